This is an optimization exercise on Yosys and OpenROAD, whose aim is small area, a short achievable clock period and few clock cycles, not a production implementation. At most, simulation tests tie the RTL to the original design; equivalence was not proved. Order is by start time. A run may have started before the one above it ended, and the first run may already hold edits. Some runs may be left out. An edit can pass the tests and still lose a function that they never use. Function not checked in runs 7, 8, 10, 11, 13 to 17, 27, 28, 31 and 38: the RTL went through the layout flow alone.

$ cat run.sh
#!/bin/bash
# synth_recipe.tcl (not shown) runs the flow's synth.tcl, then flattens the netlist and writes it again
# the make line also repeats each setting of config.mk as NAME=value (left out here)
make -C /OpenROAD-flow-scripts/flow DESIGN_CONFIG=/design/flow/config.mk WORK_HOME=/design/flow/orfs CLKGATE_MAP_FILE= SYNTH_SCRIPT=/design/flow/synth_recipe.tcl finish
$ cat config.mk
export PLATFORM = sky130hd
export DESIGN_NAME = Cordic
export DESIGN_NICKNAME = Cordic
export VERILOG_FILES = /design/flow/design.v
export SDC_FILE = /design/flow/constraint.sdc
export NUM_CORES = 4
export LEC_CHECK = 0
export CAP_MARGIN = 20
export CORE_MARGIN = 2
export CORE_UTILIZATION = 40
export SLEW_MARGIN = 20
$ cat constraint.sdc
create_clock -name core_clock -period 8.0 [get_ports {clk}]
set_input_delay 1.6000 -clock core_clock [delete_from_list [all_inputs] [get_ports {clk}]]
set_output_delay 1.6000 -clock core_clock [all_outputs]
set_load 0.01 [all_outputs]
$ cat design.v
module AtanROM #(parameter DW = 16 , AW = 4)(
	input         [(AW-1):0] address,
	output signed [DW-1:0]   AtanValue);
	reg           [DW-1:0]   romAtan;
	always @ (*)
	begin
		case (address)
			4'd0:    romAtan = 16'h3244;
			4'd1:    romAtan = 16'h1dac;
			4'd2:    romAtan = 16'h0fae;
			4'd3:    romAtan = 16'h07f5;
			4'd4:    romAtan = 16'h03ff;
			4'd5:    romAtan = 16'h0200;
			4'd6:    romAtan = 16'h0100;
			4'd7:    romAtan = 16'h0080;
			4'd8:    romAtan = 16'h0040;
			4'd9:    romAtan = 16'h0020;
			4'd10:   romAtan = 16'h0010;
			4'd11:   romAtan = 16'h0008;
			4'd12:   romAtan = 16'h0004;
			4'd13:   romAtan = 16'h0002;
			4'd14:   romAtan = 16'h0001;
			default: romAtan = 16'h0001;
		endcase
	end
	assign AtanValue 	= romAtan;
endmodule
module Cordic #(parameter DW=16, AW=4)(
	input                  clk, rst, en,
	output                 done,
	input  signed [DW-1:0] z,
	output signed [DW-1:0] x,y);
	reg signed 	[19:0] 	 x_present, x_next;
	reg signed 	[19:0] 	 y_present, y_next;
	reg signed 	[19:0] 	 z_present, z_next;
	reg 		[1:0] 	 state, state_next; 
	reg 		[AW-1:0] n, n_next;
	reg                  done_int, done_delay;	
	localparam IDLE 	 = 1'b0;
	localparam ITERATION = 1'b1;
	wire        [DW-1:0] AtanValue;
	AtanROM #(.DW(DW),.AW(AW)) UUT (.address(n), .AtanValue(AtanValue));
	always @ (posedge clk, posedge rst) 
	begin
		if (rst)
		begin
			state 		<= 	IDLE;
			n 	  	    <= 	0;
			x_present 	<= 	0;
			y_present 	<= 	0;
			z_present 	<= 	0;
			done_delay 	<=	1;
		end
		else
		begin
			state 		<= 	state_next;
			n 	  	    <= 	n_next;
			x_present 	<= 	x_next;
			y_present 	<= 	y_next;
			z_present 	<= 	z_next;
			done_delay 	<= 	done_int;
		end	
	end
	always @ (*)
	begin
		n_next 			        = n;
		state_next 		        = state;
		x_next 			        = x_present;
		y_next 			        = y_present;
		z_next 			        = z_present;
		done_int 		        = 1'b0;
		case (state)
			IDLE:
			begin
				n_next 			= 0;
				done_int		= 1'b1;
				x_next 			= 16'h26dd;
				y_next 			= 0;
				z_next 			= z;	
				if (en) 
				begin
					state_next 	= ITERATION;
				end
				else 
				begin
					state_next 	= IDLE;
				end			
			end
			ITERATION:
			begin
				if (z_present[DW-1] == 1'b0) 
				begin
					x_next 		= x_present - (y_present >>> n);
					y_next 		= y_present + (x_present >>> n);
					z_next 		= z_present - AtanValue;
				end
				else
				begin
					x_next 		= x_present + (y_present >>> n);
					y_next 		= y_present - (x_present >>> n);
					z_next 		= z_present + AtanValue;
				end
				if (n == (DW-2)) 
				begin
					state_next 	= IDLE;
				end
				else 
				begin
					n_next 		= n + 1'b1;
					state_next 	= ITERATION;
				end				
			end		
		endcase
	end
	assign done 	           = done_int & (~done_delay);   
	assign x 	               = done ? x_present : 0;
	assign y 	               = done ? y_present : 0;
endmodule
==> results of run 1 <==
worst max-delay path: cells and delay by family (launching register included):
kind            cells  cell delay [ns]
compound gates      6             1.08
xor+xnor            2             0.55
fa+ha+maj           2             0.58
buf+inv             1             0.53
flops               1             0.94
mux                 2             0.92
simple gates        5             0.83
metrics by stage:
step | setup slack, ns | util | hold WS (ns)
2_1_floorplan | 3.495 | - | 0.5642
3_3_place_gp | 2.624 | 0.4386 | 0.5870
3_5_place_dp | 2.564 | 0.4386 | 0.5986
4_1_cts | 2.515 | 0.4556 | 0.6111
5_1_grt | 2.058 | 0.4558 | 0.6371
6_report | 2.479 | 0.4558 | 0.6038
logic make-up (layout without fill, tap and decap cells):
family | count (synthesis) | after routing
fa+ha+maj | 72 | 72
xor+xnor | 81 | 81
simple gates | 311 | 311
compound gates | 227 | 227
mux | 98 | 98
flops | 62 | 62
buf+inv | 83 | 110
metal layers:
metal / GRT usage / part of all wire
met5: 0 / 0
met4: 0.06214 / 0.022
met3: 0.03500 / 0.059
met2: 0.3411 / 0.45
met1: 0.3146 / 0.47
state kept, by name, summed over array words and instances, names as in the netlist:
| signal | cells |
|---|---|
| n | 4 |
| state | 1 |
| done_delay | 1 |
| x_present | 20 |
| z_present | 16 |
| y_present | 20 |
placed cells by master, fill, tap and decap left out, drive strengths merged, types with 4 or more instances in the layout:
cell type / synthesis / routed
nor3b: 9 / 9
o2111ai: 5 / 5
clkdlybuf4s50: 0 / 51
o21ai: 37 / 37
and3: 13 / 13
mux2i: 39 / 39
o31ai: 7 / 7
buf: 21 / 10
o211ai: 7 / 7
xor2: 37 / 37
o221ai: 4 / 4
nor2: 95 / 95
nand3: 13 / 13
or3: 5 / 5
nor2b: 17 / 17
dfrtp: 61 / 61
a31oi: 17 / 17
or2: 4 / 4
mux2: 25 / 25
clkbuf: 29 / 12
o21a: 17 / 17
nand2b: 18 / 18
a21oi: 64 / 64
a21boi: 6 / 6
a22oi: 9 / 9
nor3: 21 / 21
nand2: 61 / 61
nand3b: 4 / 4
and2: 38 / 38
inv: 33 / 33
mux4: 34 / 34
a21o: 12 / 12
a211oi: 8 / 8
nor4: 4 / 4
ha: 69 / 69
xnor2: 42 / 42
how the worst max path moves through the flow:
stage | from | end | slack (ns)
floorplan | n[0]$_DFFE_PP0P_ | x_present[19]$_DFF_PP0_ | 3.49
global placement | n[1]$_DFFE_PP0P_ | y_present[19]$_DFF_PP0_ | 2.62
detailed placement | n[1]$_DFFE_PP0P_ | y_present[19]$_DFF_PP0_ | 2.56
CTS | n[1]$_DFFE_PP0P_ | y_present[19]$_DFF_PP0_ | 2.51
global route | n[1]$_DFFE_PP0P_ | y_present[19]$_DFF_PP0_ | 2.06
finish | n[1]$_DFFE_PP0P_ | y_present[19]$_DFF_PP0_ | 2.48
cell type report:
cell class                      count  area [µm²]
Sequential cell                    62        1556
Multi-Input combinational cell    789        6218
Timing Repair Buffer               61       585.6
Clock buffer                       12       246.5
Clock inverter                      4       95.09
Tap cell                          270       337.8
Inverter                           33       123.9
Fill cell                        1969       10940
==> flow_summary_export.csv, run 1 <==
group,metric,value,unit
status,outcome,"complete, no violations",
sta,fin_worst_skew,0.007033,ns
synthesis,synth-edff-count,0,
synthesis,ys_ff_latch,62,
synthesis,yosysSeqAreaShare,0.1908,
synthesis,synth_ff_type,"dfrtp_1",
clocking,insertion_delay,0.35,ns
cells_and_area,fin_cells,1231,
detailed_routing,via_count,7194,
global_route,grt_pass1_vias,6902,
setup_path,worstReg2RegEnd,"y_present[19]$_DFF_PP0_",
setup_path,cp_data_required_time,8.28,ns
cells_and_area,syn_to_final_growth,12.62,%
detailed_routing,first_iter_violations,696,
floorplan,fp-row-count,52,
clocking,cts-htree-levels,3,
synthesis,synthTopCellsByArea,"dfrtp_1, ha_1, mux4_2",
synthesis,synth.avg_cell_area,8.712,µm²
setup_path,arrival,5.80,ns
setup_path,worst_setup_path_start_kind,"flip-flop",
synthesis,synth.most_common_cell,"nor2_1",
clocking,cts_root_buffer,"clkbuf_16",
setup_path,cp_max_fo,41,
synthesis,yosys_warnings,2,
floorplan,die_h,146.6,µm
synthesis,synth_nets,1025,
worst_hold_path,min_from,"z_present[0]$_DFF_PP0_",
clocking,cts.reportedPaths.clkPinSlew,0.06,ns
clocking,cts_tree,"yes",
clocking,cts_hold_buffers,0,
sta,hold_viol,0,
detailed_routing,drtPass1Iterations,7,
synthesis,ys_async_sr_fraction,1.000,
global_route,grt_pass1_wl,37550,µm
worst_hold_path,worst_hold_path.num_cells,2,
sta,setup_tns,0,ns
detailed_routing,ant_nets,0,
setup_path,crit_chain,"buf_4, mux2_2, mux4_2, a21oi_2, ha_1, nand2_1, nor4_2, nor2_1, xnor2_1, ha_1, o21a_1, o21a_1, o21ai_0, a311oi_1, nor2_1, a21oi_1, xnor3_1, nor2_1",
placed_design,place_inst,1215,
placed_design,dp_hpwl,16990,µm
global_route,gr-total-overflow,0,
placed_design,port_buffers,51,
run,maxCapViolations,0,
sta,period_minus_slack,5.521,ns
floorplan,core_area,20100,µm²
worst_hold_path,worstHoldPathType,"flip-flop to flip-flop",
floorplan,dieWidth,146.6,µm
setup_path,rr_startpoint,"n[1]$_DFFE_PP0P_",
synthesis,synth_top_family_by_area,"simple AND/OR/NAND/NOR gates",
setup_path,crit_top_cell,"nor2_1",
setup_path,cpMaxStageDelayCell,"dfrtp_2",
cells_and_area,drive_gt1_frac,0.1113,
synthesis,synthXorXnorAreaFrac,0.09057,
sta,setup_violations,0,
sta,max_freq,181.1,MHz
cells_and_area,antennaDiodeCount,0,
sta,min_period_over_period,0.6901,
setup_path,rr_worst_depth,18,
synthesis,netlist_area,8137,µm²
detailed_routing,wl_per_cell,18.78,µm
setup_path,cp-end-kind,"flip-flop",
synthesis,synthTopCellsByCount,"nor2_1, ha_1, a21oi_1",
sta,rsz0062_at_grt,"false",
detailed_routing,finalWirelength,23120,µm
synthesis,muxShareOfSynthArea,0.1787,
synthesis,yosys.area.top_type,"dfrtp_1",
setup_path,max_stage_delay,0.94,ns
sta,slew_viol_final,0,
synthesis,synth_top_area_share,0.1876,
cells_and_area,final_design_area_no_fill,9164,µm²
floorplan,initial_core_util,0.4047,
clocking,ctsResizeCount,0,
synthesis,synth_compound_area_frac,0.1838,
global_route,grt_max_degree,63,
clocking,cts_made_buffers,9,
worst_hold_path,whs_endpoint,"z_present[0]$_DFF_PP0_",
floorplan,dieArea,21500,µm²
sta,worstMarginPinSlew,0.8756,ns
placed_design,placed_area,8817,µm²
global_route,antenna_found_initial,0,
synthesis,post_synth_and_or_nand_nor_area_fraction,0.1968,
clocking,cts_num_sinks,62,
floorplan,pin_count,52,
cells_and_area,fin_nets,1047,
clocking,clock_path_buffers,2,
global_route,grt_use_total,0.2191,
placed_design,gp_congestion,0.9074,
synthesis,synth-adder-area-share,0.1135,
synthesis,syn-instance-count,934,
clocking,postCtsSetupBuffers,0,
setup_path,r2r_setup_slack,2.48,ns
detailed_routing,vias_per_cell,5.844,
synthesis,ys_types,78,
detailed_routing,drc,0,
sta,slew_headroom,0.4163,
setup_path,critPathKind,"flip-flop to flip-flop",
Testbench counts, summed over its fixed seeds: cycles 51,200.
Power of run 1 is left out: the tool's default activity adds up to more than one toggle a clock period on the data nets, which glitch-free logic cannot reach.
==> inputs of run 2 (changes only) <==
==> design.v (replaced) <==
module AtanROM #(parameter DW = 16 , AW = 4)(
	input         [(AW-1):0] address,
	output signed [DW-1:0]   AtanValue);
	reg           [DW-1:0]   romAtan;
	always @ (*)
	begin
		case (address)
			4'd0:    romAtan = 16'h3244;
			4'd1:    romAtan = 16'h1dac;
			4'd2:    romAtan = 16'h0fae;
			4'd3:    romAtan = 16'h07f5;
			4'd4:    romAtan = 16'h03ff;
			4'd5:    romAtan = 16'h0200;
			4'd6:    romAtan = 16'h0100;
			4'd7:    romAtan = 16'h0080;
			4'd8:    romAtan = 16'h0040;
			4'd9:    romAtan = 16'h0020;
			4'd10:   romAtan = 16'h0010;
			4'd11:   romAtan = 16'h0008;
			4'd12:   romAtan = 16'h0004;
			4'd13:   romAtan = 16'h0002;
			4'd14:   romAtan = 16'h0001;
			default: romAtan = 16'h0001;
		endcase
	end
	assign AtanValue = romAtan;
endmodule
module Cordic #(parameter DW=16, AW=4)(
	input                  clk, rst, en,
	output                 done,
	input  signed [DW-1:0] z,
	output signed [DW-1:0] x,y);
	reg signed [15:0] X, Y;
	reg        [15:0] Z;
	reg        [3:0]  n;         
	reg               busy, done_r;
	wire        [15:0] AtanValue;
	AtanROM #(.DW(16),.AW(4)) UUT (.address(n), .AtanValue(AtanValue));
	wire        start = en & ~busy;
	wire        last  = (n == 4'd14);
	always @ (posedge clk, posedge rst)
		if (rst) begin
			busy   <= 1'b0;
			done_r <= 1'b0;
			n      <= 4'd0;
		end else begin
			busy   <= busy ? ~last : en;
			done_r <= busy & last;
			n      <= (busy & ~last) | start ? n + 4'd1 : 4'd0;
		end
	wire               pos = ~Z[15];
	wire signed [15:0] ysh = Y >>> n;
	wire signed [15:0] xsh = X >>> n;
	wire signed [15:0] xi  = pos ? X - ysh : X + ysh;
	wire signed [15:0] yi  = pos ? Y + xsh : Y - xsh;
	wire        [15:0] zi  = pos ? Z - AtanValue : Z + AtanValue;
	wire        [15:0] z0  = z[15] ? z + 16'h3244 : z - 16'h3244;
	always @ (posedge clk) begin
		X <= busy ? xi : 16'h26dd;
		Y <= busy ? yi : (z[15] ? -16'sh26dd : 16'sh26dd);
		Z <= busy ? zi : z0;
	end
	assign done = done_r;
	assign x = X;
	assign y = Y;
endmodule
==> flow_summary_export.csv, run 2 <==
group,metric,value,unit
detailed_routing,vias_per_cell,5.717,
detailed_routing,drtPass1Iterations,5,
sta,rsz0062_at_grt,"false",
clocking,cts_num_sinks,54,
detailed_routing,drc,0,
synthesis,synthTopCellsByArea,"dfxtp_1, ha_1, a21oi_1",
detailed_routing,ant_nets,0,
placed_design,dp_hpwl,13520,µm
clocking,cts_hold_buffers,0,
status,outcome,"complete, no violations",
synthesis,yosys_warnings,2,
run,maxCapViolations,0,
detailed_routing,finalWirelength,18050,µm
sta,worstMarginPinSlew,0.8271,ns
sta,min_period_over_period,0.6632,
synthesis,syn-instance-count,839,
cells_and_area,top_regs,"X x16, Y x16, Z x16",
cells_and_area,final_common_cell,"nor2_1",
floorplan,dieWidth,135.8,µm
detailed_routing,wl_per_cell,16.57,µm
floorplan,fp-row-count,48,
setup_path,cp_data_required_time,8.19,ns
setup_path,cp-end-kind,"flip-flop",
global_route,grt_max_degree,53,
global_route,grt_pass1_vias,5696,
setup_path,worst_setup_path_start_kind,"flip-flop",
cells_and_area,fin_nets,958,
cells_and_area,fillers,1738,
sta,fin_worst_skew,0.009517,ns
floorplan,core_area,17120,µm²
clocking,cts-htree-levels,2,
global_route,grt_use_total,0.1983,
placed_design,gp_congestion,0.8300,
synthesis,synth_top_area_share,0.1383,
sta,slew_viol_final,0,
setup_path,cpMaxStageDelayCell,"dfrtp_2",
sta,max_freq,188.5,MHz
synthesis,synth.most_common_cell,"nor2_1",
clocking,cts_tree,"yes",
synthesis,synth.avg_cell_area,8.280,µm²
synthesis,synth-edff-count,0,
synthesis,yosysSeqAreaShare,0.1599,
clocking,clock_path_buffers,2,
synthesis,yosys.area.top_type,"dfxtp_1",
floorplan,die_h,135.8,µm
setup_path,crit_top_cell,"o21ai_0",
cells_and_area,antennaDiodeCount,0,
synthesis,ys_types,75,
global_route,gr-total-overflow,0,
global_route,grt_pass1_wl,29270,µm
clocking,postCtsSetupBuffers,0,
sta,period_minus_slack,5.305,ns
sta,setup_violations,0,
global_route,antenna_found_initial,0,
sta,hold_viol,0,
synthesis,synth_nets,934,
setup_path,cp_num_buf_inv,2,
clocking,ctsResizeCount,0,
cells_and_area,syn_to_final_growth,11.53,%
floorplan,dieArea,18440,µm²
synthesis,netlist_area,6947,µm²
cells_and_area,seq_area,1114,µm²
clocking,cts_made_buffers,5,
floorplan,pin_count,52,
sta,setup_tns,0,ns
cells_and_area,drive_gt1_frac,0.08565,
cells_and_area,multi_input_area,5509,µm²
clocking,cts_root_buffer,"clkbuf_16",
setup_path,crit_chain,"buf_4, mux2i_1, mux4_2, o21ai_0, inv_1, ha_1, nor2_1, xor2_1, ha_1, a21o_1, a21oi_1, o21ai_0, a31oi_1, o21ai_0, a2111oi_0, nor3_1, nand4b_1",
synthesis,ys_ff_latch,54,
synthesis,synth_ff_type,"dfxtp_1",
detailed_routing,first_iter_violations,415,
clocking,insertion_delay,0.31,ns
setup_path,path_delay_family,"compound AO/OA/AOI/OAI gates",
clocking,cts.reportedPaths.clkPinSlew,0.08,ns
setup_path,max_stage_delay,0.65,ns
worst_hold_path,worstHoldPathType,"flip-flop to flip-flop",
synthesis,ys_async_sr_fraction,0.1111,
synthesis,synthTopCellsByCount,"nor2_1, a21oi_1, ha_1",
floorplan,initial_core_util,0.4058,
setup_path,arrival,5.49,ns
setup_path,critPathKind,"flip-flop to flip-flop",
cells_and_area,layout.cells.most_common_list,"nor2_1, a21oi_1, ha_1",
detailed_routing,via_count,6226,
placed_design,port_buffers,51,
sta,slew_headroom,0.4480,
setup_path,cp_max_fo,32,
run 2: final cells by class:
| cell class | instances | area share |
|---|---|---|
| tap | 225 | 0.03634 |
| multi-input combinational | 713 | 0.7111 |
| inverter | 30 | 0.01453 |
| sequential | 54 | 0.1437 |
| clock inverter | 2 | 0.001292 |
| timing repair buffer | 59 | 0.07364 |
| clock buffer | 6 | 0.01938 |
run 2: logic make-up (layout without fill, tap and decap cells):
| family | Yosys count | after routing | synth area share |
|---|---|---|---|
| multiplexers | 75 | 75 | 0.1558 |
| adder cells (fa/ha/maj) | 76 | 76 | 0.1412 |
| flip-flops | 54 | 54 | 0.1599 |
| AO/OA/AOI/OAI | 229 | 229 | 0.2165 |
| XOR/XNOR | 82 | 82 | 0.1034 |
| buffers and inverters | 72 | 97 | 0.04701 |
| AND/OR/NAND/NOR | 251 | 251 | 0.1762 |
run 2: final timing paths:
kind / start / end / slack (ns) / depth (start not counted)
worst max-delay path: n[1]$_DFF_PP0_ / Y[14]$_DFF_P_ / 2.69 / 17
worst min-delay path: Y[0]$_SDFF_PN1_ / Y[0]$_SDFF_PN1_ / 0.58 / 3
worst max register to register: n[1]$_DFF_PP0_ / Y[14]$_DFF_P_ / 2.69 / 17
worst min register to register: Y[0]$_SDFF_PN1_ / Y[0]$_SDFF_PN1_ / 0.58 / 3
max in group asynchronous: rst / n[1]$_DFF_PP0_ / 6.26 / 2
min in group asynchronous: rst / busy$_DFF_PP0_ / 1.52 / 2
run 2: worst min-delay path, cell delays in order (launching register included):
cell,delay [ns]
dfxtp_1,0.32
inv_1,0.05
ha_1,0.12
nand2_1,0.04
run 2: through the flow:
step           setup WS (ns)  cell area, µm²  cells  utilization  hold slack [ns]
4_1_cts                2.691            7747   1089       0.4526           0.5888
3_3_place_gp           2.866            7587   1081       0.4433           0.5654
6_report               2.695            7747   1089       0.4526           0.5824
2_1_floorplan          3.343            6947    839            -           0.5556
5_1_grt                2.087            7747   1089       0.4526           0.6097
3_5_place_dp           2.740            7587   1081       0.4433           0.5767
run 2: layer usage:
layer | vias up | wire length, µm | global-route usage
met5 | - | 0 | 0
li1 | 3112 | - | -
met1 | 2950 | 8463 | 0.2678
met2 | 143 | 8514 | 0.3302
met3 | 21 | 757 | 0.02993
met4 | 0 | 313 | 0.05266
Testbench counts for the RTL of run 2, summed over its fixed seeds: cycles 48,000.
Power of run 2 is left out for the same reason.
==> inputs of run 3 (changes only) <==
--- a/config.mk
+++ b/config.mk
@@ -10,2 +10,3 @@
 export CORE_UTILIZATION = 40
+export SETUP_SLACK_MARGIN = 3.0
 export SLEW_MARGIN = 20
==> flow_summary_export.csv, run 3 <==
group,metric,value,unit
sta,rsz0062_at_grt,"true",
synthesis,synth.avg_cell_area,8.280,µm²
clocking,postCtsSetupBuffers,0,
synthesis,yosys.area.top_type,"dfxtp_1",
floorplan,dieWidth,135.8,µm
setup_path,arrival,4.94,ns
synthesis,syn-instance-count,839,
setup_path,cp-end-kind,"flip-flop",
synthesis,synthTopCellsByArea,"dfxtp_1, ha_1, a21oi_1",
synthesis,synth_nets,934,
cells_and_area,top_regs,"X x16, Y x16, Z x16",
synthesis,ys_ff_latch,54,
setup_path,cp_data_required_time,8.19,ns
floorplan,dieArea,18440,µm²
setup_path,crit_chain,"buf_6, mux4_1, mux4_2, inv_1, ha_1, nor2_1, xor2_1, ha_1, a21o_1, a21oi_1, o21ai_0, a31oi_1, o21ai_0, a2111oi_2, nor3_1, nand4b_1",
synthesis,synth_ff_type,"dfxtp_1",
clocking,clock_path_buffers,2,
setup_path,critPathKind,"flip-flop to flip-flop",
clocking,cts_num_sinks,54,
global_route,grt_max_degree,53,
global_route,grt_use_total,0.1982,
synthesis,yosysSeqAreaShare,0.1599,
clocking,cts_root_buffer,"clkbuf_16",
detailed_routing,first_iter_violations,450,
sta,period_minus_slack,4.754,ns
detailed_routing,vias_per_cell,5.738,
setup_path,max_stage_delay,0.67,ns
global_route,antenna_found_initial,0,
placed_design,port_buffers,51,
synthesis,synth_top_area_share,0.1383,
floorplan,fp-row-count,48,
floorplan,die_h,135.8,µm
clocking,cts_tree,"yes",
synthesis,ys_async_sr_fraction,0.1111,
synthesis,synth-edff-count,0,
sta,slew_viol_final,0,
cells_and_area,fin_nets,958,
detailed_routing,via_count,6249,
clocking,insertion_delay,0.31,ns
floorplan,initial_core_util,0.4058,
sta,min_period_over_period,0.5943,
cells_and_area,syn_to_final_growth,11.87,%
placed_design,dp_hpwl,13520,µm
synthesis,synthTopCellsByCount,"nor2_1, a21oi_1, ha_1",
detailed_routing,ant_nets,0,
cells_and_area,fillers,1738,
sta,setup_violations,0,
detailed_routing,drc,0,
cells_and_area,final_common_cell,"nor2_1",
floorplan,core_area,17120,µm²
sta,fin_worst_skew,0.009453,ns
clocking,cts-htree-levels,2,
sta,slew_headroom,0.4416,
status,outcome,"complete, no violations",
detailed_routing,wl_per_cell,16.54,µm
cells_and_area,antennaDiodeCount,0,
clocking,cts.reportedPaths.clkPinSlew,0.08,ns
setup_path,cp_max_fo,35,
synthesis,netlist_area,6947,µm²
synthesis,synth.most_common_cell,"nor2_1",
sta,holdWs,0.5821,ns
setup_path,cpMaxStageDelayCell,"mux4_1",
setup_path,worst_setup_path_start_kind,"flip-flop",
sta,setup_tns,0,ns
detailed_routing,finalWirelength,18010,µm
synthesis,yosys_warnings,2,
clocking,cts_made_buffers,5,
cells_and_area,layout.cells.most_common_list,"nor2_1, a21oi_1, ha_1",
setup_path,path_delay_family,"compound AO/OA/AOI/OAI gates",
global_route,grt_pass1_wl,29240,µm
floorplan,pin_count,52,
cells_and_area,drive_gt1_frac,0.08912,
sta,worstMarginPinSlew,0.8367,ns
sta,hold_viol,0,
global_route,grt_pass1_vias,5704,
setup_path,cp_num_buf_inv,2,
detailed_routing,drtPass1Iterations,5,
synthesis,ys_types,75,
worst_hold_path,worstHoldPathType,"flip-flop to flip-flop",
sta,max_freq,210.3,MHz
setup_path,r2r_setup_slack,3.25,ns
placed_design,gp_congestion,0.8300,
global_route,gr-total-overflow,0,
run,maxCapViolations,0,
[run 3: area by class of cell]
type	count	area (µm²)	share of cell area
repair buffers	59	578.1	0.07438
multi-input cells	713	5519	0.7102
clock inverters	2	10.01	0.001288
clock buffers	6	150.1	0.01932
well taps	225	281.5	0.03623
inverters	30	116.4	0.01497
flip-flops and latches	54	1116	0.1436
[run 3: cell families after synthesis]
logic type / Yosys count / share of synthesized area
AO/OA/AOI/OAI: 229 / 0.2165
multiplexers: 75 / 0.1558
adder cells (fa/ha/maj): 76 / 0.1412
flip-flops: 54 / 0.1599
XOR/XNOR: 82 / 0.1034
buffers and inverters: 72 / 0.04701
AND/OR/NAND/NOR: 251 / 0.1762
[run 3: final timing paths]
kind / startpoint / end / cells past startpoint
max: n[0]$_DFF_PP0_ / Y[14]$_DFF_P_ / 16
min: Y[0]$_SDFF_PN1_ / Y[0]$_SDFF_PN1_ / 3
max reg2reg: n[0]$_DFF_PP0_ / Y[14]$_DFF_P_ / 16
min reg2reg: Y[0]$_SDFF_PN1_ / Y[0]$_SDFF_PN1_ / 3
max in group asynchronous: rst / n[1]$_DFF_PP0_ / 2
min in group asynchronous: rst / n[1]$_DFF_PP0_ / 2
[run 3: worst register-to-register path, cell delays in order (launching register included)]
cell       delay, ns
dfrtp_1         0.42
buf_6           0.35
mux4_1          0.68
mux4_2          0.53
inv_1           0.08
ha_1            0.20
nor2_1          0.07
xor2_1          0.17
ha_1            0.34
a21o_1          0.19
a21oi_1         0.27
o21ai_0         0.13
a31oi_1         0.32
o21ai_0         0.22
a2111oi_2       0.38
nor3_1          0.10
nand4b_1        0.19
[run 3: metal layers]
layer / up-vias / part of all wire / global-route usage
li1: 3108 / - / -
met1: 2966 / 0.46 / 0.2660
met2: 152 / 0.47 / 0.3297
met3: 23 / 0.047 / 0.03180
met4: 0 / 0.018 / 0.05440
met5: - / 0 / 0
[run 3: what timing repair did]
| action | in CTS | in global routing |
|---|---|---|
| resized for setup | 3 | 5 |
| hold buffers | 0 | 0 |
| pin swaps | 0 | 0 |
| setup endpoints to repair | 4 | 6 |
[run 3: metrics by stage]
step	instance area, µm²	util	cells	setup slack (ns)
CTS	7754	0.4530	1089	3.049
global route	7771	0.4540	1089	2.888
floorplan	6947	-	839	3.343
finish	7771	0.4540	1089	3.246
detailed placement	7587	0.4433	1081	2.740
global placement	7587	0.4433	1081	2.866
Power of run 3 is left out for the same reason.
==> inputs of run 4 (changes only) <==
--- a/config.mk
+++ b/config.mk
@@ -10,3 +10,3 @@
 export CORE_UTILIZATION = 40
-export SETUP_SLACK_MARGIN = 3.0
+export SETUP_SLACK_MARGIN = 4.5
 export SLEW_MARGIN = 20
==> flow_summary_export.csv, run 4 <==
group,metric,value,unit
detailed_routing,finalWirelength,20700,µm
placed_design,port_buffers,51,
worst_hold_path,worst_hold_path.num_cells,2,
sta,setup_tns,0,ns
synthesis,synth-edff-count,0,
sta,period_minus_slack,4.233,ns
synthesis,ys_async_sr_fraction,0.1111,
run,maxCapViolations,0,
worst_hold_path,worstHoldPathType,"flip-flop to flip-flop",
sta,slew_headroom,0.3516,
cells_and_area,final_common_cell,"buf_4",
synthesis,synthTopCellsByArea,"dfxtp_1, ha_1, a21oi_1",
setup_path,cp-end-kind,"flip-flop",
sta,worstMarginPinSlew,0.9726,ns
sta,rsz0062_at_grt,"true",
detailed_routing,drtPass1Iterations,5,
synthesis,synth.avg_cell_area,8.280,µm²
setup_path,cp_data_required_time,8.20,ns
global_route,grt_use_total,0.2248,
synthesis,yosysSeqAreaShare,0.1599,
detailed_routing,ant_nets,0,
setup_path,rr_worst_depth,15,
detailed_routing,via_count,6797,
floorplan,dieWidth,135.8,µm
cells_and_area,drive_gt1_frac,0.2859,
synthesis,netlist_area,6947,µm²
floorplan,core_area,17120,µm²
floorplan,fp-row-count,48,
synthesis,synthTopCellsByCount,"nor2_1, a21oi_1, ha_1",
clocking,cts.reportedPaths.clkPinSlew,0.07,ns
synthesis,synth.most_common_cell,"nor2_1",
global_route,grt_pass1_vias,6525,
detailed_routing,drc,0,
detailed_routing,wl_per_cell,17.54,µm
cells_and_area,syn_to_final_growth,32.56,%
detailed_routing,vias_per_cell,5.760,
sta,fin_worst_skew,0.008123,ns
clocking,cts_root_buffer,"clkbuf_16",
cells_and_area,layout.cells.most_common_list,"buf_4, nor2_1, nand2_1",
sta,max_freq,236.2,MHz
setup_path,critPathKind,"flip-flop to flip-flop",
floorplan,die_h,135.8,µm
placed_design,dp_slack,3.154,ns
setup_path,r2r_setup_slack,3.77,ns
global_route,antenna_found_initial,0,
clocking,cts_made_buffers,5,
global_route,grt_pass1_wl,33260,µm
synthesis,ys_ff_latch,54,
sta,min_period_over_period,0.5292,
cells_and_area,top_regs,"X x16, Y x16, Z x16",
placed_design,dp_hpwl,13750,µm
cells_and_area,antennaDiodeCount,0,
setup_path,worst_setup_path_start_kind,"flip-flop",
global_route,gr-total-overflow,0,
clocking,cts_tree,"yes",
synthesis,synth_nets,934,
clocking,insertion_delay,0.32,ns
detailed_routing,first_iter_violations,487,
clocking,clock_path_buffers,2,
sta,setup_ws,3.767,ns
synthesis,yosys_warnings,2,
clocking,cts_num_sinks,54,
synthesis,ys_types,75,
sta,hold_viol,0,
floorplan,dieArea,18440,µm²
synthesis,yosys.area.top_type,"dfxtp_1",
clocking,cts-htree-levels,2,
synthesis,synth_ff_type,"dfxtp_1",
placed_design,gp_congestion,0.8876,
setup_path,arrival,4.44,ns
global_route,grt_max_degree,53,
cells_and_area,fin_nets,1049,
cells_and_area,post-route-util,0.5380,
sta,slew_viol_final,0,
floorplan,pin_count,52,
synthesis,synth_top_area_share,0.1383,
clocking,cts_hold_buffers,0,
status,outcome,"complete, no violations",
setup_path,cp_max_fo,5,
floorplan,initial_core_util,0.4058,
synthesis,syn-instance-count,839,
sta,setup_violations,0,
[run 4: cell counts after synthesis]
Identical to the previous run, type by type.
[run 4: path summary, 6_finish.rpt]
check	start	end
max	n[1]$_DFF_PP0_	X[15]$_SDFF_PN0_
min	Z[0]$_DFF_P_	Z[0]$_DFF_P_
max reg2reg	n[1]$_DFF_PP0_	X[15]$_SDFF_PN0_
min reg2reg	Z[0]$_DFF_P_	Z[0]$_DFF_P_
max in group asynchronous	rst	n[1]$_DFF_PP0_
min in group asynchronous	rst	done_r$_DFF_PP0_
[run 4: cells by family after synthesis]
| logic type | count (synthesis) | share of synthesized area |
|---|---|---|
| multiplexers | 75 | 0.1558 |
| AO/OA/AOI/OAI | 229 | 0.2165 |
| adder cells (fa/ha/maj) | 76 | 0.1412 |
| buffers and inverters | 72 | 0.04701 |
| flip-flops | 54 | 0.1599 |
| XOR/XNOR | 82 | 0.1034 |
| AND/OR/NAND/NOR | 251 | 0.1762 |
[run 4: what timing repair did]
action | in CTS | in global routing
setup buffers | 73 | 18
cloned | 2 | 0
setup endpoints to repair | 43 | 34
gates resized for setup | 92 | 63
pin swaps | 48 | 62
[run 4: layout make-up]
cell class | count | area [µm²]
Clock buffer | 5 | 125.1
Timing Repair inverter | 1 | 5.005
Multi-Input combinational cell | 713 | 6065
Fill cell | 1597 | 7908
Inverter | 30 | 128.9
Sequential cell | 54 | 1120
Tap cell | 225 | 281.5
Clock inverter | 3 | 40.04
Timing Repair Buffer | 149 | 1444
[run 4: worst max-delay path, cell delays in order (launching register included)]
cell and delay [ns]:
dfrtp_4 0.52, buf_12 0.15, buf_8 0.13, mux2_4 0.32, mux2_4 0.28, mux4_2 0.48
nand4bb_4 0.26, nor3_4 0.33, nand4_1 0.20, a32oi_2 0.27, o22ai_1 0.12, ha_2 0.24
or3_4 0.34, o31ai_4 0.26, nand2b_4 0.15, mux2i_1 0.06
[run 4: stage by stage]
stage	instance area, µm²	cells	hold WS, ns
2_1_floorplan	7123	839	0.5556
3_3_place_gp	7716	1079	0.5648
3_5_place_dp	7716	1079	0.5697
4_1_cts	8826	1162	0.5874
5_1_grt	9209	1180	0.6298
6_report	9209	1180	0.5815
[run 4: per-layer routing]
| layer | GRT usage | up-vias | routed length [µm] |
|---|---|---|---|
| met3 | 0.02469 | 31 | 911 |
| met5 | 0 | - | 0 |
| met1 | 0.2981 | 3317 | 9143 |
| li1 | - | 3298 | - |
| met2 | 0.3875 | 151 | 10250 |
| met4 | 0.06076 | 0 | 395 |
Power of run 4 is left out for the same reason.
==> inputs of run 5 (changes only) <==
--- a/config.mk
+++ b/config.mk
@@ -7,2 +7,3 @@
 export LEC_CHECK = 0
+export ABC_AREA = 1
 export CAP_MARGIN = 20
@@ -10,3 +11,3 @@
 export CORE_UTILIZATION = 40
-export SETUP_SLACK_MARGIN = 4.5
+export SETUP_SLACK_MARGIN = 4
 export SLEW_MARGIN = 20
==> flow_summary_export.csv, run 5 <==
group,metric,value,unit
setup_path,rr_worst_depth,22,
setup_path,critPathCapture,"Z[15]$_DFF_P_",
setup_path,r2r_setup_slack,4.22,ns
worst_hold_path,worstHoldPathType,"flip-flop to flip-flop",
detailed_routing,drtPass1Iterations,6,
detailed_routing,ant_nets,0,
cells_and_area,drive_gt1_frac,0.08903,
floorplan,core_area,16000,µm²
run,maxCapViolations,0,
synthesis,yosysSeqAreaShare,0.1685,
detailed_routing,wl_per_cell,14.49,µm
cells_and_area,layout.cells.most_common_list,"nand2_1, nand3_1, inv_1",
synthesis,synth.avg_cell_area,6.216,µm²
global_route,grt_pass1_wl,30930,µm
floorplan,initial_core_util,0.4122,
clocking,clock_path_buffers,2,
synthesis,synth.most_common_cell,"nand2_1",
global_route,use_met1,0.3183,
setup_path,cp_max_fo,11,
placed_design,port_buffers,51,
setup_path,worst_setup_path_start_kind,"flip-flop",
synthesis,synth_nets,1156,
placed_design,dp_hpwl,14420,µm
setup_path,crit_chain,"buf_4, clkbuf_16, ha_1, nand2_1, a21oi_1, a21oi_2, ha_1, inv_1, nor3_2, nand3_1, nor2_2, a21oi_2, xor2_1, ha_1, a21oi_2, o21bai_1, a21oi_1, o21ai_0, a21oi_1, xor2_1, nand2_1, nand2_1",
clocking,cts_tree,"yes",
floorplan,dieWidth,132.4,µm
clocking,cts-htree-levels,2,
sta,worstMarginPinSlew,0.5575,ns
detailed_routing,first_iter_violations,592,
floorplan,pin_count,52,
sta,setup_tns,0,ns
clocking,cts_num_sinks,54,
floorplan,dieArea,17530,µm²
sta,rsz0062_at_grt,"true",
cells_and_area,antennaDiodeCount,0,
setup_path,cp_data_required_time,8.26,ns
setup_path,critPathKind,"flip-flop to flip-flop",
sta,fin_worst_skew,0.01250,ns
sta,slew_headroom,0.6278,
sta,hold_viol,0,
synthesis,synthTopCellsByArea,"nand2_1, dfxtp_1, ha_1",
sta,setup_violations,0,
sta,min_period_over_period,0.4727,
setup_path,arrival,4.04,ns
detailed_routing,vias_per_cell,5.287,
global_route,grt_use_total,0.2137,
synthesis,ys_ff_latch,54,
cells_and_area,post-route-util,0.4857,
sta,slew_viol_final,0,
global_route,use_met3,0.02999,
synthesis,yosys.area.top_type,"nand2_1",
cells_and_area,fin_nets,1206,
clocking,cts.reportedPaths.clkPinSlew,0.08,ns
clocking,insertion_delay,0.31,ns
setup_path,crit_start,"n[0]$_DFF_PP0_",
synthesis,ys_async_sr_fraction,0.1111,
setup_path,rr_startpoint,"n[0]$_DFF_PP0_",
global_route,use_met2,0.3276,
global_route,grt_max_degree,45,
synthesis,synth_top_area_share,0.1702,
setup_path,cpMaxStageDelayCell,"dfrtp_2",
clocking,cts_root_buffer,"clkbuf_16",
floorplan,fp-row-count,46,
synthesis,netlist_area,6595,µm²
cells_and_area,final_common_cell,"nand2_1",
cells_and_area,top_regs,"X x16, Y x16, Z x16",
cells_and_area,syn_to_final_growth,17.83,%
global_route,grt-busiest-layer,"met2",
clocking,cts_made_buffers,5,
clocking,cts_hold_buffers,0,
detailed_routing,drc,0,
synthesis,synth_ff_type,"dfxtp_1",
sta,period_minus_slack,3.782,ns
detailed_routing,via_count,7021,
synthesis,synthTopCellsByCount,"nand2_1, nand3_1, inv_1",
global_route,grt_pass1_vias,6166,
synthesis,yosys_warnings,2,
sta,max_freq,264.4,MHz
setup_path,worstReg2RegEnd,"Z[15]$_DFF_P_",
synthesis,synth-edff-count,0,
synthesis,ys_types,46,
setup_path,max_stage_delay,0.46,ns
status,outcome,"complete, no violations",
floorplan,die_h,132.4,µm
synthesis,syn-instance-count,1061,
setup_path,cp-end-kind,"flip-flop",
global_route,gr-total-overflow,0,
detailed_routing,finalWirelength,19240,µm
placed_design,gp_congestion,0.9315,
global_route,antenna_found_initial,0,
run 5: timing repair:
item | 4_1_cts | 5_1_grt
resized for setup | 19 | 37
gates cloned | 1 | 2
setup buffers | 4 | 14
pin swaps | 2 | 6
setup endpoints to repair | 33 | 23
run 5: cell type report:
cell class | count | area [µm²]
Fill cell | 1747 | 8229
Multi-Input combinational cell | 870 | 5027
Sequential cell | 54 | 1120
Timing Repair Buffer | 76 | 760.7
Inverter | 104 | 422.9
Tap cell | 216 | 270.3
Clock buffer | 5 | 125.1
Clock inverter | 3 | 45.04
run 5: metal layers:
metal | up-vias | routed length, µm | share of wire
met2 | 192 | 8251 | 0.43
met1 | 3157 | 9814 | 0.51
met3 | 22 | 940 | 0.049
met5 | - | 0 | 0
li1 | 3650 | - | -
met4 | 0 | 233 | 0.012
run 5: worst min-delay path by stage:
stage | start | endpoint | cells past startpoint
5_1_grt | Z[0]$_DFF_P_ | Z[0]$_DFF_P_ | 3
3_5_place_dp | Z[0]$_DFF_P_ | Z[0]$_DFF_P_ | 3
2_1_floorplan | Z[0]$_DFF_P_ | Z[0]$_DFF_P_ | 3
3_3_place_gp | Z[0]$_DFF_P_ | Z[0]$_DFF_P_ | 3
4_1_cts | Z[0]$_DFF_P_ | Z[0]$_DFF_P_ | 3
6_report | Z[0]$_DFF_P_ | Z[0]$_DFF_P_ | 3
run 5: kinds of logic (layout without fill, tap and decap cells):
family | count (synthesis) | after routing | synth area share
DFF | 54 | 54 | 0.1685
AOI/OAI and AO/OA | 211 | 211 | 0.1800
buffers and inverters | 138 | 188 | 0.08727
and+or+nand+nor | 523 | 524 | 0.3371
xor gates and xnor gates | 59 | 59 | 0.07835
adders and majority gates | 76 | 76 | 0.1487
run 5: critical path, delay by kind of cell, from the launching register on:
family,cells,cell delay [ns]
AOI/OAI and AO/OA,8,1.03
buffers and inverters,3,0.39
xor gates and xnor gates,2,0.35
DFF,1,0.46
adders and majority gates,3,0.72
and+or+nand+nor,6,0.79
run 5: per-stage QoR:
| step | cell area [µm²] | setup slack (ns) | std cells | hold WS [ns] |
|---|---|---|---|---|
| floorplan | 6595 | 4.464 | 1061 | 0.5258 |
| global placement | 7228 | 3.062 | 1299 | 0.5390 |
| detailed placement | 7228 | 3.010 | 1299 | 0.5505 |
| CTS | 7486 | 4.021 | 1312 | 0.5704 |
| global route | 7771 | 3.917 | 1328 | 0.6212 |
| finish | 7771 | 4.218 | 1328 | 0.5654 |
Power of run 5 is left out for the same reason.
==> inputs of run 6 (changes only) <==
--- a/config.mk
+++ b/config.mk
@@ -11,3 +11,3 @@
 export CORE_UTILIZATION = 40
-export SETUP_SLACK_MARGIN = 4
+export SETUP_SLACK_MARGIN = 3
 export SLEW_MARGIN = 20
==> flow_summary_export.csv, run 6 <==
group,metric,value,unit
placed_design,gp_congestion,0.9315,
synthesis,yosysSeqAreaShare,0.1685,
cells_and_area,drive_gt1_frac,0.04858,
worst_hold_path,worst_hold_path.num_cells,3,
sta,slew_viol_final,0,
cells_and_area,syn_to_final_growth,12.24,%
synthesis,synth_nets,1156,
floorplan,die_h,132.4,µm
synthesis,synthXorXnorAreaFrac,0.07835,
clocking,cts.reportedPaths.clkPinSlew,0.08,ns
clocking,cts_made_buffers,5,
placed_design,dp_slack,3.010,ns
status,outcome,"complete, no violations",
worst_hold_path,whs_endpoint,"Z[0]$_DFF_P_",
sta,worstMarginPinSlew,0.8649,ns
detailed_routing,wl_per_cell,14.04,µm
setup_path,rr_startpoint,"n[0]$_DFF_PP0_",
synthesis,netlist_area,6595,µm²
setup_path,critPathKind,"flip-flop to flip-flop",
clocking,cts-htree-levels,2,
global_route,gr-total-overflow,0,
floorplan,core_area,16000,µm²
synthesis,ys_ff_latch,54,
clocking,cts_tree,"yes",
synthesis,muxShareOfSynthArea,0,
sta,setup_tns,0,ns
floorplan,pin_count,52,
global_route,grt_pass1_vias,6067,
synthesis,synth_compound_area_frac,0.1800,
synthesis,yosys_warnings,2,
sta,slew_headroom,0.4228,
setup_path,rr_worst_depth,21,
sta,setup_violations,0,
synthesis,ys_types,46,
synthesis,synth.most_common_cell,"nand2_1",
setup_path,cp_data_required_time,8.19,ns
global_route,grt_max_degree,45,
synthesis,ys_async_sr_fraction,0.1111,
placed_design,dp_hpwl,14420,µm
cells_and_area,fin_cells,1307,
detailed_routing,vias_per_cell,5.225,
cells_and_area,final_common_cell,"nand2_1",
synthesis,syn-instance-count,1061,
synthesis,synthTopCellsByCount,"nand2_1, nand3_1, inv_1",
clocking,clock_path_buffers,2,
placed_design,port_buffers,51,
synthesis,synthTopCellsByArea,"nand2_1, dfxtp_1, ha_1",
run,maxCapViolations,0,
floorplan,dieWidth,132.4,µm
sta,period_minus_slack,4.522,ns
detailed_routing,drc,0,
cells_and_area,fin_nets,1185,
setup_path,r2r_setup_slack,3.48,ns
cells_and_area,layout.cells.most_common_list,"nand2_1, nand3_1, inv_1",
global_route,grt_pass1_wl,30310,µm
synthesis,synth.avg_cell_area,6.216,µm²
worst_hold_path,min_from,"Z[0]$_DFF_P_",
setup_path,cp_max_fo,44,
clocking,cts_root_buffer,"clkbuf_16",
cells_and_area,top_regs,"X x16, Y x16, Z x16",
setup_path,arrival,4.71,ns
floorplan,fp-row-count,46,
sta,min_period_over_period,0.5652,
synthesis,synth_top_area_share,0.1702,
synthesis,synth_ff_type,"dfxtp_1",
clocking,cts_num_sinks,54,
synthesis,post_synth_and_or_nand_nor_area_fraction,0.3371,
cells_and_area,antennaDiodeCount,0,
sta,rsz0062_at_grt,"false",
synthesis,synth_top_family_by_area,"simple AND/OR/NAND/NOR gates",
sta,hold_viol,0,
clocking,insertion_delay,0.31,ns
sta,max_freq,221.2,MHz
global_route,grt_use_total,0.2095,
global_route,antenna_found_initial,0,
floorplan,dieArea,17530,µm²
clocking,cts_hold_buffers,0,
setup_path,cp-end-kind,"flip-flop",
cells_and_area,post-route-util,0.4626,
synthesis,synth-adder-area-share,0.1487,
synthesis,yosys.area.top_type,"nand2_1",
sta,fin_worst_skew,0.01098,ns
detailed_routing,ant_nets,0,
worst_hold_path,worstHoldPathType,"flip-flop to flip-flop",
detailed_routing,via_count,6829,
placed_design,place_inst,1299,
detailed_routing,finalWirelength,18350,µm
sta,setup_ws,3.478,ns
detailed_routing,first_iter_violations,477,
setup_path,worst_setup_path_start_kind,"flip-flop",
detailed_routing,drtPass1Iterations,5,
floorplan,initial_core_util,0.4122,
setup_path,worstReg2RegEnd,"Z[9]$_DFF_P_",
synthesis,synth-edff-count,0,
-- run 6: worst max-delay path: stages (launching register included) --
cell and delay [ns]:
dfrtp_1 0.33, buf_4 0.39, inv_2 0.37, ha_1 0.33, nand2_1 0.15, a21oi_1 0.11, a21oi_1 0.26, ha_1 0.20
inv_1 0.05, nor3_1 0.23, nand3_1 0.14, nand2_1 0.09, xor2_1 0.15, inv_1 0.06, ha_1 0.34, nand2_1 0.11
o21ai_0 0.53, nand3_1 0.15, nand2_1 0.12, o21ai_0 0.08, a21oi_1 0.15, a21oi_1 0.05
-- run 6: per-stage QoR --
stage	hold WS (ns)	area (µm²)
after detailed placement	0.5505	7228
after CTS	0.5704	7400
after global placement	0.5390	7228
final	0.5652	7402
after floorplan	0.5258	6595
after global routing	0.6212	7402
-- run 6: cell type report --
| type | instances | area, µm² |
|---|---|---|
| flip-flops and latches | 54 | 1115 |
| well taps | 216 | 270.3 |
| clock inverters | 3 | 45.04 |
| multi-input cells | 869 | 4908 |
| fillers | 1780 | 8598 |
| repair buffers | 56 | 548.0 |
| inverters | 104 | 390.4 |
| clock buffers | 5 | 125.1 |
-- run 6: worst max-delay path by stage --
stage	startpoint	to	depth (start not counted)
6_report	n[0]$_DFF_PP0_	Z[9]$_DFF_P_	21
5_1_grt	n[0]$_DFF_PP0_	Z[9]$_DFF_P_	21
4_1_cts	n[1]$_DFF_PP0_	Z[9]$_DFF_P_	20
3_5_place_dp	n[1]$_DFF_PP0_	Z[9]$_DFF_P_	20
3_3_place_gp	n[1]$_DFF_PP0_	Z[12]$_DFF_P_	23
2_1_floorplan	n[0]$_DFF_PP0_	Z[15]$_DFF_P_	25
-- run 6: layer usage --
metal | GRT usage | vias to the layer above | wire (µm)
met5 | 0 | - | 0
met4 | 0.04002 | 0 | 203
met3 | 0.02999 | 15 | 916
met2 | 0.3195 | 179 | 7762
met1 | 0.3134 | 3031 | 9472
li1 | - | 3604 | -
-- run 6: what timing repair did --
item	in CTS	in global routing
resized for setup	1	1
endpoints found under the setup margin	2	3
setup buffers	0	0
-- run 6: cells by family after synthesis --
kind of cell | Yosys count
AND/OR/NAND/NOR | 523
AO/OA/AOI/OAI | 211
buffers and inverters | 138
adder cells (fa/ha/maj) | 76
XOR/XNOR | 59
flip-flops | 54
Power of run 6 is left out for the same reason.
==> inputs of run 7 (changes only) <==
==> design.v (replaced) <==
module AtanROM #(parameter DW = 16 , AW = 4)(
	input         [(AW-1):0] address,
	output signed [DW-1:0]   AtanValue);
	reg           [DW-1:0]   romAtan;
	always @ (*)
	begin
		case (address)
			4'd0:    romAtan = 16'h1dac;
			4'd1:    romAtan = 16'h0fae;
			4'd2:    romAtan = 16'h07f5;
			4'd3:    romAtan = 16'h03ff;
			4'd4:    romAtan = 16'h0200;
			4'd5:    romAtan = 16'h0100;
			4'd6:    romAtan = 16'h0080;
			4'd7:    romAtan = 16'h0040;
			4'd8:    romAtan = 16'h0020;
			4'd9:    romAtan = 16'h0010;
			4'd10:   romAtan = 16'h0008;
			4'd11:   romAtan = 16'h0004;
			4'd12:   romAtan = 16'h0002;
			default: romAtan = 16'h0001;
		endcase
	end
	assign AtanValue = romAtan;
endmodule
module Cordic #(parameter DW=16, AW=4)(
	input                  clk, rst, en,
	output                 done,
	input  signed [DW-1:0] z,
	output signed [DW-1:0] x,y);
	reg signed [15:0] X, Y;
	reg        [15:0] Z;
	reg        [3:0]  m;         
	reg               busy, done_r;
	wire        [15:0] AtanValue;
	AtanROM #(.DW(16),.AW(4)) UUT (.address(m), .AtanValue(AtanValue));
	wire        last  = (m == 4'd13);
	always @ (posedge clk, posedge rst)
		if (rst) begin
			busy   <= 1'b0;
			done_r <= 1'b0;
			m      <= 4'd0;
		end else begin
			busy   <= busy ? ~last : en;
			done_r <= busy & last;
			m      <= busy & ~last ? m + 4'd1 : 4'd0;
		end
	wire               pos = ~Z[15];
	wire signed [14:0] y1  = Y[15:1];
	wire signed [14:0] x1  = X[15:1];
	wire signed [14:0] ysh = y1 >>> m;
	wire signed [14:0] xsh = x1 >>> m;
	wire signed [15:0] xi  = pos ? X - ysh : X + ysh;
	wire signed [15:0] yi  = pos ? Y + xsh : Y - xsh;
	wire        [15:0] zi  = pos ? Z - AtanValue : Z + AtanValue;
	wire        [15:0] z0  = z[15] ? z + 16'h3244 : z - 16'h3244;
	always @ (posedge clk) begin
		X <= busy ? xi : 16'h26dd;
		Y <= busy ? yi : (z[15] ? -16'sh26dd : 16'sh26dd);
		Z <= busy ? zi : z0;
	end
	assign done = done_r;
	assign x = X;
	assign y = Y;
endmodule
--- a/config.mk
+++ b/config.mk
@@ -11,3 +11,3 @@
 export CORE_UTILIZATION = 40
-export SETUP_SLACK_MARGIN = 3
+export SETUP_SLACK_MARGIN = 4.5
 export SLEW_MARGIN = 20
==> flow_summary_export.csv, run 7 <==
group,metric,value,unit
cells_and_area,syn_to_final_growth,40.56,%
synthesis,synth_top_family_by_area,"simple AND/OR/NAND/NOR gates",
cells_and_area,drive_gt1_frac,0.3057,
cells_and_area,antennaDiodeCount,0,
synthesis,synth_compound_area_frac,0.1728,
global_route,antenna_found_initial,0,
cells_and_area,layout.cells.most_common_list,"nand2_1, nand3_1, inv_1",
worst_hold_path,min_from,"Z[0]$_DFF_P_",
placed_design,gp_congestion,0.9448,
synthesis,syn-instance-count,1051,
floorplan,dieWidth,132.3,µm
synthesis,ys_types,50,
sta,slew_viol_final,0,
detailed_routing,first_iter_violations,536,
sta,setup_tns,0,ns
cells_and_area,fin_nets,1249,
worst_hold_path,worst_hold_path.num_cells,3,
synthesis,synthTopCellsByArea,"nand2_1, dfxtp_1, ha_1",
synthesis,yosysSeqAreaShare,0.1686,
setup_path,rr_worst_depth,26,
setup_path,cp-end-kind,"flip-flop",
floorplan,pin_count,52,
synthesis,muxShareOfSynthArea,0,
clocking,cts-htree-levels,2,
status,outcome,"complete, no violations",
global_route,grt_use_total,0.2325,
synthesis,netlist_area,6589,µm²
global_route,grt_max_degree,38,
setup_path,worstReg2RegEnd,"Y[15]$_DFF_P_",
synthesis,synth_nets,1143,
sta,holdWs,0.5722,ns
setup_path,worst_setup_path_start_kind,"flip-flop",
cells_and_area,fin_cells,1374,
setup_path,cp_max_fo,5,
detailed_routing,drc,0,
synthesis,synthTopCellsByCount,"nand2_1, nand3_1, inv_1",
sta,fin_worst_skew,0.007968,ns
sta,rsz0062_at_grt,"true",
sta,hold_viol,0,
global_route,grt_pass1_vias,6750,
clocking,cts_root_buffer,"clkbuf_16",
setup_path,r2r_setup_slack,4.34,ns
clocking,cts_num_sinks,54,
placed_design,place_inst,1286,
setup_path,cp_data_required_time,8.20,ns
floorplan,initial_core_util,0.4118,
detailed_routing,drtPass1Iterations,8,
clocking,cts_tree,"yes",
detailed_routing,via_count,7413,
clocking,insertion_delay,0.31,ns
synthesis,ys_ff_latch,54,
detailed_routing,ant_nets,0,
sta,setup_violations,0,
cells_and_area,fillers,1548,
clocking,cts_hold_buffers,0,
synthesis,synth_top_area_share,0.1601,
worst_hold_path,whs_endpoint,"Z[0]$_DFF_P_",
setup_path,rr_startpoint,"m[0]$_DFF_PP0_",
synthesis,yosys.area.top_type,"nand2_1",
run,maxCapViolations,0,
global_route,gr-total-overflow,0,
placed_design,dp_slack,3.145,ns
setup_path,critPathKind,"flip-flop to flip-flop",
sta,max_freq,273.2,MHz
placed_design,dp_hpwl,14230,µm
cells_and_area,multi_input_area,5948,µm²
placed_design,port_buffers,51,
sta,setup_ws,4.340,ns
synthesis,post_synth_and_or_nand_nor_area_fraction,0.3452,
sta,min_period_over_period,0.4575,
cells_and_area,final_common_cell,"nand2_1",
detailed_routing,wl_per_cell,16.05,µm
cells_and_area,seq_area,1125,µm²
detailed_routing,finalWirelength,22050,µm
setup_path,arrival,3.86,ns
synthesis,synth_ff_type,"dfxtp_1",
global_route,grt_pass1_wl,33230,µm
clocking,cts_made_buffers,5,
synthesis,synth-adder-area-share,0.1432,
synthesis,synthXorXnorAreaFrac,0.07444,
synthesis,ys_async_sr_fraction,0.1111,
synthesis,synth.most_common_cell,"nand2_1",
floorplan,dieArea,17520,µm²
floorplan,fp-row-count,46,
floorplan,core_area,16000,µm²
worst_hold_path,worstHoldPathType,"flip-flop to flip-flop",
clocking,clock_path_buffers,2,
synthesis,synth-edff-count,0,
sta,worstMarginPinSlew,0.5521,ns
clocking,cts.reportedPaths.clkPinSlew,0.08,ns
sta,period_minus_slack,3.660,ns
floorplan,die_h,132.3,µm
cells_and_area,top_regs,"X x16, Y x16, Z x16",
synthesis,yosys_warnings,2,
detailed_routing,vias_per_cell,5.395,
sta,slew_headroom,0.6319,
synthesis,synth.avg_cell_area,6.269,µm²
==> run 7: worst max path at each step <==
stage              startpoint            end  slack [ns]
2_1_floorplan  m[1]$_DFF_PP0_  Z[15]$_DFF_P_        4.66
3_3_place_gp   m[3]$_DFF_PP0_  Y[15]$_DFF_P_        3.08
3_5_place_dp   m[3]$_DFF_PP0_  Y[15]$_DFF_P_        3.14
4_1_cts        m[0]$_DFF_PP0_  Y[15]$_DFF_P_        4.36
5_1_grt        m[0]$_DFF_PP0_  Z[15]$_DFF_P_        4.19
6_report       m[0]$_DFF_PP0_  Y[15]$_DFF_P_        4.34
==> run 7: routing by layer <==
layer | routed length [µm] | track usage
met1 | 9433 | 0.2992
met2 | 10570 | 0.3981
met3 | 1284 | 0.03306
met4 | 768 | 0.07826
met5 | 0 | 0
==> run 7: final cells by class <==
class / instances / share of cell area
Clock buffer: 6 / 0.01392
Clock inverter: 2 / 0.004053
Inverter: 108 / 0.04999
Multi-Input combinational cell: 854 / 0.6423
Sequential cell: 54 / 0.1215
Tap cell: 216 / 0.02918
Timing Repair Buffer: 130 / 0.1356
Timing Repair inverter: 4 / 0.003513
==> run 7: timing repair <==
| item | CTS | global route |
|---|---|---|
| setup endpoints to repair | 43 | 28 |
| gates cloned | 7 | 3 |
| resized for setup | 116 | 216 |
| setup buffers | 21 | 49 |
| pin swaps | 26 | 103 |
==> run 7: logic make-up (layout without fill, tap and decap cells) <==
family          Yosys count  after routing
compound gates          206            206
xor+xnor                 56             56
fa+ha+maj                73             73
buf+inv                 143            250
flops                    54             54
simple gates            519            519
==> run 7: critical path, stage by stage (launching register included) <==
cell	delay, ns
dfrtp_2	0.47
buf_6	0.17
clkbuf_16	0.16
nand2_1	0.07
nand3_2	0.09
nand3_1	0.15
nand3_2	0.11
nand2_2	0.12
inv_2	0.04
nor2_2	0.15
nand2_4	0.08
nor2_4	0.12
nand2_2	0.08
nor2_2	0.13
nand3_2	0.09
nand2_1	0.06
nand2_1	0.08
nand2_2	0.07
ha_4	0.20
a21o_1	0.19
a21oi_1	0.15
nor2_1	0.08
a211o_1	0.30
a31oi_4	0.18
nand3_2	0.08
nand3_1	0.08
nand2_1	0.05
==> run 7: per-stage QoR <==
step,instance area (µm²),util
3_5_place_dp,7174,0.4484
5_1_grt,9261,0.5788
6_report,9261,0.5788
4_1_cts,7978,0.4986
3_3_place_gp,7174,0.4484
2_1_floorplan,6589,-
Power of run 7 is left out for the same reason.
==> inputs of run 8 (changes only) <==
==> design.v (replaced) <==
module AtanROM #(parameter DW = 16)(
	input         [3:0]    hi,
	input         [3:0]    lo,
	output        [DW-1:0] AtanValue);
	function [15:0] atan(input integer k);    
		case (k)
			0:  atan = 16'h1dac;  1:  atan = 16'h0fae;
			2:  atan = 16'h07f5;  3:  atan = 16'h03ff;
			4:  atan = 16'h0200;  5:  atan = 16'h0100;
			6:  atan = 16'h0080;  7:  atan = 16'h0040;
			8:  atan = 16'h0020;  9:  atan = 16'h0010;
			10: atan = 16'h0008;  11: atan = 16'h0004;
			12: atan = 16'h0002;  default: atan = 16'h0001;
		endcase
	endfunction
	reg [15:0] v;
	integer h, l;
	always @ (*) begin
		v = 16'h0000;
		for (h = 0; h < 4; h = h + 1)
			for (l = 0; l < 4; l = l + 1)
				if (4*h + l < 14)
					v = v | ({16{hi[h] & lo[l]}} & atan(4*h + l));
	end
	assign AtanValue = v;
endmodule
module Cordic #(parameter DW=16, AW=4)(
	input                  clk, rst, en,
	output                 done,
	input  signed [DW-1:0] z,
	output signed [DW-1:0] x,y);
	reg signed [15:0] X, Y;
	reg        [15:0] Z;
	reg        [3:0]  hi, lo;    
	reg               busy, done_r;
	wire        [15:0] AtanValue;
	AtanROM #(.DW(16)) UUT (.hi(hi), .lo(lo), .AtanValue(AtanValue));
	wire        last  = hi[3] & lo[1];           
	wire        step  = busy & ~last;
	always @ (posedge clk, posedge rst)
		if (rst) begin
			busy   <= 1'b0;
			done_r <= 1'b0;
		end else begin
			busy   <= busy ? ~last : en;
			done_r <= busy & last;
		end
	always @ (posedge clk) begin
		lo <= step ? {lo[2:0], lo[3]} : 4'b0001;
		hi <= step ? (lo[3] ? {hi[2:0], hi[3]} : hi) : 4'b0001;
	end
	function [14:0] shr(input [14:0] a, input [3:0] h1, input [3:0] l1);
		reg [14:0] s;
		begin
			s =   ({15{l1[0]}} & a)
			    | ({15{l1[1]}} & {{1{a[14]}}, a[14:1]})
			    | ({15{l1[2]}} & {{2{a[14]}}, a[14:2]})
			    | ({15{l1[3]}} & {{3{a[14]}}, a[14:3]});
			shr = ({15{h1[0]}} & s)
			    | ({15{h1[1]}} & {{4{s[14]}}, s[14:4]})
			    | ({15{h1[2]}} & {{8{s[14]}}, s[14:8]})
			    | ({15{h1[3]}} & {{12{s[14]}}, s[14:12]});
		end
	endfunction
	wire               pos = ~Z[15];
	wire        [15:0] yc  = Y ^ {16{pos}};
	wire        [15:0] xc  = X ^ {16{~pos}};
	wire        [14:0] ysh = shr(yc[15:1], hi, lo);
	wire        [14:0] xsh = shr(xc[15:1], hi, lo);
	wire        [15:0] xi  = X + {ysh[14], ysh} + {15'd0, pos};
	wire        [15:0] yi  = Y + {xsh[14], xsh} + {15'd0, ~pos};
	wire        [15:0] zi  = Z + (AtanValue ^ {16{pos}}) + {15'd0, pos};
	wire        [15:0] z0  = z[15] ? z + 16'h3244 : z - 16'h3244;
	always @ (posedge clk) begin
		X <= busy ? xi : 16'h26dd;
		Y <= busy ? yi : (z[15] ? 16'hd923 : 16'h26dd);
		Z <= busy ? zi : z0;
	end
	assign done = done_r;
	assign x = X;
	assign y = Y;
endmodule
--- a/config.mk
+++ b/config.mk
@@ -11,3 +11,3 @@
 export CORE_UTILIZATION = 40
-export SETUP_SLACK_MARGIN = 4.5
+export SETUP_SLACK_MARGIN = 4
 export SLEW_MARGIN = 20
==> flow_summary_export.csv, run 8 <==
group,metric,value,unit
setup_path,worstReg2RegEnd,"X[10]$_SDFF_PN1_",
synthesis,netlist_area,6190,µm²
sta,setup_ws,4.362,ns
placed_design,dp_hpwl,14300,µm
global_route,grt_max_degree,47,
clocking,insertion_delay,0.35,ns
cells_and_area,top_regs,"X x16, Y x16, Z x16",
sta,slew_viol_final,0,
synthesis,synth_nets,1094,
sta,hold_viol,0,
global_route,grt_pass1_wl,30260,µm
setup_path,critPathCapture,"X[10]$_SDFF_PN1_",
clocking,cts_num_sinks,58,
floorplan,fp-row-count,45,
clocking,cts-htree-levels,3,
cells_and_area,layout.cells.most_common_list,"nand2_1, a21oi_1, inv_1",
setup_path,crit_top_cell,"nand2_1",
detailed_routing,wl_per_cell,14.85,µm
synthesis,yosys.area.top_type,"nand2_1",
cells_and_area,final_common_cell,"nand2_1",
floorplan,initial_core_util,0.4087,
sta,setup_violations,0,
sta,setup_tns,0,ns
setup_path,critPathKind,"flip-flop to flip-flop",
synthesis,yosys_warnings,2,
cells_and_area,antennaDiodeCount,0,
cells_and_area,syn_to_final_growth,16.82,%
setup_path,rr_startpoint,"Z[15]$_DFF_P_",
floorplan,dieArea,16490,µm²
floorplan,die_h,128.4,µm
detailed_routing,wl_met3,1018,µm
floorplan,core_area,15150,µm²
synthesis,ys_async_sr_fraction,0.03448,
synthesis,synth.most_common_cell,"nand2_1",
synthesis,ys_types,45,
setup_path,r2r_setup_slack,4.36,ns
detailed_routing,ant_nets,0,
placed_design,gp_congestion,0.9430,
synthesis,yosysSeqAreaShare,0.1892,
run,maxCapViolations,0,
setup_path,path_depth,17,
sta,rsz0062_at_grt,"false",
detailed_routing,wl_met2,8798,µm
setup_path,cp_num_buf_inv,3,
floorplan,pin_count,52,
status,outcome,"complete, no violations",
sta,slew_headroom,0.3857,
setup_path,cpMaxStageDelayCell,"dfxtp_4",
worst_hold_path,worstHoldPathType,"flip-flop to flip-flop",
global_route,gr-total-overflow,0,
clocking,cts_made_buffers,9,
detailed_routing,wl_met1,8533,µm
placed_design,port_buffers,51,
setup_path,crit_chain,"clkinvlp_4, buf_4, or2_0, nand2_1, inv_1, a21oi_2, o21a_1, nand2_1, fa_1, fa_1, nand3_1, nand2_1, nand2_1, nand2_1, a21oi_1, or2_2, nand3_1",
detailed_routing,first_iter_violations,484,
setup_path,cp_data_required_time,8.21,ns
detailed_routing,finalWirelength,18640,µm
detailed_routing,highest_layer,"met4",
synthesis,synth.avg_cell_area,6.098,µm²
setup_path,rr_worst_depth,17,
clocking,cts_root_buffer,"clkbuf_16",
synthesis,synthTopCellsByArea,"nand2_1, dfxtp_1, ha_1",
detailed_routing,vias_per_cell,5.375,
setup_path,arrival,3.85,ns
cells_and_area,drive_gt1_frac,0.04686,
global_route,antenna_found_initial,0,
setup_path,crit_start,"Z[15]$_DFF_P_",
synthesis,synth-edff-count,0,
detailed_routing,via_count,6746,
global_route,grt_pass1_vias,6021,
synthesis,synth_ff_type,"dfxtp_1",
setup_path,max_stage_delay,0.72,ns
setup_path,path_delay_family,"simple AND/OR/NAND/NOR gates",
synthesis,synth_top_area_share,0.2122,
clocking,cts_tree,"yes",
cells_and_area,fin_nets,1141,
setup_path,worst_setup_path_start_kind,"flip-flop",
clocking,cts.reportedPaths.clkPinSlew,0.06,ns
synthesis,synthTopCellsByCount,"nand2_1, a21oi_1, inv_1",
sta,period_minus_slack,3.638,ns
sta,max_freq,274.9,MHz
placed_design,dp_slack,3.597,ns
setup_path,cp_max_fo,39,
sta,fin_worst_skew,0.009352,ns
worst_hold_path,min_from,"Z[0]$_DFF_P_",
setup_path,cp-end-kind,"flip-flop",
global_route,grt_use_total,0.2299,
detailed_routing,drtPass1Iterations,5,
synthesis,syn-instance-count,1015,
sta,min_period_over_period,0.4547,
sta,worstMarginPinSlew,0.9202,ns
synthesis,ys_ff_latch,58,
clocking,clock_path_buffers,2,
floorplan,dieWidth,128.4,µm
detailed_routing,drc,0,
## run 8: worst register-to-register path, delay by kind of cell, from the launching register on
family                     cells  cell delay, ns
and+or+nand+nor                9            0.97
adders and majority gates      2            0.90
DFF                            1            0.72
AOI/OAI and AO/OA              3            0.49
buffers and inverters          3            0.45
## run 8: worst min-delay path by stage
stage	to	slack [ns]	cells after the start
2_1_floorplan	Z[0]$_DFF_P_	0.46	2
3_3_place_gp	Z[0]$_DFF_P_	0.48	2
3_5_place_dp	Z[0]$_DFF_P_	0.49	2
4_1_cts	Z[0]$_DFF_P_	0.49	2
5_1_grt	Z[0]$_DFF_P_	0.53	2
6_report	Z[0]$_DFF_P_	0.49	2
## run 8: per-stage QoR
stage,std cells,area (µm²),hold WS (ns),utilization
3_5_place_dp,1230,6828,0.4853,0.4508
3_3_place_gp,1230,6828,0.4849,0.4508
6_report,1255,7231,0.4917,0.4774
5_1_grt,1255,7231,0.5312,0.4774
2_1_floorplan,1015,6190,0.4640,-
4_1_cts,1246,7159,0.4932,0.4727
## run 8: layout make-up
cell class | instances | area [µm²]
inverters | 88 | 334.1
clock buffers | 10 | 239.0
fillers | 1617 | 7915
flip-flops and latches | 58 | 1175
clock inverters | 6 | 90.09
well taps | 188 | 235.2
multi-input cells | 839 | 4534
repair buffers | 66 | 623.1
## run 8: metal layers
| metal | global-route usage | vias to the layer above |
|---|---|---|
| met5 | 0 | - |
| met1 | 0.3035 | 3046 |
| met4 | 0.07369 | 0 |
| met2 | 0.3827 | 201 |
| li1 | - | 3475 |
| met3 | 0.03950 | 24 |
## run 8: repair_timing
item,CTS,global route
hold endpoints to repair,0,0
hold buffers,0,0
gates resized for setup,1,1
setup endpoints to repair,11,6
setup buffers,0,9
## run 8: cells by family (layout without fill, tap and decap cells)
| group | count (synthesis) | in the layout | share of synthesized area |
|---|---|---|---|
| XOR/XNOR | 47 | 47 | 0.06893 |
| AO/OA/AOI/OAI | 198 | 198 | 0.1767 |
| flip-flops | 58 | 58 | 0.1892 |
| buffers and inverters | 118 | 170 | 0.07823 |
| AND/OR/NAND/NOR | 534 | 534 | 0.3584 |
| adder cells (fa/ha/maj) | 60 | 60 | 0.1286 |
Power of run 8 is left out for the same reason.
==> inputs of run 9 (changes only) <==
==> design.v (replaced) <==
module AtanROM #(parameter DW = 16 , AW = 4)(
	input         [(AW-1):0] address,
	output signed [DW-1:0]   AtanValue);
	reg           [DW-1:0]   romAtan;
	always @ (*)
	begin
		case (address)
			4'd0:    romAtan = 16'h1dac;
			4'd1:    romAtan = 16'h0fae;
			4'd2:    romAtan = 16'h07f5;
			4'd3:    romAtan = 16'h03ff;
			4'd4:    romAtan = 16'h0200;
			4'd5:    romAtan = 16'h0100;
			4'd6:    romAtan = 16'h0080;
			4'd7:    romAtan = 16'h0040;
			4'd8:    romAtan = 16'h0020;
			4'd9:    romAtan = 16'h0010;
			4'd10:   romAtan = 16'h0008;
			4'd11:   romAtan = 16'h0004;
			4'd12:   romAtan = 16'h0002;
			default: romAtan = 16'h0001;
		endcase
	end
	assign AtanValue = romAtan;
endmodule
module Cordic #(parameter DW=16, AW=4)(
	input                  clk, rst, en,
	output                 done,
	input  signed [DW-1:0] z,
	output signed [DW-1:0] x,y);
	reg signed [15:0] X, Y;
	reg        [15:0] Z;
	reg        [3:0]  m;         
	reg               busy, done_r;
	wire        [15:0] AtanValue;
	AtanROM #(.DW(16),.AW(4)) UUT (.address(m), .AtanValue(AtanValue));
	wire        last  = (m == 4'd13);
	always @ (posedge clk, posedge rst)
		if (rst) begin
			busy   <= 1'b0;
			done_r <= 1'b0;
			m      <= 4'd0;
		end else begin
			busy   <= busy ? ~last : en;
			done_r <= busy & last;
			m      <= busy & ~last ? m + 4'd1 : 4'd0;
		end
	wire               pos = ~Z[15];
	wire signed [15:0] yc  = Y ^ {16{pos}};    
	wire signed [15:0] xc  = X ^ {16{~pos}};   
	wire signed [14:0] y1  = yc[15:1];
	wire signed [14:0] x1  = xc[15:1];
	wire signed [14:0] ysh = y1 >>> m;
	wire signed [14:0] xsh = x1 >>> m;
	wire signed [15:0] xi  = X + {ysh[14], ysh} + pos;    
	wire signed [15:0] yi  = Y + {xsh[14], xsh} + {15'd0, ~pos};
	wire        [15:0] zi  = Z + (AtanValue ^ {16{pos}}) + pos;
	wire        [15:0] z0  = z[15] ? z + 16'h3244 : z - 16'h3244;
	always @ (posedge clk) begin
		X <= busy ? xi : 16'h26dd;
		Y <= busy ? yi : (z[15] ? -16'sh26dd : 16'sh26dd);
		Z <= busy ? zi : z0;
	end
	assign done = done_r;
	assign x = X;
	assign y = Y;
endmodule
==> flow_summary_export.csv, run 9 <==
group,metric,value,unit
status,outcome,"complete, no violations",
global_route,grt_max_degree,46,
placed_design,gp_congestion,0.9506,
synthesis,synthTopCellsByCount,"nand2_1, nand3_1, inv_1",
global_route,antenna_found_initial,0,
cells_and_area,antennaDiodeCount,0,
synthesis,yosysSeqAreaShare,0.1763,
sta,rsz0062_at_grt,"false",
detailed_routing,highest_layer,"met4",
floorplan,fp-row-count,45,
sta,min_period_over_period,0.4571,
synthesis,synth.most_common_cell,"nand2_1",
clocking,cts-htree-levels,2,
synthesis,ys_ff_latch,54,
detailed_routing,via_count,6545,
synthesis,synth_top_area_share,0.1734,
sta,hold_viol,0,
detailed_routing,finalWirelength,18210,µm
global_route,gr-total-overflow,0,
sta,max_freq,273.4,MHz
sta,worstMarginPinSlew,0.8619,ns
setup_path,arrival,3.85,ns
clocking,cts.reportedPaths.clkPinSlew,0.07,ns
clocking,cts_made_buffers,5,
cells_and_area,layout.cells.most_common_list,"nand2_1, nand3_1, inv_1",
setup_path,cp-end-kind,"flip-flop",
cells_and_area,top_regs,"X x16, Y x16, Z x16",
worst_hold_path,min_from,"Z[0]$_DFF_P_",
worst_hold_path,whs_endpoint,"Z[0]$_DFF_P_",
synthesis,synth_nets,1094,
synthesis,yosys.area.top_type,"nand2_1",
setup_path,r2r_setup_slack,4.46,ns
synthesis,ys_async_sr_fraction,0.1111,
detailed_routing,wl_met3,800,µm
sta,fin_worst_skew,0.003997,ns
setup_path,rr_worst_depth,15,
setup_path,cp_max_fo,10,
detailed_routing,vias_per_cell,5.240,
clocking,clock_path_buffers,2,
global_route,grt_pass1_vias,6028,
floorplan,core_area,15310,µm²
setup_path,max_stage_delay,0.69,ns
setup_path,cpMaxStageDelayCell,"clkdlybuf4s50_1",
synthesis,synth-edff-count,0,
sta,setup_violations,0,
synthesis,syn-instance-count,1007,
cells_and_area,syn_to_final_growth,13.01,%
sta,period_minus_slack,3.657,ns
placed_design,dp_slack,3.702,ns
detailed_routing,drtPass1Iterations,7,
cells_and_area,fin_cells,1249,
synthesis,netlist_area,6301,µm²
detailed_routing,wl_per_cell,14.58,µm
placed_design,port_buffers,51,
floorplan,dieWidth,129.5,µm
setup_path,cp_data_required_time,8.20,ns
detailed_routing,wl_met1,8730,µm
setup_path,rr_startpoint,"m[2]$_DFF_PP0_",
setup_path,worstReg2RegEnd,"X[10]$_SDFF_PN1_",
setup_path,critPathKind,"input pin to flip-flop",
cells_and_area,post-route-util,0.4650,
global_route,grt_use_total,0.2224,
sta,slew_headroom,0.4254,
clocking,cts_num_sinks,54,
clocking,cts_tree,"yes",
run,maxCapViolations,0,
synthesis,yosys_warnings,2,
floorplan,initial_core_util,0.4114,
placed_design,place_inst,1240,
cells_and_area,final_common_cell,"nand2_1",
detailed_routing,ant_nets,0,
cells_and_area,drive_gt1_frac,0.03179,
sta,setup_tns,0,ns
worst_hold_path,worst_hold_path.num_cells,2,
synthesis,synth.avg_cell_area,6.257,µm²
synthesis,synth_ff_type,"dfxtp_1",
detailed_routing,drc,0,
setup_path,crit_chain,"clkdlybuf4s50_1, inv_1, ha_1, a21oi_1, nand2_1, nand2_1, nand2_1, o21ai_0, nand2_1",
setup_path,crit_top_cell,"nand2_1",
global_route,grt_pass1_wl,29840,µm
synthesis,synthTopCellsByArea,"nand2_1, dfxtp_1, ha_1",
clocking,insertion_delay,0.31,ns
floorplan,die_h,129.5,µm
floorplan,pin_count,52,
floorplan,dieArea,16770,µm²
cells_and_area,fin_nets,1124,
synthesis,ys_types,42,
worst_hold_path,worstHoldPathType,"flip-flop to flip-flop",
detailed_routing,wl_met2,8381,µm
clocking,cts_root_buffer,"clkbuf_16",
detailed_routing,first_iter_violations,420,
setup_path,worst_setup_path_start_kind,"input pin",
sta,slew_viol_final,0,
placed_design,dp_hpwl,13920,µm
sta,setup_ws,4.343,ns
==> run 9: worst max path at each step <==
| stage | end | cells after the start | startpoint | slack, ns |
|---|---|---|---|---|
| after floorplan | X[10]$_SDFF_PN1_ | 18 | m[0]$_DFF_PP0_ | 4.93 |
| after global placement | X[10]$_SDFF_PN1_ | 17 | m[1]$_DFF_PP0_ | 3.90 |
| after detailed placement | X[10]$_SDFF_PN1_ | 17 | m[1]$_DFF_PP0_ | 3.70 |
| after CTS | X[10]$_SDFF_PN1_ | 14 | m[2]$_DFF_PP0_ | 4.08 |
| after global routing | X[10]$_SDFF_PN1_ | 20 | Z[15]$_DFF_P_ | 4.06 |
| final | Z[9]$_DFF_P_ | 9 | z[15] | 4.34 |
==> run 9: cell type report <==
type                            count  area, µm²
Inverter                           89      340.3
Timing Repair inverter              1      5.005
Sequential cell                    54       1116
Clock buffer                        6      128.9
Clock inverter                      2      37.54
Multi-Input combinational cell    829       4669
Timing Repair Buffer               57      559.3
Fill cell                        1679       8194
Tap cell                          211      264.0
==> run 9: layer usage <==
layer / up-vias / GRT usage
li1: 3413 / -
met5: - / 0
met2: 151 / 0.3734
met4: 0 / 0.05693
met3: 20 / 0.02477
met1: 2961 / 0.3050
==> run 9: critical path: cells and delay by family <==
kind | cells | cell delay, ns
buffers and inverters | 2 | 1.01
AOI/OAI and AO/OA | 2 | 0.46
adders and majority gates | 1 | 0.42
and+or+nand+nor | 4 | 0.36
==> run 9: cells by family after synthesis <==
family,after synthesis,share of synthesized area
AOI/OAI and AO/OA,189,0.1660
adders and majority gates,68,0.1422
buffers and inverters,124,0.08380
and+or+nand+nor,511,0.3407
xor gates and xnor gates,60,0.08936
DFF,54,0.1763
muxes,1,0.001589
==> run 9: what timing repair did <==
item	4_1_cts	5_1_grt
pin swaps	0	0
gates cloned	0	1
setup endpoints to repair	4	26
gates resized for setup	1	6
setup buffers	0	0
hold buffers	0	0
==> run 9: metrics by stage <==
| step | instance area, µm² | hold slack, ns |
|---|---|---|
| 2_1_floorplan | 6301 | 0.4756 |
| 3_3_place_gp | 6930 | 0.4975 |
| 3_5_place_dp | 6930 | 0.5043 |
| 4_1_cts | 7098 | 0.5146 |
| 5_1_grt | 7121 | 0.5491 |
| 6_report | 7121 | 0.5143 |
Testbench counts for the RTL of run 9, summed over its fixed seeds: cycles 48,000.
Power of run 9 is left out for the same reason.
==> inputs of run 10 (changes only) <==
==> design.v (replaced) <==
module AtanROM #(parameter DW = 16)(
	input         [3:0]    hi,
	input         [3:0]    lo,
	output        [DW-1:0] AtanValue);
	function [15:0] atan(input integer k);    
		case (k)
			0:  atan = 16'h1dac;  1:  atan = 16'h0fae;
			2:  atan = 16'h07f5;  3:  atan = 16'h03ff;
			4:  atan = 16'h0200;  5:  atan = 16'h0100;
			6:  atan = 16'h0080;  7:  atan = 16'h0040;
			8:  atan = 16'h0020;  9:  atan = 16'h0010;
			10: atan = 16'h0008;  11: atan = 16'h0004;
			12: atan = 16'h0002;  default: atan = 16'h0001;
		endcase
	endfunction
	reg [15:0] v;
	integer h, l;
	always @ (*) begin
		v = 16'h0000;
		for (h = 0; h < 4; h = h + 1)
			for (l = 0; l < 4; l = l + 1)
				if (4*h + l < 14)
					v = v | ({16{hi[h] & lo[l]}} & atan(4*h + l));
	end
	assign AtanValue = v;
endmodule
module Cordic #(parameter DW=16, AW=4)(
	input                  clk, rst, en,
	output                 done,
	input  signed [DW-1:0] z,
	output signed [DW-1:0] x,y);
	reg signed [15:0] X, Y;
	reg        [15:0] Z;
	reg        [3:0]  hx, lx;    
	reg        [3:0]  hy, ly;    
	reg        [3:0]  hz, lz;    
	reg               px, py;    
	reg               busy, done_r;
	wire        [15:0] AtanValue;
	AtanROM #(.DW(16)) UUT (.hi(hz), .lo(lz), .AtanValue(AtanValue));
	wire        last  = hz[3] & lz[1];           
	wire        step  = busy & ~last;
	always @ (posedge clk, posedge rst)
		if (rst) begin
			busy   <= 1'b0;
			done_r <= 1'b0;
		end else begin
			busy   <= busy ? ~last : en;
			done_r <= busy & last;
		end
	always @ (posedge clk) begin
		lx <= step ? {lx[2:0], lx[3]} : 4'b0001;
		hx <= step ? (lx[3] ? {hx[2:0], hx[3]} : hx) : 4'b0001;
		ly <= step ? {ly[2:0], ly[3]} : 4'b0001;
		hy <= step ? (ly[3] ? {hy[2:0], hy[3]} : hy) : 4'b0001;
		lz <= step ? {lz[2:0], lz[3]} : 4'b0001;
		hz <= step ? (lz[3] ? {hz[2:0], hz[3]} : hz) : 4'b0001;
	end
	function [14:0] shr(input [14:0] a, input [3:0] h1, input [3:0] l1);
		reg [14:0] s;
		begin
			s =   ({15{l1[0]}} & a)
			    | ({15{l1[1]}} & {{1{a[14]}}, a[14:1]})
			    | ({15{l1[2]}} & {{2{a[14]}}, a[14:2]})
			    | ({15{l1[3]}} & {{3{a[14]}}, a[14:3]});
			shr = ({15{h1[0]}} & s)
			    | ({15{h1[1]}} & {{4{s[14]}}, s[14:4]})
			    | ({15{h1[2]}} & {{8{s[14]}}, s[14:8]})
			    | ({15{h1[3]}} & {{12{s[14]}}, s[14:12]});
		end
	endfunction
	function [15:0] add16(input [15:0] a, input [15:0] b, input ci);
		reg [15:0] g, p, gg, pp;
		integer i, k;
		begin
			g = a & b;
			p = a ^ b;
			gg = g; pp = p;
			gg[0] = g[0] | (p[0] & ci);
			for (k = 1; k < 16; k = k * 2)
				for (i = 0; i < 16; i = i + 1)
					if (i & k) begin
						gg[i] = gg[i] | (pp[i] & gg[(i & ~(k - 1)) - 1]);
						pp[i] = pp[i] & pp[(i & ~(k - 1)) - 1];
					end
			add16 = p ^ {gg[14:0], ci};
		end
	endfunction
	wire               pz  = ~Z[15];
	wire        [15:0] yc  = Y ^ {16{px}};
	wire        [15:0] xc  = X ^ {16{~py}};
	wire        [14:0] ysh = shr(yc[15:1], hx, lx);
	wire        [14:0] xsh = shr(xc[15:1], hy, ly);
	wire        [15:0] xi  = add16(X, {ysh[14], ysh}, px);
	wire        [15:0] yi  = add16(Y, {xsh[14], xsh}, ~py);
	wire        [15:0] zi  = add16(Z, AtanValue ^ {16{pz}}, pz);
	wire        [15:0] z0  = z[15] ? z + 16'h3244 : z - 16'h3244;
	wire        [15:0] zn  = busy ? zi : z0;
	always @ (posedge clk) begin
		X  <= busy ? xi : 16'h26dd;
		Y  <= busy ? yi : (z[15] ? 16'hd923 : 16'h26dd);
		Z  <= zn;
		px <= ~zn[15];
		py <= ~zn[15];
	end
	assign done = done_r;
	assign x = X;
	assign y = Y;
endmodule
==> flow_summary_export.csv, run 10 <==
group,metric,value,unit
status,outcome,"complete, no violations",
sta,worstMarginPinSlew,0.5505,ns
synthesis,ys_async_sr_fraction,0.02667,
synthesis,ys_types,44,
cells_and_area,final_common_cell,"nand2_1",
setup_path,rr_startpoint,"px$_DFF_P_",
detailed_routing,drtPass1Iterations,5,
sta,holdWs,0.4810,ns
clocking,clock_path_buffers,2,
global_route,grt_pass1_wl,29300,µm
synthesis,yosys.area.top_type,"dfxtp_1",
worst_hold_path,whs_endpoint,"lz[2]$_SDFF_PN0_",
synthesis,synth.avg_cell_area,6.303,µm²
sta,setup_violations,0,
setup_path,cp-end-kind,"flip-flop",
clocking,postCtsSetupBuffers,0,
global_route,grt_max_degree,37,
setup_path,critPathKind,"flip-flop to flip-flop",
clocking,cts_hold_buffers,0,
sta,period_minus_slack,3.620,ns
detailed_routing,vias_per_cell,4.964,
clocking,ctsResizeCount,0,
setup_path,worstReg2RegEnd,"Y[8]$_DFF_P_",
sta,min_period_over_period,0.4524,
placed_design,gp_congestion,0.9098,
cells_and_area,drive_gt1_frac,0.03906,
setup_path,cp_data_required_time,8.22,ns
worst_hold_path,worstHoldPathType,"flip-flop to flip-flop",
sta,max_freq,276.3,MHz
global_route,grt_use_total,0.2045,
placed_design,port_buffers,51,
setup_path,r2r_setup_slack,4.38,ns
floorplan,pin_count,52,
cells_and_area,layout.cells.most_common_list,"nand2_1, inv_1, nand3_1",
floorplan,die_h,133.1,µm
setup_path,worst_setup_path_start_kind,"flip-flop",
synthesis,netlist_area,6669,µm²
detailed_routing,ant_nets,0,
clocking,cts_made_buffers,9,
floorplan,dieArea,17720,µm²
global_route,grt_pass1_vias,6020,
cells_and_area,fin_cells,1321,
detailed_routing,finalWirelength,17870,µm
setup_path,arrival,3.84,ns
detailed_routing,wl_per_cell,13.53,µm
clocking,insertion_delay,0.35,ns
clocking,cts.reportedPaths.clkPinSlew,0.06,ns
detailed_routing,drc,0,
setup_path,cp_max_fo,34,
synthesis,synth_nets,1143,
synthesis,ys_ff_latch,75,
synthesis,yosysSeqAreaShare,0.2266,
global_route,gr-total-overflow,0,
synthesis,yosys_warnings,2,
clocking,cts_num_sinks,75,
synthesis,synth.most_common_cell,"nand2_1",
cells_and_area,seq_area,1515,µm²
cells_and_area,multi_input_area,4483,µm²
sta,setup_tns,0,ns
cells_and_area,fin_nets,1181,
floorplan,fp-row-count,47,
synthesis,synthTopCellsByArea,"dfxtp_1, nand2_1, ha_1",
worst_hold_path,min_from,"lz[1]$_SDFF_PN0_",
clocking,cts_root_buffer,"clkbuf_16",
sta,rsz0062_at_grt,"false",
sta,slew_headroom,0.6325,
floorplan,core_area,16470,µm²
cells_and_area,syn_to_final_growth,14.58,%
synthesis,synth_top_area_share,0.2191,
run,maxCapViolations,0,
floorplan,dieWidth,133.1,µm
placed_design,place_inst,1305,
placed_design,dp_hpwl,14070,µm
cells_and_area,top_regs,"X x16, Y x16, Z x16",
sta,fin_worst_skew,0.009613,ns
detailed_routing,via_count,6557,
worst_hold_path,worst_hold_path.num_cells,2,
floorplan,initial_core_util,0.4050,
synthesis,synth_ff_type,"dfxtp_1",
global_route,antenna_found_initial,0,
cells_and_area,antennaDiodeCount,0,
clocking,cts_tree,"yes",
setup_path,rr_worst_depth,17,
sta,hold_viol,0,
clocking,cts-htree-levels,3,
cells_and_area,fillers,1761,
synthesis,synthTopCellsByCount,"nand2_1, inv_1, nand3_1",
sta,slew_viol_final,0,
synthesis,synth-edff-count,0,
synthesis,syn-instance-count,1058,
detailed_routing,first_iter_violations,421,
-- run 10: cell types whose count changed after synthesis, moves of 10 or more --
cell and delta:
nand2_1 +84, inv_1 +50, nor3_1 -10, nand4_1 +17, a21oi_1 -31, ha_1 -11
dfxtp_1 +25, nand3_1 -42
-- run 10: metrics by stage --
step / util / setup slack (ns) / instance area [µm²]
2_1_floorplan: - / 4.900 / 6669
3_3_place_gp: 0.4451 / 4.173 / 7330
3_5_place_dp: 0.4451 / 4.089 / 7330
4_1_cts: 0.4639 / 4.076 / 7639
5_1_grt: 0.4641 / 4.066 / 7641
6_report: 0.4641 / 4.380 / 7641
-- run 10: final cells by class --
class | instances | share of cell area
inverters | 142 | 0.06976
flip-flops and latches | 75 | 0.1983
multi-input cells | 815 | 0.5867
repair buffers | 53 | 0.06877
clock buffers | 9 | 0.02947
well taps | 220 | 0.03602
clock inverters | 7 | 0.01097
-- run 10: cell families after synthesis --
family | synth area share
AO/OA/AOI/OAI | 0.1141
buffers and inverters | 0.1011
flip-flops | 0.2266
multiplexers | 0.003189
adder cells (fa/ha/maj) | 0.1407
AND/OR/NAND/NOR | 0.3482
XOR/XNOR | 0.06604
-- run 10: worst max-delay path by stage --
stage | start | to | slack [ns]
2_1_floorplan | px$_DFF_P_ | Y[8]$_DFF_P_ | 4.90
3_3_place_gp | px$_DFF_P_ | Y[8]$_DFF_P_ | 4.17
3_5_place_dp | px$_DFF_P_ | Y[8]$_DFF_P_ | 4.09
4_1_cts | px$_DFF_P_ | Y[8]$_DFF_P_ | 4.08
5_1_grt | px$_DFF_P_ | Y[8]$_DFF_P_ | 4.07
6_report | px$_DFF_P_ | Y[8]$_DFF_P_ | 4.38
-- run 10: worst max-delay path, stage by stage, from the launching register on --
cell     delay [ns]
dfxtp_4        0.70
inv_2          0.18
nand2_1        0.10
nand2_1        0.10
o22ai_1        0.19
nor2_1         0.08
o21ai_1        0.13
nor2_1         0.07
fa_1           0.39
fa_1           0.40
inv_1          0.10
nand3_1        0.07
nand2_1        0.11
nand2_1        0.06
nand2_1        0.21
fa_1           0.46
nand2_1        0.07
nand2_1        0.05
-- run 10: per-layer routing --
layer | wire length [µm] | GRT usage
met1 | 8400 | 0.2626
met2 | 8469 | 0.3518
met3 | 655 | 0.03729
met4 | 344 | 0.05969
met5 | 0 | 0
Power of run 10 is left out for the same reason.
==> inputs of run 11 (changes only) <==
--- a/design.v
+++ b/design.v
@@ -88,2 +88,3 @@
 	endfunction
+	wire               first = hz[0] & lz[0];       
 	wire               pz  = ~Z[15];
@@ -95,5 +96,14 @@
 	wire        [15:0] yi  = add16(Y, {xsh[14], xsh}, ~py);
-	wire        [15:0] zi  = add16(Z, AtanValue ^ {16{pz}}, pz);
-	wire        [15:0] z0  = z[15] ? z + 16'h3244 : z - 16'h3244;
-	wire        [15:0] zn  = busy ? zi : z0;
+	reg         [15:0] k01;
+	always @ (*)
+		case ({Z[15], px})
+			2'b01:   k01 = 16'h0000 - 16'h3244 - 16'h1dac;
+			2'b00:   k01 = 16'h0000 - 16'h3244 + 16'h1dac;
+			2'b11:   k01 = 16'h3244 - 16'h1dac;
+			default: k01 = 16'h3244 + 16'h1dac;
+		endcase
+	wire        [15:0] zb  = first ? k01 : AtanValue ^ {16{pz}};
+	wire        [15:0] zi  = add16(Z, zb, pz & ~first);
+	wire               p1  = z[15] ? ($signed(z) >= -16'sh3244) : ($signed(z) >= 16'sh3244);
+	wire        [15:0] zn  = busy ? zi : z;
 	always @ (posedge clk) begin
@@ -102,4 +112,4 @@
 		Z  <= zn;
-		px <= ~zn[15];
-		py <= ~zn[15];
+		px <= busy ? ~zi[15] : p1;
+		py <= busy ? ~zi[15] : p1;
 	end
==> flow_summary_export.csv, run 11 <==
group,metric,value,unit
setup_path,path_delay_family,"simple AND/OR/NAND/NOR gates",
cells_and_area,syn_to_final_growth,15.24,%
synthesis,ys_ff_latch,75,
detailed_routing,ant_nets,0,
detailed_routing,drc,0,
floorplan,dieWidth,130.2,µm
placed_design,dp_hpwl,13270,µm
setup_path,arrival,3.81,ns
global_route,grt_pass1_wl,28990,µm
synthesis,synth-adder-area-share,0.1335,
run,maxCapViolations,0,
cells_and_area,fin_nets,1145,
clocking,cts_tree,"yes",
sta,period_minus_slack,3.583,ns
setup_path,max_stage_delay,0.46,ns
global_route,grt_pass1_vias,5804,
clocking,cts_root_buffer,"clkbuf_16",
clocking,cts-htree-levels,3,
sta,worstMarginPinSlew,0.7327,ns
setup_path,cp_num_buf_inv,2,
sta,fin_worst_skew,0.009699,ns
synthesis,synth-edff-count,0,
detailed_routing,vias_per_cell,4.898,
setup_path,rr_startpoint,"px$_DFF_P_",
setup_path,worst_setup_path_start_kind,"flip-flop",
synthesis,post_synth_and_or_nand_nor_area_fraction,0.3684,
detailed_routing,finalWirelength,17500,µm
setup_path,r2r_setup_slack,4.42,ns
global_route,grt_use_total,0.2172,
floorplan,core_area,15710,µm²
synthesis,synth_ff_type,"dfxtp_1",
detailed_routing,wl_per_cell,13.59,µm
sta,setup_violations,0,
clocking,clock_path_buffers,2,
sta,hold_viol,0,
clocking,cts_hold_buffers,0,
setup_path,worstReg2RegEnd,"Y[8]$_DFF_P_",
clocking,cts_made_buffers,9,
floorplan,die_h,130.2,µm
cells_and_area,drive_gt1_frac,0.03172,
global_route,gr-total-overflow,0,
synthesis,synth_top_family_by_area,"simple AND/OR/NAND/NOR gates",
sta,max_freq,279.1,MHz
synthesis,synthXorXnorAreaFrac,0.05558,
clocking,cts.reportedPaths.clkPinSlew,0.07,ns
setup_path,cp_data_required_time,8.23,ns
cells_and_area,top_regs,"X x16, Y x16, Z x16",
synthesis,yosys_warnings,2,
floorplan,fp-row-count,46,
synthesis,synth.avg_cell_area,6.168,µm²
synthesis,muxShareOfSynthArea,0,
synthesis,yosysSeqAreaShare,0.2372,
cells_and_area,final_common_cell,"nand2_1",
synthesis,synthTopCellsByCount,"nand2_1, inv_1, dfxtp_1",
synthesis,synth_nets,1111,
worst_hold_path,worst_hold_path.num_cells,2,
floorplan,dieArea,16950,µm²
status,outcome,"complete, no violations",
floorplan,pin_count,52,
clocking,insertion_delay,0.35,ns
synthesis,syn-instance-count,1033,
cells_and_area,antennaDiodeCount,0,
global_route,grt_max_degree,38,
synthesis,netlist_area,6371,µm²
sta,slew_headroom,0.5108,
setup_path,crit_chain,"inv_1, nand2_1, nand2_1, nand2_1, nand3_2, nand2_1, nand2_1, nor3_2, fa_1, fa_1, inv_1, nand3_1, nand2_1, nand2_1, nand2_1, fa_1, nand2_1, nand2_1",
sta,setup_tns,0,ns
setup_path,cpMaxStageDelayCell,"dfxtp_4",
setup_path,cp_max_fo,20,
synthesis,synth.most_common_cell,"nand2_1",
setup_path,critPathKind,"flip-flop to flip-flop",
sta,slew_viol_final,0,
sta,rsz0062_at_grt,"false",
synthesis,ys_async_sr_fraction,0.02667,
synthesis,synthTopCellsByArea,"nand2_1, dfxtp_1, ha_1",
detailed_routing,drtPass1Iterations,5,
setup_path,cp-end-kind,"flip-flop",
global_route,antenna_found_initial,0,
clocking,cts_num_sinks,75,
detailed_routing,first_iter_violations,370,
floorplan,initial_core_util,0.4055,
synthesis,synth_compound_area_frac,0.1029,
placed_design,gp_congestion,0.9089,
synthesis,synth_top_area_share,0.2398,
sta,holdWs,0.4971,ns
detailed_routing,via_count,6308,
worst_hold_path,min_from,"lz[2]$_SDFF_PN0_",
synthesis,ys_types,40,
cells_and_area,fillers,1629,
setup_path,crit_top_cell,"nand2_1",
worst_hold_path,worstHoldPathType,"flip-flop to flip-flop",
sta,min_period_over_period,0.4479,
worst_hold_path,whs_endpoint,"lz[3]$_SDFF_PN0_",
synthesis,yosys.area.top_type,"nand2_1",
placed_design,port_buffers,51,
setup_path,rr_worst_depth,18,
cells_and_area,layout.cells.most_common_list,"nand2_1, inv_1, dfxtp_1",
run 11: timing repair:
action                                  in CTS  in global routing
gates cloned                                 0                  0
endpoints found under the setup margin       3                  3
setup buffers                                0                  1
resized for setup                            1                  0
run 11: area by class of cell:
class                   instances  area (µm²)  area share
multi-input cells             795        4208      0.5731
flip-flops and latches         75        1515      0.2064
repair buffers                 53       545.5     0.07430
inverters                     133       499.2     0.06800
well taps                     216       270.3     0.03681
clock buffers                   9       225.2     0.03067
clock inverters                 7       78.83     0.01074
run 11: worst reg2reg max path: stages (launching register included):
cell	delay (ns)
dfxtp_4	0.46
inv_1	0.28
nand2_1	0.08
nand2_1	0.25
nand2_1	0.11
nand3_2	0.13
nand2_1	0.06
nand2_1	0.08
nor3_2	0.05
fa_1	0.39
fa_1	0.41
inv_1	0.10
nand3_1	0.07
nand2_1	0.11
nand2_1	0.06
nand2_1	0.23
fa_1	0.46
nand2_1	0.07
nand2_1	0.05
run 11: kinds of logic after synthesis:
| family | Yosys count |
|---|---|
| compound gates | 122 |
| xor+xnor | 37 |
| fa+ha+maj | 59 |
| buf+inv | 163 |
| flops | 75 |
| simple gates | 577 |
run 11: worst max path at each step:
stage,to,slack [ns],depth (start not counted),from
after floorplan,Y[8]$_DFF_P_,4.84,18,px$_DFF_P_
after global placement,Y[8]$_DFF_P_,3.96,19,px$_DFF_P_
after detailed placement,Y[8]$_DFF_P_,3.84,19,px$_DFF_P_
after CTS,Y[8]$_DFF_P_,4.20,19,px$_DFF_P_
after global routing,Y[8]$_DFF_P_,4.08,19,px$_DFF_P_
final,Y[8]$_DFF_P_,4.42,18,px$_DFF_P_
run 11: layer usage:
layer	global-route usage	part of all wire	vias to the layer above
li1	-	-	3323
met4	0.06325	0.020	0
met5	0	0	-
met2	0.3616	0.47	173
met1	0.2928	0.46	2789
met3	0.03239	0.050	23
run 11: through the flow:
step	std cells	util	cell area [µm²]	setup WS (ns)
floorplan	1033	-	6371	4.841
global placement	1271	0.4460	7008	3.961
detailed placement	1271	0.4460	7008	3.843
CTS	1287	0.4655	7315	4.203
global route	1288	0.4673	7342	4.079
finish	1288	0.4673	7342	4.417
Power of run 11 is left out for the same reason.
==> inputs of run 12 (changes only) <==
==> design.v (replaced) <==
module AtanROM #(parameter DW = 16 , AW = 4)(
	input         [(AW-1):0] address,
	output signed [DW-1:0]   AtanValue);
	reg           [DW-1:0]   romAtan;
	always @ (*)
	begin
		case (address)
			4'd0:    romAtan = 16'h1dac;
			4'd1:    romAtan = 16'h0fae;
			4'd2:    romAtan = 16'h07f5;
			4'd3:    romAtan = 16'h03ff;
			4'd4:    romAtan = 16'h0200;
			4'd5:    romAtan = 16'h0100;
			4'd6:    romAtan = 16'h0080;
			4'd7:    romAtan = 16'h0040;
			4'd8:    romAtan = 16'h0020;
			4'd9:    romAtan = 16'h0010;
			4'd10:   romAtan = 16'h0008;
			4'd11:   romAtan = 16'h0004;
			4'd12:   romAtan = 16'h0002;
			default: romAtan = 16'h0001;
		endcase
	end
	assign AtanValue = romAtan;
endmodule
module Cordic #(parameter DW=16, AW=4)(
	input                  clk, rst, en,
	output                 done,
	input  signed [DW-1:0] z,
	output signed [DW-1:0] x,y);
	reg signed [15:0] X, Y;
	reg        [15:0] Z;
	reg        [3:0]  m;         
	reg               busy, done_r;
	wire        [15:0] AtanValue;
	AtanROM #(.DW(16),.AW(4)) UUT (.address(m), .AtanValue(AtanValue));
	wire        last  = (m == 4'd13);
	always @ (posedge clk, posedge rst)
		if (rst) begin
			busy   <= 1'b0;
			done_r <= 1'b0;
			m      <= 4'd0;
		end else begin
			busy   <= busy ? ~last : en;
			done_r <= busy & last;
			m      <= busy & ~last ? m + 4'd1 : 4'd0;
		end
	wire               pos = ~Z[15];
	wire signed [15:0] yc  = Y ^ {16{pos}};    
	wire signed [15:0] xc  = X ^ {16{~pos}};   
	wire signed [14:0] y1  = yc[15:1];
	wire signed [14:0] x1  = xc[15:1];
	wire signed [14:0] ysh = y1 >>> m;
	wire signed [14:0] xsh = x1 >>> m;
	wire signed [15:0] xi  = X + {ysh[14], ysh} + pos;    
	wire signed [15:0] yi  = Y + {xsh[14], xsh} + {15'd0, ~pos};
	wire        [15:0] zi  = Z + (AtanValue ^ {16{pos}}) + pos;
	wire        [15:0] z0  = z[15] ? z + 16'h3244 : z - 16'h3244;
	always @ (posedge clk) begin
		X <= busy ? xi : 16'h26dd;
		Y <= busy ? yi : (z[15] ? -16'sh26dd : 16'sh26dd);
		Z <= busy ? zi : z0;
	end
	assign done = done_r;
	assign x = X;
	assign y = Y;
endmodule
==> flow/run.sh (new file) <==
#!/bin/bash
# The standard layout (standard synthesis included), with the ports
# buffered by the smallest buffer instead of the delay cell buffer_ports
# picks by default. The whole output of the flow goes to flow.log here;
# each ORFS step also keeps its own log under orfs/logs/.
set -euo pipefail
export BUFFER_PORTS_ARGS="-buffer_cell sky130_fd_sc_hd__buf_1"
bash standard.sh finish > flow.log 2>&1
==> standard.sh (new file) <==
#!/bin/bash
# synth_recipe.tcl (not shown) runs the flow's synth.tcl, then flattens the netlist and writes it again
# the make line also repeats each setting of config.mk as NAME=value (left out here)
make -C /OpenROAD-flow-scripts/flow DESIGN_CONFIG=/design/flow/config.mk WORK_HOME=/design/flow/orfs CLKGATE_MAP_FILE= SYNTH_SCRIPT=/design/flow/synth_recipe.tcl "${@:-finish}"
removed: run.sh
==> flow_summary_export.csv, run 12 <==
group,metric,value,unit
floorplan,dieArea,16770,µm²
floorplan,initial_core_util,0.4114,
detailed_routing,first_iter_violations,504,
sta,rsz0062_at_grt,"false",
synthesis,yosysSeqAreaShare,0.1763,
setup_path,cpMaxStageDelayCell,"clkinvlp_2",
clocking,cts_root_buffer,"clkbuf_16",
global_route,grt_pass1_vias,5951,
synthesis,ys_async_sr_fraction,0.1111,
worst_hold_path,min_from,"Z[0]$_DFF_P_",
setup_path,cp_data_required_time,8.19,ns
synthesis,yosys_warnings,2,
setup_path,cp_max_fo,45,
floorplan,fp-row-count,45,
synthesis,synth_nets,1094,
floorplan,die_h,129.5,µm
sta,fin_worst_skew,0.008372,ns
setup_path,cp_num_buf_inv,3,
synthesis,yosys.area.top_type,"nand2_1",
cells_and_area,post-route-util,0.4451,
cells_and_area,syn_to_final_growth,8.181,%
sta,hold_viol,0,
worst_hold_path,whs_endpoint,"Z[0]$_DFF_P_",
floorplan,dieWidth,129.5,µm
global_route,gr-total-overflow,0,
synthesis,synth_ff_type,"dfxtp_1",
synthesis,netlist_area,6301,µm²
cells_and_area,final_common_cell,"nand2_1",
setup_path,path_delay_family,"simple AND/OR/NAND/NOR gates",
detailed_routing,wl_per_cell,14.35,µm
setup_path,arrival,3.87,ns
setup_path,worstReg2RegEnd,"Y[14]$_DFF_P_",
global_route,grt_use_total,0.2172,
sta,period_minus_slack,3.676,ns
detailed_routing,ant_nets,0,
floorplan,pin_count,52,
cells_and_area,fin_nets,1127,
run,maxCapViolations,0,
sta,slew_viol_final,0,
clocking,cts_made_buffers,5,
sta,max_freq,272.0,MHz
placed_design,port_buffers,51,
global_route,antenna_found_initial,0,
setup_path,max_stage_delay,0.68,ns
setup_path,crit_chain,"buf_4, clkinvlp_2, nand2_1, o21ai_0, nand2_1, nand3_1, nand2_1, nand2_1, fa_1, inv_1, fa_1, nand3_1, nand3_1, nand3_1, nand2_1, nand2_1, nand2_1, nand2_1, nand3_1, nand2_1",
placed_design,gp_congestion,0.9359,
detailed_routing,via_count,6574,
detailed_routing,finalWirelength,17970,µm
synthesis,synth_top_area_share,0.1734,
clocking,cts.reportedPaths.clkPinSlew,0.07,ns
status,outcome,"complete, no violations",
detailed_routing,drc,0,
global_route,grt_max_degree,46,
synthesis,synthTopCellsByArea,"nand2_1, dfxtp_1, ha_1",
clocking,cts_tree,"yes",
sta,worstMarginPinSlew,0.7844,ns
synthesis,ys_ff_latch,54,
cells_and_area,antennaDiodeCount,0,
clocking,clock_path_buffers,2,
cells_and_area,layout.cells.most_common_list,"nand2_1, nand3_1, inv_1",
setup_path,worst_setup_path_start_kind,"flip-flop",
cells_and_area,top_regs,"X x16, Y x16, Z x16",
clocking,insertion_delay,0.32,ns
setup_path,rr_startpoint,"m[0]$_DFF_PP0_",
floorplan,core_area,15310,µm²
cells_and_area,drive_gt1_frac,0.03842,
setup_path,r2r_setup_slack,4.32,ns
sta,setup_violations,0,
worst_hold_path,worstHoldPathType,"flip-flop to flip-flop",
sta,min_period_over_period,0.4596,
synthesis,syn-instance-count,1007,
synthesis,synth.avg_cell_area,6.257,µm²
synthesis,synth-edff-count,0,
setup_path,cp-end-kind,"flip-flop",
worst_hold_path,worst_hold_path.num_cells,2,
clocking,cts_num_sinks,54,
synthesis,synth.most_common_cell,"nand2_1",
detailed_routing,drtPass1Iterations,5,
synthesis,ys_types,42,
sta,slew_headroom,0.4765,
clocking,cts-htree-levels,2,
setup_path,crit_top_cell,"nand2_1",
detailed_routing,vias_per_cell,5.251,
setup_path,rr_worst_depth,20,
global_route,grt_pass1_wl,29070,µm
sta,setup_tns,0,ns
placed_design,dp_hpwl,13760,µm
setup_path,critPathKind,"flip-flop to flip-flop",
synthesis,synthTopCellsByCount,"nand2_1, nand3_1, inv_1",
[run 12: metrics by stage]
step	cells	hold slack [ns]	worst slack, ns	cell area [µm²]
6_report	1252	0.5161	4.324	6817
5_1_grt	1252	0.5580	4.014	6817
4_1_cts	1245	0.5159	4.099	6745
3_5_place_dp	1237	0.5061	3.794	6589
3_3_place_gp	1237	0.4981	3.881	6589
2_1_floorplan	1007	0.4756	4.933	6301
[run 12: kinds of logic (layout without fill, tap and decap cells)]
group | count (synthesis) | in the layout | share of synthesized area
AOI/OAI and AO/OA | 189 | 189 | 0.1660
xor gates and xnor gates | 60 | 60 | 0.08936
adders and majority gates | 68 | 68 | 0.1422
buffers and inverters | 124 | 158 | 0.08380
DFF | 54 | 54 | 0.1763
muxes | 1 | 1 | 0.001589
and+or+nand+nor | 511 | 511 | 0.3407
[run 12: final cells by class]
| class | instances | area [µm²] |
|---|---|---|
| Multi-Input combinational cell | 829 | 4669 |
| Clock inverter | 2 | 16.27 |
| Timing Repair inverter | 2 | 10.01 |
| Tap cell | 211 | 264.0 |
| Timing Repair Buffer | 59 | 255.2 |
| Sequential cell | 54 | 1119 |
| Inverter | 89 | 344.1 |
| Clock buffer | 6 | 138.9 |
| Fill cell | 1705 | 8498 |
[run 12: how the worst max path moves through the flow]
stage,startpoint,slack [ns],cells past startpoint,to
6_report,m[0]$_DFF_PP0_,4.32,20,Y[14]$_DFF_P_
5_1_grt,m[0]$_DFF_PP0_,4.01,20,Y[14]$_DFF_P_
4_1_cts,m[2]$_DFF_PP0_,4.10,14,X[10]$_SDFF_PN1_
3_5_place_dp,m[1]$_DFF_PP0_,3.79,17,X[10]$_SDFF_PN1_
3_3_place_gp,m[1]$_DFF_PP0_,3.88,17,X[10]$_SDFF_PN1_
2_1_floorplan,m[0]$_DFF_PP0_,4.93,18,X[10]$_SDFF_PN1_
[run 12: routing by layer]
layer | wire [µm] | global-route usage | vias to the layer above
met3 | 761 | 0.02519 | 26
met1 | 8723 | 0.2989 | 2960
met5 | 0 | 0 | -
li1 | - | - | 3419
met4 | 364 | 0.06641 | 0
met2 | 8117 | 0.3576 | 169
[run 12: timing repair]
item	CTS	global route
endpoints found under the setup margin	4	30
hold buffers	0	0
gates resized for setup	1	9
gates cloned	0	2
buffers inserted	0	5
[run 12: tightest hold or removal path: stages (launching register included)]
cell	delay [ns]
dfxtp_1	0.32
nand3_1	0.08
a31oi_1	0.07
Testbench counts for the RTL of run 12, summed over its fixed seeds: cycles 48,000.
Power of run 12 is left out for the same reason.
==> inputs of run 13 (changes only) <==
==> design.v: back to that of run 11 <==
==> flow/run.sh (replaced) <==
#!/bin/bash
# The standard layout with two changes: adders are left to abc as plain
# gates (no full/half adder cells, ADDER_MAP_FILE empty), and the ports are
# buffered by the smallest buffer instead of the delay cell buffer_ports
# picks by default. Synthesis is otherwise the standard one (synth_recipe.tcl:
# no fsm or share pass, flattened, function nets renamed), so the registers
# and their names are the standard synthesis's. The whole output goes to
# flow.log here; each ORFS step also keeps its own log under orfs/logs/.
set -euo pipefail
export ADDER_MAP_FILE=
export BUFFER_PORTS_ARGS="-buffer_cell sky130_fd_sc_hd__buf_1"
bash standard.sh finish > flow.log 2>&1
==> flow_summary_export.csv, run 13 <==
group,metric,value,unit
cells_and_area,final_common_cell,"nand2_1",
global_route,antenna_found_initial,1,
synthesis,synth.most_common_cell,"nand2_1",
synthesis,yosysSeqAreaShare,0.2308,
synthesis,yosys_warnings,2,
sta,max_freq,305.4,MHz
detailed_routing,drc,0,
run,maxCapViolations,0,
global_route,grt_max_degree,37,
clocking,cts_root_buffer,"clkbuf_16",
clocking,clock_path_buffers,2,
floorplan,initial_core_util,0.4108,
clocking,cts_tree,"yes",
detailed_routing,via_count,7011,
cells_and_area,antennaDiodeCount,0,
synthesis,netlist_area,6550,µm²
sta,setup_tns,0,ns
floorplan,fp-row-count,46,
cells_and_area,seq_area,1513,µm²
cells_and_area,multi_input_area,4313,µm²
synthesis,ys_ff_latch,75,
detailed_routing,drtPass1Iterations,5,
synthesis,syn-instance-count,1159,
synthesis,yosys.area.top_type,"nand2_1",
cells_and_area,layout.cells.most_common_list,"nand2_1, inv_1, nor2_1",
detailed_routing,wl_per_cell,13.10,µm
cells_and_area,top_regs,"X x16, Y x16, Z x16",
floorplan,dieWidth,132.0,µm
sta,slew_viol_final,0,
synthesis,synth-edff-count,0,
detailed_routing,finalWirelength,18510,µm
floorplan,die_h,132.0,µm
sta,worstMarginPinSlew,0.9752,ns
setup_path,worstReg2RegEnd,"Y[9]$_DFF_P_",
sta,hold_viol,0,
global_route,grt_use_total,0.2164,
detailed_routing,first_iter_violations,435,
synthesis,ys_async_sr_fraction,0.02667,
clocking,cts_made_buffers,9,
placed_design,port_buffers,51,
global_route,grt_pass1_wl,30840,µm
global_route,grt_pass1_vias,6398,
placed_design,dp_hpwl,14420,µm
setup_path,cp_max_fo,36,
placed_design,gp_congestion,0.9312,
worst_hold_path,worstHoldPathType,"flip-flop to flip-flop",
floorplan,pin_count,52,
cells_and_area,drive_gt1_frac,0.06767,
sta,setup_violations,0,
synthesis,synthTopCellsByArea,"nand2_1, dfxtp_1, inv_1",
global_route,gr-total-overflow,0,
sta,rsz0062_at_grt,"false",
setup_path,cp-end-kind,"flip-flop",
setup_path,r2r_setup_slack,4.73,ns
setup_path,critPathKind,"flip-flop to flip-flop",
clocking,cts_num_sinks,75,
synthesis,ys_types,56,
sta,fin_worst_skew,0.008535,ns
sta,period_minus_slack,3.274,ns
sta,holdWs,0.4894,ns
clocking,ctsResizeCount,0,
setup_path,worst_setup_path_start_kind,"flip-flop",
clocking,cts-htree-levels,3,
setup_path,rr_worst_depth,20,
sta,min_period_over_period,0.4093,
synthesis,synth_ff_type,"dfxtp_1",
synthesis,synthTopCellsByCount,"nand2_1, inv_1, nor2_1",
synthesis,synth_nets,1178,
synthesis,synth_top_area_share,0.2481,
status,outcome,"complete, no violations",
clocking,postCtsSetupBuffers,0,
detailed_routing,vias_per_cell,4.962,
clocking,cts.reportedPaths.clkPinSlew,0.07,ns
setup_path,arrival,3.51,ns
setup_path,critPathCapture,"Y[9]$_DFF_P_",
cells_and_area,fin_nets,1211,
cells_and_area,syn_to_final_growth,9.188,%
cells_and_area,fillers,1790,
floorplan,core_area,15940,µm²
clocking,insertion_delay,0.36,ns
setup_path,rr_startpoint,"px$_DFF_P_",
synthesis,synth.avg_cell_area,5.651,µm²
sta,slew_headroom,0.3499,
detailed_routing,ant_nets,0,
floorplan,dieArea,17410,µm²
setup_path,cp_data_required_time,8.24,ns
setup_path,crit_start,"px$_DFF_P_",
clocking,cts_hold_buffers,0,
-- run 13: cell types whose count changed in the layout (fill, tap and decap cells not counted), moves of 9 or more --
| cell | delta |
|---|---|
| a21oi_1 | -32 |
| a21o_1 | -9 |
| inv_1 | +49 |
| ha_1 | -62 |
| nand2_1 | +142 |
| xnor2_1 | -17 |
| nor2_1 | +43 |
| nand2_2 | +19 |
| nand3_1 | -23 |
| dfxtp_1 | +25 |
-- run 13: through the flow --
stage | utilization | instance area [µm²] | setup WS [ns] | instances
after floorplan | - | 6550 | 5.218 | 1159
after global placement | 0.4291 | 6840 | 4.724 | 1397
after detailed placement | 0.4291 | 6840 | 4.737 | 1397
after CTS | 0.4486 | 7152 | 4.733 | 1413
after global routing | 0.4486 | 7152 | 4.345 | 1413
final | 0.4486 | 7152 | 4.726 | 1413
-- run 13: routing by layer --
metal / track usage / part of all wire
met4: 0.06341 / 0.016
met5: 0 / 0
met1: 0.2747 / 0.47
met2: 0.3750 / 0.47
met3: 0.03768 / 0.038
-- run 13: final cells by class --
class                           instances  area share
Inverter                              144     0.07628
Sequential cell                        75      0.2115
Tap cell                              216     0.03779
Clock inverter                          7     0.01207
Clock buffer                            9     0.03149
Timing Repair Buffer                   52     0.02782
Multi-Input combinational cell        910      0.6030
-- run 13: how the worst min path moves through the flow --
stage / endpoint / start / cells after the start / slack (ns)
after floorplan: lz[3]$_SDFF_PN0_ / lz[2]$_SDFF_PN0_ / 2 / 0.44
after global placement: hy[3]$_SDFFE_PN0P_ / hy[3]$_SDFFE_PN0P_ / 2 / 0.47
after detailed placement: hx[3]$_SDFFE_PN0P_ / hx[3]$_SDFFE_PN0P_ / 2 / 0.48
after CTS: hx[3]$_SDFFE_PN0P_ / hx[3]$_SDFFE_PN0P_ / 2 / 0.49
after global routing: hx[3]$_SDFFE_PN0P_ / hx[3]$_SDFFE_PN0P_ / 2 / 0.51
final: hx[3]$_SDFFE_PN0P_ / hx[3]$_SDFFE_PN0P_ / 2 / 0.49
-- run 13: logic make-up (layout without fill, tap and decap cells) --
kind of cell	count (synthesis)	count (layout)	synth area share
AOI/OAI and AO/OA	157	157	0.1408
xor gates and xnor gates	35	35	0.04967
buffers and inverters	174	212	0.1108
DFF	75	75	0.2308
and+or+nand+nor	718	718	0.4680
-- run 13: worst max-delay path, cell delays in order, from the launching register on --
cell	delay [ns]
dfxtp_2	0.97
inv_6	0.23
nand2_1	0.12
nand2_1	0.11
nand2_1	0.13
nor2_1	0.08
inv_2	0.08
nand2_1	0.09
inv_1	0.10
nand3_1	0.12
or2_0	0.23
nand2_1	0.11
inv_1	0.06
nand2_1	0.08
nor2_1	0.05
nor2_2	0.14
nand2_4	0.10
nand2_1	0.11
nand3b_1	0.08
nand3_1	0.08
nand2_1	0.06
Power of run 13 is left out for the same reason.
==> inputs of run 14 (changes only) <==
--- a/config.mk
+++ b/config.mk
@@ -11,3 +11,3 @@
 export CORE_UTILIZATION = 40
-export SETUP_SLACK_MARGIN = 4
+export SETUP_SLACK_MARGIN = 4.5
 export SLEW_MARGIN = 20
==> flow_summary_export.csv, run 14 <==
group,metric,value,unit
sta,hold_viol,0,
clocking,cts.reportedPaths.clkPinSlew,0.07,ns
setup_path,cp-end-kind,"flip-flop",
placed_design,placed_area,6840,µm²
global_route,grt_use_total,0.2164,
clocking,clock_path_buffers,2,
clocking,cts_num_sinks,75,
cells_and_area,syn_to_final_growth,9.226,%
synthesis,synthXorXnorAreaFrac,0.04967,
clocking,cts-htree-levels,3,
global_route,grt_pass1_wl,30840,µm
synthesis,netlist_area,6550,µm²
global_route,gr-total-overflow,0,
global_route,grt_pass1_vias,6398,
detailed_routing,ant_nets,0,
synthesis,ys_ff_latch,75,
setup_path,cp_data_required_time,8.24,ns
detailed_routing,vias_per_cell,4.968,
sta,min_period_over_period,0.3675,
detailed_routing,drtPass1Iterations,7,
synthesis,ys_async_sr_fraction,0.02667,
sta,setup_tns,0,ns
placed_design,dp_slack,4.737,ns
cells_and_area,seq_area,1515,µm²
sta,setup_violations,0,
cells_and_area,final_design_area_no_fill,7154,µm²
synthesis,yosysSeqAreaShare,0.2308,
synthesis,synthTopCellsByCount,"nand2_1, inv_1, nor2_1",
clocking,insertion_delay,0.36,ns
cells_and_area,final_common_cell,"nand2_1",
clocking,cts_tree,"yes",
placed_design,port_buffers,51,
setup_path,critPathKind,"flip-flop to flip-flop",
floorplan,dieWidth,132.0,µm
setup_path,cp_max_fo,36,
synthesis,synthTopCellsByArea,"nand2_1, dfxtp_1, inv_1",
cells_and_area,fin_nets,1211,
cells_and_area,antennaDiodeCount,0,
global_route,grt_max_degree,37,
sta,fin_worst_skew,0.008444,ns
sta,rsz0062_at_grt,"false",
floorplan,pin_count,52,
synthesis,synth_compound_area_frac,0.1408,
placed_design,gp_congestion,0.9312,
synthesis,yosys.area.top_type,"nand2_1",
synthesis,synth_nets,1178,
status,outcome,"complete, no violations",
floorplan,die_h,132.0,µm
cells_and_area,multi_input_area,4313,µm²
synthesis,synth-edff-count,0,
synthesis,synth_top_family_by_area,"simple AND/OR/NAND/NOR gates",
worst_hold_path,worstHoldPathType,"flip-flop to flip-flop",
cells_and_area,fillers,1789,
sta,setup_ws,5.060,ns
detailed_routing,drc,0,
cells_and_area,drive_gt1_frac,0.06767,
sta,worstMarginPinSlew,0.8967,ns
synthesis,synth.avg_cell_area,5.651,µm²
synthesis,yosys_warnings,2,
floorplan,dieArea,17410,µm²
sta,slew_headroom,0.3985,
synthesis,synth-adder-area-share,0,
floorplan,fp-row-count,46,
sta,slew_viol_final,0,
synthesis,synth.most_common_cell,"nand2_1",
sta,period_minus_slack,2.940,ns
clocking,postCtsSetupBuffers,0,
synthesis,post_synth_and_or_nand_nor_area_fraction,0.4680,
synthesis,syn-instance-count,1159,
clocking,cts_hold_buffers,0,
global_route,antenna_found_initial,1,
run,maxCapViolations,0,
setup_path,arrival,3.18,ns
synthesis,synth_top_area_share,0.2481,
synthesis,muxShareOfSynthArea,0,
sta,max_freq,340.1,MHz
clocking,cts_root_buffer,"clkbuf_16",
detailed_routing,via_count,7020,
cells_and_area,layout.cells.most_common_list,"nand2_1, inv_1, nor2_1",
clocking,cts_made_buffers,9,
floorplan,core_area,15940,µm²
setup_path,worst_setup_path_start_kind,"flip-flop",
detailed_routing,first_iter_violations,430,
floorplan,initial_core_util,0.4108,
detailed_routing,wl_per_cell,13.08,µm
synthesis,ys_types,56,
placed_design,dp_hpwl,14420,µm
detailed_routing,finalWirelength,18490,µm
cells_and_area,top_regs,"X x16, Y x16, Z x16",
synthesis,synth_ff_type,"dfxtp_1",
run 14: cell counts after synthesis:
No cell type changed its count.
run 14: what timing repair did:
item,in CTS,in global routing
resized for setup,0,1
hold endpoints to repair,0,0
endpoints found under the setup margin,0,7
run 14: layer usage:
layer | up-vias | wire (µm) | GRT usage
li1 | 3740 | - | -
met5 | - | 0 | 0
met3 | 21 | 702 | 0.03768
met4 | 0 | 304 | 0.06341
met2 | 132 | 8708 | 0.3750
met1 | 3127 | 8769 | 0.2747
run 14: worst max-delay path: stages, from the launching register on:
cell and delay, ns:
dfxtp_4 0.70, inv_6 0.19, nand2_1 0.10, nand2_1 0.10
nand2_1 0.13, nor2_1 0.08, inv_2 0.08, nand2_1 0.09
inv_1 0.10, nand3_1 0.12, or2_0 0.23, nand2_1 0.11
inv_1 0.06, nand2_1 0.08, nor2_1 0.05, nor2_2 0.14
nand2_4 0.10, nand2_1 0.11, nand3b_1 0.08, nand3_1 0.08
nand2_1 0.06
run 14: kinds of logic (layout without fill, tap and decap cells):
logic type / count (synthesis) / count (layout)
AND/OR/NAND/NOR: 718 / 718
buffers and inverters: 174 / 212
AO/OA/AOI/OAI: 157 / 157
flip-flops: 75 / 75
XOR/XNOR: 35 / 35
run 14: area by class of cell:
type / instances / share of cell area
clock buffers: 9 / 0.03148
flip-flops and latches: 75 / 0.2118
well taps: 216 / 0.03778
multi-input cells: 910 / 0.6028
repair buffers: 52 / 0.02781
clock inverters: 7 / 0.01207
inverters: 144 / 0.07625
run 14: final timing paths:
kind                                     from                  to  slack [ns]  cells past startpoint
max in group asynchronous                 rst      busy$_DFF_PP0_        6.84                      2
max                                px$_DFF_P_        Y[9]$_DFF_P_        5.06                     20
max reg2reg                        px$_DFF_P_        Y[9]$_DFF_P_        5.06                     20
min reg2reg                hx[3]$_SDFFE_PN0P_  hx[3]$_SDFFE_PN0P_        0.49                      2
min in group asynchronous                 rst    done_r$_DFF_PP0_        1.05                      2
min                        hx[3]$_SDFFE_PN0P_  hx[3]$_SDFFE_PN0P_        0.49                      2
run 14: through the flow:
stage | instances | util | hold WS [ns]
after floorplan | 1159 | - | 0.4406
after detailed placement | 1397 | 0.4291 | 0.4774
after CTS | 1413 | 0.4486 | 0.4891
final | 1413 | 0.4488 | 0.4894
after global routing | 1413 | 0.4488 | 0.5108
after global placement | 1397 | 0.4291 | 0.4746
Power of run 14 is left out for the same reason.
==> inputs of run 15 (changes only) <==
--- a/config.mk
+++ b/config.mk
@@ -11,3 +11,3 @@
 export CORE_UTILIZATION = 40
-export SETUP_SLACK_MARGIN = 4.5
+export SETUP_SLACK_MARGIN = 5
 export SLEW_MARGIN = 20
==> flow_summary_export.csv, run 15 <==
group,metric,value,unit
global_route,gr-total-overflow,0,
synthesis,synthTopCellsByArea,"nand2_1, dfxtp_1, inv_1",
detailed_routing,finalWirelength,18780,µm
sta,worstMarginPinSlew,0.8793,ns
sta,setup_tns,0,ns
floorplan,dieArea,17410,µm²
placed_design,port_buffers,51,
cells_and_area,syn_to_final_growth,10.45,%
synthesis,ys_ff_latch,75,
cells_and_area,fillers,1785,
synthesis,yosysSeqAreaShare,0.2308,
synthesis,synth.avg_cell_area,5.651,µm²
clocking,cts_num_sinks,75,
detailed_routing,via_count,7074,
setup_path,critPathKind,"input pin to flip-flop",
sta,hold_viol,0,
detailed_routing,ant_nets,0,
detailed_routing,vias_per_cell,4.989,
synthesis,syn-instance-count,1159,
sta,max_freq,346.8,MHz
worst_hold_path,whs_endpoint,"hx[3]$_SDFFE_PN0P_",
clocking,cts-htree-levels,3,
synthesis,synth-edff-count,0,
worst_hold_path,worstHoldPathType,"flip-flop to flip-flop",
synthesis,synth_ff_type,"dfxtp_1",
setup_path,worst_setup_path_start_kind,"input pin",
clocking,cts_root_buffer,"clkbuf_16",
global_route,grt_use_total,0.2164,
clocking,insertion_delay,0.36,ns
setup_path,cp_max_fo,3,
sta,slew_headroom,0.4124,
status,outcome,"complete, no violations",
setup_path,worstReg2RegEnd,"Y[13]$_DFF_P_",
clocking,cts.reportedPaths.clkPinSlew,0.07,ns
cells_and_area,antennaDiodeCount,0,
synthesis,synth_top_area_share,0.2481,
sta,rsz0062_at_grt,"false",
placed_design,gp_congestion,0.9312,
cells_and_area,drive_gt1_frac,0.07820,
synthesis,netlist_area,6550,µm²
floorplan,pin_count,52,
setup_path,r2r_setup_slack,5.31,ns
detailed_routing,wl_per_cell,13.24,µm
sta,period_minus_slack,2.883,ns
clocking,cts_hold_buffers,0,
synthesis,yosys.area.top_type,"nand2_1",
global_route,antenna_found_initial,1,
synthesis,yosys_warnings,2,
synthesis,synth.most_common_cell,"nand2_1",
setup_path,cp-end-kind,"flip-flop",
floorplan,die_h,132.0,µm
synthesis,synthTopCellsByCount,"nand2_1, inv_1, nor2_1",
clocking,cts_made_buffers,9,
cells_and_area,seq_area,1523,µm²
sta,fin_worst_skew,0.008061,ns
cells_and_area,layout.cells.most_common_list,"nand2_1, inv_1, nor2_1",
detailed_routing,drtPass1Iterations,8,
run,maxCapViolations,0,
detailed_routing,drc,0,
synthesis,ys_async_sr_fraction,0.02667,
detailed_routing,first_iter_violations,417,
setup_path,arrival,3.12,ns
sta,min_period_over_period,0.3604,
sta,slew_viol_final,0,
global_route,grt_pass1_wl,30840,µm
placed_design,dp_hpwl,14420,µm
synthesis,ys_types,56,
floorplan,fp-row-count,46,
setup_path,rr_startpoint,"px$_DFF_P_",
floorplan,initial_core_util,0.4108,
sta,setup_violations,0,
floorplan,core_area,15940,µm²
cells_and_area,final_common_cell,"nand2_1",
cells_and_area,top_regs,"X x16, Y x16, Z x16",
clocking,cts_tree,"yes",
setup_path,cp_data_required_time,8.23,ns
cells_and_area,fin_nets,1216,
floorplan,dieWidth,132.0,µm
worst_hold_path,min_from,"hx[3]$_SDFFE_PN0P_",
setup_path,rr_worst_depth,21,
synthesis,synth_nets,1178,
cells_and_area,multi_input_area,4324,µm²
worst_hold_path,worst_hold_path.num_cells,2,
clocking,clock_path_buffers,2,
global_route,grt_max_degree,37,
global_route,grt_pass1_vias,6398,
-- run 15: how the worst max path moves through the flow --
stage / depth (start not counted) / from / end
after floorplan: 7 / z[5] / px$_DFF_P_
after global placement: 8 / z[5] / px$_DFF_P_
after detailed placement: 8 / z[5] / px$_DFF_P_
after CTS: 20 / px$_DFF_P_ / Y[9]$_DFF_P_
after global routing: 21 / px$_DFF_P_ / Y[9]$_DFF_P_
final: 8 / z[5] / px$_DFF_P_
-- run 15: per-layer routing --
| layer | track usage | share of wire |
|---|---|---|
| met5 | 0 | 0 |
| met2 | 0.3750 | 0.47 |
| met4 | 0.06341 | 0.019 |
| met3 | 0.03768 | 0.038 |
| met1 | 0.2747 | 0.47 |
-- run 15: layout make-up --
cell class,instances,area share
clock buffers,9,0.03113
clock inverters,7,0.01193
inverters,144,0.07627
multi-input cells,910,0.5977
flip-flops and latches,75,0.2105
well taps,216,0.03736
repair buffers,57,0.03511
-- run 15: timing repair --
item | in CTS | in global routing
setup endpoints to repair | 28 | 27
pin swaps | 0 | 0
gates cloned | 0 | 0
endpoints found under the hold margin | 0 | 0
resized for setup | 1 | 10
buffers inserted | 0 | 5
-- run 15: worst max-delay path, cell delays in order --
cell and delay, ns:
buf_1 0.10, nor4_2 0.30, nor2_1 0.07, o31a_1 0.25
o311ai_0 0.33, a21oi_1 0.12, a31oi_1 0.22, nand2_1 0.12
-- run 15: kinds of logic (layout without fill, tap and decap cells) --
| kind of cell | Yosys count | after routing | share of synthesized area |
|---|---|---|---|
| simple gates | 718 | 718 | 0.4680 |
| compound gates | 157 | 157 | 0.1408 |
| xor+xnor | 35 | 35 | 0.04967 |
| flops | 75 | 75 | 0.2308 |
| buf+inv | 174 | 217 | 0.1108 |
-- run 15: through the flow --
stage / setup WS [ns] / instances / area, µm² / utilization / hold WS [ns]
after floorplan: 5.218 / 1159 / 6550 / - / 0.4406
after global placement: 4.724 / 1397 / 6840 / 0.4291 / 0.4746
after detailed placement: 4.737 / 1397 / 6840 / 0.4291 / 0.4774
after CTS: 5.060 / 1413 / 7154 / 0.4488 / 0.4891
after global routing: 4.989 / 1418 / 7234 / 0.4538 / 0.5108
final: 5.117 / 1418 / 7234 / 0.4538 / 0.4911
Power of run 15 is left out for the same reason.
==> inputs of run 16 (changes only) <==
--- a/design.v
+++ b/design.v
@@ -36,3 +36,3 @@
 	reg        [3:0]  hz, lz;    
-	reg               px, py;    
+	reg               px, ny;    
 	reg               busy, done_r;
@@ -91,3 +91,3 @@
 	wire        [15:0] yc  = Y ^ {16{px}};
-	wire        [15:0] xc  = X ^ {16{~py}};
+	wire        [15:0] xc  = X ^ {16{ny}};
 	wire        [14:0] ysh = shr(yc[15:1], hx, lx);
@@ -95,3 +95,3 @@
 	wire        [15:0] xi  = add16(X, {ysh[14], ysh}, px);
-	wire        [15:0] yi  = add16(Y, {xsh[14], xsh}, ~py);
+	wire        [15:0] yi  = add16(Y, {xsh[14], xsh}, ny);
 	reg         [15:0] k01;
@@ -113,3 +113,3 @@
 		px <= busy ? ~zi[15] : p1;
-		py <= busy ? ~zi[15] : p1;
+		ny <= busy ? zi[15] : ~p1;
 	end
==> flow_summary_export.csv, run 16 <==
group,metric,value,unit
synthesis,syn-instance-count,1151,
status,outcome,"complete, no violations",
synthesis,synth_ff_type,"dfxtp_1",
worst_hold_path,worstHoldPathType,"flip-flop to flip-flop",
floorplan,initial_core_util,0.4100,
setup_path,cp_data_required_time,8.22,ns
synthesis,synthTopCellsByCount,"nand2_1, inv_1, nor2_1",
synthesis,ys_async_sr_fraction,0.02632,
cells_and_area,fin_nets,1206,
floorplan,fp-row-count,46,
run,maxCapViolations,0,
sta,setup_tns,0,ns
worst_hold_path,worst_hold_path.num_cells,2,
clocking,cts.reportedPaths.clkPinSlew,0.06,ns
detailed_routing,finalWirelength,18280,µm
worst_hold_path,whs_endpoint,"hy[3]$_SDFFE_PN0P_",
floorplan,die_h,131.6,µm
synthesis,synth-edff-count,0,
global_route,gr-total-overflow,0,
synthesis,synth_compound_area_frac,0.1364,
setup_path,arrival,2.95,ns
floorplan,core_area,15890,µm²
clocking,cts_made_buffers,9,
setup_path,cp-end-kind,"flip-flop",
setup_path,max_stage_delay,0.53,ns
clocking,cts_num_sinks,76,
setup_path,cp_max_fo,17,
synthesis,muxShareOfSynthArea,0,
sta,min_period_over_period,0.3416,
floorplan,dieWidth,131.6,µm
floorplan,pin_count,52,
floorplan,dieArea,17320,µm²
detailed_routing,first_iter_violations,430,
global_route,grt_pass1_wl,30910,µm
setup_path,r2r_setup_slack,5.27,ns
global_route,antenna_found_initial,0,
synthesis,synthTopCellsByArea,"nand2_1, dfxtp_1, inv_1",
worst_hold_path,min_from,"hy[3]$_SDFFE_PN0P_",
detailed_routing,vias_per_cell,4.952,
sta,slew_headroom,0.5212,
setup_path,crit_top_cell,"nand2_1",
sta,fin_worst_skew,0.007242,ns
synthesis,synth-adder-area-share,0.001537,
detailed_routing,wl_per_cell,12.99,µm
detailed_routing,drc,0,
detailed_routing,ant_nets,0,
cells_and_area,drive_gt1_frac,0.07466,
setup_path,rr_startpoint,"px$_DFF_P_",
cells_and_area,antennaDiodeCount,0,
setup_path,critPathKind,"flip-flop to flip-flop",
setup_path,crit_chain,"xor2_1, nand2_1, nand3_1, nand2_1, nand2_1, nor2_1, nor2_1, a21oi_2, o21bai_4, nand2_2, nand2_2, nand2_2, nand2_4, nand2_1, nand3b_1, nand3_1",
placed_design,port_buffers,51,
sta,period_minus_slack,2.732,ns
synthesis,synth.most_common_cell,"nand2_1",
setup_path,rr_worst_depth,16,
sta,rsz0062_at_grt,"false",
cells_and_area,top_regs,"X x16, Y x16, Z x16",
clocking,clock_path_buffers,2,
synthesis,synth_top_area_share,0.2352,
clocking,cts_tree,"yes",
synthesis,synth.avg_cell_area,5.658,µm²
sta,setup_violations,0,
sta,hold_viol,0,
sta,slew_viol_final,0,
synthesis,ys_ff_latch,76,
clocking,cts_root_buffer,"clkbuf_16",
cells_and_area,final_common_cell,"nand2_1",
synthesis,yosysSeqAreaShare,0.2352,
setup_path,cpMaxStageDelayCell,"dfxtp_4",
clocking,postCtsSetupBuffers,0,
cells_and_area,syn_to_final_growth,9.798,%
synthesis,synth_top_family_by_area,"simple AND/OR/NAND/NOR gates",
setup_path,worstReg2RegEnd,"X[13]$_SDFF_PN1_",
clocking,cts-htree-levels,3,
global_route,grt_use_total,0.2168,
sta,max_freq,366.0,MHz
clocking,insertion_delay,0.35,ns
synthesis,synthXorXnorAreaFrac,0.04899,
setup_path,path_delay_family,"simple AND/OR/NAND/NOR gates",
global_route,grt_pass1_vias,6464,
sta,worstMarginPinSlew,0.7155,ns
synthesis,ys_types,50,
synthesis,post_synth_and_or_nand_nor_area_fraction,0.4646,
synthesis,yosys.area.top_type,"nand2_1",
placed_design,dp_hpwl,14280,µm
synthesis,yosys_warnings,2,
detailed_routing,drtPass1Iterations,7,
synthesis,synth_nets,1170,
setup_path,cp_num_buf_inv,0,
detailed_routing,via_count,6973,
setup_path,worst_setup_path_start_kind,"flip-flop",
cells_and_area,layout.cells.most_common_list,"nand2_1, inv_1, nor2_1",
placed_design,gp_congestion,0.9574,
synthesis,netlist_area,6512,µm²
global_route,grt_max_degree,40,
-- run 16: cells by family after synthesis --
family | after synthesis
AND/OR/NAND/NOR | 707
buffers and inverters | 183
AO/OA/AOI/OAI | 151
flip-flops | 76
XOR/XNOR | 33
adder cells (fa/ha/maj) | 1
-- run 16: area by class of cell --
type	instances	area, µm²
Clock inverter	6	63.81
Multi-Input combinational cell	892	4245
Timing Repair Buffer	53	206.4
Sequential cell	76	1549
Clock buffer	10	229.0
Fill cell	1777	8735
Tap cell	216	270.3
Inverter	155	586.8
-- run 16: worst max-delay path by stage --
stage / startpoint / slack (ns) / cells past startpoint / endpoint
6_report: px$_DFF_P_ / 5.27 / 16 / X[13]$_SDFF_PN1_
5_1_grt: hz[0]$_SDFFE_PN1P_ / 5.01 / 15 / Z[9]$_DFF_P_
4_1_cts: px$_DFF_P_ / 5.15 / 16 / X[10]$_SDFF_PN1_
3_5_place_dp: px$_DFF_P_ / 4.73 / 17 / X[13]$_SDFF_PN1_
3_3_place_gp: px$_DFF_P_ / 4.81 / 18 / px$_DFF_P_
2_1_floorplan: z[5] / 5.51 / 8 / px$_DFF_P_
-- run 16: layer usage --
metal  GRT usage  wire length (µm)  up-vias
met4     0.07669               491        0
met2      0.3752              8728      167
li1            -                 -     3716
met3     0.04167               822       41
met5           0                 0        -
met1      0.2677              8241     3049
-- run 16: what timing repair did --
item | CTS | global route
hold buffers | 0 | 0
endpoints found under the setup margin | 32 | 30
resized for setup | 2 | 12
-- run 16: tightest hold or removal path, stage by stage, from the launching register on --
cell	delay [ns]
dfxtp_1	0.32
nand2_1	0.06
a21oi_1	0.05
-- run 16: stage by stage --
| step | hold WS [ns] | setup WS [ns] | area, µm² | util | instances |
|---|---|---|---|---|---|
| 3_5_place_dp | 0.4801 | 4.732 | 6838 | 0.4305 | 1392 |
| 2_1_floorplan | 0.4427 | 5.515 | 6513 | - | 1151 |
| 4_1_cts | 0.4892 | 5.148 | 7133 | 0.4490 | 1408 |
| 6_report | 0.4844 | 5.268 | 7151 | 0.4501 | 1408 |
| 5_1_grt | 0.5254 | 5.009 | 7151 | 0.4501 | 1408 |
| 3_3_place_gp | 0.4766 | 4.808 | 6838 | 0.4305 | 1392 |
Power of run 16 is left out for the same reason.
==> inputs of run 17 (changes only) <==
--- a/design.v
+++ b/design.v
@@ -33,4 +33,2 @@
 	reg        [15:0] Z;
-	reg        [3:0]  hx, lx;    
-	reg        [3:0]  hy, ly;    
 	reg        [3:0]  hz, lz;    
@@ -51,6 +49,2 @@
 	always @ (posedge clk) begin
-		lx <= step ? {lx[2:0], lx[3]} : 4'b0001;
-		hx <= step ? (lx[3] ? {hx[2:0], hx[3]} : hx) : 4'b0001;
-		ly <= step ? {ly[2:0], ly[3]} : 4'b0001;
-		hy <= step ? (ly[3] ? {hy[2:0], hy[3]} : hy) : 4'b0001;
 		lz <= step ? {lz[2:0], lz[3]} : 4'b0001;
@@ -92,4 +86,4 @@
 	wire        [15:0] xc  = X ^ {16{ny}};
-	wire        [14:0] ysh = shr(yc[15:1], hx, lx);
-	wire        [14:0] xsh = shr(xc[15:1], hy, ly);
+	wire        [14:0] ysh = shr(yc[15:1], hz, lz);
+	wire        [14:0] xsh = shr(xc[15:1], hz, lz);
 	wire        [15:0] xi  = add16(X, {ysh[14], ysh}, px);
==> flow_summary_export.csv, run 17 <==
group,metric,value,unit
status,outcome,"complete, no violations",
placed_design,dp_hpwl,14020,µm
synthesis,synth-edff-count,0,
detailed_routing,first_iter_violations,474,
run,maxCapViolations,0,
clocking,cts_made_buffers,9,
detailed_routing,finalWirelength,18320,µm
synthesis,synthTopCellsByArea,"nand2_1, dfxtp_1, nand3_1",
synthesis,synth_top_area_share,0.2511,
sta,setup_violations,0,
cells_and_area,multi_input_area,4099,µm²
setup_path,rr_startpoint,"lz[2]$_SDFF_PN0_",
synthesis,syn-instance-count,1117,
cells_and_area,layout.cells.most_common_list,"nand2_1, inv_1, nor2_1",
clocking,cts-htree-levels,3,
setup_path,cp_max_fo,23,
detailed_routing,via_count,6802,
synthesis,ys_ff_latch,60,
detailed_routing,drc,0,
worst_hold_path,whs_endpoint,"Z[15]$_DFF_P_",
sta,rsz0062_at_grt,"false",
global_route,antenna_found_initial,0,
detailed_routing,vias_per_cell,5.084,
setup_path,max_stage_delay,0.43,ns
setup_path,r2r_setup_slack,5.26,ns
synthesis,ys_types,48,
detailed_routing,drtPass1Iterations,5,
clocking,cts_root_buffer,"clkbuf_16",
floorplan,dieArea,16090,µm²
detailed_routing,ant_nets,0,
worst_hold_path,worst_hold_path.num_cells,3,
sta,fin_worst_skew,0.01299,ns
global_route,gr-total-overflow,0,
floorplan,die_h,126.9,µm
sta,period_minus_slack,2.741,ns
setup_path,worst_setup_path_start_kind,"flip-flop",
cells_and_area,top_regs,"X x16, Y x16, Z x16",
synthesis,yosys_warnings,2,
clocking,cts_num_sinks,60,
global_route,grt_use_total,0.2303,
floorplan,dieWidth,126.9,µm
synthesis,netlist_area,6038,µm²
sta,slew_headroom,0.4753,
sta,slew_viol_final,0,
setup_path,arrival,2.97,ns
placed_design,port_buffers,51,
synthesis,synthTopCellsByCount,"nand2_1, inv_1, nor2_1",
floorplan,core_area,14640,µm²
synthesis,yosysSeqAreaShare,0.2006,
clocking,cts_hold_buffers,0,
setup_path,cpMaxStageDelayCell,"dfxtp_4",
global_route,grt_max_degree,42,
setup_path,cp-end-kind,"flip-flop",
clocking,cts_tree,"yes",
clocking,cts.reportedPaths.clkPinSlew,0.06,ns
setup_path,rr_worst_depth,21,
floorplan,pin_count,52,
synthesis,synth.most_common_cell,"nand2_1",
placed_design,gp_congestion,1.007,
synthesis,synth.avg_cell_area,5.406,µm²
global_route,grt_pass1_vias,6047,
cells_and_area,final_common_cell,"nand2_1",
floorplan,fp-row-count,44,
cells_and_area,drive_gt1_frac,0.07886,
setup_path,critPathKind,"flip-flop to flip-flop",
global_route,grt_pass1_wl,29930,µm
floorplan,initial_core_util,0.4123,
detailed_routing,wl_per_cell,13.69,µm
setup_path,cp_data_required_time,8.22,ns
setup_path,worstReg2RegEnd,"Y[10]$_DFF_P_",
sta,hold_viol,0,
setup_path,crit_top_cell,"nand2_1",
cells_and_area,antennaDiodeCount,0,
sta,holdWs,0.5622,ns
synthesis,synth_nets,1136,
setup_path,crit_chain,"inv_2, nand2_1, nor2_2, nand2_2, nand2_2, inv_2, nand2_1, nand3_1, nor2_2, nand3_1, nand2_1, nand2_1, o21a_1, nand2_4, nand2_4, nand2_4, nand2_1, nand2_1, nand2_1, nand3_1, nand2_1",
clocking,clock_path_buffers,2,
synthesis,yosys.area.top_type,"nand2_1",
clocking,insertion_delay,0.35,ns
cells_and_area,fillers,1633,
cells_and_area,seq_area,1241,µm²
sta,max_freq,364.8,MHz
sta,min_period_over_period,0.3426,
cells_and_area,syn_to_final_growth,10.07,%
worst_hold_path,worstHoldPathType,"flip-flop to flip-flop",
sta,setup_tns,0,ns
synthesis,ys_async_sr_fraction,0.03333,
worst_hold_path,min_from,"Z[14]$_DFF_P_",
synthesis,synth_ff_type,"dfxtp_1",
cells_and_area,fin_nets,1169,
sta,worstMarginPinSlew,0.7822,ns
==> run 17: cell types whose count changed in the layout (fill, tap and decap cells not counted), moves of 8 or more <==
cell,before,now
dfxtp_1,64,48
inv_1,141,126
inv_2,12,20
nand3_1,96,113
nor2_1,109,117
o21ai_0,53,31
o21ai_1,10,22
==> run 17: routing by layer <==
metal | up-vias | track usage | wire length (µm)
li1 | 3600 | - | -
met5 | - | 0 | 0
met3 | 25 | 0.05609 | 923
met1 | 3037 | 0.3126 | 9017
met4 | 0 | 0.06335 | 314
met2 | 140 | 0.3653 | 8061
==> run 17: how the worst max path moves through the flow <==
stage / from / slack (ns) / endpoint
after floorplan: z[5] / 5.51 / px$_DFF_P_
after global placement: lz[0]$_SDFF_PN1_ / 4.66 / px$_DFF_P_
after detailed placement: lz[0]$_SDFF_PN1_ / 4.71 / px$_DFF_P_
after CTS: lz[0]$_SDFF_PN1_ / 5.11 / ny$_DFF_P_
after global routing: ny$_DFF_P_ / 5.00 / Y[10]$_DFF_P_
final: lz[2]$_SDFF_PN0_ / 5.26 / Y[10]$_DFF_P_
==> run 17: final cells by class <==
class,count,share of cell area
tap,184,0.03464
timing repair buffer,52,0.02993
clock inverter,2,0.005271
multi-input combinational,875,0.6167
clock buffer,13,0.03916
sequential,60,0.1867
inverter,152,0.08754
==> run 17: timing repair <==
action / in CTS / in global routing
endpoints found under the setup margin: 35 / 32
gates resized for setup: 8 / 15
buffers inserted: 0 / 0
endpoints found under the hold margin: 0 / 0
==> run 17: logic make-up after synthesis <==
group / after synthesis / share of synthesized area
DFF: 60 / 0.2006
xor gates and xnor gates: 26 / 0.03896
AOI/OAI and AO/OA: 135 / 0.1312
and+or+nand+nor: 714 / 0.5056
buffers and inverters: 182 / 0.1237
==> run 17: worst max-delay path: cells and delay by family (launching register included) <==
family | cells | cell delay, ns
DFF | 1 | 0.43
and+or+nand+nor | 18 | 1.74
AOI/OAI and AO/OA | 1 | 0.22
buffers and inverters | 2 | 0.19
==> run 17: through the flow <==
stage / utilization / cells / area (µm²) / worst slack, ns
after CTS: 0.4508 / 1338 / 6601 / 5.113
after detailed placement: 0.4299 / 1323 / 6296 / 4.713
final: 0.4539 / 1338 / 6646 / 5.259
after global placement: 0.4299 / 1323 / 6296 / 4.665
after global routing: 0.4539 / 1338 / 6646 / 5.000
after floorplan: - / 1117 / 6038 / 5.508
Power of run 17 is left out for the same reason.
==> inputs of run 18 (changes only) <==
--- a/design.v
+++ b/design.v
@@ -33,2 +33,4 @@
 	reg        [15:0] Z;
+	reg        [3:0]  hx, lx;    
+	reg        [3:0]  hy, ly;    
 	reg        [3:0]  hz, lz;    
@@ -49,2 +51,6 @@
 	always @ (posedge clk) begin
+		lx <= step ? {lx[2:0], lx[3]} : 4'b0001;
+		hx <= step ? (lx[3] ? {hx[2:0], hx[3]} : hx) : 4'b0001;
+		ly <= step ? {ly[2:0], ly[3]} : 4'b0001;
+		hy <= step ? (ly[3] ? {hy[2:0], hy[3]} : hy) : 4'b0001;
 		lz <= step ? {lz[2:0], lz[3]} : 4'b0001;
@@ -86,4 +92,4 @@
 	wire        [15:0] xc  = X ^ {16{ny}};
-	wire        [14:0] ysh = shr(yc[15:1], hz, lz);
-	wire        [14:0] xsh = shr(xc[15:1], hz, lz);
+	wire        [14:0] ysh = shr(yc[15:1], hx, lx);
+	wire        [14:0] xsh = shr(xc[15:1], hy, ly);
 	wire        [15:0] xi  = add16(X, {ysh[14], ysh}, px);
@@ -100,3 +106,3 @@
 	wire        [15:0] zi  = add16(Z, zb, pz & ~first);
-	wire               p1  = z[15] ? ($signed(z) >= -16'sh3244) : ($signed(z) >= 16'sh3244);
+	wire               p1  = z[15] ? (z >= 16'hcdbc) : (z >= 16'h3244);
 	wire        [15:0] zn  = busy ? zi : z;
==> flow_summary_export.csv, run 18 <==
group,metric,value,unit
status,outcome,"complete, no violations",
clocking,cts-htree-levels,3,
synthesis,yosys.area.top_type,"nand2_1",
cells_and_area,drive_gt1_frac,0.08063,
sta,max_freq,364.6,MHz
sta,worstMarginPinSlew,0.7705,ns
placed_design,port_buffers,51,
setup_path,cpMaxStageDelayCell,"maj3_1",
sta,setup_violations,0,
detailed_routing,drc,0,
setup_path,cp-end-kind,"flip-flop",
floorplan,dieWidth,132.7,µm
global_route,gr-total-overflow,0,
synthesis,synthTopCellsByCount,"nand2_1, inv_1, nor2_1",
floorplan,die_h,132.7,µm
sta,slew_viol_final,0,
clocking,postCtsSetupBuffers,0,
global_route,use_met2,0.3742,
cells_and_area,fillers,1799,
cells_and_area,antennaDiodeCount,0,
clocking,insertion_delay,0.35,ns
cells_and_area,final_common_cell,"nand2_1",
detailed_routing,wl_per_cell,13.04,µm
synthesis,synth.most_common_cell,"nand2_1",
global_route,grt_use_total,0.2155,
synthesis,synth_nets,1183,
synthesis,synth_ff_type,"dfxtp_1",
sta,slew_headroom,0.4844,
synthesis,ys_ff_latch,76,
detailed_routing,finalWirelength,18560,µm
setup_path,crit_chain,"nand2_2, inv_1, nor2_2, inv_1, maj3_1, o21ai_1, nand2_1, nand2_1, nand2_1, nand2_2, nand2_1, nand2_1, nand2_1, nand3_1, nand2_1",
setup_path,crit_top_cell,"nand2_1",
global_route,grt-busiest-layer,"met2",
sta,period_minus_slack,2.743,ns
clocking,cts_num_sinks,76,
sta,min_period_over_period,0.3428,
detailed_routing,first_iter_violations,403,
clocking,clock_path_buffers,2,
synthesis,synthTopCellsByArea,"nand2_1, dfxtp_1, inv_1",
synthesis,ys_types,54,
global_route,grt_pass1_vias,6300,
sta,fin_worst_skew,0.009936,ns
synthesis,netlist_area,6621,µm²
synthesis,yosysSeqAreaShare,0.2313,
placed_design,dp_hpwl,14530,µm
sta,rsz0062_at_grt,"false",
detailed_routing,drtPass1Iterations,5,
synthesis,yosys_warnings,2,
cells_and_area,top_regs,"X x16, Y x16, Z x16",
global_route,antenna_found_initial,0,
floorplan,initial_core_util,0.4036,
cells_and_area,fin_nets,1218,
synthesis,synth-edff-count,0,
detailed_routing,via_count,7028,
synthesis,ys_async_sr_fraction,0.02632,
floorplan,core_area,16410,µm²
synthesis,synth.avg_cell_area,5.688,µm²
placed_design,gp_congestion,0.9379,
global_route,use_met1,0.2712,
synthesis,synth_top_area_share,0.2347,
clocking,cts.reportedPaths.clkPinSlew,0.06,ns
setup_path,cp_num_buf_inv,2,
cells_and_area,layout.cells.most_common_list,"nand2_1, inv_1, nor2_1",
clocking,cts_made_buffers,9,
cells_and_area,syn_to_final_growth,9.524,%
detailed_routing,ant_nets,0,
floorplan,dieArea,17600,µm²
floorplan,pin_count,52,
sta,setup_tns,0,ns
worst_hold_path,worstHoldPathType,"flip-flop to flip-flop",
clocking,cts_root_buffer,"clkbuf_16",
floorplan,fp-row-count,47,
global_route,use_met3,0.02797,
setup_path,critPathKind,"flip-flop to flip-flop",
detailed_routing,vias_per_cell,4.939,
setup_path,path_delay_family,"simple AND/OR/NAND/NOR gates",
setup_path,cp_max_fo,12,
setup_path,max_stage_delay,0.40,ns
synthesis,syn-instance-count,1164,
clocking,cts_tree,"yes",
global_route,grt_max_degree,41,
setup_path,worst_setup_path_start_kind,"flip-flop",
global_route,grt_pass1_wl,30870,µm
setup_path,arrival,2.94,ns
run,maxCapViolations,0,
sta,hold_viol,0,
setup_path,cp_data_required_time,8.19,ns
==> run 18: cell type report <==
| cell class | count | area (µm²) | share of cell area |
|---|---|---|---|
| Multi-Input combinational cell | 910 | 4363 | 0.6016 |
| Sequential cell | 76 | 1539 | 0.2122 |
| Inverter | 148 | 561.8 | 0.07747 |
| Tap cell | 220 | 275.3 | 0.03796 |
| Clock buffer | 10 | 239.0 | 0.03295 |
| Timing Repair Buffer | 54 | 221.5 | 0.03054 |
| Clock inverter | 5 | 52.55 | 0.007246 |
==> run 18: metrics by stage <==
step	instances	setup WS, ns	hold slack [ns]	util	cell area [µm²]
final	1423	5.257	0.4937	0.4420	7252
after global routing	1423	5.012	0.5249	0.4420	7252
after CTS	1423	5.005	0.4928	0.4406	7229
after detailed placement	1408	5.025	0.4820	0.4229	6938
after global placement	1408	5.021	0.4749	0.4229	6938
after floorplan	1164	5.573	0.4427	-	6621
==> run 18: worst paths after layout <==
kind / cells after the start / from / end / slack [ns]
min: 2 / hy[3]$_SDFFE_PN0P_ / hy[3]$_SDFFE_PN0P_ / 0.49
min in group asynchronous: 2 / rst / busy$_DFF_PP0_ / 1.07
max in group asynchronous: 2 / rst / done_r$_DFF_PP0_ / 6.82
min reg2reg: 2 / hy[3]$_SDFFE_PN0P_ / hy[3]$_SDFFE_PN0P_ / 0.49
max reg2reg: 15 / hz[0]$_SDFFE_PN1P_ / ny$_DFF_P_ / 5.26
max: 15 / hz[0]$_SDFFE_PN1P_ / ny$_DFF_P_ / 5.26
==> run 18: per-layer routing <==
metal,up-vias,part of all wire
li1,3738,-
met4,0,0.024
met5,-,0
met1,3131,0.46
met3,32,0.033
met2,127,0.48
==> run 18: timing repair <==
action | in CTS | in global routing
gates resized for setup | 0 | 10
endpoints found under the hold margin | 0 | 0
endpoints found under the setup margin | 0 | 30
hold buffers | 0 | 0
==> run 18: worst register-to-register path, cell delays in order, from the launching register on <==
cell and delay [ns]:
dfxtp_1 0.36, nand2_2 0.22, inv_1 0.14, nor2_2 0.19, inv_1 0.14, maj3_1 0.40
o21ai_1 0.24, nand2_1 0.08, nand2_1 0.11, nand2_1 0.11, nand2_2 0.14, nand2_1 0.08
nand2_1 0.09, nand2_1 0.05, nand3_1 0.09, nand2_1 0.15
==> run 18: cells by family (layout without fill, tap and decap cells) <==
family	Yosys count	after routing	synth area share
AND/OR/NAND/NOR	729	729	0.4745
buffers and inverters	178	217	0.1109
AO/OA/AOI/OAI	149	149	0.1323
flip-flops	76	76	0.2313
XOR/XNOR	31	31	0.04951
adder cells (fa/ha/maj)	1	1	0.001512
Testbench counts for the RTL of run 18, summed over its fixed seeds: cycles 48,000.
Power of run 18 is left out for the same reason.
==> inputs of run 19 (changes only) <==
--- a/design.v
+++ b/design.v
@@ -33,4 +33,2 @@
 	reg        [15:0] Z;
-	reg        [3:0]  hx, lx;    
-	reg        [3:0]  hy, ly;    
 	reg        [3:0]  hz, lz;    
@@ -51,6 +49,2 @@
 	always @ (posedge clk) begin
-		lx <= step ? {lx[2:0], lx[3]} : 4'b0001;
-		hx <= step ? (lx[3] ? {hx[2:0], hx[3]} : hx) : 4'b0001;
-		ly <= step ? {ly[2:0], ly[3]} : 4'b0001;
-		hy <= step ? (ly[3] ? {hy[2:0], hy[3]} : hy) : 4'b0001;
 		lz <= step ? {lz[2:0], lz[3]} : 4'b0001;
@@ -92,4 +86,4 @@
 	wire        [15:0] xc  = X ^ {16{ny}};
-	wire        [14:0] ysh = shr(yc[15:1], hx, lx);
-	wire        [14:0] xsh = shr(xc[15:1], hy, ly);
+	wire        [14:0] ysh = shr(yc[15:1], hz, lz);
+	wire        [14:0] xsh = shr(xc[15:1], hz, lz);
 	wire        [15:0] xi  = add16(X, {ysh[14], ysh}, px);
--- a/config.mk
+++ b/config.mk
@@ -11,2 +11,3 @@
 export CORE_UTILIZATION = 40
+export CTS_BUF_LIST = sky130_fd_sc_hd__clkbuf_4
 export SETUP_SLACK_MARGIN = 5
==> flow_summary_export.csv, run 19 <==
group,metric,value,unit
status,outcome,"complete, no violations",
synthesis,synth_nets,1132,
synthesis,syn-instance-count,1113,
detailed_routing,drc,0,
sta,max_freq,357.5,MHz
global_route,gr-total-overflow,0,
clocking,insertion_delay,0.48,ns
synthesis,synth.most_common_cell,"nand2_1",
floorplan,die_h,127.4,µm
cells_and_area,drive_gt1_frac,0.1023,
clocking,cts.reportedPaths.clkPinSlew,0.12,ns
setup_path,critPathKind,"flip-flop to flip-flop",
synthesis,synthTopCellsByCount,"nand2_1, nand3_1, inv_1",
setup_path,arrival,3.16,ns
run,maxCapViolations,0,
synthesis,synth-edff-count,0,
floorplan,core_area,15030,µm²
synthesis,ys_async_sr_fraction,0.03333,
clocking,clock_path_buffers,2,
sta,fin_worst_skew,0.01729,ns
setup_path,worst_setup_path_start_kind,"flip-flop",
synthesis,ys_ff_latch,60,
global_route,grt_max_degree,44,
synthesis,synthTopCellsByArea,"nand2_1, dfxtp_1, nand3_1",
sta,rsz0062_at_grt,"true",
sta,hold_viol,0,
clocking,cts_num_sinks,60,
sta,setup_violations,0,
synthesis,yosysSeqAreaShare,0.1989,
placed_design,dp_hpwl,13580,µm
global_route,grt_use_total,0.2230,
synthesis,ys_types,50,
floorplan,dieArea,16230,µm²
global_route,antenna_found_initial,1,
floorplan,pin_count,52,
setup_path,cp-end-kind,"flip-flop",
clocking,cts_tree,"yes",
detailed_routing,ant_nets,0,
detailed_routing,via_count,6778,
floorplan,dieWidth,127.4,µm
synthesis,yosys_warnings,2,
cells_and_area,seq_area,1237,µm²
cells_and_area,syn_to_final_growth,7.335,%
sta,worstMarginPinSlew,0.7297,ns
clocking,cts_root_buffer,"clkbuf_4",
worst_hold_path,worstHoldPathType,"flip-flop to flip-flop",
clocking,cts_made_buffers,9,
placed_design,port_buffers,51,
detailed_routing,finalWirelength,17900,µm
setup_path,r2r_setup_slack,5.20,ns
synthesis,synth_ff_type,"dfxtp_1",
detailed_routing,wl_per_cell,13.34,µm
detailed_routing,vias_per_cell,5.051,
detailed_routing,first_iter_violations,572,
sta,period_minus_slack,2.797,ns
cells_and_area,multi_input_area,4135,µm²
floorplan,fp-row-count,45,
synthesis,netlist_area,6090,µm²
synthesis,yosys.area.top_type,"nand2_1",
cells_and_area,final_common_cell,"nand2_1",
sta,min_period_over_period,0.3496,
cells_and_area,fin_nets,1167,
placed_design,gp_congestion,1.020,
sta,slew_viol_final,0,
global_route,grt_pass1_wl,29360,µm
global_route,grt_pass1_vias,5943,
cells_and_area,fillers,1688,
cells_and_area,layout.cells.most_common_list,"nand2_1, nand3_1, inv_1",
synthesis,synth.avg_cell_area,5.471,µm²
sta,setup_tns,0,ns
synthesis,synth_top_area_share,0.2527,
clocking,cts-htree-levels,3,
sta,slew_headroom,0.5105,
cells_and_area,top_regs,"X x16, Y x16, Z x16",
setup_path,cp_max_fo,25,
floorplan,initial_core_util,0.4051,
detailed_routing,drtPass1Iterations,5,
setup_path,cp_data_required_time,8.36,ns
-- run 19: per-layer routing --
metal,up-vias,track usage,share of wire
met4,0,0.07628,0.022
met2,197,0.3363,0.41
met5,-,0,0
li1,3602,-,-
met3,30,0.03224,0.064
met1,2949,0.3243,0.50
-- run 19: critical path, cell delays in order, from the launching register on --
cell and delay, ns:
dfxtp_4 0.46, inv_2 0.17, nand2_2 0.11, nor2_4 0.12, nand2_2 0.09, nand2_2 0.12, nor2_2 0.08, nor3_1 0.33
nand3_1 0.23, xor2_2 0.22, o21a_1 0.20, nand2_2 0.10, nand2_2 0.07, nand2_4 0.12, nand2_1 0.09, nand3b_1 0.09
nand3_1 0.07
-- run 19: final cells by class --
cell class                 instances  area share
antenna                            1   0.0003828
clock buffer                      10     0.01149
clock inverter                     6    0.009954
inverter                         144     0.08518
multi-input combinational        877      0.6327
sequential                        60      0.1893
tap                              188     0.03599
timing repair buffer              56     0.03503
-- run 19: logic make-up after synthesis --
logic type,share of synthesized area
DFF,0.1989
and+or+nand+nor,0.5118
buffers and inverters,0.1233
xor gates and xnor gates,0.04150
AOI/OAI and AO/OA,0.1245
-- run 19: what timing repair did --
item / 4_1_cts / 5_1_grt
buffers inserted: 0 / 4
hold buffers: 0 / 0
setup endpoints to repair: 36 / 35
gates resized for setup: 7 / 12
-- run 19: final timing paths --
path | from | cells past startpoint | endpoint
min in group asynchronous | rst | 2 | done_r$_DFF_PP0_
setup reg to reg | lz[3]$_SDFF_PN0_ | 16 | X[9]$_SDFF_PN1_
hold / removal | X[6]$_SDFF_PN1_ | 3 | X[7]$_SDFF_PN1_
setup / recovery | lz[3]$_SDFF_PN0_ | 16 | X[9]$_SDFF_PN1_
max in group asynchronous | rst | 2 | busy$_DFF_PP0_
hold reg to reg | X[6]$_SDFF_PN1_ | 3 | X[7]$_SDFF_PN1_
-- run 19: per-stage QoR --
stage | worst slack (ns) | area (µm²) | hold WS, ns | instances | utilization
finish | 5.203 | 6536 | 0.6382 | 1342 | 0.4348
global route | 4.988 | 6536 | 0.6829 | 1342 | 0.4348
CTS | 5.039 | 6467 | 0.6547 | 1337 | 0.4302
detailed placement | 4.648 | 6319 | 0.6221 | 1321 | 0.4203
global placement | 4.613 | 6319 | 0.6189 | 1321 | 0.4203
floorplan | 5.566 | 6090 | 0.5418 | 1113 | -
Testbench counts for the RTL of run 19, summed over its fixed seeds: cycles 48,000.
Power of run 19 is left out for the same reason.
==> inputs of run 20 (changes only) <==
--- a/config.mk
+++ b/config.mk
@@ -11,3 +11,2 @@
 export CORE_UTILIZATION = 40
-export CTS_BUF_LIST = sky130_fd_sc_hd__clkbuf_4
 export SETUP_SLACK_MARGIN = 5
==> flow_summary_export.csv, run 20 <==
group,metric,value,unit
status,outcome,"complete, no violations",
sta,period_minus_slack,2.745,ns
synthesis,yosys_warnings,2,
clocking,cts_tree,"yes",
synthesis,synth_compound_area_frac,0.1245,
placed_design,dp_hpwl,13580,µm
synthesis,muxShareOfSynthArea,0,
floorplan,pin_count,52,
floorplan,die_h,127.4,µm
detailed_routing,ant_nets,0,
synthesis,yosysSeqAreaShare,0.1989,
synthesis,netlist_area,6090,µm²
sta,max_freq,364.3,MHz
clocking,insertion_delay,0.35,ns
setup_path,cp-end-kind,"flip-flop",
clocking,cts.reportedPaths.clkPinSlew,0.06,ns
global_route,grt_pass1_vias,5935,
clocking,cts_root_buffer,"clkbuf_16",
sta,setup_violations,0,
cells_and_area,final_common_cell,"nand2_1",
global_route,grt_max_degree,44,
detailed_routing,drc,0,
floorplan,initial_core_util,0.4051,
setup_path,cp_max_fo,20,
synthesis,synth-edff-count,0,
synthesis,post_synth_and_or_nand_nor_area_fraction,0.5118,
cells_and_area,layout.cells.most_common_list,"nand2_1, nand3_1, inv_1",
synthesis,synth_top_family_by_area,"simple AND/OR/NAND/NOR gates",
sta,hold_viol,0,
detailed_routing,drtPass1Iterations,5,
sta,min_period_over_period,0.3431,
clocking,cts_hold_buffers,0,
synthesis,synth_nets,1132,
detailed_routing,via_count,6786,
run,maxCapViolations,0,
cells_and_area,fin_nets,1166,
global_route,gr-total-overflow,0,
synthesis,synth.most_common_cell,"nand2_1",
floorplan,dieWidth,127.4,µm
synthesis,synth.avg_cell_area,5.471,µm²
synthesis,ys_ff_latch,60,
sta,slew_viol_final,0,
synthesis,synthTopCellsByArea,"nand2_1, dfxtp_1, nand3_1",
placed_design,port_buffers,51,
cells_and_area,syn_to_final_growth,9.862,%
clocking,cts-htree-levels,3,
global_route,grt_pass1_wl,29420,µm
setup_path,arrival,2.96,ns
floorplan,dieArea,16230,µm²
placed_design,gp_congestion,1.020,
floorplan,fp-row-count,45,
synthesis,synthXorXnorAreaFrac,0.04150,
global_route,antenna_found_initial,0,
sta,slew_headroom,0.5112,
sta,fin_worst_skew,0.007368,ns
detailed_routing,wl_per_cell,13.38,µm
sta,rsz0062_at_grt,"true",
detailed_routing,first_iter_violations,572,
setup_path,cp_data_required_time,8.22,ns
synthesis,ys_async_sr_fraction,0.03333,
sta,worstMarginPinSlew,0.7287,ns
clocking,clock_path_buffers,2,
synthesis,yosys.area.top_type,"nand2_1",
synthesis,synth_ff_type,"dfxtp_1",
global_route,grt_use_total,0.2241,
worst_hold_path,worstHoldPathType,"flip-flop to flip-flop",
cells_and_area,drive_gt1_frac,0.1024,
clocking,cts_made_buffers,9,
synthesis,synth_top_area_share,0.2527,
cells_and_area,top_regs,"X x16, Y x16, Z x16",
sta,setup_tns,0,ns
clocking,cts_num_sinks,60,
setup_path,worst_setup_path_start_kind,"flip-flop",
floorplan,core_area,15030,µm²
synthesis,synth-adder-area-share,0,
synthesis,syn-instance-count,1113,
cells_and_area,antennaDiodeCount,0,
detailed_routing,finalWirelength,17930,µm
synthesis,synthTopCellsByCount,"nand2_1, nand3_1, inv_1",
setup_path,critPathKind,"flip-flop to flip-flop",
detailed_routing,vias_per_cell,5.064,
synthesis,ys_types,50,
==> run 20: per-layer routing <==
layer,global-route usage,part of all wire,vias up
met5,0,0,-
met4,0.08339,0.021,0
met3,0.03224,0.058,27
met2,0.3356,0.41,204
met1,0.3254,0.51,2956
li1,-,-,3599
==> run 20: final cells by class <==
cell class,count,area [µm²]
Sequential cell,60,1237
Clock buffer,10,229.0
Tap cell,188,235.2
Timing Repair Buffer,55,221.5
Fill cell,1674,8343
Inverter,144,556.8
Multi-Input combinational cell,877,4145
Clock inverter,6,65.06
==> run 20: through the flow <==
stage / hold slack, ns / setup slack, ns / utilization / std cells / cell area, µm²
after floorplan: 0.5418 / 5.566 / - / 1113 / 6090
after global placement: 0.6189 / 4.613 / 0.4203 / 1321 / 6319
after detailed placement: 0.6221 / 4.648 / 0.4203 / 1321 / 6319
after CTS: 0.6368 / 5.053 / 0.4404 / 1337 / 6621
after global routing: 0.6900 / 4.948 / 0.4450 / 1340 / 6690
final: 0.6354 / 5.255 / 0.4450 / 1340 / 6690
==> run 20: worst max-delay path, stage by stage (launching register included) <==
cell and delay [ns]:
dfxtp_4 0.49, clkinvlp_4 0.23, nand2_2 0.16, nand2_1 0.08, nand3_1 0.31, nand2_1 0.10, nand3_1 0.13, nor3_1 0.07
o21ai_1 0.21, nand2_1 0.10, nand2_1 0.09, nand2_1 0.08, nand2_2 0.10, nand2_2 0.07, nand2_4 0.12, nand2_1 0.09
nand3b_1 0.09, nand3_1 0.07
==> run 20: cells by family (layout without fill, tap and decap cells) <==
kind of cell | count (synthesis) | count (layout)
buffers and inverters | 176 | 215
flip-flops | 60 | 60
XOR/XNOR | 28 | 28
AND/OR/NAND/NOR | 717 | 717
AO/OA/AOI/OAI | 132 | 132
==> run 20: timing repair <==
action,CTS,global route
setup buffers,0,3
resized for setup,7,14
endpoints found under the hold margin,0,0
endpoints found under the setup margin,35,35
==> run 20: final timing paths <==
check	startpoint	endpoint	slack, ns	cells after the start
worst max-delay path	lz[2]$_SDFF_PN0_	X[9]$_SDFF_PN1_	5.25	17
worst min-delay path	X[6]$_SDFF_PN1_	X[7]$_SDFF_PN1_	0.64	3
worst max register to register	lz[2]$_SDFF_PN0_	X[9]$_SDFF_PN1_	5.25	17
worst min register to register	X[6]$_SDFF_PN1_	X[7]$_SDFF_PN1_	0.64	3
max in group asynchronous	rst	busy$_DFF_PP0_	6.83	2
min in group asynchronous	rst	done_r$_DFF_PP0_	1.06	2
Power of run 20 is left out for the same reason.
==> inputs of run 21 (changes only) <==
--- a/config.mk
+++ b/config.mk
@@ -11,2 +11,3 @@
 export CORE_UTILIZATION = 40
+export CTS_BUF_LIST = sky130_fd_sc_hd__clkbuf_8
 export SETUP_SLACK_MARGIN = 5
==> flow_summary_export.csv, run 21 <==
group,metric,value,unit
setup_path,arrival,3.06,ns
cells_and_area,fin_nets,1167,
detailed_routing,finalWirelength,18020,µm
cells_and_area,antennaDiodeCount,0,
setup_path,cpMaxStageDelayCell,"dfxtp_4",
floorplan,pin_count,52,
setup_path,cp-end-kind,"flip-flop",
sta,setup_tns,0,ns
setup_path,crit_top_cell,"nand2_2",
sta,slew_headroom,0.5034,
synthesis,synthTopCellsByCount,"nand2_1, nand3_1, inv_1",
sta,hold_viol,0,
setup_path,crit_chain,"inv_2, nand2_2, nor2_4, nand2_2, nand2_2, nor2_2, nor3_1, nand3_1, xor2_2, o21a_1, nand2_2, nand2_2, nand2_4, nand2_1, nand3b_1, nand3_1",
detailed_routing,drtPass1Iterations,6,
worst_hold_path,worstHoldPathType,"flip-flop to flip-flop",
synthesis,yosys.area.top_type,"nand2_1",
placed_design,dp_hpwl,13580,µm
setup_path,r2r_setup_slack,5.19,ns
floorplan,dieArea,16230,µm²
floorplan,initial_core_util,0.4051,
detailed_routing,via_count,6829,
sta,period_minus_slack,2.811,ns
sta,slew_viol_final,0,
cells_and_area,multi_input_area,4135,µm²
setup_path,cp_data_required_time,8.25,ns
global_route,antenna_found_initial,0,
clocking,clock_path_buffers,2,
global_route,grt_pass1_vias,5946,
detailed_routing,vias_per_cell,5.092,
cells_and_area,top_regs,"X x16, Y x16, Z x16",
detailed_routing,wl_per_cell,13.43,µm
synthesis,synth.most_common_cell,"nand2_1",
synthesis,ys_async_sr_fraction,0.03333,
sta,max_freq,355.7,MHz
floorplan,core_area,15030,µm²
placed_design,gp_congestion,1.020,
sta,rsz0062_at_grt,"true",
floorplan,fp-row-count,45,
global_route,grt_max_degree,44,
setup_path,critPathCapture,"X[9]$_SDFF_PN1_",
synthesis,ys_types,50,
global_route,gr-total-overflow,0,
synthesis,synth.avg_cell_area,5.471,µm²
clocking,cts_made_buffers,9,
cells_and_area,layout.cells.most_common_list,"nand2_1, nand3_1, inv_1",
clocking,cts_tree,"yes",
cells_and_area,seq_area,1237,µm²
detailed_routing,first_iter_violations,575,
setup_path,rr_startpoint,"lz[3]$_SDFF_PN0_",
cells_and_area,final_common_cell,"nand2_1",
cells_and_area,fillers,1679,
clocking,cts-htree-levels,3,
placed_design,port_buffers,51,
run,maxCapViolations,0,
synthesis,synth_nets,1132,
synthesis,yosys_warnings,2,
clocking,cts_root_buffer,"clkbuf_8",
synthesis,syn-instance-count,1113,
setup_path,worst_setup_path_start_kind,"flip-flop",
setup_path,cp_max_fo,25,
clocking,cts_num_sinks,60,
cells_and_area,drive_gt1_frac,0.1015,
global_route,grt_pass1_wl,29410,µm
floorplan,die_h,127.4,µm
synthesis,synthTopCellsByArea,"nand2_1, dfxtp_1, nand3_1",
cells_and_area,syn_to_final_growth,8.157,%
setup_path,worstReg2RegEnd,"X[9]$_SDFF_PN1_",
synthesis,synth_top_area_share,0.2527,
sta,worstMarginPinSlew,0.7403,ns
synthesis,netlist_area,6090,µm²
synthesis,synth-edff-count,0,
synthesis,yosysSeqAreaShare,0.1989,
sta,fin_worst_skew,0.01103,ns
floorplan,dieWidth,127.4,µm
synthesis,synth_ff_type,"dfxtp_1",
status,outcome,"complete, no violations",
setup_path,critPathKind,"flip-flop to flip-flop",
clocking,cts_hold_buffers,0,
detailed_routing,drc,0,
setup_path,crit_start,"lz[3]$_SDFF_PN0_",
synthesis,ys_ff_latch,60,
setup_path,rr_worst_depth,16,
setup_path,max_stage_delay,0.45,ns
detailed_routing,ant_nets,0,
clocking,insertion_delay,0.38,ns
clocking,cts.reportedPaths.clkPinSlew,0.08,ns
sta,setup_violations,0,
sta,min_period_over_period,0.3514,
global_route,grt_use_total,0.2234,
==> run 21: worst max-delay path: cells and delay by family (launching register included) <==
family,cells,cell delay [ns]
AND/OR/NAND/NOR,13,1.63
flip-flops,1,0.45
XOR/XNOR,1,0.22
AO/OA/AOI/OAI,1,0.20
buffers and inverters,1,0.17
==> run 21: stage by stage <==
stage	cell area (µm²)	util	hold WS [ns]	setup WS [ns]	instances
after floorplan	6090	-	0.5418	5.566	1113
final	6586	0.4381	0.6321	5.189	1341
after CTS	6520	0.4337	0.6455	5.050	1337
after global routing	6586	0.4381	0.6828	4.993	1341
after global placement	6319	0.4203	0.6189	4.613	1321
after detailed placement	6319	0.4203	0.6221	4.648	1321
==> run 21: per-layer routing <==
| metal | GRT usage | share of wire |
|---|---|---|
| met4 | 0.07563 | 0.023 |
| met2 | 0.3360 | 0.41 |
| met5 | 0 | 0 |
| met1 | 0.3254 | 0.51 |
| met3 | 0.03350 | 0.060 |
==> run 21: what timing repair did <==
item / CTS / global route
resized for setup: 7 / 12
endpoints found under the setup margin: 36 / 35
buffers inserted: 0 / 4
pin swaps: 0 / 0
==> run 21: worst min path at each step <==
stage | startpoint | end | slack, ns | depth (start not counted)
after floorplan | hz[3]$_SDFFE_PN0P_ | done_r$_DFF_PP0_ | 0.54 | 2
after global placement | X[6]$_SDFF_PN1_ | X[7]$_SDFF_PN1_ | 0.62 | 3
after detailed placement | X[6]$_SDFF_PN1_ | X[7]$_SDFF_PN1_ | 0.62 | 3
after CTS | Z[14]$_DFF_P_ | Z[15]$_DFF_P_ | 0.65 | 5
after global routing | lz[2]$_SDFF_PN0_ | lz[3]$_SDFF_PN0_ | 0.68 | 2
final | X[6]$_SDFF_PN1_ | X[7]$_SDFF_PN1_ | 0.63 | 3
==> run 21: kinds of logic after synthesis <==
group           count (synthesis)  synth area share
simple gates                  717            0.5118
xor+xnor                       28           0.04150
buf+inv                       176            0.1233
compound gates                132            0.1245
flops                          60            0.1989
==> run 21: area by class of cell <==
type                            count  area share
Multi-Input combinational cell    877      0.6278
Sequential cell                    60      0.1879
Inverter                          144     0.08454
Tap cell                          188     0.03571
Timing Repair Buffer               56     0.03476
Clock buffer                        9     0.01881
Clock inverter                      7     0.01045
Power of run 21 is left out for the same reason.
==> inputs of run 22 (changes only) <==
--- a/config.mk
+++ b/config.mk
@@ -7,3 +7,3 @@
 export LEC_CHECK = 0
-export ABC_AREA = 1
+export ABC_AREA = 0
 export CAP_MARGIN = 20
@@ -11,3 +11,2 @@
 export CORE_UTILIZATION = 40
-export CTS_BUF_LIST = sky130_fd_sc_hd__clkbuf_8
 export SETUP_SLACK_MARGIN = 5
==> flow_summary_export.csv, run 22 <==
group,metric,value,unit
cells_and_area,drive_gt1_frac,0.3298,
sta,hold_viol,0,
synthesis,syn-instance-count,747,
worst_hold_path,worstHoldPathType,"flip-flop to flip-flop",
cells_and_area,fin_nets,872,
sta,holdWs,0.6022,ns
clocking,clock_path_buffers,2,
floorplan,dieWidth,123.0,µm
global_route,use_met3,0.05581,
synthesis,yosys_warnings,2,
detailed_routing,via_count,6280,
placed_design,port_buffers,51,
detailed_routing,drc,0,
detailed_routing,drtPass1Iterations,5,
global_route,use_met2,0.4548,
synthesis,ys_async_sr_fraction,0.03333,
global_route,grt_max_degree,57,
setup_path,arrival,4.00,ns
floorplan,initial_core_util,0.4083,
global_route,grt_pass1_vias,6176,
sta,setup_tns,0,ns
status,outcome,"complete, no violations",
placed_design,dp_hpwl,13080,µm
floorplan,dieArea,15140,µm²
global_route,grt_pass1_wl,32580,µm
synthesis,synth_nets,766,
synthesis,synth.most_common_cell,"nand2_1",
worst_hold_path,worst_hold_path.num_cells,3,
synthesis,synth_ff_type,"dfxtp_1",
clocking,cts_tree,"yes",
placed_design,gp_congestion,0.9710,
clocking,cts.reportedPaths.clkPinSlew,0.06,ns
detailed_routing,vias_per_cell,6.050,
cells_and_area,fillers,1191,
cells_and_area,top_regs,"X x16, Y x16, Z x16",
global_route,gr-total-overflow,0,
detailed_routing,first_iter_violations,545,
clocking,cts-htree-levels,3,
sta,fin_worst_skew,0.009177,ns
synthesis,synthTopCellsByArea,"dfxtp_1, xnor2_1, xor2_1",
sta,rsz0062_at_grt,"true",
setup_path,cp_data_required_time,8.24,ns
detailed_routing,ant_nets,0,
global_route,grt_use_total,0.2805,
sta,slew_headroom,0.4391,
floorplan,fp-row-count,43,
global_route,grt-busiest-layer,"met2",
synthesis,synth.avg_cell_area,7.588,µm²
clocking,cts_root_buffer,"clkbuf_16",
setup_path,rr_worst_depth,14,
synthesis,synth-edff-count,0,
clocking,cts_num_sinks,60,
cells_and_area,multi_input_area,5156,µm²
detailed_routing,finalWirelength,20840,µm
setup_path,worst_setup_path_start_kind,"flip-flop",
detailed_routing,wl_per_cell,20.07,µm
cells_and_area,syn_to_final_growth,45.98,%
sta,setup_violations,0,
synthesis,synth_top_area_share,0.2049,
cells_and_area,seq_area,1247,µm²
synthesis,yosys.area.top_type,"dfxtp_1",
synthesis,netlist_area,5668,µm²
global_route,antenna_found_initial,0,
setup_path,cp-end-kind,"flip-flop",
sta,period_minus_slack,3.761,ns
clocking,cts_hold_buffers,0,
cells_and_area,layout.cells.most_common_list,"buf_4, xnor2_1, nand2_1",
sta,worstMarginPinSlew,0.8397,ns
floorplan,pin_count,52,
floorplan,core_area,13880,µm²
sta,min_period_over_period,0.4702,
synthesis,yosysSeqAreaShare,0.2137,
floorplan,die_h,123.0,µm
cells_and_area,final_common_cell,"buf_4",
clocking,cts_made_buffers,9,
clocking,insertion_delay,0.35,ns
cells_and_area,antennaDiodeCount,0,
setup_path,critPathKind,"flip-flop to flip-flop",
run,maxCapViolations,0,
setup_path,cp_max_fo,6,
global_route,use_met1,0.3476,
synthesis,synthTopCellsByCount,"nand2_1, xnor2_1, a21oi_1",
sta,slew_viol_final,0,
synthesis,ys_ff_latch,60,
sta,max_freq,265.9,MHz
synthesis,ys_types,74,
[run 22: layer usage]
layer,share of wire,vias up,wire length [µm]
met5,0,-,0
met4,0.053,0,1099
met3,0.070,74,1462
met2,0.47,280,9851
met1,0.40,3021,8424
li1,-,2905,-
[run 22: metrics by stage]
stage,setup slack (ns),util,instance area [µm²],cells
2_1_floorplan,4.644,-,5971,747
3_3_place_gp,3.820,0.4447,6172,940
3_5_place_dp,3.710,0.4447,6172,940
4_1_cts,4.438,0.5765,8003,1029
5_1_grt,4.164,0.5961,8274,1038
6_report,4.239,0.5961,8274,1038
[run 22: final cells by class]
type	count	area share
Clock buffer	9	0.02722
Timing Repair Buffer	140	0.1415
Tap cell	180	0.02722
Clock inverter	7	0.01497
Inverter	31	0.01512
Multi-Input combinational cell	611	0.6232
Sequential cell	60	0.1508
[run 22: kinds of logic (layout without fill, tap and decap cells)]
family,count (synthesis),in the layout,share of synthesized area
adder cells (fa/ha/maj),24,24,0.04349
buffers and inverters,76,187,0.05960
XOR/XNOR,111,111,0.1728
multiplexers,9,9,0.01722
AO/OA/AOI/OAI,253,253,0.3102
AND/OR/NAND/NOR,214,214,0.1830
flip-flops,60,60,0.2137
[run 22: worst paths after layout]
check	from	end	slack (ns)
worst max register to register	ny$_DFF_P_	Y[15]$_DFF_P_	4.24
min in group asynchronous	rst	done_r$_DFF_PP0_	1.06
max in group asynchronous	rst	busy$_DFF_PP0_	6.83
worst min register to register	Z[14]$_DFF_P_	Z[15]$_DFF_P_	0.60
worst min-delay path	Z[14]$_DFF_P_	Z[15]$_DFF_P_	0.60
worst max-delay path	ny$_DFF_P_	Y[15]$_DFF_P_	4.24
[run 22: repair_timing]
item                                    in CTS  in global routing
cloned                                       6                  0
pin swaps                                   48                 22
setup buffers                               67                  9
gates resized for setup                    139                 38
endpoints found under the setup margin      37                 34
[run 22: critical path, stage by stage (launching register included)]
cell      delay (ns)
dfxtp_4         0.40
buf_12          0.19
xor2_4          0.23
a22o_1          0.27
o21ai_1         0.16
and3_1          0.23
maj3_1          0.35
maj3_2          0.35
a211oi_4        0.39
o31ai_4         0.13
a31oi_2         0.24
maj3_2          0.24
mux2i_1         0.21
xnor2_1         0.09
a21o_1          0.15
Power of run 22 is left out for the same reason.
==> inputs of run 23 (changes only) <==
--- a/config.mk
+++ b/config.mk
@@ -7,3 +7,3 @@
 export LEC_CHECK = 0
-export ABC_AREA = 0
+export ABC_AREA = 1
 export CAP_MARGIN = 20
@@ -11,2 +11,4 @@
 export CORE_UTILIZATION = 40
+export CTS_CLUSTER_DIAMETER = 200
+export CTS_CLUSTER_SIZE = 40
 export SETUP_SLACK_MARGIN = 5
==> flow_summary_export.csv, run 23 <==
group,metric,value,unit
status,outcome,"complete, no violations",
sta,fin_worst_skew,0.007368,ns
detailed_routing,wl_per_cell,13.38,µm
setup_path,cp-end-kind,"flip-flop",
clocking,cts_root_buffer,"clkbuf_16",
cells_and_area,layout.cells.most_common_list,"nand2_1, nand3_1, inv_1",
sta,period_minus_slack,2.745,ns
clocking,cts-htree-levels,3,
synthesis,muxShareOfSynthArea,0,
global_route,grt_pass1_wl,29420,µm
sta,slew_viol_final,0,
synthesis,ys_async_sr_fraction,0.03333,
synthesis,synth_top_family_by_area,"simple AND/OR/NAND/NOR gates",
global_route,gr-total-overflow,0,
setup_path,worst_setup_path_start_kind,"flip-flop",
floorplan,die_h,127.4,µm
setup_path,arrival,2.96,ns
sta,worstMarginPinSlew,0.7287,ns
global_route,grt_use_total,0.2241,
sta,setup_tns,0,ns
cells_and_area,top_regs,"X x16, Y x16, Z x16",
cells_and_area,syn_to_final_growth,9.862,%
cells_and_area,drive_gt1_frac,0.1024,
setup_path,cp_data_required_time,8.22,ns
detailed_routing,drc,0,
clocking,cts.reportedPaths.clkPinSlew,0.06,ns
clocking,insertion_delay,0.35,ns
synthesis,synth_compound_area_frac,0.1245,
setup_path,rr_worst_depth,17,
sta,setup_ws,5.255,ns
detailed_routing,ant_nets,0,
clocking,cts_tree,"yes",
detailed_routing,finalWirelength,17930,µm
cells_and_area,final_common_cell,"nand2_1",
sta,slew_headroom,0.5112,
placed_design,dp_hpwl,13580,µm
synthesis,synthTopCellsByArea,"nand2_1, dfxtp_1, nand3_1",
sta,max_freq,364.3,MHz
sta,setup_violations,0,
detailed_routing,via_count,6786,
synthesis,netlist_area,6090,µm²
synthesis,synth_ff_type,"dfxtp_1",
floorplan,dieArea,16230,µm²
cells_and_area,antennaDiodeCount,0,
sta,min_period_over_period,0.3431,
synthesis,synth-adder-area-share,0,
floorplan,fp-row-count,45,
synthesis,synth.most_common_cell,"nand2_1",
synthesis,yosysSeqAreaShare,0.1989,
placed_design,port_buffers,51,
clocking,cts_num_sinks,60,
synthesis,synth.avg_cell_area,5.471,µm²
setup_path,critPathKind,"flip-flop to flip-flop",
floorplan,dieWidth,127.4,µm
floorplan,core_area,15030,µm²
floorplan,pin_count,52,
sta,hold_viol,0,
worst_hold_path,worstHoldPathType,"flip-flop to flip-flop",
placed_design,dp_slack,4.648,ns
synthesis,syn-instance-count,1113,
placed_design,gp_congestion,1.020,
global_route,antenna_found_initial,0,
cells_and_area,fin_nets,1166,
synthesis,ys_ff_latch,60,
detailed_routing,first_iter_violations,572,
detailed_routing,vias_per_cell,5.064,
synthesis,synth_top_area_share,0.2527,
global_route,grt_max_degree,44,
synthesis,post_synth_and_or_nand_nor_area_fraction,0.5118,
run,maxCapViolations,0,
sta,rsz0062_at_grt,"true",
clocking,clock_path_buffers,2,
detailed_routing,drtPass1Iterations,5,
synthesis,synth_nets,1132,
synthesis,synth-edff-count,0,
global_route,grt_pass1_vias,5935,
clocking,cts_made_buffers,9,
synthesis,ys_types,50,
worst_hold_path,worst_hold_path.num_cells,3,
synthesis,synthXorXnorAreaFrac,0.04150,
synthesis,yosys.area.top_type,"nand2_1",
synthesis,synthTopCellsByCount,"nand2_1, nand3_1, inv_1",
setup_path,cp_max_fo,20,
synthesis,yosys_warnings,2,
floorplan,initial_core_util,0.4051,
run 23: cell types whose count changed after synthesis, sizes merged, moves of 25 or more:
| cell | previous run | this run |
|---|---|---|
| nand2 | 64 | 434 |
| nand3 | 11 | 125 |
| inv | 30 | 142 |
| xnor2 | 63 | 4 |
| nor2 | 54 | 111 |
| a22oi | 32 | 1 |
| o21ai | 40 | 65 |
run 23: critical path, stage by stage, from the launching register on:
cell and delay [ns]:
dfxtp_4 0.49, clkinvlp_4 0.23, nand2_2 0.16, nand2_1 0.08
nand3_1 0.31, nand2_1 0.10, nand3_1 0.13, nor3_1 0.07
o21ai_1 0.21, nand2_1 0.10, nand2_1 0.09, nand2_1 0.08
nand2_2 0.10, nand2_2 0.07, nand2_4 0.12, nand2_1 0.09
nand3b_1 0.09, nand3_1 0.07
run 23: kinds of logic after synthesis:
| family | count (synthesis) |
|---|---|
| compound gates | 132 |
| flops | 60 |
| xor+xnor | 28 |
| buf+inv | 176 |
| simple gates | 717 |
run 23: routing by layer:
metal | share of wire | GRT usage | up-vias
met1 | 0.51 | 0.3254 | 2956
li1 | - | - | 3599
met2 | 0.41 | 0.3356 | 204
met4 | 0.021 | 0.08339 | 0
met5 | 0 | 0 | -
met3 | 0.058 | 0.03224 | 27
run 23: repair_timing:
action / 4_1_cts / 5_1_grt
setup endpoints to repair: 35 / 35
pin swaps: 0 / 0
hold buffers: 0 / 0
hold endpoints to repair: 0 / 0
resized for setup: 7 / 14
buffers inserted: 0 / 3
run 23: cell type report:
cell class                      instances  area, µm²
Clock inverter                          6      65.06
Clock buffer                           10      229.0
Inverter                              144      556.8
Sequential cell                        60       1237
Tap cell                              188      235.2
Timing Repair Buffer                   55      221.5
Fill cell                            1674       8343
Multi-Input combinational cell        877       4145
run 23: through the flow:
stage,std cells,utilization,hold WS [ns],instance area [µm²]
floorplan,1113,-,0.5418,6090
global placement,1321,0.4203,0.6189,6319
detailed placement,1321,0.4203,0.6221,6319
CTS,1337,0.4404,0.6368,6621
global route,1340,0.4450,0.6900,6690
finish,1340,0.4450,0.6354,6690
run 23: final timing paths:
check / start / endpoint / slack, ns
setup reg to reg: lz[2]$_SDFF_PN0_ / X[9]$_SDFF_PN1_ / 5.25
hold / removal: X[6]$_SDFF_PN1_ / X[7]$_SDFF_PN1_ / 0.64
hold reg to reg: X[6]$_SDFF_PN1_ / X[7]$_SDFF_PN1_ / 0.64
setup / recovery: lz[2]$_SDFF_PN0_ / X[9]$_SDFF_PN1_ / 5.25
min in group asynchronous: rst / done_r$_DFF_PP0_ / 1.06
max in group asynchronous: rst / busy$_DFF_PP0_ / 6.83
Power of run 23 is left out for the same reason.
==> inputs of run 24 (changes only) <==
==> flow/run.sh (replaced) <==
#!/bin/bash
# The standard layout with three changes:
#  - abc maps for area (flow/abc_area.script: "map -a" instead of "map"),
#    through a copy of ORFS's scripts folder that differs only in that file;
#  - adders are left to abc as plain gates (ADDER_MAP_FILE empty);
#  - the ports are buffered by the smallest buffer (buf_1) instead of the
#    delay cell buffer_ports picks by default.
# Synthesis is otherwise the standard one (synth_recipe.tcl: no fsm or share
# pass, flattened, function nets renamed), so the registers and their names
# are the standard synthesis's. The whole output goes to flow.log here; each
# ORFS step also keeps its own log under orfs/logs/.
set -euo pipefail
here=$(pwd)
cp -r "$FLOW_HOME/scripts" "$here/scripts"
cp "$here/flow/abc_area.script" "$here/scripts/abc_area.script"
export SCRIPTS_DIR="$here/scripts"
export ADDER_MAP_FILE=
export BUFFER_PORTS_ARGS="-buffer_cell sky130_fd_sc_hd__buf_1"
bash standard.sh finish > flow.log 2>&1
==> flow/abc_area.script (new file) <==
strash
dch
map -a -B 0.9
topo
stime -c
buffer -c
upsize -c
dnsize -c
--- a/config.mk
+++ b/config.mk
@@ -10,5 +10,3 @@
 export CORE_MARGIN = 2
-export CORE_UTILIZATION = 40
-export CTS_CLUSTER_DIAMETER = 200
-export CTS_CLUSTER_SIZE = 40
+export CORE_UTILIZATION = 60
 export SETUP_SLACK_MARGIN = 5
==> flow_summary_export.csv, run 24 <==
group,metric,value,unit
floorplan,fp-row-count,34,
global_route,grt_max_degree,49,
synthesis,synth-adder-area-share,0.008471,
detailed_routing,finalWirelength,19150,µm
synthesis,synth_top_area_share,0.2184,
setup_path,crit_top_cell,"nor3_2",
sta,fin_worst_skew,0.01638,ns
cells_and_area,layout.cells.most_common_list,"nand2_1, nor2_1, inv_1",
floorplan,dieWidth,98.14,µm
synthesis,post_synth_and_or_nand_nor_area_fraction,0.2741,
detailed_routing,drc,0,
synthesis,syn-instance-count,847,
global_route,grt_pass1_vias,5838,
detailed_routing,ant_nets,0,
floorplan,core_area,8678,µm²
setup_path,cp_data_required_time,8.29,ns
clocking,clock_path_buffers,2,
floorplan,dieArea,9631,µm²
global_route,antenna_found_initial,0,
setup_path,max_stage_delay,0.38,ns
clocking,cts_num_sinks,60,
clocking,cts-htree-levels,3,
status,outcome,"complete, no violations",
detailed_routing,via_count,6524,
synthesis,synth_ff_type,"dfxtp_1",
placed_design,place_inst,975,
floorplan,initial_core_util,0.6127,
synthesis,synthXorXnorAreaFrac,0.1132,
cells_and_area,fin_nets,985,
setup_path,path_delay_family,"simple AND/OR/NAND/NOR gates",
sta,worstMarginPinSlew,0.8447,ns
cells_and_area,final_common_cell,"nand2_1",
synthesis,yosys.area.top_type,"dfxtp_1",
cells_and_area,fin_cells,1079,
cells_and_area,final_design_area_no_fill,7153,µm²
floorplan,die_h,98.14,µm
setup_path,arrival,3.59,ns
setup_path,critPathKind,"flip-flop to flip-flop",
synthesis,synthTopCellsByCount,"nand2_1, nor2_1, inv_1",
setup_path,cp_max_fo,7,
worst_hold_path,worstHoldPathType,"flip-flop to flip-flop",
setup_path,critPathCapture,"X[15]$_SDFF_PN0_",
clocking,cts_root_buffer,"clkbuf_8",
cells_and_area,syn_to_final_growth,34.52,%
detailed_routing,wl_per_cell,17.75,µm
synthesis,yosys_warnings,2,
floorplan,pin_count,52,
setup_path,cp-end-kind,"flip-flop",
global_route,grt_pass1_wl,28480,µm
cells_and_area,top_regs,"X x16, Y x16, Z x16",
cells_and_area,antennaDiodeCount,0,
synthesis,synth.avg_cell_area,6.278,µm²
global_route,gr-total-overflow,0,
placed_design,dp_hpwl,11800,µm
synthesis,netlist_area,5318,µm²
sta,slew_viol_final,0,
placed_design,gp_congestion,1.019,
detailed_routing,first_iter_violations,776,
global_route,grt_use_total,0.3632,
synthesis,ys_async_sr_fraction,0.03333,
clocking,cts_tree,"yes",
synthesis,synth_compound_area_frac,0.2605,
synthesis,synthTopCellsByArea,"dfxtp_1, nand2_1, xor2_1",
setup_path,crit_start,"px$_DFF_P_",
clocking,cts_hold_buffers,0,
setup_path,r2r_setup_slack,4.70,ns
sta,setup_tns,0,ns
synthesis,synth_nets,866,
detailed_routing,vias_per_cell,6.046,
synthesis,muxShareOfSynthArea,0.001882,
sta,rsz0062_at_grt,"true",
sta,min_period_over_period,0.4119,
setup_path,rr_startpoint,"px$_DFF_P_",
synthesis,ys_types,58,
setup_path,worst_setup_path_start_kind,"flip-flop",
synthesis,synth_top_family_by_area,"simple AND/OR/NAND/NOR gates",
detailed_routing,drtPass1Iterations,8,
placed_design,port_buffers,51,
synthesis,synth-edff-count,0,
run,maxCapViolations,0,
sta,slew_headroom,0.4368,
synthesis,yosysSeqAreaShare,0.2278,
setup_path,rr_worst_depth,20,
sta,hold_viol,0,
clocking,insertion_delay,0.36,ns
clocking,cts_made_buffers,9,
setup_path,worstReg2RegEnd,"X[15]$_SDFF_PN0_",
setup_path,cpMaxStageDelayCell,"dfxtp_4",
sta,setup_violations,0,
cells_and_area,drive_gt1_frac,0.2812,
synthesis,ys_ff_latch,60,
sta,period_minus_slack,3.295,ns
sta,max_freq,303.5,MHz
placed_design,placed_area,5484,µm²
setup_path,crit_chain,"buf_4, buf_4, or2_4, nand2_2, o22ai_1, a221oi_2, nor2_1, nor3_2, nor2_1, inv_1, nand2_1, nor3_2, nand3_2, nand2_4, inv_4, nor3_2, inv_2, o41ai_4, o21ai_1, a21oi_1",
synthesis,synth.most_common_cell,"nand2_1",
setup_path,cp_num_buf_inv,5,
setup_path,path_depth,20,
clocking,cts.reportedPaths.clkPinSlew,0.08,ns
-- run 24: timing repair --
| action | CTS | global route |
|---|---|---|
| gates cloned | 2 | 1 |
| endpoints found under the setup margin | 42 | 38 |
| setup buffers | 49 | 36 |
| pin swaps | 31 | 43 |
| resized for setup | 91 | 109 |
-- run 24: final cells by class --
cell class	instances	area [µm²]
clock buffers	10	127.6
flip-flops and latches	60	1242
fillers	581	1525
clock inverters	6	90.09
repair buffers	137	928.4
well taps	108	135.1
inverters	117	489.2
multi-input cells	638	4119
repair inverters	3	21.27
-- run 24: cell families (layout without fill, tap and decap cells) --
logic type,after synthesis,in the layout
buffers and inverters,149,273
AND/OR/NAND/NOR,346,346
adder cells (fa/ha/maj),4,4
flip-flops,60,60
AO/OA/AOI/OAI,220,220
XOR/XNOR,67,67
multiplexers,1,1
-- run 24: worst reg2reg max path, stage by stage (launching register included) --
cell      delay [ns]
dfxtp_4         0.38
buf_4           0.14
buf_4           0.16
or2_4           0.26
nand2_2         0.08
o22ai_1         0.11
a221oi_2        0.26
nor2_1          0.09
nor3_2          0.24
nor2_1          0.15
inv_1           0.08
nand2_1         0.10
nor3_2          0.22
nand3_2         0.14
nand2_4         0.10
inv_4           0.04
nor3_2          0.13
inv_2           0.09
o41ai_4         0.23
o21ai_1         0.08
a21oi_1         0.14
-- run 24: metrics by stage --
stage | hold WS, ns | utilization | setup WS [ns]
CTS | 0.5845 | 0.7457 | 4.779
finish | 0.6192 | 0.8243 | 4.705
global placement | 0.6087 | 0.6319 | 4.084
detailed placement | 0.5990 | 0.6319 | 4.080
floorplan | 0.4980 | - | 5.038
global route | 0.6346 | 0.8243 | 4.501
-- run 24: how the worst min path moves through the flow --
stage,from,end,depth (start not counted)
after global placement,Z[14]$_DFF_P_,Z[15]$_DFF_P_,3
final,Z[14]$_DFF_P_,Z[15]$_DFF_P_,3
after floorplan,hz[3]$_SDFFE_PN0P_,done_r$_DFF_PP0_,2
after global routing,Z[14]$_DFF_P_,Z[15]$_DFF_P_,3
after detailed placement,Z[14]$_DFF_P_,Z[15]$_DFF_P_,3
after CTS,lz[1]$_SDFF_PN0_,lz[2]$_SDFF_PN0_,2
-- run 24: layer usage --
metal,share of wire,up-vias,global-route usage
met2,0.46,414,0.5927
met3,0.096,113,0.07158
li1,-,3028,-
met5,0,-,0
met1,0.39,2969,0.4729
met4,0.048,0,0.1475
Power of run 24 is left out for the same reason.
==> inputs of run 25 (changes only) <==
==> flow/run.sh (replaced) <==
#!/bin/bash
# The standard layout with two changes: adders are left to abc as plain
# gates (no full/half adder cells, ADDER_MAP_FILE empty), and the ports are
# buffered by the smallest buffer instead of the delay cell buffer_ports
# picks by default. Synthesis is otherwise the standard one (synth_recipe.tcl:
# no fsm or share pass, flattened, function nets renamed), so the registers
# and their names are the standard synthesis's. The whole output goes to
# flow.log here; each ORFS step also keeps its own log under orfs/logs/.
set -euo pipefail
export ADDER_MAP_FILE=
export BUFFER_PORTS_ARGS="-buffer_cell sky130_fd_sc_hd__buf_1"
bash standard.sh finish > flow.log 2>&1
--- a/config.mk
+++ b/config.mk
@@ -10,3 +10,3 @@
 export CORE_MARGIN = 2
-export CORE_UTILIZATION = 60
+export CORE_UTILIZATION = 75
 export SETUP_SLACK_MARGIN = 5
removed: flow/abc_area.script
==> flow_summary_export.csv, run 25 <==
group,metric,value,unit
status,outcome,"complete, no violations",
synthesis,yosys.area.top_type,"nand2_1",
setup_path,arrival,3.11,ns
setup_path,critPathKind,"flip-flop to flip-flop",
setup_path,crit_chain,"nand2_2, nand3_2, nor2_2, o21ai_1, nand2_1, nand2_1, o21ai_1, or2_1, nand2_1, o21ai_1, a21boi_2, nand2_4, nand2_1, nand2_1, nand2_1, nand2_1, nand2_1, inv_2",
clocking,cts_made_buffers,9,
sta,hold_viol,0,
clocking,insertion_delay,0.36,ns
placed_design,place_inst,1236,
sta,period_minus_slack,2.846,ns
global_route,grt_pass1_wl,28740,µm
setup_path,cpMaxStageDelayCell,"dfxtp_2",
clocking,cts.reportedPaths.clkPinSlew,0.08,ns
sta,max_freq,351.3,MHz
clocking,clock_path_buffers,2,
sta,slew_headroom,0.4934,
setup_path,max_stage_delay,0.67,ns
clocking,cts_root_buffer,"clkbuf_8",
detailed_routing,via_count,7161,
cells_and_area,final_common_cell,"nand2_1",
placed_design,placed_area,6218,µm²
global_route,grt_use_total,0.3999,
detailed_routing,wl_per_cell,13.95,µm
synthesis,ys_types,50,
setup_path,worst_setup_path_start_kind,"flip-flop",
clocking,cts-htree-levels,3,
synthesis,netlist_area,6090,µm²
global_route,grt-busiest-layer,"met2",
global_route,grt_pass1_vias,6378,
setup_path,rr_startpoint,"lz[1]$_SDFF_PN0_",
synthesis,synthTopCellsByArea,"nand2_1, dfxtp_1, nand3_1",
cells_and_area,syn_to_final_growth,6.780,%
cells_and_area,fin_nets,1165,
setup_path,cp_num_buf_inv,1,
setup_path,cp_data_required_time,8.27,ns
sta,setup_violations,0,
global_route,antenna_found_initial,0,
cells_and_area,final_design_area_no_fill,6502,µm²
worst_hold_path,min_from,"lz[3]$_SDFF_PN0_",
synthesis,synth.most_common_cell,"nand2_1",
detailed_routing,drc,0,
cells_and_area,drive_gt1_frac,0.1008,
floorplan,dieArea,8857,µm²
worst_hold_path,worst_hold_path.num_cells,2,
global_route,use_met1,0.5539,
setup_path,cp_max_fo,24,
cells_and_area,antennaDiodeCount,0,
setup_path,path_delay_family,"simple AND/OR/NAND/NOR gates",
floorplan,die_h,94.11,µm
setup_path,crit_top_cell,"nand2_1",
setup_path,r2r_setup_slack,5.15,ns
global_route,use_met3,0.07865,
worst_hold_path,worstHoldPathType,"flip-flop to flip-flop",
floorplan,pin_count,52,
detailed_routing,finalWirelength,17480,µm
worst_hold_path,whs_endpoint,"hz[2]$_SDFFE_PN0P_",
run,maxCapViolations,0,
floorplan,core_area,7807,µm²
cells_and_area,fin_cells,1253,
sta,min_period_over_period,0.3558,
clocking,cts_tree,"yes",
synthesis,ys_async_sr_fraction,0.03333,
sta,rsz0062_at_grt,"false",
synthesis,synthTopCellsByCount,"nand2_1, nand3_1, inv_1",
global_route,use_met2,0.6304,
setup_path,worstReg2RegEnd,"px$_DFF_P_",
detailed_routing,vias_per_cell,5.715,
placed_design,port_buffers,51,
placed_design,dp_hpwl,12680,µm
placed_design,gp_congestion,1.022,
global_route,grt_max_degree,45,
detailed_routing,first_iter_violations,939,
detailed_routing,ant_nets,0,
synthesis,ys_ff_latch,60,
clocking,cts_hold_buffers,0,
floorplan,initial_core_util,0.7800,
cells_and_area,layout.cells.most_common_list,"nand2_1, nand3_1, inv_1",
clocking,cts_num_sinks,60,
sta,slew_viol_final,0,
cells_and_area,top_regs,"X x16, Y x16, Z x16",
synthesis,synth-edff-count,0,
sta,fin_worst_skew,0.01120,ns
sta,worstMarginPinSlew,0.7552,ns
synthesis,yosys_warnings,2,
synthesis,synth.avg_cell_area,5.471,µm²
synthesis,syn-instance-count,1113,
setup_path,rr_worst_depth,18,
synthesis,synth_ff_type,"dfxtp_1",
floorplan,dieWidth,94.11,µm
floorplan,fp-row-count,32,
synthesis,yosysSeqAreaShare,0.1989,
detailed_routing,drtPass1Iterations,6,
global_route,gr-total-overflow,0,
synthesis,synth_top_area_share,0.2527,
sta,setup_tns,0,ns
synthesis,synth_nets,1132,
setup_path,cp-end-kind,"flip-flop",
run 25: cell count changes after synthesis, moves of 13 or more:
cell	previous run	this run
nand2_2	4	20
inv_2	12	25
a21oi_1	50	34
nand3_1	11	123
xnor2_1	18	4
xor2_1	47	23
o21ai_0	64	34
nand2_1	186	410
run 25: area by class of cell:
| class | count | area [µm²] |
|---|---|---|
| Clock buffer | 9 | 123.9 |
| Inverter | 144 | 549.3 |
| Clock inverter | 7 | 100.1 |
| Multi-Input combinational cell | 877 | 4149 |
| Tap cell | 102 | 127.6 |
| Timing Repair Buffer | 54 | 217.7 |
| Fill cell | 611 | 1305 |
| Sequential cell | 60 | 1235 |
run 25: how the worst max path moves through the flow:
stage	startpoint	endpoint	slack, ns	cells past startpoint
6_report	lz[1]$_SDFF_PN0_	px$_DFF_P_	5.15	18
5_1_grt	lz[1]$_SDFF_PN0_	px$_DFF_P_	5.00	18
4_1_cts	ny$_DFF_P_	Y[11]$_DFF_P_	5.05	20
3_5_place_dp	hz[0]$_SDFFE_PN1P_	px$_DFF_P_	4.72	18
3_3_place_gp	hz[0]$_SDFFE_PN1P_	px$_DFF_P_	4.88	17
2_1_floorplan	z[5]	px$_DFF_P_	5.57	8
run 25: cell families after synthesis:
| family | synth area share |
|---|---|
| AND/OR/NAND/NOR | 0.5118 |
| buffers and inverters | 0.1233 |
| AO/OA/AOI/OAI | 0.1245 |
| flip-flops | 0.1989 |
| XOR/XNOR | 0.04150 |
run 25: tightest hold or removal path, cell delays in order (launching register included):
cell     delay, ns
dfxtp_2       0.37
nand2_1       0.12
o22ai_1       0.10
run 25: repair_timing:
| action | 4_1_cts | 5_1_grt |
|---|---|---|
| cloned | 0 | 0 |
| setup buffers | 0 | 1 |
| pin swaps | 0 | 1 |
| endpoints found under the setup margin | 31 | 32 |
| resized for setup | 6 | 15 |
| hold endpoints to repair | 0 | 0 |
run 25: per-layer routing:
layer,part of all wire,vias up
met5,0,-
met4,0.023,0
met3,0.11,49
met2,0.43,392
met1,0.44,3128
li1,-,3592
run 25: stage by stage:
stage	worst slack (ns)	hold WS, ns	util
final	5.154	0.6329	0.8329
after global routing	5.001	0.6529	0.8329
after CTS	5.051	0.6539	0.8261
after detailed placement	4.725	0.6345	0.7965
after global placement	4.882	0.6143	0.7965
after floorplan	5.566	0.5418	-
Power of run 25 is left out for the same reason.
==> inputs of run 26 (changes only) <==
--- a/config.mk
+++ b/config.mk
@@ -10,3 +10,3 @@
 export CORE_MARGIN = 2
-export CORE_UTILIZATION = 75
+export CORE_UTILIZATION = 60
 export SETUP_SLACK_MARGIN = 5
==> flow_summary_export.csv, run 26 <==
group,metric,value,unit
status,outcome,"complete, no violations",
sta,max_freq,370.0,MHz
sta,fin_worst_skew,0.01346,ns
sta,min_period_over_period,0.3378,
cells_and_area,fillers,1033,
sta,slew_headroom,0.5164,
setup_path,cpMaxStageDelayCell,"dfxtp_2",
synthesis,synth-edff-count,0,
sta,setup_tns,0,ns
global_route,gr-total-overflow,0,
sta,rsz0062_at_grt,"false",
detailed_routing,via_count,6831,
placed_design,port_buffers,51,
placed_design,gp_congestion,1.023,
setup_path,critPathKind,"flip-flop to flip-flop",
clocking,cts_made_buffers,9,
placed_design,dp_hpwl,12630,µm
clocking,insertion_delay,0.38,ns
clocking,cts.reportedPaths.clkPinSlew,0.08,ns
synthesis,yosys_warnings,2,
floorplan,dieArea,10970,µm²
setup_path,cp_max_fo,19,
floorplan,fp-row-count,36,
synthesis,netlist_area,6090,µm²
cells_and_area,top_regs,"X x16, Y x16, Z x16",
global_route,grt_use_total,0.3085,
cells_and_area,fin_nets,1164,
sta,setup_violations,0,
clocking,cts_root_buffer,"clkbuf_8",
synthesis,ys_types,50,
setup_path,cp_data_required_time,8.25,ns
floorplan,dieWidth,104.7,µm
clocking,cts-htree-levels,3,
sta,hold_viol,0,
sta,slew_viol_final,0,
detailed_routing,drtPass1Iterations,5,
floorplan,pin_count,52,
global_route,antenna_found_initial,0,
sta,period_minus_slack,2.703,ns
floorplan,initial_core_util,0.6202,
clocking,cts_num_sinks,60,
setup_path,cp-end-kind,"flip-flop",
cells_and_area,antennaDiodeCount,0,
synthesis,syn-instance-count,1113,
detailed_routing,finalWirelength,16630,µm
cells_and_area,post-route-util,0.6625,
synthesis,synth.avg_cell_area,5.471,µm²
synthesis,synth_nets,1132,
global_route,grt_max_degree,45,
setup_path,cp_num_buf_inv,4,
synthesis,synth.most_common_cell,"nand2_1",
synthesis,ys_async_sr_fraction,0.03333,
setup_path,path_delay_family,"simple AND/OR/NAND/NOR gates",
setup_path,max_stage_delay,0.37,ns
synthesis,yosys.area.top_type,"nand2_1",
detailed_routing,wl_per_cell,12.96,µm
global_route,grt_pass1_wl,27610,µm
setup_path,crit_top_cell,"nand2_1",
setup_path,worst_setup_path_start_kind,"flip-flop",
cells_and_area,syn_to_final_growth,6.821,%
detailed_routing,drc,0,
detailed_routing,ant_nets,0,
floorplan,core_area,9819,µm²
floorplan,die_h,104.7,µm
cells_and_area,final_common_cell,"nand2_1",
synthesis,synthTopCellsByCount,"nand2_1, nand3_1, inv_1",
synthesis,yosysSeqAreaShare,0.1989,
worst_hold_path,worstHoldPathType,"flip-flop to flip-flop",
cells_and_area,layout.cells.most_common_list,"nand2_1, nand3_1, inv_1",
setup_path,arrival,2.95,ns
synthesis,synthTopCellsByArea,"nand2_1, dfxtp_1, nand3_1",
detailed_routing,first_iter_violations,669,
clocking,cts_hold_buffers,0,
sta,worstMarginPinSlew,0.7210,ns
detailed_routing,vias_per_cell,5.324,
synthesis,synth_top_area_share,0.2527,
clocking,cts_tree,"yes",
cells_and_area,drive_gt1_frac,0.1000,
run,maxCapViolations,0,
synthesis,synth_ff_type,"dfxtp_1",
synthesis,ys_ff_latch,60,
global_route,grt_pass1_vias,5818,
clocking,clock_path_buffers,2,
clocking,postCtsSetupBuffers,0,
setup_path,crit_chain,"buf_6, inv_2, nand2_2, nor2_4, nand2_2, nand2_4, nor2_2, inv_2, nand2_1, a21oi_2, nand2_1, nand2_1, nand2_1, nor2_2, inv_2, nor2_1, nand2_2, nand2_4, nand2_1, nand2_1, nand2_1, nand3_1, nand2_1",
clocking,ctsResizeCount,4,
-- run 26: cell counts after synthesis --
No cell type changed its count.
-- run 26: layout make-up --
| class | count | area [µm²] | area share |
|---|---|---|---|
| Sequential cell | 60 | 1235 | 0.1898 |
| Clock buffer | 10 | 137.6 | 0.02116 |
| Timing Repair Buffer | 53 | 210.2 | 0.03231 |
| Inverter | 144 | 549.3 | 0.08444 |
| Clock inverter | 6 | 63.81 | 0.009810 |
| Multi-Input combinational cell | 877 | 4143 | 0.6369 |
| Tap cell | 133 | 166.4 | 0.02558 |
-- run 26: worst reg2reg max path: cells and delay by family, from the launching register on --
family	cells	cell delay [ns]
flops	1	0.37
simple gates	18	1.64
compound gates	1	0.12
buf+inv	4	0.45
-- run 26: kinds of logic after synthesis --
| kind of cell | after synthesis | synth area share |
|---|---|---|
| AO/OA/AOI/OAI | 132 | 0.1245 |
| XOR/XNOR | 28 | 0.04150 |
| buffers and inverters | 176 | 0.1233 |
| flip-flops | 60 | 0.1989 |
| AND/OR/NAND/NOR | 717 | 0.5118 |
-- run 26: worst paths after layout --
| path | start | endpoint | slack, ns | cells after the start |
|---|---|---|---|---|
| worst max register to register | lz[3]$_SDFF_PN0_ | Y[11]$_DFF_P_ | 5.30 | 23 |
| worst min register to register | lz[3]$_SDFF_PN0_ | hz[2]$_SDFFE_PN0P_ | 0.61 | 2 |
| max in group asynchronous | rst | done_r$_DFF_PP0_ | 6.86 | 2 |
| worst max-delay path | lz[3]$_SDFF_PN0_ | Y[11]$_DFF_P_ | 5.30 | 23 |
| min in group asynchronous | rst | busy$_DFF_PP0_ | 1.03 | 2 |
| worst min-delay path | lz[3]$_SDFF_PN0_ | hz[2]$_SDFFE_PN0P_ | 0.61 | 2 |
-- run 26: stage by stage --
stage	instance area (µm²)	hold slack, ns	setup WS (ns)	instances
2_1_floorplan	6090	0.5418	5.566	1113
3_3_place_gp	6257	0.6154	4.828	1267
3_5_place_dp	6257	0.6155	4.812	1267
4_1_cts	6464	0.6299	4.995	1283
5_1_grt	6505	0.6526	5.012	1283
6_report	6505	0.6063	5.297	1283
-- run 26: per-layer routing --
metal,up-vias,GRT usage,part of all wire
met5,-,0,0
met4,0,0.09524,0.014
met3,25,0.06613,0.083
met2,266,0.4332,0.40
met1,2959,0.4653,0.51
li1,3581,-,-
Power of run 26 is left out for the same reason.
==> inputs of run 27 (changes only) <==
--- a/design.v
+++ b/design.v
@@ -33,3 +33,5 @@
 	reg        [15:0] Z;
-	reg        [3:0]  hz, lz;    
+	reg        [3:0]  m;         
+	wire       [3:0]  hz = 4'b0001 << m[3:2];    
+	wire       [3:0]  lz = 4'b0001 << m[1:0];    
 	reg               px, ny;    
@@ -49,4 +51,3 @@
 	always @ (posedge clk) begin
-		lz <= step ? {lz[2:0], lz[3]} : 4'b0001;
-		hz <= step ? (lz[3] ? {hz[2:0], hz[3]} : hz) : 4'b0001;
+		m  <= step ? m + 4'd1 : 4'd0;
 	end
==> flow_summary_export.csv, run 27 <==
group,metric,value,unit
setup_path,cp_max_fo,19,
sta,fin_worst_skew,0.01333,ns
floorplan,dieWidth,103.2,µm
detailed_routing,ant_nets,0,
global_route,antenna_found_initial,0,
setup_path,cp_data_required_time,8.23,ns
cells_and_area,fin_nets,1159,
detailed_routing,vias_per_cell,5.338,
synthesis,netlist_area,5907,µm²
global_route,grt_use_total,0.3148,
placed_design,dp_hpwl,12220,µm
detailed_routing,finalWirelength,16830,µm
synthesis,synth-edff-count,0,
cells_and_area,final_design_area_no_fill,6386,µm²
detailed_routing,first_iter_violations,544,
sta,max_freq,360.8,MHz
floorplan,initial_core_util,0.6099,
cells_and_area,layout.cells.most_common_list,"nand2_1, inv_1, nor2_1",
cells_and_area,syn_to_final_growth,8.113,%
cells_and_area,drive_gt1_frac,0.08764,
synthesis,ys_async_sr_fraction,0.03571,
synthesis,ys_types,49,
cells_and_area,antennaDiodeCount,0,
cells_and_area,post-route-util,0.6594,
synthesis,synth.most_common_cell,"nand2_1",
setup_path,crit_top_cell,"nand2_1",
synthesis,yosys.area.top_type,"nand2_1",
placed_design,gp_congestion,0.9683,
setup_path,crit_chain,"inv_6, nand2_1, nand2_2, inv_1, o21ai_1, nand2_1, nand2_1, nor2_1, nor2_1, nor2_1, a21oi_2, o21bai_1, a21boi_1, nand2_1, nand2_1, nand3_1, nand2_1",
sta,slew_viol_final,0,
global_route,gr-total-overflow,0,
floorplan,pin_count,52,
run,maxCapViolations,0,
detailed_routing,wl_per_cell,13.21,µm
clocking,cts_num_sinks,56,
floorplan,die_h,103.2,µm
global_route,grt_max_degree,45,
worst_hold_path,worstHoldPathType,"flip-flop to flip-flop",
global_route,grt_pass1_wl,26720,µm
cells_and_area,top_regs,"X x16, Y x16, Z x16",
detailed_routing,via_count,6800,
setup_path,critPathKind,"flip-flop to flip-flop",
floorplan,fp-row-count,36,
detailed_routing,drtPass1Iterations,6,
sta,min_period_over_period,0.3464,
synthesis,synth_ff_type,"dfxtp_1",
clocking,cts_tree,"yes",
clocking,cts-htree-levels,2,
placed_design,port_buffers,51,
global_route,grt_pass1_vias,5697,
synthesis,synth.avg_cell_area,5.404,µm²
clocking,cts.reportedPaths.clkPinSlew,0.12,ns
clocking,cts_root_buffer,"clkbuf_8",
synthesis,yosysSeqAreaShare,0.1915,
synthesis,synth_nets,1112,
cells_and_area,final_common_cell,"nand2_1",
sta,hold_viol,0,
clocking,cts_made_buffers,5,
setup_path,arrival,3.00,ns
clocking,insertion_delay,0.34,ns
synthesis,synthTopCellsByArea,"nand2_1, dfxtp_1, nand3_1",
setup_path,cp-end-kind,"flip-flop",
synthesis,syn-instance-count,1093,
synthesis,synth_top_area_share,0.2650,
sta,setup_violations,0,
detailed_routing,drc,0,
status,outcome,"complete, no violations",
sta,setup_tns,0,ns
floorplan,core_area,9684,µm²
setup_path,cpMaxStageDelayCell,"dfxtp_4",
floorplan,dieArea,10650,µm²
placed_design,placed_area,6063,µm²
sta,slew_headroom,0.4561,
setup_path,max_stage_delay,0.53,ns
synthesis,ys_ff_latch,56,
synthesis,synthTopCellsByCount,"nand2_1, inv_1, nor2_1",
setup_path,worst_setup_path_start_kind,"flip-flop",
clocking,clock_path_buffers,2,
sta,rsz0062_at_grt,"true",
sta,period_minus_slack,2.771,ns
sta,worstMarginPinSlew,0.8108,ns
synthesis,yosys_warnings,2,
==> run 27: critical path, delay by kind of cell, from the launching register on <==
family          cells  cell delay [ns]
buf+inv             2             0.31
flops               1             0.53
simple gates       11             1.00
compound gates      4             0.80
==> run 27: worst paths after layout <==
path / cells after the start / startpoint / to / slack, ns
min in group asynchronous: 2 / rst / done_r$_DFF_PP0_ / 1.07
worst min register to register: 1 / m[0]$_SDFF_PN0_ / m[0]$_SDFF_PN0_ / 0.55
worst min-delay path: 1 / m[0]$_SDFF_PN0_ / m[0]$_SDFF_PN0_ / 0.55
worst max register to register: 17 / ny$_DFF_P_ / Y[14]$_DFF_P_ / 5.23
worst max-delay path: 17 / ny$_DFF_P_ / Y[14]$_DFF_P_ / 5.23
max in group asynchronous: 2 / rst / busy$_DFF_PP0_ / 6.83
==> run 27: repair_timing <==
action,CTS,global route
hold buffers,0,0
setup endpoints to repair,33,35
gates resized for setup,3,18
gates cloned,2,2
buffers inserted,0,14
pin swaps,2,4
==> run 27: cell type report <==
| cell class | instances | area (µm²) |
|---|---|---|
| Multi-Input combinational cell | 872 | 4088 |
| Fill cell | 991 | 3298 |
| Sequential cell | 56 | 1149 |
| Inverter | 139 | 533.0 |
| Timing Repair Buffer | 66 | 329.1 |
| Tap cell | 133 | 166.4 |
| Clock buffer | 6 | 82.58 |
| Clock inverter | 2 | 38.79 |
==> run 27: kinds of logic (layout without fill, tap and decap cells) <==
kind of cell,count (synthesis),in the layout,synth area share
xor gates and xnor gates,30,30,0.04448
adders and majority gates,1,1,0.001906
AOI/OAI and AO/OA,122,122,0.1146
buffers and inverters,169,213,0.1248
DFF,56,56,0.1915
and+or+nand+nor,715,719,0.5228
==> run 27: per-layer routing <==
layer / up-vias / wire, µm / GRT usage
met5: - / 0 / 0
met4: 0 / 570 / 0.1113
met3: 58 / 1427 / 0.05981
met2: 297 / 7182 / 0.4870
met1: 2916 / 7645 / 0.4387
li1: 3529 / - / -
==> run 27: metrics by stage <==
step | cells | worst slack (ns) | hold slack, ns
6_report | 1274 | 5.229 | 0.5526
5_1_grt | 1274 | 4.956 | 0.5603
4_1_cts | 1258 | 5.005 | 0.6288
3_5_place_dp | 1248 | 4.680 | 0.5941
3_3_place_gp | 1248 | 4.723 | 0.5872
2_1_floorplan | 1093 | 5.566 | 0.5381
Power of run 27 is left out for the same reason.
==> inputs of run 28 (changes only) <==
--- a/design.v
+++ b/design.v
@@ -33,5 +33,3 @@
 	reg        [15:0] Z;
-	reg        [3:0]  m;         
-	wire       [3:0]  hz = 4'b0001 << m[3:2];    
-	wire       [3:0]  lz = 4'b0001 << m[1:0];    
+	reg        [3:0]  hz, lz;    
 	reg               px, ny;    
@@ -51,3 +49,4 @@
 	always @ (posedge clk) begin
-		m  <= step ? m + 4'd1 : 4'd0;
+		lz <= step ? {lz[2:0], lz[3]} : 4'b0001;
+		hz <= step ? (lz[3] ? {hz[2:0], hz[3]} : hz) : 4'b0001;
 	end
@@ -75,7 +74,11 @@
 			for (k = 1; k < 16; k = k * 2)
-				for (i = 0; i < 16; i = i + 1)
-					if (i & k) begin
-						gg[i] = gg[i] | (pp[i] & gg[(i & ~(k - 1)) - 1]);
-						pp[i] = pp[i] & pp[(i & ~(k - 1)) - 1];
-					end
+				for (i = 2 * k - 1; i < 16; i = i + 2 * k) begin
+					gg[i] = gg[i] | (pp[i] & gg[i - k]);
+					pp[i] = pp[i] & pp[i - k];
+				end
+			for (k = 4; k >= 1; k = k / 2)
+				for (i = 3 * k - 1; i < 16; i = i + 2 * k) begin
+					gg[i] = gg[i] | (pp[i] & gg[i - k]);
+					pp[i] = pp[i] & pp[i - k];
+				end
 			add16 = p ^ {gg[14:0], ci};
==> flow_summary_export.csv, run 28 <==
group,metric,value,unit
clocking,cts_tree,"yes",
setup_path,cp_data_required_time,8.24,ns
synthesis,ys_types,49,
sta,holdWs,0.5883,ns
sta,rsz0062_at_grt,"true",
setup_path,cpMaxStageDelayCell,"dfxtp_4",
setup_path,crit_chain,"clkinvlp_4, buf_4, o21bai_1, or2_1, nand3_2, xor2_2, inv_2, nand2_2, nand2_1, nand2_2, nand2_2, nand2_2, nand2_2, nand3_2, nand2_2, nand2_2, nand2_1, nand2_1, nand2_1, nand2_1, nand2_1, nand2_2",
placed_design,gp_congestion,0.9720,
global_route,grt_pass1_vias,5865,
clocking,insertion_delay,0.36,ns
global_route,grt_use_total,0.3356,
global_route,grt_pass1_wl,27660,µm
floorplan,core_area,9328,µm²
placed_design,dp_hpwl,12660,µm
synthesis,ys_ff_latch,60,
cells_and_area,top_regs,"X x16, Y x16, Z x16",
synthesis,synthTopCellsByArea,"nand2_1, dfxtp_1, inv_1",
synthesis,syn-instance-count,1020,
cells_and_area,fin_nets,1087,
floorplan,die_h,102.3,µm
setup_path,cp_max_fo,13,
status,outcome,"complete, no violations",
sta,period_minus_slack,2.829,ns
detailed_routing,drc,0,
clocking,cts_made_buffers,9,
synthesis,synth.most_common_cell,"nand2_1",
floorplan,fp-row-count,35,
floorplan,dieArea,10470,µm²
global_route,gr-total-overflow,0,
cells_and_area,fillers,931,
sta,setup_violations,0,
placed_design,port_buffers,51,
detailed_routing,first_iter_violations,633,
cells_and_area,final_common_cell,"nand2_1",
setup_path,cp_num_buf_inv,3,
synthesis,synthTopCellsByCount,"nand2_1, inv_1, nor2_1",
floorplan,dieWidth,102.3,µm
setup_path,cp-end-kind,"flip-flop",
clocking,cts.reportedPaths.clkPinSlew,0.07,ns
synthesis,yosysSeqAreaShare,0.2088,
cells_and_area,drive_gt1_frac,0.1323,
worst_hold_path,worstHoldPathType,"flip-flop to flip-flop",
setup_path,arrival,3.06,ns
sta,hold_viol,0,
detailed_routing,vias_per_cell,5.469,
setup_path,critPathKind,"flip-flop to flip-flop",
cells_and_area,layout.cells.most_common_list,"nand2_1, inv_1, nor2_1",
floorplan,pin_count,52,
setup_path,max_stage_delay,0.49,ns
synthesis,netlist_area,5799,µm²
global_route,antenna_found_initial,0,
detailed_routing,finalWirelength,17520,µm
synthesis,yosys.area.top_type,"nand2_1",
global_route,grt_max_degree,39,
sta,min_period_over_period,0.3536,
setup_path,path_delay_family,"simple AND/OR/NAND/NOR gates",
sta,fin_worst_skew,0.01114,ns
synthesis,ys_async_sr_fraction,0.03333,
synthesis,yosys_warnings,2,
synthesis,synth.avg_cell_area,5.686,µm²
synthesis,synth_ff_type,"dfxtp_1",
detailed_routing,wl_per_cell,14.58,µm
detailed_routing,ant_nets,0,
setup_path,worst_setup_path_start_kind,"flip-flop",
sta,max_freq,353.5,MHz
cells_and_area,antennaDiodeCount,0,
detailed_routing,via_count,6574,
sta,slew_headroom,0.6137,
cells_and_area,syn_to_final_growth,11.59,%
floorplan,initial_core_util,0.6217,
clocking,cts-htree-levels,3,
synthesis,synth-edff-count,0,
sta,setup_tns,0,ns
clocking,cts_hold_buffers,0,
sta,slew_viol_final,0,
run,maxCapViolations,0,
sta,worstMarginPinSlew,0.5788,ns
clocking,cts_root_buffer,"clkbuf_8",
setup_path,crit_top_cell,"nand2_2",
synthesis,synth_nets,1039,
clocking,clock_path_buffers,2,
detailed_routing,drtPass1Iterations,6,
synthesis,synth_top_area_share,0.2324,
clocking,cts_num_sinks,60,
[run 28: changes by cell type after synthesis, moves of 15 or more]
cell     previous run  this run
a21oi_1            44        29
inv_1             122       106
nand3_1            96        76
nor2_1            114        92
nand2_2            21        37
o21ai_0            39        66
nand2_1           417       359
[run 28: path summary, 6_finish.rpt]
check                                        start                 end  slack, ns  cells past startpoint
worst max-delay path              lz[0]$_SDFF_PN1_          ny$_DFF_P_       5.17                     22
worst min-delay path            hz[0]$_SDFFE_PN1P_  hz[0]$_SDFFE_PN1P_       0.59                      2
worst max register to register    lz[0]$_SDFF_PN1_          ny$_DFF_P_       5.17                     22
worst min register to register  hz[0]$_SDFFE_PN1P_  hz[0]$_SDFFE_PN1P_       0.59                      2
max in group asynchronous                      rst      busy$_DFF_PP0_       6.77                      2
min in group asynchronous                      rst    done_r$_DFF_PP0_       1.08                      2
[run 28: layer usage]
layer | track usage | up-vias | wire (µm)
met5 | 0 | - | 0
li1 | - | 3331 | -
met1 | 0.4341 | 2887 | 7543
met2 | 0.5369 | 303 | 7843
met4 | 0.1621 | 0 | 696
met3 | 0.06566 | 53 | 1438
[run 28: cell families (layout without fill, tap and decap cells)]
| group | count (synthesis) | count (layout) | synth area share |
|---|---|---|---|
| XOR/XNOR | 42 | 42 | 0.06473 |
| AND/OR/NAND/NOR | 621 | 621 | 0.4675 |
| buffers and inverters | 148 | 201 | 0.1133 |
| flip-flops | 60 | 60 | 0.2088 |
| AO/OA/AOI/OAI | 149 | 149 | 0.1456 |
[run 28: worst min-delay path: stages, from the launching register on]
cell and delay, ns:
dfxtp_4 0.39, nand2_1 0.08, o211ai_1 0.08
[run 28: final cells by class]
cell class | instances | area [µm²] | area share
multi-input cells | 812 | 4014 | 0.6203
flip-flops and latches | 60 | 1237 | 0.1912
inverters | 114 | 450.4 | 0.06961
repair buffers | 70 | 386.6 | 0.05974
well taps | 129 | 161.4 | 0.02494
clock buffers | 11 | 141.4 | 0.02185
clock inverters | 5 | 75.07 | 0.01160
repair inverters | 1 | 5.005 | 0.0007734
[run 28: what timing repair did]
action | CTS | global route
pin swaps | 0 | 4
endpoints found under the setup margin | 35 | 30
gates cloned | 0 | 1
resized for setup | 6 | 38
buffers inserted | 0 | 15
[run 28: metrics by stage]
step | instances | setup WS (ns) | util | area (µm²)
finish | 1202 | 5.171 | 0.6938 | 6471
global route | 1202 | 4.929 | 0.6938 | 6471
CTS | 1186 | 4.988 | 0.6632 | 6186
detailed placement | 1170 | 4.568 | 0.6390 | 5961
global placement | 1170 | 4.568 | 0.6390 | 5961
floorplan | 1020 | 5.566 | - | 5799
Power of run 28 is left out for the same reason.
==> inputs of run 29 (changes only) <==
--- a/design.v
+++ b/design.v
@@ -74,11 +74,7 @@
 			for (k = 1; k < 16; k = k * 2)
-				for (i = 2 * k - 1; i < 16; i = i + 2 * k) begin
-					gg[i] = gg[i] | (pp[i] & gg[i - k]);
-					pp[i] = pp[i] & pp[i - k];
-				end
-			for (k = 4; k >= 1; k = k / 2)
-				for (i = 3 * k - 1; i < 16; i = i + 2 * k) begin
-					gg[i] = gg[i] | (pp[i] & gg[i - k]);
-					pp[i] = pp[i] & pp[i - k];
-				end
+				for (i = 0; i < 16; i = i + 1)
+					if (i & k) begin
+						gg[i] = gg[i] | (pp[i] & gg[(i & ~(k - 1)) - 1]);
+						pp[i] = pp[i] & pp[(i & ~(k - 1)) - 1];
+					end
 			add16 = p ^ {gg[14:0], ci};
--- a/config.mk
+++ b/config.mk
@@ -11,2 +11,3 @@
 export CORE_UTILIZATION = 60
+export GPL_TIMING_DRIVEN = 1
 export SETUP_SLACK_MARGIN = 5
==> flow_summary_export.csv, run 29 <==
group,metric,value,unit
clocking,cts.reportedPaths.clkPinSlew,0.08,ns
run,maxCapViolations,0,
setup_path,critPathKind,"flip-flop to flip-flop",
clocking,cts_made_buffers,9,
cells_and_area,antennaDiodeCount,0,
synthesis,ys_ff_latch,60,
setup_path,rr_startpoint,"lz[3]$_SDFF_PN0_",
sta,setup_violations,0,
sta,max_freq,370.0,MHz
synthesis,synth_ff_type,"dfxtp_1",
cells_and_area,fin_nets,1164,
sta,period_minus_slack,2.703,ns
floorplan,initial_core_util,0.6202,
synthesis,synth-edff-count,0,
detailed_routing,finalWirelength,16630,µm
global_route,use_met1,0.4653,
setup_path,worst_setup_path_start_kind,"flip-flop",
detailed_routing,ant_nets,0,
setup_path,cp_data_required_time,8.25,ns
global_route,gr-total-overflow,0,
placed_design,port_buffers,51,
global_route,grt_pass1_wl,27610,µm
synthesis,yosys_warnings,2,
global_route,grt_pass1_vias,5818,
worst_hold_path,min_from,"lz[3]$_SDFF_PN0_",
floorplan,dieArea,10970,µm²
setup_path,cp-end-kind,"flip-flop",
detailed_routing,drtPass1Iterations,5,
synthesis,synth.most_common_cell,"nand2_1",
sta,slew_headroom,0.5164,
setup_path,arrival,2.95,ns
floorplan,dieWidth,104.7,µm
clocking,cts_num_sinks,60,
global_route,antenna_found_initial,0,
synthesis,yosys.area.top_type,"nand2_1",
placed_design,gp_congestion,1.023,
clocking,cts_root_buffer,"clkbuf_8",
synthesis,synth.avg_cell_area,5.471,µm²
global_route,grt_use_total,0.3085,
synthesis,synthTopCellsByArea,"nand2_1, dfxtp_1, nand3_1",
status,outcome,"complete, no violations",
detailed_routing,via_count,6831,
clocking,cts_tree,"yes",
synthesis,syn-instance-count,1113,
cells_and_area,layout.cells.most_common_list,"nand2_1, nand3_1, inv_1",
cells_and_area,top_regs,"X x16, Y x16, Z x16",
clocking,clock_path_buffers,2,
global_route,grt-busiest-layer,"met1",
synthesis,synth_top_area_share,0.2527,
global_route,grt_max_degree,45,
setup_path,crit_top_cell,"nand2_1",
setup_path,max_stage_delay,0.37,ns
sta,slew_viol_final,0,
synthesis,yosysSeqAreaShare,0.1989,
sta,min_period_over_period,0.3378,
synthesis,synthTopCellsByCount,"nand2_1, nand3_1, inv_1",
setup_path,crit_start,"lz[3]$_SDFF_PN0_",
setup_path,crit_chain,"buf_6, inv_2, nand2_2, nor2_4, nand2_2, nand2_4, nor2_2, inv_2, nand2_1, a21oi_2, nand2_1, nand2_1, nand2_1, nor2_2, inv_2, nor2_1, nand2_2, nand2_4, nand2_1, nand2_1, nand2_1, nand3_1, nand2_1",
detailed_routing,vias_per_cell,5.324,
synthesis,netlist_area,6090,µm²
sta,worstMarginPinSlew,0.7210,ns
detailed_routing,wl_per_cell,12.96,µm
cells_and_area,seq_area,1235,µm²
synthesis,ys_types,50,
clocking,insertion_delay,0.38,ns
cells_and_area,multi_input_area,4143,µm²
cells_and_area,final_common_cell,"nand2_1",
global_route,use_met2,0.4332,
setup_path,cp_max_fo,19,
floorplan,pin_count,52,
sta,setup_tns,0,ns
placed_design,dp_hpwl,12630,µm
setup_path,path_delay_family,"simple AND/OR/NAND/NOR gates",
synthesis,synth_nets,1132,
detailed_routing,first_iter_violations,669,
synthesis,ys_async_sr_fraction,0.03333,
floorplan,fp-row-count,36,
cells_and_area,syn_to_final_growth,6.821,%
sta,fin_worst_skew,0.01346,ns
setup_path,cpMaxStageDelayCell,"dfxtp_2",
cells_and_area,fillers,1033,
global_route,use_met3,0.06613,
floorplan,die_h,104.7,µm
worst_hold_path,worstHoldPathType,"flip-flop to flip-flop",
sta,rsz0062_at_grt,"false",
detailed_routing,drc,0,
floorplan,core_area,9819,µm²
clocking,cts_hold_buffers,0,
sta,hold_viol,0,
cells_and_area,drive_gt1_frac,0.1000,
clocking,cts-htree-levels,3,
setup_path,cp_num_buf_inv,4,
==> run 29: cell count changes after synthesis, sizes merged, moves of 4 or more <==
cell	delta
nand2	+37
xnor2	-4
nor2	+12
inv	+28
a21oi	+6
xor2	-10
o21ai	-25
nand3	+45
==> run 29: timing repair <==
| action | 4_1_cts | 5_1_grt |
|---|---|---|
| gates resized for setup | 4 | 16 |
| hold endpoints to repair | 0 | 0 |
| setup endpoints to repair | 29 | 38 |
| setup buffers | 0 | 0 |
==> run 29: final cells by class <==
type | instances | area share
inverters | 144 | 0.08444
clock inverters | 6 | 0.009810
clock buffers | 10 | 0.02116
repair buffers | 53 | 0.03231
multi-input cells | 877 | 0.6369
flip-flops and latches | 60 | 0.1898
well taps | 133 | 0.02558
==> run 29: cells by family after synthesis <==
| kind of cell | synth area share |
|---|---|
| and+or+nand+nor | 0.5118 |
| AOI/OAI and AO/OA | 0.1245 |
| DFF | 0.1989 |
| buffers and inverters | 0.1233 |
| xor gates and xnor gates | 0.04150 |
==> run 29: worst paths after layout <==
| check | slack, ns | endpoint | cells after the start |
|---|---|---|---|
| setup / recovery | 5.30 | Y[11]$_DFF_P_ | 23 |
| hold / removal | 0.61 | hz[2]$_SDFFE_PN0P_ | 2 |
| setup reg to reg | 5.30 | Y[11]$_DFF_P_ | 23 |
| hold reg to reg | 0.61 | hz[2]$_SDFFE_PN0P_ | 2 |
| max in group asynchronous | 6.86 | done_r$_DFF_PP0_ | 2 |
| min in group asynchronous | 1.03 | busy$_DFF_PP0_ | 2 |
==> run 29: stage by stage <==
stage | utilization | area [µm²] | std cells | worst slack, ns | hold slack, ns
3_5_place_dp | 0.6372 | 6257 | 1267 | 4.812 | 0.6155
2_1_floorplan | - | 6090 | 1113 | 5.566 | 0.5418
6_report | 0.6625 | 6505 | 1283 | 5.297 | 0.6063
4_1_cts | 0.6583 | 6464 | 1283 | 4.995 | 0.6299
3_3_place_gp | 0.6372 | 6257 | 1267 | 4.828 | 0.6154
5_1_grt | 0.6625 | 6505 | 1283 | 5.012 | 0.6526
==> run 29: metal layers <==
layer,routed length (µm),vias to the layer above
met2,6609,266
met5,0,-
met1,8404,2959
met3,1379,25
met4,240,0
li1,-,3581
==> run 29: worst register-to-register path, cell delays in order (launching register included) <==
cell and delay [ns]:
dfxtp_2 0.37, buf_6 0.18, inv_2 0.15, nand2_2 0.10
nor2_4 0.12, nand2_2 0.09, nand2_4 0.11, nor2_2 0.05
inv_2 0.08, nand2_1 0.06, a21oi_2 0.12, nand2_1 0.08
nand2_1 0.13, nand2_1 0.12, nor2_2 0.18, inv_2 0.04
nor2_1 0.13, nand2_2 0.09, nand2_4 0.10, nand2_1 0.07
nand2_1 0.06, nand2_1 0.04, nand3_1 0.06, nand2_1 0.05
Testbench counts for the RTL of run 29, summed over its fixed seeds: cycles 48,000.
Power of run 29 is left out for the same reason.
==> inputs of run 30 (changes only) <==
--- a/config.mk
+++ b/config.mk
@@ -10,4 +10,3 @@
 export CORE_MARGIN = 2
-export CORE_UTILIZATION = 60
-export GPL_TIMING_DRIVEN = 1
+export CORE_UTILIZATION = 50
 export SETUP_SLACK_MARGIN = 5
==> flow_summary_export.csv, run 30 <==
group,metric,value,unit
setup_path,rr_worst_depth,18,
sta,setup_violations,0,
detailed_routing,wl_per_cell,13.87,µm
synthesis,yosys.area.top_type,"nand2_1",
synthesis,yosysSeqAreaShare,0.1989,
setup_path,r2r_setup_slack,5.28,ns
sta,min_period_over_period,0.3402,
synthesis,synth.avg_cell_area,5.471,µm²
cells_and_area,top_regs,"X x16, Y x16, Z x16",
setup_path,cpMaxStageDelayCell,"dfxtp_4",
global_route,antenna_found_initial,0,
cells_and_area,drive_gt1_frac,0.1016,
cells_and_area,post-route-util,0.5550,
cells_and_area,final_common_cell,"nand2_1",
worst_hold_path,worstHoldPathType,"flip-flop to flip-flop",
floorplan,core_area,11960,µm²
synthesis,synth_top_area_share,0.2527,
synthesis,synth_nets,1132,
floorplan,dieWidth,114.4,µm
global_route,grt_pass1_wl,29370,µm
floorplan,initial_core_util,0.5091,
sta,slew_viol_final,0,
detailed_routing,vias_per_cell,5.206,
synthesis,synth_ff_type,"dfxtp_1",
synthesis,ys_async_sr_fraction,0.03333,
detailed_routing,first_iter_violations,600,
global_route,grt_max_degree,44,
synthesis,synth-edff-count,0,
detailed_routing,drtPass1Iterations,6,
synthesis,syn-instance-count,1113,
detailed_routing,ant_nets,0,
synthesis,synthTopCellsByCount,"nand2_1, nand3_1, inv_1",
cells_and_area,antennaDiodeCount,0,
clocking,cts-htree-levels,3,
synthesis,netlist_area,6090,µm²
sta,period_minus_slack,2.721,ns
cells_and_area,syn_to_final_growth,9.020,%
clocking,cts_root_buffer,"clkbuf_16",
placed_design,dp_hpwl,13710,µm
sta,fin_worst_skew,0.008831,ns
setup_path,cp_num_buf_inv,1,
sta,hold_viol,0,
sta,rsz0062_at_grt,"false",
clocking,clock_path_buffers,2,
synthesis,synthTopCellsByArea,"nand2_1, dfxtp_1, nand3_1",
setup_path,cp_data_required_time,8.24,ns
clocking,cts.reportedPaths.clkPinSlew,0.06,ns
setup_path,critPathKind,"flip-flop to flip-flop",
setup_path,path_depth,18,
sta,setup_tns,0,ns
run,maxCapViolations,0,
cells_and_area,layout.cells.most_common_list,"nand2_1, nand3_1, inv_1",
floorplan,dieArea,13080,µm²
placed_design,gp_congestion,0.9535,
cells_and_area,fin_nets,1166,
setup_path,cp_max_fo,24,
setup_path,arrival,2.96,ns
clocking,cts_made_buffers,9,
synthesis,ys_ff_latch,60,
clocking,insertion_delay,0.35,ns
global_route,grt_pass1_vias,5795,
setup_path,crit_chain,"nand2_2, nand3_2, nor2_2, o21ai_1, nand2_1, nand2_1, o21ai_1, or2_1, nand2_1, o21ai_1, a21boi_2, nand2_4, nand2_1, nand2_1, nand2_1, nand2_1, nand2_1, inv_2",
global_route,gr-total-overflow,0,
setup_path,crit_top_cell,"nand2_1",
sta,max_freq,367.5,MHz
placed_design,port_buffers,51,
detailed_routing,via_count,6763,
worst_hold_path,worst_hold_path.num_cells,5,
floorplan,die_h,114.4,µm
setup_path,path_delay_family,"simple AND/OR/NAND/NOR gates",
setup_path,max_stage_delay,0.53,ns
sta,worstMarginPinSlew,0.5327,ns
detailed_routing,drc,0,
status,outcome,"complete, no violations",
detailed_routing,finalWirelength,18010,µm
sta,slew_headroom,0.6449,
clocking,cts_tree,"yes",
clocking,cts_num_sinks,60,
synthesis,synth.most_common_cell,"nand2_1",
synthesis,yosys_warnings,2,
floorplan,fp-row-count,40,
global_route,grt_use_total,0.2825,
setup_path,worst_setup_path_start_kind,"flip-flop",
synthesis,ys_types,50,
floorplan,pin_count,52,
setup_path,cp-end-kind,"flip-flop",
run 30: cell counts after synthesis:
No cell type changed its count.
run 30: cell type report:
class                           instances  area (µm²)
Fill cell                            1273        5323
Clock buffer                           10       229.0
Timing Repair Buffer                   55       221.5
Clock inverter                          6       65.06
Inverter                              144       549.3
Tap cell                              147       183.9
Sequential cell                        60        1232
Multi-Input combinational cell        877        4158
run 30: through the flow:
step	instance area, µm²	cells	hold WS, ns	setup slack (ns)
2_1_floorplan	6090	1113	0.5418	5.566
3_3_place_gp	6290	1283	0.6273	4.679
3_5_place_dp	6290	1283	0.6249	4.714
4_1_cts	6589	1299	0.6389	5.012
5_1_grt	6639	1299	0.6869	5.027
6_report	6639	1299	0.6348	5.279
run 30: logic make-up (layout without fill, tap and decap cells):
| group | count (synthesis) | in the layout | share of synthesized area |
|---|---|---|---|
| compound gates | 132 | 132 | 0.1245 |
| simple gates | 717 | 717 | 0.5118 |
| xor+xnor | 28 | 28 | 0.04150 |
| flops | 60 | 60 | 0.1989 |
| buf+inv | 176 | 215 | 0.1233 |
run 30: worst reg2reg max path: cells and delay by family (launching register included):
family | cells | cell delay (ns)
AND/OR/NAND/NOR | 13 | 1.52
flip-flops | 1 | 0.53
AO/OA/AOI/OAI | 4 | 0.54
buffers and inverters | 1 | 0.03
run 30: metal layers:
metal,share of wire,GRT usage
met5,0,0
met4,0.016,0.09106
met3,0.057,0.03653
met2,0.39,0.3968
met1,0.54,0.4395
run 30: final timing paths:
kind | start | endpoint
setup / recovery | hz[0]$_SDFFE_PN1P_ | px$_DFF_P_
hold / removal | Z[14]$_DFF_P_ | Z[15]$_DFF_P_
setup reg to reg | hz[0]$_SDFFE_PN1P_ | px$_DFF_P_
hold reg to reg | Z[14]$_DFF_P_ | Z[15]$_DFF_P_
max in group asynchronous | rst | busy$_DFF_PP0_
min in group asynchronous | rst | done_r$_DFF_PP0_
run 30: timing repair:
| item | 4_1_cts | 5_1_grt |
|---|---|---|
| hold buffers | 0 | 0 |
| setup endpoints to repair | 33 | 31 |
| buffers inserted | 0 | 0 |
| gates resized for setup | 4 | 15 |
Power of run 30 is left out for the same reason.
==> inputs of run 31 (changes only) <==
--- a/design.v
+++ b/design.v
@@ -34,2 +34,3 @@
 	reg        [3:0]  hz, lz;    
+	reg        [3:0]  ly;        
 	reg               px, ny;    
@@ -50,2 +51,3 @@
 		lz <= step ? {lz[2:0], lz[3]} : 4'b0001;
+		ly <= step ? {ly[2:0], ly[3]} : 4'b0001;
 		hz <= step ? (lz[3] ? {hz[2:0], hz[3]} : hz) : 4'b0001;
@@ -87,3 +89,3 @@
 	wire        [14:0] ysh = shr(yc[15:1], hz, lz);
-	wire        [14:0] xsh = shr(xc[15:1], hz, lz);
+	wire        [14:0] xsh = shr(xc[15:1], hz, ly);
 	wire        [15:0] xi  = add16(X, {ysh[14], ysh}, px);
--- a/config.mk
+++ b/config.mk
@@ -10,3 +10,3 @@
 export CORE_MARGIN = 2
-export CORE_UTILIZATION = 50
+export CORE_UTILIZATION = 60
 export SETUP_SLACK_MARGIN = 5
==> flow_summary_export.csv, run 31 <==
group,metric,value,unit
worst_hold_path,min_from,"ly[2]$_SDFF_PN0_",
cells_and_area,antennaDiodeCount,0,
clocking,clock_path_buffers,2,
floorplan,dieWidth,106.5,µm
placed_design,placed_area,6454,µm²
global_route,gr-total-overflow,0,
floorplan,dieArea,11340,µm²
synthesis,synth.most_common_cell,"nand2_1",
synthesis,synthTopCellsByArea,"nand2_1, dfxtp_1, nand3_1",
global_route,grt_pass1_wl,27700,µm
placed_design,dp_slack,4.683,ns
clocking,insertion_delay,0.38,ns
synthesis,netlist_area,6301,µm²
cells_and_area,post-route-util,0.6549,
sta,min_period_over_period,0.3345,
sta,setup_ws,5.324,ns
global_route,grt_pass1_vias,6007,
synthesis,yosysSeqAreaShare,0.2049,
synthesis,ys_types,55,
floorplan,die_h,106.5,µm
synthesis,yosys_warnings,2,
cells_and_area,fin_nets,1168,
synthesis,synth_nets,1136,
synthesis,synth_ff_type,"dfxtp_1",
setup_path,worst_setup_path_start_kind,"flip-flop",
global_route,grt_max_degree,44,
global_route,antenna_found_initial,0,
cells_and_area,top_regs,"X x16, Y x16, Z x16",
detailed_routing,first_iter_violations,527,
setup_path,crit_chain,"xor2_1, nand2_1, nand2_1, nor2_1, o21ai_2, nor2_1, nor2_1, a21oi_2, o21ai_2, nand2_2, nand2_2, nand2_2, nand2_4, nand2_1, nand3b_1, nand3_1",
sta,hold_viol,0,
synthesis,syn-instance-count,1117,
clocking,cts_made_buffers,9,
sta,period_minus_slack,2.676,ns
synthesis,synth.avg_cell_area,5.641,µm²
sta,setup_violations,0,
detailed_routing,via_count,6908,
setup_path,path_delay_family,"simple AND/OR/NAND/NOR gates",
floorplan,pin_count,52,
sta,slew_headroom,0.5628,
setup_path,arrival,2.93,ns
sta,max_freq,373.7,MHz
setup_path,cp_max_fo,17,
synthesis,synth-edff-count,0,
placed_design,port_buffers,51,
cells_and_area,final_common_cell,"nand2_1",
status,outcome,"complete, no violations",
cells_and_area,layout.cells.most_common_list,"nand2_1, inv_1, nor2_1",
placed_design,dp_hpwl,13160,µm
floorplan,initial_core_util,0.6131,
detailed_routing,wl_per_cell,13.36,µm
detailed_routing,vias_per_cell,5.355,
sta,rsz0062_at_grt,"false",
setup_path,cp_data_required_time,8.25,ns
synthesis,synth_top_area_share,0.2389,
cells_and_area,syn_to_final_growth,6.811,%
detailed_routing,drc,0,
clocking,cts_tree,"yes",
sta,setup_tns,0,ns
setup_path,cp_num_buf_inv,0,
setup_path,critPathKind,"flip-flop to flip-flop",
sta,slew_viol_final,0,
setup_path,cpMaxStageDelayCell,"dfxtp_4",
setup_path,max_stage_delay,0.57,ns
clocking,cts-htree-levels,3,
detailed_routing,finalWirelength,17230,µm
global_route,grt_use_total,0.3067,
cells_and_area,fillers,1028,
cells_and_area,drive_gt1_frac,0.1066,
synthesis,synthTopCellsByCount,"nand2_1, inv_1, nor2_1",
detailed_routing,ant_nets,0,
synthesis,ys_async_sr_fraction,0.03125,
clocking,cts_num_sinks,64,
setup_path,cp-end-kind,"flip-flop",
floorplan,fp-row-count,37,
worst_hold_path,worstHoldPathType,"flip-flop to flip-flop",
detailed_routing,drtPass1Iterations,5,
setup_path,crit_start,"px$_DFF_P_",
run,maxCapViolations,0,
setup_path,rr_startpoint,"px$_DFF_P_",
sta,worstMarginPinSlew,0.6550,ns
clocking,cts_root_buffer,"clkbuf_8",
clocking,cts.reportedPaths.clkPinSlew,0.08,ns
placed_design,gp_congestion,0.9572,
synthesis,yosys.area.top_type,"nand2_1",
floorplan,core_area,10280,µm²
sta,fin_worst_skew,0.01200,ns
cells_and_area,final_design_area_no_fill,6730,µm²
synthesis,ys_ff_latch,64,
==> run 31: changes by cell type in the layout (fill, tap and decap cells not counted), moves of 12 or more <==
cell	previous run	this run
nand3_1	123	102
inv_2	26	11
o21ai_1	28	14
nor2_1	97	109
==> run 31: area by class of cell <==
type / count / area [µm²] / share of cell area
clock inverter: 6 / 91.34 / 0.01357
timing repair buffer: 56 / 229.0 / 0.03402
tap: 136 / 170.2 / 0.02528
inverter: 134 / 514.2 / 0.07641
multi-input combinational: 884 / 4278 / 0.6356
sequential: 64 / 1310 / 0.1946
clock buffer: 10 / 137.6 / 0.02045
==> run 31: path summary, 6_finish.rpt <==
check	endpoint	slack, ns	depth (start not counted)
hold reg to reg	ly[3]$_SDFF_PN0_	0.60	2
setup / recovery	X[9]$_SDFF_PN1_	5.32	16
min in group asynchronous	done_r$_DFF_PP0_	1.02	2
setup reg to reg	X[9]$_SDFF_PN1_	5.32	16
max in group asynchronous	busy$_DFF_PP0_	6.87	2
hold / removal	ly[3]$_SDFF_PN0_	0.60	2
==> run 31: routing by layer <==
layer,share of wire,global-route usage
met1,0.46,0.3923
met2,0.46,0.5201
met3,0.055,0.03801
met4,0.028,0.1299
met5,0,0
==> run 31: what timing repair did <==
item / CTS / global route
gates resized for setup: 3 / 11
pin swaps: 0 / 0
hold buffers: 0 / 0
buffers inserted: 0 / 3
gates cloned: 0 / 0
setup endpoints to repair: 26 / 27
==> run 31: logic make-up after synthesis <==
group	after synthesis	share of synthesized area
AO/OA/AOI/OAI	134	0.1277
AND/OR/NAND/NOR	716	0.4958
flip-flops	64	0.2049
buffers and inverters	169	0.1166
XOR/XNOR	34	0.05500
==> run 31: stage by stage <==
stage / hold WS [ns] / instances
floorplan: 0.4885 / 1117
global placement: 0.6023 / 1271
detailed placement: 0.6065 / 1271
CTS: 0.6276 / 1287
global route: 0.6251 / 1290
finish: 0.5974 / 1290
==> run 31: tightest hold or removal path, delay by kind of cell (launching register included) <==
family | cells | cell delay, ns
buffers and inverters | 1 | 0.09
and+or+nand+nor | 1 | 0.04
DFF | 1 | 0.43
Power of run 31 is left out for the same reason.
==> inputs of run 32 (changes only) <==
--- a/design.v
+++ b/design.v
@@ -34,3 +34,2 @@
 	reg        [3:0]  hz, lz;    
-	reg        [3:0]  ly;        
 	reg               px, ny;    
@@ -51,3 +50,2 @@
 		lz <= step ? {lz[2:0], lz[3]} : 4'b0001;
-		ly <= step ? {ly[2:0], ly[3]} : 4'b0001;
 		hz <= step ? (lz[3] ? {hz[2:0], hz[3]} : hz) : 4'b0001;
@@ -89,3 +87,3 @@
 	wire        [14:0] ysh = shr(yc[15:1], hz, lz);
-	wire        [14:0] xsh = shr(xc[15:1], hz, ly);
+	wire        [14:0] xsh = shr(xc[15:1], hz, lz);
 	wire        [15:0] xi  = add16(X, {ysh[14], ysh}, px);
==> flow/run.sh (replaced) <==
#!/bin/bash
# The standard layout with three changes:
#  - adders are left to abc as plain gates (ADDER_MAP_FILE empty);
#  - the ports are buffered by the smallest buffer (buf_1) instead of the
#    delay cell buffer_ports picks by default;
#  - timing repair aims at 5.5 ns of setup slack (SETUP_SLACK_MARGIN).
# Synthesis is otherwise the standard one (synth_recipe.tcl: no fsm or share
# pass, flattened, function nets renamed), so the registers and their names
# are the standard synthesis's. The whole output goes to flow.log here; each
# ORFS step also keeps its own log under orfs/logs/.
set -euo pipefail
export ADDER_MAP_FILE=
export BUFFER_PORTS_ARGS="-buffer_cell sky130_fd_sc_hd__buf_1"
export SETUP_SLACK_MARGIN=5.5
bash standard.sh finish > flow.log 2>&1
--- a/config.mk
+++ b/config.mk
@@ -11,3 +11,2 @@
 export CORE_UTILIZATION = 60
-export SETUP_SLACK_MARGIN = 5
 export SLEW_MARGIN = 20
==> flow_summary_export.csv, run 32 <==
group,metric,value,unit
floorplan,dieArea,10970,µm²
cells_and_area,fillers,659,
synthesis,syn-instance-count,1113,
floorplan,core_area,9819,µm²
clocking,cts_num_sinks,60,
setup_path,arrival,2.96,ns
detailed_routing,highest_layer,"met4",
detailed_routing,ant_nets,0,
placed_design,dp_hpwl,12630,µm
setup_path,critPathKind,"flip-flop to flip-flop",
clocking,cts.reportedPaths.clkPinSlew,0.07,ns
sta,setup_tns,0,ns
synthesis,ys_types,50,
synthesis,yosysSeqAreaShare,0.1989,
detailed_routing,via_count,7926,
clocking,cts_root_buffer,"clkbuf_8",
clocking,cts_tree,"yes",
clocking,clock_path_buffers,2,
synthesis,synth.avg_cell_area,5.471,µm²
run,maxCapViolations,0,
synthesis,synth_top_area_share,0.2527,
cells_and_area,final_common_cell,"nand2_1",
floorplan,fp-row-count,36,
floorplan,pin_count,52,
synthesis,synth_compound_area_frac,0.1245,
cells_and_area,antennaDiodeCount,0,
sta,min_period_over_period,0.3311,
sta,hold_viol,0,
detailed_routing,first_iter_violations,1101,
floorplan,initial_core_util,0.6202,
detailed_routing,wl_per_cell,15.74,µm
detailed_routing,wl_met2,9499,µm
synthesis,netlist_area,6090,µm²
sta,worstMarginPinSlew,0.5338,ns
setup_path,cp-end-kind,"flip-flop",
setup_path,worst_setup_path_start_kind,"flip-flop",
clocking,insertion_delay,0.38,ns
synthesis,synth_ff_type,"dfxtp_1",
synthesis,synth-edff-count,0,
placed_design,place_inst,1267,
cells_and_area,syn_to_final_growth,35.89,%
global_route,grt_use_total,0.3202,
setup_path,r2r_setup_slack,5.35,ns
placed_design,gp_congestion,1.023,
detailed_routing,vias_per_cell,5.764,
sta,rsz0062_at_grt,"true",
sta,slew_headroom,0.6438,
detailed_routing,finalWirelength,21640,µm
global_route,grt_pass1_wl,28530,µm
synthesis,synth-adder-area-share,0,
sta,fin_worst_skew,0.01747,ns
detailed_routing,drtPass1Iterations,6,
global_route,gr-total-overflow,0,
global_route,grt_max_degree,45,
worst_hold_path,worstHoldPathType,"flip-flop to flip-flop",
synthesis,synth_nets,1132,
setup_path,cp_max_fo,7,
sta,slew_viol_final,0,
sta,holdWs,0.5950,ns
synthesis,synth.most_common_cell,"nand2_1",
setup_path,cp_data_required_time,8.31,ns
detailed_routing,drc,0,
sta,setup_violations,0,
cells_and_area,drive_gt1_frac,0.3599,
status,outcome,"complete, no violations",
clocking,cts-htree-levels,3,
floorplan,dieWidth,104.7,µm
cells_and_area,post-route-util,0.8428,
detailed_routing,wl_met3,2257,µm
detailed_routing,wl_met1,8953,µm
setup_path,rr_worst_depth,18,
sta,period_minus_slack,2.649,ns
placed_design,port_buffers,51,
global_route,grt_pass1_vias,6024,
floorplan,die_h,104.7,µm
synthesis,yosys.area.top_type,"nand2_1",
synthesis,yosys_warnings,2,
cells_and_area,fin_nets,1256,
clocking,cts_made_buffers,9,
cells_and_area,fin_cells,1375,
global_route,antenna_found_initial,0,
synthesis,muxShareOfSynthArea,0,
synthesis,synth_top_family_by_area,"simple AND/OR/NAND/NOR gates",
worst_hold_path,worst_hold_path.num_cells,2,
cells_and_area,top_regs,"X x16, Y x16, Z x16",
synthesis,ys_async_sr_fraction,0.03333,
synthesis,synthXorXnorAreaFrac,0.04150,
synthesis,synthTopCellsByCount,"nand2_1, nand3_1, inv_1",
sta,max_freq,377.5,MHz
synthesis,synthTopCellsByArea,"nand2_1, dfxtp_1, nand3_1",
synthesis,ys_ff_latch,60,
synthesis,post_synth_and_or_nand_nor_area_fraction,0.5118,
cells_and_area,layout.cells.most_common_list,"nand2_1, nand3_1, inv_1",
## run 32: changes by cell type after synthesis, sizes merged, moves of 4 or more
cell	change
a21oi	-6
and2	-4
dfxtp	-4
inv	+10
nand3	+18
nor2	-8
nor3	-4
o22ai	+4
xor2	-6
## run 32: logic make-up after synthesis
group	count (synthesis)
buffers and inverters	176
AO/OA/AOI/OAI	132
AND/OR/NAND/NOR	717
flip-flops	60
XOR/XNOR	28
## run 32: final timing paths
path                                     from                  to
setup / recovery                   ny$_DFF_P_       Y[15]$_DFF_P_
hold / removal             hz[1]$_SDFFE_PN0P_  hz[2]$_SDFFE_PN0P_
setup reg to reg                   ny$_DFF_P_       Y[15]$_DFF_P_
hold reg to reg            hz[1]$_SDFFE_PN0P_  hz[2]$_SDFFE_PN0P_
max in group asynchronous                 rst    done_r$_DFF_PP0_
min in group asynchronous                 rst      busy$_DFF_PP0_
## run 32: through the flow
| stage | worst slack [ns] | area [µm²] |
|---|---|---|
| after global placement | 4.828 | 6257 |
| after detailed placement | 4.812 | 6257 |
| after floorplan | 5.566 | 6090 |
| final | 5.351 | 8275 |
| after CTS | 5.457 | 6769 |
| after global routing | 5.226 | 8275 |
## run 32: critical path: stages (launching register included)
cell,delay (ns)
dfxtp_4,0.37
buf_4,0.12
buf_12,0.13
nand2_2,0.07
nand3_1,0.08
nand2_1,0.08
o21ai_0,0.41
nand2_1,0.16
nand2_2,0.15
nand2_2,0.08
nand2_2,0.08
nor2_1,0.06
nor2_2,0.24
nand2_8,0.15
nand2_4,0.11
nand2_2,0.04
nand2_1,0.06
nand3_1,0.09
nand2_1,0.08
## run 32: repair_timing
item	in CTS	in global routing
pin swaps	7	91
resized for setup	103	260
setup buffers	15	74
hold endpoints to repair	0	0
hold buffers	0	0
setup endpoints to repair	75	55
cloned	0	3
## run 32: layout make-up
type	instances	area, µm²	area share
Timing Repair Buffer	142	1006	0.1216
Timing Repair inverter	2	17.52	0.002117
Multi-Input combinational cell	878	4974	0.6010
Clock buffer	10	137.6	0.01663
Sequential cell	60	1313	0.1586
Inverter	144	598.1	0.07227
Tap cell	133	166.4	0.02011
Clock inverter	6	63.81	0.007711
## run 32: layer usage
| layer | up-vias | global-route usage |
|---|---|---|
| li1 | 3775 | - |
| met1 | 3497 | 0.4666 |
| met2 | 535 | 0.4587 |
| met3 | 119 | 0.07486 |
| met4 | 0 | 0.1114 |
| met5 | - | 0 |
Testbench counts for the RTL of run 32, summed over its fixed seeds: cycles 48,000.
Power of run 32 is left out for the same reason.
==> inputs of run 33 (changes only) <==
==> flow/run.sh (replaced) <==
#!/bin/bash
# The standard layout with two changes: adders are left to abc as plain
# gates (no full/half adder cells, ADDER_MAP_FILE empty), and the ports are
# buffered by the smallest buffer instead of the delay cell buffer_ports
# picks by default. Synthesis is otherwise the standard one (synth_recipe.tcl:
# no fsm or share pass, flattened, function nets renamed), so the registers
# and their names are the standard synthesis's. The whole output goes to
# flow.log here; each ORFS step also keeps its own log under orfs/logs/.
set -euo pipefail
export ADDER_MAP_FILE=
export BUFFER_PORTS_ARGS="-buffer_cell sky130_fd_sc_hd__buf_1"
bash standard.sh finish > flow.log 2>&1
--- a/config.mk
+++ b/config.mk
@@ -10,3 +10,4 @@
 export CORE_MARGIN = 2
-export CORE_UTILIZATION = 60
+export CORE_UTILIZATION = 65
+export SETUP_SLACK_MARGIN = 5
 export SLEW_MARGIN = 20
==> flow_summary_export.csv, run 33 <==
group,metric,value,unit
status,outcome,"complete, no violations",
cells_and_area,fin_nets,1165,
cells_and_area,layout.cells.most_common_list,"nand2_1, nand3_1, inv_1",
floorplan,initial_core_util,0.6653,
synthesis,synth-edff-count,0,
placed_design,placed_area,6237,µm²
setup_path,max_stage_delay,0.30,ns
global_route,grt_pass1_vias,5961,
sta,max_freq,357.1,MHz
synthesis,synth_top_area_share,0.2527,
synthesis,yosys.area.top_type,"nand2_1",
setup_path,arrival,3.05,ns
sta,setup_ws,5.200,ns
detailed_routing,drc,0,
detailed_routing,via_count,6859,
detailed_routing,vias_per_cell,5.439,
sta,fin_worst_skew,0.01467,ns
floorplan,fp-row-count,35,
cells_and_area,fillers,884,
floorplan,pin_count,52,
synthesis,synth.avg_cell_area,5.471,µm²
clocking,cts_num_sinks,60,
detailed_routing,drtPass1Iterations,8,
synthesis,netlist_area,6090,µm²
placed_design,port_buffers,51,
detailed_routing,first_iter_violations,635,
cells_and_area,antennaDiodeCount,0,
sta,hold_viol,0,
floorplan,dieWidth,100.8,µm
synthesis,syn-instance-count,1113,
placed_design,dp_hpwl,12760,µm
global_route,antenna_found_initial,0,
cells_and_area,drive_gt1_frac,0.09913,
clocking,cts_tree,"yes",
synthesis,synth.most_common_cell,"nand2_1",
synthesis,yosysSeqAreaShare,0.1989,
sta,min_period_over_period,0.3500,
sta,slew_viol_final,0,
global_route,grt_max_degree,45,
floorplan,die_h,100.8,µm
setup_path,cp_max_fo,25,
global_route,grt_pass1_wl,27790,µm
cells_and_area,top_regs,"X x16, Y x16, Z x16",
clocking,clock_path_buffers,2,
sta,period_minus_slack,2.800,ns
synthesis,ys_types,50,
global_route,gr-total-overflow,0,
setup_path,cpMaxStageDelayCell,"dfxtp_1",
setup_path,critPathKind,"flip-flop to flip-flop",
clocking,cts-htree-levels,3,
synthesis,ys_ff_latch,60,
worst_hold_path,worstHoldPathType,"flip-flop to flip-flop",
setup_path,crit_top_cell,"nand2_2",
synthesis,synth_nets,1132,
sta,slew_headroom,0.6262,
synthesis,synthTopCellsByCount,"nand2_1, nand3_1, inv_1",
detailed_routing,wl_per_cell,13.36,µm
synthesis,synthTopCellsByArea,"nand2_1, dfxtp_1, nand3_1",
setup_path,path_delay_family,"simple AND/OR/NAND/NOR gates",
sta,worstMarginPinSlew,0.5607,ns
setup_path,crit_chain,"buf_4, inv_2, nand2_2, nor2_4, nand2_2, nand2_2, nor2_2, nor3_1, nand3_1, xor2_2, o21a_1, nand2_2, nand2_2, nand2_4, nand2_2, a21oi_1, nor2_1",
placed_design,dp_slack,4.827,ns
synthesis,ys_async_sr_fraction,0.03333,
cells_and_area,final_design_area_no_fill,6445,µm²
cells_and_area,final_common_cell,"nand2_1",
detailed_routing,finalWirelength,16840,µm
clocking,postCtsSetupBuffers,0,
clocking,cts_root_buffer,"clkbuf_8",
clocking,cts_hold_buffers,0,
placed_design,gp_congestion,0.9850,
run,maxCapViolations,0,
setup_path,worst_setup_path_start_kind,"flip-flop",
clocking,insertion_delay,0.35,ns
floorplan,dieArea,10160,µm²
global_route,grt_use_total,0.3382,
clocking,cts_made_buffers,9,
sta,setup_tns,0,ns
detailed_routing,ant_nets,0,
clocking,ctsResizeCount,4,
sta,rsz0062_at_grt,"true",
floorplan,core_area,9153,µm²
synthesis,synth_ff_type,"dfxtp_1",
sta,setup_violations,0,
synthesis,yosys_warnings,2,
setup_path,cp-end-kind,"flip-flop",
setup_path,cp_data_required_time,8.25,ns
setup_path,cp_num_buf_inv,2,
clocking,cts.reportedPaths.clkPinSlew,0.08,ns
cells_and_area,syn_to_final_growth,5.835,%
-- run 33: per-layer routing --
| metal | wire, µm | share of wire | track usage |
|---|---|---|---|
| met1 | 8353 | 0.50 | 0.5102 |
| met2 | 6880 | 0.41 | 0.4990 |
| met3 | 1382 | 0.082 | 0.04993 |
| met4 | 227 | 0.013 | 0.08957 |
| met5 | 0 | 0 | 0 |
-- run 33: area by class of cell --
cell class / instances / area [µm²] / area share
Tap cell: 111 / 138.9 / 0.02155
Multi-Input combinational cell: 877 / 4140 / 0.6424
Sequential cell: 60 / 1226 / 0.1903
Inverter: 144 / 549.3 / 0.08523
Clock buffer: 11 / 151.4 / 0.02349
Clock inverter: 4 / 25.02 / 0.003883
Timing Repair Buffer: 54 / 214.0 / 0.03320
-- run 33: kinds of logic after synthesis --
logic type             after synthesis  synth area share
flip-flops                          60            0.1989
AO/OA/AOI/OAI                      132            0.1245
XOR/XNOR                            28           0.04150
buffers and inverters              176            0.1233
AND/OR/NAND/NOR                    717            0.5118
-- run 33: metrics by stage --
step,cells,util,hold slack [ns]
2_1_floorplan,1113,-,0.5418
3_3_place_gp,1246,0.6815,0.6169
3_5_place_dp,1246,0.6815,0.6309
4_1_cts,1261,0.7013,0.6452
5_1_grt,1261,0.7042,0.6866
6_report,1261,0.7042,0.6440
-- run 33: worst paths after layout --
kind	cells after the start	to	slack, ns	from
setup / recovery	17	X[15]$_SDFF_PN0_	5.20	lz[3]$_SDFF_PN0_
hold / removal	3	X[7]$_SDFF_PN1_	0.64	X[6]$_SDFF_PN1_
setup reg to reg	17	X[15]$_SDFF_PN0_	5.20	lz[3]$_SDFF_PN0_
hold reg to reg	3	X[7]$_SDFF_PN1_	0.64	X[6]$_SDFF_PN1_
max in group asynchronous	2	busy$_DFF_PP0_	6.84	rst
min in group asynchronous	2	done_r$_DFF_PP0_	1.06	rst
-- run 33: worst reg2reg max path, stage by stage (launching register included) --
cell,delay (ns)
dfxtp_1,0.30
buf_4,0.22
inv_2,0.18
nand2_2,0.11
nor2_4,0.12
nand2_2,0.10
nand2_2,0.15
nor2_2,0.08
nor3_1,0.26
nand3_1,0.19
xor2_2,0.20
o21a_1,0.20
nand2_2,0.10
nand2_2,0.07
nand2_4,0.12
nand2_2,0.08
a21oi_1,0.14
nor2_1,0.06
Power of run 33 is left out for the same reason.
==> inputs of run 34 (changes only) <==
--- a/config.mk
+++ b/config.mk
@@ -9,4 +9,6 @@
 export CAP_MARGIN = 20
+export CELL_PAD_IN_SITES_DETAIL_PLACEMENT = 0
+export CELL_PAD_IN_SITES_GLOBAL_PLACEMENT = 0
 export CORE_MARGIN = 2
-export CORE_UTILIZATION = 65
+export CORE_UTILIZATION = 60
 export SETUP_SLACK_MARGIN = 5
==> flow_summary_export.csv, run 34 <==
group,metric,value,unit
synthesis,synthTopCellsByArea,"nand2_1, dfxtp_1, nand3_1",
global_route,gr-total-overflow,0,
synthesis,synth_nets,1132,
setup_path,worst_setup_path_start_kind,"flip-flop",
global_route,grt_pass1_wl,27610,µm
cells_and_area,fillers,1033,
cells_and_area,drive_gt1_frac,0.1000,
sta,setup_tns,0,ns
synthesis,yosysSeqAreaShare,0.1989,
sta,period_minus_slack,2.703,ns
cells_and_area,final_common_cell,"nand2_1",
sta,worstMarginPinSlew,0.7210,ns
sta,fin_worst_skew,0.01346,ns
cells_and_area,fin_nets,1164,
setup_path,cp_max_fo,19,
synthesis,syn-instance-count,1113,
global_route,grt_use_total,0.3085,
status,outcome,"complete, no violations",
placed_design,dp_hpwl,12630,µm
floorplan,dieArea,10970,µm²
synthesis,synth.avg_cell_area,5.471,µm²
clocking,postCtsSetupBuffers,0,
synthesis,ys_types,50,
detailed_routing,ant_nets,0,
floorplan,fp-row-count,36,
detailed_routing,vias_per_cell,5.324,
cells_and_area,antennaDiodeCount,0,
setup_path,cp_data_required_time,8.25,ns
synthesis,yosys_warnings,2,
detailed_routing,first_iter_violations,669,
sta,max_freq,370.0,MHz
detailed_routing,finalWirelength,16630,µm
cells_and_area,layout.cells.most_common_list,"nand2_1, nand3_1, inv_1",
placed_design,gp_congestion,1.023,
clocking,cts_made_buffers,9,
detailed_routing,wl_per_cell,12.96,µm
floorplan,pin_count,52,
synthesis,synth_top_area_share,0.2527,
global_route,antenna_found_initial,0,
synthesis,synth_ff_type,"dfxtp_1",
synthesis,yosys.area.top_type,"nand2_1",
detailed_routing,drtPass1Iterations,5,
sta,setup_violations,0,
sta,slew_headroom,0.5164,
floorplan,die_h,104.7,µm
cells_and_area,syn_to_final_growth,6.821,%
cells_and_area,fin_cells,1283,
clocking,cts_num_sinks,60,
setup_path,cp-end-kind,"flip-flop",
floorplan,initial_core_util,0.6202,
clocking,cts_tree,"yes",
run,maxCapViolations,0,
worst_hold_path,worstHoldPathType,"flip-flop to flip-flop",
synthesis,ys_ff_latch,60,
placed_design,port_buffers,51,
sta,rsz0062_at_grt,"false",
global_route,grt_pass1_vias,5818,
clocking,clock_path_buffers,2,
synthesis,synth-edff-count,0,
synthesis,synth.most_common_cell,"nand2_1",
synthesis,netlist_area,6090,µm²
clocking,cts-htree-levels,3,
global_route,grt_max_degree,45,
detailed_routing,via_count,6831,
sta,min_period_over_period,0.3378,
clocking,cts_root_buffer,"clkbuf_8",
floorplan,core_area,9819,µm²
clocking,cts_hold_buffers,0,
clocking,insertion_delay,0.38,ns
placed_design,place_inst,1267,
cells_and_area,top_regs,"X x16, Y x16, Z x16",
setup_path,arrival,2.95,ns
clocking,ctsResizeCount,4,
synthesis,ys_async_sr_fraction,0.03333,
clocking,cts.reportedPaths.clkPinSlew,0.08,ns
detailed_routing,drc,0,
setup_path,critPathKind,"flip-flop to flip-flop",
floorplan,dieWidth,104.7,µm
sta,hold_viol,0,
synthesis,synthTopCellsByCount,"nand2_1, nand3_1, inv_1",
sta,slew_viol_final,0,
==> run 34: cell counts after synthesis <==
No cell type changed its count.
==> run 34: final timing paths <==
check                                      start                  to  slack (ns)  cells past startpoint
worst min register to register  lz[3]$_SDFF_PN0_  hz[2]$_SDFFE_PN0P_        0.61                      2
worst min-delay path            lz[3]$_SDFF_PN0_  hz[2]$_SDFFE_PN0P_        0.61                      2
worst max register to register  lz[3]$_SDFF_PN0_       Y[11]$_DFF_P_        5.30                     23
min in group asynchronous                    rst      busy$_DFF_PP0_        1.03                      2
worst max-delay path            lz[3]$_SDFF_PN0_       Y[11]$_DFF_P_        5.30                     23
max in group asynchronous                    rst    done_r$_DFF_PP0_        6.86                      2
==> run 34: cell families (layout without fill, tap and decap cells) <==
group                     Yosys count  in the layout  synth area share
DFF                                60             60            0.1989
xor gates and xnor gates           28             28           0.04150
buffers and inverters             176            213            0.1233
and+or+nand+nor                   717            717            0.5118
AOI/OAI and AO/OA                 132            132            0.1245
==> run 34: worst max-delay path, stage by stage (launching register included) <==
cell	delay, ns
dfxtp_2	0.37
buf_6	0.18
inv_2	0.14
nand2_2	0.10
nor2_4	0.12
nand2_2	0.09
nand2_4	0.11
nor2_2	0.05
inv_2	0.08
nand2_1	0.06
a21oi_2	0.12
nand2_1	0.08
nand2_1	0.13
nand2_1	0.12
nor2_2	0.18
inv_2	0.04
nor2_1	0.13
nand2_2	0.09
nand2_4	0.10
nand2_1	0.07
nand2_1	0.06
nand2_1	0.04
nand3_1	0.06
nand2_1	0.05
==> run 34: stage by stage <==
stage | cell area [µm²] | util | setup slack [ns] | hold WS (ns)
floorplan | 6090 | - | 5.566 | 0.5418
global placement | 6257 | 0.6372 | 4.828 | 0.6154
detailed placement | 6257 | 0.6372 | 4.812 | 0.6155
CTS | 6464 | 0.6583 | 4.995 | 0.6299
global route | 6505 | 0.6625 | 5.012 | 0.6526
finish | 6505 | 0.6625 | 5.297 | 0.6063
==> run 34: per-layer routing <==
layer | vias to the layer above | wire, µm | global-route usage
met4 | 0 | 240 | 0.09524
li1 | 3581 | - | -
met3 | 25 | 1379 | 0.06613
met1 | 2959 | 8404 | 0.4653
met2 | 266 | 6609 | 0.4332
met5 | - | 0 | 0
==> run 34: cell type report <==
| type | instances | area, µm² | area share |
|---|---|---|---|
| Sequential cell | 60 | 1235 | 0.1898 |
| Multi-Input combinational cell | 877 | 4143 | 0.6369 |
| Inverter | 144 | 549.3 | 0.08444 |
| Clock buffer | 10 | 137.6 | 0.02116 |
| Clock inverter | 6 | 63.81 | 0.009810 |
| Tap cell | 133 | 166.4 | 0.02558 |
| Timing Repair Buffer | 53 | 210.2 | 0.03231 |
Power of run 34 is left out for the same reason.
==> inputs of run 35 (changes only) <==
--- a/config.mk
+++ b/config.mk
@@ -9,6 +9,5 @@
 export CAP_MARGIN = 20
-export CELL_PAD_IN_SITES_DETAIL_PLACEMENT = 0
-export CELL_PAD_IN_SITES_GLOBAL_PLACEMENT = 0
 export CORE_MARGIN = 2
 export CORE_UTILIZATION = 60
+export PLACE_DENSITY = 0.8
 export SETUP_SLACK_MARGIN = 5
==> flow_summary_export.csv, run 35 <==
group,metric,value,unit
sta,setup_violations,0,
synthesis,synth-edff-count,0,
sta,min_period_over_period,0.3411,
cells_and_area,layout.cells.most_common_list,"nand2_1, nand3_1, inv_1",
floorplan,fp-row-count,36,
cells_and_area,antennaDiodeCount,0,
clocking,postCtsSetupBuffers,0,
synthesis,ys_ff_latch,60,
detailed_routing,vias_per_cell,5.414,
detailed_routing,wl_met1,8023,µm
sta,hold_viol,0,
global_route,grt_pass1_wl,27740,µm
setup_path,rr_worst_depth,22,
global_route,grt_max_degree,45,
setup_path,path_delay_family,"simple AND/OR/NAND/NOR gates",
clocking,clock_path_buffers,2,
global_route,gr-total-overflow,0,
cells_and_area,final_common_cell,"nand2_1",
clocking,cts.reportedPaths.clkPinSlew,0.08,ns
setup_path,cp-end-kind,"flip-flop",
clocking,cts-htree-levels,3,
detailed_routing,drtPass1Iterations,6,
status,outcome,"complete, no violations",
synthesis,yosys.area.top_type,"nand2_1",
detailed_routing,ant_nets,0,
cells_and_area,fin_cells,1282,
placed_design,dp_hpwl,12410,µm
synthesis,synth.most_common_cell,"nand2_1",
cells_and_area,top_regs,"X x16, Y x16, Z x16",
floorplan,dieWidth,104.7,µm
detailed_routing,wl_per_cell,12.97,µm
synthesis,synth_ff_type,"dfxtp_1",
setup_path,crit_chain,"clkinvlp_4, nand2_2, nand3_1, nand3_1, nand2_1, inv_1, nor2_1, nand2_1, nand2_1, nand3_1, nand2_1, nand2_1, nand2_2, nand2_2, nand2_2, nand2_2, nand2_4, nand2_1, nand2_1, nand2_1, nand3_1, nand2_1",
cells_and_area,fillers,1006,
clocking,insertion_delay,0.37,ns
cells_and_area,fin_nets,1163,
worst_hold_path,worst_hold_path.num_cells,3,
synthesis,syn-instance-count,1113,
setup_path,arrival,2.99,ns
cells_and_area,post-route-util,0.6674,
detailed_routing,drc,0,
setup_path,crit_top_cell,"nand2_1",
clocking,cts_tree,"yes",
placed_design,port_buffers,51,
detailed_routing,first_iter_violations,778,
sta,slew_viol_final,0,
synthesis,yosys_warnings,2,
run,maxCapViolations,0,
sta,holdWs,0.6530,ns
synthesis,ys_async_sr_fraction,0.03333,
setup_path,critPathKind,"flip-flop to flip-flop",
setup_path,worst_setup_path_start_kind,"flip-flop",
clocking,cts_root_buffer,"clkbuf_8",
floorplan,pin_count,52,
floorplan,die_h,104.7,µm
global_route,grt_pass1_vias,5987,
sta,period_minus_slack,2.729,ns
cells_and_area,syn_to_final_growth,7.623,%
setup_path,rr_startpoint,"lz[2]$_SDFF_PN0_",
sta,worstMarginPinSlew,0.7354,ns
worst_hold_path,min_from,"X[6]$_SDFF_PN1_",
setup_path,cpMaxStageDelayCell,"dfxtp_4",
placed_design,place_inst,1266,
detailed_routing,wl_met2,6679,µm
sta,slew_headroom,0.5067,
setup_path,max_stage_delay,0.43,ns
setup_path,cp_max_fo,20,
setup_path,cp_data_required_time,8.26,ns
detailed_routing,finalWirelength,16620,µm
synthesis,synth.avg_cell_area,5.471,µm²
synthesis,synth_top_area_share,0.2527,
global_route,grt_use_total,0.3055,
sta,rsz0062_at_grt,"false",
synthesis,yosysSeqAreaShare,0.1989,
cells_and_area,drive_gt1_frac,0.09922,
clocking,cts_num_sinks,60,
setup_path,crit_start,"lz[2]$_SDFF_PN0_",
synthesis,synth_nets,1132,
clocking,cts_made_buffers,9,
detailed_routing,highest_layer,"met4",
floorplan,initial_core_util,0.6202,
setup_path,cp_num_buf_inv,2,
setup_path,r2r_setup_slack,5.27,ns
synthesis,synthTopCellsByArea,"nand2_1, dfxtp_1, nand3_1",
sta,max_freq,366.4,MHz
synthesis,ys_types,50,
detailed_routing,via_count,6941,
placed_design,gp_congestion,1.011,
worst_hold_path,whs_endpoint,"X[7]$_SDFF_PN1_",
synthesis,synthTopCellsByCount,"nand2_1, nand3_1, inv_1",
sta,fin_worst_skew,0.009764,ns
worst_hold_path,worstHoldPathType,"flip-flop to flip-flop",
floorplan,core_area,9819,µm²
global_route,antenna_found_initial,0,
setup_path,worstReg2RegEnd,"Y[13]$_DFF_P_",
floorplan,dieArea,10970,µm²
sta,setup_tns,0,ns
synthesis,netlist_area,6090,µm²
detailed_routing,wl_met3,1549,µm
==> run 35: repair_timing <==
| action | 4_1_cts | 5_1_grt |
|---|---|---|
| setup endpoints to repair | 26 | 38 |
| resized for setup | 4 | 15 |
| hold buffers | 0 | 0 |
| pin swaps | 0 | 0 |
==> run 35: logic make-up after synthesis <==
kind of cell           Yosys count  share of synthesized area
flip-flops                      60                     0.1989
AO/OA/AOI/OAI                  132                     0.1245
buffers and inverters          176                     0.1233
AND/OR/NAND/NOR                717                     0.5118
XOR/XNOR                        28                    0.04150
==> run 35: tightest hold or removal path, stage by stage, from the launching register on <==
cell,delay (ns)
dfxtp_1,0.35
nand2_1,0.12
nand3_1,0.08
nand3_1,0.08
==> run 35: worst max path at each step <==
| stage | cells past startpoint | slack (ns) | to |
|---|---|---|---|
| floorplan | 8 | 5.57 | px$_DFF_P_ |
| global placement | 18 | 4.86 | Y[15]$_DFF_P_ |
| detailed placement | 18 | 4.86 | Y[15]$_DFF_P_ |
| CTS | 18 | 5.02 | px$_DFF_P_ |
| global route | 22 | 5.00 | Y[14]$_DFF_P_ |
| finish | 22 | 5.27 | Y[13]$_DFF_P_ |
==> run 35: cell type report <==
| cell class | count | area (µm²) | share of cell area |
|---|---|---|---|
| Timing Repair Buffer | 52 | 198.9 | 0.03036 |
| Clock inverter | 5 | 107.6 | 0.01642 |
| Inverter | 144 | 553.0 | 0.08438 |
| Clock buffer | 11 | 151.4 | 0.02310 |
| Sequential cell | 60 | 1237 | 0.1888 |
| Tap cell | 133 | 166.4 | 0.02539 |
| Multi-Input combinational cell | 877 | 4139 | 0.6315 |
==> run 35: routing by layer <==
metal / vias up / global-route usage
met5: - / 0
met4: 0 / 0.09524
met3: 42 / 0.05802
met2: 307 / 0.4471
met1: 3005 / 0.4495
li1: 3587 / -
==> run 35: through the flow <==
stage	setup WS, ns	area (µm²)
detailed placement	4.864	6250
finish	5.271	6554
CTS	5.017	6514
global route	4.996	6554
floorplan	5.566	6090
global placement	4.864	6250
Power of run 35 is left out for the same reason.
==> inputs of run 36 (changes only) <==
--- a/config.mk
+++ b/config.mk
@@ -11,4 +11,4 @@
 export CORE_UTILIZATION = 60
-export PLACE_DENSITY = 0.8
 export SETUP_SLACK_MARGIN = 5
 export SLEW_MARGIN = 20
+export TNS_END_PERCENT = 30
==> flow_summary_export.csv, run 36 <==
group,metric,value,unit
status,outcome,"complete, no violations",
placed_design,dp_hpwl,12630,µm
cells_and_area,antennaDiodeCount,0,
synthesis,ys_types,50,
detailed_routing,drtPass1Iterations,5,
cells_and_area,syn_to_final_growth,6.821,%
placed_design,placed_area,6257,µm²
floorplan,core_area,9819,µm²
placed_design,port_buffers,51,
sta,rsz0062_at_grt,"false",
clocking,clock_path_buffers,2,
setup_path,critPathKind,"flip-flop to flip-flop",
setup_path,arrival,2.95,ns
cells_and_area,fin_nets,1164,
synthesis,netlist_area,6090,µm²
setup_path,rr_startpoint,"lz[3]$_SDFF_PN0_",
cells_and_area,final_design_area_no_fill,6505,µm²
synthesis,yosysSeqAreaShare,0.1989,
synthesis,yosys_warnings,2,
detailed_routing,vias_per_cell,5.324,
synthesis,synth_compound_area_frac,0.1245,
global_route,grt_use_total,0.3085,
global_route,antenna_found_initial,0,
detailed_routing,ant_nets,0,
global_route,grt_pass1_vias,5818,
sta,slew_headroom,0.5164,
clocking,cts_root_buffer,"clkbuf_8",
setup_path,cp-end-kind,"flip-flop",
sta,max_freq,370.0,MHz
sta,slew_viol_final,0,
synthesis,yosys.area.top_type,"nand2_1",
synthesis,synthTopCellsByCount,"nand2_1, nand3_1, inv_1",
clocking,insertion_delay,0.38,ns
detailed_routing,via_count,6831,
global_route,grt_pass1_wl,27610,µm
global_route,grt_max_degree,45,
floorplan,fp-row-count,36,
setup_path,cp_data_required_time,8.25,ns
setup_path,worst_setup_path_start_kind,"flip-flop",
synthesis,ys_ff_latch,60,
sta,hold_viol,0,
floorplan,pin_count,52,
worst_hold_path,min_from,"lz[3]$_SDFF_PN0_",
clocking,cts_tree,"yes",
synthesis,synth_ff_type,"dfxtp_1",
synthesis,synth.most_common_cell,"nand2_1",
placed_design,gp_congestion,1.023,
cells_and_area,drive_gt1_frac,0.1000,
detailed_routing,finalWirelength,16630,µm
cells_and_area,fillers,1033,
clocking,cts_num_sinks,60,
setup_path,crit_start,"lz[3]$_SDFF_PN0_",
sta,fin_worst_skew,0.01346,ns
floorplan,initial_core_util,0.6202,
cells_and_area,top_regs,"X x16, Y x16, Z x16",
sta,setup_tns,0,ns
synthesis,synth_top_family_by_area,"simple AND/OR/NAND/NOR gates",
cells_and_area,layout.cells.most_common_list,"nand2_1, nand3_1, inv_1",
run,maxCapViolations,0,
synthesis,synthTopCellsByArea,"nand2_1, dfxtp_1, nand3_1",
synthesis,post_synth_and_or_nand_nor_area_fraction,0.5118,
sta,min_period_over_period,0.3378,
floorplan,dieArea,10970,µm²
setup_path,cp_max_fo,19,
cells_and_area,final_common_cell,"nand2_1",
sta,period_minus_slack,2.703,ns
synthesis,syn-instance-count,1113,
sta,setup_violations,0,
worst_hold_path,worstHoldPathType,"flip-flop to flip-flop",
detailed_routing,wl_per_cell,12.96,µm
clocking,cts.reportedPaths.clkPinSlew,0.08,ns
clocking,cts-htree-levels,3,
detailed_routing,first_iter_violations,669,
clocking,cts_made_buffers,9,
clocking,postCtsSetupBuffers,0,
synthesis,synth_top_area_share,0.2527,
synthesis,synth-edff-count,0,
global_route,gr-total-overflow,0,
synthesis,synthXorXnorAreaFrac,0.04150,
synthesis,ys_async_sr_fraction,0.03333,
detailed_routing,drc,0,
floorplan,die_h,104.7,µm
synthesis,synth_nets,1132,
synthesis,muxShareOfSynthArea,0,
synthesis,synth.avg_cell_area,5.471,µm²
floorplan,dieWidth,104.7,µm
synthesis,synth-adder-area-share,0,
sta,worstMarginPinSlew,0.7210,ns
==> run 36: cell types whose count changed in the layout (fill, tap and decap cells not counted), sizes merged <==
cell and change:
inv +1, bufinv -2, clkbuf -1, clkinvlp +1, buf +1, clkinv +1
==> run 36: cell type report <==
class | count | area, µm² | area share
well taps | 133 | 166.4 | 0.02558
flip-flops and latches | 60 | 1235 | 0.1898
inverters | 144 | 549.3 | 0.08444
multi-input cells | 877 | 4143 | 0.6369
repair buffers | 53 | 210.2 | 0.03231
clock buffers | 10 | 137.6 | 0.02116
clock inverters | 6 | 63.81 | 0.009810
==> run 36: worst max-delay path, cell delays in order (launching register included) <==
cell and delay [ns]:
dfxtp_2 0.37, buf_6 0.18, inv_2 0.14, nand2_2 0.10
nor2_4 0.12, nand2_2 0.09, nand2_4 0.11, nor2_2 0.05
inv_2 0.08, nand2_1 0.06, a21oi_2 0.12, nand2_1 0.08
nand2_1 0.13, nand2_1 0.12, nor2_2 0.18, inv_2 0.04
nor2_1 0.13, nand2_2 0.09, nand2_4 0.10, nand2_1 0.07
nand2_1 0.06, nand2_1 0.04, nand3_1 0.06, nand2_1 0.05
==> run 36: what timing repair did <==
| action | CTS | global route |
|---|---|---|
| gates cloned | 0 | 0 |
| gates resized for setup | 4 | 16 |
| hold buffers | 0 | 0 |
| endpoints found under the setup margin | 29 | 38 |
==> run 36: cells by family after synthesis <==
logic type | count (synthesis)
simple gates | 717
buf+inv | 176
compound gates | 132
flops | 60
xor+xnor | 28
==> run 36: layer usage <==
| metal | part of all wire | wire length [µm] | up-vias | GRT usage |
|---|---|---|---|---|
| met5 | 0 | 0 | - | 0 |
| met4 | 0.014 | 240 | 0 | 0.09524 |
| met3 | 0.083 | 1379 | 25 | 0.06613 |
| met2 | 0.40 | 6609 | 266 | 0.4332 |
| met1 | 0.51 | 8404 | 2959 | 0.4653 |
| li1 | - | - | 3581 | - |
==> run 36: final timing paths <==
check | to | slack (ns) | cells past startpoint
min reg2reg | hz[2]$_SDFFE_PN0P_ | 0.61 | 2
max reg2reg | Y[11]$_DFF_P_ | 5.30 | 23
max in group asynchronous | done_r$_DFF_PP0_ | 6.86 | 2
max | Y[11]$_DFF_P_ | 5.30 | 23
min in group asynchronous | busy$_DFF_PP0_ | 1.03 | 2
min | hz[2]$_SDFFE_PN0P_ | 0.61 | 2
==> run 36: per-stage QoR <==
stage | hold slack [ns] | setup slack, ns | std cells | util
after floorplan | 0.5418 | 5.566 | 1113 | -
after global placement | 0.6154 | 4.828 | 1267 | 0.6372
after detailed placement | 0.6155 | 4.812 | 1267 | 0.6372
after CTS | 0.6299 | 4.995 | 1283 | 0.6583
after global routing | 0.6526 | 5.012 | 1283 | 0.6625
final | 0.6063 | 5.297 | 1283 | 0.6625
Power of run 36 is left out for the same reason.
==> inputs of run 37 (changes only) <==
--- a/config.mk
+++ b/config.mk
@@ -13,2 +13,2 @@
 export SLEW_MARGIN = 20
-export TNS_END_PERCENT = 30
+export TNS_END_PERCENT = 0
==> flow_summary_export.csv, run 37 <==
group,metric,value,unit
detailed_routing,finalWirelength,16640,µm
clocking,insertion_delay,0.37,ns
setup_path,r2r_setup_slack,5.22,ns
setup_path,arrival,3.06,ns
sta,setup_tns,0,ns
sta,slew_headroom,0.5163,
synthesis,ys_async_sr_fraction,0.03333,
cells_and_area,fin_nets,1164,
setup_path,worst_setup_path_start_kind,"flip-flop",
detailed_routing,first_iter_violations,666,
sta,setup_ws,5.215,ns
floorplan,die_h,104.7,µm
floorplan,core_area,9819,µm²
clocking,cts_tree,"yes",
synthesis,synthTopCellsByCount,"nand2_1, nand3_1, inv_1",
placed_design,port_buffers,51,
placed_design,place_inst,1267,
sta,min_period_over_period,0.3481,
clocking,cts_made_buffers,9,
placed_design,gp_congestion,1.023,
synthesis,ys_types,50,
global_route,gr-total-overflow,0,
clocking,clock_path_buffers,2,
synthesis,netlist_area,6090,µm²
cells_and_area,final_common_cell,"nand2_1",
synthesis,syn-instance-count,1113,
setup_path,cpMaxStageDelayCell,"dfxtp_1",
setup_path,rr_worst_depth,16,
floorplan,initial_core_util,0.6202,
floorplan,fp-row-count,36,
clocking,cts-htree-levels,3,
sta,worstMarginPinSlew,0.7211,ns
clocking,cts_num_sinks,60,
run,maxCapViolations,0,
detailed_routing,vias_per_cell,5.345,
floorplan,dieArea,10970,µm²
global_route,grt_pass1_wl,27610,µm
sta,fin_worst_skew,0.01530,ns
sta,slew_viol_final,0,
cells_and_area,antennaDiodeCount,0,
detailed_routing,wl_per_cell,12.97,µm
synthesis,synth_ff_type,"dfxtp_1",
floorplan,pin_count,52,
global_route,grt_use_total,0.3085,
global_route,grt_pass1_vias,5818,
sta,max_freq,359.1,MHz
placed_design,dp_hpwl,12630,µm
floorplan,dieWidth,104.7,µm
clocking,cts_root_buffer,"clkbuf_8",
setup_path,worstReg2RegEnd,"px$_DFF_P_",
detailed_routing,via_count,6858,
clocking,cts_hold_buffers,0,
cells_and_area,top_regs,"X x16, Y x16, Z x16",
setup_path,critPathKind,"flip-flop to flip-flop",
synthesis,synth_top_area_share,0.2527,
setup_path,crit_top_cell,"nand2_1",
synthesis,synth-edff-count,0,
status,outcome,"complete, no violations",
detailed_routing,drc,0,
setup_path,crit_start,"hz[2]$_SDFFE_PN0P_",
synthesis,synth_nets,1132,
synthesis,ys_ff_latch,60,
setup_path,max_stage_delay,0.65,ns
clocking,postCtsSetupBuffers,0,
clocking,cts.reportedPaths.clkPinSlew,0.07,ns
cells_and_area,layout.cells.most_common_list,"nand2_1, nand3_1, inv_1",
setup_path,crit_chain,"clkinvlp_4, o21ai_1, nand2_1, nand2_1, o21ai_1, or2_1, nand2_1, o21ai_1, a21boi_2, nand2_4, nand2_1, nand2_1, nand2_1, nand2_1, nand2_1, inv_2",
setup_path,critPathCapture,"px$_DFF_P_",
detailed_routing,drtPass1Iterations,6,
synthesis,synthTopCellsByArea,"nand2_1, dfxtp_1, nand3_1",
synthesis,yosys_warnings,2,
detailed_routing,ant_nets,0,
synthesis,synth.most_common_cell,"nand2_1",
setup_path,rr_startpoint,"hz[2]$_SDFFE_PN0P_",
cells_and_area,drive_gt1_frac,0.09826,
synthesis,synth.avg_cell_area,5.471,µm²
synthesis,yosys.area.top_type,"nand2_1",
setup_path,cp_max_fo,10,
global_route,antenna_found_initial,0,
cells_and_area,fin_cells,1283,
sta,period_minus_slack,2.785,ns
sta,setup_violations,0,
setup_path,cp_data_required_time,8.28,ns
sta,hold_viol,0,
sta,rsz0062_at_grt,"true",
synthesis,yosysSeqAreaShare,0.1989,
worst_hold_path,worstHoldPathType,"flip-flop to flip-flop",
cells_and_area,syn_to_final_growth,6.719,%
setup_path,cp-end-kind,"flip-flop",
global_route,grt_max_degree,45,
placed_design,dp_slack,4.812,ns
==> run 37: cell counts after synthesis <==
Identical to the previous run, type by type.
==> run 37: routing by layer <==
layer	wire, µm	GRT usage	vias to the layer above	share of wire
li1	-	-	3581	-
met4	279	0.09524	0	0.017
met1	8389	0.4653	2966	0.50
met3	1408	0.06613	31	0.085
met2	6566	0.4332	280	0.39
met5	0	0	-	0
==> run 37: how the worst min path moves through the flow <==
stage / start / to / slack, ns / depth (start not counted)
global route: lz[3]$_SDFF_PN0_ / hz[2]$_SDFFE_PN0P_ / 0.66 / 2
detailed placement: X[6]$_SDFF_PN1_ / X[7]$_SDFF_PN1_ / 0.62 / 3
CTS: X[6]$_SDFF_PN1_ / X[7]$_SDFF_PN1_ / 0.63 / 3
finish: lz[3]$_SDFF_PN0_ / hz[2]$_SDFFE_PN0P_ / 0.61 / 2
global placement: X[6]$_SDFF_PN1_ / X[7]$_SDFF_PN1_ / 0.62 / 3
floorplan: hz[3]$_SDFFE_PN0P_ / done_r$_DFF_PP0_ / 0.54 / 2
==> run 37: logic make-up (layout without fill, tap and decap cells) <==
kind of cell           after synthesis  after routing  share of synthesized area
AO/OA/AOI/OAI                      132            132                     0.1245
XOR/XNOR                            28             28                    0.04150
buffers and inverters              176            213                     0.1233
flip-flops                          60             60                     0.1989
AND/OR/NAND/NOR                    717            717                     0.5118
==> run 37: per-stage QoR <==
step | hold WS (ns) | utilization | cell area, µm²
2_1_floorplan | 0.5418 | - | 6090
3_3_place_gp | 0.6154 | 0.6372 | 6257
3_5_place_dp | 0.6155 | 0.6372 | 6257
4_1_cts | 0.6299 | 0.6583 | 6464
5_1_grt | 0.6601 | 0.6618 | 6499
6_report | 0.6125 | 0.6618 | 6499
==> run 37: timing repair <==
action / CTS / global route
endpoints found under the setup margin: 29 / 38
endpoints found under the hold margin: 0 / 0
gates resized for setup: 4 / 14
==> run 37: critical path: cells and delay by family (launching register included) <==
family	cells	cell delay (ns)
AO/OA/AOI/OAI	4	0.62
buffers and inverters	2	0.42
flip-flops	1	0.65
AND/OR/NAND/NOR	10	0.98
==> run 37: layout make-up <==
cell class | instances | area (µm²)
clock buffers | 10 | 137.6
clock inverters | 6 | 63.81
fillers | 1035 | 3321
inverters | 144 | 549.3
multi-input cells | 877 | 4138
flip-flops and latches | 60 | 1234
well taps | 133 | 166.4
repair buffers | 53 | 210.2
Power of run 37 is left out for the same reason.
==> inputs of run 38 (changes only) <==
--- a/design.v
+++ b/design.v
@@ -33,3 +33,4 @@
 	reg        [15:0] Z;
-	reg        [3:0]  hz, lz;    
+	reg        [3:0]  hz, lzn;   
+	wire       [3:0]  lz = ~lzn;
 	reg               px, ny;    
@@ -49,3 +50,3 @@
 	always @ (posedge clk) begin
-		lz <= step ? {lz[2:0], lz[3]} : 4'b0001;
+		lzn <= step ? {lzn[2:0], lzn[3]} : 4'b1110;
 		hz <= step ? (lz[3] ? {hz[2:0], hz[3]} : hz) : 4'b0001;
--- a/config.mk
+++ b/config.mk
@@ -13,2 +13 @@
 export SLEW_MARGIN = 20
-export TNS_END_PERCENT = 0
==> flow_summary_export.csv, run 38 <==
group,metric,value,unit
setup_path,worst_setup_path_start_kind,"flip-flop",
sta,slew_viol_final,0,
global_route,grt_max_degree,41,
clocking,cts_hold_buffers,0,
status,outcome,"complete, no violations",
clocking,insertion_delay,0.37,ns
sta,max_freq,361.3,MHz
global_route,grt_pass1_wl,28740,µm
setup_path,cp_max_fo,26,
detailed_routing,first_iter_violations,596,
detailed_routing,vias_per_cell,5.298,
sta,fin_worst_skew,0.008096,ns
setup_path,cp-end-kind,"flip-flop",
clocking,cts_root_buffer,"clkbuf_8",
floorplan,initial_core_util,0.6128,
global_route,grt_pass1_vias,5877,
synthesis,netlist_area,6270,µm²
detailed_routing,drc,0,
global_route,antenna_found_initial,0,
synthesis,synth.most_common_cell,"nand2_1",
sta,holdWs,0.5741,ns
detailed_routing,finalWirelength,17340,µm
sta,min_period_over_period,0.3460,
placed_design,dp_hpwl,13050,µm
synthesis,yosysSeqAreaShare,0.1932,
clocking,cts_made_buffers,9,
synthesis,yosys_warnings,2,
clocking,clock_path_buffers,2,
cells_and_area,final_design_area_no_fill,6696,µm²
sta,rsz0062_at_grt,"true",
sta,setup_violations,0,
placed_design,gp_congestion,0.9477,
floorplan,fp-row-count,37,
synthesis,synth.avg_cell_area,5.583,µm²
setup_path,arrival,3.05,ns
floorplan,core_area,10230,µm²
synthesis,synth_ff_type,"dfxtp_1",
cells_and_area,drive_gt1_frac,0.1104,
cells_and_area,top_regs,"X x16, Y x16, Z x16",
clocking,cts-htree-levels,3,
global_route,grt_use_total,0.3178,
sta,period_minus_slack,2.768,ns
synthesis,synth-edff-count,0,
sta,worstMarginPinSlew,0.9624,ns
floorplan,dieWidth,106.2,µm
detailed_routing,ant_nets,0,
synthesis,synth_top_area_share,0.2407,
cells_and_area,antennaDiodeCount,0,
placed_design,port_buffers,51,
cells_and_area,layout.cells.most_common_list,"nand2_1, inv_1, nand3_1",
cells_and_area,final_common_cell,"nand2_1",
clocking,cts.reportedPaths.clkPinSlew,0.08,ns
placed_design,placed_area,6442,µm²
sta,hold_viol,0,
run,maxCapViolations,0,
detailed_routing,via_count,6861,
global_route,gr-total-overflow,0,
cells_and_area,post-route-util,0.6545,
synthesis,synth_nets,1142,
worst_hold_path,worstHoldPathType,"flip-flop to flip-flop",
cells_and_area,fin_nets,1173,
detailed_routing,drtPass1Iterations,5,
synthesis,ys_types,52,
synthesis,ys_ff_latch,60,
setup_path,critPathKind,"flip-flop to flip-flop",
synthesis,syn-instance-count,1123,
synthesis,synthTopCellsByArea,"nand2_1, dfxtp_1, nand3_1",
cells_and_area,syn_to_final_growth,6.805,%
synthesis,yosys.area.top_type,"nand2_1",
clocking,cts_tree,"yes",
floorplan,dieArea,11280,µm²
clocking,cts_num_sinks,60,
floorplan,die_h,106.2,µm
synthesis,ys_async_sr_fraction,0.03333,
detailed_routing,wl_per_cell,13.39,µm
synthesis,synthTopCellsByCount,"nand2_1, inv_1, nand3_1",
floorplan,pin_count,52,
sta,setup_tns,0,ns
sta,slew_headroom,0.3577,
setup_path,cp_data_required_time,8.28,ns
## run 38: path summary, 6_finish.rpt
| check | to | startpoint | slack, ns | depth (start not counted) |
|---|---|---|---|---|
| setup reg to reg | px$_DFF_P_ | lzn[1]$_SDFF_PN1_ | 5.23 | 19 |
| setup / recovery | px$_DFF_P_ | lzn[1]$_SDFF_PN1_ | 5.23 | 19 |
| hold / removal | Z[15]$_DFF_P_ | Z[14]$_DFF_P_ | 0.57 | 3 |
| max in group asynchronous | done_r$_DFF_PP0_ | rst | 6.85 | 2 |
| hold reg to reg | Z[15]$_DFF_P_ | Z[14]$_DFF_P_ | 0.57 | 3 |
| min in group asynchronous | busy$_DFF_PP0_ | rst | 1.04 | 2 |
## run 38: area by class of cell
cell class              instances  area, µm²
fillers                      1034       3535
repair buffers                 53      214.0
clock inverters                 7      98.84
well taps                     136      170.2
clock buffers                   9      123.9
flip-flops and latches         60       1225
multi-input cells             891       4328
inverters                     139      536.8
## run 38: logic make-up after synthesis
family          after synthesis  synth area share
xor+xnor                     26           0.03871
flops                        60            0.1932
compound gates              133            0.1261
simple gates                732            0.5254
buf+inv                     172            0.1165
## run 38: repair_timing
item / in CTS / in global routing
endpoints found under the setup margin: 24 / 28
resized for setup: 3 / 14
setup buffers: 0 / 0
pin swaps: 0 / 0
## run 38: metal layers
metal  routed length, µm  track usage
met4                 333       0.1015
met2                7043       0.4652
met5                   0            0
met3                1210      0.04966
met1                8747       0.4736
## run 38: worst max-delay path, cell delays in order (launching register included)
cell and delay (ns):
dfxtp_1 0.41, inv_2 0.41, nand2_1 0.28, nand2_1 0.13
nand2_1 0.07, nand3_1 0.09, xor2_1 0.26, o21ai_2 0.11
nand2_1 0.08, nand2_2 0.07, nand2_1 0.08, nand2_2 0.06
nand2_1 0.12, nand2_2 0.12, nand2_2 0.09, nand2_2 0.05
nand2_1 0.07, nand3_2 0.07, nand2_2 0.08, inv_2 0.03
## run 38: per-stage QoR
step | setup WS (ns) | cells
5_1_grt | 4.979 | 1295
2_1_floorplan | 5.566 | 1123
3_5_place_dp | 4.758 | 1279
3_3_place_gp | 4.779 | 1279
6_report | 5.232 | 1295
4_1_cts | 5.024 | 1295
Power of run 38 is left out for the same reason.
==> inputs of run 39 (changes only) <==
--- a/design.v
+++ b/design.v
@@ -33,4 +33,3 @@
 	reg        [15:0] Z;
-	reg        [3:0]  hz, lzn;   
-	wire       [3:0]  lz = ~lzn;
+	reg        [3:0]  hz, lz;    
 	reg               px, ny;    
@@ -50,3 +49,3 @@
 	always @ (posedge clk) begin
-		lzn <= step ? {lzn[2:0], lzn[3]} : 4'b1110;
+		lz <= step ? {lz[2:0], lz[3]} : 4'b0001;
 		hz <= step ? (lz[3] ? {hz[2:0], hz[3]} : hz) : 4'b0001;
--- a/config.mk
+++ b/config.mk
@@ -8,3 +8,3 @@
 export ABC_AREA = 1
-export CAP_MARGIN = 20
+export CAP_MARGIN = 5
 export CORE_MARGIN = 2
@@ -12,2 +12,2 @@
 export SETUP_SLACK_MARGIN = 5
-export SLEW_MARGIN = 20
+export SLEW_MARGIN = 5
==> flow_summary_export.csv, run 39 <==
group,metric,value,unit
status,outcome,"complete, no violations",
floorplan,pin_count,52,
sta,setup_tns,0,ns
clocking,cts_made_buffers,9,
sta,max_freq,370.0,MHz
synthesis,synth_top_area_share,0.2527,
synthesis,synth_ff_type,"dfxtp_1",
synthesis,netlist_area,6090,µm²
clocking,postCtsSetupBuffers,0,
sta,min_period_over_period,0.3378,
floorplan,dieArea,10970,µm²
setup_path,crit_chain,"buf_6, inv_2, nand2_2, nor2_4, nand2_2, nand2_4, nor2_2, inv_2, nand2_1, a21oi_2, nand2_1, nand2_1, nand2_1, nor2_2, inv_2, nor2_1, nand2_2, nand2_4, nand2_1, nand2_1, nand2_1, nand3_1, nand2_1",
floorplan,die_h,104.7,µm
detailed_routing,wl_per_cell,12.96,µm
sta,fin_worst_skew,0.01346,ns
detailed_routing,via_count,6831,
detailed_routing,vias_per_cell,5.324,
cells_and_area,drive_gt1_frac,0.1000,
global_route,antenna_found_initial,0,
cells_and_area,antennaDiodeCount,0,
clocking,cts-htree-levels,3,
sta,slew_headroom,0.5164,
clocking,clock_path_buffers,2,
global_route,grt_pass1_wl,27610,µm
global_route,grt_use_total,0.3085,
detailed_routing,drc,0,
floorplan,core_area,9819,µm²
sta,period_minus_slack,2.703,ns
setup_path,cpMaxStageDelayCell,"dfxtp_2",
synthesis,synthTopCellsByCount,"nand2_1, nand3_1, inv_1",
global_route,gr-total-overflow,0,
synthesis,synthTopCellsByArea,"nand2_1, dfxtp_1, nand3_1",
synthesis,ys_ff_latch,60,
setup_path,cp_max_fo,19,
detailed_routing,first_iter_violations,669,
floorplan,fp-row-count,36,
sta,rsz0062_at_grt,"false",
synthesis,yosys.area.top_type,"nand2_1",
clocking,cts_tree,"yes",
setup_path,arrival,2.95,ns
sta,slew_viol_final,0,
sta,worstMarginPinSlew,0.7210,ns
global_route,grt_pass1_vias,5818,
global_route,grt_max_degree,45,
synthesis,ys_async_sr_fraction,0.03333,
placed_design,port_buffers,51,
detailed_routing,drtPass1Iterations,5,
floorplan,initial_core_util,0.6202,
cells_and_area,top_regs,"X x16, Y x16, Z x16",
synthesis,synth.avg_cell_area,5.471,µm²
setup_path,critPathKind,"flip-flop to flip-flop",
clocking,insertion_delay,0.38,ns
cells_and_area,fin_nets,1164,
detailed_routing,ant_nets,0,
run,maxCapViolations,0,
synthesis,syn-instance-count,1113,
setup_path,cp_num_buf_inv,4,
synthesis,ys_types,50,
synthesis,yosys_warnings,2,
placed_design,gp_congestion,1.023,
setup_path,cp-end-kind,"flip-flop",
clocking,cts_root_buffer,"clkbuf_8",
cells_and_area,layout.cells.most_common_list,"nand2_1, nand3_1, inv_1",
setup_path,max_stage_delay,0.37,ns
cells_and_area,syn_to_final_growth,6.821,%
synthesis,yosysSeqAreaShare,0.1989,
setup_path,crit_top_cell,"nand2_1",
setup_path,path_delay_family,"simple AND/OR/NAND/NOR gates",
cells_and_area,final_common_cell,"nand2_1",
setup_path,cp_data_required_time,8.25,ns
setup_path,worst_setup_path_start_kind,"flip-flop",
clocking,cts.reportedPaths.clkPinSlew,0.08,ns
worst_hold_path,worstHoldPathType,"flip-flop to flip-flop",
synthesis,synth-edff-count,0,
synthesis,synth_nets,1132,
sta,hold_viol,0,
detailed_routing,finalWirelength,16630,µm
placed_design,dp_hpwl,12630,µm
floorplan,dieWidth,104.7,µm
sta,setup_violations,0,
clocking,cts_num_sinks,60,
synthesis,synth.most_common_cell,"nand2_1",
==> run 39: changes by cell type in the layout (fill, tap and decap cells not counted), sizes merged, moves of 3 or more <==
cell and change:
nor2 +7, clkinv -4, nand3 +9, a21oi -4, a21boi +3, nand2 -16, o21bai -3, nand4 -6
inv +7, and2 -8
==> run 39: per-stage QoR <==
stage / worst slack, ns / cell area, µm² / hold WS (ns) / std cells / util
floorplan: 5.566 / 6090 / 0.5418 / 1113 / -
global placement: 4.828 / 6257 / 0.6154 / 1267 / 0.6372
detailed placement: 4.812 / 6257 / 0.6155 / 1267 / 0.6372
CTS: 4.995 / 6464 / 0.6299 / 1283 / 0.6583
global route: 5.012 / 6505 / 0.6526 / 1283 / 0.6625
finish: 5.297 / 6505 / 0.6063 / 1283 / 0.6625
==> run 39: timing repair <==
action,4_1_cts,5_1_grt
gates resized for setup,4,16
pin swaps,0,0
endpoints found under the setup margin,29,38
hold buffers,0,0
==> run 39: cell type report <==
type	instances	area (µm²)
fillers	1033	3314
well taps	133	166.4
flip-flops and latches	60	1235
inverters	144	549.3
repair buffers	53	210.2
clock inverters	6	63.81
multi-input cells	877	4143
clock buffers	10	137.6
==> run 39: worst paths after layout <==
path                                   from            endpoint  slack [ns]  cells after the start
max in group asynchronous               rst    done_r$_DFF_PP0_        6.86                      2
min                        lz[3]$_SDFF_PN0_  hz[2]$_SDFFE_PN0P_        0.61                      2
max                        lz[3]$_SDFF_PN0_       Y[11]$_DFF_P_        5.30                     23
min in group asynchronous               rst      busy$_DFF_PP0_        1.03                      2
min reg2reg                lz[3]$_SDFF_PN0_  hz[2]$_SDFFE_PN0P_        0.61                      2
max reg2reg                lz[3]$_SDFF_PN0_       Y[11]$_DFF_P_        5.30                     23
==> run 39: logic make-up (layout without fill, tap and decap cells) <==
family,Yosys count,count (layout),share of synthesized area
compound gates,132,132,0.1245
xor+xnor,28,28,0.04150
buf+inv,176,213,0.1233
flops,60,60,0.1989
simple gates,717,717,0.5118
==> run 39: per-layer routing <==
metal	global-route usage	share of wire	up-vias
met1	0.4653	0.51	2959
met2	0.4332	0.40	266
met4	0.09524	0.014	0
met3	0.06613	0.083	25
met5	0	0	-
li1	-	-	3581
==> run 39: worst min-delay path, stage by stage, from the launching register on <==
cell,delay [ns]
dfxtp_2,0.37
nand2_1,0.11
o22ai_1,0.09
Testbench counts for the RTL of run 39, summed over its fixed seeds: cycles 48,000.
Power of run 39 is left out for the same reason.
==> inputs of run 40 (changes only) <==
==> design.v (replaced) <==
module AtanROM #(parameter DW = 16)(
	input         [2:0]    hi,
	input         [3:0]    lo,
	output        [DW-1:0] AtanValue);
	function [15:0] atan(input integer k);    
		case (k)
			0:  atan = 16'h07f5;  1:  atan = 16'h03ff;
			2:  atan = 16'h0200;  3:  atan = 16'h0100;
			4:  atan = 16'h0080;  5:  atan = 16'h0040;
			6:  atan = 16'h0020;  7:  atan = 16'h0010;
			8:  atan = 16'h0008;  9:  atan = 16'h0004;
			10: atan = 16'h0002;  default: atan = 16'h0001;
		endcase
	endfunction
	reg [15:0] v;
	integer h, l;
	always @ (*) begin
		v = 16'h0000;
		for (h = 0; h < 3; h = h + 1)
			for (l = 0; l < 4; l = l + 1)
				v = v | ({16{hi[h] & lo[l]}} & atan(4*h + l));
	end
	assign AtanValue = v;
endmodule
module Cordic #(parameter DW=16, AW=4)(
	input                  clk, rst, en,
	output                 done,
	input  signed [DW-1:0] z,
	output signed [DW-1:0] x,y);
	reg signed [15:0] X, Y;
	reg        [15:0] Z;
	reg        [2:0]  hz;        
	reg        [3:0]  lz;        
	reg               px, ny;    
	reg               first;     
	reg               busy, done_r;
	wire        [15:0] AtanValue;
	AtanROM #(.DW(16)) UUT (.hi(hz), .lo(lz), .AtanValue(AtanValue));
	wire        last  = hz[2] & lz[3];           
	wire        step  = busy & ~first & ~last;
	always @ (posedge clk, posedge rst)
		if (rst) begin
			busy   <= 1'b0;
			done_r <= 1'b0;
		end else begin
			busy   <= busy ? ~last : en;
			done_r <= busy & last;
		end
	always @ (posedge clk) begin
		first <= ~busy;
		lz <= step ? {lz[2:0], lz[3]} : 4'b0001;
		hz <= step ? (lz[3] ? {hz[1:0], hz[2]} : hz) : 3'b001;
	end
	function [12:0] shr(input [12:0] a, input [2:0] h1, input [3:0] l1);
		reg [12:0] s;
		begin
			s =   ({13{l1[0]}} & a)
			    | ({13{l1[1]}} & {{1{a[12]}}, a[12:1]})
			    | ({13{l1[2]}} & {{2{a[12]}}, a[12:2]})
			    | ({13{l1[3]}} & {{3{a[12]}}, a[12:3]});
			shr = ({13{h1[0]}} & s)
			    | ({13{h1[1]}} & {{4{s[12]}}, s[12:4]})
			    | ({13{h1[2]}} & {{8{s[12]}}, s[12:8]});
		end
	endfunction
	function [15:0] add16(input [15:0] a, input [15:0] b, input ci);
		reg [15:0] g, p, gg, pp;
		integer i, k;
		begin
			g = a & b;
			p = a ^ b;
			gg = g; pp = p;
			gg[0] = g[0] | (p[0] & ci);
			for (k = 1; k < 16; k = k * 2)
				for (i = 0; i < 16; i = i + 1)
					if (i & k) begin
						gg[i] = gg[i] | (pp[i] & gg[(i & ~(k - 1)) - 1]);
						pp[i] = pp[i] & pp[(i & ~(k - 1)) - 1];
					end
			add16 = p ^ {gg[14:0], ci};
		end
	endfunction
	wire               pz  = ~Z[15];
	wire        [15:0] yc  = Y ^ {16{px}};
	wire        [15:0] xc  = X ^ {16{ny}};
	wire        [12:0] ysh = shr(yc[15:3], hz, lz);
	wire        [12:0] xsh = shr(xc[15:3], hz, lz);
	wire        [15:0] xi  = add16(X, {{3{ysh[12]}}, ysh}, px);
	wire        [15:0] yi  = add16(Y, {{3{xsh[12]}}, xsh}, ny);
	reg         [15:0] x3, y3, k3;
	always @ (*)
		case ({~Z[15], px, ny})
			3'b000:  begin x3 = 16'h04db; y3 = 16'hc0da; k3 = 16'h5f9e; end
			3'b001:  begin x3 = 16'h2201; y3 = 16'hca90; k3 = 16'h4042; end
			3'b010:  begin x3 = 16'h3570; y3 = 16'hddfe; k3 = 16'h2446; end
			3'b011:  begin x3 = 16'h3f28; y3 = 16'hfb24; k3 = 16'h04ea; end
			3'b100:  begin x3 = 16'h3f26; y3 = 16'h04dd; k3 = 16'hfb16; end
			3'b101:  begin x3 = 16'h3570; y3 = 16'h2201; k3 = 16'hdbba; end
			3'b110:  begin x3 = 16'h2201; y3 = 16'h3570; k3 = 16'hbfbe; end
			default: begin x3 = 16'h04dd; y3 = 16'h3f26; k3 = 16'ha062; end
		endcase
	wire        [15:0] zb  = first ? k3 : AtanValue ^ {16{pz}};
	wire        [15:0] zi  = add16(Z, zb, pz & ~first);
	wire               p1  = z[15] ? (z >= 16'hcdbc) : (z >= 16'h3244);
	wire               p2  = z[15] ? (p1 ? (z >= 16'heb68) : (z >= 16'hb010))
	                               : (p1 ? (z >= 16'h4ff0) : (z >= 16'h1498));
	wire        [15:0] zn  = busy ? zi : z;
	always @ (posedge clk) begin
		X  <= first ? x3 : xi;
		Y  <= first ? y3 : yi;
		Z  <= zn;
		px <= busy ? ~zi[15] : p1;
		ny <= busy ? zi[15] : p2;
	end
	assign done = done_r;
	assign x = X;
	assign y = Y;
endmodule
--- a/config.mk
+++ b/config.mk
@@ -8,3 +8,3 @@
 export ABC_AREA = 1
-export CAP_MARGIN = 5
+export CAP_MARGIN = 20
 export CORE_MARGIN = 2
@@ -12,2 +12,2 @@
 export SETUP_SLACK_MARGIN = 5
-export SLEW_MARGIN = 5
+export SLEW_MARGIN = 20
==> flow_summary_export.csv, run 40 <==
group,metric,value,unit
synthesis,synthTopCellsByCount,"nand2_1, inv_1, nand3_1",
detailed_routing,first_iter_violations,746,
sta,hold_viol,0,
setup_path,cp-end-kind,"flip-flop",
synthesis,ys_ff_latch,60,
synthesis,synth-edff-count,0,
cells_and_area,syn_to_final_growth,7.540,%
sta,slew_headroom,0.3952,
cells_and_area,final_common_cell,"nand2_1",
synthesis,synth_ff_type,"dfxtp_1",
cells_and_area,layout.cells.most_common_list,"nand2_1, inv_1, nand3_1",
placed_design,dp_slack,4.890,ns
sta,slew_viol_final,0,
detailed_routing,wl_met2,8024,µm
detailed_routing,vias_per_cell,5.534,
run,maxCapViolations,0,
setup_path,cp_max_fo,22,
floorplan,pin_count,52,
detailed_routing,highest_layer,"met4",
sta,setup_tns,0,ns
clocking,cts_made_buffers,9,
clocking,cts.reportedPaths.clkPinSlew,0.08,ns
setup_path,r2r_setup_slack,5.23,ns
sta,rsz0062_at_grt,"false",
detailed_routing,drc,0,
sta,period_minus_slack,2.773,ns
setup_path,arrival,3.02,ns
worst_hold_path,worstHoldPathType,"flip-flop to flip-flop",
detailed_routing,ant_nets,0,
setup_path,cp_data_required_time,8.25,ns
clocking,insertion_delay,0.37,ns
cells_and_area,multi_input_area,4078,µm²
global_route,antenna_found_initial,0,
clocking,cts_root_buffer,"clkbuf_8",
sta,max_freq,360.6,MHz
setup_path,worst_setup_path_start_kind,"flip-flop",
floorplan,initial_core_util,0.6157,
synthesis,synth.most_common_cell,"nand2_1",
global_route,grt_use_total,0.3313,
sta,fin_worst_skew,0.01896,ns
cells_and_area,final_design_area_no_fill,6442,µm²
sta,worstMarginPinSlew,0.8977,ns
clocking,cts-htree-levels,3,
detailed_routing,wl_per_cell,14.11,µm
global_route,grt_max_degree,28,
cells_and_area,drive_gt1_frac,0.07155,
synthesis,netlist_area,5991,µm²
detailed_routing,drtPass1Iterations,5,
detailed_routing,via_count,7000,
global_route,gr-total-overflow,0,
synthesis,ys_async_sr_fraction,0.03333,
synthesis,synth_nets,1112,
placed_design,dp_hpwl,13300,µm
synthesis,yosys.area.top_type,"nand2_1",
sta,setup_ws,5.227,ns
floorplan,die_h,103.9,µm
floorplan,dieWidth,103.9,µm
clocking,cts_tree,"yes",
detailed_routing,finalWirelength,17850,µm
global_route,grt_pass1_vias,6198,
status,outcome,"complete, no violations",
synthesis,yosys_warnings,2,
detailed_routing,wl_met1,7976,µm
cells_and_area,antennaDiodeCount,0,
clocking,cts_num_sinks,60,
placed_design,port_buffers,51,
cells_and_area,fin_nets,1146,
synthesis,yosysSeqAreaShare,0.2022,
setup_path,critPathKind,"flip-flop to flip-flop",
synthesis,synthTopCellsByArea,"nand2_1, dfxtp_1, nand3_1",
clocking,clock_path_buffers,2,
sta,setup_violations,0,
placed_design,placed_area,6185,µm²
synthesis,synth.avg_cell_area,5.481,µm²
cells_and_area,fillers,986,
floorplan,core_area,9729,µm²
floorplan,fp-row-count,36,
synthesis,ys_types,52,
global_route,grt_pass1_wl,29480,µm
detailed_routing,wl_met3,1368,µm
floorplan,dieArea,10800,µm²
synthesis,synth_top_area_share,0.2450,
synthesis,syn-instance-count,1093,
sta,min_period_over_period,0.3466,
cells_and_area,top_regs,"X x16, Y x16, Z x16",
cells_and_area,seq_area,1225,µm²
placed_design,gp_congestion,1.003,
run 40: cell count changes in the layout (fill, tap and decap cells not counted), moves of 9 or more:
| cell | change |
|---|---|
| o21ai_0 | +21 |
| inv_1 | +9 |
| nand2_1 | -19 |
| inv_2 | -18 |
| a21oi_1 | +18 |
| nor2_1 | -9 |
run 40: layout make-up:
type,count,share of cell area
multi-input cells,862,0.6329
well taps,133,0.02583
clock inverters,4,0.007768
repair inverters,1,0.0007768
clock buffers,12,0.02253
inverters,135,0.08040
repair buffers,58,0.03962
flip-flops and latches,60,0.1901
run 40: cells by family (layout without fill, tap and decap cells):
group / after synthesis / count (layout) / synth area share
and+or+nand+nor: 668 / 668 / 0.4772
buffers and inverters: 171 / 210 / 0.1184
AOI/OAI and AO/OA: 162 / 162 / 0.1516
DFF: 60 / 60 / 0.2022
xor gates and xnor gates: 32 / 32 / 0.05054
run 40: what timing repair did:
action                                  CTS  global route
cloned                                    0             1
setup buffers                             0             2
hold buffers                              0             0
hold endpoints to repair                  0             0
resized for setup                         2            18
endpoints found under the setup margin   12            36
run 40: path summary, 6_finish.rpt:
| kind | start | endpoint | depth (start not counted) |
|---|---|---|---|
| min in group asynchronous | rst | done_r$_DFF_PP0_ | 2 |
| max in group asynchronous | rst | busy$_DFF_PP0_ | 2 |
| worst min-delay path | Z[1]$_DFF_P_ | Z[1]$_DFF_P_ | 5 |
| worst min register to register | Z[1]$_DFF_P_ | Z[1]$_DFF_P_ | 5 |
| worst max register to register | ny$_DFF_P_ | Y[11]$_DFF_P_ | 20 |
| worst max-delay path | ny$_DFF_P_ | Y[11]$_DFF_P_ | 20 |
run 40: metal layers:
layer | GRT usage | up-vias
li1 | - | 3572
met1 | 0.4501 | 3088
met2 | 0.5376 | 296
met3 | 0.04323 | 44
met4 | 0.1236 | 0
met5 | 0 | -
run 40: stage by stage:
stage                       util  std cells  hold WS [ns]
final                     0.6622       1265        0.6460
after global routing      0.6622       1265        0.7126
after CTS                 0.6560       1262        0.6499
after detailed placement  0.6357       1246        0.6320
after global placement    0.6357       1246        0.6276
after floorplan                -       1093        0.4709
run 40: worst max-delay path: stages (launching register included):
cell and delay [ns]:
dfxtp_1 0.33, buf_6 0.24, inv_4 0.15, nand2_1 0.11, and2_1 0.17, nand2_1 0.06, o21ai_1 0.23, nand2_1 0.09
nand3_1 0.19, xor2_1 0.24, nor2_1 0.06, nand2_1 0.11, nand2_2 0.09, nand2_2 0.09, nand2_4 0.08, nand2_1 0.10
nand2_1 0.06, nand2_1 0.05, nand2_1 0.06, nand2_1 0.07, nand2_1 0.05
Testbench counts for the RTL of run 40, summed over its fixed seeds: cycles 44,800.
Power of run 40 is left out for the same reason.

==> port drivers added, routing unchanged <==
No port has a modelled driver above. Below, the same layouts with a new extraction and two added sets of constraints. Step 1, drivers: a clkbuf_16 drives clk and a buf_2 each remaining input, both assumed. Step 2 times the ports against the registers' clock, not the clock port: input delays grow and output delays shrink by t, the midpoint of the rising clock arrivals with the driver on. Three values: no drivers, after step 1, after step 2; two values: the first two.
| run | t (ns) | setup slack, ns | worst hold slack (ns) | worst setup path after step 2 |
|---|---|---|---|---|
| run 1 | 0.395 | 2.479 / 2.479 / 2.479 | 0.604 / 0.604 / 0.604 | register to register |
| run 2 | 0.348 | 2.695 / 2.695 / 2.695 | 0.582 / 0.582 / 0.582 | register to register |
| run 3 | 0.348 | 3.246 / 3.246 / 3.246 | 0.582 / 0.582 / 0.582 | register to register |
| run 4 | 0.356 | 3.767 / 3.767 / 3.767 | 0.582 / 0.582 / 0.582 | register to register |
| run 5 | 0.348 | 4.218 / 4.218 / 3.913 | 0.565 / 0.565 / 0.565 | input to register |
| run 6 | 0.346 | 3.478 / 3.478 / 3.411 | 0.565 / 0.565 / 0.565 | input to register |
| run 7 | 0.355 | 4.340 / 4.340 / 4.246 | 0.572 / 0.572 / 0.572 | input to register |
| run 8 | 0.383 | 4.362 / 4.362 / 4.052 | 0.492 / 0.492 / 0.492 | input to register |
| run 9 | 0.351 | 4.343 / 4.361 / 4.010 | 0.514 / 0.514 / 0.514 | input to register |
| run 10 | 0.387 | 4.380 / 4.380 / 4.221 | 0.481 / 0.481 / 0.481 | input to register |
| run 11 | 0.385 | 4.417 / 4.417 / 4.417 | 0.497 / 0.497 / 0.497 | register to register |
| run 12 | 0.354 | 4.324 / 4.324 / 4.214 | 0.516 / 0.516 / 0.516 | input to register |
| run 13 | 0.395 | 4.726 / 4.726 / 4.726 | 0.489 / 0.489 / 0.489 | register to register |
| run 14 | 0.396 | 5.060 / 5.060 / 4.727 | 0.489 / 0.489 / 0.489 | input to register |
| run 15 | 0.397 | 5.117 / 5.137 / 4.740 | 0.491 / 0.491 / 0.491 | input to register |
| run 16 | 0.387 | 5.268 / 5.268 / 5.154 | 0.484 / 0.484 / 0.484 | input to register |
| run 17 | 0.388 | 5.259 / 5.259 / 5.091 | 0.562 / 0.562 / 0.562 | input to register |
| run 18 | 0.388 | 5.257 / 5.257 / 5.065 | 0.494 / 0.494 / 0.494 | input to register |
| run 19 | 0.504 | 5.203 / 5.203 / 5.161 | 0.638 / 0.638 / 0.638 | input to register |
| run 20 | 0.390 | 5.255 / 5.255 / 5.152 | 0.635 / 0.635 / 0.635 | input to register |
| run 21 | 0.410 | 5.189 / 5.189 / 5.140 | 0.632 / 0.632 / 0.632 | input to register |
| run 22 | 0.388 | 4.239 / 4.239 / 4.239 | 0.602 / 0.602 / 0.602 | register to register |
| run 23 | 0.390 | 5.255 / 5.255 / 5.152 | 0.635 / 0.635 / 0.635 | input to register |
| run 24 | 0.382 | 4.705 / 4.705 / 4.705 | 0.619 / 0.619 / 0.619 | register to register |
| run 25 | 0.394 | 5.154 / 5.154 / 5.097 | 0.633 / 0.633 / 0.633 | input to register |
| run 26 | 0.404 | 5.297 / 5.297 / 5.064 | 0.606 / 0.606 / 0.606 | input to register |
| run 27 | 0.367 | 5.229 / 5.229 / 5.176 | 0.553 / 0.553 / 0.553 | input to register |
| run 28 | 0.390 | 5.171 / 5.171 / 5.171 | 0.588 / 0.588 / 0.588 | register to register |
| run 29 | 0.404 | 5.297 / 5.297 / 5.064 | 0.606 / 0.606 / 0.606 | input to register |
| run 30 | 0.384 | 5.279 / 5.279 / 4.984 | 0.635 / 0.635 / 0.635 | input to register |
| run 31 | 0.413 | 5.324 / 5.295 / 5.179 | 0.597 / 0.597 / 0.597 | input to register |
| run 32 | 0.411 | 5.351 / 5.351 / 5.167 | 0.595 / 0.595 / 0.595 | input to register |
| run 33 | 0.378 | 5.200 / 5.200 / 5.056 | 0.644 / 0.644 / 0.644 | input to register |
| run 34 | 0.404 | 5.297 / 5.297 / 5.064 | 0.606 / 0.606 / 0.606 | input to register |
| run 35 | 0.403 | 5.271 / 5.271 / 5.070 | 0.653 / 0.653 / 0.653 | input to register |
| run 36 | 0.404 | 5.297 / 5.297 / 5.064 | 0.606 / 0.606 / 0.606 | input to register |
| run 37 | 0.401 | 5.215 / 5.215 / 5.068 | 0.613 / 0.613 / 0.613 | input to register |
| run 38 | 0.404 | 5.232 / 5.232 / 4.986 | 0.574 / 0.574 / 0.574 | input to register |
| run 39 | 0.404 | 5.297 / 5.297 / 5.064 | 0.606 / 0.606 / 0.606 | input to register |
| run 40 | 0.391 | 5.227 / 5.227 / 5.085 | 0.646 / 0.646 / 0.646 | input to register |
After both steps every run listed still meets setup and hold. The setup slack of run 15, which loses most, moves by +0.020 ns with the drivers and by -0.377 ns with both steps.
